This is an optimization exercise on Yosys and OpenROAD, whose aim is small area and a short achievable clock period, not a production implementation.
RTL that was checked went through simulation tests only; none was proved equivalent to the original.
Runs are listed by start time; runs that overlapped did not see each other's results, and the first one shown may already differ from the original design.
The series may have gaps, and a smaller design here may also do less where the tests do not look.
No functional check of the RTL was part of runs 2 and 8.

[flow/design.v]
module ntt4point(
    input clk, rst,
    input [15:0] in0, in1, in2, in3,
    output reg [15:0] out0, out1, out2, out3
);
    wire [15:0] q_val = 16'd7681;
    wire [15:0] phi1 = 16'd1925;
    wire [15:0] phi2 = 16'd3383;
    wire [15:0] phi3 = 16'd6468;
    wire [15:0] temp0, temp1, temp2, temp3;
    wire [15:0] y0, y1, y2, y3;
    ctbf u0(.in_up(in0), .in_down(in2), .twf(phi2), .q(q_val), .out_up(temp0), .out_down(temp2));
    ctbf u1(.in_up(in1), .in_down(in3), .twf(phi2), .q(q_val), .out_up(temp1), .out_down(temp3));
    ctbf u2(.in_up(temp0), .in_down(temp1), .twf(phi1), .q(q_val), .out_up(y0), .out_down(y1));
    ctbf u3(.in_up(temp2), .in_down(temp3), .twf(phi3), .q(q_val), .out_up(y2), .out_down(y3));
    always @(posedge clk) begin
      if (rst) begin
        out0 <= 0;
        out1 <= 0;
        out2 <= 0;
        out3 <= 0;
      end else begin
        out0 <= y0;   
        out1 <= y2;  
        out2 <= y1;  
        out3 <= y3; 
      end
    end  
endmodule
module ctbf(
  input [15:0] in_up, in_down, twf, q,
  output [15:0] out_up, out_down
);
  wire [15:0] temp;
  modmul mm(.a(in_down), .b(twf), .q(q), .y(temp));
  modadd ma(.a(in_up), .b(temp), .q(q), .y(out_up));
  modsub ms(.a(in_up), .b(temp), .q(q), .y(out_down)); 
endmodule
module modadd(
    input [15:0] a, b, q,
    output [15:0] y
);
    wire [16:0] sum;
    assign sum = a + b;
    assign y = (sum >= q) ? sum - q : sum;
endmodule
module modsub(
    input [15:0] a, b, q,
    output [15:0] y
);
    wire [16:0] qplusa;
    assign qplusa = q + a;
    assign y = (a >= b) ? (a - b) : (qplusa - b);
endmodule
module modmul(
    input [15:0] a, b, q,
    output [15:0] y
);
    wire [31:0] result;
    assign result = a * b;
    assign y = result % q;
endmodule
[flow/run.sh]
#!/bin/bash
# synth_recipe.tcl (not shown) runs the flow's synth.tcl, then flattens the netlist and writes it again
# the make line also repeats each setting of config.mk as NAME=value (left out here)
make -C /OpenROAD-flow-scripts/flow DESIGN_CONFIG=/design/flow/config.mk WORK_HOME=/design/flow/orfs CLKGATE_MAP_FILE= SYNTH_SCRIPT=/design/flow/synth_recipe.tcl finish
[flow/config.mk]
export PLATFORM = sky130hd
export DESIGN_NAME = ntt4point
export DESIGN_NICKNAME = ntt4point
export VERILOG_FILES = /design/flow/design.v
export SDC_FILE = /design/flow/constraint.sdc
export NUM_CORES = 4
export LEC_CHECK = 0
export CAP_MARGIN = 20
export CORE_MARGIN = 2
export CORE_UTILIZATION = 40
export SLEW_MARGIN = 20
[flow/constraint.sdc]
create_clock -name core_clock -period 65.0 [get_ports {clk}]
set_input_delay 13.0000 -clock core_clock [delete_from_list [all_inputs] [get_ports {clk}]]
set_output_delay 13.0000 -clock core_clock [all_outputs]
set_load 0.01 [all_outputs]
==> qor.yml, run 1 <==
synthesis:
  async_reset_ff_frac: 0
  post-synth-top-area-fraction: 0.131
  synth_area_mm2: 0.0557
  seq_area_frac_synth: 0.0230
  post_synth_main_area_contributors: "sky130_fd_sc_hd__ha_1, sky130_fd_sc_hd__fa_1, sky130_fd_sc_hd__xnor2_1"
  yosysTopAreaCell: "sky130_fd_sc_hd__ha_1"
  ys_types: 153
  postSynthRegisterBits: 64
  avgSynthCellArea_um2: 7.34
  number_of_synthesized_flops_with_an_enable_pin: 0
  synth-warning-count: 1
  netlist_instances: 7596
  dominant_register_cell_in_the_synthesized_netlist: "sky130_fd_sc_hd__dfxtp_1"
worst_setup_path:
  cpLargestDelayFamily: "compound AO/OA/AOI/OAI gates"
  cp.buffers_inverters: 25
  timing.setup.critical_path_class: "in2reg"
  timing.critical_path.slowest_stage_cell: "sky130_fd_sc_hd__a221oi_1"
  cp_data_required_time_ps: 65190
  setup.worst_path.start: "in3[3]"
  crit_cells: 189
  worstPathMaxFanout: 19
  critical_path.endpoint_type: "flip-flop"
  worstSetupStartpointType: "primary input"
  crit_end: "out1[11]$_SDFF_PP0_"
  worst_path_most_repeated_cell: "sky130_fd_sc_hd__buf_4"
  signal_arrival_time_at_the_worst_endpoint_ps: 62320
  crit_path_max_incr_delay_ps: 650
detailed_routing:
  drt-wirelength-per-cell_um: 17.5
  count_of_unresolved_drc_violations_after_routing: 0
  via_per_inst: 5.93
  detailroute.via_count: 57500
  drt-initial-drc-count: 4386
  drt-total-wl_mm: 170
  postRouteAntennaNets: 0
  detail_route.first_pass.iterations: 8
clocking:
  root_buffer: "sky130_fd_sc_hd__clkbuf_16"
  clk_path_buf_depth: 2
  cts.hold.buffers_added: 0
  cts.reportedPaths.clkPinSlew_ps: 50
  cts_tree: "built"
  cts_num_sinks: 64
  tritoncts.num_buffers: 9
  cts_htree_levels: 3
global_routing:
  global_route_wire_length_before_repair_mm: 278
  via_count_of_the_first_global_routing_pass: 54400
  gr-total-overflow: 0
  global_route.usage.total: 0.228
  grt_antenna_before_repair: 0
  grt_max_degree: 65
hold_path:
  worstHoldPathType: "in2reg"
sta:
  finalCritPeriodShare: 0.956
  timing_hold_violations_final: 0
  period_minus_slack_ps: 62130
  maximum_clock_frequency_mhz: 16.1
  relSlewSlack: 0.248
  worstMarginPinSlew_ps: 1110
  final-setup-viol-count: 0
  timing.setup.tns_ps: 0
  drv_slew: 0
run:
  max_cap_violations: 0
floorplan:
  placeable_core_area_mm2: 0.138
  floorplan.die.height_um: 377
  start_util: 0.404
  chipWidth_um: 377
  boundaryPins: 130
  fp_rows: 136
  design.die.area_mm2: 0.142
status:
  outcome: "finished clean"
placement:
  dp_hpwl_mm: 144
  placement.io_buffers: 129
  finalWeightedCongestion: 0.956
finish:
  n_antenna_cell: 0
  drive_above_1_share: 0.111
  finish.net_count: 8823
  layout_overhead_on_the_synthesized_area_pct: 12.3
cells in the final DEF (no fill, tap or decap), types with 89 or more instances in the layout:
master / instances
sky130_fd_sc_hd__inv_1: 710
sky130_fd_sc_hd__nor2_1: 645
sky130_fd_sc_hd__ha_1: 585
sky130_fd_sc_hd__nand2_1: 516
sky130_fd_sc_hd__xnor2_1: 490
sky130_fd_sc_hd__a21oi_1: 454
sky130_fd_sc_hd__buf_4: 355
sky130_fd_sc_hd__fa_1: 275
sky130_fd_sc_hd__o21ai_0: 267
sky130_fd_sc_hd__nand3_1: 228
sky130_fd_sc_hd__xor2_1: 227
sky130_fd_sc_hd__nor3_1: 213
sky130_fd_sc_hd__a21o_1: 128
sky130_fd_sc_hd__clkdlybuf4s50_1: 127
sky130_fd_sc_hd__a211oi_1: 113
sky130_fd_sc_hd__a31oi_1: 106
sky130_fd_sc_hd__and2_1: 104
sky130_fd_sc_hd__nand4_1: 101
sky130_fd_sc_hd__and3_1: 98
sky130_fd_sc_hd__o211ai_1: 95
sky130_fd_sc_hd__nand2b_1: 91
sky130_fd_sc_hd__or3_1: 89
Yosys cell counts, drive strengths merged (101+ instances only):
cell type	n
a211oi	135
a21o	132
a21oi	484
a31oi	121
and2	109
and3	101
clkbuf	118
fa	275
ha	585
inv	718
nand2	523
nand3	231
nand4	102
nor2	658
nor3	233
nor4	110
o21ai	328
xnor2	510
xor2	231
worst min path at each step:
stage | from | end | slack (ps) | depth (start not counted)
final | rst | out3[2]$_SDFF_PP0_ | 13290 | 3
after global routing | rst | out1[12]$_SDFF_PP0_ | 13340 | 3
after CTS | rst | out1[11]$_SDFF_PP0_ | 13290 | 3
after detailed placement | rst | out1[5]$_SDFF_PP0_ | 13640 | 3
after global placement | rst | out1[15]$_SDFF_PP0_ | 13630 | 3
after floorplan | out0[0]$_SDFF_PP0_ | out0[0] | 13300 | 0
state kept, by name, summed over array words and instances (netlist names):
name / count
out0: 16
out1: 16
out2: 16
out3: 16
metrics by stage:
stage	cell area (um^2)	worst slack, ps	hold slack [ps]	cells	util
after floorplan	55700	4550	13300	7596	-
after global placement	60900	161	13630	9652	0.442
after detailed placement	60900	-831	13640	9652	0.442
after CTS	61300	67.0	13290	9668	0.444
after global routing	62600	-224	13340	9696	0.454
final	62600	2870	13290	9696	0.454
repair_timing:
| item | in CTS | in global routing |
|---|---|---|
| pin swaps | 0 | 24 |
| gates resized for setup | 4 | 206 |
| gates cloned | 0 | 2 |
| endpoints found under the setup margin | 25 | 64 |
| setup buffers | 0 | 26 |
cell type report:
| cell class | instances | area [um^2] |
|---|---|---|
| clock inverter | 5 | 80.1 |
| multi-input combinational | 6619 | 52100 |
| timing repair buffer | 484 | 3950 |
| inverter | 719 | 2700 |
| tap | 1794 | 2240 |
| sequential | 64 | 1280 |
| clock buffer | 11 | 243 |
| fill | 14100 | 75300 |
logic make-up after synthesis:
family,count (synthesis),share of synthesized area
AO/OA/AOI/OAI,2238,0.292
XOR/XNOR,743,0.119
AND/OR/NAND/NOR,2611,0.241
multiplexers,152,0.0289
adder cells (fa/ha/maj),873,0.232
buffers and inverters,915,0.0638
flip-flops,64,0.0230
metal layers:
layer | up-vias | share of wire | global-route usage
met5 | - | 0 | 0
met4 | 0 | 0.015 | 0.0380
met3 | 170 | 0.036 | 0.00847
met2 | 1440 | 0.47 | 0.392
met1 | 27400 | 0.48 | 0.319
li1 | 28600 | - | -
Power of run 1 is not shown: default switching activity piles up to over one toggle a cycle in this logic, so the estimate is an artifact.
==> run 2: changes to the inputs <==
==> flow/design.v (replaced) <==
module ntt4point(
    input clk, rst,
    input [15:0] in0, in1, in2, in3,
    output [15:0] out0, out1, out2, out3
);
  reg [12:0] ra;
  reg [12:0] rb;
  reg [12:0] rc;
  reg [12:0] rd;
  wire n1 = ~in2[1];
  wire n2 = ~in2[0];
  wire n3 = n1 ^ n2;
  wire n4 = n1 & n2;
  wire n5 = ~in2[2];
  wire n6 = n5 ^ n4;
  wire n7 = n5 & n4;
  wire n8 = ~in2[3];
  wire n9 = n8 ^ n7;
  wire n10 = n8 & n7;
  wire n11 = ~in2[4];
  wire n12 = n11 ^ n10;
  wire n13 = n11 & n10;
  wire n14 = ~in2[5];
  wire n15 = n14 ^ n13;
  wire n16 = n14 & n13;
  wire n17 = ~in2[6];
  wire n18 = n17 ^ n16;
  wire n19 = n17 & n16;
  wire n20 = ~in2[7];
  wire n21 = n20 ^ in2[0] ^ n19;
  wire n22 = (n20 & in2[0]) | (n20 & n19) | (in2[0] & n19);
  wire n23 = ~in2[8];
  wire n24 = n23 ^ in2[1] ^ n22;
  wire n25 = (n23 & in2[1]) | (n23 & n22) | (in2[1] & n22);
  wire n26 = ~in2[9];
  wire n27 = n26 ^ in2[2] ^ n25;
  wire n28 = (n26 & in2[2]) | (n26 & n25) | (in2[2] & n25);
  wire n29 = ~in2[10];
  wire n30 = n29 ^ in2[3] ^ n28;
  wire n31 = (n29 & in2[3]) | (n29 & n28) | (in2[3] & n28);
  wire n32 = ~in2[11];
  wire n33 = n32 ^ in2[4] ^ n31;
  wire n34 = (n32 & in2[4]) | (n32 & n31) | (in2[4] & n31);
  wire n35 = ~in2[12];
  wire n36 = n35 ^ in2[5] ^ n34;
  wire n37 = (n35 & in2[5]) | (n35 & n34) | (in2[5] & n34);
  wire n38 = ~n37;
  wire n39 = n17 ^ n38;
  wire n40 = n17 & n38;
  wire n41 = n20 ^ n40;
  wire n42 = n20 & n40;
  wire n43 = n23 ^ n42;
  wire n44 = n23 & n42;
  wire n45 = n26 ^ n44;
  wire n46 = n26 & n44;
  wire n47 = n29 ^ n46;
  wire n48 = n29 & n46;
  wire n49 = n32 ^ n48;
  wire n50 = n32 & n48;
  wire n51 = n35 ^ n50;
  wire n52 = n35 & n50;
  wire n53 = n39 ^ in2[0];
  wire n54 = n39 & in2[0];
  wire n55 = ~n15;
  wire n56 = n55 ^ n41 ^ n3;
  wire n57 = (n55 & n41) | (n55 & n3) | (n41 & n3);
  wire n58 = ~n18;
  wire n59 = n58 ^ n43 ^ n6;
  wire n60 = (n58 & n43) | (n58 & n6) | (n43 & n6);
  wire n61 = ~n21;
  wire n62 = n61 ^ n45 ^ n9;
  wire n63 = (n61 & n45) | (n61 & n9) | (n45 & n9);
  wire n64 = ~n24;
  wire n65 = n64 ^ n47 ^ n12;
  wire n66 = (n64 & n47) | (n64 & n12) | (n47 & n12);
  wire n67 = n49 ^ n15;
  wire n68 = n49 & n15;
  wire n69 = n51 ^ n18;
  wire n70 = n51 & n18;
  wire n71 = n70 ^ n21;
  wire n72 = n70 & n21;
  wire n73 = n72 ^ n24;
  wire n74 = n72 & n24;
  wire n75 = n27 ^ in2[0];
  wire n76 = n27 & in2[0];
  wire n77 = n30 ^ n3 ^ n76;
  wire n78 = (n30 & n3) | (n30 & n76) | (n3 & n76);
  wire n79 = n33 ^ n6 ^ n78;
  wire n80 = (n33 & n6) | (n33 & n78) | (n6 & n78);
  wire n81 = n36 ^ n9 ^ n80;
  wire n82 = (n36 & n9) | (n36 & n80) | (n9 & n80);
  wire n83 = ~n53;
  wire n84 = n83 ^ n12 ^ n82;
  wire n85 = (n83 & n12) | (n83 & n82) | (n12 & n82);
  wire n86 = ~n85;
  wire n87 = n54 ^ n56 ^ n86;
  wire n88 = (n54 & n56) | (n54 & n86) | (n56 & n86);
  wire n89 = n57 ^ n59 ^ n88;
  wire n90 = (n57 & n59) | (n57 & n88) | (n59 & n88);
  wire n91 = n60 ^ n62 ^ n90;
  wire n92 = (n60 & n62) | (n60 & n90) | (n62 & n90);
  wire n93 = n63 ^ n65 ^ n92;
  wire n94 = (n63 & n65) | (n63 & n92) | (n65 & n92);
  wire n95 = n66 ^ n67 ^ n94;
  wire n96 = (n66 & n67) | (n66 & n94) | (n67 & n94);
  wire n97 = n68 ^ n69 ^ n96;
  wire n98 = (n68 & n69) | (n68 & n96) | (n69 & n96);
  wire n99 = ~n71;
  wire n100 = ~n98;
  wire n101 = n99 ^ n100;
  wire n102 = n99 & n100;
  wire n103 = ~n73;
  wire n104 = n103 ^ n102;
  wire n105 = n103 & n102;
  wire n106 = ~n105;
  wire n107 = n74 ^ n106;
  wire n108 = n74 & n106;
  wire n109 = ~n75;
  wire n110 = n109 ^ n95;
  wire n111 = n109 & n95;
  wire n112 = ~n84;
  wire n113 = n112 ^ n107 ^ n75;
  wire n114 = (n112 & n107) | (n112 & n75) | (n107 & n75);
  wire n115 = ~n77;
  wire n116 = n115 ^ n111 ^ n97;
  wire n117 = (n115 & n111) | (n115 & n97) | (n111 & n97);
  wire n118 = n87 ^ n77 ^ n114;
  wire n119 = (n87 & n77) | (n87 & n114) | (n77 & n114);
  wire n120 = ~n117;
  wire n121 = n101 ^ n79 ^ n120;
  wire n122 = (n101 & n79) | (n101 & n120) | (n79 & n120);
  wire n123 = n89 ^ n79 ^ n119;
  wire n124 = (n89 & n79) | (n89 & n119) | (n79 & n119);
  wire n125 = n81 ^ n104 ^ n122;
  wire n126 = (n81 & n104) | (n81 & n122) | (n104 & n122);
  wire n127 = n91 ^ n81 ^ n124;
  wire n128 = (n91 & n81) | (n91 & n124) | (n81 & n124);
  wire n129 = ~n113;
  wire n130 = n126 ^ n129;
  wire n131 = n126 & n129;
  wire n132 = ~n118;
  wire n133 = n132 ^ n131;
  wire n134 = n132 & n131;
  wire n135 = ~n123;
  wire n136 = n135 ^ n134;
  wire n137 = n135 & n134;
  wire n138 = ~n127;
  wire n139 = n138 ^ n137;
  wire n140 = n138 & n137;
  wire n141 = ~n140;
  wire n142 = n128 ^ n84 ^ n141;
  wire n143 = (n128 & n84) | (n128 & n141) | (n84 & n141);
  wire n144 = ~n143;
  wire n145 = n87 ^ n144;
  wire n146 = n87 & n144;
  wire n147 = n89 ^ n146;
  wire n148 = n89 & n146;
  wire n149 = n91 ^ n148;
  wire n150 = n91 & n148;
  wire n151 = ~n110;
  wire n152 = ~n93;
  wire n153 = n151 ^ n152;
  wire n154 = n151 & n152;
  wire n155 = ~n116;
  wire n156 = n155 ^ n154;
  wire n157 = n155 & n154;
  wire n158 = n121 ^ n157;
  wire n159 = n121 & n157;
  wire n160 = n125 ^ n159;
  wire n161 = n125 & n159;
  wire n162 = n130 ^ n161;
  wire n163 = n130 & n161;
  wire n164 = n133 ^ n163;
  wire n165 = n133 & n163;
  wire n166 = n136 ^ n165;
  wire n167 = n136 & n165;
  wire n168 = n139 ^ n167;
  wire n169 = n139 & n167;
  wire n170 = ~n169;
  wire n171 = n142 ^ n170;
  wire n172 = n142 & n170;
  wire n173 = ~n145;
  wire n174 = n173 ^ n172;
  wire n175 = n173 & n172;
  wire n176 = ~n147;
  wire n177 = n176 ^ n175;
  wire n178 = n176 & n175;
  wire n179 = ~n149;
  wire n180 = n179 ^ n178;
  wire n181 = n179 & n178;
  wire n182 = n150 ? ~n93 : n93;
  wire n183 = n150 ? ~n110 : n153;
  wire n184 = n150 ? ~n116 : n156;
  wire n185 = n150 ? n121 : n158;
  wire n186 = n150 ? n125 : n160;
  wire n187 = n150 ? n130 : n162;
  wire n188 = n150 ? n133 : n164;
  wire n189 = n150 ? n136 : n166;
  wire n190 = n150 ? n139 : n168;
  wire n191 = n150 ? ~n142 : ~n171;
  wire n192 = n150 ? n145 : ~n174;
  wire n193 = n150 ? n147 : ~n177;
  wire n194 = n150 ? n149 : ~n180;
  wire n195 = in0[0] ^ n182;
  wire n196 = in0[0] & n182;
  wire n197 = in0[1] ^ n183 ^ n196;
  wire n198 = (in0[1] & n183) | (in0[1] & n196) | (n183 & n196);
  wire n199 = in0[2] ^ n184 ^ n198;
  wire n200 = (in0[2] & n184) | (in0[2] & n198) | (n184 & n198);
  wire n201 = in0[3] ^ n185 ^ n200;
  wire n202 = (in0[3] & n185) | (in0[3] & n200) | (n185 & n200);
  wire n203 = in0[4] ^ n186 ^ n202;
  wire n204 = (in0[4] & n186) | (in0[4] & n202) | (n186 & n202);
  wire n205 = in0[5] ^ n187 ^ n204;
  wire n206 = (in0[5] & n187) | (in0[5] & n204) | (n187 & n204);
  wire n207 = in0[6] ^ n188 ^ n206;
  wire n208 = (in0[6] & n188) | (in0[6] & n206) | (n188 & n206);
  wire n209 = in0[7] ^ n189 ^ n208;
  wire n210 = (in0[7] & n189) | (in0[7] & n208) | (n189 & n208);
  wire n211 = in0[8] ^ n190 ^ n210;
  wire n212 = (in0[8] & n190) | (in0[8] & n210) | (n190 & n210);
  wire n213 = in0[9] ^ n191 ^ n212;
  wire n214 = (in0[9] & n191) | (in0[9] & n212) | (n191 & n212);
  wire n215 = in0[10] ^ n192 ^ n214;
  wire n216 = (in0[10] & n192) | (in0[10] & n214) | (n192 & n214);
  wire n217 = in0[11] ^ n193 ^ n216;
  wire n218 = (in0[11] & n193) | (in0[11] & n216) | (n193 & n216);
  wire n219 = in0[12] ^ n194 ^ n218;
  wire n220 = (in0[12] & n194) | (in0[12] & n218) | (n194 & n218);
  wire n221 = ~in0[0];
  wire n222 = n221 ^ n182;
  wire n223 = n221 & n182;
  wire n224 = ~in0[1];
  wire n225 = n224 ^ n223 ^ n183;
  wire n226 = (n224 & n223) | (n224 & n183) | (n223 & n183);
  wire n227 = ~in0[2];
  wire n228 = n227 ^ n226 ^ n184;
  wire n229 = (n227 & n226) | (n227 & n184) | (n226 & n184);
  wire n230 = ~in0[3];
  wire n231 = n230 ^ n229 ^ n185;
  wire n232 = (n230 & n229) | (n230 & n185) | (n229 & n185);
  wire n233 = ~in0[4];
  wire n234 = n233 ^ n232 ^ n186;
  wire n235 = (n233 & n232) | (n233 & n186) | (n232 & n186);
  wire n236 = ~in0[5];
  wire n237 = n236 ^ n235 ^ n187;
  wire n238 = (n236 & n235) | (n236 & n187) | (n235 & n187);
  wire n239 = ~in0[6];
  wire n240 = n239 ^ n238 ^ n188;
  wire n241 = (n239 & n238) | (n239 & n188) | (n238 & n188);
  wire n242 = ~in0[7];
  wire n243 = n242 ^ n241 ^ n189;
  wire n244 = (n242 & n241) | (n242 & n189) | (n241 & n189);
  wire n245 = ~in0[8];
  wire n246 = n245 ^ n244 ^ n190;
  wire n247 = (n245 & n244) | (n245 & n190) | (n244 & n190);
  wire n248 = ~in0[9];
  wire n249 = n248 ^ n247 ^ n191;
  wire n250 = (n248 & n247) | (n248 & n191) | (n247 & n191);
  wire n251 = ~in0[10];
  wire n252 = n251 ^ n250 ^ n192;
  wire n253 = (n251 & n250) | (n251 & n192) | (n250 & n192);
  wire n254 = ~in0[11];
  wire n255 = n254 ^ n253 ^ n193;
  wire n256 = (n254 & n253) | (n254 & n193) | (n253 & n193);
  wire n257 = ~in0[12];
  wire n258 = n257 ^ n256 ^ n194;
  wire n259 = (n257 & n256) | (n257 & n194) | (n256 & n194);
  wire n260 = ~n197;
  wire n261 = ~n195;
  wire n262 = n260 ^ n261;
  wire n263 = n260 & n261;
  wire n264 = ~n199;
  wire n265 = n264 ^ n263;
  wire n266 = n264 & n263;
  wire n267 = ~n201;
  wire n268 = n267 ^ n266;
  wire n269 = n267 & n266;
  wire n270 = ~n203;
  wire n271 = n270 ^ n269;
  wire n272 = n270 & n269;
  wire n273 = ~n205;
  wire n274 = n273 ^ n272;
  wire n275 = n273 & n272;
  wire n276 = ~n207;
  wire n277 = n276 ^ n275;
  wire n278 = n276 & n275;
  wire n279 = ~n209;
  wire n280 = n279 ^ n278;
  wire n281 = n279 & n278;
  wire n282 = ~n211;
  wire n283 = n282 ^ n281;
  wire n284 = n282 & n281;
  wire n285 = ~n284;
  wire n286 = n213 ^ n285;
  wire n287 = n213 & n285;
  wire n288 = n215 ^ n287;
  wire n289 = n215 & n287;
  wire n290 = n217 ^ n289;
  wire n291 = n217 & n289;
  wire n292 = n219 ^ n291;
  wire n293 = n219 & n291;
  wire n294 = ~n220;
  wire n295 = ~n293;
  wire n296 = n294 ^ n295;
  wire n297 = n294 & n295;
  wire n298 = n296 ? ~n195 : n195;
  wire n299 = n296 ? ~n262 : n197;
  wire n300 = n296 ? ~n265 : n199;
  wire n301 = n296 ? ~n268 : n201;
  wire n302 = n296 ? ~n271 : n203;
  wire n303 = n296 ? ~n274 : n205;
  wire n304 = n296 ? ~n277 : n207;
  wire n305 = n296 ? ~n280 : n209;
  wire n306 = n296 ? ~n283 : n211;
  wire n307 = n296 ? n286 : n213;
  wire n308 = n296 ? n288 : n215;
  wire n309 = n296 ? n290 : n217;
  wire n310 = n296 ? n292 : n219;
  wire n311 = ~n225;
  wire n312 = ~n222;
  wire n313 = n311 ^ n312;
  wire n314 = n311 & n312;
  wire n315 = ~n228;
  wire n316 = n315 ^ n314;
  wire n317 = n315 & n314;
  wire n318 = ~n231;
  wire n319 = n318 ^ n317;
  wire n320 = n318 & n317;
  wire n321 = ~n234;
  wire n322 = n321 ^ n320;
  wire n323 = n321 & n320;
  wire n324 = ~n237;
  wire n325 = n324 ^ n323;
  wire n326 = n324 & n323;
  wire n327 = ~n240;
  wire n328 = n327 ^ n326;
  wire n329 = n327 & n326;
  wire n330 = ~n243;
  wire n331 = n330 ^ n329;
  wire n332 = n330 & n329;
  wire n333 = ~n246;
  wire n334 = n333 ^ n332;
  wire n335 = n333 & n332;
  wire n336 = ~n335;
  wire n337 = n249 ^ n336;
  wire n338 = n249 & n336;
  wire n339 = n252 ^ n338;
  wire n340 = n252 & n338;
  wire n341 = n255 ^ n340;
  wire n342 = n255 & n340;
  wire n343 = n258 ^ n342;
  wire n344 = n258 & n342;
  wire n345 = ~n259 ? ~n222 : n222;
  wire n346 = ~n259 ? ~n225 : n313;
  wire n347 = ~n259 ? ~n228 : n316;
  wire n348 = ~n259 ? ~n231 : n319;
  wire n349 = ~n259 ? ~n234 : n322;
  wire n350 = ~n259 ? ~n237 : n325;
  wire n351 = ~n259 ? ~n240 : n328;
  wire n352 = ~n259 ? ~n243 : n331;
  wire n353 = ~n259 ? ~n246 : n334;
  wire n354 = ~n259 ? ~n249 : ~n337;
  wire n355 = ~n259 ? ~n252 : ~n339;
  wire n356 = ~n259 ? ~n255 : ~n341;
  wire n357 = ~n259 ? ~n258 : ~n343;
  wire n358 = ~in3[1];
  wire n359 = ~in3[0];
  wire n360 = n358 ^ n359;
  wire n361 = n358 & n359;
  wire n362 = ~in3[2];
  wire n363 = n362 ^ n361;
  wire n364 = n362 & n361;
  wire n365 = ~in3[3];
  wire n366 = n365 ^ n364;
  wire n367 = n365 & n364;
  wire n368 = ~in3[4];
  wire n369 = n368 ^ n367;
  wire n370 = n368 & n367;
  wire n371 = ~in3[5];
  wire n372 = n371 ^ n370;
  wire n373 = n371 & n370;
  wire n374 = ~in3[6];
  wire n375 = n374 ^ n373;
  wire n376 = n374 & n373;
  wire n377 = ~in3[7];
  wire n378 = n377 ^ in3[0] ^ n376;
  wire n379 = (n377 & in3[0]) | (n377 & n376) | (in3[0] & n376);
  wire n380 = ~in3[8];
  wire n381 = n380 ^ in3[1] ^ n379;
  wire n382 = (n380 & in3[1]) | (n380 & n379) | (in3[1] & n379);
  wire n383 = ~in3[9];
  wire n384 = n383 ^ in3[2] ^ n382;
  wire n385 = (n383 & in3[2]) | (n383 & n382) | (in3[2] & n382);
  wire n386 = ~in3[10];
  wire n387 = n386 ^ in3[3] ^ n385;
  wire n388 = (n386 & in3[3]) | (n386 & n385) | (in3[3] & n385);
  wire n389 = ~in3[11];
  wire n390 = n389 ^ in3[4] ^ n388;
  wire n391 = (n389 & in3[4]) | (n389 & n388) | (in3[4] & n388);
  wire n392 = ~in3[12];
  wire n393 = n392 ^ in3[5] ^ n391;
  wire n394 = (n392 & in3[5]) | (n392 & n391) | (in3[5] & n391);
  wire n395 = ~n394;
  wire n396 = n374 ^ n395;
  wire n397 = n374 & n395;
  wire n398 = n377 ^ n397;
  wire n399 = n377 & n397;
  wire n400 = n380 ^ n399;
  wire n401 = n380 & n399;
  wire n402 = n383 ^ n401;
  wire n403 = n383 & n401;
  wire n404 = n386 ^ n403;
  wire n405 = n386 & n403;
  wire n406 = n389 ^ n405;
  wire n407 = n389 & n405;
  wire n408 = n392 ^ n407;
  wire n409 = n392 & n407;
  wire n410 = n396 ^ in3[0];
  wire n411 = n396 & in3[0];
  wire n412 = ~n372;
  wire n413 = n412 ^ n398 ^ n360;
  wire n414 = (n412 & n398) | (n412 & n360) | (n398 & n360);
  wire n415 = ~n375;
  wire n416 = n415 ^ n400 ^ n363;
  wire n417 = (n415 & n400) | (n415 & n363) | (n400 & n363);
  wire n418 = ~n378;
  wire n419 = n418 ^ n402 ^ n366;
  wire n420 = (n418 & n402) | (n418 & n366) | (n402 & n366);
  wire n421 = ~n381;
  wire n422 = n421 ^ n404 ^ n369;
  wire n423 = (n421 & n404) | (n421 & n369) | (n404 & n369);
  wire n424 = n406 ^ n372;
  wire n425 = n406 & n372;
  wire n426 = n408 ^ n375;
  wire n427 = n408 & n375;
  wire n428 = n427 ^ n378;
  wire n429 = n427 & n378;
  wire n430 = n429 ^ n381;
  wire n431 = n429 & n381;
  wire n432 = n384 ^ in3[0];
  wire n433 = n384 & in3[0];
  wire n434 = n387 ^ n360 ^ n433;
  wire n435 = (n387 & n360) | (n387 & n433) | (n360 & n433);
  wire n436 = n390 ^ n363 ^ n435;
  wire n437 = (n390 & n363) | (n390 & n435) | (n363 & n435);
  wire n438 = n393 ^ n366 ^ n437;
  wire n439 = (n393 & n366) | (n393 & n437) | (n366 & n437);
  wire n440 = ~n410;
  wire n441 = n440 ^ n369 ^ n439;
  wire n442 = (n440 & n369) | (n440 & n439) | (n369 & n439);
  wire n443 = ~n442;
  wire n444 = n411 ^ n413 ^ n443;
  wire n445 = (n411 & n413) | (n411 & n443) | (n413 & n443);
  wire n446 = n414 ^ n416 ^ n445;
  wire n447 = (n414 & n416) | (n414 & n445) | (n416 & n445);
  wire n448 = n417 ^ n419 ^ n447;
  wire n449 = (n417 & n419) | (n417 & n447) | (n419 & n447);
  wire n450 = n420 ^ n422 ^ n449;
  wire n451 = (n420 & n422) | (n420 & n449) | (n422 & n449);
  wire n452 = n423 ^ n424 ^ n451;
  wire n453 = (n423 & n424) | (n423 & n451) | (n424 & n451);
  wire n454 = n425 ^ n426 ^ n453;
  wire n455 = (n425 & n426) | (n425 & n453) | (n426 & n453);
  wire n456 = ~n428;
  wire n457 = ~n455;
  wire n458 = n456 ^ n457;
  wire n459 = n456 & n457;
  wire n460 = ~n430;
  wire n461 = n460 ^ n459;
  wire n462 = n460 & n459;
  wire n463 = ~n462;
  wire n464 = n431 ^ n463;
  wire n465 = n431 & n463;
  wire n466 = ~n432;
  wire n467 = n466 ^ n452;
  wire n468 = n466 & n452;
  wire n469 = ~n441;
  wire n470 = n469 ^ n464 ^ n432;
  wire n471 = (n469 & n464) | (n469 & n432) | (n464 & n432);
  wire n472 = ~n434;
  wire n473 = n472 ^ n468 ^ n454;
  wire n474 = (n472 & n468) | (n472 & n454) | (n468 & n454);
  wire n475 = n444 ^ n434 ^ n471;
  wire n476 = (n444 & n434) | (n444 & n471) | (n434 & n471);
  wire n477 = ~n474;
  wire n478 = n458 ^ n436 ^ n477;
  wire n479 = (n458 & n436) | (n458 & n477) | (n436 & n477);
  wire n480 = n446 ^ n436 ^ n476;
  wire n481 = (n446 & n436) | (n446 & n476) | (n436 & n476);
  wire n482 = n438 ^ n461 ^ n479;
  wire n483 = (n438 & n461) | (n438 & n479) | (n461 & n479);
  wire n484 = n448 ^ n438 ^ n481;
  wire n485 = (n448 & n438) | (n448 & n481) | (n438 & n481);
  wire n486 = ~n470;
  wire n487 = n483 ^ n486;
  wire n488 = n483 & n486;
  wire n489 = ~n475;
  wire n490 = n489 ^ n488;
  wire n491 = n489 & n488;
  wire n492 = ~n480;
  wire n493 = n492 ^ n491;
  wire n494 = n492 & n491;
  wire n495 = ~n484;
  wire n496 = n495 ^ n494;
  wire n497 = n495 & n494;
  wire n498 = ~n497;
  wire n499 = n485 ^ n441 ^ n498;
  wire n500 = (n485 & n441) | (n485 & n498) | (n441 & n498);
  wire n501 = ~n500;
  wire n502 = n444 ^ n501;
  wire n503 = n444 & n501;
  wire n504 = n446 ^ n503;
  wire n505 = n446 & n503;
  wire n506 = n448 ^ n505;
  wire n507 = n448 & n505;
  wire n508 = ~n467;
  wire n509 = ~n450;
  wire n510 = n508 ^ n509;
  wire n511 = n508 & n509;
  wire n512 = ~n473;
  wire n513 = n512 ^ n511;
  wire n514 = n512 & n511;
  wire n515 = n478 ^ n514;
  wire n516 = n478 & n514;
  wire n517 = n482 ^ n516;
  wire n518 = n482 & n516;
  wire n519 = n487 ^ n518;
  wire n520 = n487 & n518;
  wire n521 = n490 ^ n520;
  wire n522 = n490 & n520;
  wire n523 = n493 ^ n522;
  wire n524 = n493 & n522;
  wire n525 = n496 ^ n524;
  wire n526 = n496 & n524;
  wire n527 = ~n526;
  wire n528 = n499 ^ n527;
  wire n529 = n499 & n527;
  wire n530 = ~n502;
  wire n531 = n530 ^ n529;
  wire n532 = n530 & n529;
  wire n533 = ~n504;
  wire n534 = n533 ^ n532;
  wire n535 = n533 & n532;
  wire n536 = ~n506;
  wire n537 = n536 ^ n535;
  wire n538 = n536 & n535;
  wire n539 = n507 ? ~n450 : n450;
  wire n540 = n507 ? ~n467 : n510;
  wire n541 = n507 ? ~n473 : n513;
  wire n542 = n507 ? n478 : n515;
  wire n543 = n507 ? n482 : n517;
  wire n544 = n507 ? n487 : n519;
  wire n545 = n507 ? n490 : n521;
  wire n546 = n507 ? n493 : n523;
  wire n547 = n507 ? n496 : n525;
  wire n548 = n507 ? ~n499 : ~n528;
  wire n549 = n507 ? n502 : ~n531;
  wire n550 = n507 ? n504 : ~n534;
  wire n551 = n507 ? n506 : ~n537;
  wire n552 = in1[0] ^ n539;
  wire n553 = in1[0] & n539;
  wire n554 = in1[1] ^ n540 ^ n553;
  wire n555 = (in1[1] & n540) | (in1[1] & n553) | (n540 & n553);
  wire n556 = in1[2] ^ n541 ^ n555;
  wire n557 = (in1[2] & n541) | (in1[2] & n555) | (n541 & n555);
  wire n558 = in1[3] ^ n542 ^ n557;
  wire n559 = (in1[3] & n542) | (in1[3] & n557) | (n542 & n557);
  wire n560 = in1[4] ^ n543 ^ n559;
  wire n561 = (in1[4] & n543) | (in1[4] & n559) | (n543 & n559);
  wire n562 = in1[5] ^ n544 ^ n561;
  wire n563 = (in1[5] & n544) | (in1[5] & n561) | (n544 & n561);
  wire n564 = in1[6] ^ n545 ^ n563;
  wire n565 = (in1[6] & n545) | (in1[6] & n563) | (n545 & n563);
  wire n566 = in1[7] ^ n546 ^ n565;
  wire n567 = (in1[7] & n546) | (in1[7] & n565) | (n546 & n565);
  wire n568 = in1[8] ^ n547 ^ n567;
  wire n569 = (in1[8] & n547) | (in1[8] & n567) | (n547 & n567);
  wire n570 = in1[9] ^ n548 ^ n569;
  wire n571 = (in1[9] & n548) | (in1[9] & n569) | (n548 & n569);
  wire n572 = in1[10] ^ n549 ^ n571;
  wire n573 = (in1[10] & n549) | (in1[10] & n571) | (n549 & n571);
  wire n574 = in1[11] ^ n550 ^ n573;
  wire n575 = (in1[11] & n550) | (in1[11] & n573) | (n550 & n573);
  wire n576 = in1[12] ^ n551 ^ n575;
  wire n577 = (in1[12] & n551) | (in1[12] & n575) | (n551 & n575);
  wire n578 = ~in1[0];
  wire n579 = n578 ^ n539;
  wire n580 = n578 & n539;
  wire n581 = ~in1[1];
  wire n582 = n581 ^ n580 ^ n540;
  wire n583 = (n581 & n580) | (n581 & n540) | (n580 & n540);
  wire n584 = ~in1[2];
  wire n585 = n584 ^ n583 ^ n541;
  wire n586 = (n584 & n583) | (n584 & n541) | (n583 & n541);
  wire n587 = ~in1[3];
  wire n588 = n587 ^ n586 ^ n542;
  wire n589 = (n587 & n586) | (n587 & n542) | (n586 & n542);
  wire n590 = ~in1[4];
  wire n591 = n590 ^ n589 ^ n543;
  wire n592 = (n590 & n589) | (n590 & n543) | (n589 & n543);
  wire n593 = ~in1[5];
  wire n594 = n593 ^ n592 ^ n544;
  wire n595 = (n593 & n592) | (n593 & n544) | (n592 & n544);
  wire n596 = ~in1[6];
  wire n597 = n596 ^ n595 ^ n545;
  wire n598 = (n596 & n595) | (n596 & n545) | (n595 & n545);
  wire n599 = ~in1[7];
  wire n600 = n599 ^ n598 ^ n546;
  wire n601 = (n599 & n598) | (n599 & n546) | (n598 & n546);
  wire n602 = ~in1[8];
  wire n603 = n602 ^ n601 ^ n547;
  wire n604 = (n602 & n601) | (n602 & n547) | (n601 & n547);
  wire n605 = ~in1[9];
  wire n606 = n605 ^ n604 ^ n548;
  wire n607 = (n605 & n604) | (n605 & n548) | (n604 & n548);
  wire n608 = ~in1[10];
  wire n609 = n608 ^ n607 ^ n549;
  wire n610 = (n608 & n607) | (n608 & n549) | (n607 & n549);
  wire n611 = ~in1[11];
  wire n612 = n611 ^ n610 ^ n550;
  wire n613 = (n611 & n610) | (n611 & n550) | (n610 & n550);
  wire n614 = ~in1[12];
  wire n615 = n614 ^ n613 ^ n551;
  wire n616 = (n614 & n613) | (n614 & n551) | (n613 & n551);
  wire n617 = ~n554;
  wire n618 = ~n552;
  wire n619 = n617 ^ n618;
  wire n620 = n617 & n618;
  wire n621 = ~n556;
  wire n622 = n621 ^ n620;
  wire n623 = n621 & n620;
  wire n624 = ~n558;
  wire n625 = n624 ^ n623;
  wire n626 = n624 & n623;
  wire n627 = ~n560;
  wire n628 = n627 ^ n626;
  wire n629 = n627 & n626;
  wire n630 = ~n562;
  wire n631 = n630 ^ n629;
  wire n632 = n630 & n629;
  wire n633 = ~n564;
  wire n634 = n633 ^ n632;
  wire n635 = n633 & n632;
  wire n636 = ~n566;
  wire n637 = n636 ^ n635;
  wire n638 = n636 & n635;
  wire n639 = ~n568;
  wire n640 = n639 ^ n638;
  wire n641 = n639 & n638;
  wire n642 = ~n641;
  wire n643 = n570 ^ n642;
  wire n644 = n570 & n642;
  wire n645 = n572 ^ n644;
  wire n646 = n572 & n644;
  wire n647 = n574 ^ n646;
  wire n648 = n574 & n646;
  wire n649 = n576 ^ n648;
  wire n650 = n576 & n648;
  wire n651 = ~n577;
  wire n652 = ~n650;
  wire n653 = n651 ^ n652;
  wire n654 = n651 & n652;
  wire n655 = n653 ? ~n552 : n552;
  wire n656 = n653 ? ~n619 : n554;
  wire n657 = n653 ? ~n622 : n556;
  wire n658 = n653 ? ~n625 : n558;
  wire n659 = n653 ? ~n628 : n560;
  wire n660 = n653 ? ~n631 : n562;
  wire n661 = n653 ? ~n634 : n564;
  wire n662 = n653 ? ~n637 : n566;
  wire n663 = n653 ? ~n640 : n568;
  wire n664 = n653 ? n643 : n570;
  wire n665 = n653 ? n645 : n572;
  wire n666 = n653 ? n647 : n574;
  wire n667 = n653 ? n649 : n576;
  wire n668 = ~n582;
  wire n669 = ~n579;
  wire n670 = n668 ^ n669;
  wire n671 = n668 & n669;
  wire n672 = ~n585;
  wire n673 = n672 ^ n671;
  wire n674 = n672 & n671;
  wire n675 = ~n588;
  wire n676 = n675 ^ n674;
  wire n677 = n675 & n674;
  wire n678 = ~n591;
  wire n679 = n678 ^ n677;
  wire n680 = n678 & n677;
  wire n681 = ~n594;
  wire n682 = n681 ^ n680;
  wire n683 = n681 & n680;
  wire n684 = ~n597;
  wire n685 = n684 ^ n683;
  wire n686 = n684 & n683;
  wire n687 = ~n600;
  wire n688 = n687 ^ n686;
  wire n689 = n687 & n686;
  wire n690 = ~n603;
  wire n691 = n690 ^ n689;
  wire n692 = n690 & n689;
  wire n693 = ~n692;
  wire n694 = n606 ^ n693;
  wire n695 = n606 & n693;
  wire n696 = n609 ^ n695;
  wire n697 = n609 & n695;
  wire n698 = n612 ^ n697;
  wire n699 = n612 & n697;
  wire n700 = n615 ^ n699;
  wire n701 = n615 & n699;
  wire n702 = ~n616 ? ~n579 : n579;
  wire n703 = ~n616 ? ~n582 : n670;
  wire n704 = ~n616 ? ~n585 : n673;
  wire n705 = ~n616 ? ~n588 : n676;
  wire n706 = ~n616 ? ~n591 : n679;
  wire n707 = ~n616 ? ~n594 : n682;
  wire n708 = ~n616 ? ~n597 : n685;
  wire n709 = ~n616 ? ~n600 : n688;
  wire n710 = ~n616 ? ~n603 : n691;
  wire n711 = ~n616 ? ~n606 : ~n694;
  wire n712 = ~n616 ? ~n609 : ~n696;
  wire n713 = ~n616 ? ~n612 : ~n698;
  wire n714 = ~n616 ? ~n615 : ~n700;
  always @(posedge clk) begin
    if (rst) begin
      ra[0] <= 1'b0;
      ra[1] <= 1'b0;
      ra[2] <= 1'b0;
      ra[3] <= 1'b0;
      ra[4] <= 1'b0;
      ra[5] <= 1'b0;
      ra[6] <= 1'b0;
      ra[7] <= 1'b0;
      ra[8] <= 1'b0;
      ra[9] <= 1'b0;
      ra[10] <= 1'b0;
      ra[11] <= 1'b0;
      ra[12] <= 1'b0;
      rb[0] <= 1'b0;
      rb[1] <= 1'b0;
      rb[2] <= 1'b0;
      rb[3] <= 1'b0;
      rb[4] <= 1'b0;
      rb[5] <= 1'b0;
      rb[6] <= 1'b0;
      rb[7] <= 1'b0;
      rb[8] <= 1'b0;
      rb[9] <= 1'b0;
      rb[10] <= 1'b0;
      rb[11] <= 1'b0;
      rb[12] <= 1'b0;
      rc[0] <= 1'b0;
      rc[1] <= 1'b0;
      rc[2] <= 1'b0;
      rc[3] <= 1'b0;
      rc[4] <= 1'b0;
      rc[5] <= 1'b0;
      rc[6] <= 1'b0;
      rc[7] <= 1'b0;
      rc[8] <= 1'b0;
      rc[9] <= 1'b0;
      rc[10] <= 1'b0;
      rc[11] <= 1'b0;
      rc[12] <= 1'b0;
      rd[0] <= 1'b0;
      rd[1] <= 1'b0;
      rd[2] <= 1'b0;
      rd[3] <= 1'b0;
      rd[4] <= 1'b0;
      rd[5] <= 1'b0;
      rd[6] <= 1'b0;
      rd[7] <= 1'b0;
      rd[8] <= 1'b0;
      rd[9] <= 1'b0;
      rd[10] <= 1'b0;
      rd[11] <= 1'b0;
      rd[12] <= 1'b0;
    end else begin
      ra[0] <= n298;
      ra[1] <= n299;
      ra[2] <= n300;
      ra[3] <= n301;
      ra[4] <= n302;
      ra[5] <= n303;
      ra[6] <= n304;
      ra[7] <= n305;
      ra[8] <= n306;
      ra[9] <= n307;
      ra[10] <= n308;
      ra[11] <= n309;
      ra[12] <= n310;
      rb[0] <= n345;
      rb[1] <= n346;
      rb[2] <= n347;
      rb[3] <= n348;
      rb[4] <= n349;
      rb[5] <= n350;
      rb[6] <= n351;
      rb[7] <= n352;
      rb[8] <= n353;
      rb[9] <= n354;
      rb[10] <= n355;
      rb[11] <= n356;
      rb[12] <= n357;
      rc[0] <= n655;
      rc[1] <= n656;
      rc[2] <= n657;
      rc[3] <= n658;
      rc[4] <= n659;
      rc[5] <= n660;
      rc[6] <= n661;
      rc[7] <= n662;
      rc[8] <= n663;
      rc[9] <= n664;
      rc[10] <= n665;
      rc[11] <= n666;
      rc[12] <= n667;
      rd[0] <= n702;
      rd[1] <= n703;
      rd[2] <= n704;
      rd[3] <= n705;
      rd[4] <= n706;
      rd[5] <= n707;
      rd[6] <= n708;
      rd[7] <= n709;
      rd[8] <= n710;
      rd[9] <= n711;
      rd[10] <= n712;
      rd[11] <= n713;
      rd[12] <= n714;
    end
  end
  wire n715 = rc[4] ^ rc[0];
  wire n716 = rc[4] & rc[0];
  wire n717 = rc[0] ^ rc[2] ^ rc[6];
  wire n718 = (rc[0] & rc[2]) | (rc[0] & rc[6]) | (rc[2] & rc[6]);
  wire n719 = rc[1] ^ rc[3] ^ rc[7];
  wire n720 = (rc[1] & rc[3]) | (rc[1] & rc[7]) | (rc[3] & rc[7]);
  wire n721 = rc[2] ^ rc[4] ^ rc[8];
  wire n722 = (rc[2] & rc[4]) | (rc[2] & rc[8]) | (rc[4] & rc[8]);
  wire n723 = rc[3] ^ rc[5] ^ rc[9];
  wire n724 = (rc[3] & rc[5]) | (rc[3] & rc[9]) | (rc[5] & rc[9]);
  wire n725 = rc[4] ^ rc[6] ^ rc[10];
  wire n726 = (rc[4] & rc[6]) | (rc[4] & rc[10]) | (rc[6] & rc[10]);
  wire n727 = rc[5] ^ rc[7] ^ rc[11];
  wire n728 = (rc[5] & rc[7]) | (rc[5] & rc[11]) | (rc[7] & rc[11]);
  wire n729 = rc[6] ^ rc[8] ^ rc[12];
  wire n730 = (rc[6] & rc[8]) | (rc[6] & rc[12]) | (rc[8] & rc[12]);
  wire n731 = rc[9] ^ rc[7];
  wire n732 = rc[9] & rc[7];
  wire n733 = rc[10] ^ rc[8];
  wire n734 = rc[10] & rc[8];
  wire n735 = rc[11] ^ rc[9];
  wire n736 = rc[11] & rc[9];
  wire n737 = rc[12] ^ rc[10];
  wire n738 = rc[12] & rc[10];
  wire n739 = ~rc[9];
  wire n740 = n739 ^ rc[12];
  wire n741 = n739 & rc[12];
  wire n742 = rc[1] ^ rc[5] ^ n716;
  wire n743 = (rc[1] & rc[5]) | (rc[1] & n716) | (rc[5] & n716);
  wire n744 = ~rc[0];
  wire n745 = n744 ^ n722 ^ n723;
  wire n746 = (n744 & n722) | (n744 & n723) | (n722 & n723);
  wire n747 = ~rc[1];
  wire n748 = n747 ^ n724 ^ n725;
  wire n749 = (n747 & n724) | (n747 & n725) | (n724 & n725);
  wire n750 = ~rc[2];
  wire n751 = n750 ^ n726 ^ n727;
  wire n752 = (n750 & n726) | (n750 & n727) | (n726 & n727);
  wire n753 = ~rc[3];
  wire n754 = n753 ^ n728 ^ n729;
  wire n755 = (n753 & n728) | (n753 & n729) | (n728 & n729);
  wire n756 = ~rc[4];
  wire n757 = n756 ^ n730 ^ n731;
  wire n758 = (n756 & n730) | (n756 & n731) | (n730 & n731);
  wire n759 = ~rc[5];
  wire n760 = n759 ^ n732 ^ n733;
  wire n761 = (n759 & n732) | (n759 & n733) | (n732 & n733);
  wire n762 = ~rc[6];
  wire n763 = n762 ^ n734 ^ n735;
  wire n764 = (n762 & n734) | (n762 & n735) | (n734 & n735);
  wire n765 = ~rc[7];
  wire n766 = n765 ^ n736 ^ n737;
  wire n767 = (n765 & n736) | (n765 & n737) | (n736 & n737);
  wire n768 = ~rc[8];
  wire n769 = n768 ^ n738 ^ rc[11];
  wire n770 = (n768 & n738) | (n768 & rc[11]) | (n738 & rc[11]);
  wire n771 = n743 ^ n717;
  wire n772 = n743 & n717;
  wire n773 = n719 ^ n718 ^ n772;
  wire n774 = (n719 & n718) | (n719 & n772) | (n718 & n772);
  wire n775 = n721 ^ n720 ^ n774;
  wire n776 = (n721 & n720) | (n721 & n774) | (n720 & n774);
  wire n777 = n747 ^ n744;
  wire n778 = n747 & n744;
  wire n779 = n750 ^ n778;
  wire n780 = n750 & n778;
  wire n781 = n753 ^ n780;
  wire n782 = n753 & n780;
  wire n783 = ~n715;
  wire n784 = n783 ^ n782;
  wire n785 = n783 & n782;
  wire n786 = ~n742;
  wire n787 = n786 ^ n785;
  wire n788 = n786 & n785;
  wire n789 = ~n771;
  wire n790 = n789 ^ n788;
  wire n791 = n789 & n788;
  wire n792 = ~n773;
  wire n793 = n792 ^ n791;
  wire n794 = n792 & n791;
  wire n795 = ~n775;
  wire n796 = n795 ^ n794;
  wire n797 = n795 & n794;
  wire n798 = ~n797;
  wire n799 = n776 ^ n745 ^ n798;
  wire n800 = (n776 & n745) | (n776 & n798) | (n745 & n798);
  wire n801 = n746 ^ n748 ^ n800;
  wire n802 = (n746 & n748) | (n746 & n800) | (n748 & n800);
  wire n803 = n749 ^ n751 ^ n802;
  wire n804 = (n749 & n751) | (n749 & n802) | (n751 & n802);
  wire n805 = n752 ^ n754 ^ n804;
  wire n806 = (n752 & n754) | (n752 & n804) | (n754 & n804);
  wire n807 = n755 ^ n757 ^ n806;
  wire n808 = (n755 & n757) | (n755 & n806) | (n757 & n806);
  wire n809 = n758 ^ n760 ^ n808;
  wire n810 = (n758 & n760) | (n758 & n808) | (n760 & n808);
  wire n811 = n761 ^ n763 ^ n810;
  wire n812 = (n761 & n763) | (n761 & n810) | (n763 & n810);
  wire n813 = n764 ^ n766 ^ n812;
  wire n814 = (n764 & n766) | (n764 & n812) | (n766 & n812);
  wire n815 = n767 ^ n769 ^ n814;
  wire n816 = (n767 & n769) | (n767 & n814) | (n769 & n814);
  wire n817 = n770 ^ n740 ^ n816;
  wire n818 = (n770 & n740) | (n770 & n816) | (n740 & n816);
  wire n819 = ~rc[10];
  wire n820 = n741 ^ n819 ^ n818;
  wire n821 = (n741 & n819) | (n741 & n818) | (n819 & n818);
  wire n822 = ~rc[11];
  wire n823 = n822 ^ n821;
  wire n824 = n822 & n821;
  wire n825 = ~rc[12];
  wire n826 = n825 ^ n824;
  wire n827 = n825 & n824;
  wire n828 = n807 ^ rc[0];
  wire n829 = n807 & rc[0];
  wire n830 = ~n787;
  wire n831 = n830 ^ n809 ^ n777;
  wire n832 = (n830 & n809) | (n830 & n777) | (n809 & n777);
  wire n833 = ~n790;
  wire n834 = n833 ^ n811 ^ n779;
  wire n835 = (n833 & n811) | (n833 & n779) | (n811 & n779);
  wire n836 = ~n793;
  wire n837 = n836 ^ n813 ^ n781;
  wire n838 = (n836 & n813) | (n836 & n781) | (n813 & n781);
  wire n839 = ~n796;
  wire n840 = n839 ^ n815 ^ n784;
  wire n841 = (n839 & n815) | (n839 & n784) | (n815 & n784);
  wire n842 = n817 ^ n787;
  wire n843 = n817 & n787;
  wire n844 = n820 ^ n790;
  wire n845 = n820 & n790;
  wire n846 = n823 ^ n793;
  wire n847 = n823 & n793;
  wire n848 = n826 ^ n796;
  wire n849 = n826 & n796;
  wire n850 = ~n799;
  wire n851 = n850 ^ rc[0];
  wire n852 = n850 & rc[0];
  wire n853 = ~n801;
  wire n854 = n853 ^ n777 ^ n852;
  wire n855 = (n853 & n777) | (n853 & n852) | (n777 & n852);
  wire n856 = ~n803;
  wire n857 = n856 ^ n779 ^ n855;
  wire n858 = (n856 & n779) | (n856 & n855) | (n779 & n855);
  wire n859 = ~n805;
  wire n860 = n859 ^ n781 ^ n858;
  wire n861 = (n859 & n781) | (n859 & n858) | (n781 & n858);
  wire n862 = ~n828;
  wire n863 = n862 ^ n784 ^ n861;
  wire n864 = (n862 & n784) | (n862 & n861) | (n784 & n861);
  wire n865 = ~n864;
  wire n866 = n829 ^ n831 ^ n865;
  wire n867 = (n829 & n831) | (n829 & n865) | (n831 & n865);
  wire n868 = n832 ^ n834 ^ n867;
  wire n869 = (n832 & n834) | (n832 & n867) | (n834 & n867);
  wire n870 = n835 ^ n837 ^ n869;
  wire n871 = (n835 & n837) | (n835 & n869) | (n837 & n869);
  wire n872 = n838 ^ n840 ^ n871;
  wire n873 = (n838 & n840) | (n838 & n871) | (n840 & n871);
  wire n874 = n841 ^ n842 ^ n873;
  wire n875 = (n841 & n842) | (n841 & n873) | (n842 & n873);
  wire n876 = n843 ^ n844 ^ n875;
  wire n877 = (n843 & n844) | (n843 & n875) | (n844 & n875);
  wire n878 = n845 ^ n846 ^ n877;
  wire n879 = (n845 & n846) | (n845 & n877) | (n846 & n877);
  wire n880 = n847 ^ n848 ^ n879;
  wire n881 = (n847 & n848) | (n847 & n879) | (n848 & n879);
  wire n882 = n849 ^ n881;
  wire n883 = n849 & n881;
  wire n884 = ~n851;
  wire n885 = n884 ^ n874;
  wire n886 = n884 & n874;
  wire n887 = ~n863;
  wire n888 = n887 ^ n882 ^ n851;
  wire n889 = (n887 & n882) | (n887 & n851) | (n882 & n851);
  wire n890 = ~n854;
  wire n891 = n890 ^ n886 ^ n876;
  wire n892 = (n890 & n886) | (n890 & n876) | (n886 & n876);
  wire n893 = n866 ^ n854 ^ n889;
  wire n894 = (n866 & n854) | (n866 & n889) | (n854 & n889);
  wire n895 = ~n857;
  wire n896 = n895 ^ n892 ^ n878;
  wire n897 = (n895 & n892) | (n895 & n878) | (n892 & n878);
  wire n898 = n868 ^ n857 ^ n894;
  wire n899 = (n868 & n857) | (n868 & n894) | (n857 & n894);
  wire n900 = ~n860;
  wire n901 = n900 ^ n897 ^ n880;
  wire n902 = (n900 & n897) | (n900 & n880) | (n897 & n880);
  wire n903 = n870 ^ n860 ^ n899;
  wire n904 = (n870 & n860) | (n870 & n899) | (n860 & n899);
  wire n905 = ~n902;
  wire n906 = ~n888;
  wire n907 = n905 ^ n906;
  wire n908 = n905 & n906;
  wire n909 = ~n893;
  wire n910 = n909 ^ n908;
  wire n911 = n909 & n908;
  wire n912 = ~n898;
  wire n913 = n912 ^ n911;
  wire n914 = n912 & n911;
  wire n915 = ~n903;
  wire n916 = n915 ^ n914;
  wire n917 = n915 & n914;
  wire n918 = ~n917;
  wire n919 = n904 ^ n863 ^ n918;
  wire n920 = (n904 & n863) | (n904 & n918) | (n863 & n918);
  wire n921 = ~n920;
  wire n922 = n866 ^ n921;
  wire n923 = n866 & n921;
  wire n924 = n868 ^ n923;
  wire n925 = n868 & n923;
  wire n926 = n870 ^ n925;
  wire n927 = n870 & n925;
  wire n928 = ~n885;
  wire n929 = ~n872;
  wire n930 = n928 ^ n929;
  wire n931 = n928 & n929;
  wire n932 = ~n891;
  wire n933 = n932 ^ n931;
  wire n934 = n932 & n931;
  wire n935 = ~n896;
  wire n936 = n935 ^ n934;
  wire n937 = n935 & n934;
  wire n938 = ~n901;
  wire n939 = n938 ^ n937;
  wire n940 = n938 & n937;
  wire n941 = n907 ^ n940;
  wire n942 = n907 & n940;
  wire n943 = n910 ^ n942;
  wire n944 = n910 & n942;
  wire n945 = n913 ^ n944;
  wire n946 = n913 & n944;
  wire n947 = n916 ^ n946;
  wire n948 = n916 & n946;
  wire n949 = ~n948;
  wire n950 = n919 ^ n949;
  wire n951 = n919 & n949;
  wire n952 = ~n922;
  wire n953 = n952 ^ n951;
  wire n954 = n952 & n951;
  wire n955 = ~n924;
  wire n956 = n955 ^ n954;
  wire n957 = n955 & n954;
  wire n958 = ~n926;
  wire n959 = n958 ^ n957;
  wire n960 = n958 & n957;
  wire n961 = n927 ? ~n872 : n872;
  wire n962 = n927 ? ~n885 : n930;
  wire n963 = n927 ? ~n891 : n933;
  wire n964 = n927 ? ~n896 : n936;
  wire n965 = n927 ? ~n901 : n939;
  wire n966 = n927 ? n907 : n941;
  wire n967 = n927 ? n910 : n943;
  wire n968 = n927 ? n913 : n945;
  wire n969 = n927 ? n916 : n947;
  wire n970 = n927 ? ~n919 : ~n950;
  wire n971 = n927 ? n922 : ~n953;
  wire n972 = n927 ? n924 : ~n956;
  wire n973 = n927 ? n926 : ~n959;
  wire n974 = ra[0] ^ n961;
  wire n975 = ra[0] & n961;
  wire n976 = ra[1] ^ n962 ^ n975;
  wire n977 = (ra[1] & n962) | (ra[1] & n975) | (n962 & n975);
  wire n978 = ra[2] ^ n963 ^ n977;
  wire n979 = (ra[2] & n963) | (ra[2] & n977) | (n963 & n977);
  wire n980 = ra[3] ^ n964 ^ n979;
  wire n981 = (ra[3] & n964) | (ra[3] & n979) | (n964 & n979);
  wire n982 = ra[4] ^ n965 ^ n981;
  wire n983 = (ra[4] & n965) | (ra[4] & n981) | (n965 & n981);
  wire n984 = ra[5] ^ n966 ^ n983;
  wire n985 = (ra[5] & n966) | (ra[5] & n983) | (n966 & n983);
  wire n986 = ra[6] ^ n967 ^ n985;
  wire n987 = (ra[6] & n967) | (ra[6] & n985) | (n967 & n985);
  wire n988 = ra[7] ^ n968 ^ n987;
  wire n989 = (ra[7] & n968) | (ra[7] & n987) | (n968 & n987);
  wire n990 = ra[8] ^ n969 ^ n989;
  wire n991 = (ra[8] & n969) | (ra[8] & n989) | (n969 & n989);
  wire n992 = ra[9] ^ n970 ^ n991;
  wire n993 = (ra[9] & n970) | (ra[9] & n991) | (n970 & n991);
  wire n994 = ra[10] ^ n971 ^ n993;
  wire n995 = (ra[10] & n971) | (ra[10] & n993) | (n971 & n993);
  wire n996 = ra[11] ^ n972 ^ n995;
  wire n997 = (ra[11] & n972) | (ra[11] & n995) | (n972 & n995);
  wire n998 = ra[12] ^ n973 ^ n997;
  wire n999 = (ra[12] & n973) | (ra[12] & n997) | (n973 & n997);
  wire n1000 = ~ra[0];
  wire n1001 = n1000 ^ n961;
  wire n1002 = n1000 & n961;
  wire n1003 = ~ra[1];
  wire n1004 = n1003 ^ n1002 ^ n962;
  wire n1005 = (n1003 & n1002) | (n1003 & n962) | (n1002 & n962);
  wire n1006 = ~ra[2];
  wire n1007 = n1006 ^ n1005 ^ n963;
  wire n1008 = (n1006 & n1005) | (n1006 & n963) | (n1005 & n963);
  wire n1009 = ~ra[3];
  wire n1010 = n1009 ^ n1008 ^ n964;
  wire n1011 = (n1009 & n1008) | (n1009 & n964) | (n1008 & n964);
  wire n1012 = ~ra[4];
  wire n1013 = n1012 ^ n1011 ^ n965;
  wire n1014 = (n1012 & n1011) | (n1012 & n965) | (n1011 & n965);
  wire n1015 = ~ra[5];
  wire n1016 = n1015 ^ n1014 ^ n966;
  wire n1017 = (n1015 & n1014) | (n1015 & n966) | (n1014 & n966);
  wire n1018 = ~ra[6];
  wire n1019 = n1018 ^ n1017 ^ n967;
  wire n1020 = (n1018 & n1017) | (n1018 & n967) | (n1017 & n967);
  wire n1021 = ~ra[7];
  wire n1022 = n1021 ^ n1020 ^ n968;
  wire n1023 = (n1021 & n1020) | (n1021 & n968) | (n1020 & n968);
  wire n1024 = ~ra[8];
  wire n1025 = n1024 ^ n1023 ^ n969;
  wire n1026 = (n1024 & n1023) | (n1024 & n969) | (n1023 & n969);
  wire n1027 = ~ra[9];
  wire n1028 = n1027 ^ n1026 ^ n970;
  wire n1029 = (n1027 & n1026) | (n1027 & n970) | (n1026 & n970);
  wire n1030 = ~ra[10];
  wire n1031 = n1030 ^ n1029 ^ n971;
  wire n1032 = (n1030 & n1029) | (n1030 & n971) | (n1029 & n971);
  wire n1033 = ~ra[11];
  wire n1034 = n1033 ^ n1032 ^ n972;
  wire n1035 = (n1033 & n1032) | (n1033 & n972) | (n1032 & n972);
  wire n1036 = ~ra[12];
  wire n1037 = n1036 ^ n1035 ^ n973;
  wire n1038 = (n1036 & n1035) | (n1036 & n973) | (n1035 & n973);
  wire n1039 = ~n976;
  wire n1040 = ~n974;
  wire n1041 = n1039 ^ n1040;
  wire n1042 = n1039 & n1040;
  wire n1043 = ~n978;
  wire n1044 = n1043 ^ n1042;
  wire n1045 = n1043 & n1042;
  wire n1046 = ~n980;
  wire n1047 = n1046 ^ n1045;
  wire n1048 = n1046 & n1045;
  wire n1049 = ~n982;
  wire n1050 = n1049 ^ n1048;
  wire n1051 = n1049 & n1048;
  wire n1052 = ~n984;
  wire n1053 = n1052 ^ n1051;
  wire n1054 = n1052 & n1051;
  wire n1055 = ~n986;
  wire n1056 = n1055 ^ n1054;
  wire n1057 = n1055 & n1054;
  wire n1058 = ~n988;
  wire n1059 = n1058 ^ n1057;
  wire n1060 = n1058 & n1057;
  wire n1061 = ~n990;
  wire n1062 = n1061 ^ n1060;
  wire n1063 = n1061 & n1060;
  wire n1064 = ~n1063;
  wire n1065 = n992 ^ n1064;
  wire n1066 = n992 & n1064;
  wire n1067 = n994 ^ n1066;
  wire n1068 = n994 & n1066;
  wire n1069 = n996 ^ n1068;
  wire n1070 = n996 & n1068;
  wire n1071 = n998 ^ n1070;
  wire n1072 = n998 & n1070;
  wire n1073 = ~n999;
  wire n1074 = ~n1072;
  wire n1075 = n1073 ^ n1074;
  wire n1076 = n1073 & n1074;
  wire n1077 = ~n1004;
  wire n1078 = ~n1001;
  wire n1079 = n1077 ^ n1078;
  wire n1080 = n1077 & n1078;
  wire n1081 = ~n1007;
  wire n1082 = n1081 ^ n1080;
  wire n1083 = n1081 & n1080;
  wire n1084 = ~n1010;
  wire n1085 = n1084 ^ n1083;
  wire n1086 = n1084 & n1083;
  wire n1087 = ~n1013;
  wire n1088 = n1087 ^ n1086;
  wire n1089 = n1087 & n1086;
  wire n1090 = ~n1016;
  wire n1091 = n1090 ^ n1089;
  wire n1092 = n1090 & n1089;
  wire n1093 = ~n1019;
  wire n1094 = n1093 ^ n1092;
  wire n1095 = n1093 & n1092;
  wire n1096 = ~n1022;
  wire n1097 = n1096 ^ n1095;
  wire n1098 = n1096 & n1095;
  wire n1099 = ~n1025;
  wire n1100 = n1099 ^ n1098;
  wire n1101 = n1099 & n1098;
  wire n1102 = ~n1101;
  wire n1103 = n1028 ^ n1102;
  wire n1104 = n1028 & n1102;
  wire n1105 = n1031 ^ n1104;
  wire n1106 = n1031 & n1104;
  wire n1107 = n1034 ^ n1106;
  wire n1108 = n1034 & n1106;
  wire n1109 = n1037 ^ n1108;
  wire n1110 = n1037 & n1108;
  wire n1111 = rd[2] ^ rd[0];
  wire n1112 = rd[2] & rd[0];
  wire n1113 = rd[0] ^ rd[3] ^ rd[5];
  wire n1114 = (rd[0] & rd[3]) | (rd[0] & rd[5]) | (rd[3] & rd[5]);
  wire n1115 = rd[1] ^ rd[4] ^ rd[6];
  wire n1116 = (rd[1] & rd[4]) | (rd[1] & rd[6]) | (rd[4] & rd[6]);
  wire n1117 = rd[2] ^ rd[5] ^ rd[7];
  wire n1118 = (rd[2] & rd[5]) | (rd[2] & rd[7]) | (rd[5] & rd[7]);
  wire n1119 = rd[0] ^ rd[3] ^ rd[6];
  wire n1120 = (rd[0] & rd[3]) | (rd[0] & rd[6]) | (rd[3] & rd[6]);
  wire n1121 = rd[1] ^ rd[4] ^ rd[7];
  wire n1122 = (rd[1] & rd[4]) | (rd[1] & rd[7]) | (rd[4] & rd[7]);
  wire n1123 = rd[0] ^ rd[2] ^ rd[5];
  wire n1124 = (rd[0] & rd[2]) | (rd[0] & rd[5]) | (rd[2] & rd[5]);
  wire n1125 = ~rd[10];
  wire n1126 = ~rd[8];
  wire n1127 = n1125 ^ n1126;
  wire n1128 = n1125 & n1126;
  wire n1129 = rd[1] ^ rd[3] ^ rd[6];
  wire n1130 = (rd[1] & rd[3]) | (rd[1] & rd[6]) | (rd[3] & rd[6]);
  wire n1131 = rd[11] ^ rd[9];
  wire n1132 = rd[11] & rd[9];
  wire n1133 = rd[2] ^ rd[4] ^ rd[7];
  wire n1134 = (rd[2] & rd[4]) | (rd[2] & rd[7]) | (rd[4] & rd[7]);
  wire n1135 = rd[12] ^ rd[10];
  wire n1136 = rd[12] & rd[10];
  wire n1137 = rd[3] ^ rd[5] ^ rd[8];
  wire n1138 = (rd[3] & rd[5]) | (rd[3] & rd[8]) | (rd[5] & rd[8]);
  wire n1139 = rd[4] ^ rd[6] ^ rd[9];
  wire n1140 = (rd[4] & rd[6]) | (rd[4] & rd[9]) | (rd[6] & rd[9]);
  wire n1141 = rd[5] ^ rd[7] ^ rd[10];
  wire n1142 = (rd[5] & rd[7]) | (rd[5] & rd[10]) | (rd[7] & rd[10]);
  wire n1143 = rd[6] ^ rd[8] ^ rd[11];
  wire n1144 = (rd[6] & rd[8]) | (rd[6] & rd[11]) | (rd[8] & rd[11]);
  wire n1145 = rd[7] ^ rd[9] ^ rd[12];
  wire n1146 = (rd[7] & rd[9]) | (rd[7] & rd[12]) | (rd[9] & rd[12]);
  wire n1147 = rd[10] ^ rd[8];
  wire n1148 = rd[10] & rd[8];
  wire n1149 = rd[12] ^ rd[10];
  wire n1150 = rd[12] & rd[10];
  wire n1151 = rd[1] ^ rd[3] ^ n1112;
  wire n1152 = (rd[1] & rd[3]) | (rd[1] & n1112) | (rd[3] & n1112);
  wire n1153 = rd[8] ^ n1119 ^ n1118;
  wire n1154 = (rd[8] & n1119) | (rd[8] & n1118) | (n1119 & n1118);
  wire n1155 = rd[9] ^ n1121 ^ n1120;
  wire n1156 = (rd[9] & n1121) | (rd[9] & n1120) | (n1121 & n1120);
  wire n1157 = ~n1127;
  wire n1158 = n1157 ^ n1122 ^ n1123;
  wire n1159 = (n1157 & n1122) | (n1157 & n1123) | (n1122 & n1123);
  wire n1160 = n1131 ^ n1129 ^ n1124;
  wire n1161 = (n1131 & n1129) | (n1131 & n1124) | (n1129 & n1124);
  wire n1162 = n1135 ^ n1133 ^ n1132;
  wire n1163 = (n1135 & n1133) | (n1135 & n1132) | (n1133 & n1132);
  wire n1164 = rd[11] ^ n1137 ^ n1136;
  wire n1165 = (rd[11] & n1137) | (rd[11] & n1136) | (n1137 & n1136);
  wire n1166 = rd[12] ^ n1139 ^ n1138;
  wire n1167 = (rd[12] & n1139) | (rd[12] & n1138) | (n1139 & n1138);
  wire n1168 = n1140 ^ n1141;
  wire n1169 = n1140 & n1141;
  wire n1170 = n1142 ^ n1143;
  wire n1171 = n1142 & n1143;
  wire n1172 = rd[9] ^ rd[11] ^ n1148;
  wire n1173 = (rd[9] & rd[11]) | (rd[9] & n1148) | (rd[11] & n1148);
  wire n1174 = n1150 ^ rd[11];
  wire n1175 = n1150 & rd[11];
  wire n1176 = rd[2] ^ rd[4] ^ n1152;
  wire n1177 = (rd[2] & rd[4]) | (rd[2] & n1152) | (rd[4] & n1152);
  wire n1178 = n1154 ^ n1155;
  wire n1179 = n1154 & n1155;
  wire n1180 = ~n1128;
  wire n1181 = n1180 ^ n1159 ^ n1160;
  wire n1182 = (n1180 & n1159) | (n1180 & n1160) | (n1159 & n1160);
  wire n1183 = n1130 ^ n1162 ^ n1161;
  wire n1184 = (n1130 & n1162) | (n1130 & n1161) | (n1162 & n1161);
  wire n1185 = n1134 ^ n1164 ^ n1163;
  wire n1186 = (n1134 & n1164) | (n1134 & n1163) | (n1164 & n1163);
  wire n1187 = n1145 ^ n1144 ^ n1171;
  wire n1188 = (n1145 & n1144) | (n1145 & n1171) | (n1144 & n1171);
  wire n1189 = n1175 ^ rd[12];
  wire n1190 = n1175 & rd[12];
  wire n1191 = n1177 ^ n1113;
  wire n1192 = n1177 & n1113;
  wire n1193 = n1158 ^ n1156 ^ n1179;
  wire n1194 = (n1158 & n1156) | (n1158 & n1179) | (n1156 & n1179);
  wire n1195 = n1184 ^ n1185;
  wire n1196 = n1184 & n1185;
  wire n1197 = n1166 ^ n1165 ^ n1186;
  wire n1198 = (n1166 & n1165) | (n1166 & n1186) | (n1165 & n1186);
  wire n1199 = n1147 ^ n1146 ^ n1188;
  wire n1200 = (n1147 & n1146) | (n1147 & n1188) | (n1146 & n1188);
  wire n1201 = n1115 ^ n1114 ^ n1192;
  wire n1202 = (n1115 & n1114) | (n1115 & n1192) | (n1114 & n1192);
  wire n1203 = n1168 ^ n1167 ^ n1198;
  wire n1204 = (n1168 & n1167) | (n1168 & n1198) | (n1167 & n1198);
  wire n1205 = n1117 ^ n1116 ^ n1202;
  wire n1206 = (n1117 & n1116) | (n1117 & n1202) | (n1116 & n1202);
  wire n1207 = n1170 ^ n1169 ^ n1204;
  wire n1208 = (n1170 & n1169) | (n1170 & n1204) | (n1169 & n1204);
  wire n1209 = n1206 ^ n1153;
  wire n1210 = n1206 & n1153;
  wire n1211 = ~rd[1];
  wire n1212 = ~rd[0];
  wire n1213 = n1211 ^ n1212;
  wire n1214 = n1211 & n1212;
  wire n1215 = ~n1111;
  wire n1216 = n1215 ^ n1214;
  wire n1217 = n1215 & n1214;
  wire n1218 = ~n1151;
  wire n1219 = n1218 ^ n1217;
  wire n1220 = n1218 & n1217;
  wire n1221 = ~n1176;
  wire n1222 = n1221 ^ n1220;
  wire n1223 = n1221 & n1220;
  wire n1224 = ~n1191;
  wire n1225 = n1224 ^ n1223;
  wire n1226 = n1224 & n1223;
  wire n1227 = ~n1201;
  wire n1228 = n1227 ^ n1226;
  wire n1229 = n1227 & n1226;
  wire n1230 = ~n1205;
  wire n1231 = n1230 ^ n1229;
  wire n1232 = n1230 & n1229;
  wire n1233 = ~n1209;
  wire n1234 = n1233 ^ n1232;
  wire n1235 = n1233 & n1232;
  wire n1236 = ~n1235;
  wire n1237 = n1210 ^ n1178 ^ n1236;
  wire n1238 = (n1210 & n1178) | (n1210 & n1236) | (n1178 & n1236);
  wire n1239 = ~n1193;
  wire n1240 = ~n1238;
  wire n1241 = n1239 ^ n1240;
  wire n1242 = n1239 & n1240;
  wire n1243 = ~n1242;
  wire n1244 = n1194 ^ n1181 ^ n1243;
  wire n1245 = (n1194 & n1181) | (n1194 & n1243) | (n1181 & n1243);
  wire n1246 = n1182 ^ n1183 ^ n1245;
  wire n1247 = (n1182 & n1183) | (n1182 & n1245) | (n1183 & n1245);
  wire n1248 = ~n1195;
  wire n1249 = ~n1247;
  wire n1250 = n1248 ^ n1249;
  wire n1251 = n1248 & n1249;
  wire n1252 = ~n1251;
  wire n1253 = n1196 ^ n1197 ^ n1252;
  wire n1254 = (n1196 & n1197) | (n1196 & n1252) | (n1197 & n1252);
  wire n1255 = ~n1203;
  wire n1256 = ~n1254;
  wire n1257 = n1255 ^ n1256;
  wire n1258 = n1255 & n1256;
  wire n1259 = ~n1207;
  wire n1260 = n1259 ^ n1258;
  wire n1261 = n1259 & n1258;
  wire n1262 = ~n1261;
  wire n1263 = n1208 ^ n1187 ^ n1262;
  wire n1264 = (n1208 & n1187) | (n1208 & n1262) | (n1187 & n1262);
  wire n1265 = ~n1199;
  wire n1266 = ~n1264;
  wire n1267 = n1265 ^ n1266;
  wire n1268 = n1265 & n1266;
  wire n1269 = ~n1268;
  wire n1270 = n1200 ^ n1172 ^ n1269;
  wire n1271 = (n1200 & n1172) | (n1200 & n1269) | (n1172 & n1269);
  wire n1272 = n1173 ^ n1149 ^ n1271;
  wire n1273 = (n1173 & n1149) | (n1173 & n1271) | (n1149 & n1271);
  wire n1274 = ~n1174;
  wire n1275 = ~n1273;
  wire n1276 = n1274 ^ n1275;
  wire n1277 = n1274 & n1275;
  wire n1278 = ~n1189;
  wire n1279 = n1278 ^ n1277;
  wire n1280 = n1278 & n1277;
  wire n1281 = ~n1280;
  wire n1282 = n1190 ^ n1281;
  wire n1283 = n1190 & n1281;
  wire n1284 = n1212 ^ n1237;
  wire n1285 = n1212 & n1237;
  wire n1286 = ~n1216;
  wire n1287 = n1286 ^ n1244;
  wire n1288 = n1286 & n1244;
  wire n1289 = n1250 ^ n1222 ^ n1212;
  wire n1290 = (n1250 & n1222) | (n1250 & n1212) | (n1222 & n1212);
  wire n1291 = n1253 ^ n1213;
  wire n1292 = n1253 & n1213;
  wire n1293 = n1257 ^ n1228 ^ n1286;
  wire n1294 = (n1257 & n1228) | (n1257 & n1286) | (n1228 & n1286);
  wire n1295 = ~n1219;
  wire n1296 = n1260 ^ n1231 ^ n1295;
  wire n1297 = (n1260 & n1231) | (n1260 & n1295) | (n1231 & n1295);
  wire n1298 = ~n1234;
  wire n1299 = n1298 ^ n1263 ^ n1222;
  wire n1300 = (n1298 & n1263) | (n1298 & n1222) | (n1263 & n1222);
  wire n1301 = n1270 ^ n1228;
  wire n1302 = n1270 & n1228;
  wire n1303 = n1272 ^ n1231;
  wire n1304 = n1272 & n1231;
  wire n1305 = ~n1276;
  wire n1306 = n1305 ^ n1234;
  wire n1307 = n1305 & n1234;
  wire n1308 = ~n1285;
  wire n1309 = n1241 ^ n1213 ^ n1308;
  wire n1310 = (n1241 & n1213) | (n1241 & n1308) | (n1213 & n1308);
  wire n1311 = n1295 ^ n1288 ^ n1246;
  wire n1312 = (n1295 & n1288) | (n1295 & n1246) | (n1288 & n1246);
  wire n1313 = ~n1291;
  wire n1314 = n1290 ^ n1225 ^ n1313;
  wire n1315 = (n1290 & n1225) | (n1290 & n1313) | (n1225 & n1313);
  wire n1316 = ~n1293;
  wire n1317 = n1316 ^ n1292;
  wire n1318 = n1316 & n1292;
  wire n1319 = ~n1294;
  wire n1320 = ~n1296;
  wire n1321 = n1319 ^ n1320;
  wire n1322 = n1319 & n1320;
  wire n1323 = ~n1267;
  wire n1324 = n1323 ^ n1300 ^ n1225;
  wire n1325 = (n1323 & n1300) | (n1323 & n1225) | (n1300 & n1225);
  wire n1326 = ~n1279;
  wire n1327 = n1326 ^ n1307;
  wire n1328 = n1326 & n1307;
  wire n1329 = ~n1297;
  wire n1330 = n1329 ^ n1322 ^ n1299;
  wire n1331 = (n1329 & n1322) | (n1329 & n1299) | (n1322 & n1299);
  wire n1332 = n1328 ^ n1282;
  wire n1333 = n1328 & n1282;
  wire n1334 = ~n1287;
  wire n1335 = n1310 ^ n1334;
  wire n1336 = n1310 & n1334;
  wire n1337 = ~n1311;
  wire n1338 = n1337 ^ n1336;
  wire n1339 = n1337 & n1336;
  wire n1340 = ~n1312;
  wire n1341 = n1340 ^ n1289 ^ n1339;
  wire n1342 = (n1340 & n1289) | (n1340 & n1339) | (n1289 & n1339);
  wire n1343 = n1314 ^ n1342;
  wire n1344 = n1314 & n1342;
  wire n1345 = ~n1317;
  wire n1346 = n1315 ^ n1345 ^ n1344;
  wire n1347 = (n1315 & n1345) | (n1315 & n1344) | (n1345 & n1344);
  wire n1348 = ~n1347;
  wire n1349 = n1318 ^ n1321 ^ n1348;
  wire n1350 = (n1318 & n1321) | (n1318 & n1348) | (n1321 & n1348);
  wire n1351 = ~n1330;
  wire n1352 = ~n1350;
  wire n1353 = n1351 ^ n1352;
  wire n1354 = n1351 & n1352;
  wire n1355 = ~n1354;
  wire n1356 = n1331 ^ n1324 ^ n1355;
  wire n1357 = (n1331 & n1324) | (n1331 & n1355) | (n1324 & n1355);
  wire n1358 = n1325 ^ n1301 ^ n1357;
  wire n1359 = (n1325 & n1301) | (n1325 & n1357) | (n1301 & n1357);
  wire n1360 = n1302 ^ n1303 ^ n1359;
  wire n1361 = (n1302 & n1303) | (n1302 & n1359) | (n1303 & n1359);
  wire n1362 = n1304 ^ n1306 ^ n1361;
  wire n1363 = (n1304 & n1306) | (n1304 & n1361) | (n1306 & n1361);
  wire n1364 = ~n1327;
  wire n1365 = ~n1363;
  wire n1366 = n1364 ^ n1365;
  wire n1367 = n1364 & n1365;
  wire n1368 = ~n1332;
  wire n1369 = n1368 ^ n1367;
  wire n1370 = n1368 & n1367;
  wire n1371 = n1356 ^ n1284;
  wire n1372 = n1356 & n1284;
  wire n1373 = ~n1309;
  wire n1374 = n1373 ^ n1358;
  wire n1375 = n1373 & n1358;
  wire n1376 = ~n1338;
  wire n1377 = n1376 ^ n1362;
  wire n1378 = n1376 & n1362;
  wire n1379 = n1341 ^ n1284 ^ n1366;
  wire n1380 = (n1341 & n1284) | (n1341 & n1366) | (n1284 & n1366);
  wire n1381 = n1369 ^ n1343 ^ n1373;
  wire n1382 = (n1369 & n1343) | (n1369 & n1373) | (n1343 & n1373);
  wire n1383 = ~n1346;
  wire n1384 = n1383 ^ n1335;
  wire n1385 = n1383 & n1335;
  wire n1386 = n1338 ^ n1349;
  wire n1387 = n1338 & n1349;
  wire n1388 = ~n1335;
  wire n1389 = n1388 ^ n1375 ^ n1360;
  wire n1390 = (n1388 & n1375) | (n1388 & n1360) | (n1375 & n1360);
  wire n1391 = ~n1379;
  wire n1392 = n1391 ^ n1378;
  wire n1393 = n1391 & n1378;
  wire n1394 = n1387 ^ n1341;
  wire n1395 = n1387 & n1341;
  wire n1396 = ~n1393;
  wire n1397 = n1380 ^ n1381 ^ n1396;
  wire n1398 = (n1380 & n1381) | (n1380 & n1396) | (n1381 & n1396);
  wire n1399 = n1395 ^ n1343;
  wire n1400 = n1395 & n1343;
  wire n1401 = ~n1384;
  wire n1402 = n1398 ^ n1382 ^ n1401;
  wire n1403 = (n1398 & n1382) | (n1398 & n1401) | (n1382 & n1401);
  wire n1404 = n1400 ^ n1346;
  wire n1405 = n1400 & n1346;
  wire n1406 = ~n1403;
  wire n1407 = n1406 ^ n1385 ^ n1386;
  wire n1408 = (n1406 & n1385) | (n1406 & n1386) | (n1385 & n1386);
  wire n1409 = ~n1349;
  wire n1410 = n1409 ^ n1405;
  wire n1411 = n1409 & n1405;
  wire n1412 = ~n1372;
  wire n1413 = ~n1374;
  wire n1414 = n1412 ^ n1413;
  wire n1415 = n1412 & n1413;
  wire n1416 = ~n1389;
  wire n1417 = n1416 ^ n1415;
  wire n1418 = n1416 & n1415;
  wire n1419 = ~n1418;
  wire n1420 = n1390 ^ n1377 ^ n1419;
  wire n1421 = (n1390 & n1377) | (n1390 & n1419) | (n1377 & n1419);
  wire n1422 = ~n1392;
  wire n1423 = ~n1421;
  wire n1424 = n1422 ^ n1423;
  wire n1425 = n1422 & n1423;
  wire n1426 = n1397 ^ n1425;
  wire n1427 = n1397 & n1425;
  wire n1428 = n1402 ^ n1427;
  wire n1429 = n1402 & n1427;
  wire n1430 = ~n1407;
  wire n1431 = n1430 ^ n1429;
  wire n1432 = n1430 & n1429;
  wire n1433 = ~n1432;
  wire n1434 = n1408 ^ n1394 ^ n1433;
  wire n1435 = (n1408 & n1394) | (n1408 & n1433) | (n1394 & n1433);
  wire n1436 = ~n1399;
  wire n1437 = ~n1435;
  wire n1438 = n1436 ^ n1437;
  wire n1439 = n1436 & n1437;
  wire n1440 = ~n1404;
  wire n1441 = n1440 ^ n1439;
  wire n1442 = n1440 & n1439;
  wire n1443 = ~n1410;
  wire n1444 = n1443 ^ n1442;
  wire n1445 = n1443 & n1442;
  wire n1446 = ~n1445;
  wire n1447 = n1411 ^ n1446;
  wire n1448 = n1411 & n1446;
  wire n1449 = ~n1371;
  wire n1450 = n1414 ^ n1449;
  wire n1451 = n1414 & n1449;
  wire n1452 = n1417 ^ n1451;
  wire n1453 = n1417 & n1451;
  wire n1454 = ~n1420;
  wire n1455 = n1454 ^ n1453;
  wire n1456 = n1454 & n1453;
  wire n1457 = n1424 ^ n1456;
  wire n1458 = n1424 & n1456;
  wire n1459 = n1426 ^ n1458;
  wire n1460 = n1426 & n1458;
  wire n1461 = n1428 ^ n1460;
  wire n1462 = n1428 & n1460;
  wire n1463 = n1431 ^ n1462;
  wire n1464 = n1431 & n1462;
  wire n1465 = ~n1434;
  wire n1466 = n1465 ^ n1464;
  wire n1467 = n1465 & n1464;
  wire n1468 = ~n1438;
  wire n1469 = ~n1467;
  wire n1470 = n1468 ^ n1469;
  wire n1471 = n1468 & n1469;
  wire n1472 = ~n1441;
  wire n1473 = n1472 ^ n1471;
  wire n1474 = n1472 & n1471;
  wire n1475 = ~n1444;
  wire n1476 = n1475 ^ n1474;
  wire n1477 = n1475 & n1474;
  wire n1478 = n1449 ^ n1353;
  wire n1479 = n1449 & n1353;
  wire n1480 = n1414 ^ n1479;
  wire n1481 = n1414 & n1479;
  wire n1482 = n1417 ^ n1481;
  wire n1483 = n1417 & n1481;
  wire n1484 = n1454 ^ n1483;
  wire n1485 = n1454 & n1483;
  wire n1486 = n1424 ^ n1485;
  wire n1487 = n1424 & n1485;
  wire n1488 = n1426 ^ n1487;
  wire n1489 = n1426 & n1487;
  wire n1490 = n1428 ^ n1489;
  wire n1491 = n1428 & n1489;
  wire n1492 = n1431 ^ n1491;
  wire n1493 = n1431 & n1491;
  wire n1494 = ~n1493;
  wire n1495 = n1434 ^ n1494;
  wire n1496 = n1434 & n1494;
  wire n1497 = n1468 ^ n1496;
  wire n1498 = n1468 & n1496;
  wire n1499 = n1472 ^ n1498;
  wire n1500 = n1472 & n1498;
  wire n1501 = n1475 ^ n1500;
  wire n1502 = n1475 & n1500;
  wire n1503 = n1447 ^ n1502;
  wire n1504 = n1447 & n1502;
  wire n1505 = n1503 ? ~n1353 : n1353;
  wire n1506 = n1503 ? n1478 : n1371;
  wire n1507 = n1503 ? n1480 : n1450;
  wire n1508 = n1503 ? n1482 : n1452;
  wire n1509 = n1503 ? n1484 : n1455;
  wire n1510 = n1503 ? n1486 : n1457;
  wire n1511 = n1503 ? n1488 : n1459;
  wire n1512 = n1503 ? n1490 : n1461;
  wire n1513 = n1503 ? n1492 : n1463;
  wire n1514 = n1503 ? ~n1495 : n1466;
  wire n1515 = n1503 ? ~n1497 : ~n1470;
  wire n1516 = n1503 ? ~n1499 : ~n1473;
  wire n1517 = n1503 ? ~n1501 : ~n1476;
  wire n1518 = ~n1447 ? n1353 : n1505;
  wire n1519 = ~n1447 ? ~n1371 : n1506;
  wire n1520 = ~n1447 ? n1414 : n1507;
  wire n1521 = ~n1447 ? n1417 : n1508;
  wire n1522 = ~n1447 ? ~n1420 : n1509;
  wire n1523 = ~n1447 ? n1424 : n1510;
  wire n1524 = ~n1447 ? n1426 : n1511;
  wire n1525 = ~n1447 ? n1428 : n1512;
  wire n1526 = ~n1447 ? n1431 : n1513;
  wire n1527 = ~n1447 ? ~n1434 : n1514;
  wire n1528 = ~n1447 ? n1438 : n1515;
  wire n1529 = ~n1447 ? n1441 : n1516;
  wire n1530 = ~n1447 ? n1444 : n1517;
  wire n1531 = rb[0] ^ n1518;
  wire n1532 = rb[0] & n1518;
  wire n1533 = rb[1] ^ n1519 ^ n1532;
  wire n1534 = (rb[1] & n1519) | (rb[1] & n1532) | (n1519 & n1532);
  wire n1535 = rb[2] ^ n1520 ^ n1534;
  wire n1536 = (rb[2] & n1520) | (rb[2] & n1534) | (n1520 & n1534);
  wire n1537 = rb[3] ^ n1521 ^ n1536;
  wire n1538 = (rb[3] & n1521) | (rb[3] & n1536) | (n1521 & n1536);
  wire n1539 = rb[4] ^ n1522 ^ n1538;
  wire n1540 = (rb[4] & n1522) | (rb[4] & n1538) | (n1522 & n1538);
  wire n1541 = rb[5] ^ n1523 ^ n1540;
  wire n1542 = (rb[5] & n1523) | (rb[5] & n1540) | (n1523 & n1540);
  wire n1543 = rb[6] ^ n1524 ^ n1542;
  wire n1544 = (rb[6] & n1524) | (rb[6] & n1542) | (n1524 & n1542);
  wire n1545 = rb[7] ^ n1525 ^ n1544;
  wire n1546 = (rb[7] & n1525) | (rb[7] & n1544) | (n1525 & n1544);
  wire n1547 = rb[8] ^ n1526 ^ n1546;
  wire n1548 = (rb[8] & n1526) | (rb[8] & n1546) | (n1526 & n1546);
  wire n1549 = rb[9] ^ n1527 ^ n1548;
  wire n1550 = (rb[9] & n1527) | (rb[9] & n1548) | (n1527 & n1548);
  wire n1551 = rb[10] ^ n1528 ^ n1550;
  wire n1552 = (rb[10] & n1528) | (rb[10] & n1550) | (n1528 & n1550);
  wire n1553 = rb[11] ^ n1529 ^ n1552;
  wire n1554 = (rb[11] & n1529) | (rb[11] & n1552) | (n1529 & n1552);
  wire n1555 = rb[12] ^ n1530 ^ n1554;
  wire n1556 = (rb[12] & n1530) | (rb[12] & n1554) | (n1530 & n1554);
  wire n1557 = ~rb[0];
  wire n1558 = n1557 ^ n1518;
  wire n1559 = n1557 & n1518;
  wire n1560 = ~rb[1];
  wire n1561 = n1560 ^ n1559 ^ n1519;
  wire n1562 = (n1560 & n1559) | (n1560 & n1519) | (n1559 & n1519);
  wire n1563 = ~rb[2];
  wire n1564 = n1563 ^ n1562 ^ n1520;
  wire n1565 = (n1563 & n1562) | (n1563 & n1520) | (n1562 & n1520);
  wire n1566 = ~rb[3];
  wire n1567 = n1566 ^ n1565 ^ n1521;
  wire n1568 = (n1566 & n1565) | (n1566 & n1521) | (n1565 & n1521);
  wire n1569 = ~rb[4];
  wire n1570 = n1569 ^ n1568 ^ n1522;
  wire n1571 = (n1569 & n1568) | (n1569 & n1522) | (n1568 & n1522);
  wire n1572 = ~rb[5];
  wire n1573 = n1572 ^ n1571 ^ n1523;
  wire n1574 = (n1572 & n1571) | (n1572 & n1523) | (n1571 & n1523);
  wire n1575 = ~rb[6];
  wire n1576 = n1575 ^ n1574 ^ n1524;
  wire n1577 = (n1575 & n1574) | (n1575 & n1524) | (n1574 & n1524);
  wire n1578 = ~rb[7];
  wire n1579 = n1578 ^ n1577 ^ n1525;
  wire n1580 = (n1578 & n1577) | (n1578 & n1525) | (n1577 & n1525);
  wire n1581 = ~rb[8];
  wire n1582 = n1581 ^ n1580 ^ n1526;
  wire n1583 = (n1581 & n1580) | (n1581 & n1526) | (n1580 & n1526);
  wire n1584 = ~rb[9];
  wire n1585 = n1584 ^ n1583 ^ n1527;
  wire n1586 = (n1584 & n1583) | (n1584 & n1527) | (n1583 & n1527);
  wire n1587 = ~rb[10];
  wire n1588 = n1587 ^ n1586 ^ n1528;
  wire n1589 = (n1587 & n1586) | (n1587 & n1528) | (n1586 & n1528);
  wire n1590 = ~rb[11];
  wire n1591 = n1590 ^ n1589 ^ n1529;
  wire n1592 = (n1590 & n1589) | (n1590 & n1529) | (n1589 & n1529);
  wire n1593 = ~rb[12];
  wire n1594 = n1593 ^ n1592 ^ n1530;
  wire n1595 = (n1593 & n1592) | (n1593 & n1530) | (n1592 & n1530);
  wire n1596 = ~n1533;
  wire n1597 = ~n1531;
  wire n1598 = n1596 ^ n1597;
  wire n1599 = n1596 & n1597;
  wire n1600 = ~n1535;
  wire n1601 = n1600 ^ n1599;
  wire n1602 = n1600 & n1599;
  wire n1603 = ~n1537;
  wire n1604 = n1603 ^ n1602;
  wire n1605 = n1603 & n1602;
  wire n1606 = ~n1539;
  wire n1607 = n1606 ^ n1605;
  wire n1608 = n1606 & n1605;
  wire n1609 = ~n1541;
  wire n1610 = n1609 ^ n1608;
  wire n1611 = n1609 & n1608;
  wire n1612 = ~n1543;
  wire n1613 = n1612 ^ n1611;
  wire n1614 = n1612 & n1611;
  wire n1615 = ~n1545;
  wire n1616 = n1615 ^ n1614;
  wire n1617 = n1615 & n1614;
  wire n1618 = ~n1547;
  wire n1619 = n1618 ^ n1617;
  wire n1620 = n1618 & n1617;
  wire n1621 = ~n1620;
  wire n1622 = n1549 ^ n1621;
  wire n1623 = n1549 & n1621;
  wire n1624 = n1551 ^ n1623;
  wire n1625 = n1551 & n1623;
  wire n1626 = n1553 ^ n1625;
  wire n1627 = n1553 & n1625;
  wire n1628 = n1555 ^ n1627;
  wire n1629 = n1555 & n1627;
  wire n1630 = ~n1556;
  wire n1631 = ~n1629;
  wire n1632 = n1630 ^ n1631;
  wire n1633 = n1630 & n1631;
  wire n1634 = ~n1561;
  wire n1635 = ~n1558;
  wire n1636 = n1634 ^ n1635;
  wire n1637 = n1634 & n1635;
  wire n1638 = ~n1564;
  wire n1639 = n1638 ^ n1637;
  wire n1640 = n1638 & n1637;
  wire n1641 = ~n1567;
  wire n1642 = n1641 ^ n1640;
  wire n1643 = n1641 & n1640;
  wire n1644 = ~n1570;
  wire n1645 = n1644 ^ n1643;
  wire n1646 = n1644 & n1643;
  wire n1647 = ~n1573;
  wire n1648 = n1647 ^ n1646;
  wire n1649 = n1647 & n1646;
  wire n1650 = ~n1576;
  wire n1651 = n1650 ^ n1649;
  wire n1652 = n1650 & n1649;
  wire n1653 = ~n1579;
  wire n1654 = n1653 ^ n1652;
  wire n1655 = n1653 & n1652;
  wire n1656 = ~n1582;
  wire n1657 = n1656 ^ n1655;
  wire n1658 = n1656 & n1655;
  wire n1659 = ~n1658;
  wire n1660 = n1585 ^ n1659;
  wire n1661 = n1585 & n1659;
  wire n1662 = n1588 ^ n1661;
  wire n1663 = n1588 & n1661;
  wire n1664 = n1591 ^ n1663;
  wire n1665 = n1591 & n1663;
  wire n1666 = n1594 ^ n1665;
  wire n1667 = n1594 & n1665;
  assign out0[15:13] = 3'b000;
  assign out0[0] = (n1075 ? ~n974 : n974);
  assign out0[1] = (n1075 ? ~n1041 : n976);
  assign out0[2] = (n1075 ? ~n1044 : n978);
  assign out0[3] = (n1075 ? ~n1047 : n980);
  assign out0[4] = (n1075 ? ~n1050 : n982);
  assign out0[5] = (n1075 ? ~n1053 : n984);
  assign out0[6] = (n1075 ? ~n1056 : n986);
  assign out0[7] = (n1075 ? ~n1059 : n988);
  assign out0[8] = (n1075 ? ~n1062 : n990);
  assign out0[9] = (n1075 ? n1065 : n992);
  assign out0[10] = (n1075 ? n1067 : n994);
  assign out0[11] = (n1075 ? n1069 : n996);
  assign out0[12] = (n1075 ? n1071 : n998);
  assign out1[15:13] = 3'b000;
  assign out1[0] = (n1632 ? ~n1531 : n1531);
  assign out1[1] = (n1632 ? ~n1598 : n1533);
  assign out1[2] = (n1632 ? ~n1601 : n1535);
  assign out1[3] = (n1632 ? ~n1604 : n1537);
  assign out1[4] = (n1632 ? ~n1607 : n1539);
  assign out1[5] = (n1632 ? ~n1610 : n1541);
  assign out1[6] = (n1632 ? ~n1613 : n1543);
  assign out1[7] = (n1632 ? ~n1616 : n1545);
  assign out1[8] = (n1632 ? ~n1619 : n1547);
  assign out1[9] = (n1632 ? n1622 : n1549);
  assign out1[10] = (n1632 ? n1624 : n1551);
  assign out1[11] = (n1632 ? n1626 : n1553);
  assign out1[12] = (n1632 ? n1628 : n1555);
  assign out2[15:13] = 3'b000;
  assign out2[0] = (~n1038 ? ~n1001 : n1001);
  assign out2[1] = (~n1038 ? ~n1004 : n1079);
  assign out2[2] = (~n1038 ? ~n1007 : n1082);
  assign out2[3] = (~n1038 ? ~n1010 : n1085);
  assign out2[4] = (~n1038 ? ~n1013 : n1088);
  assign out2[5] = (~n1038 ? ~n1016 : n1091);
  assign out2[6] = (~n1038 ? ~n1019 : n1094);
  assign out2[7] = (~n1038 ? ~n1022 : n1097);
  assign out2[8] = (~n1038 ? ~n1025 : n1100);
  assign out2[9] = (~n1038 ? ~n1028 : ~n1103);
  assign out2[10] = (~n1038 ? ~n1031 : ~n1105);
  assign out2[11] = (~n1038 ? ~n1034 : ~n1107);
  assign out2[12] = (~n1038 ? ~n1037 : ~n1109);
  assign out3[15:13] = 3'b000;
  assign out3[0] = (~n1595 ? ~n1558 : n1558);
  assign out3[1] = (~n1595 ? ~n1561 : n1636);
  assign out3[2] = (~n1595 ? ~n1564 : n1639);
  assign out3[3] = (~n1595 ? ~n1567 : n1642);
  assign out3[4] = (~n1595 ? ~n1570 : n1645);
  assign out3[5] = (~n1595 ? ~n1573 : n1648);
  assign out3[6] = (~n1595 ? ~n1576 : n1651);
  assign out3[7] = (~n1595 ? ~n1579 : n1654);
  assign out3[8] = (~n1595 ? ~n1582 : n1657);
  assign out3[9] = (~n1595 ? ~n1585 : ~n1660);
  assign out3[10] = (~n1595 ? ~n1588 : ~n1662);
  assign out3[11] = (~n1595 ? ~n1591 : ~n1664);
  assign out3[12] = (~n1595 ? ~n1594 : ~n1666);
endmodule
==> flow/flow/run.sh (new file) <==
#!/bin/bash
set -euo pipefail
bash standard.sh ADDER_MAP_FILE= finish > flow_make.log 2>&1
==> flow/standard.sh (new file) <==
#!/bin/bash
# synth_recipe.tcl (not shown) runs the flow's synth.tcl, then flattens the netlist and writes it again
# the make line also repeats each setting of config.mk as NAME=value (left out here)
make -C /OpenROAD-flow-scripts/flow DESIGN_CONFIG=/design/flow/config.mk WORK_HOME=/design/flow/orfs CLKGATE_MAP_FILE= SYNTH_SCRIPT=/design/flow/synth_recipe.tcl "${@:-finish}"
--- a/flow/config.mk
+++ b/flow/config.mk
@@ -7,2 +7,3 @@
 export LEC_CHECK = 0
+export ABC_AREA = 1
 export CAP_MARGIN = 20
removed: flow/run.sh
==> run 2 against run 1 <==
- highest routed layer unchanged
- sequential share of layout area is 3.8 points higher
- count of clock-buffer cells in the layout is 6 lower
- synthesized cell count is 58% lower
- critical path type is now reg2out
==> qor.yml, run 2 <==
floorplan:
  design.die.area_mm2: 0.0423  # -70%
  placeable_core_area_mm2: 0.0399  # -71%
  boundaryPins: 130  # unchanged
  floorplan.die.height_um: 206  # -45%
  chipWidth_um: 206  # -45%
  start_util: 0.408  # +0.00356
  fp_rows: 73  # -46%
placement:
  finalWeightedCongestion: 0.876  # -8.4%
  total_instance_count_after_detailed_placement: 3817  # -60%
  placement.io_buffers: 105  # -19%
  dp_hpwl_mm: 36.0  # -75%
synthesis:
  yosysTopAreaCell: "sky130_fd_sc_hd__nand2_1"
  number_of_synthesized_flops_with_an_enable_pin: 0  # unchanged
  synth-warning-count: 1  # unchanged
  post-synth-top-area-fraction: 0.296  # +0.165
  ys_types: 56  # -63%
  seq_area_frac_synth: 0.0639  # +0.0409
  avgSynthCellArea_um2: 5.07  # -31%
  post_synth_main_area_contributors: "sky130_fd_sc_hd__nand2_1, sky130_fd_sc_hd__inv_1, sky130_fd_sc_hd__xor2_1"
  async_reset_ff_frac: 0  # unchanged
  dominant_register_cell_in_the_synthesized_netlist: "sky130_fd_sc_hd__dfxtp_1"
  netlist_instances: 3211  # -58%
  ys_top_cells_by_count: "sky130_fd_sc_hd__nand2_1, sky130_fd_sc_hd__inv_1, sky130_fd_sc_hd__nor2_1"
  cell_with_the_most_instances_after_synthesis: "sky130_fd_sc_hd__nand2_1"
  synth_area_mm2: 0.0163  # -71%
  postSynthRegisterBits: 52  # -19%
global_routing:
  global_route_wire_length_before_repair_mm: 69.7  # -75%
  grtUsageMet1: 0.249  # -0.0690
  grt_max_degree: 33  # -49%
  via_count_of_the_first_global_routing_pass: 16200  # -70%
  gr-total-overflow: 0  # unchanged
  fraction_of_met3_tracks_used_by_global_routing: 0.0168  # +0.00832
  use_met2: 0.359  # -0.0334
  globalRoute.busiestLayer: "met2"
  global_route.usage.total: 0.195  # -0.0324
  grt_antenna_before_repair: 1  # +1
worst_setup_path:
  worst_path_most_repeated_cell: "sky130_fd_sc_hd__nand2_1"
  signal_arrival_time_at_the_worst_endpoint_ps: 9380  # -52,940 ps
  worstPathMaxFanout: 12  # -7
  timing.critical_path.slowest_stage_cell: "sky130_fd_sc_hd__dfxtp_1"
  crit_path_max_incr_delay_ps: 610  # -40 ps
  worstSetupStartpointType: "flip-flop"
  cp_data_required_time_ps: 52000  # -13,190 ps
  critical_path.endpoint_type: "primary output"
  timing.setup.critical_path_class: "reg2out"
clocking:
  cts.repair_timing.setup_buffer_count: 0  # unchanged
  cts_htree_levels: 2  # -1
  root_buffer: "sky130_fd_sc_hd__clkbuf_16"
  tritoncts.num_buffers: 5  # -4
  cts.hold.buffers_added: 0  # unchanged
  cts_tree: "built"
  clk_path_buf_depth: 2  # unchanged
  cts_num_sinks: 52  # -19%
  cts.reportedPaths.clkPinSlew_ps: 80  # +30 ps
  cts-resized-gates: 0  # -4
detailed_routing:
  drt-initial-drc-count: 768  # -82%
  detail_route.first_pass.iterations: 6  # -2
  drt-wirelength-per-cell_um: 10.5  # -40%
  count_of_unresolved_drc_violations_after_routing: 0  # unchanged
  detailroute.via_count: 17500  # -70%
  postRouteAntennaNets: 0  # unchanged
  drt-total-wl_mm: 40.1  # -76%
  via_per_inst: 4.58  # -23%
sta:
  rsz0062_at_grt: "false"
  maximum_clock_frequency_mhz: 44.7  # +180%
  drv_slew: 0  # unchanged
  worstMarginPinSlew_ps: 818  # -295 ps
  relSlewSlack: 0.453  # +0.204
  finalCritPeriodShare: 0.344  # -0.612
  period_minus_slack_ps: 22380  # -39,750 ps
  final-setup-viol-count: 0  # unchanged
  timing.setup.tns_ps: 0  # unchanged
  timing_hold_violations_final: 0  # unchanged
finish:
  drive_above_1_share: 0.0985  # -0.0124
  finalNonFillerCells: 3825  # -61%
  layout_common_cells: "sky130_fd_sc_hd__nand2_1, sky130_fd_sc_hd__inv_1, sky130_fd_sc_hd__nor2_1"
  mostFrequentLayoutCell: "sky130_fd_sc_hd__nand2_1"
  layout_overhead_on_the_synthesized_area_pct: 10.0
  n_antenna_cell: 0  # unchanged
  finish.net_count: 3365  # -62%
run:
  max_cap_violations: 0  # unchanged
hold_path:
  worstHoldPathType: "in2reg"
  hold_path_depth: 3  # unchanged
status:
  outcome: "finished clean"
-- run 2: metrics by stage --
step	cell area [um^2]	worst slack [ps]	hold WS [ps]	util
floorplan	16300	44790	13080	-
global placement	17700	43070	13830	0.444
detailed placement	17700	42910	13830	0.444
CTS	17900	42550	13520	0.449
global route	17900	41310	13560	0.449
finish	17900	42620	13520	0.449
-- run 2: cells by family (layout without fill, tap and decap cells) --
| group | count (synthesis) | after routing | share of synthesized area |
|---|---|---|---|
| compound gates | 210 | 210 | 0.0725 |
| xor+xnor | 299 | 299 | 0.165 |
| fa+ha+maj | 2 | 2 | 0.00131 |
| buf+inv | 599 | 677 | 0.148 |
| flops | 52 | 52 | 0.0639 |
| mux | 1 | 1 | 0.000692 |
| other cells | 1 | 12 | 0.000230 |
| simple gates | 2047 | 2047 | 0.548 |
-- run 2: layout make-up --
cell class	count	area [um^2]
Clock buffer	5	125
Clock inverter	3	46.3
Fill cell	4411	22000
Inverter	563	2120
Multi-Input combinational cell	2571	12900
Sequential cell	52	1040
Tap cell	525	657
Timing Repair Buffer	106	1060
-- run 2: worst paths after layout --
path	end	from	slack (ps)
max	out1[11]	rd[0]$_SDFF_PP0_	42620
min	ra[1]$_SDFF_PP0_	rst	13520
-- run 2: layer usage --
| layer | part of all wire | vias up |
|---|---|---|
| met1 | 0.49 | 7479 |
| met4 | 0.012 | 0 |
| met3 | 0.030 | 38 |
| met2 | 0.47 | 213 |
| met5 | 0 | - |
| li1 | - | 9794 |
-- run 2: critical path, delay by kind of cell, from the launching register on --
family	cells	cell delay (ps)
xor+xnor	4	940
compound gates	2	470
buf+inv	9	1130
simple gates	54	5860
flops	1	610
Power of run 2 is left out for the same reason.
==> run 3: too many edits to list; what changed since run 2 <==
flow/design.v: 1842 -> 1675 lines; modules unchanged: 0
  ntt4point: edited, 1842 -> 1675 lines, shown in part
==> module ntt4point as of run 3, first 65 of 1675 lines <==
module ntt4point(
    input clk, rst,
    input [15:0] in0, in1, in2, in3,
    output [15:0] out0, out1, out2, out3
);
  reg [12:0] ra;
  reg [12:0] rb;
  reg [12:0] rc;
  reg [12:0] rd;
  wire n1 = ~in2[1];
  wire n2 = ~in2[0];
  wire n3 = n1 ^ n2;
  wire n4 = n1 & n2;
  wire n5 = ~in2[2];
  wire n6 = n5 ^ n4;
  wire n7 = n5 & n4;
  wire n8 = ~in2[3];
  wire n9 = n8 ^ n7;
  wire n10 = n8 & n7;
  wire n11 = ~in2[4];
  wire n12 = n11 ^ n10;
  wire n13 = n11 & n10;
  wire n14 = ~in2[5];
  wire n15 = n14 ^ n13;
  wire n16 = n14 & n13;
  wire n17 = ~in2[6];
  wire n18 = n17 ^ n16;
  wire n19 = n17 & n16;
  wire n20 = ~in2[7];
  wire n21 = n20 ^ in2[0] ^ n19;
  wire n22 = (n20 & in2[0]) | (n20 & n19) | (in2[0] & n19);
  wire n23 = ~in2[8];
  wire n24 = n23 ^ in2[1] ^ n22;
  wire n25 = (n23 & in2[1]) | (n23 & n22) | (in2[1] & n22);
  wire n26 = ~in2[9];
  wire n27 = n26 ^ in2[2] ^ n25;
  wire n28 = (n26 & in2[2]) | (n26 & n25) | (in2[2] & n25);
  wire n29 = ~in2[10];
  wire n30 = n29 ^ in2[3] ^ n28;
  wire n31 = (n29 & in2[3]) | (n29 & n28) | (in2[3] & n28);
  wire n32 = ~in2[11];
  wire n33 = n32 ^ in2[4] ^ n31;
  wire n34 = (n32 & in2[4]) | (n32 & n31) | (in2[4] & n31);
  wire n35 = ~in2[12];
  wire n36 = n35 ^ in2[5] ^ n34;
  wire n37 = (n35 & in2[5]) | (n35 & n34) | (in2[5] & n34);
  wire n38 = ~n37;
  wire n39 = n17 ^ n38;
  wire n40 = n17 & n38;
  wire n41 = n20 ^ n40;
  wire n42 = n20 & n40;
  wire n43 = n23 ^ n42;
  wire n44 = n23 & n42;
  wire n45 = n26 ^ n44;
  wire n46 = n26 & n44;
  wire n47 = n29 ^ n46;
  wire n48 = n29 & n46;
  wire n49 = n32 ^ n48;
  wire n50 = n32 & n48;
  wire n51 = n35 ^ n50;
  wire n52 = n35 & n50;
  wire n53 = n39 ^ in2[0];
  wire n54 = n39 & in2[0];
  wire n55 = ~n15;
  wire n56 = n55 ^ n41 ^ n3;
==> run 3 against run 2 <==
- first-iteration DRC count is 21% lower
- die area is 7.9% lower
- critical endpoint is now out1[10]
- utilization is 0.070 points higher
- wire length decreased by 7.9%
- largest cell class unchanged
- synthesized area is 8.0% lower
- via count fell by 9.9%
==> qor.yml, run 3 <==
sta:
  finalCritPeriodShare: 0.329  # -0.0156
  timing_hold_violations_final: 0  # unchanged
  drv_slew: 0  # unchanged
  rsz0062_at_grt: "false"
  worstMarginPinSlew_ps: 712  # -106 ps
  maximum_clock_frequency_mhz: 46.8  # +4.8%
  relSlewSlack: 0.525  # +0.0725
  period_minus_slack_ps: 21360  # -1020 ps
  final-setup-viol-count: 0  # unchanged
  timing.setup.tns_ps: 0  # unchanged
  worst_slack_ps: 43640  # +1020 ps
finish:
  mostFrequentLayoutCell: "sky130_fd_sc_hd__nand2_1"
  finish.net_count: 3022  # -10%
  n_antenna_cell: 0  # unchanged
  layout_common_cells: "sky130_fd_sc_hd__nand2_1, sky130_fd_sc_hd__inv_1, sky130_fd_sc_hd__nand3_1"
  layout_overhead_on_the_synthesized_area_pct: 10.1
  final_core_utilization: 0.449  # +0.000705
  filler_cell_count: 4066  # -7.8%
  drive_above_1_share: 0.112  # +0.0138
detailed_routing:
  drt-initial-drc-count: 603  # -21%
  postRouteAntennaNets: 0  # unchanged
  detail_route.first_pass.iterations: 6  # unchanged
  drt-wirelength-per-cell_um: 10.8  # +2.8%
  drt-total-wl_mm: 36.9  # -7.9%
  count_of_unresolved_drc_violations_after_routing: 0  # unchanged
  detailroute.via_count: 15800  # -9.9%
  via_per_inst: 4.61  # +0.64%
synthesis:
  synth_area_mm2: 0.0150  # -8.0%
  synth-warning-count: 1  # unchanged
  post-synth-top-area-fraction: 0.293  # -0.00374
  number_of_synthesized_flops_with_an_enable_pin: 0  # unchanged
  dominant_register_cell_in_the_synthesized_netlist: "sky130_fd_sc_hd__dfxtp_1"
  cell_with_the_most_instances_after_synthesis: "sky130_fd_sc_hd__nand2_1"
  postSynthRegisterBits: 52  # unchanged
  yosysTopAreaCell: "sky130_fd_sc_hd__nand2_1"
  seq_area_frac_synth: 0.0695  # +0.00558
  post_synth_main_area_contributors: "sky130_fd_sc_hd__nand2_1, sky130_fd_sc_hd__inv_1, sky130_fd_sc_hd__xor2_1"
  avgSynthCellArea_um2: 5.22  # +2.9%
  netlist_instances: 2869  # -11%
  ys_top_cells_by_count: "sky130_fd_sc_hd__nand2_1, sky130_fd_sc_hd__inv_1, sky130_fd_sc_hd__nand3_1"
  async_reset_ff_frac: 0  # unchanged
  ys_types: 58  # +3.6%
floorplan:
  fp_rows: 70  # -4.1%
  floorplan.die.height_um: 197  # -4.0%
  design.die.area_mm2: 0.0390  # -7.9%
  start_util: 0.408  # about the same
  boundaryPins: 130  # unchanged
  chipWidth_um: 197  # -4.0%
  placeable_core_area_mm2: 0.0367  # -8.1%
placement:
  finalWeightedCongestion: 0.853  # -2.6%
  dp_hpwl_mm: 32.9  # -8.6%
  place_ws_ps: 44060  # +1160 ps
  placement.io_buffers: 105  # unchanged
global_routing:
  gr-total-overflow: 0  # unchanged
  grt_max_degree: 40  # +21%
  grt_antenna_before_repair: 3  # +2
  via_count_of_the_first_global_routing_pass: 14300  # -11%
  global_route.usage.total: 0.191  # -0.00409
  global_route_wire_length_before_repair_mm: 63.0  # -9.6%
worst_setup_path:
  worstPathMaxFanout: 14  # +2
  timing.setup.critical_path_class: "reg2out"
  cp_data_required_time_ps: 52000  # about the same
  cp.buffers_inverters: 8  # -1
  timing.critical_path.slowest_stage_cell: "sky130_fd_sc_hd__clkdlybuf4s50_1"
  crit_path_max_incr_delay_ps: 560  # -50 ps
  critical_path.endpoint_type: "primary output"
  worstSetupStartpointType: "flip-flop"
  cpLargestDelayFamily: "simple AND/OR/NAND/NOR gates"
  worst_path_most_repeated_cell: "sky130_fd_sc_hd__nand2_1"
  signal_arrival_time_at_the_worst_endpoint_ps: 8360  # -1020 ps
hold_path:
  worstHoldPathType: "in2reg"
clocking:
  cts.repair_timing.setup_buffer_count: 0  # unchanged
  tritoncts.num_buffers: 5  # unchanged
  cts_tree: "built"
  clk_path_buf_depth: 2  # unchanged
  cts-resized-gates: 0  # unchanged
  cts.reportedPaths.clkPinSlew_ps: 80  # about the same
  root_buffer: "sky130_fd_sc_hd__clkbuf_16"
  cts_htree_levels: 2  # unchanged
  cts_num_sinks: 52  # unchanged
  cts.hold.buffers_added: 0  # unchanged
status:
  outcome: "finished clean"
run:
  max_cap_violations: 0  # unchanged
==> run 3: changes by cell type after synthesis, sizes merged, moves of 5 or more <==
cell   change
nand2    -106
inv      -105
nor2      -61
nand3     +54
a21oi     -37
xor2      -28
or2       -27
o21ai      -8
and2       -6
xnor2      -6
nand4      -5
==> run 3: final timing paths <==
path        startpoint                end  slack (ps)  cells past startpoint
min            in0[12]  rb[12]$_SDFF_PP0_       13450                      4
max   rd[1]$_SDFF_PP0_           out1[10]       43640                     61
==> run 3: cell type report <==
| class | instances | area [um^2] | area share |
|---|---|---|---|
| clock buffer | 5 | 125 | 0.00759 |
| clock inverter | 3 | 28.8 | 0.00174 |
| inverter | 454 | 1710 | 0.103 |
| multi-input combinational | 2337 | 11900 | 0.724 |
| sequential | 52 | 1040 | 0.0631 |
| tap | 468 | 586 | 0.0355 |
| timing repair buffer | 106 | 1060 | 0.0642 |
==> run 3: cell families after synthesis <==
family,Yosys count,synth area share
flops,52,0.0695
other cells,1,0.000250
buf+inv,491,0.135
xor+xnor,265,0.162
simple gates,1891,0.564
compound gates,169,0.0692
==> run 3: per-stage QoR <==
step | instance area [um^2] | std cells | hold slack (ps)
2_1_floorplan | 15000 | 2880 | 13190
3_3_place_gp | 16300 | 3417 | 13760
3_5_place_dp | 16300 | 3417 | 13780
4_1_cts | 16500 | 3425 | 13450
5_1_grt | 16500 | 3425 | 13500
6_report | 16500 | 3425 | 13450
==> run 3: layer usage <==
layer / GRT usage / wire length [um] / vias up
li1: - / - / 8843
met1: 0.237 / 17600 / 6758
met2: 0.366 / 18100 / 172
met3: 0.00990 / 808 / 19
met4: 0.0326 / 389 / 0
met5: 0 / 0 / -
Power of run 3 is left out for the same reason.
==> run 4: changes to the inputs <==
==> flow/flow/run.sh (replaced) <==
#!/bin/bash
set -euo pipefail
bash standard.sh ADDER_MAP_FILE= BUFFER_PORTS_ARGS="-buffer_cell sky130_fd_sc_hd__buf_1" finish > flow_make.log 2>&1
==> run 4 against run 3 <==
- critical path depth is 2 lower
- final cell count is essentially flat
- critical path type unchanged
- via count increased by 0.20%
- non-clock buffer count decreased by 1
- count of clock-buffer cells in the layout unchanged
- final area decreased by 4.0%
- die area stayed put
- flip-flop and latch count is the same
- hold slack got worse by 340 ps
- fmax up 2.0%
- first-iteration DRC count increased by 13%
- critical endpoint unchanged
- worst setup slack improved by 420 ps
- still clean on timing, DRC and antenna
==> qor.yml, run 4 <==
status:
  outcome: "finished clean"
synthesis:
  post_synth_main_area_contributors: "sky130_fd_sc_hd__nand2_1, sky130_fd_sc_hd__inv_1, sky130_fd_sc_hd__xor2_1"
  combinational_family_with_the_most_area_after_synthesis: "simple AND/OR/NAND/NOR gates"
  post-synth-top-area-fraction: 0.293  # unchanged
  post_synth_fa_ha_maj_area_fraction: 0  # unchanged
  yosysTopAreaCell: "sky130_fd_sc_hd__nand2_1"
  seq_area_frac_synth: 0.0695  # unchanged
  postSynthRegisterBits: 52  # unchanged
  netlist_instances: 2869  # unchanged
  ys_types: 58  # unchanged
  post_synth_mux_area_share: 0  # unchanged
  number_of_synthesized_flops_with_an_enable_pin: 0  # unchanged
  avgSynthCellArea_um2: 5.22  # unchanged
  synth_area_mm2: 0.0150  # unchanged
  post_synth_xor_area_fraction: 0.162  # unchanged
  dominant_register_cell_in_the_synthesized_netlist: "sky130_fd_sc_hd__dfxtp_1"
  ys_top_cells_by_count: "sky130_fd_sc_hd__nand2_1, sky130_fd_sc_hd__inv_1, sky130_fd_sc_hd__nand3_1"
  synth_simple_gate_area_frac: 0.564  # unchanged
  complex_gate_fraction_of_the_synthesized_area: 0.0692  # unchanged
  synth-warning-count: 1  # unchanged
  cell_with_the_most_instances_after_synthesis: "sky130_fd_sc_hd__nand2_1"
  async_reset_ff_frac: 0  # unchanged
clocking:
  clk_path_buf_depth: 2  # unchanged
  cts_htree_levels: 2  # unchanged
  root_buffer: "sky130_fd_sc_hd__clkbuf_16"
  tritoncts.num_buffers: 5  # unchanged
  cts_tree: "built"
  cts_num_sinks: 52  # unchanged
  cts.reportedPaths.clkPinSlew_ps: 80  # about the same
  cts-resized-gates: 0  # unchanged
  cts.hold.buffers_added: 0  # unchanged
  cts.repair_timing.setup_buffer_count: 0  # unchanged
worst_setup_path:
  crit_path_max_incr_delay_ps: 450  # -110 ps
  timing.setup.critical_path_class: "reg2out"
  worstSetupStartpointType: "flip-flop"
  critical_path.endpoint_type: "primary output"
  timing.critical_path.slowest_stage_cell: "sky130_fd_sc_hd__dfxtp_1"
  signal_arrival_time_at_the_worst_endpoint_ps: 7940  # -420 ps
  cp.buffers_inverters: 8  # unchanged
  cpLargestDelayFamily: "simple AND/OR/NAND/NOR gates"
  worst_path_most_repeated_cell: "sky130_fd_sc_hd__nand2_1"
  cp_data_required_time_ps: 52000  # about the same
  worstPathMaxFanout: 14  # unchanged
sta:
  rsz0062_at_grt: "false"
  timing.setup.tns_ps: 0  # unchanged
  finalCritPeriodShare: 0.322  # -0.00654
  period_minus_slack_ps: 20940  # -425 ps
  timing_hold_violations_final: 0  # unchanged
  relSlewSlack: 0.426  # -0.0989
  worst_slack_ps: 44060  # +425 ps
  whs_ps: 13110  # -337 ps
  final-setup-viol-count: 0  # unchanged
  drv_slew: 0  # unchanged
  worstMarginPinSlew_ps: 861  # +148 ps
  maximum_clock_frequency_mhz: 47.8  # +2.0%
detailed_routing:
  via_per_inst: 4.62  # +0.17%
  drt-wirelength-per-cell_um: 10.7  # -1.2%
  count_of_unresolved_drc_violations_after_routing: 0  # unchanged
  drt-total-wl_mm: 36.5  # -1.1%
  drt-initial-drc-count: 679  # +13%
  postRouteAntennaNets: 0  # unchanged
  detail_route.first_pass.iterations: 5  # -1
  detailroute.via_count: 15800  # +0.20%
finish:
  mostFrequentLayoutCell: "sky130_fd_sc_hd__nand2_1"
  drive_above_1_share: 0.112  # about the same
  finish.net_count: 3021  # -0.033%
  layout_common_cells: "sky130_fd_sc_hd__nand2_1, sky130_fd_sc_hd__inv_1, sky130_fd_sc_hd__nand3_1"
  layout_overhead_on_the_synthesized_area_pct: 5.72
global_routing:
  gr-total-overflow: 0  # unchanged
  global_route.usage.total: 0.190  # -0.00150
  grt_max_degree: 40  # unchanged
  grt_antenna_before_repair: 10  # +7
  via_count_of_the_first_global_routing_pass: 14500  # +1.0%
  global_route_wire_length_before_repair_mm: 62.6  # -0.68%
floorplan:
  start_util: 0.408  # unchanged
  placeable_core_area_mm2: 0.0367  # unchanged
  chipWidth_um: 197  # unchanged
  floorplan.die.height_um: 197  # unchanged
  boundaryPins: 130  # unchanged
  fp_rows: 70  # unchanged
  design.die.area_mm2: 0.0390  # unchanged
placement:
  placement.io_buffers: 105  # unchanged
  place_ws_ps: 44450  # +383 ps
  finalWeightedCongestion: 0.862  # +1.1%
  dp_hpwl_mm: 32.5  # -1.3%
run:
  max_cap_violations: 0  # unchanged
hold_path:
  worstHoldPathType: "in2reg"
-- run 4: final cells by class --
class	count	area [um^2]
Clock buffer	5	125
Sequential cell	52	1040
Inverter	454	1710
Antenna cell	2	5.00
Multi-Input combinational cell	2337	11900
Clock inverter	3	26.3
Tap cell	468	586
Fill cell	4062	20900
Timing Repair Buffer	105	395
-- run 4: per-layer routing --
layer	vias to the layer above	part of all wire	GRT usage
li1	8845	-	-
met1	6734	0.47	0.233
met2	194	0.47	0.351
met3	47	0.033	0.0167
met4	4	0.024	0.0532
met5	-	0.00063	0
-- run 4: path summary, 6_finish.rpt --
kind,start,endpoint,slack [ps],cells past startpoint
worst min-delay path,in0[12],rb[12]$_SDFF_PP0_,13110,5
worst max-delay path,rd[2]$_SDFF_PP0_,out1[10],44060,59
-- run 4: logic make-up (layout without fill, tap and decap cells) --
group | Yosys count | count (layout)
other | 1 | 14
xor gates and xnor gates | 265 | 265
and+or+nand+nor | 1891 | 1891
AOI/OAI and AO/OA | 169 | 169
buffers and inverters | 491 | 567
DFF | 52 | 52
-- run 4: stage by stage --
step | utilization | cells | area [um^2]
6_report | 0.431 | 3426 | 15800
5_1_grt | 0.431 | 3424 | 15800
4_1_cts | 0.431 | 3424 | 15800
3_5_place_dp | 0.427 | 3416 | 15700
3_3_place_gp | 0.427 | 3416 | 15700
2_1_floorplan | - | 2880 | 15000
Power of run 4 is left out for the same reason.
==> run 5: changes to the inputs <==
==> flow/flow/run.sh (replaced) <==
#!/bin/bash
set -euo pipefail
bash standard.sh ADDER_MAP_FILE= BUFFER_PORTS_ARGS="-buffer_cell sky130_fd_sc_hd__buf_2" finish > flow_make.log 2>&1
==> run 5 against run 4 <==
- die area did not move
- utilization up 0.36 points
- count of clock-buffer cells in the layout unchanged
- final area rose by 0.84%
- worst setup slack better by 100 ps
- hold slack better by 9.1 ps
- synthesized cell count did not move
- wire length shrank 0.76%
- final cell count about the same
- critical path depth up 4
==> qor.yml, run 5 <==
worst_setup_path:
  critical_path.endpoint_type: "primary output"
  timing.critical_path.slowest_stage_cell: "sky130_fd_sc_hd__dfxtp_1"
  worstSetupStartpointType: "flip-flop"
  worstPathMaxFanout: 14  # unchanged
  setup.worst_path.start: "rd[2]$_SDFF_PP0_"
  worst_path_most_repeated_cell: "sky130_fd_sc_hd__nand2_1"
  crit_end: "out1[10]"
  cp_data_required_time_ps: 52000  # about the same
  crit_path_max_incr_delay_ps: 460  # about the same
  timing.setup.critical_path_class: "reg2out"
  signal_arrival_time_at_the_worst_endpoint_ps: 7840  # -100 ps
clocking:
  cts_htree_levels: 2  # unchanged
  cts_tree: "built"
  root_buffer: "sky130_fd_sc_hd__clkbuf_16"
  cts.reportedPaths.clkPinSlew_ps: 70  # about the same
  cts_num_sinks: 52  # unchanged
  tritoncts.num_buffers: 5  # unchanged
  cts.repair_timing.setup_buffer_count: 0  # unchanged
  clk_path_buf_depth: 2  # unchanged
  cts.hold.buffers_added: 0  # unchanged
  cts-resized-gates: 0  # unchanged
floorplan:
  design.die.area_mm2: 0.0390  # unchanged
  start_util: 0.408  # unchanged
  placeable_core_area_mm2: 0.0367  # unchanged
  floorplan.die.height_um: 197  # unchanged
  boundaryPins: 130  # unchanged
  fp_rows: 70  # unchanged
  chipWidth_um: 197  # unchanged
synthesis:
  netlist_instances: 2869  # unchanged
  post_synth_mux_area_share: 0  # unchanged
  seq_area_frac_synth: 0.0695  # unchanged
  dominant_register_cell_in_the_synthesized_netlist: "sky130_fd_sc_hd__dfxtp_1"
  post-synth-top-area-fraction: 0.293  # unchanged
  cell_with_the_most_instances_after_synthesis: "sky130_fd_sc_hd__nand2_1"
  post_synth_main_area_contributors: "sky130_fd_sc_hd__nand2_1, sky130_fd_sc_hd__inv_1, sky130_fd_sc_hd__xor2_1"
  synth-warning-count: 1  # unchanged
  async_reset_ff_frac: 0  # unchanged
  post_synth_fa_ha_maj_area_fraction: 0  # unchanged
  synth_simple_gate_area_frac: 0.564  # unchanged
  complex_gate_fraction_of_the_synthesized_area: 0.0692  # unchanged
  synth_area_mm2: 0.0150  # unchanged
  ys_top_cells_by_count: "sky130_fd_sc_hd__nand2_1, sky130_fd_sc_hd__inv_1, sky130_fd_sc_hd__nand3_1"
  avgSynthCellArea_um2: 5.22  # unchanged
  number_of_synthesized_flops_with_an_enable_pin: 0  # unchanged
  ys_types: 58  # unchanged
  postSynthRegisterBits: 52  # unchanged
  yosysTopAreaCell: "sky130_fd_sc_hd__nand2_1"
  combinational_family_with_the_most_area_after_synthesis: "simple AND/OR/NAND/NOR gates"
  post_synth_xor_area_fraction: 0.162  # unchanged
sta:
  drv_slew: 0  # unchanged
  finalCritPeriodShare: 0.321  # -0.00153
  relSlewSlack: 0.478  # +0.0516
  final-setup-viol-count: 0  # unchanged
  timing.setup.tns_ps: 0  # unchanged
  period_minus_slack_ps: 20840  # -99.7 ps
  whs_ps: 13120  # +9.10 ps
  timing_hold_violations_final: 0  # unchanged
  maximum_clock_frequency_mhz: 48.0  # +0.48%
  rsz0062_at_grt: "false"
  worstMarginPinSlew_ps: 783  # -77.3 ps
detailed_routing:
  drt-initial-drc-count: 614  # -9.6%
  drt-total-wl_mm: 36.2  # -0.76%
  via_per_inst: 4.61  # about the same
  postRouteAntennaNets: 0  # unchanged
  count_of_unresolved_drc_violations_after_routing: 0  # unchanged
  drt-wirelength-per-cell_um: 10.6  # -0.79%
  detail_route.first_pass.iterations: 5  # unchanged
  detailroute.via_count: 15800  # -0.057%
placement:
  dp_hpwl_mm: 32.3  # -0.39%
  finalWeightedCongestion: 0.885  # +2.7%
  placement.io_buffers: 105  # unchanged
  total_instance_count_after_detailed_placement: 3416  # unchanged
  placement.cell_area_mm2: 0.0158  # +0.83%
run:
  max_cap_violations: 0  # unchanged
global_routing:
  grt_max_degree: 40  # unchanged
  gr-total-overflow: 0  # unchanged
  global_route_wire_length_before_repair_mm: 62.3  # -0.47%
  via_count_of_the_first_global_routing_pass: 14200  # -1.8%
  global_route.usage.total: 0.189  # -0.00107
  grt_antenna_before_repair: 9  # -1
hold_path:
  worstHoldPathType: "in2reg"
finish:
  finalNonFillerCells: 3427  # +0.029%
  layout.cell_area.non_filler_mm2: 0.0160  # +0.84%
  layout_common_cells: "sky130_fd_sc_hd__nand2_1, sky130_fd_sc_hd__inv_1, sky130_fd_sc_hd__nand3_1"
  finish.net_count: 3021  # unchanged
  filler_cell_count: 4016  # -1.1%
  mostFrequentLayoutCell: "sky130_fd_sc_hd__nand2_1"
  layout_overhead_on_the_synthesized_area_pct: 6.61
  drive_above_1_share: 0.147  # +0.0352
status:
  outcome: "finished clean"
run 5: changes by cell type in the layout (fill, tap and decap cells not counted):
cell / change
sky130_fd_sc_hd__buf_1: -104
sky130_fd_sc_hd__buf_2: +105
sky130_fd_sc_hd__clkbuf_2: -1
sky130_fd_sc_hd__diode_2: +1
run 5: stage by stage:
stage / util / setup slack (ps)
after global placement: 0.431 / 44670
after global routing: 0.435 / 42950
after CTS: 0.435 / 44140
final: 0.435 / 44160
after floorplan: - / 45840
after detailed placement: 0.431 / 44480
run 5: how the worst min path moves through the flow:
stage / startpoint / to / depth (start not counted)
after floorplan: rst / rc[12]$_SDFF_PP0_ / 3
after global placement: in0[12] / rb[12]$_SDFF_PP0_ / 5
after CTS: in1[12] / rd[9]$_SDFF_PP0_ / 4
final: in1[12] / rd[9]$_SDFF_PP0_ / 4
after global routing: in1[12] / rd[9]$_SDFF_PP0_ / 4
after detailed placement: in1[12] / rd[9]$_SDFF_PP0_ / 4
run 5: layer usage:
metal  part of all wire  GRT usage  up-vias  wire length (um)
met4              0.018     0.0409        4               642
li1                   -          -     8850                 -
met5            0.00072          0        -                26
met3              0.033     0.0159       36              1190
met1               0.47      0.237     6725             17200
met2               0.47      0.348      200             17200
run 5: logic make-up after synthesis:
| group | count (synthesis) |
|---|---|
| flip-flops | 52 |
| AO/OA/AOI/OAI | 169 |
| XOR/XNOR | 265 |
| other | 1 |
| buffers and inverters | 491 |
| AND/OR/NAND/NOR | 1891 |
run 5: final cells by class:
cell class,count,area (um^2),share of cell area
Inverter,454,1710,0.107
Sequential cell,52,1040,0.0652
Antenna cell,3,7.51,0.000470
Multi-Input combinational cell,2337,11900,0.748
Tap cell,468,586,0.0367
Timing Repair Buffer,105,526,0.0329
Clock inverter,3,26.3,0.00165
Clock buffer,5,125,0.00784
run 5: critical path: cells and delay by family (launching register included):
| kind | cells | cell delay (ps) |
|---|---|---|
| XOR/XNOR | 4 | 810 |
| AO/OA/AOI/OAI | 5 | 600 |
| flip-flops | 1 | 460 |
| AND/OR/NAND/NOR | 46 | 4680 |
| buffers and inverters | 8 | 950 |
Power of run 5 is left out for the same reason.
==> run 6: changes to the inputs <==
==> flow/flow/run.sh (replaced) <==
#!/bin/bash
set -euo pipefail
bash standard.sh ADDER_MAP_FILE= BUFFER_PORTS_ARGS="-buffer_cell sky130_fd_sc_hd__buf_1" finish > flow_make.log 2>&1
--- a/flow/config.mk
+++ b/flow/config.mk
@@ -10,3 +10,3 @@
 export CORE_MARGIN = 2
-export CORE_UTILIZATION = 40
+export CORE_UTILIZATION = 75
 export SLEW_MARGIN = 20
==> run 6 against run 5 <==
- still clean
- fmax is 1.2% lower
- synthesized area stayed put
- wire length is 0.50% higher
- largest cell class unchanged
- highest routed layer unchanged
==> qor.yml, run 6 <==
status:
  outcome: "finished clean"
worst_setup_path:
  cp_data_required_time_ps: 52000  # about the same
  critical_path.endpoint_type: "primary output"
  signal_arrival_time_at_the_worst_endpoint_ps: 8090  # +250 ps
  worst_path_most_repeated_cell: "sky130_fd_sc_hd__nand2_1"
  timing.setup.critical_path_class: "reg2out"
  worstPathMaxFanout: 14  # unchanged
  worstSetupStartpointType: "flip-flop"
  timing.critical_path.slowest_stage_cell: "sky130_fd_sc_hd__dfxtp_1"
  crit_path_max_incr_delay_ps: 490  # +30 ps
sta:
  worstMarginPinSlew_ps: 700  # -83.6 ps
  relSlewSlack: 0.534  # +0.0557
  drv_slew: 0  # unchanged
  period_minus_slack_ps: 21090  # +256 ps
  timing.setup.tns_ps: 0  # unchanged
  maximum_clock_frequency_mhz: 47.4  # -1.2%
  timing_hold_violations_final: 0  # unchanged
  rsz0062_at_grt: "false"
  final-setup-viol-count: 0  # unchanged
  finalCritPeriodShare: 0.325  # +0.00394
synthesis:
  dominant_register_cell_in_the_synthesized_netlist: "sky130_fd_sc_hd__dfxtp_1"
  netlist_instances: 2869  # unchanged
  avgSynthCellArea_um2: 5.22  # unchanged
  post-synth-top-area-fraction: 0.293  # unchanged
  synth-warning-count: 1  # unchanged
  ys_types: 58  # unchanged
  synth_area_mm2: 0.0150  # unchanged
  postSynthRegisterBits: 52  # unchanged
  seq_area_frac_synth: 0.0695  # unchanged
  cell_with_the_most_instances_after_synthesis: "sky130_fd_sc_hd__nand2_1"
  async_reset_ff_frac: 0  # unchanged
  number_of_synthesized_flops_with_an_enable_pin: 0  # unchanged
  ys_top_cells_by_count: "sky130_fd_sc_hd__nand2_1, sky130_fd_sc_hd__inv_1, sky130_fd_sc_hd__nand3_1"
  yosysTopAreaCell: "sky130_fd_sc_hd__nand2_1"
  post_synth_main_area_contributors: "sky130_fd_sc_hd__nand2_1, sky130_fd_sc_hd__inv_1, sky130_fd_sc_hd__xor2_1"
finish:
  layout.cell_area.non_filler_mm2: 0.0156  # -2.4%
  filler_cell_count: 1694  # -58%
  drive_above_1_share: 0.113  # -0.0349
  finish.net_count: 3022  # +0.033%
  mostFrequentLayoutCell: "sky130_fd_sc_hd__nand2_1"
  layout_common_cells: "sky130_fd_sc_hd__nand2_1, sky130_fd_sc_hd__inv_1, sky130_fd_sc_hd__nand3_1"
  layout_overhead_on_the_synthesized_area_pct: 4.05
detailed_routing:
  detailroute.via_count: 16800  # +6.4%
  drt-initial-drc-count: 978  # +59%
  count_of_unresolved_drc_violations_after_routing: 0  # unchanged
  via_per_inst: 5.22  # +13%
  detail_route.first_pass.iterations: 5  # unchanged
  postRouteAntennaNets: 0  # unchanged
  drt-wirelength-per-cell_um: 11.3  # +6.9%
  drt-total-wl_mm: 36.4  # +0.50%
placement:
  dp_hpwl_mm: 31.4  # -3.1%
  placement.io_buffers: 105  # unchanged
  finalWeightedCongestion: 0.944  # +6.6%
  placement.cell_area_mm2: 0.0154  # -2.4%
global_routing:
  grt_max_degree: 40  # unchanged
  gr-total-overflow: 0  # unchanged
  via_count_of_the_first_global_routing_pass: 15000  # +5.5%
  global_route.usage.total: 0.334  # +0.145
  global_route_wire_length_before_repair_mm: 62.1  # -0.37%
  grt_antenna_before_repair: 2  # -7
clocking:
  clk_path_buf_depth: 2  # unchanged
  cts_htree_levels: 2  # unchanged
  cts.hold.buffers_added: 0  # unchanged
  cts-resized-gates: 0  # unchanged
  cts_tree: "built"
  cts.repair_timing.setup_buffer_count: 0  # unchanged
  cts.reportedPaths.clkPinSlew_ps: 70  # about the same
  cts_num_sinks: 52  # unchanged
  tritoncts.num_buffers: 5  # unchanged
  root_buffer: "sky130_fd_sc_hd__clkbuf_16"
floorplan:
  floorplan.die.height_um: 145  # -26%
  placeable_core_area_mm2: 0.0195  # -47%
  fp_rows: 51  # -27%
  chipWidth_um: 145  # -26%
  start_util: 0.767  # +0.359
  boundaryPins: 130  # unchanged
  design.die.area_mm2: 0.0211  # -46%
run:
  max_cap_violations: 0  # unchanged
hold_path:
  worstHoldPathType: "in2reg"
  hold_path_depth: 5  # +1
run 6: cell counts after synthesis:
Identical to the previous run, type by type.
run 6: cell type report:
type / count / area [um^2] / area share
timing repair buffer: 106 / 403 / 0.0259
inverter: 454 / 1710 / 0.110
clock inverter: 3 / 25.0 / 0.00161
tap: 265 / 332 / 0.0213
sequential: 52 / 1040 / 0.0668
clock buffer: 5 / 125 / 0.00803
multi-input combinational: 2337 / 11900 / 0.767
antenna: 1 / 2.50 / 0.000161
run 6: per-layer routing:
| metal | share of wire | vias up | global-route usage |
|---|---|---|---|
| met1 | 0.44 | 7405 | 0.416 |
| met5 | 0.00033 | - | 0 |
| met2 | 0.48 | 487 | 0.618 |
| met3 | 0.053 | 78 | 0.0233 |
| li1 | - | 8861 | - |
| met4 | 0.025 | 2 | 0.0922 |
run 6: worst paths after layout:
check,start,end
worst min-delay path,in0[12],rb[12]$_SDFF_PP0_
worst max-delay path,rd[3]$_SDFF_PP0_,out1[3]
run 6: logic make-up after synthesis:
kind of cell / count (synthesis) / synth area share
compound gates: 169 / 0.0692
xor+xnor: 265 / 0.162
buf+inv: 491 / 0.135
flops: 52 / 0.0695
other cells: 1 / 0.000250
simple gates: 1891 / 0.564
run 6: worst max-delay path: cells and delay by family, from the launching register on:
family,cells,cell delay [ps]
AOI/OAI and AO/OA,5,640
DFF,1,490
and+or+nand+nor,46,4730
xor gates and xnor gates,4,890
buffers and inverters,8,1050
run 6: metrics by stage:
| stage | util | setup WS, ps | std cells | hold slack [ps] |
|---|---|---|---|---|
| CTS | 0.798 | 44050 | 3222 | 13170 |
| global placement | 0.790 | 44670 | 3214 | 13460 |
| floorplan | - | 45840 | 2880 | 13190 |
| detailed placement | 0.790 | 44390 | 3214 | 13470 |
| global route | 0.798 | 43010 | 3223 | 13220 |
| finish | 0.798 | 43910 | 3223 | 13190 |
Power of run 6 is left out for the same reason.
==> run 7: changes to the inputs <==
--- a/flow/config.mk
+++ b/flow/config.mk
@@ -10,3 +10,3 @@
 export CORE_MARGIN = 2
-export CORE_UTILIZATION = 75
+export CORE_UTILIZATION = 60
 export SLEW_MARGIN = 20
==> run 7 against run 6 <==
- still clean on timing, DRC and antenna
- sequential share of layout area barely moved
- flip-flop and latch count did not move
- synthesized area did not move
- fmax rose by 0.21%
- largest cell class unchanged
==> qor.yml, run 7 <==
finish:
  n_antenna_cell: 0  # -1
  drive_above_1_share: 0.112  # -0.000300
  layout_overhead_on_the_synthesized_area_pct: 4.49
  layout_common_cells: "sky130_fd_sc_hd__nand2_1, sky130_fd_sc_hd__inv_1, sky130_fd_sc_hd__nand3_1"
  finish.net_count: 3021  # -0.033%
  finalNonFillerCells: 3280  # +1.8%
  mostFrequentLayoutCell: "sky130_fd_sc_hd__nand2_1"
  final_core_utilization: 0.642  # -0.156
sta:
  timing.setup.tns_ps: 0  # unchanged
  maximum_clock_frequency_mhz: 47.5  # +0.21%
  worstMarginPinSlew_ps: 878  # +179 ps
  relSlewSlack: 0.414  # -0.119
  drv_slew: 0  # unchanged
  period_minus_slack_ps: 21050  # -44.6 ps
  rsz0062_at_grt: "false"
  finalCritPeriodShare: 0.324  # -0.000686
  timing_hold_violations_final: 0  # unchanged
  final-setup-viol-count: 0  # unchanged
  whs_ps: 13160  # -32.3 ps
worst_setup_path:
  worstPathMaxFanout: 14  # unchanged
  timing.critical_path.slowest_stage_cell: "sky130_fd_sc_hd__dfxtp_1"
  signal_arrival_time_at_the_worst_endpoint_ps: 8050  # -40 ps
  worst_path_most_repeated_cell: "sky130_fd_sc_hd__nand2_1"
  cp_data_required_time_ps: 52000  # about the same
  worstSetupStartpointType: "flip-flop"
  crit_path_max_incr_delay_ps: 480  # about the same
  timing.setup.critical_path_class: "reg2out"
  critical_path.endpoint_type: "primary output"
  setup.worst_path.start: "rd[3]$_SDFF_PP0_"
placement:
  total_instance_count_after_detailed_placement: 3272  # +1.8%
  finalWeightedCongestion: 0.905  # -4.1%
  dp_hpwl_mm: 30.2  # -3.6%
  placement.io_buffers: 105  # unchanged
synthesis:
  synth_area_mm2: 0.0150  # unchanged
  dominant_register_cell_in_the_synthesized_netlist: "sky130_fd_sc_hd__dfxtp_1"
  post-synth-top-area-fraction: 0.293  # unchanged
  yosysTopAreaCell: "sky130_fd_sc_hd__nand2_1"
  combinational_family_with_the_most_area_after_synthesis: "simple AND/OR/NAND/NOR gates"
  post_synth_xor_area_fraction: 0.162  # unchanged
  synth-warning-count: 1  # unchanged
  cell_with_the_most_instances_after_synthesis: "sky130_fd_sc_hd__nand2_1"
  ys_types: 58  # unchanged
  postSynthRegisterBits: 52  # unchanged
  async_reset_ff_frac: 0  # unchanged
  synth_simple_gate_area_frac: 0.564  # unchanged
  number_of_synthesized_flops_with_an_enable_pin: 0  # unchanged
  ys_top_cells_by_count: "sky130_fd_sc_hd__nand2_1, sky130_fd_sc_hd__inv_1, sky130_fd_sc_hd__nand3_1"
  post_synth_mux_area_share: 0  # unchanged
  complex_gate_fraction_of_the_synthesized_area: 0.0692  # unchanged
  avgSynthCellArea_um2: 5.22  # unchanged
  netlist_instances: 2869  # unchanged
  post_synth_fa_ha_maj_area_fraction: 0  # unchanged
  seq_area_frac_synth: 0.0695  # unchanged
  post_synth_main_area_contributors: "sky130_fd_sc_hd__nand2_1, sky130_fd_sc_hd__inv_1, sky130_fd_sc_hd__xor2_1"
global_routing:
  use_met2: 0.474  # -0.144
  grt_max_degree: 40  # unchanged
  globalRoute.busiestLayer: "met2"
  via_count_of_the_first_global_routing_pass: 13800  # -8.0%
  grtUsageMet1: 0.357  # -0.0586
  grt_antenna_before_repair: 0  # -2
  global_route.usage.total: 0.263  # -0.0713
  gr-total-overflow: 0  # unchanged
  fraction_of_met3_tracks_used_by_global_routing: 0.0112  # -0.0120
  global_route_wire_length_before_repair_mm: 59.6  # -4.0%
clocking:
  cts.repair_timing.setup_buffer_count: 0  # unchanged
  clk_path_buf_depth: 2  # unchanged
  tritoncts.num_buffers: 5  # unchanged
  cts_tree: "built"
  root_buffer: "sky130_fd_sc_hd__clkbuf_16"
  cts-resized-gates: 0  # unchanged
  cts_htree_levels: 2  # unchanged
  cts_num_sinks: 52  # unchanged
  cts.hold.buffers_added: 0  # unchanged
  cts.reportedPaths.clkPinSlew_ps: 70  # about the same
hold_path:
  min_to: "rb[12]$_SDFF_PP0_"
  timing.hold.worst.start: "in0[12]"
  worstHoldPathType: "in2reg"
  hold_path_depth: 5  # unchanged
floorplan:
  start_util: 0.614  # -0.153
  floorplan.die.height_um: 162  # +11%
  boundaryPins: 130  # unchanged
  chipWidth_um: 162  # +11%
  placeable_core_area_mm2: 0.0244  # +25%
  design.die.area_mm2: 0.0262  # +24%
  fp_rows: 57  # +12%
detailed_routing:
  drt-wirelength-per-cell_um: 10.5  # -7.2%
  detailroute.via_count: 16000  # -5.1%
  detail_route.first_pass.iterations: 6  # +1
  drt-initial-drc-count: 816  # -17%
  postRouteAntennaNets: 0  # unchanged
  drt-total-wl_mm: 34.4  # -5.5%
  via_per_inst: 4.87  # -6.7%
  count_of_unresolved_drc_violations_after_routing: 0  # unchanged
status:
  outcome: "finished clean"
run:
  max_cap_violations: 0  # unchanged
run 7: worst max-delay path, delay by kind of cell, from the launching register on:
kind	cells	cell delay, ps
AOI/OAI and AO/OA	5	610
xor gates and xnor gates	4	850
buffers and inverters	8	1060
DFF	1	480
and+or+nand+nor	46	4720
run 7: cell type report:
cell class / instances / area, um^2
multi-input cells: 2337 / 11900
fillers: 2558 / 8740
inverters: 454 / 1710
flip-flops and latches: 52 / 1040
well taps: 324 / 405
repair buffers: 105 / 395
clock buffers: 5 / 125
clock inverters: 3 / 26.3
run 7: cells by family after synthesis:
logic type	after synthesis
AO/OA/AOI/OAI	169
XOR/XNOR	265
buffers and inverters	491
flip-flops	52
other	1
AND/OR/NAND/NOR	1891
run 7: worst max path at each step:
stage,to,slack [ps],depth (start not counted)
after global routing,out1[3],42930,59
after detailed placement,out1[3],44420,59
final,out1[3],43950,63
after global placement,out1[3],44610,59
after CTS,out1[3],44070,59
after floorplan,out2[10],45840,67
run 7: through the flow:
stage               cell area, um^2  setup WS, ps
floorplan                     15000         45840
global placement              15500         44610
detailed placement            15500         44420
CTS                           15600         44070
global route                  15600         42930
finish                        15600         43950
run 7: metal layers:
| layer | up-vias | share of wire |
|---|---|---|
| met3 | 16 | 0.032 |
| met2 | 243 | 0.47 |
| li1 | 8839 | - |
| met1 | 6881 | 0.50 |
| met5 | - | 0 |
| met4 | 0 | 0.0065 |
Power of run 7 is left out for the same reason.
==> run 8: changes to the inputs <==
==> flow/design.v (replaced) <==
module ntt4point(
    input clk, rst,
    input [15:0] in0, in1, in2, in3,
    output [15:0] out0, out1, out2, out3
);
  reg [12:0] ra;
  reg [12:0] rb;
  reg [12:0] rc;
  reg [12:0] rd;
  wire n1 = ~in2[1];
  wire n2 = ~in2[0];
  wire n3 = n1 ^ n2;
  wire n4 = n1 & n2;
  wire n5 = ~in2[2];
  wire n6 = n5 ^ n4;
  wire n7 = n5 & n4;
  wire n8 = ~in2[3];
  wire n9 = n8 ^ n7;
  wire n10 = n8 & n7;
  wire n11 = ~in2[4];
  wire n12 = n11 ^ n10;
  wire n13 = n11 & n10;
  wire n14 = ~in2[5];
  wire n15 = n14 ^ n13;
  wire n16 = n14 & n13;
  wire n17 = ~in2[6];
  wire n18 = n17 ^ n16;
  wire n19 = n17 & n16;
  wire n20 = ~in2[7];
  wire n21 = n20 ^ in2[0] ^ n19;
  wire n22 = (n20 & in2[0]) | (n20 & n19) | (in2[0] & n19);
  wire n23 = ~in2[8];
  wire n24 = in2[1] ^ n22 ^ n23;
  wire n25 = (in2[1] & n22) | (in2[1] & n23) | (n22 & n23);
  wire n26 = ~in2[9];
  wire n27 = in2[2] ^ in2[0] ^ n26;
  wire n28 = (in2[2] & in2[0]) | (in2[2] & n26) | (in2[0] & n26);
  wire n29 = ~in2[10];
  wire n30 = in2[3] ^ n3 ^ n29;
  wire n31 = (in2[3] & n3) | (in2[3] & n29) | (n3 & n29);
  wire n32 = ~in2[11];
  wire n33 = in2[4] ^ n6 ^ n32;
  wire n34 = (in2[4] & n6) | (in2[4] & n32) | (n6 & n32);
  wire n35 = ~in2[12];
  wire n36 = in2[5] ^ n9 ^ n35;
  wire n37 = (in2[5] & n9) | (in2[5] & n35) | (n9 & n35);
  wire n38 = in2[6] ^ n12 ^ n2;
  wire n39 = (in2[6] & n12) | (in2[6] & n2) | (n12 & n2);
  wire n40 = ~n3;
  wire n41 = in2[7] ^ n15 ^ n40;
  wire n42 = (in2[7] & n15) | (in2[7] & n40) | (n15 & n40);
  wire n43 = ~n6;
  wire n44 = in2[8] ^ n18 ^ n43;
  wire n45 = (in2[8] & n18) | (in2[8] & n43) | (n18 & n43);
  wire n46 = ~n9;
  wire n47 = in2[9] ^ n21 ^ n46;
  wire n48 = (in2[9] & n21) | (in2[9] & n46) | (n21 & n46);
  wire n49 = ~n12;
  wire n50 = n48 ^ in2[10] ^ n49;
  wire n51 = (n48 & in2[10]) | (n48 & n49) | (in2[10] & n49);
  wire n52 = ~n15;
  wire n53 = n51 ^ in2[11] ^ n52;
  wire n54 = (n51 & in2[11]) | (n51 & n52) | (in2[11] & n52);
  wire n55 = ~n18;
  wire n56 = n54 ^ in2[12] ^ n55;
  wire n57 = (n54 & in2[12]) | (n54 & n55) | (in2[12] & n55);
  wire n58 = n25 ^ n27;
  wire n59 = n25 & n27;
  wire n60 = n28 ^ n30 ^ n59;
  wire n61 = (n28 & n30) | (n28 & n59) | (n30 & n59);
  wire n62 = n31 ^ n33 ^ n61;
  wire n63 = (n31 & n33) | (n31 & n61) | (n33 & n61);
  wire n64 = n34 ^ n36 ^ n63;
  wire n65 = (n34 & n36) | (n34 & n63) | (n36 & n63);
  wire n66 = n37 ^ n38 ^ n65;
  wire n67 = (n37 & n38) | (n37 & n65) | (n38 & n65);
  wire n68 = n39 ^ n41 ^ n67;
  wire n69 = (n39 & n41) | (n39 & n67) | (n41 & n67);
  wire n70 = n42 ^ n44 ^ n69;
  wire n71 = (n42 & n44) | (n42 & n69) | (n44 & n69);
  wire n72 = n45 ^ n47 ^ n71;
  wire n73 = (n45 & n47) | (n45 & n71) | (n47 & n71);
  wire n74 = n24 ^ n73 ^ n50;
  wire n75 = (n24 & n73) | (n24 & n50) | (n73 & n50);
  wire n76 = n57 ^ n62;
  wire n77 = n57 & n62;
  wire n78 = ~n24;
  wire n79 = n78 ^ n64;
  wire n80 = n78 & n64;
  wire n81 = ~n58;
  wire n82 = n81 ^ n66;
  wire n83 = n81 & n66;
  wire n84 = ~n60;
  wire n85 = n84 ^ n68;
  wire n86 = n84 & n68;
  wire n87 = ~n62;
  wire n88 = n87 ^ n70;
  wire n89 = n87 & n70;
  wire n90 = ~n64;
  wire n91 = n90 ^ n72;
  wire n92 = n90 & n72;
  wire n93 = n58 ^ n53 ^ n75;
  wire n94 = (n58 & n53) | (n58 & n75) | (n53 & n75);
  wire n95 = n60 ^ n56 ^ n94;
  wire n96 = (n60 & n56) | (n60 & n94) | (n56 & n94);
  wire n97 = ~n21;
  wire n98 = n97 ^ n96 ^ n76;
  wire n99 = (n97 & n96) | (n97 & n76) | (n96 & n76);
  wire n100 = n79 ^ n77 ^ n99;
  wire n101 = (n79 & n77) | (n79 & n99) | (n77 & n99);
  wire n102 = n82 ^ n80 ^ n101;
  wire n103 = (n82 & n80) | (n82 & n101) | (n80 & n101);
  wire n104 = n85 ^ n83 ^ n103;
  wire n105 = (n85 & n83) | (n85 & n103) | (n83 & n103);
  wire n106 = n88 ^ n86 ^ n105;
  wire n107 = (n88 & n86) | (n88 & n105) | (n86 & n105);
  wire n108 = n91 ^ n89 ^ n107;
  wire n109 = (n91 & n89) | (n91 & n107) | (n89 & n107);
  wire n110 = ~n66;
  wire n111 = n110 ^ n109 ^ n92;
  wire n112 = (n110 & n109) | (n110 & n92) | (n109 & n92);
  wire n113 = ~n68;
  wire n114 = n113 ^ n112;
  wire n115 = n113 & n112;
  wire n116 = ~n70;
  wire n117 = n116 ^ n115;
  wire n118 = n116 & n115;
  wire n119 = ~n72;
  wire n120 = n119 ^ n118;
  wire n121 = n119 & n118;
  wire n122 = ~n93;
  wire n123 = ~n74;
  wire n124 = n122 ^ n123;
  wire n125 = n122 & n123;
  wire n126 = ~n95;
  wire n127 = n126 ^ n125;
  wire n128 = n126 & n125;
  wire n129 = ~n98;
  wire n130 = n129 ^ n128;
  wire n131 = n129 & n128;
  wire n132 = ~n100;
  wire n133 = n132 ^ n131;
  wire n134 = n132 & n131;
  wire n135 = ~n102;
  wire n136 = n135 ^ n134;
  wire n137 = n135 & n134;
  wire n138 = ~n104;
  wire n139 = n138 ^ n137;
  wire n140 = n138 & n137;
  wire n141 = ~n106;
  wire n142 = n141 ^ n140;
  wire n143 = n141 & n140;
  wire n144 = ~n108;
  wire n145 = n144 ^ n143;
  wire n146 = n144 & n143;
  wire n147 = ~n111;
  wire n148 = n147 ^ n146;
  wire n149 = n147 & n146;
  wire n150 = ~n114;
  wire n151 = n150 ^ n149;
  wire n152 = n150 & n149;
  wire n153 = ~n117;
  wire n154 = n153 ^ n152;
  wire n155 = n153 & n152;
  wire n156 = ~n120;
  wire n157 = n156 ^ n155;
  wire n158 = n156 & n155;
  wire n159 = ~n121;
  wire n160 = n159 ^ n158;
  wire n161 = n159 & n158;
  wire n162 = ~n160;
  wire n163 = in0[0] ^ n74 ^ n162;
  wire n164 = (in0[0] & n74) | (in0[0] & n162) | (n74 & n162);
  wire n165 = n160 ^ n148 ^ in0[9];
  wire n166 = (n160 & n148) | (n160 & in0[9]) | (n148 & in0[9]);
  wire n167 = ~in0[10];
  wire n168 = ~n151;
  wire n169 = n167 ^ n168;
  wire n170 = n167 & n168;
  wire n171 = ~in0[11];
  wire n172 = ~n154;
  wire n173 = n171 ^ n172;
  wire n174 = n171 & n172;
  wire n175 = ~in0[12];
  wire n176 = ~n157;
  wire n177 = n175 ^ n176;
  wire n178 = n175 & n176;
  wire n179 = n124 ^ in0[1] ^ n164;
  wire n180 = (n124 & in0[1]) | (n124 & n164) | (in0[1] & n164);
  wire n181 = n162 ^ n178 ^ n160;
  wire n182 = (n162 & n178) | (n162 & n160) | (n178 & n160);
  wire n183 = n127 ^ in0[2] ^ n180;
  wire n184 = (n127 & in0[2]) | (n127 & n180) | (in0[2] & n180);
  wire n185 = n130 ^ in0[3] ^ n184;
  wire n186 = (n130 & in0[3]) | (n130 & n184) | (in0[3] & n184);
  wire n187 = n133 ^ in0[4] ^ n186;
  wire n188 = (n133 & in0[4]) | (n133 & n186) | (in0[4] & n186);
  wire n189 = n136 ^ in0[5] ^ n188;
  wire n190 = (n136 & in0[5]) | (n136 & n188) | (in0[5] & n188);
  wire n191 = n139 ^ in0[6] ^ n190;
  wire n192 = (n139 & in0[6]) | (n139 & n190) | (in0[6] & n190);
  wire n193 = n142 ^ in0[7] ^ n192;
  wire n194 = (n142 & in0[7]) | (n142 & n192) | (in0[7] & n192);
  wire n195 = n145 ^ in0[8] ^ n194;
  wire n196 = (n145 & in0[8]) | (n145 & n194) | (in0[8] & n194);
  wire n197 = ~n196;
  wire n198 = ~n165;
  wire n199 = n197 ^ n198;
  wire n200 = n197 & n198;
  wire n201 = ~n166;
  wire n202 = n201 ^ n200 ^ n169;
  wire n203 = (n201 & n200) | (n201 & n169) | (n200 & n169);
  wire n204 = n173 ^ n170 ^ n203;
  wire n205 = (n173 & n170) | (n173 & n203) | (n170 & n203);
  wire n206 = n177 ^ n174 ^ n205;
  wire n207 = (n177 & n174) | (n177 & n205) | (n174 & n205);
  wire n208 = ~n207;
  wire n209 = ~n181;
  wire n210 = n208 ^ n209;
  wire n211 = n208 & n209;
  wire n212 = in0[0] ^ n160 ^ n123;
  wire n213 = (in0[0] & n160) | (in0[0] & n123) | (n160 & n123);
  wire n214 = ~in0[9];
  wire n215 = n214 ^ n148 ^ n160;
  wire n216 = (n214 & n148) | (n214 & n160) | (n148 & n160);
  wire n217 = n162 ^ n160;
  wire n218 = n162 & n160;
  wire n219 = ~n124;
  wire n220 = n213 ^ in0[1] ^ n219;
  wire n221 = (n213 & in0[1]) | (n213 & n219) | (in0[1] & n219);
  wire n222 = n167 ^ n216 ^ n151;
  wire n223 = (n167 & n216) | (n167 & n151) | (n216 & n151);
  wire n224 = ~n127;
  wire n225 = n221 ^ in0[2] ^ n224;
  wire n226 = (n221 & in0[2]) | (n221 & n224) | (in0[2] & n224);
  wire n227 = n171 ^ n223 ^ n154;
  wire n228 = (n171 & n223) | (n171 & n154) | (n223 & n154);
  wire n229 = ~n130;
  wire n230 = n226 ^ in0[3] ^ n229;
  wire n231 = (n226 & in0[3]) | (n226 & n229) | (in0[3] & n229);
  wire n232 = n175 ^ n228 ^ n157;
  wire n233 = (n175 & n228) | (n175 & n157) | (n228 & n157);
  wire n234 = ~n133;
  wire n235 = n231 ^ in0[4] ^ n234;
  wire n236 = (n231 & in0[4]) | (n231 & n234) | (in0[4] & n234);
  wire n237 = ~n136;
  wire n238 = n236 ^ in0[5] ^ n237;
  wire n239 = (n236 & in0[5]) | (n236 & n237) | (in0[5] & n237);
  wire n240 = ~n139;
  wire n241 = n239 ^ in0[6] ^ n240;
  wire n242 = (n239 & in0[6]) | (n239 & n240) | (in0[6] & n240);
  wire n243 = ~n142;
  wire n244 = n242 ^ in0[7] ^ n243;
  wire n245 = (n242 & in0[7]) | (n242 & n243) | (in0[7] & n243);
  wire n246 = ~n145;
  wire n247 = n245 ^ in0[8] ^ n246;
  wire n248 = (n245 & in0[8]) | (n245 & n246) | (in0[8] & n246);
  wire n249 = ~n215;
  wire n250 = n248 ^ n249;
  wire n251 = n248 & n249;
  wire n252 = ~n222;
  wire n253 = n252 ^ n251;
  wire n254 = n252 & n251;
  wire n255 = ~n227;
  wire n256 = n255 ^ n254;
  wire n257 = n255 & n254;
  wire n258 = ~n232;
  wire n259 = n258 ^ n257;
  wire n260 = n258 & n257;
  wire n261 = ~n260;
  wire n262 = n233 ^ n217 ^ n261;
  wire n263 = (n233 & n217) | (n233 & n261) | (n217 & n261);
  wire n264 = n220 ^ n212;
  wire n265 = n220 & n212;
  wire n266 = n225 ^ n265;
  wire n267 = n225 & n265;
  wire n268 = n230 ^ n267;
  wire n269 = n230 & n267;
  wire n270 = n235 ^ n269;
  wire n271 = n235 & n269;
  wire n272 = n238 ^ n271;
  wire n273 = n238 & n271;
  wire n274 = n241 ^ n273;
  wire n275 = n241 & n273;
  wire n276 = n244 ^ n275;
  wire n277 = n244 & n275;
  wire n278 = n247 ^ n277;
  wire n279 = n247 & n277;
  wire n280 = ~n250;
  wire n281 = ~n279;
  wire n282 = n280 ^ n281;
  wire n283 = n280 & n281;
  wire n284 = ~n253;
  wire n285 = n284 ^ n283;
  wire n286 = n284 & n283;
  wire n287 = ~n256;
  wire n288 = n287 ^ n286;
  wire n289 = n287 & n286;
  wire n290 = ~n259;
  wire n291 = n290 ^ n289;
  wire n292 = n290 & n289;
  wire n293 = ~n262 ? n212 : ~n212;
  wire n294 = ~n262 ? n220 : n264;
  wire n295 = ~n262 ? n225 : n266;
  wire n296 = ~n262 ? n230 : n268;
  wire n297 = ~n262 ? n235 : n270;
  wire n298 = ~n262 ? n238 : n272;
  wire n299 = ~n262 ? n241 : n274;
  wire n300 = ~n262 ? n244 : n276;
  wire n301 = ~n262 ? n247 : n278;
  wire n302 = ~n262 ? n250 : ~n282;
  wire n303 = ~n262 ? n253 : ~n285;
  wire n304 = ~n262 ? n256 : ~n288;
  wire n305 = ~n262 ? n259 : ~n291;
  wire n306 = ~n179;
  wire n307 = ~n163;
  wire n308 = n306 ^ n307;
  wire n309 = n306 & n307;
  wire n310 = ~n183;
  wire n311 = n310 ^ n309;
  wire n312 = n310 & n309;
  wire n313 = ~n185;
  wire n314 = n313 ^ n312;
  wire n315 = n313 & n312;
  wire n316 = ~n187;
  wire n317 = n316 ^ n315;
  wire n318 = n316 & n315;
  wire n319 = ~n189;
  wire n320 = n319 ^ n318;
  wire n321 = n319 & n318;
  wire n322 = ~n191;
  wire n323 = n322 ^ n321;
  wire n324 = n322 & n321;
  wire n325 = ~n193;
  wire n326 = n325 ^ n324;
  wire n327 = n325 & n324;
  wire n328 = ~n195;
  wire n329 = n328 ^ n327;
  wire n330 = n328 & n327;
  wire n331 = ~n199;
  wire n332 = ~n330;
  wire n333 = n331 ^ n332;
  wire n334 = n331 & n332;
  wire n335 = ~n202;
  wire n336 = n335 ^ n334;
  wire n337 = n335 & n334;
  wire n338 = ~n204;
  wire n339 = n338 ^ n337;
  wire n340 = n338 & n337;
  wire n341 = ~n206;
  wire n342 = n341 ^ n340;
  wire n343 = n341 & n340;
  wire n344 = ~n210;
  wire n345 = ~n343;
  wire n346 = n344 ^ n345;
  wire n347 = n344 & n345;
  wire n348 = n346 ? ~n163 : n163;
  wire n349 = n346 ? ~n308 : n179;
  wire n350 = n346 ? ~n311 : n183;
  wire n351 = n346 ? ~n314 : n185;
  wire n352 = n346 ? ~n317 : n187;
  wire n353 = n346 ? ~n320 : n189;
  wire n354 = n346 ? ~n323 : n191;
  wire n355 = n346 ? ~n326 : n193;
  wire n356 = n346 ? ~n329 : n195;
  wire n357 = n346 ? n333 : ~n199;
  wire n358 = n346 ? n336 : ~n202;
  wire n359 = n346 ? n339 : ~n204;
  wire n360 = n346 ? n342 : ~n206;
  wire n361 = ~in3[1];
  wire n362 = ~in3[0];
  wire n363 = n361 ^ n362;
  wire n364 = n361 & n362;
  wire n365 = ~in3[2];
  wire n366 = n365 ^ n364;
  wire n367 = n365 & n364;
  wire n368 = ~in3[3];
  wire n369 = n368 ^ n367;
  wire n370 = n368 & n367;
  wire n371 = ~in3[4];
  wire n372 = n371 ^ n370;
  wire n373 = n371 & n370;
  wire n374 = ~in3[5];
  wire n375 = n374 ^ n373;
  wire n376 = n374 & n373;
  wire n377 = ~in3[6];
  wire n378 = n377 ^ n376;
  wire n379 = n377 & n376;
  wire n380 = ~in3[7];
  wire n381 = n380 ^ in3[0] ^ n379;
  wire n382 = (n380 & in3[0]) | (n380 & n379) | (in3[0] & n379);
  wire n383 = ~in3[8];
  wire n384 = in3[1] ^ n382 ^ n383;
  wire n385 = (in3[1] & n382) | (in3[1] & n383) | (n382 & n383);
  wire n386 = ~in3[9];
  wire n387 = in3[2] ^ in3[0] ^ n386;
  wire n388 = (in3[2] & in3[0]) | (in3[2] & n386) | (in3[0] & n386);
  wire n389 = ~in3[10];
  wire n390 = in3[3] ^ n363 ^ n389;
  wire n391 = (in3[3] & n363) | (in3[3] & n389) | (n363 & n389);
  wire n392 = ~in3[11];
  wire n393 = in3[4] ^ n366 ^ n392;
  wire n394 = (in3[4] & n366) | (in3[4] & n392) | (n366 & n392);
  wire n395 = ~in3[12];
  wire n396 = in3[5] ^ n369 ^ n395;
  wire n397 = (in3[5] & n369) | (in3[5] & n395) | (n369 & n395);
  wire n398 = in3[6] ^ n372 ^ n362;
  wire n399 = (in3[6] & n372) | (in3[6] & n362) | (n372 & n362);
  wire n400 = ~n363;
  wire n401 = in3[7] ^ n375 ^ n400;
  wire n402 = (in3[7] & n375) | (in3[7] & n400) | (n375 & n400);
  wire n403 = ~n366;
  wire n404 = in3[8] ^ n378 ^ n403;
  wire n405 = (in3[8] & n378) | (in3[8] & n403) | (n378 & n403);
  wire n406 = ~n369;
  wire n407 = in3[9] ^ n381 ^ n406;
  wire n408 = (in3[9] & n381) | (in3[9] & n406) | (n381 & n406);
  wire n409 = ~n372;
  wire n410 = n408 ^ in3[10] ^ n409;
  wire n411 = (n408 & in3[10]) | (n408 & n409) | (in3[10] & n409);
  wire n412 = ~n375;
  wire n413 = n411 ^ in3[11] ^ n412;
  wire n414 = (n411 & in3[11]) | (n411 & n412) | (in3[11] & n412);
  wire n415 = ~n378;
  wire n416 = n414 ^ in3[12] ^ n415;
  wire n417 = (n414 & in3[12]) | (n414 & n415) | (in3[12] & n415);
  wire n418 = n385 ^ n387;
  wire n419 = n385 & n387;
  wire n420 = n388 ^ n390 ^ n419;
  wire n421 = (n388 & n390) | (n388 & n419) | (n390 & n419);
  wire n422 = n391 ^ n393 ^ n421;
  wire n423 = (n391 & n393) | (n391 & n421) | (n393 & n421);
  wire n424 = n394 ^ n396 ^ n423;
  wire n425 = (n394 & n396) | (n394 & n423) | (n396 & n423);
  wire n426 = n397 ^ n398 ^ n425;
  wire n427 = (n397 & n398) | (n397 & n425) | (n398 & n425);
  wire n428 = n399 ^ n401 ^ n427;
  wire n429 = (n399 & n401) | (n399 & n427) | (n401 & n427);
  wire n430 = n402 ^ n404 ^ n429;
  wire n431 = (n402 & n404) | (n402 & n429) | (n404 & n429);
  wire n432 = n405 ^ n407 ^ n431;
  wire n433 = (n405 & n407) | (n405 & n431) | (n407 & n431);
  wire n434 = n384 ^ n433 ^ n410;
  wire n435 = (n384 & n433) | (n384 & n410) | (n433 & n410);
  wire n436 = n417 ^ n422;
  wire n437 = n417 & n422;
  wire n438 = ~n384;
  wire n439 = n438 ^ n424;
  wire n440 = n438 & n424;
  wire n441 = ~n418;
  wire n442 = n441 ^ n426;
  wire n443 = n441 & n426;
  wire n444 = ~n420;
  wire n445 = n444 ^ n428;
  wire n446 = n444 & n428;
  wire n447 = ~n422;
  wire n448 = n447 ^ n430;
  wire n449 = n447 & n430;
  wire n450 = ~n424;
  wire n451 = n450 ^ n432;
  wire n452 = n450 & n432;
  wire n453 = n418 ^ n413 ^ n435;
  wire n454 = (n418 & n413) | (n418 & n435) | (n413 & n435);
  wire n455 = n420 ^ n416 ^ n454;
  wire n456 = (n420 & n416) | (n420 & n454) | (n416 & n454);
  wire n457 = ~n381;
  wire n458 = n457 ^ n456 ^ n436;
  wire n459 = (n457 & n456) | (n457 & n436) | (n456 & n436);
  wire n460 = n439 ^ n437 ^ n459;
  wire n461 = (n439 & n437) | (n439 & n459) | (n437 & n459);
  wire n462 = n442 ^ n440 ^ n461;
  wire n463 = (n442 & n440) | (n442 & n461) | (n440 & n461);
  wire n464 = n445 ^ n443 ^ n463;
  wire n465 = (n445 & n443) | (n445 & n463) | (n443 & n463);
  wire n466 = n448 ^ n446 ^ n465;
  wire n467 = (n448 & n446) | (n448 & n465) | (n446 & n465);
  wire n468 = n451 ^ n449 ^ n467;
  wire n469 = (n451 & n449) | (n451 & n467) | (n449 & n467);
  wire n470 = ~n426;
  wire n471 = n470 ^ n469 ^ n452;
  wire n472 = (n470 & n469) | (n470 & n452) | (n469 & n452);
  wire n473 = ~n428;
  wire n474 = n473 ^ n472;
  wire n475 = n473 & n472;
  wire n476 = ~n430;
  wire n477 = n476 ^ n475;
  wire n478 = n476 & n475;
  wire n479 = ~n432;
  wire n480 = n479 ^ n478;
  wire n481 = n479 & n478;
  wire n482 = ~n453;
  wire n483 = ~n434;
  wire n484 = n482 ^ n483;
  wire n485 = n482 & n483;
  wire n486 = ~n455;
  wire n487 = n486 ^ n485;
  wire n488 = n486 & n485;
  wire n489 = ~n458;
  wire n490 = n489 ^ n488;
  wire n491 = n489 & n488;
  wire n492 = ~n460;
  wire n493 = n492 ^ n491;
  wire n494 = n492 & n491;
  wire n495 = ~n462;
  wire n496 = n495 ^ n494;
  wire n497 = n495 & n494;
  wire n498 = ~n464;
  wire n499 = n498 ^ n497;
  wire n500 = n498 & n497;
  wire n501 = ~n466;
  wire n502 = n501 ^ n500;
  wire n503 = n501 & n500;
  wire n504 = ~n468;
  wire n505 = n504 ^ n503;
  wire n506 = n504 & n503;
  wire n507 = ~n471;
  wire n508 = n507 ^ n506;
  wire n509 = n507 & n506;
  wire n510 = ~n474;
  wire n511 = n510 ^ n509;
  wire n512 = n510 & n509;
  wire n513 = ~n477;
  wire n514 = n513 ^ n512;
  wire n515 = n513 & n512;
  wire n516 = ~n480;
  wire n517 = n516 ^ n515;
  wire n518 = n516 & n515;
  wire n519 = ~n481;
  wire n520 = n519 ^ n518;
  wire n521 = n519 & n518;
  wire n522 = ~n520;
  wire n523 = in1[0] ^ n434 ^ n522;
  wire n524 = (in1[0] & n434) | (in1[0] & n522) | (n434 & n522);
  wire n525 = n520 ^ n508 ^ in1[9];
  wire n526 = (n520 & n508) | (n520 & in1[9]) | (n508 & in1[9]);
  wire n527 = ~in1[10];
  wire n528 = ~n511;
  wire n529 = n527 ^ n528;
  wire n530 = n527 & n528;
  wire n531 = ~in1[11];
  wire n532 = ~n514;
  wire n533 = n531 ^ n532;
  wire n534 = n531 & n532;
  wire n535 = ~in1[12];
  wire n536 = ~n517;
  wire n537 = n535 ^ n536;
  wire n538 = n535 & n536;
  wire n539 = n484 ^ in1[1] ^ n524;
  wire n540 = (n484 & in1[1]) | (n484 & n524) | (in1[1] & n524);
  wire n541 = n522 ^ n538 ^ n520;
  wire n542 = (n522 & n538) | (n522 & n520) | (n538 & n520);
  wire n543 = n487 ^ in1[2] ^ n540;
  wire n544 = (n487 & in1[2]) | (n487 & n540) | (in1[2] & n540);
  wire n545 = n490 ^ in1[3] ^ n544;
  wire n546 = (n490 & in1[3]) | (n490 & n544) | (in1[3] & n544);
  wire n547 = n493 ^ in1[4] ^ n546;
  wire n548 = (n493 & in1[4]) | (n493 & n546) | (in1[4] & n546);
  wire n549 = n496 ^ in1[5] ^ n548;
  wire n550 = (n496 & in1[5]) | (n496 & n548) | (in1[5] & n548);
  wire n551 = n499 ^ in1[6] ^ n550;
  wire n552 = (n499 & in1[6]) | (n499 & n550) | (in1[6] & n550);
  wire n553 = n502 ^ in1[7] ^ n552;
  wire n554 = (n502 & in1[7]) | (n502 & n552) | (in1[7] & n552);
  wire n555 = n505 ^ in1[8] ^ n554;
  wire n556 = (n505 & in1[8]) | (n505 & n554) | (in1[8] & n554);
  wire n557 = ~n556;
  wire n558 = ~n525;
  wire n559 = n557 ^ n558;
  wire n560 = n557 & n558;
  wire n561 = ~n526;
  wire n562 = n561 ^ n560 ^ n529;
  wire n563 = (n561 & n560) | (n561 & n529) | (n560 & n529);
  wire n564 = n533 ^ n530 ^ n563;
  wire n565 = (n533 & n530) | (n533 & n563) | (n530 & n563);
  wire n566 = n537 ^ n534 ^ n565;
  wire n567 = (n537 & n534) | (n537 & n565) | (n534 & n565);
  wire n568 = ~n567;
  wire n569 = ~n541;
  wire n570 = n568 ^ n569;
  wire n571 = n568 & n569;
  wire n572 = in1[0] ^ n520 ^ n483;
  wire n573 = (in1[0] & n520) | (in1[0] & n483) | (n520 & n483);
  wire n574 = ~in1[9];
  wire n575 = n574 ^ n508 ^ n520;
  wire n576 = (n574 & n508) | (n574 & n520) | (n508 & n520);
  wire n577 = n522 ^ n520;
  wire n578 = n522 & n520;
  wire n579 = ~n484;
  wire n580 = n573 ^ in1[1] ^ n579;
  wire n581 = (n573 & in1[1]) | (n573 & n579) | (in1[1] & n579);
  wire n582 = n527 ^ n576 ^ n511;
  wire n583 = (n527 & n576) | (n527 & n511) | (n576 & n511);
  wire n584 = ~n487;
  wire n585 = n581 ^ in1[2] ^ n584;
  wire n586 = (n581 & in1[2]) | (n581 & n584) | (in1[2] & n584);
  wire n587 = n531 ^ n583 ^ n514;
  wire n588 = (n531 & n583) | (n531 & n514) | (n583 & n514);
  wire n589 = ~n490;
  wire n590 = n586 ^ in1[3] ^ n589;
  wire n591 = (n586 & in1[3]) | (n586 & n589) | (in1[3] & n589);
  wire n592 = n535 ^ n588 ^ n517;
  wire n593 = (n535 & n588) | (n535 & n517) | (n588 & n517);
  wire n594 = ~n493;
  wire n595 = n591 ^ in1[4] ^ n594;
  wire n596 = (n591 & in1[4]) | (n591 & n594) | (in1[4] & n594);
  wire n597 = ~n496;
  wire n598 = n596 ^ in1[5] ^ n597;
  wire n599 = (n596 & in1[5]) | (n596 & n597) | (in1[5] & n597);
  wire n600 = ~n499;
  wire n601 = n599 ^ in1[6] ^ n600;
  wire n602 = (n599 & in1[6]) | (n599 & n600) | (in1[6] & n600);
  wire n603 = ~n502;
  wire n604 = n602 ^ in1[7] ^ n603;
  wire n605 = (n602 & in1[7]) | (n602 & n603) | (in1[7] & n603);
  wire n606 = ~n505;
  wire n607 = n605 ^ in1[8] ^ n606;
  wire n608 = (n605 & in1[8]) | (n605 & n606) | (in1[8] & n606);
  wire n609 = ~n575;
  wire n610 = n608 ^ n609;
  wire n611 = n608 & n609;
  wire n612 = ~n582;
  wire n613 = n612 ^ n611;
  wire n614 = n612 & n611;
  wire n615 = ~n587;
  wire n616 = n615 ^ n614;
  wire n617 = n615 & n614;
  wire n618 = ~n592;
  wire n619 = n618 ^ n617;
  wire n620 = n618 & n617;
  wire n621 = ~n620;
  wire n622 = n593 ^ n577 ^ n621;
  wire n623 = (n593 & n577) | (n593 & n621) | (n577 & n621);
  wire n624 = n580 ^ n572;
  wire n625 = n580 & n572;
  wire n626 = n585 ^ n625;
  wire n627 = n585 & n625;
  wire n628 = n590 ^ n627;
  wire n629 = n590 & n627;
  wire n630 = n595 ^ n629;
  wire n631 = n595 & n629;
  wire n632 = n598 ^ n631;
  wire n633 = n598 & n631;
  wire n634 = n601 ^ n633;
  wire n635 = n601 & n633;
  wire n636 = n604 ^ n635;
  wire n637 = n604 & n635;
  wire n638 = n607 ^ n637;
  wire n639 = n607 & n637;
  wire n640 = ~n610;
  wire n641 = ~n639;
  wire n642 = n640 ^ n641;
  wire n643 = n640 & n641;
  wire n644 = ~n613;
  wire n645 = n644 ^ n643;
  wire n646 = n644 & n643;
  wire n647 = ~n616;
  wire n648 = n647 ^ n646;
  wire n649 = n647 & n646;
  wire n650 = ~n619;
  wire n651 = n650 ^ n649;
  wire n652 = n650 & n649;
  wire n653 = ~n622 ? n572 : ~n572;
  wire n654 = ~n622 ? n580 : n624;
  wire n655 = ~n622 ? n585 : n626;
  wire n656 = ~n622 ? n590 : n628;
  wire n657 = ~n622 ? n595 : n630;
  wire n658 = ~n622 ? n598 : n632;
  wire n659 = ~n622 ? n601 : n634;
  wire n660 = ~n622 ? n604 : n636;
  wire n661 = ~n622 ? n607 : n638;
  wire n662 = ~n622 ? n610 : ~n642;
  wire n663 = ~n622 ? n613 : ~n645;
  wire n664 = ~n622 ? n616 : ~n648;
  wire n665 = ~n622 ? n619 : ~n651;
  wire n666 = ~n539;
  wire n667 = ~n523;
  wire n668 = n666 ^ n667;
  wire n669 = n666 & n667;
  wire n670 = ~n543;
  wire n671 = n670 ^ n669;
  wire n672 = n670 & n669;
  wire n673 = ~n545;
  wire n674 = n673 ^ n672;
  wire n675 = n673 & n672;
  wire n676 = ~n547;
  wire n677 = n676 ^ n675;
  wire n678 = n676 & n675;
  wire n679 = ~n549;
  wire n680 = n679 ^ n678;
  wire n681 = n679 & n678;
  wire n682 = ~n551;
  wire n683 = n682 ^ n681;
  wire n684 = n682 & n681;
  wire n685 = ~n553;
  wire n686 = n685 ^ n684;
  wire n687 = n685 & n684;
  wire n688 = ~n555;
  wire n689 = n688 ^ n687;
  wire n690 = n688 & n687;
  wire n691 = ~n559;
  wire n692 = ~n690;
  wire n693 = n691 ^ n692;
  wire n694 = n691 & n692;
  wire n695 = ~n562;
  wire n696 = n695 ^ n694;
  wire n697 = n695 & n694;
  wire n698 = ~n564;
  wire n699 = n698 ^ n697;
  wire n700 = n698 & n697;
  wire n701 = ~n566;
  wire n702 = n701 ^ n700;
  wire n703 = n701 & n700;
  wire n704 = ~n570;
  wire n705 = ~n703;
  wire n706 = n704 ^ n705;
  wire n707 = n704 & n705;
  wire n708 = n706 ? ~n523 : n523;
  wire n709 = n706 ? ~n668 : n539;
  wire n710 = n706 ? ~n671 : n543;
  wire n711 = n706 ? ~n674 : n545;
  wire n712 = n706 ? ~n677 : n547;
  wire n713 = n706 ? ~n680 : n549;
  wire n714 = n706 ? ~n683 : n551;
  wire n715 = n706 ? ~n686 : n553;
  wire n716 = n706 ? ~n689 : n555;
  wire n717 = n706 ? n693 : ~n559;
  wire n718 = n706 ? n696 : ~n562;
  wire n719 = n706 ? n699 : ~n564;
  wire n720 = n706 ? n702 : ~n566;
  always @(posedge clk) begin
    if (rst) begin
      ra[0] <= 1'b0;
      ra[1] <= 1'b0;
      ra[2] <= 1'b0;
      ra[3] <= 1'b0;
      ra[4] <= 1'b0;
      ra[5] <= 1'b0;
      ra[6] <= 1'b0;
      ra[7] <= 1'b0;
      ra[8] <= 1'b0;
      ra[9] <= 1'b0;
      ra[10] <= 1'b0;
      ra[11] <= 1'b0;
      ra[12] <= 1'b0;
      rb[0] <= 1'b0;
      rb[1] <= 1'b0;
      rb[2] <= 1'b0;
      rb[3] <= 1'b0;
      rb[4] <= 1'b0;
      rb[5] <= 1'b0;
      rb[6] <= 1'b0;
      rb[7] <= 1'b0;
      rb[8] <= 1'b0;
      rb[9] <= 1'b0;
      rb[10] <= 1'b0;
      rb[11] <= 1'b0;
      rb[12] <= 1'b0;
      rc[0] <= 1'b0;
      rc[1] <= 1'b0;
      rc[2] <= 1'b0;
      rc[3] <= 1'b0;
      rc[4] <= 1'b0;
      rc[5] <= 1'b0;
      rc[6] <= 1'b0;
      rc[7] <= 1'b0;
      rc[8] <= 1'b0;
      rc[9] <= 1'b0;
      rc[10] <= 1'b0;
      rc[11] <= 1'b0;
      rc[12] <= 1'b0;
      rd[0] <= 1'b0;
      rd[1] <= 1'b0;
      rd[2] <= 1'b0;
      rd[3] <= 1'b0;
      rd[4] <= 1'b0;
      rd[5] <= 1'b0;
      rd[6] <= 1'b0;
      rd[7] <= 1'b0;
      rd[8] <= 1'b0;
      rd[9] <= 1'b0;
      rd[10] <= 1'b0;
      rd[11] <= 1'b0;
      rd[12] <= 1'b0;
    end else begin
      ra[0] <= n293;
      ra[1] <= n294;
      ra[2] <= n295;
      ra[3] <= n296;
      ra[4] <= n297;
      ra[5] <= n298;
      ra[6] <= n299;
      ra[7] <= n300;
      ra[8] <= n301;
      ra[9] <= n302;
      ra[10] <= n303;
      ra[11] <= n304;
      ra[12] <= n305;
      rb[0] <= n348;
      rb[1] <= n349;
      rb[2] <= n350;
      rb[3] <= n351;
      rb[4] <= n352;
      rb[5] <= n353;
      rb[6] <= n354;
      rb[7] <= n355;
      rb[8] <= n356;
      rb[9] <= n357;
      rb[10] <= n358;
      rb[11] <= n359;
      rb[12] <= n360;
      rc[0] <= n653;
      rc[1] <= n654;
      rc[2] <= n655;
      rc[3] <= n656;
      rc[4] <= n657;
      rc[5] <= n658;
      rc[6] <= n659;
      rc[7] <= n660;
      rc[8] <= n661;
      rc[9] <= n662;
      rc[10] <= n663;
      rc[11] <= n664;
      rc[12] <= n665;
      rd[0] <= n708;
      rd[1] <= n709;
      rd[2] <= n710;
      rd[3] <= n711;
      rd[4] <= n712;
      rd[5] <= n713;
      rd[6] <= n714;
      rd[7] <= n715;
      rd[8] <= n716;
      rd[9] <= n717;
      rd[10] <= n718;
      rd[11] <= n719;
      rd[12] <= n720;
    end
  end
  wire n721 = ~rc[1];
  wire n722 = ~rc[0];
  wire n723 = n721 ^ n722;
  wire n724 = n721 & n722;
  wire n725 = ~rc[2];
  wire n726 = n725 ^ n724;
  wire n727 = n725 & n724;
  wire n728 = ~rc[3];
  wire n729 = n728 ^ n727;
  wire n730 = n728 & n727;
  wire n731 = ~rc[4];
  wire n732 = n731 ^ n730;
  wire n733 = n731 & n730;
  wire n734 = ~rc[5];
  wire n735 = n734 ^ n733;
  wire n736 = n734 & n733;
  wire n737 = ~rc[6];
  wire n738 = n737 ^ n736;
  wire n739 = n737 & n736;
  wire n740 = ~rc[7];
  wire n741 = n740 ^ n739;
  wire n742 = n740 & n739;
  wire n743 = ~rc[8];
  wire n744 = n743 ^ n742;
  wire n745 = n743 & n742;
  wire n746 = ~rc[9];
  wire n747 = n745 ^ rc[0] ^ n746;
  wire n748 = (n745 & rc[0]) | (n745 & n746) | (rc[0] & n746);
  wire n749 = ~rc[11];
  wire n750 = rc[0] ^ n726 ^ n749;
  wire n751 = (rc[0] & n726) | (rc[0] & n749) | (n726 & n749);
  wire n752 = ~rc[12];
  wire n753 = rc[1] ^ n729 ^ n752;
  wire n754 = (rc[1] & n729) | (rc[1] & n752) | (n729 & n752);
  wire n755 = rc[2] ^ n732 ^ n722;
  wire n756 = (rc[2] & n732) | (rc[2] & n722) | (n732 & n722);
  wire n757 = ~n723;
  wire n758 = rc[3] ^ n735 ^ n757;
  wire n759 = (rc[3] & n735) | (rc[3] & n757) | (n735 & n757);
  wire n760 = ~n726;
  wire n761 = rc[4] ^ n738 ^ n760;
  wire n762 = (rc[4] & n738) | (rc[4] & n760) | (n738 & n760);
  wire n763 = ~n729;
  wire n764 = rc[5] ^ n741 ^ n763;
  wire n765 = (rc[5] & n741) | (rc[5] & n763) | (n741 & n763);
  wire n766 = ~n732;
  wire n767 = rc[6] ^ n744 ^ n766;
  wire n768 = (rc[6] & n744) | (rc[6] & n766) | (n744 & n766);
  wire n769 = ~rc[10];
  wire n770 = n748 ^ n723 ^ n769;
  wire n771 = (n748 & n723) | (n748 & n769) | (n723 & n769);
  wire n772 = ~n735;
  wire n773 = n768 ^ rc[7] ^ n772;
  wire n774 = (n768 & rc[7]) | (n768 & n772) | (rc[7] & n772);
  wire n775 = ~n738;
  wire n776 = n774 ^ rc[8] ^ n775;
  wire n777 = (n774 & rc[8]) | (n774 & n775) | (rc[8] & n775);
  wire n778 = ~n741;
  wire n779 = n777 ^ rc[9] ^ n778;
  wire n780 = (n777 & rc[9]) | (n777 & n778) | (rc[9] & n778);
  wire n781 = ~n744;
  wire n782 = n780 ^ rc[10] ^ n781;
  wire n783 = (n780 & rc[10]) | (n780 & n781) | (rc[10] & n781);
  wire n784 = ~n783;
  wire n785 = n784 ^ n749;
  wire n786 = n784 & n749;
  wire n787 = n752 ^ n786;
  wire n788 = n752 & n786;
  wire n789 = n785 ^ n747;
  wire n790 = n785 & n747;
  wire n791 = n770 ^ n787 ^ n790;
  wire n792 = (n770 & n787) | (n770 & n790) | (n787 & n790);
  wire n793 = n792 ^ n788;
  wire n794 = n792 & n788;
  wire n795 = n771 ^ n750;
  wire n796 = n771 & n750;
  wire n797 = n751 ^ n753 ^ n796;
  wire n798 = (n751 & n753) | (n751 & n796) | (n753 & n796);
  wire n799 = n754 ^ n755 ^ n798;
  wire n800 = (n754 & n755) | (n754 & n798) | (n755 & n798);
  wire n801 = n756 ^ n758 ^ n800;
  wire n802 = (n756 & n758) | (n756 & n800) | (n758 & n800);
  wire n803 = n759 ^ n761 ^ n802;
  wire n804 = (n759 & n761) | (n759 & n802) | (n761 & n802);
  wire n805 = n762 ^ n764 ^ n804;
  wire n806 = (n762 & n764) | (n762 & n804) | (n764 & n804);
  wire n807 = n765 ^ n767 ^ n806;
  wire n808 = (n765 & n767) | (n765 & n806) | (n767 & n806);
  wire n809 = n773 ^ n747 ^ n808;
  wire n810 = (n773 & n747) | (n773 & n808) | (n747 & n808);
  wire n811 = n776 ^ n770 ^ n810;
  wire n812 = (n776 & n770) | (n776 & n810) | (n770 & n810);
  wire n813 = n779 ^ n812;
  wire n814 = n779 & n812;
  wire n815 = n782 ^ n814;
  wire n816 = n782 & n814;
  wire n817 = ~n789;
  wire n818 = n817 ^ n816;
  wire n819 = n817 & n816;
  wire n820 = ~n791;
  wire n821 = n820 ^ n819;
  wire n822 = n820 & n819;
  wire n823 = ~n793;
  wire n824 = n823 ^ n822;
  wire n825 = n823 & n822;
  wire n826 = ~n824;
  wire n827 = ra[0] ^ n795 ^ n826;
  wire n828 = (ra[0] & n795) | (ra[0] & n826) | (n795 & n826);
  wire n829 = n824 ^ n813 ^ ra[9];
  wire n830 = (n824 & n813) | (n824 & ra[9]) | (n813 & ra[9]);
  wire n831 = ~ra[10];
  wire n832 = ~n815;
  wire n833 = n831 ^ n832;
  wire n834 = n831 & n832;
  wire n835 = ~ra[11];
  wire n836 = ~n818;
  wire n837 = n835 ^ n836;
  wire n838 = n835 & n836;
  wire n839 = ~ra[12];
  wire n840 = ~n821;
  wire n841 = n839 ^ n840;
  wire n842 = n839 & n840;
  wire n843 = n797 ^ ra[1] ^ n828;
  wire n844 = (n797 & ra[1]) | (n797 & n828) | (ra[1] & n828);
  wire n845 = n826 ^ n842 ^ n824;
  wire n846 = (n826 & n842) | (n826 & n824) | (n842 & n824);
  wire n847 = n799 ^ ra[2] ^ n844;
  wire n848 = (n799 & ra[2]) | (n799 & n844) | (ra[2] & n844);
  wire n849 = n801 ^ ra[3] ^ n848;
  wire n850 = (n801 & ra[3]) | (n801 & n848) | (ra[3] & n848);
  wire n851 = n803 ^ ra[4] ^ n850;
  wire n852 = (n803 & ra[4]) | (n803 & n850) | (ra[4] & n850);
  wire n853 = n805 ^ ra[5] ^ n852;
  wire n854 = (n805 & ra[5]) | (n805 & n852) | (ra[5] & n852);
  wire n855 = n807 ^ ra[6] ^ n854;
  wire n856 = (n807 & ra[6]) | (n807 & n854) | (ra[6] & n854);
  wire n857 = n809 ^ ra[7] ^ n856;
  wire n858 = (n809 & ra[7]) | (n809 & n856) | (ra[7] & n856);
  wire n859 = n811 ^ ra[8] ^ n858;
  wire n860 = (n811 & ra[8]) | (n811 & n858) | (ra[8] & n858);
  wire n861 = ~n860;
  wire n862 = ~n829;
  wire n863 = n861 ^ n862;
  wire n864 = n861 & n862;
  wire n865 = ~n830;
  wire n866 = n865 ^ n864 ^ n833;
  wire n867 = (n865 & n864) | (n865 & n833) | (n864 & n833);
  wire n868 = n837 ^ n834 ^ n867;
  wire n869 = (n837 & n834) | (n837 & n867) | (n834 & n867);
  wire n870 = n841 ^ n838 ^ n869;
  wire n871 = (n841 & n838) | (n841 & n869) | (n838 & n869);
  wire n872 = ~n871;
  wire n873 = ~n845;
  wire n874 = n872 ^ n873;
  wire n875 = n872 & n873;
  wire n876 = ~n795;
  wire n877 = ra[0] ^ n824 ^ n876;
  wire n878 = (ra[0] & n824) | (ra[0] & n876) | (n824 & n876);
  wire n879 = ~ra[9];
  wire n880 = n879 ^ n813 ^ n824;
  wire n881 = (n879 & n813) | (n879 & n824) | (n813 & n824);
  wire n882 = n826 ^ n824;
  wire n883 = n826 & n824;
  wire n884 = ~n797;
  wire n885 = n878 ^ ra[1] ^ n884;
  wire n886 = (n878 & ra[1]) | (n878 & n884) | (ra[1] & n884);
  wire n887 = n831 ^ n881 ^ n815;
  wire n888 = (n831 & n881) | (n831 & n815) | (n881 & n815);
  wire n889 = ~n799;
  wire n890 = n886 ^ ra[2] ^ n889;
  wire n891 = (n886 & ra[2]) | (n886 & n889) | (ra[2] & n889);
  wire n892 = n835 ^ n888 ^ n818;
  wire n893 = (n835 & n888) | (n835 & n818) | (n888 & n818);
  wire n894 = ~n801;
  wire n895 = n891 ^ ra[3] ^ n894;
  wire n896 = (n891 & ra[3]) | (n891 & n894) | (ra[3] & n894);
  wire n897 = n839 ^ n893 ^ n821;
  wire n898 = (n839 & n893) | (n839 & n821) | (n893 & n821);
  wire n899 = ~n803;
  wire n900 = n896 ^ ra[4] ^ n899;
  wire n901 = (n896 & ra[4]) | (n896 & n899) | (ra[4] & n899);
  wire n902 = ~n805;
  wire n903 = n901 ^ ra[5] ^ n902;
  wire n904 = (n901 & ra[5]) | (n901 & n902) | (ra[5] & n902);
  wire n905 = ~n807;
  wire n906 = n904 ^ ra[6] ^ n905;
  wire n907 = (n904 & ra[6]) | (n904 & n905) | (ra[6] & n905);
  wire n908 = ~n809;
  wire n909 = n907 ^ ra[7] ^ n908;
  wire n910 = (n907 & ra[7]) | (n907 & n908) | (ra[7] & n908);
  wire n911 = ~n811;
  wire n912 = n910 ^ ra[8] ^ n911;
  wire n913 = (n910 & ra[8]) | (n910 & n911) | (ra[8] & n911);
  wire n914 = ~n880;
  wire n915 = n913 ^ n914;
  wire n916 = n913 & n914;
  wire n917 = ~n887;
  wire n918 = n917 ^ n916;
  wire n919 = n917 & n916;
  wire n920 = ~n892;
  wire n921 = n920 ^ n919;
  wire n922 = n920 & n919;
  wire n923 = ~n897;
  wire n924 = n923 ^ n922;
  wire n925 = n923 & n922;
  wire n926 = ~n925;
  wire n927 = n898 ^ n882 ^ n926;
  wire n928 = (n898 & n882) | (n898 & n926) | (n882 & n926);
  wire n929 = ~n843;
  wire n930 = ~n827;
  wire n931 = n929 ^ n930;
  wire n932 = n929 & n930;
  wire n933 = ~n847;
  wire n934 = n933 ^ n932;
  wire n935 = n933 & n932;
  wire n936 = ~n849;
  wire n937 = n936 ^ n935;
  wire n938 = n936 & n935;
  wire n939 = ~n851;
  wire n940 = n939 ^ n938;
  wire n941 = n939 & n938;
  wire n942 = ~n853;
  wire n943 = n942 ^ n941;
  wire n944 = n942 & n941;
  wire n945 = ~n855;
  wire n946 = n945 ^ n944;
  wire n947 = n945 & n944;
  wire n948 = ~n857;
  wire n949 = n948 ^ n947;
  wire n950 = n948 & n947;
  wire n951 = ~n859;
  wire n952 = n951 ^ n950;
  wire n953 = n951 & n950;
  wire n954 = ~n863;
  wire n955 = ~n953;
  wire n956 = n954 ^ n955;
  wire n957 = n954 & n955;
  wire n958 = ~n866;
  wire n959 = n958 ^ n957;
  wire n960 = n958 & n957;
  wire n961 = ~n868;
  wire n962 = n961 ^ n960;
  wire n963 = n961 & n960;
  wire n964 = ~n870;
  wire n965 = n964 ^ n963;
  wire n966 = n964 & n963;
  wire n967 = ~n874;
  wire n968 = ~n966;
  wire n969 = n967 ^ n968;
  wire n970 = n967 & n968;
  wire n971 = n885 ^ n877;
  wire n972 = n885 & n877;
  wire n973 = n890 ^ n972;
  wire n974 = n890 & n972;
  wire n975 = n895 ^ n974;
  wire n976 = n895 & n974;
  wire n977 = n900 ^ n976;
  wire n978 = n900 & n976;
  wire n979 = n903 ^ n978;
  wire n980 = n903 & n978;
  wire n981 = n906 ^ n980;
  wire n982 = n906 & n980;
  wire n983 = n909 ^ n982;
  wire n984 = n909 & n982;
  wire n985 = n912 ^ n984;
  wire n986 = n912 & n984;
  wire n987 = ~n915;
  wire n988 = ~n986;
  wire n989 = n987 ^ n988;
  wire n990 = n987 & n988;
  wire n991 = ~n918;
  wire n992 = n991 ^ n990;
  wire n993 = n991 & n990;
  wire n994 = ~n921;
  wire n995 = n994 ^ n993;
  wire n996 = n994 & n993;
  wire n997 = ~n924;
  wire n998 = n997 ^ n996;
  wire n999 = n997 & n996;
  wire n1000 = ~rd[7];
  wire n1001 = rd[4] ^ rd[0] ^ n1000;
  wire n1002 = (rd[4] & rd[0]) | (rd[4] & n1000) | (rd[0] & n1000);
  wire n1003 = ~rd[8];
  wire n1004 = rd[5] ^ rd[1] ^ n1003;
  wire n1005 = (rd[5] & rd[1]) | (rd[5] & n1003) | (rd[1] & n1003);
  wire n1006 = ~rd[9];
  wire n1007 = rd[6] ^ rd[2] ^ n1006;
  wire n1008 = (rd[6] & rd[2]) | (rd[6] & n1006) | (rd[2] & n1006);
  wire n1009 = rd[0] ^ rd[3] ^ rd[7];
  wire n1010 = (rd[0] & rd[3]) | (rd[0] & rd[7]) | (rd[3] & rd[7]);
  wire n1011 = rd[1] ^ rd[4] ^ rd[8];
  wire n1012 = (rd[1] & rd[4]) | (rd[1] & rd[8]) | (rd[4] & rd[8]);
  wire n1013 = rd[2] ^ rd[5] ^ rd[9];
  wire n1014 = (rd[2] & rd[5]) | (rd[2] & rd[9]) | (rd[5] & rd[9]);
  wire n1015 = rd[3] ^ rd[6] ^ rd[10];
  wire n1016 = (rd[3] & rd[6]) | (rd[3] & rd[10]) | (rd[6] & rd[10]);
  wire n1017 = rd[4] ^ rd[7] ^ rd[11];
  wire n1018 = (rd[4] & rd[7]) | (rd[4] & rd[11]) | (rd[7] & rd[11]);
  wire n1019 = rd[5] ^ rd[8] ^ rd[12];
  wire n1020 = (rd[5] & rd[8]) | (rd[5] & rd[12]) | (rd[8] & rd[12]);
  wire n1021 = ~rd[6];
  wire n1022 = n1006 ^ n1021;
  wire n1023 = n1006 & n1021;
  wire n1024 = ~rd[10];
  wire n1025 = n1024 ^ n1000;
  wire n1026 = n1024 & n1000;
  wire n1027 = ~rd[11];
  wire n1028 = n1027 ^ n1003;
  wire n1029 = n1027 & n1003;
  wire n1030 = ~rd[12];
  wire n1031 = n1030 ^ n1006;
  wire n1032 = n1030 & n1006;
  wire n1033 = n1008 ^ n1009 ^ n1024;
  wire n1034 = (n1008 & n1009) | (n1008 & n1024) | (n1009 & n1024);
  wire n1035 = n1010 ^ n1011 ^ n1027;
  wire n1036 = (n1010 & n1011) | (n1010 & n1027) | (n1011 & n1027);
  wire n1037 = n1012 ^ n1013 ^ n1030;
  wire n1038 = (n1012 & n1013) | (n1012 & n1030) | (n1013 & n1030);
  wire n1039 = ~n1014;
  wire n1040 = ~n1015;
  wire n1041 = n1039 ^ n1040;
  wire n1042 = n1039 & n1040;
  wire n1043 = ~n1016;
  wire n1044 = ~n1017;
  wire n1045 = n1043 ^ n1044;
  wire n1046 = n1043 & n1044;
  wire n1047 = ~n1018;
  wire n1048 = ~n1019;
  wire n1049 = n1047 ^ n1048;
  wire n1050 = n1047 & n1048;
  wire n1051 = n1024 ^ n1032;
  wire n1052 = n1024 & n1032;
  wire n1053 = ~n1020;
  wire n1054 = n1053 ^ n1050 ^ n1022;
  wire n1055 = (n1053 & n1050) | (n1053 & n1022) | (n1050 & n1022);
  wire n1056 = n1027 ^ n1052;
  wire n1057 = n1027 & n1052;
  wire n1058 = n1025 ^ n1023 ^ n1055;
  wire n1059 = (n1025 & n1023) | (n1025 & n1055) | (n1023 & n1055);
  wire n1060 = n1030 ^ n1057;
  wire n1061 = n1030 & n1057;
  wire n1062 = n1028 ^ n1026 ^ n1059;
  wire n1063 = (n1028 & n1026) | (n1028 & n1059) | (n1026 & n1059);
  wire n1064 = n1031 ^ n1029 ^ n1063;
  wire n1065 = (n1031 & n1029) | (n1031 & n1063) | (n1029 & n1063);
  wire n1066 = ~rd[1];
  wire n1067 = ~rd[0];
  wire n1068 = n1066 ^ n1067;
  wire n1069 = n1066 & n1067;
  wire n1070 = ~rd[2];
  wire n1071 = n1070 ^ n1069;
  wire n1072 = n1070 & n1069;
  wire n1073 = ~rd[3];
  wire n1074 = n1073 ^ rd[0] ^ n1072;
  wire n1075 = (n1073 & rd[0]) | (n1073 & n1072) | (rd[0] & n1072);
  wire n1076 = ~rd[4];
  wire n1077 = n1076 ^ rd[1] ^ n1075;
  wire n1078 = (n1076 & rd[1]) | (n1076 & n1075) | (rd[1] & n1075);
  wire n1079 = ~rd[5];
  wire n1080 = n1079 ^ rd[2] ^ n1078;
  wire n1081 = (n1079 & rd[2]) | (n1079 & n1078) | (rd[2] & n1078);
  wire n1082 = rd[3] ^ n1081 ^ n1021;
  wire n1083 = (rd[3] & n1081) | (rd[3] & n1021) | (n1081 & n1021);
  wire n1084 = rd[0] ^ n1007 ^ n1005;
  wire n1085 = (rd[0] & n1007) | (rd[0] & n1005) | (n1007 & n1005);
  wire n1086 = n1071 ^ n1035 ^ n1034;
  wire n1087 = (n1071 & n1035) | (n1071 & n1034) | (n1035 & n1034);
  wire n1088 = n1074 ^ n1037 ^ n1036;
  wire n1089 = (n1074 & n1037) | (n1074 & n1036) | (n1037 & n1036);
  wire n1090 = n1041 ^ rd[0];
  wire n1091 = n1041 & rd[0];
  wire n1092 = n1038 ^ n1077;
  wire n1093 = n1038 & n1077;
  wire n1094 = n1068 ^ n1045 ^ n1042;
  wire n1095 = (n1068 & n1045) | (n1068 & n1042) | (n1045 & n1042);
  wire n1096 = n1071 ^ n1049 ^ n1046;
  wire n1097 = (n1071 & n1049) | (n1071 & n1046) | (n1049 & n1046);
  wire n1098 = n1065 ^ n1051;
  wire n1099 = n1065 & n1051;
  wire n1100 = n1068 ^ n1033 ^ n1085;
  wire n1101 = (n1068 & n1033) | (n1068 & n1085) | (n1033 & n1085);
  wire n1102 = ~n1090;
  wire n1103 = n1089 ^ n1092 ^ n1102;
  wire n1104 = (n1089 & n1092) | (n1089 & n1102) | (n1092 & n1102);
  wire n1105 = ~n1091;
  wire n1106 = n1093 ^ n1080 ^ n1105;
  wire n1107 = (n1093 & n1080) | (n1093 & n1105) | (n1080 & n1105);
  wire n1108 = n1074 ^ n1054 ^ n1097;
  wire n1109 = (n1074 & n1054) | (n1074 & n1097) | (n1054 & n1097);
  wire n1110 = n1099 ^ n1056;
  wire n1111 = n1099 & n1056;
  wire n1112 = ~n1094;
  wire n1113 = n1104 ^ n1106 ^ n1112;
  wire n1114 = (n1104 & n1106) | (n1104 & n1112) | (n1106 & n1112);
  wire n1115 = ~n1107;
  wire n1116 = n1115 ^ n1095 ^ n1096;
  wire n1117 = (n1115 & n1095) | (n1115 & n1096) | (n1095 & n1096);
  wire n1118 = n1077 ^ n1058 ^ n1109;
  wire n1119 = (n1077 & n1058) | (n1077 & n1109) | (n1058 & n1109);
  wire n1120 = n1111 ^ n1060;
  wire n1121 = n1111 & n1060;
  wire n1122 = n1080 ^ n1062 ^ n1119;
  wire n1123 = (n1080 & n1062) | (n1080 & n1119) | (n1062 & n1119);
  wire n1124 = n1123 ^ n1064;
  wire n1125 = n1123 & n1064;
  wire n1126 = n1083 ^ n1001;
  wire n1127 = n1083 & n1001;
  wire n1128 = n1002 ^ n1004 ^ n1127;
  wire n1129 = (n1002 & n1004) | (n1002 & n1127) | (n1004 & n1127);
  wire n1130 = n1084 ^ n1129;
  wire n1131 = n1084 & n1129;
  wire n1132 = n1100 ^ n1131;
  wire n1133 = n1100 & n1131;
  wire n1134 = n1101 ^ n1086 ^ n1133;
  wire n1135 = (n1101 & n1086) | (n1101 & n1133) | (n1086 & n1133);
  wire n1136 = n1135 ^ n1088 ^ n1087;
  wire n1137 = (n1135 & n1088) | (n1135 & n1087) | (n1088 & n1087);
  wire n1138 = ~n1116;
  wire n1139 = n1114 ^ n1082 ^ n1138;
  wire n1140 = (n1114 & n1082) | (n1114 & n1138) | (n1082 & n1138);
  wire n1141 = ~n1126;
  wire n1142 = n1141 ^ n1117 ^ n1108;
  wire n1143 = (n1141 & n1117) | (n1141 & n1108) | (n1117 & n1108);
  wire n1144 = n1124 ^ n1082;
  wire n1145 = n1124 & n1082;
  wire n1146 = n1126 ^ n1098 ^ n1125;
  wire n1147 = (n1126 & n1098) | (n1126 & n1125) | (n1098 & n1125);
  wire n1148 = n1132 ^ n1061 ^ n1121;
  wire n1149 = (n1132 & n1061) | (n1132 & n1121) | (n1061 & n1121);
  wire n1150 = ~n1128;
  wire n1151 = n1150 ^ n1143 ^ n1118;
  wire n1152 = (n1150 & n1143) | (n1150 & n1118) | (n1143 & n1118);
  wire n1153 = ~n1134;
  wire n1154 = n1153 ^ n1145 ^ n1146;
  wire n1155 = (n1153 & n1145) | (n1153 & n1146) | (n1145 & n1146);
  wire n1156 = n1128 ^ n1110 ^ n1147;
  wire n1157 = (n1128 & n1110) | (n1128 & n1147) | (n1110 & n1147);
  wire n1158 = n1149 ^ n1134;
  wire n1159 = n1149 & n1134;
  wire n1160 = ~n1130;
  wire n1161 = n1160 ^ n1152 ^ n1122;
  wire n1162 = (n1160 & n1152) | (n1160 & n1122) | (n1152 & n1122);
  wire n1163 = n1130 ^ n1120 ^ n1157;
  wire n1164 = (n1130 & n1120) | (n1130 & n1157) | (n1120 & n1157);
  wire n1165 = ~n1132;
  wire n1166 = n1165 ^ n1162 ^ n1144;
  wire n1167 = (n1165 & n1162) | (n1165 & n1144) | (n1162 & n1144);
  wire n1168 = n1137 ^ n1103;
  wire n1169 = n1137 & n1103;
  wire n1170 = n1113 ^ n1169;
  wire n1171 = n1113 & n1169;
  wire n1172 = n1139 ^ n1171;
  wire n1173 = n1139 & n1171;
  wire n1174 = ~n1142;
  wire n1175 = n1140 ^ n1174 ^ n1173;
  wire n1176 = (n1140 & n1174) | (n1140 & n1173) | (n1174 & n1173);
  wire n1177 = ~n1151;
  wire n1178 = n1177 ^ n1176;
  wire n1179 = n1177 & n1176;
  wire n1180 = ~n1161;
  wire n1181 = n1180 ^ n1179;
  wire n1182 = n1180 & n1179;
  wire n1183 = ~n1166;
  wire n1184 = n1183 ^ n1182;
  wire n1185 = n1183 & n1182;
  wire n1186 = ~n1185;
  wire n1187 = n1167 ^ n1154 ^ n1186;
  wire n1188 = (n1167 & n1154) | (n1167 & n1186) | (n1154 & n1186);
  wire n1189 = n1155 ^ n1156 ^ n1188;
  wire n1190 = (n1155 & n1156) | (n1155 & n1188) | (n1156 & n1188);
  wire n1191 = ~n1163;
  wire n1192 = ~n1190;
  wire n1193 = n1191 ^ n1192;
  wire n1194 = n1191 & n1192;
  wire n1195 = ~n1194;
  wire n1196 = n1164 ^ n1148 ^ n1195;
  wire n1197 = (n1164 & n1148) | (n1164 & n1195) | (n1148 & n1195);
  wire n1198 = ~n1158;
  wire n1199 = ~n1197;
  wire n1200 = n1198 ^ n1199;
  wire n1201 = n1198 & n1199;
  wire n1202 = ~n1201;
  wire n1203 = n1159 ^ n1202;
  wire n1204 = n1159 & n1202;
  wire n1205 = n1203 ^ n1136 ^ rb[0];
  wire n1206 = (n1203 & n1136) | (n1203 & rb[0]) | (n1136 & rb[0]);
  wire n1207 = n1189 ^ n1203;
  wire n1208 = n1189 & n1203;
  wire n1209 = ~rb[10];
  wire n1210 = ~n1193;
  wire n1211 = n1209 ^ n1210;
  wire n1212 = n1209 & n1210;
  wire n1213 = ~rb[11];
  wire n1214 = n1213 ^ n1196;
  wire n1215 = n1213 & n1196;
  wire n1216 = ~rb[12];
  wire n1217 = ~n1200;
  wire n1218 = n1216 ^ n1217;
  wire n1219 = n1216 & n1217;
  wire n1220 = n1168 ^ rb[1] ^ n1206;
  wire n1221 = (n1168 & rb[1]) | (n1168 & n1206) | (rb[1] & n1206);
  wire n1222 = ~n1203;
  wire n1223 = n1222 ^ n1219 ^ n1203;
  wire n1224 = (n1222 & n1219) | (n1222 & n1203) | (n1219 & n1203);
  wire n1225 = n1170 ^ rb[2] ^ n1221;
  wire n1226 = (n1170 & rb[2]) | (n1170 & n1221) | (rb[2] & n1221);
  wire n1227 = n1172 ^ rb[3] ^ n1226;
  wire n1228 = (n1172 & rb[3]) | (n1172 & n1226) | (rb[3] & n1226);
  wire n1229 = n1175 ^ rb[4] ^ n1228;
  wire n1230 = (n1175 & rb[4]) | (n1175 & n1228) | (rb[4] & n1228);
  wire n1231 = n1178 ^ rb[5] ^ n1230;
  wire n1232 = (n1178 & rb[5]) | (n1178 & n1230) | (rb[5] & n1230);
  wire n1233 = n1181 ^ rb[6] ^ n1232;
  wire n1234 = (n1181 & rb[6]) | (n1181 & n1232) | (rb[6] & n1232);
  wire n1235 = n1184 ^ rb[7] ^ n1234;
  wire n1236 = (n1184 & rb[7]) | (n1184 & n1234) | (rb[7] & n1234);
  wire n1237 = ~n1187;
  wire n1238 = n1236 ^ rb[8] ^ n1237;
  wire n1239 = (n1236 & rb[8]) | (n1236 & n1237) | (rb[8] & n1237);
  wire n1240 = ~n1207;
  wire n1241 = n1239 ^ rb[9] ^ n1240;
  wire n1242 = (n1239 & rb[9]) | (n1239 & n1240) | (rb[9] & n1240);
  wire n1243 = ~n1242;
  wire n1244 = n1243 ^ n1208 ^ n1211;
  wire n1245 = (n1243 & n1208) | (n1243 & n1211) | (n1208 & n1211);
  wire n1246 = n1214 ^ n1212 ^ n1245;
  wire n1247 = (n1214 & n1212) | (n1214 & n1245) | (n1212 & n1245);
  wire n1248 = n1218 ^ n1215 ^ n1247;
  wire n1249 = (n1218 & n1215) | (n1218 & n1247) | (n1215 & n1247);
  wire n1250 = ~n1249;
  wire n1251 = ~n1223;
  wire n1252 = n1250 ^ n1251;
  wire n1253 = n1250 & n1251;
  wire n1254 = ~rb[0];
  wire n1255 = n1254 ^ n1136 ^ n1203;
  wire n1256 = (n1254 & n1136) | (n1254 & n1203) | (n1136 & n1203);
  wire n1257 = n1203 ^ n1189 ^ rb[9];
  wire n1258 = (n1203 & n1189) | (n1203 & rb[9]) | (n1189 & rb[9]);
  wire n1259 = n1222 ^ n1203;
  wire n1260 = n1222 & n1203;
  wire n1261 = ~rb[1];
  wire n1262 = n1261 ^ n1256 ^ n1168;
  wire n1263 = (n1261 & n1256) | (n1261 & n1168) | (n1256 & n1168);
  wire n1264 = n1258 ^ rb[10] ^ n1210;
  wire n1265 = (n1258 & rb[10]) | (n1258 & n1210) | (rb[10] & n1210);
  wire n1266 = ~rb[2];
  wire n1267 = n1266 ^ n1263 ^ n1170;
  wire n1268 = (n1266 & n1263) | (n1266 & n1170) | (n1263 & n1170);
  wire n1269 = n1196 ^ rb[11] ^ n1265;
  wire n1270 = (n1196 & rb[11]) | (n1196 & n1265) | (rb[11] & n1265);
  wire n1271 = ~rb[3];
  wire n1272 = n1271 ^ n1268 ^ n1172;
  wire n1273 = (n1271 & n1268) | (n1271 & n1172) | (n1268 & n1172);
  wire n1274 = n1270 ^ rb[12] ^ n1217;
  wire n1275 = (n1270 & rb[12]) | (n1270 & n1217) | (rb[12] & n1217);
  wire n1276 = ~rb[4];
  wire n1277 = n1276 ^ n1273 ^ n1175;
  wire n1278 = (n1276 & n1273) | (n1276 & n1175) | (n1273 & n1175);
  wire n1279 = ~rb[5];
  wire n1280 = n1279 ^ n1278 ^ n1178;
  wire n1281 = (n1279 & n1278) | (n1279 & n1178) | (n1278 & n1178);
  wire n1282 = ~rb[6];
  wire n1283 = n1282 ^ n1281 ^ n1181;
  wire n1284 = (n1282 & n1281) | (n1282 & n1181) | (n1281 & n1181);
  wire n1285 = ~rb[7];
  wire n1286 = n1285 ^ n1284 ^ n1184;
  wire n1287 = (n1285 & n1284) | (n1285 & n1184) | (n1284 & n1184);
  wire n1288 = ~n1287;
  wire n1289 = rb[8] ^ n1187 ^ n1288;
  wire n1290 = (rb[8] & n1187) | (rb[8] & n1288) | (n1187 & n1288);
  wire n1291 = n1290 ^ n1257;
  wire n1292 = n1290 & n1257;
  wire n1293 = n1264 ^ n1292;
  wire n1294 = n1264 & n1292;
  wire n1295 = n1269 ^ n1294;
  wire n1296 = n1269 & n1294;
  wire n1297 = n1274 ^ n1296;
  wire n1298 = n1274 & n1296;
  wire n1299 = ~n1259;
  wire n1300 = n1275 ^ n1299 ^ n1298;
  wire n1301 = (n1275 & n1299) | (n1275 & n1298) | (n1299 & n1298);
  wire n1302 = ~n1220;
  wire n1303 = ~n1205;
  wire n1304 = n1302 ^ n1303;
  wire n1305 = n1302 & n1303;
  wire n1306 = ~n1225;
  wire n1307 = n1306 ^ n1305;
  wire n1308 = n1306 & n1305;
  wire n1309 = ~n1227;
  wire n1310 = n1309 ^ n1308;
  wire n1311 = n1309 & n1308;
  wire n1312 = ~n1229;
  wire n1313 = n1312 ^ n1311;
  wire n1314 = n1312 & n1311;
  wire n1315 = ~n1231;
  wire n1316 = n1315 ^ n1314;
  wire n1317 = n1315 & n1314;
  wire n1318 = ~n1233;
  wire n1319 = n1318 ^ n1317;
  wire n1320 = n1318 & n1317;
  wire n1321 = ~n1235;
  wire n1322 = n1321 ^ n1320;
  wire n1323 = n1321 & n1320;
  wire n1324 = ~n1238;
  wire n1325 = n1324 ^ n1323;
  wire n1326 = n1324 & n1323;
  wire n1327 = ~n1326;
  wire n1328 = n1241 ^ n1327;
  wire n1329 = n1241 & n1327;
  wire n1330 = ~n1244;
  wire n1331 = n1330 ^ n1329;
  wire n1332 = n1330 & n1329;
  wire n1333 = ~n1246;
  wire n1334 = n1333 ^ n1332;
  wire n1335 = n1333 & n1332;
  wire n1336 = ~n1248;
  wire n1337 = n1336 ^ n1335;
  wire n1338 = n1336 & n1335;
  wire n1339 = ~n1252;
  wire n1340 = ~n1338;
  wire n1341 = n1339 ^ n1340;
  wire n1342 = n1339 & n1340;
  wire n1343 = ~n1262;
  wire n1344 = ~n1255;
  wire n1345 = n1343 ^ n1344;
  wire n1346 = n1343 & n1344;
  wire n1347 = ~n1267;
  wire n1348 = n1347 ^ n1346;
  wire n1349 = n1347 & n1346;
  wire n1350 = ~n1272;
  wire n1351 = n1350 ^ n1349;
  wire n1352 = n1350 & n1349;
  wire n1353 = ~n1277;
  wire n1354 = n1353 ^ n1352;
  wire n1355 = n1353 & n1352;
  wire n1356 = ~n1280;
  wire n1357 = n1356 ^ n1355;
  wire n1358 = n1356 & n1355;
  wire n1359 = ~n1283;
  wire n1360 = n1359 ^ n1358;
  wire n1361 = n1359 & n1358;
  wire n1362 = ~n1286;
  wire n1363 = n1362 ^ n1361;
  wire n1364 = n1362 & n1361;
  wire n1365 = n1289 ^ n1364;
  wire n1366 = n1289 & n1364;
  wire n1367 = ~n1291;
  wire n1368 = ~n1366;
  wire n1369 = n1367 ^ n1368;
  wire n1370 = n1367 & n1368;
  wire n1371 = ~n1293;
  wire n1372 = n1371 ^ n1370;
  wire n1373 = n1371 & n1370;
  wire n1374 = ~n1295;
  wire n1375 = n1374 ^ n1373;
  wire n1376 = n1374 & n1373;
  wire n1377 = ~n1297;
  wire n1378 = n1377 ^ n1376;
  wire n1379 = n1377 & n1376;
  assign out0[15:13] = 3'b000;
  assign out0[0] = (n969 ? ~n827 : n827);
  assign out0[1] = (n969 ? ~n931 : n843);
  assign out0[2] = (n969 ? ~n934 : n847);
  assign out0[3] = (n969 ? ~n937 : n849);
  assign out0[4] = (n969 ? ~n940 : n851);
  assign out0[5] = (n969 ? ~n943 : n853);
  assign out0[6] = (n969 ? ~n946 : n855);
  assign out0[7] = (n969 ? ~n949 : n857);
  assign out0[8] = (n969 ? ~n952 : n859);
  assign out0[9] = (n969 ? n956 : ~n863);
  assign out0[10] = (n969 ? n959 : ~n866);
  assign out0[11] = (n969 ? n962 : ~n868);
  assign out0[12] = (n969 ? n965 : ~n870);
  assign out1[15:13] = 3'b000;
  assign out1[0] = (n1341 ? ~n1205 : n1205);
  assign out1[1] = (n1341 ? ~n1304 : n1220);
  assign out1[2] = (n1341 ? ~n1307 : n1225);
  assign out1[3] = (n1341 ? ~n1310 : n1227);
  assign out1[4] = (n1341 ? ~n1313 : n1229);
  assign out1[5] = (n1341 ? ~n1316 : n1231);
  assign out1[6] = (n1341 ? ~n1319 : n1233);
  assign out1[7] = (n1341 ? ~n1322 : n1235);
  assign out1[8] = (n1341 ? ~n1325 : n1238);
  assign out1[9] = (n1341 ? n1328 : n1241);
  assign out1[10] = (n1341 ? n1331 : ~n1244);
  assign out1[11] = (n1341 ? n1334 : ~n1246);
  assign out1[12] = (n1341 ? n1337 : ~n1248);
  assign out2[15:13] = 3'b000;
  assign out2[0] = (~n927 ? n877 : ~n877);
  assign out2[1] = (~n927 ? n885 : n971);
  assign out2[2] = (~n927 ? n890 : n973);
  assign out2[3] = (~n927 ? n895 : n975);
  assign out2[4] = (~n927 ? n900 : n977);
  assign out2[5] = (~n927 ? n903 : n979);
  assign out2[6] = (~n927 ? n906 : n981);
  assign out2[7] = (~n927 ? n909 : n983);
  assign out2[8] = (~n927 ? n912 : n985);
  assign out2[9] = (~n927 ? n915 : ~n989);
  assign out2[10] = (~n927 ? n918 : ~n992);
  assign out2[11] = (~n927 ? n921 : ~n995);
  assign out2[12] = (~n927 ? n924 : ~n998);
  assign out3[15:13] = 3'b000;
  assign out3[0] = (n1300 ? ~n1255 : n1255);
  assign out3[1] = (n1300 ? ~n1262 : n1345);
  assign out3[2] = (n1300 ? ~n1267 : n1348);
  assign out3[3] = (n1300 ? ~n1272 : n1351);
  assign out3[4] = (n1300 ? ~n1277 : n1354);
  assign out3[5] = (n1300 ? ~n1280 : n1357);
  assign out3[6] = (n1300 ? ~n1283 : n1360);
  assign out3[7] = (n1300 ? ~n1286 : n1363);
  assign out3[8] = (n1300 ? n1289 : n1365);
  assign out3[9] = (n1300 ? n1291 : ~n1369);
  assign out3[10] = (n1300 ? n1293 : ~n1372);
  assign out3[11] = (n1300 ? n1295 : ~n1375);
  assign out3[12] = (n1300 ? n1297 : ~n1378);
endmodule
--- a/flow/config.mk
+++ b/flow/config.mk
@@ -10,3 +10,3 @@
 export CORE_MARGIN = 2
-export CORE_UTILIZATION = 60
+export CORE_UTILIZATION = 40
 export SLEW_MARGIN = 20
==> run 8 against run 7 <==
- still clean
- hold slack better by 47 ps
- synthesized cell count is 11% lower
- synthesized area is 9.5% lower
- via count is 12% lower
- flip-flop and latch count stayed put
- critical path type unchanged
==> qor.yml, run 8 <==
run:
  max_cap_violations: 0  # unchanged
finish:
  finish.net_count: 2726  # -9.8%
  drive_above_1_share: 0.121  # +0.00832
  layout.cell_area.non_filler_mm2: 0.0145  # -7.6%
  mostFrequentLayoutCell: "sky130_fd_sc_hd__nand2_1"
  filler_cell_count: 3645  # +42%
  layout_common_cells: "sky130_fd_sc_hd__nand2_1, sky130_fd_sc_hd__inv_1, sky130_fd_sc_hd__nor2_1"
  n_antenna_cell: 0  # unchanged
  layout_overhead_on_the_synthesized_area_pct: 6.65
clocking:
  tritoncts.num_buffers: 5  # unchanged
  cts_num_sinks: 52  # unchanged
  cts_tree: "built"
  cts.hold.buffers_added: 0  # unchanged
  cts-resized-gates: 0  # unchanged
  cts.reportedPaths.clkPinSlew_ps: 70  # about the same
  cts_htree_levels: 2  # unchanged
  clk_path_buf_depth: 2  # unchanged
  root_buffer: "sky130_fd_sc_hd__clkbuf_16"
  cts.repair_timing.setup_buffer_count: 0  # unchanged
worst_setup_path:
  worstPathMaxFanout: 9  # -5
  cpLargestDelayFamily: "simple AND/OR/NAND/NOR gates"
  timing.setup.critical_path_class: "reg2out"
  worstSetupStartpointType: "flip-flop"
  worst_path_most_repeated_cell: "sky130_fd_sc_hd__nand2_1"
  cp_data_required_time_ps: 52000  # about the same
  timing.critical_path.slowest_stage_cell: "sky130_fd_sc_hd__dfxtp_1"
  cp.buffers_inverters: 5  # -3
  signal_arrival_time_at_the_worst_endpoint_ps: 6850  # -1200 ps
  crit_path_max_incr_delay_ps: 360  # -120 ps
  critical_path.endpoint_type: "primary output"
sta:
  rsz0062_at_grt: "false"
  drv_slew: 0  # unchanged
  whs_ps: 13200  # +46.6 ps
  timing_hold_violations_final: 0  # unchanged
  maximum_clock_frequency_mhz: 50.4  # +6.0%
  worstMarginPinSlew_ps: 713  # -166 ps
  relSlewSlack: 0.524  # +0.110
  final-setup-viol-count: 0  # unchanged
  period_minus_slack_ps: 19850  # -1200 ps
  timing.setup.tns_ps: 0  # unchanged
  finalCritPeriodShare: 0.305  # -0.0184
synthesis:
  async_reset_ff_frac: 0  # unchanged
  netlist_instances: 2564  # -11%
  number_of_synthesized_flops_with_an_enable_pin: 0  # unchanged
  ys_types: 54  # -6.9%
  ys_top_cells_by_count: "sky130_fd_sc_hd__nand2_1, sky130_fd_sc_hd__inv_1, sky130_fd_sc_hd__nor2_1"
  post-synth-top-area-fraction: 0.261  # -0.0316
  post_synth_main_area_contributors: "sky130_fd_sc_hd__nand2_1, sky130_fd_sc_hd__inv_1, sky130_fd_sc_hd__xor2_1"
  seq_area_frac_synth: 0.0768  # +0.00730
  synth-warning-count: 1  # unchanged
  avgSynthCellArea_um2: 5.29  # +1.3%
  yosysTopAreaCell: "sky130_fd_sc_hd__nand2_1"
  synth_area_mm2: 0.0136  # -9.5%
  cell_with_the_most_instances_after_synthesis: "sky130_fd_sc_hd__nand2_1"
  postSynthRegisterBits: 52  # unchanged
  dominant_register_cell_in_the_synthesized_netlist: "sky130_fd_sc_hd__dfxtp_1"
floorplan:
  placeable_core_area_mm2: 0.0334  # +37%
  chipWidth_um: 188  # +16%
  start_util: 0.405  # -0.209
  fp_rows: 67  # +18%
  floorplan.die.height_um: 188  # +16%
  boundaryPins: 130  # unchanged
  design.die.area_mm2: 0.0354  # +35%
detailed_routing:
  drt-initial-drc-count: 480  # -41%
  drt-total-wl_mm: 30.3  # -12%
  postRouteAntennaNets: 0  # unchanged
  detailroute.via_count: 14000  # -12%
  via_per_inst: 4.51  # -7.4%
  drt-wirelength-per-cell_um: 9.74  # -7.1%
  count_of_unresolved_drc_violations_after_routing: 0  # unchanged
  detail_route.first_pass.iterations: 5  # -1
status:
  outcome: "finished clean"
global_routing:
  global_route_wire_length_before_repair_mm: 53.5  # -10%
  grt_max_degree: 32  # -20%
  gr-total-overflow: 0  # unchanged
  grt_antenna_before_repair: 0  # unchanged
  global_route.usage.total: 0.175  # -0.0876
  via_count_of_the_first_global_routing_pass: 12800  # -7.2%
placement:
  placement.cell_area_mm2: 0.0143  # -7.7%
  dp_hpwl_mm: 27.4  # -9.5%
  finalWeightedCongestion: 0.924  # +2.1%
  placement.io_buffers: 105  # unchanged
hold_path:
  worstHoldPathType: "in2reg"
## run 8: changes by cell type in the layout (fill, tap and decap cells not counted), moves of 9 or more
| cell | change |
|---|---|
| sky130_fd_sc_hd__nand2_1 | -225 |
| sky130_fd_sc_hd__nand3_1 | -82 |
| sky130_fd_sc_hd__a21oi_1 | +32 |
| sky130_fd_sc_hd__or2_2 | +26 |
| sky130_fd_sc_hd__inv_2 | -16 |
| sky130_fd_sc_hd__o21ai_0 | +15 |
| sky130_fd_sc_hd__inv_1 | -11 |
| sky130_fd_sc_hd__xor2_1 | -11 |
| sky130_fd_sc_hd__o21ai_1 | -10 |
| sky130_fd_sc_hd__xnor2_1 | +10 |
| sky130_fd_sc_hd__nor2_1 | +9 |
## run 8: per-stage QoR
stage	setup slack (ps)	instances	util
final	45150	3109	0.432
after detailed placement	45510	3101	0.428
after global routing	44180	3109	0.432
after global placement	45660	3101	0.428
after floorplan	46490	2575	-
after CTS	45170	3109	0.432
## run 8: cells by family (layout without fill, tap and decap cells)
logic type             after synthesis  count (layout)  share of synthesized area
buffers and inverters              457             543                      0.138
AO/OA/AOI/OAI                      198             198                     0.0838
other                                1              12                   0.000277
XOR/XNOR                           255             255                      0.167
flip-flops                          52              52                     0.0768
multiplexers                         1               1                   0.000739
AND/OR/NAND/NOR                   1600            1600                      0.534
## run 8: final cells by class
cell class | count | area [um^2] | share of cell area
flip-flops and latches | 52 | 1040 | 0.0720
clock buffers | 5 | 125 | 0.00866
clock inverters | 3 | 23.8 | 0.00164
repair buffers | 106 | 402 | 0.0278
multi-input cells | 2066 | 10700 | 0.740
inverters | 429 | 1610 | 0.112
well taps | 448 | 561 | 0.0388
## run 8: worst paths after layout
kind / startpoint / end / slack, ps / cells after the start
worst min-delay path: rst / rd[9]$_SDFF_PP0_ / 13200 / 3
worst max-delay path: rc[0]$_SDFF_PP0_ / out0[2] / 45150 / 57
## run 8: routing by layer
metal  vias to the layer above  part of all wire  GRT usage
li1                       7900                 -          -
met4                         0             0.020     0.0436
met2                       181              0.49      0.335
met1                      5910              0.46      0.207
met3                        39             0.032     0.0168
met5                         -                 0          0
Power of run 8 is left out for the same reason.
==> run 9: changes to the inputs <==
==> flow/design.v (replaced) <==
module ntt4point(
    input clk, rst,
    input [15:0] in0, in1, in2, in3,
    output [15:0] out0, out1, out2, out3
);
  reg [12:0] ra;
  reg [12:0] rb;
  reg [12:0] rc;
  reg [12:0] rd;
  wire n1 = ~in2[1];
  wire n2 = ~in2[0];
  wire n3 = n1 ^ n2;
  wire n4 = n1 & n2;
  wire n5 = ~in2[2];
  wire n6 = n5 ^ n4;
  wire n7 = n5 & n4;
  wire n8 = ~in2[3];
  wire n9 = n8 ^ n7;
  wire n10 = n8 & n7;
  wire n11 = ~in2[4];
  wire n12 = n11 ^ n10;
  wire n13 = n11 & n10;
  wire n14 = ~in2[5];
  wire n15 = n14 ^ n13;
  wire n16 = n14 & n13;
  wire n17 = ~in2[6];
  wire n18 = n17 ^ n16;
  wire n19 = n17 & n16;
  wire n20 = ~in2[7];
  wire n21 = n20 ^ in2[0] ^ n19;
  wire n22 = (n20 & in2[0]) | (n20 & n19) | (in2[0] & n19);
  wire n23 = ~in2[8];
  wire n24 = in2[1] ^ n22 ^ n23;
  wire n25 = (in2[1] & n22) | (in2[1] & n23) | (n22 & n23);
  wire n26 = ~in2[9];
  wire n27 = in2[2] ^ in2[0] ^ n26;
  wire n28 = (in2[2] & in2[0]) | (in2[2] & n26) | (in2[0] & n26);
  wire n29 = ~in2[10];
  wire n30 = in2[3] ^ n3 ^ n29;
  wire n31 = (in2[3] & n3) | (in2[3] & n29) | (n3 & n29);
  wire n32 = ~in2[11];
  wire n33 = in2[4] ^ n6 ^ n32;
  wire n34 = (in2[4] & n6) | (in2[4] & n32) | (n6 & n32);
  wire n35 = ~in2[12];
  wire n36 = in2[5] ^ n9 ^ n35;
  wire n37 = (in2[5] & n9) | (in2[5] & n35) | (n9 & n35);
  wire n38 = in2[6] ^ n12 ^ n2;
  wire n39 = (in2[6] & n12) | (in2[6] & n2) | (n12 & n2);
  wire n40 = ~n3;
  wire n41 = in2[7] ^ n15 ^ n40;
  wire n42 = (in2[7] & n15) | (in2[7] & n40) | (n15 & n40);
  wire n43 = ~n6;
  wire n44 = in2[8] ^ n18 ^ n43;
  wire n45 = (in2[8] & n18) | (in2[8] & n43) | (n18 & n43);
  wire n46 = ~n9;
  wire n47 = in2[9] ^ n21 ^ n46;
  wire n48 = (in2[9] & n21) | (in2[9] & n46) | (n21 & n46);
  wire n49 = ~n12;
  wire n50 = n48 ^ in2[10] ^ n49;
  wire n51 = (n48 & in2[10]) | (n48 & n49) | (in2[10] & n49);
  wire n52 = ~n15;
  wire n53 = n51 ^ in2[11] ^ n52;
  wire n54 = (n51 & in2[11]) | (n51 & n52) | (in2[11] & n52);
  wire n55 = ~n18;
  wire n56 = n54 ^ in2[12] ^ n55;
  wire n57 = (n54 & in2[12]) | (n54 & n55) | (in2[12] & n55);
  wire n58 = n25 ^ n27;
  wire n59 = n25 & n27;
  wire n60 = n28 ^ n30 ^ n59;
  wire n61 = (n28 & n30) | (n28 & n59) | (n30 & n59);
  wire n62 = n31 ^ n33 ^ n61;
  wire n63 = (n31 & n33) | (n31 & n61) | (n33 & n61);
  wire n64 = n34 ^ n36 ^ n63;
  wire n65 = (n34 & n36) | (n34 & n63) | (n36 & n63);
  wire n66 = n37 ^ n38 ^ n65;
  wire n67 = (n37 & n38) | (n37 & n65) | (n38 & n65);
  wire n68 = n39 ^ n41 ^ n67;
  wire n69 = (n39 & n41) | (n39 & n67) | (n41 & n67);
  wire n70 = n42 ^ n44 ^ n69;
  wire n71 = (n42 & n44) | (n42 & n69) | (n44 & n69);
  wire n72 = n45 ^ n47 ^ n71;
  wire n73 = (n45 & n47) | (n45 & n71) | (n47 & n71);
  wire n74 = n24 ^ n73 ^ n50;
  wire n75 = (n24 & n73) | (n24 & n50) | (n73 & n50);
  wire n76 = ~n21;
  wire n77 = n57 ^ n62 ^ n76;
  wire n78 = (n57 & n62) | (n57 & n76) | (n62 & n76);
  wire n79 = n58 ^ n53 ^ n75;
  wire n80 = (n58 & n53) | (n58 & n75) | (n53 & n75);
  wire n81 = ~n24;
  wire n82 = n78 ^ n64 ^ n81;
  wire n83 = (n78 & n64) | (n78 & n81) | (n64 & n81);
  wire n84 = n60 ^ n56 ^ n80;
  wire n85 = (n60 & n56) | (n60 & n80) | (n56 & n80);
  wire n86 = ~n58;
  wire n87 = n83 ^ n66 ^ n86;
  wire n88 = (n83 & n66) | (n83 & n86) | (n66 & n86);
  wire n89 = ~n60;
  wire n90 = n88 ^ n68 ^ n89;
  wire n91 = (n88 & n68) | (n88 & n89) | (n68 & n89);
  wire n92 = ~n62;
  wire n93 = n91 ^ n70 ^ n92;
  wire n94 = (n91 & n70) | (n91 & n92) | (n70 & n92);
  wire n95 = ~n64;
  wire n96 = n94 ^ n72 ^ n95;
  wire n97 = (n94 & n72) | (n94 & n95) | (n72 & n95);
  wire n98 = n85 ^ n77;
  wire n99 = n85 & n77;
  wire n100 = n82 ^ n99;
  wire n101 = n82 & n99;
  wire n102 = n87 ^ n101;
  wire n103 = n87 & n101;
  wire n104 = n90 ^ n103;
  wire n105 = n90 & n103;
  wire n106 = n93 ^ n105;
  wire n107 = n93 & n105;
  wire n108 = n96 ^ n107;
  wire n109 = n96 & n107;
  wire n110 = ~n66;
  wire n111 = n97 ^ n110 ^ n109;
  wire n112 = (n97 & n110) | (n97 & n109) | (n110 & n109);
  wire n113 = ~n68;
  wire n114 = n113 ^ n112;
  wire n115 = n113 & n112;
  wire n116 = ~n70;
  wire n117 = n116 ^ n115;
  wire n118 = n116 & n115;
  wire n119 = ~n72;
  wire n120 = n119 ^ n118;
  wire n121 = n119 & n118;
  wire n122 = ~n121;
  wire n123 = in0[0] ^ n74 ^ n122;
  wire n124 = (in0[0] & n74) | (in0[0] & n122) | (n74 & n122);
  wire n125 = n121 ^ n111 ^ in0[9];
  wire n126 = (n121 & n111) | (n121 & in0[9]) | (n111 & in0[9]);
  wire n127 = ~in0[10];
  wire n128 = ~n114;
  wire n129 = n127 ^ n128;
  wire n130 = n127 & n128;
  wire n131 = ~in0[11];
  wire n132 = ~n117;
  wire n133 = n131 ^ n132;
  wire n134 = n131 & n132;
  wire n135 = ~in0[12];
  wire n136 = ~n120;
  wire n137 = n135 ^ n136;
  wire n138 = n135 & n136;
  wire n139 = n79 ^ in0[1] ^ n124;
  wire n140 = (n79 & in0[1]) | (n79 & n124) | (in0[1] & n124);
  wire n141 = n122 ^ n138 ^ n121;
  wire n142 = (n122 & n138) | (n122 & n121) | (n138 & n121);
  wire n143 = n84 ^ in0[2] ^ n140;
  wire n144 = (n84 & in0[2]) | (n84 & n140) | (in0[2] & n140);
  wire n145 = n98 ^ in0[3] ^ n144;
  wire n146 = (n98 & in0[3]) | (n98 & n144) | (in0[3] & n144);
  wire n147 = n100 ^ in0[4] ^ n146;
  wire n148 = (n100 & in0[4]) | (n100 & n146) | (in0[4] & n146);
  wire n149 = n102 ^ in0[5] ^ n148;
  wire n150 = (n102 & in0[5]) | (n102 & n148) | (in0[5] & n148);
  wire n151 = n104 ^ in0[6] ^ n150;
  wire n152 = (n104 & in0[6]) | (n104 & n150) | (in0[6] & n150);
  wire n153 = n106 ^ in0[7] ^ n152;
  wire n154 = (n106 & in0[7]) | (n106 & n152) | (in0[7] & n152);
  wire n155 = n108 ^ in0[8] ^ n154;
  wire n156 = (n108 & in0[8]) | (n108 & n154) | (in0[8] & n154);
  wire n157 = ~n156;
  wire n158 = ~n125;
  wire n159 = n157 ^ n158;
  wire n160 = n157 & n158;
  wire n161 = ~n126;
  wire n162 = n161 ^ n160 ^ n129;
  wire n163 = (n161 & n160) | (n161 & n129) | (n160 & n129);
  wire n164 = n133 ^ n130 ^ n163;
  wire n165 = (n133 & n130) | (n133 & n163) | (n130 & n163);
  wire n166 = n137 ^ n134 ^ n165;
  wire n167 = (n137 & n134) | (n137 & n165) | (n134 & n165);
  wire n168 = ~n167;
  wire n169 = ~n141;
  wire n170 = n168 ^ n169;
  wire n171 = n168 & n169;
  wire n172 = ~n74;
  wire n173 = in0[0] ^ n121 ^ n172;
  wire n174 = (in0[0] & n121) | (in0[0] & n172) | (n121 & n172);
  wire n175 = ~in0[9];
  wire n176 = n175 ^ n111 ^ n121;
  wire n177 = (n175 & n111) | (n175 & n121) | (n111 & n121);
  wire n178 = n122 ^ n121;
  wire n179 = n122 & n121;
  wire n180 = ~n79;
  wire n181 = n174 ^ in0[1] ^ n180;
  wire n182 = (n174 & in0[1]) | (n174 & n180) | (in0[1] & n180);
  wire n183 = n127 ^ n177 ^ n114;
  wire n184 = (n127 & n177) | (n127 & n114) | (n177 & n114);
  wire n185 = ~n84;
  wire n186 = n182 ^ in0[2] ^ n185;
  wire n187 = (n182 & in0[2]) | (n182 & n185) | (in0[2] & n185);
  wire n188 = n131 ^ n184 ^ n117;
  wire n189 = (n131 & n184) | (n131 & n117) | (n184 & n117);
  wire n190 = ~n98;
  wire n191 = n187 ^ in0[3] ^ n190;
  wire n192 = (n187 & in0[3]) | (n187 & n190) | (in0[3] & n190);
  wire n193 = n135 ^ n189 ^ n120;
  wire n194 = (n135 & n189) | (n135 & n120) | (n189 & n120);
  wire n195 = ~n100;
  wire n196 = n192 ^ in0[4] ^ n195;
  wire n197 = (n192 & in0[4]) | (n192 & n195) | (in0[4] & n195);
  wire n198 = ~n102;
  wire n199 = n197 ^ in0[5] ^ n198;
  wire n200 = (n197 & in0[5]) | (n197 & n198) | (in0[5] & n198);
  wire n201 = ~n104;
  wire n202 = n200 ^ in0[6] ^ n201;
  wire n203 = (n200 & in0[6]) | (n200 & n201) | (in0[6] & n201);
  wire n204 = ~n106;
  wire n205 = n203 ^ in0[7] ^ n204;
  wire n206 = (n203 & in0[7]) | (n203 & n204) | (in0[7] & n204);
  wire n207 = ~n108;
  wire n208 = n206 ^ in0[8] ^ n207;
  wire n209 = (n206 & in0[8]) | (n206 & n207) | (in0[8] & n207);
  wire n210 = ~n176;
  wire n211 = n209 ^ n210;
  wire n212 = n209 & n210;
  wire n213 = ~n183;
  wire n214 = n213 ^ n212;
  wire n215 = n213 & n212;
  wire n216 = ~n188;
  wire n217 = n216 ^ n215;
  wire n218 = n216 & n215;
  wire n219 = ~n193;
  wire n220 = n219 ^ n218;
  wire n221 = n219 & n218;
  wire n222 = ~n221;
  wire n223 = n194 ^ n178 ^ n222;
  wire n224 = (n194 & n178) | (n194 & n222) | (n178 & n222);
  wire n225 = ~n139;
  wire n226 = ~n123;
  wire n227 = n225 ^ n226;
  wire n228 = n225 & n226;
  wire n229 = ~n143;
  wire n230 = n229 ^ n228;
  wire n231 = n229 & n228;
  wire n232 = ~n145;
  wire n233 = n232 ^ n231;
  wire n234 = n232 & n231;
  wire n235 = ~n147;
  wire n236 = n235 ^ n234;
  wire n237 = n235 & n234;
  wire n238 = ~n149;
  wire n239 = n238 ^ n237;
  wire n240 = n238 & n237;
  wire n241 = ~n151;
  wire n242 = n241 ^ n240;
  wire n243 = n241 & n240;
  wire n244 = ~n153;
  wire n245 = n244 ^ n243;
  wire n246 = n244 & n243;
  wire n247 = ~n155;
  wire n248 = n247 ^ n246;
  wire n249 = n247 & n246;
  wire n250 = ~n159;
  wire n251 = ~n249;
  wire n252 = n250 ^ n251;
  wire n253 = n250 & n251;
  wire n254 = ~n162;
  wire n255 = n254 ^ n253;
  wire n256 = n254 & n253;
  wire n257 = ~n164;
  wire n258 = n257 ^ n256;
  wire n259 = n257 & n256;
  wire n260 = ~n166;
  wire n261 = n260 ^ n259;
  wire n262 = n260 & n259;
  wire n263 = ~n170;
  wire n264 = ~n262;
  wire n265 = n263 ^ n264;
  wire n266 = n263 & n264;
  wire n267 = n265 ? ~n123 : n123;
  wire n268 = n265 ? ~n227 : n139;
  wire n269 = n265 ? ~n230 : n143;
  wire n270 = n265 ? ~n233 : n145;
  wire n271 = n265 ? ~n236 : n147;
  wire n272 = n265 ? ~n239 : n149;
  wire n273 = n265 ? ~n242 : n151;
  wire n274 = n265 ? ~n245 : n153;
  wire n275 = n265 ? ~n248 : n155;
  wire n276 = n265 ? n252 : ~n159;
  wire n277 = n265 ? n255 : ~n162;
  wire n278 = n265 ? n258 : ~n164;
  wire n279 = n265 ? n261 : ~n166;
  wire n280 = n181 ^ n173;
  wire n281 = n181 & n173;
  wire n282 = n186 ^ n281;
  wire n283 = n186 & n281;
  wire n284 = n191 ^ n283;
  wire n285 = n191 & n283;
  wire n286 = n196 ^ n285;
  wire n287 = n196 & n285;
  wire n288 = n199 ^ n287;
  wire n289 = n199 & n287;
  wire n290 = n202 ^ n289;
  wire n291 = n202 & n289;
  wire n292 = n205 ^ n291;
  wire n293 = n205 & n291;
  wire n294 = n208 ^ n293;
  wire n295 = n208 & n293;
  wire n296 = ~n211;
  wire n297 = ~n295;
  wire n298 = n296 ^ n297;
  wire n299 = n296 & n297;
  wire n300 = ~n214;
  wire n301 = n300 ^ n299;
  wire n302 = n300 & n299;
  wire n303 = ~n217;
  wire n304 = n303 ^ n302;
  wire n305 = n303 & n302;
  wire n306 = ~n220;
  wire n307 = n306 ^ n305;
  wire n308 = n306 & n305;
  wire n309 = ~n223 ? n173 : ~n173;
  wire n310 = ~n223 ? n181 : n280;
  wire n311 = ~n223 ? n186 : n282;
  wire n312 = ~n223 ? n191 : n284;
  wire n313 = ~n223 ? n196 : n286;
  wire n314 = ~n223 ? n199 : n288;
  wire n315 = ~n223 ? n202 : n290;
  wire n316 = ~n223 ? n205 : n292;
  wire n317 = ~n223 ? n208 : n294;
  wire n318 = ~n223 ? n211 : ~n298;
  wire n319 = ~n223 ? n214 : ~n301;
  wire n320 = ~n223 ? n217 : ~n304;
  wire n321 = ~n223 ? n220 : ~n307;
  wire n322 = ~in3[1];
  wire n323 = ~in3[0];
  wire n324 = n322 ^ n323;
  wire n325 = n322 & n323;
  wire n326 = ~in3[2];
  wire n327 = n326 ^ n325;
  wire n328 = n326 & n325;
  wire n329 = ~in3[3];
  wire n330 = n329 ^ n328;
  wire n331 = n329 & n328;
  wire n332 = ~in3[4];
  wire n333 = n332 ^ n331;
  wire n334 = n332 & n331;
  wire n335 = ~in3[5];
  wire n336 = n335 ^ n334;
  wire n337 = n335 & n334;
  wire n338 = ~in3[6];
  wire n339 = n338 ^ n337;
  wire n340 = n338 & n337;
  wire n341 = ~in3[7];
  wire n342 = n341 ^ in3[0] ^ n340;
  wire n343 = (n341 & in3[0]) | (n341 & n340) | (in3[0] & n340);
  wire n344 = ~in3[8];
  wire n345 = in3[1] ^ n343 ^ n344;
  wire n346 = (in3[1] & n343) | (in3[1] & n344) | (n343 & n344);
  wire n347 = ~in3[9];
  wire n348 = in3[2] ^ in3[0] ^ n347;
  wire n349 = (in3[2] & in3[0]) | (in3[2] & n347) | (in3[0] & n347);
  wire n350 = ~in3[10];
  wire n351 = in3[3] ^ n324 ^ n350;
  wire n352 = (in3[3] & n324) | (in3[3] & n350) | (n324 & n350);
  wire n353 = ~in3[11];
  wire n354 = in3[4] ^ n327 ^ n353;
  wire n355 = (in3[4] & n327) | (in3[4] & n353) | (n327 & n353);
  wire n356 = ~in3[12];
  wire n357 = in3[5] ^ n330 ^ n356;
  wire n358 = (in3[5] & n330) | (in3[5] & n356) | (n330 & n356);
  wire n359 = in3[6] ^ n333 ^ n323;
  wire n360 = (in3[6] & n333) | (in3[6] & n323) | (n333 & n323);
  wire n361 = ~n324;
  wire n362 = in3[7] ^ n336 ^ n361;
  wire n363 = (in3[7] & n336) | (in3[7] & n361) | (n336 & n361);
  wire n364 = ~n327;
  wire n365 = in3[8] ^ n339 ^ n364;
  wire n366 = (in3[8] & n339) | (in3[8] & n364) | (n339 & n364);
  wire n367 = ~n330;
  wire n368 = in3[9] ^ n342 ^ n367;
  wire n369 = (in3[9] & n342) | (in3[9] & n367) | (n342 & n367);
  wire n370 = ~n333;
  wire n371 = n369 ^ in3[10] ^ n370;
  wire n372 = (n369 & in3[10]) | (n369 & n370) | (in3[10] & n370);
  wire n373 = ~n336;
  wire n374 = n372 ^ in3[11] ^ n373;
  wire n375 = (n372 & in3[11]) | (n372 & n373) | (in3[11] & n373);
  wire n376 = ~n339;
  wire n377 = n375 ^ in3[12] ^ n376;
  wire n378 = (n375 & in3[12]) | (n375 & n376) | (in3[12] & n376);
  wire n379 = n346 ^ n348;
  wire n380 = n346 & n348;
  wire n381 = n349 ^ n351 ^ n380;
  wire n382 = (n349 & n351) | (n349 & n380) | (n351 & n380);
  wire n383 = n352 ^ n354 ^ n382;
  wire n384 = (n352 & n354) | (n352 & n382) | (n354 & n382);
  wire n385 = n355 ^ n357 ^ n384;
  wire n386 = (n355 & n357) | (n355 & n384) | (n357 & n384);
  wire n387 = n358 ^ n359 ^ n386;
  wire n388 = (n358 & n359) | (n358 & n386) | (n359 & n386);
  wire n389 = n360 ^ n362 ^ n388;
  wire n390 = (n360 & n362) | (n360 & n388) | (n362 & n388);
  wire n391 = n363 ^ n365 ^ n390;
  wire n392 = (n363 & n365) | (n363 & n390) | (n365 & n390);
  wire n393 = n366 ^ n368 ^ n392;
  wire n394 = (n366 & n368) | (n366 & n392) | (n368 & n392);
  wire n395 = n345 ^ n394 ^ n371;
  wire n396 = (n345 & n394) | (n345 & n371) | (n394 & n371);
  wire n397 = ~n342;
  wire n398 = n378 ^ n383 ^ n397;
  wire n399 = (n378 & n383) | (n378 & n397) | (n383 & n397);
  wire n400 = n379 ^ n374 ^ n396;
  wire n401 = (n379 & n374) | (n379 & n396) | (n374 & n396);
  wire n402 = ~n345;
  wire n403 = n399 ^ n385 ^ n402;
  wire n404 = (n399 & n385) | (n399 & n402) | (n385 & n402);
  wire n405 = n381 ^ n377 ^ n401;
  wire n406 = (n381 & n377) | (n381 & n401) | (n377 & n401);
  wire n407 = ~n379;
  wire n408 = n404 ^ n387 ^ n407;
  wire n409 = (n404 & n387) | (n404 & n407) | (n387 & n407);
  wire n410 = ~n381;
  wire n411 = n409 ^ n389 ^ n410;
  wire n412 = (n409 & n389) | (n409 & n410) | (n389 & n410);
  wire n413 = ~n383;
  wire n414 = n412 ^ n391 ^ n413;
  wire n415 = (n412 & n391) | (n412 & n413) | (n391 & n413);
  wire n416 = ~n385;
  wire n417 = n415 ^ n393 ^ n416;
  wire n418 = (n415 & n393) | (n415 & n416) | (n393 & n416);
  wire n419 = n406 ^ n398;
  wire n420 = n406 & n398;
  wire n421 = n403 ^ n420;
  wire n422 = n403 & n420;
  wire n423 = n408 ^ n422;
  wire n424 = n408 & n422;
  wire n425 = n411 ^ n424;
  wire n426 = n411 & n424;
  wire n427 = n414 ^ n426;
  wire n428 = n414 & n426;
  wire n429 = n417 ^ n428;
  wire n430 = n417 & n428;
  wire n431 = ~n387;
  wire n432 = n418 ^ n431 ^ n430;
  wire n433 = (n418 & n431) | (n418 & n430) | (n431 & n430);
  wire n434 = ~n389;
  wire n435 = n434 ^ n433;
  wire n436 = n434 & n433;
  wire n437 = ~n391;
  wire n438 = n437 ^ n436;
  wire n439 = n437 & n436;
  wire n440 = ~n393;
  wire n441 = n440 ^ n439;
  wire n442 = n440 & n439;
  wire n443 = ~n442;
  wire n444 = in1[0] ^ n395 ^ n443;
  wire n445 = (in1[0] & n395) | (in1[0] & n443) | (n395 & n443);
  wire n446 = n442 ^ n432 ^ in1[9];
  wire n447 = (n442 & n432) | (n442 & in1[9]) | (n432 & in1[9]);
  wire n448 = ~in1[10];
  wire n449 = ~n435;
  wire n450 = n448 ^ n449;
  wire n451 = n448 & n449;
  wire n452 = ~in1[11];
  wire n453 = ~n438;
  wire n454 = n452 ^ n453;
  wire n455 = n452 & n453;
  wire n456 = ~in1[12];
  wire n457 = ~n441;
  wire n458 = n456 ^ n457;
  wire n459 = n456 & n457;
  wire n460 = n400 ^ in1[1] ^ n445;
  wire n461 = (n400 & in1[1]) | (n400 & n445) | (in1[1] & n445);
  wire n462 = n443 ^ n459 ^ n442;
  wire n463 = (n443 & n459) | (n443 & n442) | (n459 & n442);
  wire n464 = n405 ^ in1[2] ^ n461;
  wire n465 = (n405 & in1[2]) | (n405 & n461) | (in1[2] & n461);
  wire n466 = n419 ^ in1[3] ^ n465;
  wire n467 = (n419 & in1[3]) | (n419 & n465) | (in1[3] & n465);
  wire n468 = n421 ^ in1[4] ^ n467;
  wire n469 = (n421 & in1[4]) | (n421 & n467) | (in1[4] & n467);
  wire n470 = n423 ^ in1[5] ^ n469;
  wire n471 = (n423 & in1[5]) | (n423 & n469) | (in1[5] & n469);
  wire n472 = n425 ^ in1[6] ^ n471;
  wire n473 = (n425 & in1[6]) | (n425 & n471) | (in1[6] & n471);
  wire n474 = n427 ^ in1[7] ^ n473;
  wire n475 = (n427 & in1[7]) | (n427 & n473) | (in1[7] & n473);
  wire n476 = n429 ^ in1[8] ^ n475;
  wire n477 = (n429 & in1[8]) | (n429 & n475) | (in1[8] & n475);
  wire n478 = ~n477;
  wire n479 = ~n446;
  wire n480 = n478 ^ n479;
  wire n481 = n478 & n479;
  wire n482 = ~n447;
  wire n483 = n482 ^ n481 ^ n450;
  wire n484 = (n482 & n481) | (n482 & n450) | (n481 & n450);
  wire n485 = n454 ^ n451 ^ n484;
  wire n486 = (n454 & n451) | (n454 & n484) | (n451 & n484);
  wire n487 = n458 ^ n455 ^ n486;
  wire n488 = (n458 & n455) | (n458 & n486) | (n455 & n486);
  wire n489 = ~n488;
  wire n490 = ~n462;
  wire n491 = n489 ^ n490;
  wire n492 = n489 & n490;
  wire n493 = ~n395;
  wire n494 = in1[0] ^ n442 ^ n493;
  wire n495 = (in1[0] & n442) | (in1[0] & n493) | (n442 & n493);
  wire n496 = ~in1[9];
  wire n497 = n496 ^ n432 ^ n442;
  wire n498 = (n496 & n432) | (n496 & n442) | (n432 & n442);
  wire n499 = n443 ^ n442;
  wire n500 = n443 & n442;
  wire n501 = ~n400;
  wire n502 = n495 ^ in1[1] ^ n501;
  wire n503 = (n495 & in1[1]) | (n495 & n501) | (in1[1] & n501);
  wire n504 = n448 ^ n498 ^ n435;
  wire n505 = (n448 & n498) | (n448 & n435) | (n498 & n435);
  wire n506 = ~n405;
  wire n507 = n503 ^ in1[2] ^ n506;
  wire n508 = (n503 & in1[2]) | (n503 & n506) | (in1[2] & n506);
  wire n509 = n452 ^ n505 ^ n438;
  wire n510 = (n452 & n505) | (n452 & n438) | (n505 & n438);
  wire n511 = ~n419;
  wire n512 = n508 ^ in1[3] ^ n511;
  wire n513 = (n508 & in1[3]) | (n508 & n511) | (in1[3] & n511);
  wire n514 = n456 ^ n510 ^ n441;
  wire n515 = (n456 & n510) | (n456 & n441) | (n510 & n441);
  wire n516 = ~n421;
  wire n517 = n513 ^ in1[4] ^ n516;
  wire n518 = (n513 & in1[4]) | (n513 & n516) | (in1[4] & n516);
  wire n519 = ~n423;
  wire n520 = n518 ^ in1[5] ^ n519;
  wire n521 = (n518 & in1[5]) | (n518 & n519) | (in1[5] & n519);
  wire n522 = ~n425;
  wire n523 = n521 ^ in1[6] ^ n522;
  wire n524 = (n521 & in1[6]) | (n521 & n522) | (in1[6] & n522);
  wire n525 = ~n427;
  wire n526 = n524 ^ in1[7] ^ n525;
  wire n527 = (n524 & in1[7]) | (n524 & n525) | (in1[7] & n525);
  wire n528 = ~n429;
  wire n529 = n527 ^ in1[8] ^ n528;
  wire n530 = (n527 & in1[8]) | (n527 & n528) | (in1[8] & n528);
  wire n531 = ~n497;
  wire n532 = n530 ^ n531;
  wire n533 = n530 & n531;
  wire n534 = ~n504;
  wire n535 = n534 ^ n533;
  wire n536 = n534 & n533;
  wire n537 = ~n509;
  wire n538 = n537 ^ n536;
  wire n539 = n537 & n536;
  wire n540 = ~n514;
  wire n541 = n540 ^ n539;
  wire n542 = n540 & n539;
  wire n543 = ~n542;
  wire n544 = n515 ^ n499 ^ n543;
  wire n545 = (n515 & n499) | (n515 & n543) | (n499 & n543);
  wire n546 = ~n460;
  wire n547 = ~n444;
  wire n548 = n546 ^ n547;
  wire n549 = n546 & n547;
  wire n550 = ~n464;
  wire n551 = n550 ^ n549;
  wire n552 = n550 & n549;
  wire n553 = ~n466;
  wire n554 = n553 ^ n552;
  wire n555 = n553 & n552;
  wire n556 = ~n468;
  wire n557 = n556 ^ n555;
  wire n558 = n556 & n555;
  wire n559 = ~n470;
  wire n560 = n559 ^ n558;
  wire n561 = n559 & n558;
  wire n562 = ~n472;
  wire n563 = n562 ^ n561;
  wire n564 = n562 & n561;
  wire n565 = ~n474;
  wire n566 = n565 ^ n564;
  wire n567 = n565 & n564;
  wire n568 = ~n476;
  wire n569 = n568 ^ n567;
  wire n570 = n568 & n567;
  wire n571 = ~n480;
  wire n572 = ~n570;
  wire n573 = n571 ^ n572;
  wire n574 = n571 & n572;
  wire n575 = ~n483;
  wire n576 = n575 ^ n574;
  wire n577 = n575 & n574;
  wire n578 = ~n485;
  wire n579 = n578 ^ n577;
  wire n580 = n578 & n577;
  wire n581 = ~n487;
  wire n582 = n581 ^ n580;
  wire n583 = n581 & n580;
  wire n584 = ~n491;
  wire n585 = ~n583;
  wire n586 = n584 ^ n585;
  wire n587 = n584 & n585;
  wire n588 = n586 ? ~n444 : n444;
  wire n589 = n586 ? ~n548 : n460;
  wire n590 = n586 ? ~n551 : n464;
  wire n591 = n586 ? ~n554 : n466;
  wire n592 = n586 ? ~n557 : n468;
  wire n593 = n586 ? ~n560 : n470;
  wire n594 = n586 ? ~n563 : n472;
  wire n595 = n586 ? ~n566 : n474;
  wire n596 = n586 ? ~n569 : n476;
  wire n597 = n586 ? n573 : ~n480;
  wire n598 = n586 ? n576 : ~n483;
  wire n599 = n586 ? n579 : ~n485;
  wire n600 = n586 ? n582 : ~n487;
  wire n601 = n502 ^ n494;
  wire n602 = n502 & n494;
  wire n603 = n507 ^ n602;
  wire n604 = n507 & n602;
  wire n605 = n512 ^ n604;
  wire n606 = n512 & n604;
  wire n607 = n517 ^ n606;
  wire n608 = n517 & n606;
  wire n609 = n520 ^ n608;
  wire n610 = n520 & n608;
  wire n611 = n523 ^ n610;
  wire n612 = n523 & n610;
  wire n613 = n526 ^ n612;
  wire n614 = n526 & n612;
  wire n615 = n529 ^ n614;
  wire n616 = n529 & n614;
  wire n617 = ~n532;
  wire n618 = ~n616;
  wire n619 = n617 ^ n618;
  wire n620 = n617 & n618;
  wire n621 = ~n535;
  wire n622 = n621 ^ n620;
  wire n623 = n621 & n620;
  wire n624 = ~n538;
  wire n625 = n624 ^ n623;
  wire n626 = n624 & n623;
  wire n627 = ~n541;
  wire n628 = n627 ^ n626;
  wire n629 = n627 & n626;
  wire n630 = ~n544 ? n494 : ~n494;
  wire n631 = ~n544 ? n502 : n601;
  wire n632 = ~n544 ? n507 : n603;
  wire n633 = ~n544 ? n512 : n605;
  wire n634 = ~n544 ? n517 : n607;
  wire n635 = ~n544 ? n520 : n609;
  wire n636 = ~n544 ? n523 : n611;
  wire n637 = ~n544 ? n526 : n613;
  wire n638 = ~n544 ? n529 : n615;
  wire n639 = ~n544 ? n532 : ~n619;
  wire n640 = ~n544 ? n535 : ~n622;
  wire n641 = ~n544 ? n538 : ~n625;
  wire n642 = ~n544 ? n541 : ~n628;
  always @(posedge clk) begin
    if (rst) begin
      ra[0] <= 1'b0;
      ra[1] <= 1'b0;
      ra[2] <= 1'b0;
      ra[3] <= 1'b0;
      ra[4] <= 1'b0;
      ra[5] <= 1'b0;
      ra[6] <= 1'b0;
      ra[7] <= 1'b0;
      ra[8] <= 1'b0;
      ra[9] <= 1'b0;
      ra[10] <= 1'b0;
      ra[11] <= 1'b0;
      ra[12] <= 1'b0;
      rb[0] <= 1'b0;
      rb[1] <= 1'b0;
      rb[2] <= 1'b0;
      rb[3] <= 1'b0;
      rb[4] <= 1'b0;
      rb[5] <= 1'b0;
      rb[6] <= 1'b0;
      rb[7] <= 1'b0;
      rb[8] <= 1'b0;
      rb[9] <= 1'b0;
      rb[10] <= 1'b0;
      rb[11] <= 1'b0;
      rb[12] <= 1'b0;
      rc[0] <= 1'b0;
      rc[1] <= 1'b0;
      rc[2] <= 1'b0;
      rc[3] <= 1'b0;
      rc[4] <= 1'b0;
      rc[5] <= 1'b0;
      rc[6] <= 1'b0;
      rc[7] <= 1'b0;
      rc[8] <= 1'b0;
      rc[9] <= 1'b0;
      rc[10] <= 1'b0;
      rc[11] <= 1'b0;
      rc[12] <= 1'b0;
      rd[0] <= 1'b0;
      rd[1] <= 1'b0;
      rd[2] <= 1'b0;
      rd[3] <= 1'b0;
      rd[4] <= 1'b0;
      rd[5] <= 1'b0;
      rd[6] <= 1'b0;
      rd[7] <= 1'b0;
      rd[8] <= 1'b0;
      rd[9] <= 1'b0;
      rd[10] <= 1'b0;
      rd[11] <= 1'b0;
      rd[12] <= 1'b0;
    end else begin
      ra[0] <= n267;
      ra[1] <= n268;
      ra[2] <= n269;
      ra[3] <= n270;
      ra[4] <= n271;
      ra[5] <= n272;
      ra[6] <= n273;
      ra[7] <= n274;
      ra[8] <= n275;
      ra[9] <= n276;
      ra[10] <= n277;
      ra[11] <= n278;
      ra[12] <= n279;
      rb[0] <= n309;
      rb[1] <= n310;
      rb[2] <= n311;
      rb[3] <= n312;
      rb[4] <= n313;
      rb[5] <= n314;
      rb[6] <= n315;
      rb[7] <= n316;
      rb[8] <= n317;
      rb[9] <= n318;
      rb[10] <= n319;
      rb[11] <= n320;
      rb[12] <= n321;
      rc[0] <= n588;
      rc[1] <= n589;
      rc[2] <= n590;
      rc[3] <= n591;
      rc[4] <= n592;
      rc[5] <= n593;
      rc[6] <= n594;
      rc[7] <= n595;
      rc[8] <= n596;
      rc[9] <= n597;
      rc[10] <= n598;
      rc[11] <= n599;
      rc[12] <= n600;
      rd[0] <= n630;
      rd[1] <= n631;
      rd[2] <= n632;
      rd[3] <= n633;
      rd[4] <= n634;
      rd[5] <= n635;
      rd[6] <= n636;
      rd[7] <= n637;
      rd[8] <= n638;
      rd[9] <= n639;
      rd[10] <= n640;
      rd[11] <= n641;
      rd[12] <= n642;
    end
  end
  wire n643 = ~rc[1];
  wire n644 = ~rc[0];
  wire n645 = n643 ^ n644;
  wire n646 = n643 & n644;
  wire n647 = ~rc[2];
  wire n648 = n647 ^ n646;
  wire n649 = n647 & n646;
  wire n650 = ~rc[3];
  wire n651 = n650 ^ n649;
  wire n652 = n650 & n649;
  wire n653 = ~rc[4];
  wire n654 = n653 ^ n652;
  wire n655 = n653 & n652;
  wire n656 = ~rc[5];
  wire n657 = n656 ^ n655;
  wire n658 = n656 & n655;
  wire n659 = ~rc[6];
  wire n660 = n659 ^ n658;
  wire n661 = n659 & n658;
  wire n662 = ~rc[7];
  wire n663 = n662 ^ n661;
  wire n664 = n662 & n661;
  wire n665 = ~rc[8];
  wire n666 = n665 ^ n664;
  wire n667 = n665 & n664;
  wire n668 = ~rc[9];
  wire n669 = n668 ^ rc[0] ^ n667;
  wire n670 = (n668 & rc[0]) | (n668 & n667) | (rc[0] & n667);
  wire n671 = ~rc[10];
  wire n672 = n671 ^ n645 ^ n670;
  wire n673 = (n671 & n645) | (n671 & n670) | (n645 & n670);
  wire n674 = n648 ^ n673 ^ rc[0];
  wire n675 = (n648 & n673) | (n648 & rc[0]) | (n673 & rc[0]);
  wire n676 = ~rc[12];
  wire n677 = rc[1] ^ n651 ^ n676;
  wire n678 = (rc[1] & n651) | (rc[1] & n676) | (n651 & n676);
  wire n679 = rc[2] ^ n654 ^ n644;
  wire n680 = (rc[2] & n654) | (rc[2] & n644) | (n654 & n644);
  wire n681 = ~n645;
  wire n682 = rc[3] ^ n657 ^ n681;
  wire n683 = (rc[3] & n657) | (rc[3] & n681) | (n657 & n681);
  wire n684 = ~n648;
  wire n685 = rc[4] ^ n660 ^ n684;
  wire n686 = (rc[4] & n660) | (rc[4] & n684) | (n660 & n684);
  wire n687 = ~n651;
  wire n688 = rc[5] ^ n663 ^ n687;
  wire n689 = (rc[5] & n663) | (rc[5] & n687) | (n663 & n687);
  wire n690 = ~n654;
  wire n691 = rc[6] ^ n666 ^ n690;
  wire n692 = (rc[6] & n666) | (rc[6] & n690) | (n666 & n690);
  wire n693 = ~n657;
  wire n694 = rc[7] ^ n669 ^ n693;
  wire n695 = (rc[7] & n669) | (rc[7] & n693) | (n669 & n693);
  wire n696 = ~n660;
  wire n697 = rc[8] ^ n672 ^ n696;
  wire n698 = (rc[8] & n672) | (rc[8] & n696) | (n672 & n696);
  wire n699 = ~n663;
  wire n700 = n698 ^ rc[9] ^ n699;
  wire n701 = (n698 & rc[9]) | (n698 & n699) | (rc[9] & n699);
  wire n702 = ~n666;
  wire n703 = n701 ^ rc[10] ^ n702;
  wire n704 = (n701 & rc[10]) | (n701 & n702) | (rc[10] & n702);
  wire n705 = ~n669;
  wire n706 = n704 ^ rc[11] ^ n705;
  wire n707 = (n704 & rc[11]) | (n704 & n705) | (rc[11] & n705);
  wire n708 = ~n672;
  wire n709 = n707 ^ rc[12] ^ n708;
  wire n710 = (n707 & rc[12]) | (n707 & n708) | (rc[12] & n708);
  wire n711 = ~rc[11];
  wire n712 = n674 ^ n711;
  wire n713 = n674 & n711;
  wire n714 = n675 ^ n677 ^ n713;
  wire n715 = (n675 & n677) | (n675 & n713) | (n677 & n713);
  wire n716 = n678 ^ n679 ^ n715;
  wire n717 = (n678 & n679) | (n678 & n715) | (n679 & n715);
  wire n718 = n680 ^ n682 ^ n717;
  wire n719 = (n680 & n682) | (n680 & n717) | (n682 & n717);
  wire n720 = n683 ^ n685 ^ n719;
  wire n721 = (n683 & n685) | (n683 & n719) | (n685 & n719);
  wire n722 = n686 ^ n688 ^ n721;
  wire n723 = (n686 & n688) | (n686 & n721) | (n688 & n721);
  wire n724 = n689 ^ n691 ^ n723;
  wire n725 = (n689 & n691) | (n689 & n723) | (n691 & n723);
  wire n726 = n692 ^ n694 ^ n725;
  wire n727 = (n692 & n694) | (n692 & n725) | (n694 & n725);
  wire n728 = n695 ^ n697 ^ n727;
  wire n729 = (n695 & n697) | (n695 & n727) | (n697 & n727);
  wire n730 = n700 ^ n729;
  wire n731 = n700 & n729;
  wire n732 = n703 ^ n731;
  wire n733 = n703 & n731;
  wire n734 = n706 ^ n733;
  wire n735 = n706 & n733;
  wire n736 = n709 ^ n735;
  wire n737 = n709 & n735;
  wire n738 = n710 ^ n737;
  wire n739 = n710 & n737;
  wire n740 = ~n738;
  wire n741 = ra[0] ^ n712 ^ n740;
  wire n742 = (ra[0] & n712) | (ra[0] & n740) | (n712 & n740);
  wire n743 = n738 ^ n730 ^ ra[9];
  wire n744 = (n738 & n730) | (n738 & ra[9]) | (n730 & ra[9]);
  wire n745 = ~ra[10];
  wire n746 = ~n732;
  wire n747 = n745 ^ n746;
  wire n748 = n745 & n746;
  wire n749 = ~ra[11];
  wire n750 = ~n734;
  wire n751 = n749 ^ n750;
  wire n752 = n749 & n750;
  wire n753 = ~ra[12];
  wire n754 = ~n736;
  wire n755 = n753 ^ n754;
  wire n756 = n753 & n754;
  wire n757 = n714 ^ ra[1] ^ n742;
  wire n758 = (n714 & ra[1]) | (n714 & n742) | (ra[1] & n742);
  wire n759 = n740 ^ n756 ^ n738;
  wire n760 = (n740 & n756) | (n740 & n738) | (n756 & n738);
  wire n761 = n716 ^ ra[2] ^ n758;
  wire n762 = (n716 & ra[2]) | (n716 & n758) | (ra[2] & n758);
  wire n763 = n718 ^ ra[3] ^ n762;
  wire n764 = (n718 & ra[3]) | (n718 & n762) | (ra[3] & n762);
  wire n765 = n720 ^ ra[4] ^ n764;
  wire n766 = (n720 & ra[4]) | (n720 & n764) | (ra[4] & n764);
  wire n767 = n722 ^ ra[5] ^ n766;
  wire n768 = (n722 & ra[5]) | (n722 & n766) | (ra[5] & n766);
  wire n769 = n724 ^ ra[6] ^ n768;
  wire n770 = (n724 & ra[6]) | (n724 & n768) | (ra[6] & n768);
  wire n771 = n726 ^ ra[7] ^ n770;
  wire n772 = (n726 & ra[7]) | (n726 & n770) | (ra[7] & n770);
  wire n773 = n728 ^ ra[8] ^ n772;
  wire n774 = (n728 & ra[8]) | (n728 & n772) | (ra[8] & n772);
  wire n775 = ~n774;
  wire n776 = ~n743;
  wire n777 = n775 ^ n776;
  wire n778 = n775 & n776;
  wire n779 = ~n744;
  wire n780 = n779 ^ n778 ^ n747;
  wire n781 = (n779 & n778) | (n779 & n747) | (n778 & n747);
  wire n782 = n751 ^ n748 ^ n781;
  wire n783 = (n751 & n748) | (n751 & n781) | (n748 & n781);
  wire n784 = n755 ^ n752 ^ n783;
  wire n785 = (n755 & n752) | (n755 & n783) | (n752 & n783);
  wire n786 = ~n785;
  wire n787 = ~n759;
  wire n788 = n786 ^ n787;
  wire n789 = n786 & n787;
  wire n790 = ~n712;
  wire n791 = ra[0] ^ n738 ^ n790;
  wire n792 = (ra[0] & n738) | (ra[0] & n790) | (n738 & n790);
  wire n793 = ~ra[9];
  wire n794 = n793 ^ n730 ^ n738;
  wire n795 = (n793 & n730) | (n793 & n738) | (n730 & n738);
  wire n796 = n740 ^ n738;
  wire n797 = n740 & n738;
  wire n798 = ~n714;
  wire n799 = n792 ^ ra[1] ^ n798;
  wire n800 = (n792 & ra[1]) | (n792 & n798) | (ra[1] & n798);
  wire n801 = n745 ^ n795 ^ n732;
  wire n802 = (n745 & n795) | (n745 & n732) | (n795 & n732);
  wire n803 = ~n716;
  wire n804 = n800 ^ ra[2] ^ n803;
  wire n805 = (n800 & ra[2]) | (n800 & n803) | (ra[2] & n803);
  wire n806 = n749 ^ n802 ^ n734;
  wire n807 = (n749 & n802) | (n749 & n734) | (n802 & n734);
  wire n808 = ~n718;
  wire n809 = n805 ^ ra[3] ^ n808;
  wire n810 = (n805 & ra[3]) | (n805 & n808) | (ra[3] & n808);
  wire n811 = n753 ^ n807 ^ n736;
  wire n812 = (n753 & n807) | (n753 & n736) | (n807 & n736);
  wire n813 = ~n720;
  wire n814 = n810 ^ ra[4] ^ n813;
  wire n815 = (n810 & ra[4]) | (n810 & n813) | (ra[4] & n813);
  wire n816 = ~n722;
  wire n817 = n815 ^ ra[5] ^ n816;
  wire n818 = (n815 & ra[5]) | (n815 & n816) | (ra[5] & n816);
  wire n819 = ~n724;
  wire n820 = n818 ^ ra[6] ^ n819;
  wire n821 = (n818 & ra[6]) | (n818 & n819) | (ra[6] & n819);
  wire n822 = ~n726;
  wire n823 = n821 ^ ra[7] ^ n822;
  wire n824 = (n821 & ra[7]) | (n821 & n822) | (ra[7] & n822);
  wire n825 = ~n728;
  wire n826 = n824 ^ ra[8] ^ n825;
  wire n827 = (n824 & ra[8]) | (n824 & n825) | (ra[8] & n825);
  wire n828 = ~n794;
  wire n829 = n827 ^ n828;
  wire n830 = n827 & n828;
  wire n831 = ~n801;
  wire n832 = n831 ^ n830;
  wire n833 = n831 & n830;
  wire n834 = ~n806;
  wire n835 = n834 ^ n833;
  wire n836 = n834 & n833;
  wire n837 = ~n811;
  wire n838 = n837 ^ n836;
  wire n839 = n837 & n836;
  wire n840 = ~n839;
  wire n841 = n812 ^ n796 ^ n840;
  wire n842 = (n812 & n796) | (n812 & n840) | (n796 & n840);
  wire n843 = ~n757;
  wire n844 = ~n741;
  wire n845 = n843 ^ n844;
  wire n846 = n843 & n844;
  wire n847 = ~n761;
  wire n848 = n847 ^ n846;
  wire n849 = n847 & n846;
  wire n850 = ~n763;
  wire n851 = n850 ^ n849;
  wire n852 = n850 & n849;
  wire n853 = ~n765;
  wire n854 = n853 ^ n852;
  wire n855 = n853 & n852;
  wire n856 = ~n767;
  wire n857 = n856 ^ n855;
  wire n858 = n856 & n855;
  wire n859 = ~n769;
  wire n860 = n859 ^ n858;
  wire n861 = n859 & n858;
  wire n862 = ~n771;
  wire n863 = n862 ^ n861;
  wire n864 = n862 & n861;
  wire n865 = ~n773;
  wire n866 = n865 ^ n864;
  wire n867 = n865 & n864;
  wire n868 = ~n777;
  wire n869 = ~n867;
  wire n870 = n868 ^ n869;
  wire n871 = n868 & n869;
  wire n872 = ~n780;
  wire n873 = n872 ^ n871;
  wire n874 = n872 & n871;
  wire n875 = ~n782;
  wire n876 = n875 ^ n874;
  wire n877 = n875 & n874;
  wire n878 = ~n784;
  wire n879 = n878 ^ n877;
  wire n880 = n878 & n877;
  wire n881 = ~n788;
  wire n882 = ~n880;
  wire n883 = n881 ^ n882;
  wire n884 = n881 & n882;
  wire n885 = n799 ^ n791;
  wire n886 = n799 & n791;
  wire n887 = n804 ^ n886;
  wire n888 = n804 & n886;
  wire n889 = n809 ^ n888;
  wire n890 = n809 & n888;
  wire n891 = n814 ^ n890;
  wire n892 = n814 & n890;
  wire n893 = n817 ^ n892;
  wire n894 = n817 & n892;
  wire n895 = n820 ^ n894;
  wire n896 = n820 & n894;
  wire n897 = n823 ^ n896;
  wire n898 = n823 & n896;
  wire n899 = n826 ^ n898;
  wire n900 = n826 & n898;
  wire n901 = ~n829;
  wire n902 = ~n900;
  wire n903 = n901 ^ n902;
  wire n904 = n901 & n902;
  wire n905 = ~n832;
  wire n906 = n905 ^ n904;
  wire n907 = n905 & n904;
  wire n908 = ~n835;
  wire n909 = n908 ^ n907;
  wire n910 = n908 & n907;
  wire n911 = ~n838;
  wire n912 = n911 ^ n910;
  wire n913 = n911 & n910;
  wire n914 = ~rd[7];
  wire n915 = rd[4] ^ rd[0] ^ n914;
  wire n916 = (rd[4] & rd[0]) | (rd[4] & n914) | (rd[0] & n914);
  wire n917 = ~rd[8];
  wire n918 = rd[5] ^ rd[1] ^ n917;
  wire n919 = (rd[5] & rd[1]) | (rd[5] & n917) | (rd[1] & n917);
  wire n920 = ~rd[9];
  wire n921 = rd[6] ^ rd[2] ^ n920;
  wire n922 = (rd[6] & rd[2]) | (rd[6] & n920) | (rd[2] & n920);
  wire n923 = rd[0] ^ rd[3] ^ rd[7];
  wire n924 = (rd[0] & rd[3]) | (rd[0] & rd[7]) | (rd[3] & rd[7]);
  wire n925 = rd[1] ^ rd[4] ^ rd[8];
  wire n926 = (rd[1] & rd[4]) | (rd[1] & rd[8]) | (rd[4] & rd[8]);
  wire n927 = rd[2] ^ rd[5] ^ rd[9];
  wire n928 = (rd[2] & rd[5]) | (rd[2] & rd[9]) | (rd[5] & rd[9]);
  wire n929 = rd[3] ^ rd[6] ^ rd[10];
  wire n930 = (rd[3] & rd[6]) | (rd[3] & rd[10]) | (rd[6] & rd[10]);
  wire n931 = rd[4] ^ rd[7] ^ rd[11];
  wire n932 = (rd[4] & rd[7]) | (rd[4] & rd[11]) | (rd[7] & rd[11]);
  wire n933 = rd[5] ^ rd[8] ^ rd[12];
  wire n934 = (rd[5] & rd[8]) | (rd[5] & rd[12]) | (rd[8] & rd[12]);
  wire n935 = ~rd[6];
  wire n936 = n920 ^ n935;
  wire n937 = n920 & n935;
  wire n938 = ~rd[10];
  wire n939 = n938 ^ n914;
  wire n940 = n938 & n914;
  wire n941 = ~rd[11];
  wire n942 = n941 ^ n917;
  wire n943 = n941 & n917;
  wire n944 = ~rd[12];
  wire n945 = n944 ^ n920;
  wire n946 = n944 & n920;
  wire n947 = n922 ^ n923 ^ n938;
  wire n948 = (n922 & n923) | (n922 & n938) | (n923 & n938);
  wire n949 = n924 ^ n925 ^ n941;
  wire n950 = (n924 & n925) | (n924 & n941) | (n925 & n941);
  wire n951 = n926 ^ n927 ^ n944;
  wire n952 = (n926 & n927) | (n926 & n944) | (n927 & n944);
  wire n953 = ~n928;
  wire n954 = ~n929;
  wire n955 = n953 ^ n954;
  wire n956 = n953 & n954;
  wire n957 = ~n930;
  wire n958 = ~n931;
  wire n959 = n957 ^ n958;
  wire n960 = n957 & n958;
  wire n961 = ~n932;
  wire n962 = ~n933;
  wire n963 = n961 ^ n962;
  wire n964 = n961 & n962;
  wire n965 = n938 ^ n946;
  wire n966 = n938 & n946;
  wire n967 = ~n934;
  wire n968 = n967 ^ n964 ^ n936;
  wire n969 = (n967 & n964) | (n967 & n936) | (n964 & n936);
  wire n970 = n941 ^ n966;
  wire n971 = n941 & n966;
  wire n972 = n939 ^ n937 ^ n969;
  wire n973 = (n939 & n937) | (n939 & n969) | (n937 & n969);
  wire n974 = n944 ^ n971;
  wire n975 = n944 & n971;
  wire n976 = n942 ^ n940 ^ n973;
  wire n977 = (n942 & n940) | (n942 & n973) | (n940 & n973);
  wire n978 = n945 ^ n943 ^ n977;
  wire n979 = (n945 & n943) | (n945 & n977) | (n943 & n977);
  wire n980 = ~rd[1];
  wire n981 = ~rd[0];
  wire n982 = n980 ^ n981;
  wire n983 = n980 & n981;
  wire n984 = ~rd[2];
  wire n985 = n984 ^ n983;
  wire n986 = n984 & n983;
  wire n987 = ~rd[3];
  wire n988 = n987 ^ rd[0] ^ n986;
  wire n989 = (n987 & rd[0]) | (n987 & n986) | (rd[0] & n986);
  wire n990 = ~rd[4];
  wire n991 = rd[1] ^ n989 ^ n990;
  wire n992 = (rd[1] & n989) | (rd[1] & n990) | (n989 & n990);
  wire n993 = rd[0] ^ n921 ^ n919;
  wire n994 = (rd[0] & n921) | (rd[0] & n919) | (n921 & n919);
  wire n995 = n985 ^ n949 ^ n948;
  wire n996 = (n985 & n949) | (n985 & n948) | (n949 & n948);
  wire n997 = n988 ^ n951 ^ n950;
  wire n998 = (n988 & n951) | (n988 & n950) | (n951 & n950);
  wire n999 = n955 ^ rd[0];
  wire n1000 = n955 & rd[0];
  wire n1001 = n982 ^ n959 ^ n956;
  wire n1002 = (n982 & n959) | (n982 & n956) | (n959 & n956);
  wire n1003 = n985 ^ n963 ^ n960;
  wire n1004 = (n985 & n963) | (n985 & n960) | (n963 & n960);
  wire n1005 = n979 ^ n965;
  wire n1006 = n979 & n965;
  wire n1007 = ~rd[5];
  wire n1008 = n992 ^ rd[2] ^ n1007;
  wire n1009 = (n992 & rd[2]) | (n992 & n1007) | (rd[2] & n1007);
  wire n1010 = n982 ^ n947 ^ n994;
  wire n1011 = (n982 & n947) | (n982 & n994) | (n947 & n994);
  wire n1012 = ~n999;
  wire n1013 = n998 ^ n952 ^ n1012;
  wire n1014 = (n998 & n952) | (n998 & n1012) | (n952 & n1012);
  wire n1015 = n988 ^ n968 ^ n1004;
  wire n1016 = (n988 & n968) | (n988 & n1004) | (n968 & n1004);
  wire n1017 = n1006 ^ n970;
  wire n1018 = n1006 & n970;
  wire n1019 = n1009 ^ rd[3] ^ n935;
  wire n1020 = (n1009 & rd[3]) | (n1009 & n935) | (rd[3] & n935);
  wire n1021 = ~n1014;
  wire n1022 = n1021 ^ n1000 ^ n1001;
  wire n1023 = (n1021 & n1000) | (n1021 & n1001) | (n1000 & n1001);
  wire n1024 = n1016 ^ n972;
  wire n1025 = n1016 & n972;
  wire n1026 = n1018 ^ n974;
  wire n1027 = n1018 & n974;
  wire n1028 = n1003 ^ n1002 ^ n1023;
  wire n1029 = (n1003 & n1002) | (n1003 & n1023) | (n1002 & n1023);
  wire n1030 = n1025 ^ n976;
  wire n1031 = n1025 & n976;
  wire n1032 = n1031 ^ n978;
  wire n1033 = n1031 & n978;
  wire n1034 = n1020 ^ n915;
  wire n1035 = n1020 & n915;
  wire n1036 = n916 ^ n918 ^ n1035;
  wire n1037 = (n916 & n918) | (n916 & n1035) | (n918 & n1035);
  wire n1038 = n993 ^ n1037;
  wire n1039 = n993 & n1037;
  wire n1040 = n1010 ^ n1039;
  wire n1041 = n1010 & n1039;
  wire n1042 = n1011 ^ n995 ^ n1041;
  wire n1043 = (n1011 & n995) | (n1011 & n1041) | (n995 & n1041);
  wire n1044 = n1043 ^ n997 ^ n996;
  wire n1045 = (n1043 & n997) | (n1043 & n996) | (n997 & n996);
  wire n1046 = ~n1034;
  wire n1047 = n1046 ^ n1029 ^ n1015;
  wire n1048 = (n1046 & n1029) | (n1046 & n1015) | (n1029 & n1015);
  wire n1049 = n1024 ^ n991;
  wire n1050 = n1024 & n991;
  wire n1051 = ~n1038;
  wire n1052 = n1051 ^ n1030 ^ n1008;
  wire n1053 = (n1051 & n1030) | (n1051 & n1008) | (n1030 & n1008);
  wire n1054 = ~n1040;
  wire n1055 = n1054 ^ n1032 ^ n1019;
  wire n1056 = (n1054 & n1032) | (n1054 & n1019) | (n1032 & n1019);
  wire n1057 = n1034 ^ n1005 ^ n1033;
  wire n1058 = (n1034 & n1005) | (n1034 & n1033) | (n1005 & n1033);
  wire n1059 = n1040 ^ n975 ^ n1027;
  wire n1060 = (n1040 & n975) | (n1040 & n1027) | (n975 & n1027);
  wire n1061 = n991 ^ n1013 ^ n1045;
  wire n1062 = (n991 & n1013) | (n991 & n1045) | (n1013 & n1045);
  wire n1063 = ~n1036;
  wire n1064 = n1063 ^ n1048 ^ n1049;
  wire n1065 = (n1063 & n1048) | (n1063 & n1049) | (n1048 & n1049);
  wire n1066 = ~n1042;
  wire n1067 = n1066 ^ n1056 ^ n1057;
  wire n1068 = (n1066 & n1056) | (n1066 & n1057) | (n1056 & n1057);
  wire n1069 = n1036 ^ n1017 ^ n1058;
  wire n1070 = (n1036 & n1017) | (n1036 & n1058) | (n1017 & n1058);
  wire n1071 = n1060 ^ n1042;
  wire n1072 = n1060 & n1042;
  wire n1073 = ~n1022;
  wire n1074 = n1062 ^ n1008 ^ n1073;
  wire n1075 = (n1062 & n1008) | (n1062 & n1073) | (n1008 & n1073);
  wire n1076 = n1052 ^ n1050 ^ n1065;
  wire n1077 = (n1052 & n1050) | (n1052 & n1065) | (n1050 & n1065);
  wire n1078 = n1038 ^ n1026 ^ n1070;
  wire n1079 = (n1038 & n1026) | (n1038 & n1070) | (n1026 & n1070);
  wire n1080 = ~n1028;
  wire n1081 = n1075 ^ n1019 ^ n1080;
  wire n1082 = (n1075 & n1019) | (n1075 & n1080) | (n1019 & n1080);
  wire n1083 = n1055 ^ n1053 ^ n1077;
  wire n1084 = (n1055 & n1053) | (n1055 & n1077) | (n1053 & n1077);
  wire n1085 = ~n1047;
  wire n1086 = n1082 ^ n1085;
  wire n1087 = n1082 & n1085;
  wire n1088 = ~n1064;
  wire n1089 = n1088 ^ n1087;
  wire n1090 = n1088 & n1087;
  wire n1091 = ~n1076;
  wire n1092 = n1091 ^ n1090;
  wire n1093 = n1091 & n1090;
  wire n1094 = ~n1083;
  wire n1095 = n1094 ^ n1093;
  wire n1096 = n1094 & n1093;
  wire n1097 = ~n1096;
  wire n1098 = n1084 ^ n1067 ^ n1097;
  wire n1099 = (n1084 & n1067) | (n1084 & n1097) | (n1067 & n1097);
  wire n1100 = n1068 ^ n1069 ^ n1099;
  wire n1101 = (n1068 & n1069) | (n1068 & n1099) | (n1069 & n1099);
  wire n1102 = ~n1078;
  wire n1103 = ~n1101;
  wire n1104 = n1102 ^ n1103;
  wire n1105 = n1102 & n1103;
  wire n1106 = ~n1105;
  wire n1107 = n1079 ^ n1059 ^ n1106;
  wire n1108 = (n1079 & n1059) | (n1079 & n1106) | (n1059 & n1106);
  wire n1109 = ~n1071;
  wire n1110 = ~n1108;
  wire n1111 = n1109 ^ n1110;
  wire n1112 = n1109 & n1110;
  wire n1113 = ~n1112;
  wire n1114 = n1072 ^ n1113;
  wire n1115 = n1072 & n1113;
  wire n1116 = n1114 ^ n1044 ^ rb[0];
  wire n1117 = (n1114 & n1044) | (n1114 & rb[0]) | (n1044 & rb[0]);
  wire n1118 = n1100 ^ n1114;
  wire n1119 = n1100 & n1114;
  wire n1120 = ~rb[10];
  wire n1121 = ~n1104;
  wire n1122 = n1120 ^ n1121;
  wire n1123 = n1120 & n1121;
  wire n1124 = ~rb[11];
  wire n1125 = n1124 ^ n1107;
  wire n1126 = n1124 & n1107;
  wire n1127 = ~rb[12];
  wire n1128 = ~n1111;
  wire n1129 = n1127 ^ n1128;
  wire n1130 = n1127 & n1128;
  wire n1131 = n1061 ^ rb[1] ^ n1117;
  wire n1132 = (n1061 & rb[1]) | (n1061 & n1117) | (rb[1] & n1117);
  wire n1133 = ~n1114;
  wire n1134 = n1133 ^ n1130 ^ n1114;
  wire n1135 = (n1133 & n1130) | (n1133 & n1114) | (n1130 & n1114);
  wire n1136 = n1074 ^ rb[2] ^ n1132;
  wire n1137 = (n1074 & rb[2]) | (n1074 & n1132) | (rb[2] & n1132);
  wire n1138 = n1081 ^ rb[3] ^ n1137;
  wire n1139 = (n1081 & rb[3]) | (n1081 & n1137) | (rb[3] & n1137);
  wire n1140 = n1086 ^ rb[4] ^ n1139;
  wire n1141 = (n1086 & rb[4]) | (n1086 & n1139) | (rb[4] & n1139);
  wire n1142 = n1089 ^ rb[5] ^ n1141;
  wire n1143 = (n1089 & rb[5]) | (n1089 & n1141) | (rb[5] & n1141);
  wire n1144 = n1092 ^ rb[6] ^ n1143;
  wire n1145 = (n1092 & rb[6]) | (n1092 & n1143) | (rb[6] & n1143);
  wire n1146 = n1095 ^ rb[7] ^ n1145;
  wire n1147 = (n1095 & rb[7]) | (n1095 & n1145) | (rb[7] & n1145);
  wire n1148 = ~n1098;
  wire n1149 = n1147 ^ rb[8] ^ n1148;
  wire n1150 = (n1147 & rb[8]) | (n1147 & n1148) | (rb[8] & n1148);
  wire n1151 = ~n1118;
  wire n1152 = n1150 ^ rb[9] ^ n1151;
  wire n1153 = (n1150 & rb[9]) | (n1150 & n1151) | (rb[9] & n1151);
  wire n1154 = ~n1153;
  wire n1155 = n1154 ^ n1119 ^ n1122;
  wire n1156 = (n1154 & n1119) | (n1154 & n1122) | (n1119 & n1122);
  wire n1157 = n1125 ^ n1123 ^ n1156;
  wire n1158 = (n1125 & n1123) | (n1125 & n1156) | (n1123 & n1156);
  wire n1159 = n1129 ^ n1126 ^ n1158;
  wire n1160 = (n1129 & n1126) | (n1129 & n1158) | (n1126 & n1158);
  wire n1161 = ~n1160;
  wire n1162 = ~n1134;
  wire n1163 = n1161 ^ n1162;
  wire n1164 = n1161 & n1162;
  wire n1165 = ~rb[0];
  wire n1166 = n1165 ^ n1044 ^ n1114;
  wire n1167 = (n1165 & n1044) | (n1165 & n1114) | (n1044 & n1114);
  wire n1168 = n1114 ^ n1100 ^ rb[9];
  wire n1169 = (n1114 & n1100) | (n1114 & rb[9]) | (n1100 & rb[9]);
  wire n1170 = n1133 ^ n1114;
  wire n1171 = n1133 & n1114;
  wire n1172 = ~rb[1];
  wire n1173 = n1172 ^ n1167 ^ n1061;
  wire n1174 = (n1172 & n1167) | (n1172 & n1061) | (n1167 & n1061);
  wire n1175 = n1169 ^ rb[10] ^ n1121;
  wire n1176 = (n1169 & rb[10]) | (n1169 & n1121) | (rb[10] & n1121);
  wire n1177 = ~rb[2];
  wire n1178 = n1177 ^ n1174 ^ n1074;
  wire n1179 = (n1177 & n1174) | (n1177 & n1074) | (n1174 & n1074);
  wire n1180 = n1107 ^ rb[11] ^ n1176;
  wire n1181 = (n1107 & rb[11]) | (n1107 & n1176) | (rb[11] & n1176);
  wire n1182 = ~rb[3];
  wire n1183 = n1182 ^ n1179 ^ n1081;
  wire n1184 = (n1182 & n1179) | (n1182 & n1081) | (n1179 & n1081);
  wire n1185 = n1181 ^ rb[12] ^ n1128;
  wire n1186 = (n1181 & rb[12]) | (n1181 & n1128) | (rb[12] & n1128);
  wire n1187 = ~rb[4];
  wire n1188 = n1187 ^ n1184 ^ n1086;
  wire n1189 = (n1187 & n1184) | (n1187 & n1086) | (n1184 & n1086);
  wire n1190 = ~rb[5];
  wire n1191 = n1190 ^ n1189 ^ n1089;
  wire n1192 = (n1190 & n1189) | (n1190 & n1089) | (n1189 & n1089);
  wire n1193 = ~rb[6];
  wire n1194 = n1193 ^ n1192 ^ n1092;
  wire n1195 = (n1193 & n1192) | (n1193 & n1092) | (n1192 & n1092);
  wire n1196 = ~rb[7];
  wire n1197 = n1196 ^ n1195 ^ n1095;
  wire n1198 = (n1196 & n1195) | (n1196 & n1095) | (n1195 & n1095);
  wire n1199 = ~n1198;
  wire n1200 = rb[8] ^ n1098 ^ n1199;
  wire n1201 = (rb[8] & n1098) | (rb[8] & n1199) | (n1098 & n1199);
  wire n1202 = n1201 ^ n1168;
  wire n1203 = n1201 & n1168;
  wire n1204 = n1175 ^ n1203;
  wire n1205 = n1175 & n1203;
  wire n1206 = n1180 ^ n1205;
  wire n1207 = n1180 & n1205;
  wire n1208 = n1185 ^ n1207;
  wire n1209 = n1185 & n1207;
  wire n1210 = ~n1170;
  wire n1211 = n1186 ^ n1210 ^ n1209;
  wire n1212 = (n1186 & n1210) | (n1186 & n1209) | (n1210 & n1209);
  wire n1213 = ~n1131;
  wire n1214 = ~n1116;
  wire n1215 = n1213 ^ n1214;
  wire n1216 = n1213 & n1214;
  wire n1217 = ~n1136;
  wire n1218 = n1217 ^ n1216;
  wire n1219 = n1217 & n1216;
  wire n1220 = ~n1138;
  wire n1221 = n1220 ^ n1219;
  wire n1222 = n1220 & n1219;
  wire n1223 = ~n1140;
  wire n1224 = n1223 ^ n1222;
  wire n1225 = n1223 & n1222;
  wire n1226 = ~n1142;
  wire n1227 = n1226 ^ n1225;
  wire n1228 = n1226 & n1225;
  wire n1229 = ~n1144;
  wire n1230 = n1229 ^ n1228;
  wire n1231 = n1229 & n1228;
  wire n1232 = ~n1146;
  wire n1233 = n1232 ^ n1231;
  wire n1234 = n1232 & n1231;
  wire n1235 = ~n1149;
  wire n1236 = n1235 ^ n1234;
  wire n1237 = n1235 & n1234;
  wire n1238 = ~n1237;
  wire n1239 = n1152 ^ n1238;
  wire n1240 = n1152 & n1238;
  wire n1241 = ~n1155;
  wire n1242 = n1241 ^ n1240;
  wire n1243 = n1241 & n1240;
  wire n1244 = ~n1157;
  wire n1245 = n1244 ^ n1243;
  wire n1246 = n1244 & n1243;
  wire n1247 = ~n1159;
  wire n1248 = n1247 ^ n1246;
  wire n1249 = n1247 & n1246;
  wire n1250 = ~n1163;
  wire n1251 = ~n1249;
  wire n1252 = n1250 ^ n1251;
  wire n1253 = n1250 & n1251;
  wire n1254 = ~n1173;
  wire n1255 = ~n1166;
  wire n1256 = n1254 ^ n1255;
  wire n1257 = n1254 & n1255;
  wire n1258 = ~n1178;
  wire n1259 = n1258 ^ n1257;
  wire n1260 = n1258 & n1257;
  wire n1261 = ~n1183;
  wire n1262 = n1261 ^ n1260;
  wire n1263 = n1261 & n1260;
  wire n1264 = ~n1188;
  wire n1265 = n1264 ^ n1263;
  wire n1266 = n1264 & n1263;
  wire n1267 = ~n1191;
  wire n1268 = n1267 ^ n1266;
  wire n1269 = n1267 & n1266;
  wire n1270 = ~n1194;
  wire n1271 = n1270 ^ n1269;
  wire n1272 = n1270 & n1269;
  wire n1273 = ~n1197;
  wire n1274 = n1273 ^ n1272;
  wire n1275 = n1273 & n1272;
  wire n1276 = n1200 ^ n1275;
  wire n1277 = n1200 & n1275;
  wire n1278 = ~n1202;
  wire n1279 = ~n1277;
  wire n1280 = n1278 ^ n1279;
  wire n1281 = n1278 & n1279;
  wire n1282 = ~n1204;
  wire n1283 = n1282 ^ n1281;
  wire n1284 = n1282 & n1281;
  wire n1285 = ~n1206;
  wire n1286 = n1285 ^ n1284;
  wire n1287 = n1285 & n1284;
  wire n1288 = ~n1208;
  wire n1289 = n1288 ^ n1287;
  wire n1290 = n1288 & n1287;
  assign out0[15:13] = 3'b000;
  assign out0[0] = (n883 ? ~n741 : n741);
  assign out0[1] = (n883 ? ~n845 : n757);
  assign out0[2] = (n883 ? ~n848 : n761);
  assign out0[3] = (n883 ? ~n851 : n763);
  assign out0[4] = (n883 ? ~n854 : n765);
  assign out0[5] = (n883 ? ~n857 : n767);
  assign out0[6] = (n883 ? ~n860 : n769);
  assign out0[7] = (n883 ? ~n863 : n771);
  assign out0[8] = (n883 ? ~n866 : n773);
  assign out0[9] = (n883 ? n870 : ~n777);
  assign out0[10] = (n883 ? n873 : ~n780);
  assign out0[11] = (n883 ? n876 : ~n782);
  assign out0[12] = (n883 ? n879 : ~n784);
  assign out1[15:13] = 3'b000;
  assign out1[0] = (n1252 ? ~n1116 : n1116);
  assign out1[1] = (n1252 ? ~n1215 : n1131);
  assign out1[2] = (n1252 ? ~n1218 : n1136);
  assign out1[3] = (n1252 ? ~n1221 : n1138);
  assign out1[4] = (n1252 ? ~n1224 : n1140);
  assign out1[5] = (n1252 ? ~n1227 : n1142);
  assign out1[6] = (n1252 ? ~n1230 : n1144);
  assign out1[7] = (n1252 ? ~n1233 : n1146);
  assign out1[8] = (n1252 ? ~n1236 : n1149);
  assign out1[9] = (n1252 ? n1239 : n1152);
  assign out1[10] = (n1252 ? n1242 : ~n1155);
  assign out1[11] = (n1252 ? n1245 : ~n1157);
  assign out1[12] = (n1252 ? n1248 : ~n1159);
  assign out2[15:13] = 3'b000;
  assign out2[0] = (~n841 ? n791 : ~n791);
  assign out2[1] = (~n841 ? n799 : n885);
  assign out2[2] = (~n841 ? n804 : n887);
  assign out2[3] = (~n841 ? n809 : n889);
  assign out2[4] = (~n841 ? n814 : n891);
  assign out2[5] = (~n841 ? n817 : n893);
  assign out2[6] = (~n841 ? n820 : n895);
  assign out2[7] = (~n841 ? n823 : n897);
  assign out2[8] = (~n841 ? n826 : n899);
  assign out2[9] = (~n841 ? n829 : ~n903);
  assign out2[10] = (~n841 ? n832 : ~n906);
  assign out2[11] = (~n841 ? n835 : ~n909);
  assign out2[12] = (~n841 ? n838 : ~n912);
  assign out3[15:13] = 3'b000;
  assign out3[0] = (n1211 ? ~n1166 : n1166);
  assign out3[1] = (n1211 ? ~n1173 : n1256);
  assign out3[2] = (n1211 ? ~n1178 : n1259);
  assign out3[3] = (n1211 ? ~n1183 : n1262);
  assign out3[4] = (n1211 ? ~n1188 : n1265);
  assign out3[5] = (n1211 ? ~n1191 : n1268);
  assign out3[6] = (n1211 ? ~n1194 : n1271);
  assign out3[7] = (n1211 ? ~n1197 : n1274);
  assign out3[8] = (n1211 ? n1200 : n1276);
  assign out3[9] = (n1211 ? n1202 : ~n1280);
  assign out3[10] = (n1211 ? n1204 : ~n1283);
  assign out3[11] = (n1211 ? n1206 : ~n1286);
  assign out3[12] = (n1211 ? n1208 : ~n1289);
endmodule
==> run 9 against run 8 <==
- sequential share of layout area decreased by 0.17 points
- final area increased by 2.4%
- utilization decreased by 0.14 points
- via count increased by 3.4%
- critical path depth decreased by 5
==> qor.yml, run 9 <==
synthesis:
  synth_area_mm2: 0.0139  # +2.7%
  ys_types: 54  # unchanged
  synth-warning-count: 1  # unchanged
  ys_top_cells_by_count: "sky130_fd_sc_hd__nand2_1, sky130_fd_sc_hd__inv_1, sky130_fd_sc_hd__nand3_1"
  cell_with_the_most_instances_after_synthesis: "sky130_fd_sc_hd__nand2_1"
  number_of_synthesized_flops_with_an_enable_pin: 0  # unchanged
  post-synth-top-area-fraction: 0.268  # +0.00732
  seq_area_frac_synth: 0.0748  # -0.00205
  post_synth_main_area_contributors: "sky130_fd_sc_hd__nand2_1, sky130_fd_sc_hd__xor2_1, sky130_fd_sc_hd__inv_1"
  async_reset_ff_frac: 0  # unchanged
  dominant_register_cell_in_the_synthesized_netlist: "sky130_fd_sc_hd__dfxtp_1"
  yosysTopAreaCell: "sky130_fd_sc_hd__nand2_1"
  avgSynthCellArea_um2: 5.33  # +0.89%
  postSynthRegisterBits: 52  # unchanged
  netlist_instances: 2611  # +1.8%
worst_setup_path:
  crit_path_max_incr_delay_ps: 540  # +180 ps
  signal_arrival_time_at_the_worst_endpoint_ps: 6350  # -500 ps
  worstSetupStartpointType: "flip-flop"
  critical_path.endpoint_type: "primary output"
  cp_data_required_time_ps: 52000  # about the same
  timing.critical_path.slowest_stage_cell: "sky130_fd_sc_hd__dfxtp_1"
  timing.setup.critical_path_class: "reg2out"
  worstPathMaxFanout: 14  # +5
  worst_path_most_repeated_cell: "sky130_fd_sc_hd__nand2_1"
global_routing:
  grt_max_degree: 34  # +6.3%
  grt_antenna_before_repair: 0  # unchanged
  grtUsageMet1: 0.225  # +0.0185
  globalRoute.busiestLayer: "met2"
  use_met2: 0.343  # +0.00870
  global_route_wire_length_before_repair_mm: 56.2  # +5.0%
  fraction_of_met3_tracks_used_by_global_routing: 0.0151  # -0.00175
  global_route.usage.total: 0.181  # +0.00638
  gr-total-overflow: 0  # unchanged
  via_count_of_the_first_global_routing_pass: 13100  # +2.3%
clocking:
  cts_num_sinks: 52  # unchanged
  clk_path_buf_depth: 2  # unchanged
  tritoncts.num_buffers: 5  # unchanged
  root_buffer: "sky130_fd_sc_hd__clkbuf_16"
  cts-resized-gates: 0  # unchanged
  cts_htree_levels: 2  # unchanged
  cts_tree: "built"
  cts.hold.buffers_added: 0  # unchanged
  cts.repair_timing.setup_buffer_count: 0  # unchanged
  cts.reportedPaths.clkPinSlew_ps: 70  # about the same
placement:
  place_ws_ps: 45940  # +426 ps
  finalWeightedCongestion: 0.842  # -8.8%
  dp_hpwl_mm: 28.9  # +5.6%
  total_instance_count_after_detailed_placement: 3147  # +1.5%
  placement.io_buffers: 105  # unchanged
floorplan:
  design.die.area_mm2: 0.0363  # +2.7%
  fp_rows: 68  # +1.5%
  placeable_core_area_mm2: 0.0344  # +2.8%
  boundaryPins: 130  # unchanged
  floorplan.die.height_um: 191  # +1.3%
  start_util: 0.405  # about the same
  chipWidth_um: 191  # +1.3%
sta:
  period_minus_slack_ps: 19350  # -500 ps
  final-setup-viol-count: 0  # unchanged
  worstMarginPinSlew_ps: 652  # -60.4 ps
  relSlewSlack: 0.565  # +0.0403
  timing.setup.tns_ps: 0  # unchanged
  finalCritPeriodShare: 0.298  # -0.00769
  rsz0062_at_grt: "false"
  whs_ps: 13190  # -19.1 ps
  timing_hold_violations_final: 0  # unchanged
  worst_slack_ps: 45650  # +500 ps
  drv_slew: 0  # unchanged
  maximum_clock_frequency_mhz: 51.7  # +2.6%
finish:
  finalNonFillerCells: 3155  # +1.5%
  layout_overhead_on_the_synthesized_area_pct: 6.32
  mostFrequentLayoutCell: "sky130_fd_sc_hd__nand2_1"
  layout_common_cells: "sky130_fd_sc_hd__nand2_1, sky130_fd_sc_hd__inv_1, sky130_fd_sc_hd__nand3_1"
  n_antenna_cell: 0  # unchanged
  drive_above_1_share: 0.122  # +0.00122
  finish.net_count: 2765  # +1.4%
  filler_cell_count: 3807  # +4.4%
detailed_routing:
  postRouteAntennaNets: 0  # unchanged
  drt-wirelength-per-cell_um: 10.3  # +5.5%
  count_of_unresolved_drc_violations_after_routing: 0  # unchanged
  via_per_inst: 4.60  # +1.9%
  detailroute.via_count: 14500  # +3.4%
  drt-initial-drc-count: 581  # +21%
  drt-total-wl_mm: 32.4  # +7.1%
  detail_route.first_pass.iterations: 5  # unchanged
hold_path:
  worstHoldPathType: "in2reg"
run:
  max_cap_violations: 0  # unchanged
status:
  outcome: "finished clean"
==> run 9: cell types whose count changed after synthesis, moves of 7 or more <==
| cell | previous run | this run |
|---|---|---|
| sky130_fd_sc_hd__a21oi_2 | 13 | 4 |
| sky130_fd_sc_hd__buf_6 | 2 | 9 |
| sky130_fd_sc_hd__inv_1 | 394 | 382 |
| sky130_fd_sc_hd__nand2_1 | 942 | 995 |
| sky130_fd_sc_hd__nand2_2 | 121 | 134 |
| sky130_fd_sc_hd__nand3_1 | 147 | 185 |
| sky130_fd_sc_hd__nand3b_1 | 6 | 13 |
| sky130_fd_sc_hd__nor2_1 | 213 | 173 |
| sky130_fd_sc_hd__o21ai_0 | 60 | 43 |
| sky130_fd_sc_hd__o21ai_1 | 13 | 25 |
| sky130_fd_sc_hd__or2_2 | 47 | 37 |
| sky130_fd_sc_hd__xnor2_1 | 94 | 66 |
| sky130_fd_sc_hd__xor2_1 | 157 | 173 |
==> run 9: worst max-delay path: cells and delay by family (launching register included) <==
family                    cells  cell delay, ps
and+or+nand+nor              42            4160
xor gates and xnor gates      1             270
DFF                           1             540
buffers and inverters         4             400
AOI/OAI and AO/OA             5             650
==> run 9: kinds of logic after synthesis <==
kind of cell / count (synthesis) / synth area share
other: 1 / 0.000269
AO/OA/AOI/OAI: 186 / 0.0749
XOR/XNOR: 253 / 0.167
buffers and inverters: 449 / 0.132
flip-flops: 52 / 0.0748
AND/OR/NAND/NOR: 1670 / 0.551
==> run 9: worst paths after layout <==
path / start / to / cells after the start
setup / recovery: rd[11]$_SDFF_PP0_ / out1[3] / 52
hold / removal: rst / ra[10]$_SDFF_PP0_ / 3
==> run 9: layer usage <==
metal / vias up / wire length, um
met1: 6227 / 15400
met3: 16 / 938
met4: 0 / 307
li1: 8089 / -
met2: 169 / 15800
met5: - / 0
==> run 9: area by class of cell <==
| class | count | area [um^2] | share of cell area |
|---|---|---|---|
| timing repair buffer | 106 | 402 | 0.0271 |
| multi-input combinational | 2121 | 11100 | 0.749 |
| tap | 455 | 569 | 0.0385 |
| clock buffer | 6 | 139 | 0.00938 |
| inverter | 413 | 1550 | 0.105 |
| sequential | 52 | 1040 | 0.0703 |
| clock inverter | 2 | 15.0 | 0.00101 |
==> run 9: through the flow <==
| stage | util | area (um^2) |
|---|---|---|
| global route | 0.431 | 14800 |
| global placement | 0.426 | 14700 |
| finish | 0.431 | 14800 |
| detailed placement | 0.426 | 14700 |
| CTS | 0.431 | 14800 |
| floorplan | - | 14000 |
Power of run 9 is left out for the same reason.

[port drivers added, routing unchanged]
Ports are ideal in the flow. The routed layouts listed here were re-timed in OpenROAD. Step 1 (the two cells are an assumption about what drives the block):
set clk [get_ports {clk}]
set_driving_cell -lib_cell sky130_fd_sc_hd__clkbuf_16 $clk
set_driving_cell -lib_cell sky130_fd_sc_hd__buf_2 [delete_from_list [all_inputs] $clk]
Step 2 adds t to the input delays and takes it off the output delays; t is the mean of the earliest and latest rising clock arrival at the registers after step 1. Input paths then give back, and output paths get back, about the clock's delay inside the block. Three values: no drivers, after step 1, after step 2; two values: the first two.
run	t, ns	slack for setup (ns)	worst hold slack (ns)	worst slew at a driven data input, ns	cell pins on the clock port's net
run 1	0.363	2.873 / 2.885 / 2.522	13.294 / 13.279 / 13.642	0.07	1
run 2	0.354	42.621 / 42.571 / 42.925	13.516 / 13.491 / 13.845	0.05	1
run 3	0.354	43.637 / 43.591 / 43.945	13.449 / 13.432 / 13.786	0.04	1
run 4	0.346	44.062 / 44.016 / 44.362	13.112 / 13.097 / 13.443	0.10	1
run 5	0.344	44.162 / 44.117 / 44.460	13.121 / 13.097 / 13.441	0.11	1
run 6	0.329	43.906 / 43.866 / 44.195	13.190 / 13.170 / 13.499	0.07	1
run 7	0.337	43.951 / 43.908 / 44.245	13.158 / 13.137 / 13.474	0.07	1
run 8	0.334	45.148 / 45.103 / 45.437	13.204 / 13.179 / 13.513	0.06	1
run 9	0.330	45.648 / 45.603 / 45.933	13.185 / 13.160 / 13.490	0.05	1
After both steps setup and hold are still met in every run listed. The setup slack of run 1, which loses most, moves by +0.012 ns with the drivers and by -0.351 ns with both steps.
